What follows belongs to an exercise in optimizing a design on an open flow for a short achievable clock period and few clock cycles; a production flow would make more cautious choices. Where RTL was checked, it was by simulation tests only, not by an equivalence proof against the original. Order is by start time. A run may have started before the one above it ended, and the first run may already hold edits. Some runs may be left out. An edit can pass the tests and still lose a function that they never use. For runs 1, 3 to 6, 8 to 15, 17 to 19 and 27, only the layout was checked, not whether the RTL still works. No activity file was given, so power comes from the tool's default toggle rates.

`flow/run.sh`:
```
#!/bin/bash
# synth_recipe.tcl (not shown) runs the flow's synth.tcl, then flattens the netlist and writes it again
# the make line also repeats each setting of config.mk as NAME=value (left out here)
make -C /OpenROAD-flow-scripts/flow DESIGN_CONFIG=/design/flow/config.mk WORK_HOME=/design/flow/orfs CLKGATE_MAP_FILE= SYNTH_SCRIPT=/design/flow/synth_recipe.tcl finish
```
`flow/config.mk`:
```
export PLATFORM = sky130hd
export DESIGN_NAME = bitty_cpu
export DESIGN_NICKNAME = bitty_cpu
export VERILOG_FILES = /design/flow/design.v
export SDC_FILE = /design/flow/constraint.sdc
export NUM_CORES = 4
export LEC_CHECK = 0
export ABC_CLOCK_PERIOD_IN_PS = 2000
export CAP_MARGIN = 20
export CORE_MARGIN = 2
export CORE_UTILIZATION = 40
export SETUP_SLACK_MARGIN = 3.5
export SLEW_MARGIN = 20
```
`flow/constraint.sdc`:
```
create_clock -name core_clock -period 6.0 [get_ports {clk}]
set_input_delay 1.2000 -clock core_clock [delete_from_list [all_inputs] [get_ports {clk}]]
set_output_delay 1.2000 -clock core_clock [all_outputs]
set_load 0.01 [all_outputs]
```
`flow/design.v`:
```
module ALU(
    input  wire [15:0] in_a,
    input  wire [15:0] in_b,
    input  wire [2:0]  select,
    output reg  [15:0] ALU_out
);
wire big = |in_b[15:4];    
always @(*) begin
    case (select)
        3'b000: ALU_out = in_a + in_b;
        3'b001: ALU_out = in_a - in_b;
        3'b010: ALU_out = in_a & in_b;
        3'b011: ALU_out = in_a | in_b;
        3'b100: ALU_out = in_a ^ in_b;
        3'b101: ALU_out = big ? 16'd0 : (in_a << in_b[3:0]);
        3'b110: ALU_out = big ? 16'd0 : (in_a >> in_b[3:0]);
        default: ALU_out = (in_a == in_b) ? 16'd0 : ((in_a > in_b) ? 16'd1 : 16'd2);
    endcase
end
endmodule
module bitty_cpu(
    input clk,
    input rst,
    output [7:0] imem_addr,
    input [15:0] imem_rdata,
    output [15:0] dmem_addr,
    output [15:0] dmem_wdata,
    output dmem_we,
    input [15:0] dmem_rdata,
    output reg halted
    );
reg [15:0] r [0:7];
reg        c0, c1, c2;
reg [7:0]  fa;           
reg        arr_ok;       
reg        in_reset;     
reg        replay;       
reg [15:0] ibuf;
reg        e_valid, e_alu, e_ld, e_st, e_br;
reg [2:0]  e_op, e_rx;
reg [1:0]  e_cond;
reg [7:0]  e_tgt;
reg [15:0] e_a, e_b;
reg        m_valid;
reg [2:0]  m_rx;
wire [15:0] alu_out;
ALU alu(.in_a(e_a), .in_b(e_b), .select(e_op), .ALU_out(alu_out));
wire e_wr    = e_valid & e_alu;
wire e_taken = e_valid & e_br &
               ((e_cond == 2'b00 & c0) | (e_cond == 2'b01 & c1) | (e_cond == 2'b10 & c2));
assign imem_addr  = e_taken ? e_tgt : fa;
assign dmem_addr  = e_b;
assign dmem_wdata = e_a;
assign dmem_we    = e_valid & e_st;
wire [15:0] ins = replay ? ibuf : imem_rdata;
wire        dv  = (replay | arr_ok) & ~e_taken & ~halted;
wire [1:0] fmt  = ins[1:0];
wire [2:0] rx   = ins[15:13];
wire [2:0] ry   = ins[12:10];
wire       d_alu  = ~fmt[1];
wire       d_ld   = fmt == 2'b11 & ~ins[2];
wire       d_st   = fmt == 2'b11 &  ins[2];
wire       d_br   = fmt == 2'b10 & ins[3:2] != 2'b11;
wire       d_halt = fmt == 2'b10 & ins[3:2] == 2'b11;
wire use_rx = d_alu | d_st;
wire use_ry = fmt == 2'b00 | fmt == 2'b11;
wire stall  = dv & e_valid & e_ld &
              ((use_rx & rx == e_rx) | (use_ry & ry == e_rx) | d_br);
wire m_wr = m_valid;
wire [15:0] ra = (e_wr & e_rx == rx) ? alu_out :
                 (m_wr & m_rx == rx) ? dmem_rdata : r[rx];
wire [15:0] rb = (e_wr & e_rx == ry) ? alu_out :
                 (m_wr & m_rx == ry) ? dmem_rdata : r[ry];
function [2:0] cflags(input [15:0] v);
    cflags = {v == 16'd2, v == 16'd1, v == 16'd0};
endfunction
wire [2:0] alu_fl = cflags(alu_out);
wire [2:0] ld_fl  = cflags(dmem_rdata);
integer i;
always @(posedge clk) begin
    if (rst) begin
        for (i = 0; i < 8; i = i + 1) r[i] <= 16'd0;
        {c2, c1, c0} <= 3'b001;
        arr_ok   <= in_reset & fa == 8'd0;
        fa       <= (in_reset & fa == 8'd0) ? 8'd1 : 8'd0;
        in_reset <= 1'b1;
        replay   <= 1'b0;
        e_valid  <= 1'b0;
        m_valid  <= 1'b0;
        halted   <= 1'b0;
    end else begin
        in_reset <= 1'b0;
        arr_ok   <= 1'b1;
        for (i = 0; i < 8; i = i + 1)
            if (e_wr & e_rx == i)
                r[i] <= alu_out;
            else if (m_wr & m_rx == i)
                r[i] <= dmem_rdata;
        if (e_wr)
            {c2, c1, c0} <= alu_fl;
        else if (m_wr)
            {c2, c1, c0} <= ld_fl;
        m_valid <= e_valid & e_ld;
        m_rx    <= e_rx;
        if (stall) begin
            fa      <= imem_addr;
            replay  <= 1'b1;
            ibuf    <= ins;
            e_valid <= 1'b0;
        end else begin
            fa      <= imem_addr + 8'd1;
            replay  <= 1'b0;
            e_valid <= dv & ~d_halt;
        end
        if (dv & d_halt)
            halted <= 1'b1;
        e_alu  <= d_alu;
        e_ld   <= d_ld;
        e_st   <= d_st;
        e_br   <= d_br;
        e_op   <= ins[4:2];
        e_rx   <= rx;
        e_cond <= ins[3:2];
        e_tgt  <= ins[11:4];
        e_a    <= ra;
        e_b    <= (fmt == 2'b01) ? {8'd0, ins[12:5]} : rb;
    end
end
endmodule
```
==> impl_metrics.csv, run 1 <==
group,metric,value,unit
floorplan,die_h,205,um
critical_path,critPathRequiredTime,4.80,ns
routing,drc,0,
layout,fin_cells,2808,
timing,period_minus_slack,3.43,ns
timing,worst_clock_skew,0.0130,ns
power_and_ir_drop,power-per-cell-area,217,mW/mm2
timing,fmaxAchievable,0.291,GHz
critical_path,worst-setup-path-type,"register to primary output",
routing,final_routed_wirelength_across_all_metal_layers,75.2,mm
clocking,clkSlewWorstSetupHoldPaths,0.06,ns
clocking,numClockSinks,213,
layout,design.final.nets,2354,
placed_design,routabilityCongestion,0.985,
timing,finalMaxSlewViolations,0,
critical_path,setup.worst_path.start_class,"register",
clocking,cts_inserted_buffers,26,
routing,drt_iter0_drc,2433,
placed_design,post_dp_cell_area,0.0182,mm2
layout,synthToLayoutAreaGrowth,52.1,%
synthesis,asyncSetResetFlopFracSynth,0,
routing,drt-pass1-iter-count,6,
timing,setup_repair_after_global_routing_missed_its_margin,"true",
synthesis,ys_ff_latch,213,
layout,drive_gt1_frac,0.429,
clocking,cts-htree-levels,1,
grt,grt_antenna_before_repair,1,
grt,grt_overflow_total,0,
min_path,min_path_type,"register to register",
critical_path,path_cells,"buf_6, mux2i_2, o22ai_2, and2_4, buf_6, mux2_4, buf_6",
critical_path,timing.critical_path.buf_inv,3,
job,maxCapViolations,0,
floorplan,io_pins,76,
critical_path,worst_path_max_delay_cell,"edfxtp_1",
routing,ant_nets,0,
clocking,clk-insertion-delay-late,0.55,ns
synthesis,synth_edf_count,68,
critical_path,crit_start,"e_op[0]",
critical_path,worst_path_largest_cell_delay,0.43,ns
synthesis,post_synth_inst_count,1966,
synthesis,synth_top_flop_cell,"dfxtp_1",
synthesis,post_synth_instance_area,0.0161,mm2
floorplan,rows,73,
power_and_ir_drop,leakagePower,9.23,nW
timing,finalHoldViolCount,0,
clocking,post_cts_hold_buffer_count,0,
critical_path,worst_path_most_repeated_cell,"buf_6",
critical_path,rrSetupSlack,2.65,ns
floorplan,initial_utilization,0.406,
clocking,cts-root-to-sink-buffers,3,
synthesis,synth-seq-area-share,0.306,
layout,layout.core_utilization,0.618,
grt,grt_use_total,0.350,
timing,tightest_slew,0.963,ns
timing,setup_viol,0,
critical_path,critPathArrivalTime,2.23,ns
routing,vias,18300,
grt,grt_start_max_net_pins,88,
synthesis,synth_fp_nets,2059,
placed_design,dp_cells,2440,
critical_path,r2r.worst_path.cells,14,
routing,route.detailed.vias_per_inst,6.51,
grt,grt_first_pass_wirelength,111,mm
synthesis,ys_top_cells_by_area,"dfxtp_1, edfxtp_1, a211oi_1, mux2_2, nand2_1",
critical_path,cp.depth,7,
critical_path,endpoint_of_the_most_critical_setup_path,"imem_addr[1]",
clocking,cts_tree,"done",
critical_path,cp-end-kind,"primary output",
layout,final_area,0.0245,mm2
floorplan,fp.coreArea,0.0397,mm2
floorplan,die-width,205,um
critical_path,critical_path_peak_fanout,4,
placed_design,port_buffers,75,
power_and_ir_drop,irDropWorstVdd,0.178,mV
timing,slew-limit-headroom,0.358,
synthesis,post_synth_num_cell_types,82,
synthesis,synth_warnings,3,
clocking,ctsRootBufferMaster,"clkbuf_16",
floorplan,floorplan_die_area,0.0420,mm2
placed_design,dp.final_hpwl,44.5,mm
synthesis,synth.top_cell.area_share,0.180,
routing,routed_wl_per_cell,26.8,um
timing,final_min_period_over_clock_period,0.572,
synthesis,synth_top_area_cell,"dfxtp_1",
timing,hold_ws,0.488,ns
grt,first_global_vias,17400,
status,status,"complete, no violations",
timing,totalNegativeSetupSlack,0,ns
critical_path,crit-reg2reg-capture,"e_a[1]",
critical_path,timing.critical_path.max_delay_family,"multiplexers",
synthesis,syn-mean-instance-area,8.21,um2
critical_path,rr_startpoint,"e_b[0]",
-- cell type report --
class | instances | area (um2)
inverters | 69 | 328
diodes | 2 | 5.00
multi-input cells | 1498 | 12700
repair buffers | 453 | 4980
clock buffers | 33 | 782
flip-flops and latches | 213 | 4950
well taps | 525 | 657
fillers | 3177 | 15200
clock inverters | 15 | 159
-- kinds of logic after synthesis --
family | synth area share
muxes | 0.135
adders and majority gates | 0.0467
buffers and inverters | 0.0629
DFF | 0.306
and+or+nand+nor | 0.187
xor gates and xnor gates | 0.0152
AOI/OAI and AO/OA | 0.247
-- worst min-delay path, delay by kind of cell, from the launching register on --
| family | cells | cell delay, ns |
|---|---|---|
| buf+inv | 1 | 0.07 |
| flops | 1 | 0.33 |
| compound gates | 1 | 0.05 |
-- per-layer routing --
metal  vias up  share of wire  GRT usage
li1       7873              -          -
met1      8859           0.38      0.450
met2      1209           0.45      0.555
met3       327          0.096     0.0584
met4         0          0.067      0.198
met5         -              0          0
-- power by group --
part	internal (W)	leakage, nW	switching (W)
sequential	0.00154	1.84	0.0000581
clock	0.00105	0.461	0.000678
combinational	0.000958	6.93	0.00105
-- through the flow --
stage / worst slack [ns] / total power (W)
finish: 2.57 / 0.00534
global route: 2.50 / 0.00548
CTS: 2.54 / 0.00511
detailed placement: 1.68 / 0.00278
global placement: 1.45 / 0.00278
floorplan: 2.96 / 0.00242
-- placed cells by master, fill, tap and decap left out, types with 14 or more instances in the layout --
cell type / netlist / routed
a211oi_2: 0 / 121
buf_8: 0 / 16
buf_12: 0 / 38
mux2_2: 73 / 69
o21ai_0: 86 / 47
dfxtp_1: 145 / 142
edfxtp_1: 68 / 68
ha_4: 0 / 17
nand2_1: 209 / 196
buf_6: 1 / 168
a211oi_1: 204 / 83
clkbuf_16: 0 / 30
buf_4: 3 / 183
ha_1: 57 / 38
o21ai_2: 0 / 15
mux4_2: 33 / 33
nor3_1: 37 / 17
inv_1: 63 / 42
o21ai_1: 4 / 24
nor2_1: 208 / 187
clkdlybuf4s50_1: 0 / 22
nand3_1: 38 / 36
nor2_2: 0 / 16
mux2i_4: 0 / 16
a31oi_1: 19 / 17
o211ai_1: 14 / 14
a21oi_1: 127 / 84
nand2b_1: 16 / 14
xnor2_1: 27 / 14
mux2i_1: 56 / 37
a21oi_2: 1 / 33
nor2b_1: 69 / 64
o22ai_1: 19 / 16
-- cells in the mapped netlist (all sizes together), types with 11 or more instances --
| cell type | count |
|---|---|
| xnor2 | 27 |
| nor2 | 208 |
| inv | 65 |
| mux2i | 57 |
| clkbuf | 149 |
| buf | 38 |
| o22ai | 20 |
| and3 | 13 |
| a211oi | 204 |
| nand2 | 209 |
| a221oi | 13 |
| a31oi | 19 |
| mux2 | 76 |
| a21oi | 128 |
| nand3 | 38 |
| a22oi | 12 |
| ha | 57 |
| dfxtp | 145 |
| mux4 | 33 |
| nand2b | 16 |
| o21ai | 90 |
| nand4 | 11 |
| nor3 | 38 |
| nor4 | 17 |
| nor2b | 69 |
| edfxtp | 68 |
| o211ai | 14 |
| a2111oi | 16 |
-- worst min path at each step --
| stage | startpoint | end | slack [ns] | depth (start not counted) |
|---|---|---|---|---|
| 6_report | c0 | c0 | 0.49 | 2 |
| 5_1_grt | c0 | c0 | 0.51 | 2 |
| 4_1_cts | in_reset | arr_ok | 0.48 | 2 |
| 3_5_place_dp | c0 | c0 | 0.46 | 2 |
| 3_3_place_gp | in_reset | arr_ok | 0.45 | 2 |
| 2_1_floorplan | e_rx[0] | m_rx[0] | 0.42 | 0 |
-- sequential cells by signal, summed over array words and instances (netlist names), 2 cells and up --
signal	count
e_a	16
e_b	16
e_op	2
e_rx	3
e_tgt	8
fa	8
ibuf	16
m_rx	3
r	128
-- what timing repair did --
action | in CTS | in global routing
pin swaps | 113 | 68
gates cloned | 16 | 1
setup endpoints to repair | 273 | 228
buffers inserted | 248 | 52
resized for setup | 655 | 134
==> run 2: changes to the inputs <==
--- a/flow/design.v
+++ b/flow/design.v
@@ -36,23 +36,49 @@
 reg        in_reset;     
 reg        replay;       
 reg [15:0] ibuf;
+reg [7:0]  ibuf_pc;
+reg        ibuf_pred;
+reg [7:0]  d_pc;         
+reg        d_pred;       
+localparam NB = 4;
+reg          b_v   [0:NB-1];
+reg [7:0]    b_pc  [0:NB-1];
+reg [7:0]    b_tgt [0:NB-1];
+reg [1:0]    b_rr;
 reg        e_valid, e_alu, e_ld, e_st, e_br;
 reg [2:0]  e_op, e_rx;
 reg [1:0]  e_cond;
-reg [7:0]  e_tgt;
+reg [7:0]  e_tgt, e_pc, e_pc1;
+reg        e_pred;
 reg [15:0] e_a, e_b;
 reg        m_valid;
 reg [2:0]  m_rx;
 wire [15:0] alu_out;
 ALU alu(.in_a(e_a), .in_b(e_b), .select(e_op), .ALU_out(alu_out));
 wire e_wr    = e_valid & e_alu;
-wire e_taken = e_valid & e_br &
+wire e_act   = e_br &
                ((e_cond == 2'b00 & c0) | (e_cond == 2'b01 & c1) | (e_cond == 2'b10 & c2));
-assign imem_addr  = e_taken ? e_tgt : fa;
+wire e_taken = e_valid & (e_act != e_pred);      
+wire [7:0] e_fix = e_act ? e_tgt : e_pc1;
+assign imem_addr  = e_taken ? e_fix : fa;
+reg       p_hit;
+reg [7:0] p_tgt;
+integer j;
+always @(*) begin
+    p_hit = 1'b0;
+    p_tgt = 8'd0;
+    for (j = 0; j < NB; j = j + 1)
+        if (b_v[j] & b_pc[j] == imem_addr) begin
+            p_hit = 1'b1;
+            p_tgt = p_tgt | b_tgt[j];
+        end
+end
 assign dmem_addr  = e_b;
 assign dmem_wdata = e_a;
 assign dmem_we    = e_valid & e_st;
-wire [15:0] ins = replay ? ibuf : imem_rdata;
+wire [15:0] ins    = replay ? ibuf : imem_rdata;
+wire [7:0]  ins_pc = replay ? ibuf_pc : d_pc;
+wire        ins_pred = replay ? ibuf_pred : d_pred;
 wire        dv  = (replay | arr_ok) & ~e_taken & ~halted;
 wire [1:0] fmt  = ins[1:0];
 wire [2:0] rx   = ins[15:13];
@@ -80,6 +106,9 @@
 always @(posedge clk) begin
     if (rst) begin
         for (i = 0; i < 8; i = i + 1) r[i] <= 16'd0;
+        for (i = 0; i < NB; i = i + 1) b_v[i] <= 1'b0;
+        b_rr     <= 2'd0;
+        d_pred   <= 1'b0;
         {c2, c1, c0} <= 3'b001;
         arr_ok   <= in_reset & fa == 8'd0;
         fa       <= (in_reset & fa == 8'd0) ? 8'd1 : 8'd0;
@@ -102,13 +131,27 @@
             {c2, c1, c0} <= ld_fl;
         m_valid <= e_valid & e_ld;
         m_rx    <= e_rx;
+        if (e_valid & e_act & ~e_pred) begin
+            b_v[b_rr]   <= 1'b1;
+            b_pc[b_rr]  <= e_pc;
+            b_tgt[b_rr] <= e_tgt;
+            b_rr        <= b_rr + 2'd1;
+        end
+        if (e_valid & e_pred & ~e_act)
+            for (i = 0; i < NB; i = i + 1)
+                if (b_pc[i] == e_pc)
+                    b_v[i] <= 1'b0;
+        d_pc   <= imem_addr;
+        d_pred <= p_hit;
         if (stall) begin
-            fa      <= imem_addr;
-            replay  <= 1'b1;
-            ibuf    <= ins;
-            e_valid <= 1'b0;
+            fa        <= imem_addr;
+            replay    <= 1'b1;
+            ibuf      <= ins;
+            ibuf_pc   <= ins_pc;
+            ibuf_pred <= ins_pred;
+            e_valid   <= 1'b0;
         end else begin
-            fa      <= imem_addr + 8'd1;
+            fa      <= p_hit ? p_tgt : imem_addr + 8'd1;
             replay  <= 1'b0;
             e_valid <= dv & ~d_halt;
         end
@@ -122,6 +165,9 @@
         e_rx   <= rx;
         e_cond <= ins[3:2];
         e_tgt  <= ins[11:4];
+        e_pc   <= ins_pc;
+        e_pc1  <= ins_pc + 8'd1;
+        e_pred <= ins_pred;
         e_a    <= ra;
         e_b    <= (fmt == 2'b01) ? {8'd0, ins[12:5]} : rb;
     end
==> impl_metrics.csv, run 2 <==
group,metric,value,unit
timing,fmaxAchievable,0.260,GHz
clocking,ctsRootBufferMaster,"clkbuf_16",
synthesis,post_synth_num_cell_types,82,
layout,insertedDiodeCount,0,
timing,worst_clock_skew,0.0353,ns
min_path,hp-start,"c2",
clocking,clk-insertion-delay-late,0.57,ns
power_and_ir_drop,power-per-cell-area,227,mW/mm2
layout,layout.core_utilization,0.593,
power_and_ir_drop,power_frac_clock,0.332,
synthesis,synth_edf_count,166,
routing,dr.max_layer_used,"met5",
floorplan,die-width,234,um
floorplan,die_h,234,um
critical_path,worst_path_max_delay_cell,"edfxtp_1",
critical_path,worst_path_largest_cell_delay,0.45,ns
floorplan,floorplan_die_area,0.0547,mm2
routing,drc,0,
job,maxCapViolations,0,
critical_path,crit_start,"e_op[1]",
power_and_ir_drop,power_switching_share,0.319,
synthesis,ys_ff_latch,318,
synthesis,post_synth_inst_count,2384,
synthesis,synth-seq-area-share,0.380,
critical_path,rr_startpoint,"e_op[1]",
routing,ant_nets,0,
layout,fin_cells,3470,
power_and_ir_drop,leakagePower,11.5,nW
timing,finalMaxSlewViolations,0,
synthesis,cell_with_the_most_instances_after_synthesis,"a211oi_1",
synthesis,asyncSetResetFlopFracSynth,0,
routing,wl_met2,41.6,mm
grt,grt_overflow_total,0,
timing,period_minus_slack,3.84,ns
clocking,numClockSinks,318,
timing,setup_viol,0,
routing,drt_iter0_drc,2561,
critical_path,path_cells,"buf_12, mux2_4, a22o_4, buf_4, mux2_4, or2_4, inv_4, buf_6",
power_and_ir_drop,pwr-share-seq,0.350,
critical_path,worst_path_most_repeated_cell,"mux2_4",
floorplan,fp.coreArea,0.0523,mm2
critical_path,cp-end-kind,"primary output",
layout,mostFrequentLayoutCell,"nand2_1",
timing,tightest_slew,1.19,ns
layout,synthToLayoutAreaGrowth,47.0,%
power_and_ir_drop,cellInternalPower,0.00481,W
layout,largest_register_ffs,128,
synthesis,post_synth_instance_area,0.0211,mm2
timing,slew-limit-headroom,0.205,
routing,wl_met1,37.7,mm
clocking,cts_tree,"done",
timing,totalNegativeSetupSlack,0,ns
synthesis,ys_top_cells_by_area,"edfxtp_1, dfxtp_1, a211oi_1, mux2_2, nor2_1",
power_and_ir_drop,total_switching_power,0.00225,W
power_and_ir_drop,comb_power_share,0.318,
floorplan,io_pins,76,
synthesis,syn-mean-instance-area,8.86,um2
floorplan,rows,84,
timing,setup_repair_after_global_routing_missed_its_margin,"true",
routing,final_routed_wirelength_across_all_metal_layers,93.7,mm
grt,grt_use_total,0.331,
synthesis,yosys-top-cells-count,"a211oi_1, nor2_1, nand2_1",
synthesis,synth.top_cell.area_share,0.236,
layout,biggestRegsByFlops,"r: 128 flops, b_pc: 32 flops, b_tgt: 32 flops",
min_path,min_path_type,"register to register",
power_and_ir_drop,report.power.total,0.00706,W
clocking,clkSlewWorstSetupHoldPaths,0.06,ns
clocking,cts_inserted_buffers,38,
routing,wl_met3,9.25,mm
placed_design,dp_cells,3002,
critical_path,critPathArrivalTime,2.64,ns
grt,grt_antenna_before_repair,1,
layout,most_frequent_cells_in_the_layout,"nand2_1, nor2_1, buf_4",
status,status,"complete, no violations",
timing,final_min_period_over_clock_period,0.641,
placed_design,routabilityCongestion,0.954,
power_and_ir_drop,irDropWorstVdd,0.165,mV
routing,drt-pass1-iter-count,12,
critical_path,worst-setup-path-type,"register to primary output",
placed_design,port_buffers,75,
synthesis,synth_top_flop_cell,"edfxtp_1",
timing,finalHoldViolCount,0,
clocking,cts-htree-levels,2,
grt,grt_first_pass_wirelength,136,mm
synthesis,synth_warnings,3,
placed_design,dp.final_hpwl,53.2,mm
synthesis,synth_fp_nets,2478,
floorplan,initial_utilization,0.404,
routing,routed_wl_per_cell,27.0,um
layout,register_with_the_most_flip_flops,"r",
routing,vias,22400,
layout,drive_gt1_frac,0.390,
grt,grt_start_max_net_pins,96,
grt,first_global_vias,21100,
synthesis,synth_top_area_cell,"edfxtp_1",
critical_path,critical_path_peak_fanout,6,
critical_path,critPathRequiredTime,4.80,ns
routing,route.detailed.vias_per_inst,6.45,
clocking,cts-root-to-sink-buffers,3,
layout,design.final.nets,2848,
critical_path,setup.worst_path.start_class,"register",
run 2: cell types whose count changed in the layout (fill, tap and decap cells not counted), sizes merged, moves of 18 or more:
| cell | before | now |
|---|---|---|
| nor2 | 208 | 243 |
| xor2 | 1 | 39 |
| mux2i | 57 | 39 |
| nand2 | 209 | 237 |
| or3 | 4 | 34 |
| nand3 | 38 | 60 |
| buf | 419 | 472 |
| edfxtp | 68 | 166 |
| clkbuf | 34 | 58 |
| mux2 | 76 | 96 |
| o21ai | 90 | 111 |
| a211oi | 204 | 254 |
run 2: cell families (layout without fill, tap and decap cells):
kind of cell             count (synthesis)  after routing  synth area share
AND/OR/NAND/NOR                        813            820             0.189
AO/OA/AOI/OAI                          695            695             0.222
flip-flops                             318            318             0.380
buffers and inverters                  275            666            0.0501
multiplexers                           159            159            0.0961
XOR/XNOR                                64             64            0.0265
adder cells (fa/ha/maj)                 60             60            0.0362
run 2: metrics by stage:
stage,hold WS (ns),worst slack (ns),cell area [um2]
after global routing,0.563,2.13,31100
after detailed placement,0.494,1.64,23000
final,0.517,2.16,31100
after floorplan,0.424,2.69,21900
after global placement,0.486,1.59,23000
after CTS,0.508,2.17,29800
run 2: metal layers:
metal | up-vias | global-route usage
met5 | - | 0
met4 | 2 | 0.155
met3 | 384 | 0.0688
met2 | 1453 | 0.509
met1 | 10900 | 0.445
li1 | 9649 | -
run 2: cell type report:
type | count | area (um2)
multi-input combinational | 1798 | 14400
fill | 4212 | 21300
clock inverter | 15 | 139
inverter | 75 | 399
clock buffer | 53 | 1100
tap | 688 | 861
timing repair inverter | 1 | 8.76
timing repair buffer | 522 | 6090
sequential | 318 | 8040
run 2: repair_timing:
action,CTS,global route
gates cloned,36,4
hold buffers,0,0
pin swaps,112,58
setup buffers,299,61
gates resized for setup,728,163
setup endpoints to repair,391,306
run 2: critical path, delay by kind of cell (launching register included):
kind            cells  cell delay [ns]
simple gates        1             0.26
flops               1             0.45
compound gates      1             0.28
mux                 2             0.63
buf+inv             4             0.48
run 2: power groups by stage:
stage | clock network, W | registers, W | logic [W]
3_5_place_dp | 0 | 0.00254 | 0.00126
5_1_grt | 0.00245 | 0.00247 | 0.00234
2_1_floorplan | 0 | 0.00249 | 0.000898
6_report | 0.00234 | 0.00247 | 0.00225
3_3_place_gp | 0 | 0.00254 | 0.00125
4_1_cts | 0.00236 | 0.00246 | 0.00198
run 2: path summary, 6_finish.rpt:
| kind | end | slack, ns | depth (start not counted) |
|---|---|---|---|
| max reg2reg | fa[0] | 2.38 | 16 |
| min reg2reg | c2 | 0.52 | 2 |
| min | c2 | 0.52 | 2 |
| max | imem_addr[6] | 2.16 | 8 |
Testbench counts for the RTL of run 2, summed over its fixed seeds: cycles 75,245.
==> run 3: changes to the inputs <==
==> flow/design.v (replaced) <==
module ALU(
    input  wire [15:0] in_a,
    input  wire [15:0] in_b,
    input  wire [7:0]  sel,
    input  wire        sub,
    output wire [15:0] ALU_out
);
wire [15:0] bb  = in_b ^ {16{sub}};
wire [16:0] sum = {1'b0, in_a} + {1'b0, bb} + {16'd0, sub};
wire        eq  = in_a == in_b;
wire        ge  = sum[16];                  
wire [15:0] cmp = {14'd0, ~ge, ge & ~eq};
wire        big = |in_b[15:4];              
wire [15:0] shl = big ? 16'd0 : in_a << in_b[3:0];
wire [15:0] shr = big ? 16'd0 : in_a >> in_b[3:0];
assign ALU_out = ({16{sel[0] | sel[1]}} & sum[15:0])
               | ({16{sel[2]}} & (in_a & in_b))
               | ({16{sel[3]}} & (in_a | in_b))
               | ({16{sel[4]}} & (in_a ^ in_b))
               | ({16{sel[5]}} & shl)
               | ({16{sel[6]}} & shr)
               | ({16{sel[7]}} & cmp);
endmodule
module bitty_cpu(
    input clk,
    input rst,
    output [7:0] imem_addr,
    input [15:0] imem_rdata,
    output [15:0] dmem_addr,
    output [15:0] dmem_wdata,
    output dmem_we,
    input [15:0] dmem_rdata,
    output reg halted
    );
reg [15:0] r [0:7];
reg [15:0] c;
reg [7:0]  fa;           
reg        arr_ok;       
reg        in_reset;     
reg [7:0]  d_pc;         
reg        d_pred;       
reg        replay;       
reg [15:0] ibuf;
reg [7:0]  ibuf_pc;
reg        ibuf_pred;
reg        e_valid, e_alu, e_ld, e_st, e_br, e_sub, e_pred;
reg [7:0]  e_sel;
reg [2:0]  e_rx;
reg [1:0]  e_cond;
reg [7:0]  e_tgt, e_pc, e_pc1;
reg [15:0] e_a, e_b;
reg        m_valid;
reg [2:0]  m_rx;
localparam NB = 4;
reg        b_v   [0:NB-1];
reg [7:0]  b_pc  [0:NB-1];
reg [7:0]  b_tgt [0:NB-1];
reg [1:0]  b_rr;
assign imem_addr  = fa;
assign dmem_addr  = e_b;
assign dmem_wdata = e_a;
assign dmem_we    = e_st;        
wire [15:0] alu_out;
ALU alu(.in_a(e_a), .in_b(e_b), .sel(e_sel), .sub(e_sub), .ALU_out(alu_out));
wire c_hi0 = c[15:2] == 14'd0;
wire e_act = e_br & c_hi0 &
             ((e_cond == 2'b00 & ~c[1] & ~c[0]) |
              (e_cond == 2'b01 & ~c[1] &  c[0]) |
              (e_cond == 2'b10 &  c[1] & ~c[0]));
wire e_miss = e_valid & (e_act != e_pred);
wire [7:0] e_fix = e_act ? e_tgt : e_pc1;
wire e_wr = e_alu;               
reg       p_hit;
reg [7:0] p_tgt;
integer j;
always @(*) begin
    p_hit = 1'b0;
    p_tgt = 8'd0;
    for (j = 0; j < NB; j = j + 1)
        if (b_v[j] & b_pc[j] == fa) begin
            p_hit = 1'b1;
            p_tgt = p_tgt | b_tgt[j];
        end
end
wire [15:0] ins      = replay ? ibuf : imem_rdata;
wire [7:0]  ins_pc   = replay ? ibuf_pc : d_pc;
wire        ins_pred = replay ? ibuf_pred : d_pred;
wire        dv       = (replay | arr_ok) & ~e_miss & ~halted;
wire [1:0] fmt    = ins[1:0];
wire [2:0] rx     = ins[15:13];
wire [2:0] ry     = ins[12:10];
wire [2:0] op     = ins[4:2];
wire       d_alu  = ~fmt[1];
wire       d_ld   = fmt == 2'b11 & ~ins[2];
wire       d_st   = fmt == 2'b11 &  ins[2];
wire       d_br   = fmt == 2'b10 & ins[3:2] != 2'b11;
wire       d_halt = fmt == 2'b10 & ins[3:2] == 2'b11;
wire use_rx = d_alu | d_st;
wire use_ry = fmt == 2'b00 | fmt == 2'b11;
wire stall  = dv & e_valid & e_ld &
              ((use_rx & rx == e_rx) | (use_ry & ry == e_rx) | d_br);
wire m_wr = m_valid;
wire [15:0] ra = (e_wr & e_rx == rx) ? alu_out :
                 (m_wr & m_rx == rx) ? dmem_rdata : r[rx];
wire [15:0] rb = (e_wr & e_rx == ry) ? alu_out :
                 (m_wr & m_rx == ry) ? dmem_rdata : r[ry];
wire go = dv & ~stall;           
integer i;
always @(posedge clk) begin
    if (rst) begin
        for (i = 0; i < 8; i = i + 1) r[i] <= 16'd0;
        for (i = 0; i < NB; i = i + 1) b_v[i] <= 1'b0;
        c        <= 16'd0;
        b_rr     <= 2'd0;
        arr_ok   <= in_reset & fa == 8'd0;
        fa       <= (in_reset & fa == 8'd0) ? 8'd1 : 8'd0;
        d_pc     <= 8'd0;
        d_pred   <= 1'b0;
        in_reset <= 1'b1;
        replay   <= 1'b0;
        e_valid  <= 1'b0;
        e_alu    <= 1'b0;
        e_ld     <= 1'b0;
        e_st     <= 1'b0;
        e_br     <= 1'b0;
        m_valid  <= 1'b0;
        halted   <= 1'b0;
    end else begin
        in_reset <= 1'b0;
        for (i = 0; i < 8; i = i + 1)
            if (e_wr & e_rx == i)
                r[i] <= alu_out;
            else if (m_wr & m_rx == i)
                r[i] <= dmem_rdata;
        if (e_wr)
            c <= alu_out;
        else if (m_wr)
            c <= dmem_rdata;
        m_valid <= e_ld;
        m_rx    <= e_rx;
        if (e_valid & e_act & ~e_pred) begin
            b_v[b_rr]   <= 1'b1;
            b_pc[b_rr]  <= e_pc;
            b_tgt[b_rr] <= e_tgt;
            b_rr        <= b_rr + 2'd1;
        end
        if (e_valid & e_pred & ~e_act)
            for (i = 0; i < NB; i = i + 1)
                if (b_pc[i] == e_pc)
                    b_v[i] <= 1'b0;
        d_pc   <= fa;
        d_pred <= p_hit;
        if (e_miss) begin
            fa     <= e_fix;
            arr_ok <= 1'b0;
            replay <= 1'b0;
        end else if (stall) begin
            fa     <= fa;
            arr_ok <= 1'b0;
            replay <= 1'b1;
        end else begin
            fa     <= p_hit ? p_tgt : fa + 8'd1;
            arr_ok <= 1'b1;
            replay <= 1'b0;
        end
        if (stall) begin
            ibuf      <= ins;
            ibuf_pc   <= ins_pc;
            ibuf_pred <= ins_pred;
        end
        if (dv & d_halt)
            halted <= 1'b1;
        e_valid <= go & ~d_halt;
        e_alu   <= go & d_alu;
        e_ld    <= go & d_ld;
        e_st    <= go & d_st;
        e_br    <= go & d_br;
        e_sub   <= op == 3'd1 | op == 3'd7;
        e_sel   <= 8'd1 << op;
        e_rx    <= rx;
        e_cond  <= ins[3:2];
        e_tgt   <= ins[11:4];
        e_pc    <= ins_pc;
        e_pc1   <= ins_pc + 8'd1;
        e_pred  <= ins_pred;
        e_a     <= ra;
        e_b     <= (fmt == 2'b01) ? {8'd0, ins[12:5]} : rb;
    end
end
endmodule
==> impl_metrics.csv, run 3 <==
group,metric,value,unit
floorplan,rows,84,
min_path,hp-start,"b_v[2]",
grt,grt_antenna_before_repair,3,
timing,fmaxAchievable,0.311,GHz
critical_path,rrSetupSlack,2.79,ns
grt,first_global_vias,20000,
timing,finalHoldViolCount,0,
floorplan,floorplan_die_area,0.0548,mm2
critical_path,worst_path_max_delay_cell,"ha_1",
synthesis,synth-seq-area-share,0.402,
clocking,cts-htree-levels,2,
synthesis,synth-adder-area-share,0.0370,
synthesis,ys_top_cells_by_area,"edfxtp_1, dfxtp_1, a211oi_1, xnor2_1, ha_1",
power_and_ir_drop,cellInternalPower,0.00480,W
timing,period_minus_slack,3.21,ns
synthesis,asyncSetResetFlopFracSynth,0,
grt,grt_start_max_net_pins,64,
synthesis,syn-mean-instance-area,9.51,um2
floorplan,io_pins,76,
timing,setup_viol,0,
routing,drt-pass1-iter-count,6,
synthesis,cell_with_the_most_instances_after_synthesis,"a211oi_1",
layout,design.final.nets,2608,
critical_path,path_cells,"buf_6, buf_12, xor2_1, ha_1, a21oi_1, o21ai_1, a31oi_1, a211o_1, o21ai_2, nor4_2, buf_6, buf_12, a211oi_2",
critical_path,rr_startpoint,"e_sub",
critical_path,setup.worst_path.start_class,"register",
synthesis,yosys-top-cells-count,"a211oi_1, nand2_1, edfxtp_1",
synthesis,synth_warnings,2,
min_path,min_path_type,"register to register",
layout,fillerInstances,4404,
power_and_ir_drop,leakagePower,10.6,nW
synthesis,post_synth_num_cell_types,96,
synthesis,yosys-mux-area-fraction,0.0737,
layout,mostFrequentLayoutCell,"buf_4",
clocking,post_cts_hold_buffer_count,0,
timing,setup_repair_after_global_routing_missed_its_margin,"true",
power_and_ir_drop,pwr-share-seq,0.366,
synthesis,synth_compound_area_frac,0.232,
timing,slew-limit-headroom,0.265,
layout,fin_cells,3228,
status,status,"complete, no violations",
grt,grt_first_pass_wirelength,134,mm
clocking,cts_inserted_buffers,38,
routing,drt_iter0_drc,2661,
power_and_ir_drop,comb_power_share,0.326,
power_and_ir_drop,irDropWorstVdd,0.188,mV
routing,final_routed_wirelength_across_all_metal_layers,92.2,mm
critical_path,critPathArrivalTime,3.63,ns
synthesis,synth_top_flop_cell,"edfxtp_1",
critical_path,critical_path_peak_fanout,8,
critical_path,timing.critical_path.max_delay_family,"compound AO/OA/AOI/OAI gates",
critical_path,crit-reg2reg-capture,"r[2][14]",
power_and_ir_drop,power-per-cell-area,245,mW/mm2
min_path,hold_critical_path_endpoint,"b_v[2]",
power_and_ir_drop,power_frac_clock,0.308,
power_and_ir_drop,total_switching_power,0.00235,W
synthesis,synth.top_cell.area_share,0.242,
power_and_ir_drop,power_switching_share,0.328,
grt,grtUsageMet1,0.428,
critical_path,critPathRequiredTime,6.42,ns
grt,met3_usage,0.0767,
routing,route.detailed.vias_per_inst,6.46,
layout,most_frequent_cells_in_the_layout,"buf_4, nand2_1, edfxtp_1",
timing,final_min_period_over_clock_period,0.536,
critical_path,r2r.worst_path.cells,13,
routing,ant_nets,0,
layout,synthToLayoutAreaGrowth,37.7,%
synthesis,synth_top_family_by_area,"compound AO/OA/AOI/OAI gates",
placed_design,dp.final_hpwl,54.7,mm
routing,routed_wl_per_cell,28.5,um
synthesis,post_synth_instance_area,0.0212,mm2
routing,vias,20800,
grt,grt_busiest_layer,"met2",
critical_path,worst_path_largest_cell_delay,0.43,ns
layout,drive_gt1_frac,0.357,
routing,drc,0,
synthesis,post_synth_inst_count,2228,
synthesis,ys_ff_latch,340,
clocking,clkSlewWorstSetupHoldPaths,0.07,ns
synthesis,synth_fp_nets,2324,
clocking,ctsRootBufferMaster,"clkbuf_16",
floorplan,initial_utilization,0.404,
layout,largest_register_ffs,128,
layout,register_with_the_most_flip_flops,"r",
clocking,cts-root-to-sink-buffers,3,
floorplan,fp.coreArea,0.0524,mm2
critical_path,worst-setup-path-type,"register to register",
synthesis,synth_top_area_cell,"edfxtp_1",
timing,finalMaxSlewViolations,0,
placed_design,dp_cells,2840,
clocking,numClockSinks,340,
timing,tightest_slew,1.10,ns
critical_path,cp-end-kind,"register",
critical_path,crit_start,"e_sub",
synthesis,synth-xor-area-share,0.0478,
placed_design,port_buffers,75,
clocking,clk-insertion-delay-late,0.58,ns
floorplan,die-width,234,um
grt,grt_use_total,0.328,
grt,gr-usage-met2,0.510,
grt,grt_overflow_total,0,
layout,biggestRegsByFlops,"r: 128 flops, b_pc: 32 flops, b_tgt: 32 flops",
job,maxCapViolations,0,
min_path,hold_depth,2,
synthesis,synth_edf_count,171,
synthesis,synthSimpleGateAreaFrac,0.152,
placed_design,routabilityCongestion,0.945,
timing,totalNegativeSetupSlack,0,ns
timing,worst_clock_skew,0.0234,ns
floorplan,die_h,234,um
critical_path,timing.critical_path.buf_inv,4,
clocking,cts_tree,"done",
[run 3: power by group through the flow]
| stage | clock, W | combinational, W | sequential (W) |
|---|---|---|---|
| 2_1_floorplan | 0 | 0.000882 | 0.00264 |
| 3_3_place_gp | 0 | 0.00122 | 0.00274 |
| 3_5_place_dp | 0 | 0.00124 | 0.00274 |
| 4_1_cts | 0.00223 | 0.00204 | 0.00261 |
| 5_1_grt | 0.00232 | 0.00240 | 0.00262 |
| 6_report | 0.00221 | 0.00233 | 0.00262 |
[run 3: routing by layer]
| metal | share of wire | vias to the layer above |
|---|---|---|
| met1 | 0.39 | 10200 |
| met4 | 0.065 | 4 |
| met2 | 0.44 | 1287 |
| met3 | 0.10 | 376 |
| li1 | - | 8932 |
| met5 | 0.00029 | - |
[run 3: worst max-delay path by stage]
stage,to,depth (start not counted)
floorplan,e_a[15],13
global placement,e_a[11],9
detailed placement,e_a[8],9
CTS,r[7][0],12
global route,r[2][14],13
finish,r[2][14],13
[run 3: worst register-to-register path, cell delays in order (launching register included)]
cell and delay [ns]:
edfxtp_1 0.39, buf_6 0.16, buf_12 0.14, xor2_1 0.17
ha_1 0.43, a21oi_1 0.32, o21ai_1 0.20, a31oi_1 0.30
a211o_1 0.24, o21ai_2 0.11, nor4_2 0.20, buf_6 0.18
buf_12 0.14, a211oi_2 0.08
[run 3: logic make-up after synthesis]
logic type                 count (synthesis)
adders and majority gates                 62
AOI/OAI and AO/OA                        681
muxes                                    123
buffers and inverters                    267
xor gates and xnor gates                 114
and+or+nand+nor                          641
DFF                                      340
[run 3: final cells by class]
| cell class | instances | area (um2) | area share |
|---|---|---|---|
| multi-input cells | 1627 | 13600 | 0.464 |
| flip-flops and latches | 340 | 8520 | 0.292 |
| repair buffers | 435 | 4770 | 0.164 |
| clock buffers | 53 | 1030 | 0.0352 |
| well taps | 688 | 861 | 0.0295 |
| inverters | 68 | 319 | 0.0109 |
| clock inverters | 14 | 114 | 0.00390 |
| repair inverters | 2 | 12.5 | 0.000429 |
| diodes | 1 | 2.50 | 0.0000857 |
[run 3: per-stage QoR]
step	hold slack, ns	instance area [um2]	setup slack, ns	utilization	power [W]
final	0.508	29200	2.79	0.557	0.00715
after global routing	0.543	29200	2.74	0.557	0.00734
after CTS	0.511	28300	2.96	0.540	0.00688
after detailed placement	0.486	22800	1.67	0.435	0.00397
after global placement	0.489	22800	1.73	0.435	0.00396
after floorplan	0.424	21800	2.98	-	0.00352
[run 3: repair_timing]
action                     CTS  global route
cloned                      23             1
setup endpoints to repair  337           254
gates resized for setup    546           124
pin swaps                   75            62
buffers inserted           260            36
==> run 4: changes to the inputs <==
--- a/flow/design.v
+++ b/flow/design.v
@@ -2,18 +2,18 @@
     input  wire [15:0] in_a,
     input  wire [15:0] in_b,
     input  wire [7:0]  sel,
-    input  wire        sub,
     output wire [15:0] ALU_out
 );
-wire [15:0] bb  = in_b ^ {16{sub}};
-wire [16:0] sum = {1'b0, in_a} + {1'b0, bb} + {16'd0, sub};
+wire [15:0] sum = in_a + in_b;
+wire [16:0] dif = {1'b0, in_a} - {1'b0, in_b};
 wire        eq  = in_a == in_b;
-wire        ge  = sum[16];                  
-wire [15:0] cmp = {14'd0, ~ge, ge & ~eq};
+wire        lt  = dif[16];                  
+wire [15:0] cmp = {14'd0, lt, ~lt & ~eq};
 wire        big = |in_b[15:4];              
 wire [15:0] shl = big ? 16'd0 : in_a << in_b[3:0];
 wire [15:0] shr = big ? 16'd0 : in_a >> in_b[3:0];
-assign ALU_out = ({16{sel[0] | sel[1]}} & sum[15:0])
+assign ALU_out = ({16{sel[0]}} & sum)
+               | ({16{sel[1]}} & dif[15:0])
                | ({16{sel[2]}} & (in_a & in_b))
                | ({16{sel[3]}} & (in_a | in_b))
                | ({16{sel[4]}} & (in_a ^ in_b))
@@ -43,14 +43,15 @@
 reg [15:0] ibuf;
 reg [7:0]  ibuf_pc;
 reg        ibuf_pred;
-reg        e_valid, e_alu, e_ld, e_st, e_br, e_sub, e_pred;
+reg        e_valid, e_alu, e_ld, e_st, e_br, e_pred;
 reg [7:0]  e_sel;
 reg [2:0]  e_rx;
 reg [1:0]  e_cond;
 reg [7:0]  e_tgt, e_pc, e_pc1;
 reg [15:0] e_a, e_b;
-reg        m_valid;
-reg [2:0]  m_rx;
+reg        w_alu, w_ld;      
+reg [2:0]  w_rx;
+reg [15:0] w_val;
 localparam NB = 4;
 reg        b_v   [0:NB-1];
 reg [7:0]  b_pc  [0:NB-1];
@@ -61,12 +62,13 @@
 assign dmem_wdata = e_a;
 assign dmem_we    = e_st;        
 wire [15:0] alu_out;
-ALU alu(.in_a(e_a), .in_b(e_b), .sel(e_sel), .sub(e_sub), .ALU_out(alu_out));
-wire c_hi0 = c[15:2] == 14'd0;
+ALU alu(.in_a(e_a), .in_b(e_b), .sel(e_sel), .ALU_out(alu_out));
+wire [15:0] cc = w_alu ? w_val : c;
+wire c_hi0 = cc[15:2] == 14'd0;
 wire e_act = e_br & c_hi0 &
-             ((e_cond == 2'b00 & ~c[1] & ~c[0]) |
-              (e_cond == 2'b01 & ~c[1] &  c[0]) |
-              (e_cond == 2'b10 &  c[1] & ~c[0]));
+             ((e_cond == 2'b00 & ~cc[1] & ~cc[0]) |
+              (e_cond == 2'b01 & ~cc[1] &  cc[0]) |
+              (e_cond == 2'b10 &  cc[1] & ~cc[0]));
 wire e_miss = e_valid & (e_act != e_pred);
 wire [7:0] e_fix = e_act ? e_tgt : e_pc1;
 wire e_wr = e_alu;               
@@ -99,11 +101,12 @@
 wire use_ry = fmt == 2'b00 | fmt == 2'b11;
 wire stall  = dv & e_valid & e_ld &
               ((use_rx & rx == e_rx) | (use_ry & ry == e_rx) | d_br);
-wire m_wr = m_valid;
+wire        w_wr   = w_alu | w_ld;
+wire [15:0] w_data = w_ld ? dmem_rdata : w_val;
 wire [15:0] ra = (e_wr & e_rx == rx) ? alu_out :
-                 (m_wr & m_rx == rx) ? dmem_rdata : r[rx];
+                 (w_wr & w_rx == rx) ? w_data : r[rx];
 wire [15:0] rb = (e_wr & e_rx == ry) ? alu_out :
-                 (m_wr & m_rx == ry) ? dmem_rdata : r[ry];
+                 (w_wr & w_rx == ry) ? w_data : r[ry];
 wire go = dv & ~stall;           
 integer i;
 always @(posedge clk) begin
@@ -123,21 +126,20 @@
         e_ld     <= 1'b0;
         e_st     <= 1'b0;
         e_br     <= 1'b0;
-        m_valid  <= 1'b0;
+        w_alu    <= 1'b0;
+        w_ld     <= 1'b0;
         halted   <= 1'b0;
     end else begin
         in_reset <= 1'b0;
         for (i = 0; i < 8; i = i + 1)
-            if (e_wr & e_rx == i)
-                r[i] <= alu_out;
-            else if (m_wr & m_rx == i)
-                r[i] <= dmem_rdata;
-        if (e_wr)
-            c <= alu_out;
-        else if (m_wr)
-            c <= dmem_rdata;
-        m_valid <= e_ld;
-        m_rx    <= e_rx;
+            if (w_wr & w_rx == i)
+                r[i] <= w_data;
+        if (w_wr)
+            c <= w_data;
+        w_alu <= e_alu;
+        w_ld  <= e_ld;
+        w_rx  <= e_rx;
+        w_val <= alu_out;
         if (e_valid & e_act & ~e_pred) begin
             b_v[b_rr]   <= 1'b1;
             b_pc[b_rr]  <= e_pc;
@@ -175,7 +177,6 @@
         e_ld    <= go & d_ld;
         e_st    <= go & d_st;
         e_br    <= go & d_br;
-        e_sub   <= op == 3'd1 | op == 3'd7;
         e_sel   <= 8'd1 << op;
         e_rx    <= rx;
         e_cond  <= ins[3:2];
==> impl_metrics.csv, run 4 <==
group,metric,value,unit
layout,final_area,0.0280,mm2
layout,synthToLayoutAreaGrowth,37.4,%
critical_path,r2r.worst_path.cells,13,
critical_path,timing.critical_path.buf_inv,4,
floorplan,io_pins,76,
synthesis,synth_edf_count,186,
timing,final_min_period_over_clock_period,0.521,
timing,period_minus_slack,3.12,ns
routing,final_routed_wirelength_across_all_metal_layers,79.8,mm
timing,setup_repair_after_global_routing_missed_its_margin,"true",
critical_path,worst_path_largest_cell_delay,0.45,ns
min_path,min_path_type,"register to register",
clocking,post_cts_hold_buffer_count,0,
floorplan,die_h,230,um
routing,ant_nets,0,
placed_design,port_buffers,75,
floorplan,floorplan_die_area,0.0528,mm2
timing,totalNegativeSetupSlack,0,ns
synthesis,synth-seq-area-share,0.441,
placed_design,dp.final_hpwl,47.8,mm
placed_design,post_dp_cell_area,0.0220,mm2
critical_path,setup.worst_path.start_class,"register",
layout,register_with_the_most_flip_flops,"r",
status,status,"complete, no violations",
routing,drc,0,
synthesis,syn-mean-instance-area,9.79,um2
layout,largest_register_ffs,128,
timing,worst_clock_skew,0.0264,ns
clocking,clk-insertion-delay-late,0.56,ns
timing,final_critical_path_setup_slack,2.88,ns
timing,tightest_slew,0.855,ns
synthesis,ys_ff_latch,356,
layout,most_frequent_cells_in_the_layout,"nor2_1, edfxtp_1, dfxtp_1",
critical_path,critPathArrivalTime,3.53,ns
routing,drt-pass1-iter-count,6,
grt,grt_first_pass_wirelength,119,mm
floorplan,die-width,230,um
grt,grt_overflow_total,0,
job,maxCapViolations,0,
grt,first_global_vias,18500,
critical_path,worst-setup-path-type,"register to register",
synthesis,yosys-top-cells-count,"nor2_1, edfxtp_1, dfxtp_1",
synthesis,asyncSetResetFlopFracSynth,0,
floorplan,initial_utilization,0.406,
layout,area_taken_by_multi_input_logic_gates,0.0121,mm2
critical_path,crit-reg2reg-capture,"e_b[14]",
routing,route.detailed.vias_per_inst,6.19,
placed_design,placement.setup.worst_slack,1.65,ns
clocking,cts_inserted_buffers,40,
critical_path,rr_startpoint,"e_a[0]",
critical_path,critPathRequiredTime,6.41,ns
routing,routed_wl_per_cell,26.1,um
clocking,clkSlewWorstSetupHoldPaths,0.06,ns
critical_path,rrSetupSlack,2.88,ns
critical_path,worst_path_max_delay_cell,"edfxtp_1",
power_and_ir_drop,power-per-cell-area,249,mW/mm2
synthesis,post_synth_num_cell_types,86,
placed_design,routabilityCongestion,0.932,
clocking,cts-root-to-sink-buffers,3,
layout,register_area,0.00900,mm2
floorplan,rows,82,
layout,design.final.nets,2451,
synthesis,synth_fp_nets,2178,
synthesis,synth_top_area_cell,"edfxtp_1",
synthesis,ys_top_cells_by_area,"edfxtp_1, dfxtp_1, a211oi_1, nor2_1, xnor2_1",
routing,drt_iter0_drc,2330,
timing,finalHoldViolCount,0,
clocking,ctsRootBufferMaster,"clkbuf_16",
synthesis,cell_with_the_most_instances_after_synthesis,"nor2_1",
layout,mostFrequentLayoutCell,"nor2_1",
grt,grt_use_total,0.294,
synthesis,post_synth_instance_area,0.0204,mm2
synthesis,synth.top_cell.area_share,0.274,
clocking,cts-htree-levels,2,
timing,finalMaxSlewViolations,0,
critical_path,path_cells,"buf_4, buf_6, ha_4, inv_2, fa_2, nor2b_4, o31a_1, o21ai_4, o31a_1, buf_4, o221a_4, o21ai_4, a22o_1",
clocking,numClockSinks,356,
timing,setup_viol,0,
timing,fmaxAchievable,0.320,GHz
layout,biggestRegsByFlops,"r: 128 flops, b_pc: 32 flops, b_tgt: 32 flops",
routing,vias,19000,
grt,grt_antenna_before_repair,0,
critical_path,crit_start,"e_a[0]",
grt,grt_start_max_net_pins,99,
critical_path,cp-end-kind,"register",
critical_path,critical_path_peak_fanout,4,
timing,slew-limit-headroom,0.430,
power_and_ir_drop,leakagePower,10.0,nW
clocking,cts_tree,"done",
synthesis,synth_top_flop_cell,"edfxtp_1",
floorplan,fp.coreArea,0.0503,mm2
synthesis,synth_warnings,2,
power_and_ir_drop,irDropWorstVdd,0.175,mV
layout,fillerInstances,4310,
layout,drive_gt1_frac,0.321,
synthesis,post_synth_inst_count,2083,
critical_path,timing.critical_path.max_delay_family,"compound AO/OA/AOI/OAI gates",
critical_path,endpoint_of_the_most_critical_setup_path,"e_b[14]",
critical_path,cp.depth,13,
-- run 4: changes by cell type in the layout (fill, tap and decap cells not counted), moves of 18 or more --
cell	delta
a211oi_2	-124
nor2_1	+124
and2_1	-55
nor2b_1	-51
a21oi_2	-38
buf_4	-31
nand2_1	-28
o21ai_0	-22
a211oi_1	+18
nor3_1	+18
-- run 4: logic make-up (layout without fill, tap and decap cells) --
logic type / after synthesis / after routing / synth area share
AO/OA/AOI/OAI: 527 / 527 / 0.186
XOR/XNOR: 94 / 94 / 0.0404
adder cells (fa/ha/maj): 61 / 61 / 0.0382
buffers and inverters: 255 / 554 / 0.0514
flip-flops: 356 / 356 / 0.441
multiplexers: 159 / 159 / 0.105
other: 0 / 1 / 0
AND/OR/NAND/NOR: 631 / 637 / 0.138
-- run 4: cell type report --
class | instances | share of cell area
antenna | 1 | 0.0000893
clock buffer | 57 | 0.0410
clock inverter | 17 | 0.00344
inverter | 82 | 0.0135
multi-input combinational | 1478 | 0.432
sequential | 356 | 0.321
tap | 672 | 0.0300
timing repair buffer | 395 | 0.158
timing repair inverter | 3 | 0.000849
-- run 4: metrics by stage --
step,instances,utilization,hold slack (ns),power [W]
6_report,3061,0.557,0.473,0.00697
5_1_grt,3060,0.557,0.482,0.00719
3_3_place_gp,2706,0.437,0.441,0.00400
4_1_cts,3014,0.539,0.473,0.00679
3_5_place_dp,2707,0.437,0.460,0.00400
2_1_floorplan,2083,-,0.438,0.00357
-- run 4: worst min-delay path by stage --
stage               from  depth (start not counted)    to  slack, ns
floorplan           e_ld                          1  w_ld       0.44
global placement    e_ld                          1  w_ld       0.44
detailed placement  e_ld                          1  w_ld       0.46
CTS                 e_ld                          1  w_ld       0.47
global route        e_ld                          1  w_ld       0.48
finish              e_ld                          1  w_ld       0.47
-- run 4: worst reg2reg max path: cells and delay by family, from the launching register on --
family | cells | cell delay [ns]
DFF | 1 | 0.45
buffers and inverters | 4 | 0.45
and+or+nand+nor | 1 | 0.13
AOI/OAI and AO/OA | 6 | 1.42
adders and majority gates | 2 | 0.55
-- run 4: timing repair --
| item | CTS | global route |
|---|---|---|
| cloned | 23 | 5 |
| setup endpoints to repair | 350 | 209 |
| hold endpoints to repair | 0 | 0 |
| resized for setup | 529 | 135 |
| buffers inserted | 210 | 41 |
| pin swaps | 77 | 75 |
-- run 4: metal layers --
metal | vias to the layer above | wire, um | GRT usage
met3 | 281 | 7860 | 0.0595
met4 | 0 | 3990 | 0.132
met2 | 1079 | 34900 | 0.447
met1 | 9291 | 33100 | 0.403
li1 | 8303 | - | -
met5 | - | 0 | 0
-- run 4: power breakdown --
| part | total (W) | internal [W] | switching (W) |
|---|---|---|---|
| Combinational | 0.00184 | 0.000828 | 0.00102 |
| Sequential | 0.00277 | 0.00266 | 0.000106 |
| Clock | 0.00236 | 0.00134 | 0.00102 |
| Total | 0.00697 | 0.00483 | 0.00214 |
==> run 5: changes to the inputs <==
--- a/flow/config.mk
+++ b/flow/config.mk
@@ -5,7 +5,7 @@
 export SDC_FILE = /design/flow/constraint.sdc
 export NUM_CORES = 4
 export LEC_CHECK = 0
-export ABC_CLOCK_PERIOD_IN_PS = 2000
+export ABC_CLOCK_PERIOD_IN_PS = 1000
 export CAP_MARGIN = 20
 export CORE_MARGIN = 2
 export CORE_UTILIZATION = 40
==> impl_metrics.csv, run 5 <==
group,metric,value,unit
status,status,"complete, no violations",
power_and_ir_drop,irDropWorstVdd,0.175,mV
routing,routed_wl_per_cell,26.1,um
clocking,cts-htree-levels,2,
layout,fin_cells,3061,
synthesis,synth_edf_count,186,
floorplan,rows,82,
timing,worst_clock_skew,0.0264,ns
critical_path,path_cells,"buf_4, buf_6, ha_4, inv_2, fa_2, nor2b_4, o31a_1, o21ai_4, o31a_1, buf_4, o221a_4, o21ai_4, a22o_1",
routing,vias,19000,
synthesis,synth_top_flop_cell,"edfxtp_1",
timing,fmaxAchievable,0.320,GHz
synthesis,synth-seq-area-share,0.441,
placed_design,dp.final_hpwl,47.8,mm
routing,drt_iter0_drc,2330,
layout,design.final.nets,2451,
layout,fillerInstances,4310,
critical_path,rr_startpoint,"e_a[0]",
timing,setup_viol,0,
layout,drive_gt1_frac,0.321,
grt,grt_overflow_total,0,
routing,ant_nets,0,
synthesis,post_synth_instance_area,0.0204,mm2
synthesis,asyncSetResetFlopFracSynth,0,
clocking,ctsRootBufferMaster,"clkbuf_16",
routing,route.detailed.vias_per_inst,6.19,
critical_path,rrSetupSlack,2.88,ns
clocking,cts_tree,"done",
power_and_ir_drop,report.power.total,0.00697,W
grt,grt_first_pass_wirelength,119,mm
floorplan,fp.coreArea,0.0503,mm2
layout,most_frequent_cells_in_the_layout,"nor2_1, edfxtp_1, dfxtp_1",
power_and_ir_drop,leakagePower,10.0,nW
timing,hold_ws,0.473,ns
placed_design,port_buffers,75,
critical_path,r2r.worst_path.cells,13,
floorplan,floorplan_die_area,0.0528,mm2
layout,register_with_the_most_flip_flops,"r",
critical_path,critPathArrivalTime,3.53,ns
synthesis,cell_with_the_most_instances_after_synthesis,"nor2_1",
min_path,hold_critical_path_endpoint,"w_ld",
job,maxCapViolations,0,
power_and_ir_drop,power-per-cell-area,249,mW/mm2
synthesis,synth_fp_nets,2178,
critical_path,setup.worst_path.start_class,"register",
clocking,numClockSinks,356,
critical_path,worst-setup-path-type,"register to register",
synthesis,ys_top_cells_by_area,"edfxtp_1, dfxtp_1, a211oi_1, nor2_1, xnor2_1",
min_path,min_path_type,"register to register",
timing,totalNegativeSetupSlack,0,ns
synthesis,syn-mean-instance-area,9.79,um2
timing,final_min_period_over_clock_period,0.521,
critical_path,critPathRequiredTime,6.41,ns
timing,slew-limit-headroom,0.430,
layout,mostFrequentLayoutCell,"nor2_1",
layout,biggestRegsByFlops,"r: 128 flops, b_pc: 32 flops, b_tgt: 32 flops",
grt,grt_antenna_before_repair,0,
critical_path,timing.critical_path.max_delay_family,"compound AO/OA/AOI/OAI gates",
synthesis,ys_ff_latch,356,
critical_path,timing.critical_path.buf_inv,4,
grt,first_global_vias,18500,
grt,grt_use_total,0.294,
timing,finalMaxSlewViolations,0,
layout,largest_register_ffs,128,
placed_design,dp_cells,2707,
synthesis,yosys-top-cells-count,"nor2_1, edfxtp_1, dfxtp_1",
min_path,hp-start,"e_ld",
synthesis,synth.top_cell.area_share,0.274,
grt,grt_start_max_net_pins,99,
floorplan,die-width,230,um
routing,drt-pass1-iter-count,6,
clocking,clk-insertion-delay-late,0.56,ns
floorplan,io_pins,76,
synthesis,post_synth_inst_count,2083,
critical_path,cp-end-kind,"register",
synthesis,synth_top_area_cell,"edfxtp_1",
floorplan,initial_utilization,0.406,
critical_path,worst_path_largest_cell_delay,0.45,ns
clocking,post_cts_hold_buffer_count,0,
timing,period_minus_slack,3.12,ns
critical_path,worst_path_max_delay_cell,"edfxtp_1",
layout,synthToLayoutAreaGrowth,37.4,%
synthesis,synth_warnings,2,
routing,drc,0,
clocking,cts_inserted_buffers,40,
synthesis,post_synth_num_cell_types,86,
timing,finalHoldViolCount,0,
timing,tightest_slew,0.855,ns
min_path,hold_depth,1,
clocking,clkSlewWorstSetupHoldPaths,0.06,ns
critical_path,critical_path_peak_fanout,4,
timing,setup_repair_after_global_routing_missed_its_margin,"true",
placed_design,routabilityCongestion,0.932,
clocking,cts-root-to-sink-buffers,3,
critical_path,crit-reg2reg-capture,"e_b[14]",
routing,final_routed_wirelength_across_all_metal_layers,79.8,mm
floorplan,die_h,230,um
## run 5: cells by family after synthesis
group / synth area share
XOR/XNOR: 0.0404
adder cells (fa/ha/maj): 0.0382
AND/OR/NAND/NOR: 0.138
multiplexers: 0.105
flip-flops: 0.441
AO/OA/AOI/OAI: 0.186
buffers and inverters: 0.0514
## run 5: cell type report
| class | count | area, um2 | share of cell area |
|---|---|---|---|
| Antenna cell | 1 | 2.50 | 0.0000893 |
| Clock buffer | 57 | 1150 | 0.0410 |
| Clock inverter | 17 | 96.3 | 0.00344 |
| Inverter | 82 | 379 | 0.0135 |
| Multi-Input combinational cell | 1478 | 12100 | 0.432 |
| Sequential cell | 356 | 9000 | 0.321 |
| Tap cell | 672 | 841 | 0.0300 |
| Timing Repair Buffer | 395 | 4420 | 0.158 |
| Timing Repair inverter | 3 | 23.8 | 0.000849 |
## run 5: repair_timing
item                                    CTS  global route
pin swaps                                77            75
gates cloned                             23             5
gates resized for setup                 529           135
buffers inserted                        210            41
endpoints found under the setup margin  350           209
## run 5: how the worst max path moves through the flow
| stage | from | endpoint | cells after the start |
|---|---|---|---|
| finish | e_a[0] | e_b[14] | 13 |
| detailed placement | imem_rdata[10] | e_b[13] | 9 |
| floorplan | imem_rdata[15] | ibuf[0] | 7 |
| global placement | imem_rdata[10] | e_b[13] | 9 |
| CTS | e_a[0] | e_a[14] | 11 |
| global route | e_a[0] | e_b[1] | 12 |
## run 5: where the power goes
part | internal [W] | switching, W
combinational | 0.000828 | 0.00102
sequential | 0.00266 | 0.000106
clock | 0.00134 | 0.00102
total | 0.00483 | 0.00214
## run 5: worst reg2reg max path, delay by kind of cell (launching register included)
| kind | cells | cell delay (ns) |
|---|---|---|
| compound gates | 6 | 1.42 |
| fa+ha+maj | 2 | 0.55 |
| buf+inv | 4 | 0.45 |
| flops | 1 | 0.45 |
| simple gates | 1 | 0.13 |
## run 5: routing by layer
layer  GRT usage  up-vias  part of all wire
met4       0.132        0             0.050
met5           0        -                 0
met2       0.447     1079              0.44
li1            -     8303                 -
met3      0.0595      281             0.098
met1       0.403     9291              0.41
## run 5: per-stage QoR
stage                     cell area (um2)  utilization  setup slack, ns
final                               28000        0.557             2.88
after global routing                28000        0.557             2.79
after CTS                           27100        0.539             2.86
after detailed placement            22000        0.437             1.65
after global placement              22000        0.437             1.71
after floorplan                     20800            -             2.77
==> run 6: changes to the inputs <==
==> flow/design.v (replaced) <==
module ALU(
    input  wire [15:0] in_a,
    input  wire [15:0] in_b,
    input  wire [7:0]  sel,
    output wire [15:0] ALU_out,
    output wire        lt
);
wire [15:0] sum, dif;
wire        sum_co, dif_co;
ks_add add_u(.a(in_a), .b(in_b),  .cin(1'b0), .s(sum), .cout(sum_co));
ks_add sub_u(.a(in_a), .b(~in_b), .cin(1'b1), .s(dif), .cout(dif_co));
wire        eq  = in_a == in_b;
assign      lt  = ~dif_co;                  
wire [15:0] cmp = {14'd0, lt, ~lt & ~eq};
wire        big = |in_b[15:4];              
wire [15:0] shl = big ? 16'd0 : in_a << in_b[3:0];
wire [15:0] shr = big ? 16'd0 : in_a >> in_b[3:0];
assign ALU_out = ({16{sel[0]}} & sum)
               | ({16{sel[1]}} & dif)
               | ({16{sel[2]}} & (in_a & in_b))
               | ({16{sel[3]}} & (in_a | in_b))
               | ({16{sel[4]}} & (in_a ^ in_b))
               | ({16{sel[5]}} & shl)
               | ({16{sel[6]}} & shr)
               | ({16{sel[7]}} & cmp);
endmodule
module ks_add(
    input  wire [15:0] a,
    input  wire [15:0] b,
    input  wire        cin,
    output wire [15:0] s,
    output wire        cout
);
wire [15:0] p = a ^ b;
wire [15:0] g0 = (a & b) | {15'd0, p[0] & cin};
wire [15:0] p0 = p;
wire [15:0] g1, p1, g2, p2, g3, p3, g4, p4;
genvar i;
generate
    for (i = 0; i < 16; i = i + 1) begin : lv
        if (i >= 1) begin
            assign g1[i] = g0[i] | (p0[i] & g0[i-1]);
            assign p1[i] = p0[i] & p0[i-1];
        end else begin
            assign g1[i] = g0[i];
            assign p1[i] = p0[i];
        end
        if (i >= 2) begin
            assign g2[i] = g1[i] | (p1[i] & g1[i-2]);
            assign p2[i] = p1[i] & p1[i-2];
        end else begin
            assign g2[i] = g1[i];
            assign p2[i] = p1[i];
        end
        if (i >= 4) begin
            assign g3[i] = g2[i] | (p2[i] & g2[i-4]);
            assign p3[i] = p2[i] & p2[i-4];
        end else begin
            assign g3[i] = g2[i];
            assign p3[i] = p2[i];
        end
        if (i >= 8) begin
            assign g4[i] = g3[i] | (p3[i] & g3[i-8]);
            assign p4[i] = p3[i] & p3[i-8];
        end else begin
            assign g4[i] = g3[i];
            assign p4[i] = p3[i];
        end
    end
endgenerate
assign s    = p ^ {g4[14:0], cin};
assign cout = g4[15];
endmodule
module ALU_flags(
    input  wire [15:0] in_a,
    input  wire [15:0] in_b,
    input  wire [7:0]  sel,
    input  wire        lt,         
    output wire [2:0]  flags       
);
wire [15:0] a = in_a, b = in_b;
wire [15:0] x  = a ^ b;
wire [15:0] o  = a | b;
wire [15:0] n  = a & b;
wire        add0 = (x[0] == 1'b0) & (x[15:1] == o[14:0]);
wire        add1 = (x[0] == 1'b1) & (x[1] == n[0]) & (x[15:2] == o[14:1]);
wire        add2 = (x[0] == 1'b0) & (x[1] == ~o[0]) & (x[2] == n[1]) & (x[15:3] == o[14:2]);
wire        eq   = x == 16'd0;
wire [15:0] ban  = b & ~a;
wire        sub1 = (x[0] == 1'b1) & (x[1] == (b[0] | ~a[0])) & (x[15:2] == ban[14:1]);
wire        sub2 = (x[0] == 1'b0) & (x[1] == 1'b1) & (x[2] == (b[1] | ~a[1])) & (x[15:3] == ban[14:2]);
function [2:0] k3(input [15:0] v);
    k3 = {v[15:2] == 14'd0} ? {v[1] & ~v[0], ~v[1] & v[0], ~v[1] & ~v[0]} : 3'b000;
endfunction
wire [2:0] fand = k3(n);
wire [2:0] forr = k3(o);
wire [2:0] fxor = k3(x);
wire        big = |b[15:4];
wire [3:0]  s   = b[3:0];
wire [15:0] mr  = 16'hffff >> s;           
wire [15:0] ml  = 16'hffff << s;           
wire [15:0] ml1 = {ml[14:0], 1'b0};        
wire [15:0] ml2 = {ml[13:0], 2'b00};       
wire        a_s  = a[s];
wire        a_s1 = (s == 4'd15) ? 1'b0 : a[s + 4'd1];
wire        shl0 = big | ((a & mr) == 16'd0);
wire        shl1 = ~big & (s == 4'd0) & (a == 16'd1);
wire        shl2 = ~big & (((s == 4'd0) & (a == 16'd2)) | ((s == 4'd1) & (a[14:0] == 15'd1)));
wire        shr0 = big | ((a & ml) == 16'd0);
wire        shr1 = ~big & a_s & ((a & ml1) == 16'd0);
wire        shr2 = ~big & a_s1 & ~a_s & ((a & ml2) == 16'd0);
wire [2:0] fadd = {add2, add1, add0};
wire [2:0] fsub = {sub2, sub1, eq};
wire [2:0] fshl = {shl2, shl1, shl0};
wire [2:0] fshr = {shr2, shr1, shr0};
wire [2:0] fcmp = {lt, ~lt & ~eq, eq};
assign flags = ({3{sel[0]}} & fadd)
             | ({3{sel[1]}} & fsub)
             | ({3{sel[2]}} & fand)
             | ({3{sel[3]}} & forr)
             | ({3{sel[4]}} & fxor)
             | ({3{sel[5]}} & fshl)
             | ({3{sel[6]}} & fshr)
             | ({3{sel[7]}} & fcmp);
endmodule
module bitty_cpu(
    input clk,
    input rst,
    output [7:0] imem_addr,
    input [15:0] imem_rdata,
    output [15:0] dmem_addr,
    output [15:0] dmem_wdata,
    output dmem_we,
    input [15:0] dmem_rdata,
    output reg halted
    );
reg [15:0] r [0:7];
reg [15:0] c;
reg [7:0]  fa;           
reg        arr_ok;       
reg        in_reset;     
reg [7:0]  d_pc;         
reg        d_pred;       
reg        replay;       
reg [15:0] ibuf;
reg [7:0]  ibuf_pc;
reg        ibuf_pred;
reg        e_alu, e_ld, e_st;    
reg [7:0]  e_sel;
reg [2:0]  e_rx;
reg [15:0] e_a, e_b;
reg        w_alu, w_ld;          
reg [2:0]  w_rx;
reg [15:0] w_val;
localparam NB = 4;
reg        b_v   [0:NB-1];
reg [7:0]  b_pc  [0:NB-1];
reg [7:0]  b_tgt [0:NB-1];
reg [1:0]  b_rr;
assign imem_addr  = fa;
assign dmem_addr  = e_b;
assign dmem_wdata = e_a;
assign dmem_we    = e_st;
wire [15:0] alu_out;
wire        alu_lt;
wire [2:0]  alu_fl;
ALU alu(.in_a(e_a), .in_b(e_b), .sel(e_sel), .ALU_out(alu_out), .lt(alu_lt));
ALU_flags alu_flags(.in_a(e_a), .in_b(e_b), .sel(e_sel), .lt(alu_lt), .flags(alu_fl));
wire        w_wr   = w_alu | w_ld;
wire [15:0] w_data = w_ld ? dmem_rdata : w_val;
reg       p_hit;
reg [7:0] p_tgt;
integer j;
always @(*) begin
    p_hit = 1'b0;
    p_tgt = 8'd0;
    for (j = 0; j < NB; j = j + 1)
        if (b_v[j] & b_pc[j] == fa) begin
            p_hit = 1'b1;
            p_tgt = p_tgt | b_tgt[j];
        end
end
wire [15:0] ins      = replay ? ibuf : imem_rdata;
wire [7:0]  ins_pc   = replay ? ibuf_pc : d_pc;
wire        ins_pred = replay ? ibuf_pred : d_pred;
wire        dv       = (replay | arr_ok) & ~halted;
wire [1:0] fmt    = ins[1:0];
wire [2:0] rx     = ins[15:13];
wire [2:0] ry     = ins[12:10];
wire [2:0] op     = ins[4:2];
wire [1:0] cond   = ins[3:2];
wire       d_alu  = ~fmt[1];
wire       d_ld   = fmt == 2'b11 & ~ins[2];
wire       d_st   = fmt == 2'b11 &  ins[2];
wire       d_br   = fmt == 2'b10 & cond != 2'b11;
wire       d_halt = fmt == 2'b10 & cond == 2'b11;
wire use_rx = d_alu | d_st;
wire use_ry = fmt == 2'b00 | fmt == 2'b11;
wire stall  = dv & e_ld &
              ((use_rx & rx == e_rx) | (use_ry & ry == e_rx) | d_br);
wire [15:0] ra = (e_alu & e_rx == rx) ? alu_out :
                 (w_wr  & w_rx == rx) ? w_data : r[rx];
wire [15:0] rb = (e_alu & e_rx == ry) ? alu_out :
                 (w_wr  & w_rx == ry) ? w_data : r[ry];
wire [15:0] cw   = w_wr ? w_data : c;
wire [2:0]  cw_fl = {cw == 16'd2, cw == 16'd1, cw == 16'd0};
wire [2:0]  fl   = e_alu ? alu_fl : cw_fl;
wire        act  = d_br & ((cond == 2'b00 & fl[0]) |
                           (cond == 2'b01 & fl[1]) |
                           (cond == 2'b10 & fl[2]));
wire        go   = dv & ~stall;              
wire        miss = go & (act != ins_pred);   
wire [7:0]  fix  = act ? ins[11:4] : ins_pc + 8'd1;
integer i;
always @(posedge clk) begin
    if (rst) begin
        for (i = 0; i < 8; i = i + 1) r[i] <= 16'd0;
        for (i = 0; i < NB; i = i + 1) b_v[i] <= 1'b0;
        c        <= 16'd0;
        b_rr     <= 2'd0;
        arr_ok   <= in_reset & fa == 8'd0;
        fa       <= (in_reset & fa == 8'd0) ? 8'd1 : 8'd0;
        d_pc     <= 8'd0;
        d_pred   <= 1'b0;
        in_reset <= 1'b1;
        replay   <= 1'b0;
        e_alu    <= 1'b0;
        e_ld     <= 1'b0;
        e_st     <= 1'b0;
        w_alu    <= 1'b0;
        w_ld     <= 1'b0;
        halted   <= 1'b0;
    end else begin
        in_reset <= 1'b0;
        for (i = 0; i < 8; i = i + 1)
            if (w_wr & w_rx == i)
                r[i] <= w_data;
        if (w_wr)
            c <= w_data;
        w_alu <= e_alu;
        w_ld  <= e_ld;
        w_rx  <= e_rx;
        w_val <= alu_out;
        if (go & act & ~ins_pred) begin
            b_v[b_rr]   <= 1'b1;
            b_pc[b_rr]  <= ins_pc;
            b_tgt[b_rr] <= ins[11:4];
            b_rr        <= b_rr + 2'd1;
        end
        if (go & ins_pred & ~act)
            for (i = 0; i < NB; i = i + 1)
                if (b_pc[i] == ins_pc)
                    b_v[i] <= 1'b0;
        d_pc   <= fa;
        d_pred <= p_hit;
        if (miss) begin
            fa     <= fix;
            arr_ok <= 1'b0;
            replay <= 1'b0;
        end else if (stall) begin
            fa     <= fa;
            arr_ok <= 1'b0;
            replay <= 1'b1;
        end else begin
            fa     <= p_hit ? p_tgt : fa + 8'd1;
            arr_ok <= 1'b1;
            replay <= 1'b0;
        end
        if (stall) begin
            ibuf      <= ins;
            ibuf_pc   <= ins_pc;
            ibuf_pred <= ins_pred;
        end
        if (dv & d_halt)
            halted <= 1'b1;
        e_alu   <= go & d_alu;
        e_ld    <= go & d_ld;
        e_st    <= go & d_st;
        e_sel   <= 8'd1 << op;
        e_rx    <= rx;
        e_a     <= ra;
        e_b     <= (fmt == 2'b01) ? {8'd0, ins[12:5]} : rb;
    end
end
endmodule
--- a/flow/config.mk
+++ b/flow/config.mk
@@ -5,7 +5,7 @@
 export SDC_FILE = /design/flow/constraint.sdc
 export NUM_CORES = 4
 export LEC_CHECK = 0
-export ABC_CLOCK_PERIOD_IN_PS = 1000
+export ABC_CLOCK_PERIOD_IN_PS = 2000
 export CAP_MARGIN = 20
 export CORE_MARGIN = 2
 export CORE_UTILIZATION = 40
==> impl_metrics.csv, run 6 <==
group,metric,value,unit
status,status,"complete, no violations",
clocking,cts-root-to-sink-buffers,3,
floorplan,initial_utilization,0.406,
grt,grt_start_max_net_pins,79,
layout,biggestRegsByFlops,"r: 128 flops, b_pc: 32 flops, b_tgt: 32 flops",
job,maxCapViolations,0,
synthesis,synth_top_flop_cell,"dfxtp_1",
routing,drc,0,
clocking,clk-insertion-delay-late,0.57,ns
power_and_ir_drop,cellInternalPower,0.00463,W
floorplan,die-width,233,um
synthesis,cell_with_the_most_instances_after_synthesis,"nor2_1",
power_and_ir_drop,power_frac_clock,0.340,
grt,grt_first_pass_wirelength,125,mm
layout,synthToLayoutAreaGrowth,32.5,%
placed_design,dp.final_hpwl,52.6,mm
routing,wl_met3,7.63,mm
layout,largest_register_ffs,128,
min_path,hp-start,"e_ld",
critical_path,r2r.worst_path.cells,17,
timing,setup_viol,0,
routing,drt-pass1-iter-count,6,
synthesis,post_synth_instance_area,0.0209,mm2
layout,design.final.nets,2732,
synthesis,syn-mean-instance-area,8.69,um2
critical_path,critPathRequiredTime,6.46,ns
min_path,min_path_type,"register to register",
routing,wl_met1,33.8,mm
layout,most_frequent_cells_in_the_layout,"nor2_1, nand2_1, dfxtp_1",
min_path,hold_depth,1,
critical_path,critical_path_peak_fanout,6,
timing,fmaxAchievable,0.258,GHz
grt,grt_use_total,0.304,
timing,final_critical_path_setup_slack,2.12,ns
clocking,numClockSinks,327,
routing,routed_wl_per_cell,25.3,um
floorplan,die_h,233,um
routing,ant_nets,0,
synthesis,synth-seq-area-share,0.389,
grt,grt_antenna_before_repair,0,
critical_path,cp-end-kind,"register",
clocking,ctsRootBufferMaster,"clkbuf_16",
routing,wl_met2,38.2,mm
grt,grt_overflow_total,0,
critical_path,crit-reg2reg-capture,"b_v[0]",
layout,drive_gt1_frac,0.268,
layout,mostFrequentLayoutCell,"nor2_1",
power_and_ir_drop,power_switching_share,0.327,
synthesis,asyncSetResetFlopFracSynth,0,
synthesis,synth_warnings,3,
synthesis,post_synth_num_cell_types,91,
floorplan,floorplan_die_area,0.0541,mm2
clocking,cts_inserted_buffers,36,
timing,slew-limit-headroom,0.230,
layout,fillerInstances,4627,
layout,area_taken_by_multi_input_logic_gates,0.0132,mm2
floorplan,rows,83,
layout,register_area,0.00815,mm2
floorplan,io_pins,76,
routing,final_routed_wirelength_across_all_metal_layers,84.2,mm
placed_design,port_buffers,75,
timing,finalMaxSlewViolations,0,
timing,totalNegativeSetupSlack,0,ns
power_and_ir_drop,irDropWorstVdd,0.180,mV
clocking,clkSlewWorstSetupHoldPaths,0.06,ns
layout,insertedDiodeCount,0,
power_and_ir_drop,leakagePower,9.87,nW
power_and_ir_drop,pwr-share-seq,0.362,
routing,drt_iter0_drc,2165,
critical_path,rrSetupSlack,2.12,ns
floorplan,fp.coreArea,0.0515,mm2
synthesis,synth_edf_count,159,
critical_path,critPathArrivalTime,4.34,ns
timing,final_min_period_over_clock_period,0.647,
critical_path,rr_startpoint,"e_b[0]",
timing,finalHoldViolCount,0,
clocking,cts_tree,"done",
routing,vias,20500,
power_and_ir_drop,power-per-cell-area,248,mW/mm2
synthesis,yosys-top-cells-count,"nor2_1, nand2_1, a211oi_1",
clocking,cts-htree-levels,2,
routing,route.detailed.vias_per_inst,6.17,
layout,register_with_the_most_flip_flops,"r",
timing,period_minus_slack,3.88,ns
synthesis,synth_top_area_cell,"edfxtp_1",
critical_path,setup.worst_path.start_class,"register",
grt,first_global_vias,19600,
placed_design,routabilityCongestion,0.988,
power_and_ir_drop,total_switching_power,0.00225,W
placed_design,placement.setup.worst_slack,1.07,ns
synthesis,ys_ff_latch,327,
timing,setup_repair_after_global_routing_missed_its_margin,"true",
power_and_ir_drop,comb_power_share,0.299,
routing,dr.max_layer_used,"met4",
min_path,hold_critical_path_endpoint,"w_ld",
synthesis,synth.top_cell.area_share,0.228,
critical_path,worst-setup-path-type,"register to register",
synthesis,ys_top_cells_by_area,"edfxtp_1, dfxtp_1, a211oi_1, nor2_1, ha_1",
timing,worst_clock_skew,0.0251,ns
synthesis,post_synth_inst_count,2405,
synthesis,synth_fp_nets,2521,
timing,tightest_slew,1.12,ns
-- run 6: cell count changes after synthesis, moves of 19 or more --
cell	before	now
ha_1	59	78
clkbuf_1	128	147
o21ai_0	57	116
xor2_1	9	65
nand2_1	169	252
a21oi_1	68	138
nor2_1	255	291
mux2_2	52	24
xnor2_1	85	66
edfxtp_1	186	159
-- run 6: worst max path at each step --
stage                   startpoint  endpoint  slack [ns]  cells past startpoint
floorplan                   e_b[1]     fa[3]        2.15                     15
global placement    dmem_rdata[11]     fa[0]        1.02                     11
detailed placement  dmem_rdata[11]     fa[5]        1.07                     11
CTS                         e_a[0]    b_v[3]        2.10                     15
global route                e_a[0]    b_v[0]        2.04                     17
finish                      e_b[0]    b_v[0]        2.12                     17
-- run 6: per-layer routing --
metal  GRT usage  up-vias
met4       0.145        0
met5           0        -
met2       0.483     1179
met3      0.0510      278
met1       0.402     9809
li1            -     9229
-- run 6: cell type report --
cell class	instances	area share
clock buffers	43	0.0342
clock inverters	23	0.00981
inverters	100	0.0163
multi-input cells	1787	0.477
flip-flops and latches	327	0.294
well taps	680	0.0307
repair buffers	361	0.137
repair inverters	3	0.00131
-- run 6: stage by stage --
stage,hold WS (ns),std cells,instance area (um2),utilization,power [W]
floorplan,0.438,2405,21300,-,0.00349
global placement,0.472,3028,22500,0.437,0.00399
detailed placement,0.470,3028,22500,0.437,0.00399
CTS,0.488,3284,26700,0.519,0.00667
global route,0.507,3324,27700,0.537,0.00710
finish,0.484,3324,27700,0.537,0.00688
-- run 6: cells by family (layout without fill, tap and decap cells) --
family,Yosys count,in the layout,synth area share
adder cells (fa/ha/maj),82,82,0.0505
XOR/XNOR,131,131,0.0549
flip-flops,327,327,0.389
buffers and inverters,295,530,0.0551
multiplexers,103,103,0.0583
AND/OR/NAND/NOR,793,797,0.171
AO/OA/AOI/OAI,674,674,0.221
-- run 6: worst max-delay path: stages, from the launching register on --
cell       delay [ns]
edfxtp_1         0.45
buf_4            0.16
ha_4             0.14
inv_2            0.04
fa_2             0.36
nor2b_4          0.15
o311a_4          0.33
o21ba_4          0.22
a2111oi_4        0.27
buf_4            0.19
nor2_2           0.06
o31ai_4          0.20
o311ai_4         0.13
buf_6            0.16
buf_6            0.13
nand2b_4         0.17
or3_4            0.34
a32o_1           0.26
-- run 6: what timing repair did --
| item | 4_1_cts | 5_1_grt |
|---|---|---|
| hold endpoints to repair | 0 | 0 |
| resized for setup | 529 | 184 |
| pin swaps | 65 | 64 |
| setup buffers | 175 | 38 |
| gates cloned | 15 | 1 |
| hold buffers | 0 | 0 |
| endpoints found under the setup margin | 328 | 299 |
-- run 6: power groups by stage --
stage	combinational [W]	sequential [W]	clock (W)
6_report	0.00205	0.00249	0.00234
5_1_grt	0.00216	0.00249	0.00245
4_1_cts	0.00183	0.00248	0.00236
3_5_place_dp	0.00142	0.00257	0
3_3_place_gp	0.00142	0.00257	0
2_1_floorplan	0.000961	0.00253	0
==> run 7: changes to the inputs <==
==> flow/design.v (replaced) <==
module ALU(
    input  wire [15:0] in_a,
    input  wire [15:0] in_b,
    input  wire [7:0]  sel,
    output wire [15:0] ALU_out
);
wire [15:0] sum, dif;
wire        sum_co, dif_co;
ks_add add_u(.a(in_a), .b(in_b),  .cin(1'b0), .s(sum), .cout(sum_co));
ks_add sub_u(.a(in_a), .b(~in_b), .cin(1'b1), .s(dif), .cout(dif_co));
wire        eq  = in_a == in_b;
wire        lt  = ~dif_co;                  
wire [15:0] cmp = {14'd0, lt, ~lt & ~eq};
wire        big = |in_b[15:4];              
wire [15:0] shl = big ? 16'd0 : in_a << in_b[3:0];
wire [15:0] shr = big ? 16'd0 : in_a >> in_b[3:0];
assign ALU_out = ({16{sel[0]}} & sum)
               | ({16{sel[1]}} & dif)
               | ({16{sel[2]}} & (in_a & in_b))
               | ({16{sel[3]}} & (in_a | in_b))
               | ({16{sel[4]}} & (in_a ^ in_b))
               | ({16{sel[5]}} & shl)
               | ({16{sel[6]}} & shr)
               | ({16{sel[7]}} & cmp);
endmodule
module ks_add(
    input  wire [15:0] a,
    input  wire [15:0] b,
    input  wire        cin,
    output wire [15:0] s,
    output wire        cout
);
wire [15:0] p = a ^ b;
wire [15:0] g0 = (a & b) | {15'd0, p[0] & cin};
wire [15:0] p0 = p;
wire [15:0] g1, p1, g2, p2, g3, p3, g4, p4;
genvar i;
generate
    for (i = 0; i < 16; i = i + 1) begin : lv
        if (i >= 1) begin
            assign g1[i] = g0[i] | (p0[i] & g0[i-1]);
            assign p1[i] = p0[i] & p0[i-1];
        end else begin
            assign g1[i] = g0[i];
            assign p1[i] = p0[i];
        end
        if (i >= 2) begin
            assign g2[i] = g1[i] | (p1[i] & g1[i-2]);
            assign p2[i] = p1[i] & p1[i-2];
        end else begin
            assign g2[i] = g1[i];
            assign p2[i] = p1[i];
        end
        if (i >= 4) begin
            assign g3[i] = g2[i] | (p2[i] & g2[i-4]);
            assign p3[i] = p2[i] & p2[i-4];
        end else begin
            assign g3[i] = g2[i];
            assign p3[i] = p2[i];
        end
        if (i >= 8) begin
            assign g4[i] = g3[i] | (p3[i] & g3[i-8]);
            assign p4[i] = p3[i] & p3[i-8];
        end else begin
            assign g4[i] = g3[i];
            assign p4[i] = p3[i];
        end
    end
endgenerate
assign s    = p ^ {g4[14:0], cin};
assign cout = g4[15];
endmodule
module bitty_cpu(
    input clk,
    input rst,
    output [7:0] imem_addr,
    input [15:0] imem_rdata,
    output [15:0] dmem_addr,
    output [15:0] dmem_wdata,
    output dmem_we,
    input [15:0] dmem_rdata,
    output reg halted
    );
reg [15:0] r [0:7];
reg [15:0] c;
reg [7:0]  fa;           
reg        arr_ok;       
reg        in_reset;     
reg [7:0]  d_pc;         
reg        d_pred;       
reg        replay;       
reg [15:0] ibuf;
reg [7:0]  ibuf_pc;
reg        ibuf_pred;
reg        e_valid, e_alu, e_ld, e_st, e_br, e_pred;
reg [7:0]  e_sel;
reg [2:0]  e_rx;
reg [1:0]  e_cond;
reg [7:0]  e_tgt, e_pc, e_pc1;
reg [15:0] e_a, e_b;
reg        w_alu, w_ld;      
reg [2:0]  w_rx;
reg [15:0] w_val;
localparam NB = 4;
reg        b_v   [0:NB-1];
reg [7:0]  b_pc  [0:NB-1];
reg [7:0]  b_tgt [0:NB-1];
reg [1:0]  b_rr;
assign imem_addr  = fa;
assign dmem_addr  = e_b;
assign dmem_wdata = e_a;
assign dmem_we    = e_st;        
wire [15:0] alu_out;
ALU alu(.in_a(e_a), .in_b(e_b), .sel(e_sel), .ALU_out(alu_out));
wire [15:0] cc = w_alu ? w_val : c;
wire c_hi0 = cc[15:2] == 14'd0;
wire e_act = e_br & c_hi0 &
             ((e_cond == 2'b00 & ~cc[1] & ~cc[0]) |
              (e_cond == 2'b01 & ~cc[1] &  cc[0]) |
              (e_cond == 2'b10 &  cc[1] & ~cc[0]));
wire e_miss = e_valid & (e_act != e_pred);
wire [7:0] e_fix = e_act ? e_tgt : e_pc1;
wire e_wr = e_alu;               
reg       p_hit;
reg [7:0] p_tgt;
integer j;
always @(*) begin
    p_hit = 1'b0;
    p_tgt = 8'd0;
    for (j = 0; j < NB; j = j + 1)
        if (b_v[j] & b_pc[j] == fa) begin
            p_hit = 1'b1;
            p_tgt = p_tgt | b_tgt[j];
        end
end
wire [15:0] ins      = replay ? ibuf : imem_rdata;
wire [7:0]  ins_pc   = replay ? ibuf_pc : d_pc;
wire        ins_pred = replay ? ibuf_pred : d_pred;
wire        dv       = (replay | arr_ok) & ~e_miss & ~halted;
wire [1:0] fmt    = ins[1:0];
wire [2:0] rx     = ins[15:13];
wire [2:0] ry     = ins[12:10];
wire [2:0] op     = ins[4:2];
wire       d_alu  = ~fmt[1];
wire       d_ld   = fmt == 2'b11 & ~ins[2];
wire       d_st   = fmt == 2'b11 &  ins[2];
wire       d_br   = fmt == 2'b10 & ins[3:2] != 2'b11;
wire       d_halt = fmt == 2'b10 & ins[3:2] == 2'b11;
wire use_rx = d_alu | d_st;
wire use_ry = fmt == 2'b00 | fmt == 2'b11;
wire stall  = dv & e_valid & e_ld &
              ((use_rx & rx == e_rx) | (use_ry & ry == e_rx) | d_br);
wire        w_wr   = w_alu | w_ld;
wire [15:0] w_data = w_ld ? dmem_rdata : w_val;
wire [15:0] ra = (e_wr & e_rx == rx) ? alu_out :
                 (w_wr & w_rx == rx) ? w_data : r[rx];
wire [15:0] rb = (e_wr & e_rx == ry) ? alu_out :
                 (w_wr & w_rx == ry) ? w_data : r[ry];
wire go = dv & ~stall;           
integer i;
always @(posedge clk) begin
    if (rst) begin
        for (i = 0; i < 8; i = i + 1) r[i] <= 16'd0;
        for (i = 0; i < NB; i = i + 1) b_v[i] <= 1'b0;
        c        <= 16'd0;
        b_rr     <= 2'd0;
        arr_ok   <= in_reset & fa == 8'd0;
        fa       <= (in_reset & fa == 8'd0) ? 8'd1 : 8'd0;
        d_pc     <= 8'd0;
        d_pred   <= 1'b0;
        in_reset <= 1'b1;
        replay   <= 1'b0;
        e_valid  <= 1'b0;
        e_alu    <= 1'b0;
        e_ld     <= 1'b0;
        e_st     <= 1'b0;
        e_br     <= 1'b0;
        w_alu    <= 1'b0;
        w_ld     <= 1'b0;
        halted   <= 1'b0;
    end else begin
        in_reset <= 1'b0;
        for (i = 0; i < 8; i = i + 1)
            if (w_wr & w_rx == i)
                r[i] <= w_data;
        if (w_wr)
            c <= w_data;
        w_alu <= e_alu;
        w_ld  <= e_ld;
        w_rx  <= e_rx;
        w_val <= alu_out;
        if (e_valid & e_act & ~e_pred) begin
            b_v[b_rr]   <= 1'b1;
            b_pc[b_rr]  <= e_pc;
            b_tgt[b_rr] <= e_tgt;
            b_rr        <= b_rr + 2'd1;
        end
        if (e_valid & e_pred & ~e_act)
            for (i = 0; i < NB; i = i + 1)
                if (b_pc[i] == e_pc)
                    b_v[i] <= 1'b0;
        d_pc   <= fa;
        d_pred <= p_hit;
        if (e_miss) begin
            fa     <= e_fix;
            arr_ok <= 1'b0;
            replay <= 1'b0;
        end else if (stall) begin
            fa     <= fa;
            arr_ok <= 1'b0;
            replay <= 1'b1;
        end else begin
            fa     <= p_hit ? p_tgt : fa + 8'd1;
            arr_ok <= 1'b1;
            replay <= 1'b0;
        end
        if (stall) begin
            ibuf      <= ins;
            ibuf_pc   <= ins_pc;
            ibuf_pred <= ins_pred;
        end
        if (dv & d_halt)
            halted <= 1'b1;
        e_valid <= go & ~d_halt;
        e_alu   <= go & d_alu;
        e_ld    <= go & d_ld;
        e_st    <= go & d_st;
        e_br    <= go & d_br;
        e_sel   <= 8'd1 << op;
        e_rx    <= rx;
        e_cond  <= ins[3:2];
        e_tgt   <= ins[11:4];
        e_pc    <= ins_pc;
        e_pc1   <= ins_pc + 8'd1;
        e_pred  <= ins_pred;
        e_a     <= ra;
        e_b     <= (fmt == 2'b01) ? {8'd0, ins[12:5]} : rb;
    end
end
endmodule
==> impl_metrics.csv, run 7 <==
group,metric,value,unit
status,status,"complete, no violations",
timing,tightest_slew,1.08,ns
synthesis,synth-xor-area-share,0.0404,
power_and_ir_drop,leakagePower,10.2,nW
layout,design.final.nets,2540,
synthesis,synth_fp_nets,2245,
floorplan,io_pins,76,
floorplan,initial_utilization,0.404,
grt,grt_antenna_before_repair,0,
layout,drive_gt1_frac,0.313,
critical_path,critical_path_peak_fanout,3,
timing,finalHoldViolCount,0,
job,maxCapViolations,0,
clocking,clkSlewWorstSetupHoldPaths,0.06,ns
grt,grt_first_pass_wirelength,116,mm
critical_path,rrSetupSlack,2.96,ns
synthesis,synth_top_area_cell,"edfxtp_1",
layout,biggestRegsByFlops,"r: 128 flops, b_pc: 32 flops, b_tgt: 32 flops",
clocking,numClockSinks,356,
critical_path,setup.worst_path.start_class,"register",
clocking,cts-root-to-sink-buffers,3,
floorplan,die-width,229,um
floorplan,rows,82,
power_and_ir_drop,power-per-cell-area,252,mW/mm2
routing,route.detailed.vias_per_inst,6.00,
synthesis,synth_compound_area_frac,0.184,
synthesis,ys_ff_latch,356,
synthesis,yosys-mux-area-fraction,0.0776,
power_and_ir_drop,power_switching_share,0.301,
timing,setup_viol,0,
timing,period_minus_slack,3.04,ns
timing,fmaxAchievable,0.329,GHz
critical_path,worst_path_max_delay_cell,"edfxtp_1",
layout,mostFrequentLayoutCell,"nor2_1",
synthesis,synth_top_family_by_area,"compound AO/OA/AOI/OAI gates",
layout,fin_cells,3150,
synthesis,cell_with_the_most_instances_after_synthesis,"nor2_1",
placed_design,port_buffers,75,
clocking,ctsRootBufferMaster,"clkbuf_16",
timing,totalNegativeSetupSlack,0,ns
power_and_ir_drop,pwr-share-seq,0.392,
timing,slew-limit-headroom,0.262,
synthesis,synth_warnings,2,
grt,first_global_vias,18100,
critical_path,crit-reg2reg-capture,"e_a[10]",
timing,setup_repair_after_global_routing_missed_its_margin,"true",
routing,drt_iter0_drc,1967,
layout,most_frequent_cells_in_the_layout,"nor2_1, nand2_1, buf_4",
critical_path,path_cells,"buf_6, ha_4, inv_2, fa_2, nor2b_4, buf_6, o2111ai_4, nand3_2, a31oi_1, o21ba_2, a221oi_2, o21ai_2, mux2_4",
clocking,cts-htree-levels,2,
routing,vias,18900,
synthesis,post_synth_instance_area,0.0202,mm2
synthesis,synth-adder-area-share,0.0386,
power_and_ir_drop,power_frac_clock,0.363,
clocking,cts_tree,"done",
grt,grt_start_max_net_pins,104,
timing,worst_clock_skew,0.0268,ns
power_and_ir_drop,cellInternalPower,0.00493,W
min_path,hold_depth,1,
clocking,clk-insertion-delay-late,0.58,ns
floorplan,fp.coreArea,0.0500,mm2
clocking,post_cts_hold_buffer_count,0,
min_path,hold_critical_path_endpoint,"w_ld",
synthesis,synthSimpleGateAreaFrac,0.162,
routing,final_routed_wirelength_across_all_metal_layers,77.2,mm
critical_path,timing.critical_path.buf_inv,3,
floorplan,floorplan_die_area,0.0522,mm2
synthesis,ys_top_cells_by_area,"edfxtp_1, dfxtp_1, a211oi_1, nor2_1, nand2_1",
synthesis,synth-seq-area-share,0.446,
synthesis,post_synth_inst_count,2150,
grt,grt_use_total,0.288,
routing,drc,0,
critical_path,worst_path_largest_cell_delay,0.50,ns
routing,routed_wl_per_cell,24.5,um
min_path,min_path_type,"register to register",
critical_path,worst_path_most_repeated_cell,"buf_6",
clocking,cts_inserted_buffers,41,
synthesis,post_synth_num_cell_types,81,
power_and_ir_drop,irDropWorstVdd,0.197,mV
routing,drt-pass1-iter-count,6,
synthesis,syn-mean-instance-area,9.38,um2
synthesis,synth_top_flop_cell,"edfxtp_1",
critical_path,r2r.worst_path.cells,13,
layout,largest_register_ffs,128,
layout,layout.core_utilization,0.559,
synthesis,synth.top_cell.area_share,0.277,
critical_path,timing.critical_path.max_delay_family,"compound AO/OA/AOI/OAI gates",
routing,ant_nets,0,
floorplan,die_h,229,um
placed_design,dp.final_hpwl,46.8,mm
timing,finalMaxSlewViolations,0,
timing,final_min_period_over_clock_period,0.507,
layout,register_with_the_most_flip_flops,"r",
synthesis,yosys-top-cells-count,"nor2_1, nand2_1, edfxtp_1",
critical_path,rr_startpoint,"e_a[0]",
placed_design,dp_cells,2768,
min_path,hp-start,"e_ld",
placed_design,placement.setup.worst_slack,1.54,ns
critical_path,cp-end-kind,"register",
placed_design,routabilityCongestion,0.980,
power_and_ir_drop,comb_power_share,0.245,
synthesis,asyncSetResetFlopFracSynth,0,
critical_path,worst-setup-path-type,"register to register",
grt,grt_overflow_total,0,
critical_path,critPathArrivalTime,3.36,ns
timing,final_critical_path_setup_slack,2.96,ns
layout,insertedDiodeCount,0,
synthesis,synth_edf_count,186,
layout,synthToLayoutAreaGrowth,38.5,%
power_and_ir_drop,total_switching_power,0.00212,W
critical_path,critPathRequiredTime,6.32,ns
## run 7: cell type report
cell class              count  area [um2]
clock inverters            19         209
flip-flops and latches    356        9000
well taps                 672         841
inverters                  89         433
clock buffers              57        1160
fillers                  4205       22000
repair buffers            416        4470
multi-input cells        1540       11800
repair inverters            1        8.76
## run 7: cell families after synthesis
| family | count (synthesis) |
|---|---|
| compound gates | 525 |
| mux | 134 |
| simple gates | 724 |
| buf+inv | 257 |
| xor+xnor | 93 |
| fa+ha+maj | 61 |
| flops | 356 |
## run 7: metrics by stage
stage | area, um2 | hold WS (ns) | total power (W)
finish | 27900 | 0.476 | 0.00705
CTS | 27100 | 0.476 | 0.00692
detailed placement | 21800 | 0.471 | 0.00394
floorplan | 20600 | 0.458 | 0.00354
global route | 27900 | 0.497 | 0.00727
global placement | 21700 | 0.478 | 0.00393
## run 7: worst max path at each step
stage	cells after the start	end	from	slack, ns
floorplan	8	ibuf[0]	imem_rdata[10]	2.89
global placement	6	e_b[3]	imem_rdata[12]	1.51
detailed placement	8	e_a[9]	imem_rdata[15]	1.54
CTS	11	e_a[0]	e_a[0]	2.99
global route	13	e_a[10]	e_a[0]	2.84
finish	13	e_a[10]	e_a[0]	2.96
## run 7: power groups by stage
stage / Clock (W) / Sequential [W] / Combinational [W]
finish: 0.00256 / 0.00276 / 0.00173
detailed placement: 0 / 0.00286 / 0.00108
CTS: 0.00259 / 0.00275 / 0.00158
global route: 0.00269 / 0.00277 / 0.00181
floorplan: 0 / 0.00278 / 0.000763
global placement: 0 / 0.00286 / 0.00107
## run 7: worst register-to-register path, cell delays in order, from the launching register on
cell and delay [ns]:
edfxtp_1 0.50, buf_6 0.16, ha_4 0.14, inv_2 0.04
fa_2 0.36, nor2b_4 0.15, buf_6 0.12, o2111ai_4 0.12
nand3_2 0.13, a31oi_1 0.08, o21ba_2 0.24, a221oi_2 0.30
o21ai_2 0.15, mux2_4 0.29
## run 7: metal layers
layer / GRT usage / vias to the layer above / part of all wire
met5: 0 / - / 0
met4: 0.118 / 0 / 0.045
met3: 0.0536 / 206 / 0.084
met2: 0.451 / 1013 / 0.45
met1: 0.392 / 9215 / 0.42
li1: - / 8480 / -
## run 7: timing repair
| item | CTS | global route |
|---|---|---|
| resized for setup | 565 | 78 |
| setup buffers | 241 | 47 |
| endpoints found under the setup margin | 224 | 195 |
| pin swaps | 97 | 60 |
| cloned | 17 | 1 |
| hold endpoints to repair | 0 | 0 |
Testbench counts for the RTL of run 7, summed over its fixed seeds: cycles 78,578.
==> run 8: changes to the inputs <==
--- a/flow/design.v
+++ b/flow/design.v
@@ -6,8 +6,8 @@
 );
 wire [15:0] sum, dif;
 wire        sum_co, dif_co;
-ks_add add_u(.a(in_a), .b(in_b),  .cin(1'b0), .s(sum), .cout(sum_co));
-ks_add sub_u(.a(in_a), .b(~in_b), .cin(1'b1), .s(dif), .cout(dif_co));
+ks_add #(0) add_u(.a(in_a), .b(in_b),  .s(sum), .cout(sum_co));
+ks_add #(1) sub_u(.a(in_a), .b(~in_b), .s(dif), .cout(dif_co));
 wire        eq  = in_a == in_b;
 wire        lt  = ~dif_co;                  
 wire [15:0] cmp = {14'd0, lt, ~lt & ~eq};
@@ -23,51 +23,57 @@
                | ({16{sel[6]}} & shr)
                | ({16{sel[7]}} & cmp);
 endmodule
-module ks_add(
+module ks_add #(parameter CIN = 0) (
     input  wire [15:0] a,
     input  wire [15:0] b,
-    input  wire        cin,
     output wire [15:0] s,
     output wire        cout
 );
 wire [15:0] p = a ^ b;
-wire [15:0] g0 = (a & b) | {15'd0, p[0] & cin};
-wire [15:0] p0 = p;
-wire [15:0] g1, p1, g2, p2, g3, p3, g4, p4;
+wire [15:0] t = a | b;
+wire [15:0] g = a & b;
+wire [15:0] g1, t1, g2, t2, g3, t3, g4, t4;
 genvar i;
 generate
     for (i = 0; i < 16; i = i + 1) begin : lv
-        if (i >= 1) begin
-            assign g1[i] = g0[i] | (p0[i] & g0[i-1]);
-            assign p1[i] = p0[i] & p0[i-1];
-        end else begin
-            assign g1[i] = g0[i];
-            assign p1[i] = p0[i];
+        if (i == 0) begin
+            if (CIN) begin
+                assign g1[i] = t[0];
+            end else begin
+                assign g1[i] = g[0];
+            end
+            assign t1[i] = t[0];
+        end else if (i == 1 && CIN) begin
+            assign g1[i] = t[1] & (g[1] | a[0] | b[0]);
+            assign t1[i] = t[1] & t[0];
+        end else begin
+            assign g1[i] = t[i] & (g[i] | a[i-1]) & (g[i] | b[i-1]);
+            assign t1[i] = t[i] & t[i-1];
         end
         if (i >= 2) begin
-            assign g2[i] = g1[i] | (p1[i] & g1[i-2]);
-            assign p2[i] = p1[i] & p1[i-2];
+            assign g2[i] = g1[i] | (t1[i] & g1[i-2]);
+            assign t2[i] = t1[i] & t1[i-2];
         end else begin
             assign g2[i] = g1[i];
-            assign p2[i] = p1[i];
+            assign t2[i] = t1[i];
         end
         if (i >= 4) begin
-            assign g3[i] = g2[i] | (p2[i] & g2[i-4]);
-            assign p3[i] = p2[i] & p2[i-4];
+            assign g3[i] = g2[i] | (t2[i] & g2[i-4]);
+            assign t3[i] = t2[i] & t2[i-4];
         end else begin
             assign g3[i] = g2[i];
-            assign p3[i] = p2[i];
+            assign t3[i] = t2[i];
         end
         if (i >= 8) begin
-            assign g4[i] = g3[i] | (p3[i] & g3[i-8]);
-            assign p4[i] = p3[i] & p3[i-8];
+            assign g4[i] = g3[i] | (t3[i] & g3[i-8]);
+            assign t4[i] = t3[i] & t3[i-8];
         end else begin
             assign g4[i] = g3[i];
-            assign p4[i] = p3[i];
+            assign t4[i] = t3[i];
         end
     end
 endgenerate
-assign s    = p ^ {g4[14:0], cin};
+assign s    = p ^ {g4[14:0], CIN[0]};
 assign cout = g4[15];
 endmodule
 module bitty_cpu(
@@ -187,8 +193,6 @@
             c <= w_data;
         w_alu <= e_alu;
         w_ld  <= e_ld;
-        w_rx  <= e_rx;
-        w_val <= alu_out;
         if (e_valid & e_act & ~e_pred) begin
             b_v[b_rr]   <= 1'b1;
             b_pc[b_rr]  <= e_pc;
@@ -214,11 +218,6 @@
             arr_ok <= 1'b1;
             replay <= 1'b0;
         end
-        if (stall) begin
-            ibuf      <= ins;
-            ibuf_pc   <= ins_pc;
-            ibuf_pred <= ins_pred;
-        end
         if (dv & d_halt)
             halted <= 1'b1;
         e_valid <= go & ~d_halt;
@@ -226,15 +225,24 @@
         e_ld    <= go & d_ld;
         e_st    <= go & d_st;
         e_br    <= go & d_br;
-        e_sel   <= 8'd1 << op;
-        e_rx    <= rx;
-        e_cond  <= ins[3:2];
-        e_tgt   <= ins[11:4];
-        e_pc    <= ins_pc;
-        e_pc1   <= ins_pc + 8'd1;
-        e_pred  <= ins_pred;
-        e_a     <= ra;
-        e_b     <= (fmt == 2'b01) ? {8'd0, ins[12:5]} : rb;
     end
 end
+always @(posedge clk) begin
+    if (stall) begin
+        ibuf      <= ins;
+        ibuf_pc   <= ins_pc;
+        ibuf_pred <= ins_pred;
+    end
+    w_rx   <= e_rx;
+    w_val  <= alu_out;
+    e_sel  <= 8'd1 << op;
+    e_rx   <= rx;
+    e_cond <= ins[3:2];
+    e_tgt  <= ins[11:4];
+    e_pc   <= ins_pc;
+    e_pc1  <= ins_pc + 8'd1;
+    e_pred <= ins_pred;
+    e_a    <= ra;
+    e_b    <= (fmt == 2'b01) ? {8'd0, ins[12:5]} : rb;
+end
 endmodule
==> impl_metrics.csv, run 8 <==
group,metric,value,unit
routing,final_routed_wirelength_across_all_metal_layers,81.7,mm
critical_path,setup.worst_path.start_class,"primary input",
synthesis,asyncSetResetFlopFracSynth,0,
grt,grt_overflow_total,0,
clocking,clk-insertion-delay-late,0.57,ns
clocking,cts_inserted_buffers,39,
critical_path,critical_path_peak_fanout,6,
routing,drt-pass1-iter-count,11,
synthesis,ys_top_cells_by_area,"dfxtp_1, edfxtp_1, a211oi_1, nor2_1, ha_1",
floorplan,initial_utilization,0.405,
routing,wl_met1,32.8,mm
layout,mostFrequentLayoutCell,"nor2_1",
synthesis,synth.top_cell.area_share,0.262,
job,maxCapViolations,0,
routing,drc,0,
synthesis,yosys-top-cells-count,"dfxtp_1, nor2_1, nand2_1",
power_and_ir_drop,comb_power_share,0.272,
floorplan,rows,81,
placed_design,routabilityCongestion,0.970,
synthesis,synth_warnings,2,
timing,worst_clock_skew,0.0252,ns
power_and_ir_drop,power-per-cell-area,253,mW/mm2
timing,finalHoldViolCount,0,
synthesis,synth_edf_count,97,
routing,ant_nets,0,
layout,drive_gt1_frac,0.316,
grt,grt_use_total,0.307,
floorplan,die-width,226,um
clocking,numClockSinks,356,
timing,setup_viol,0,
floorplan,floorplan_die_area,0.0513,mm2
routing,wl_met3,8.44,mm
timing,period_minus_slack,2.83,ns
grt,first_global_vias,18100,
clocking,ctsRootBufferMaster,"clkbuf_16",
power_and_ir_drop,power_switching_share,0.322,
routing,route.detailed.vias_per_inst,6.21,
routing,dr.max_layer_used,"met4",
layout,fillerInstances,4216,
layout,most_frequent_cells_in_the_layout,"nor2_1, dfxtp_1, buf_4",
synthesis,ys_ff_latch,356,
synthesis,synth_top_area_cell,"dfxtp_1",
critical_path,worst-setup-path-type,"primary input to register",
grt,grt_first_pass_wirelength,118,mm
timing,setup_repair_after_global_routing_missed_its_margin,"true",
timing,slew-limit-headroom,0.401,
min_path,min_path_type,"register to register",
clocking,cts-root-to-sink-buffers,3,
routing,routed_wl_per_cell,26.2,um
synthesis,post_synth_instance_area,0.0198,mm2
power_and_ir_drop,pwr-share-seq,0.392,
critical_path,critPathRequiredTime,6.29,ns
synthesis,syn-mean-instance-area,9.17,um2
placed_design,port_buffers,75,
layout,final_area,0.0271,mm2
timing,fmaxAchievable,0.353,GHz
synthesis,synth-seq-area-share,0.409,
floorplan,fp.coreArea,0.0488,mm2
grt,grt_start_max_net_pins,92,
routing,vias,19400,
timing,totalNegativeSetupSlack,0,ns
status,status,"complete, no violations",
timing,final_min_period_over_clock_period,0.472,
layout,synthToLayoutAreaGrowth,37.1,%
timing,finalMaxSlewViolations,0,
layout,area_taken_by_multi_input_logic_gates,0.0126,mm2
clocking,clkSlewWorstSetupHoldPaths,0.06,ns
power_and_ir_drop,power_frac_clock,0.337,
routing,drt_iter0_drc,2403,
clocking,post_cts_hold_buffer_count,0,
routing,wl_met2,36.9,mm
placed_design,dp.final_hpwl,49.5,mm
synthesis,synth_top_flop_cell,"dfxtp_1",
synthesis,post_synth_num_cell_types,84,
clocking,cts_tree,"done",
critical_path,cp-end-kind,"register",
layout,biggestRegsByFlops,"r: 128 flops, b_pc: 32 flops, b_tgt: 32 flops",
placed_design,post_dp_cell_area,0.0212,mm2
power_and_ir_drop,total_switching_power,0.00221,W
synthesis,post_synth_inst_count,2160,
synthesis,synth_fp_nets,2268,
floorplan,io_pins,76,
layout,design.final.nets,2528,
timing,tightest_slew,0.898,ns
floorplan,die_h,226,um
clocking,cts-htree-levels,2,
critical_path,critPathArrivalTime,3.12,ns
layout,largest_register_ffs,128,
layout,register_area,0.00823,mm2
grt,grt_antenna_before_repair,0,
power_and_ir_drop,cellInternalPower,0.00466,W
power_and_ir_drop,leakagePower,9.80,nW
power_and_ir_drop,irDropWorstVdd,0.204,mV
layout,register_with_the_most_flip_flops,"r",
==> run 8: what timing repair did <==
action	CTS	global route
endpoints found under the setup margin	336	254
pin swaps	92	95
gates cloned	16	8
gates resized for setup	469	169
buffers inserted	193	64
==> run 8: area by class of cell <==
cell class / instances / area share
multi-input combinational: 1550 / 0.463
sequential: 356 / 0.303
timing repair buffer: 380 / 0.142
clock buffer: 54 / 0.0395
tap: 664 / 0.0306
inverter: 91 / 0.0157
clock inverter: 16 / 0.00535
timing repair inverter: 2 / 0.000691
antenna: 1 / 0.0000922
==> run 8: metrics by stage <==
stage | setup WS [ns] | hold WS [ns] | total power [W] | util | instances
2_1_floorplan | 2.93 | 0.375 | 0.00350 | - | 2160
3_3_place_gp | 1.57 | 0.403 | 0.00396 | 0.433 | 2760
3_5_place_dp | 1.76 | 0.393 | 0.00397 | 0.433 | 2762
4_1_cts | 3.14 | 0.416 | 0.00666 | 0.530 | 3041
5_1_grt | 3.13 | 0.431 | 0.00708 | 0.556 | 3113
6_report | 3.17 | 0.411 | 0.00687 | 0.556 | 3114
==> run 8: worst max-delay path, stage by stage <==
cell	delay, ns
clkbuf_2	0.14
mux2i_1	0.10
inv_1	0.12
ha_2	0.21
nand2_2	0.10
a2111oi_4	0.38
o311ai_2	0.19
nand2b_4	0.25
buf_12	0.15
nor2_4	0.13
buf_6	0.15
==> run 8: layer usage <==
layer | GRT usage | vias up
met5 | 0 | -
met4 | 0.115 | 0
met3 | 0.0665 | 260
met2 | 0.482 | 1187
met1 | 0.412 | 9446
li1 | - | 8457
==> run 8: path summary, 6_finish.rpt <==
check	end	from	slack, ns	cells after the start
setup / recovery	ibuf[6]	imem_rdata[0]	3.17	11
setup reg to reg	ibuf[6]	w_val[10]	3.19	9
hold reg to reg	w_rx[0]	e_rx[0]	0.41	0
hold / removal	w_rx[0]	e_rx[0]	0.41	0
==> run 8: cells by family after synthesis <==
| kind of cell | Yosys count | share of synthesized area |
|---|---|---|
| AOI/OAI and AO/OA | 544 | 0.200 |
| xor gates and xnor gates | 112 | 0.0509 |
| adders and majority gates | 74 | 0.0468 |
| buffers and inverters | 264 | 0.0540 |
| DFF | 356 | 0.409 |
| muxes | 131 | 0.0831 |
| and+or+nand+nor | 679 | 0.156 |
==> run 8: power groups by stage <==
stage / registers (W) / clock network [W] / logic, W
2_1_floorplan: 0.00267 / 0 / 0.000831
3_3_place_gp: 0.00279 / 0 / 0.00117
3_5_place_dp: 0.00279 / 0 / 0.00118
4_1_cts: 0.00268 / 0.00234 / 0.00164
5_1_grt: 0.00269 / 0.00244 / 0.00195
6_report: 0.00269 / 0.00232 / 0.00187
==> run 9: changes to the inputs <==
--- a/flow/design.v
+++ b/flow/design.v
@@ -152,10 +152,13 @@
 wire       d_st   = fmt == 2'b11 &  ins[2];
 wire       d_br   = fmt == 2'b10 & ins[3:2] != 2'b11;
 wire       d_halt = fmt == 2'b10 & ins[3:2] == 2'b11;
-wire use_rx = d_alu | d_st;
-wire use_ry = fmt == 2'b00 | fmt == 2'b11;
-wire stall  = dv & e_valid & e_ld &
-              ((use_rx & rx == e_rx) | (use_ry & ry == e_rx) | d_br);
+wire [1:0] ifmt = imem_rdata[1:0];
+wire i_use_rx = ~ifmt[1] | ifmt == 2'b11 & imem_rdata[2];
+wire i_use_ry = ifmt == 2'b00 | ifmt == 2'b11;
+wire i_br     = ifmt == 2'b10 & imem_rdata[3:2] != 2'b11;
+wire stall  = ~replay & arr_ok & ~e_miss & ~halted & e_ld &
+              ((i_use_rx & imem_rdata[15:13] == e_rx) |
+               (i_use_ry & imem_rdata[12:10] == e_rx) | i_br);
 wire        w_wr   = w_alu | w_ld;
 wire [15:0] w_data = w_ld ? dmem_rdata : w_val;
 wire [15:0] ra = (e_wr & e_rx == rx) ? alu_out :
@@ -228,11 +231,9 @@
     end
 end
 always @(posedge clk) begin
-    if (stall) begin
-        ibuf      <= ins;
-        ibuf_pc   <= ins_pc;
-        ibuf_pred <= ins_pred;
-    end
+    ibuf      <= ins;
+    ibuf_pc   <= ins_pc;
+    ibuf_pred <= ins_pred;
     w_rx   <= e_rx;
     w_val  <= alu_out;
     e_sel  <= 8'd1 << op;
==> impl_metrics.csv, run 9 <==
group,metric,value,unit
clocking,cts-root-to-sink-buffers,3,
synthesis,asyncSetResetFlopFracSynth,0,
synthesis,synth_warnings,2,
placed_design,port_buffers,75,
floorplan,initial_utilization,0.403,
floorplan,io_pins,76,
min_path,min_path_type,"register to register",
timing,totalNegativeSetupSlack,0,ns
routing,route.detailed.vias_per_inst,6.29,
routing,final_routed_wirelength_across_all_metal_layers,77.6,mm
status,status,"complete, no violations",
clocking,clk-insertion-delay-late,0.58,ns
timing,final_min_period_over_clock_period,0.467,
synthesis,syn-mean-instance-area,8.84,um2
clocking,cts-htree-levels,2,
synthesis,synth_edf_count,73,
power_and_ir_drop,power-per-cell-area,250,mW/mm2
layout,most_frequent_cells_in_the_layout,"nor2_1, dfxtp_1, buf_4",
synthesis,synth.top_cell.area_share,0.273,
job,maxCapViolations,0,
synthesis,cell_with_the_most_instances_after_synthesis,"dfxtp_1",
clocking,cts_tree,"done",
layout,fillerInstances,4020,
critical_path,worst_path_largest_cell_delay,0.38,ns
synthesis,synth_top_flop_cell,"dfxtp_1",
critical_path,critPathArrivalTime,3.24,ns
layout,fin_cells,3066,
critical_path,cp.depth,11,
layout,design.final.nets,2532,
layout,mostFrequentLayoutCell,"nor2_1",
layout,biggestRegsByFlops,"r: 128 flops, b_pc: 32 flops, b_tgt: 32 flops",
timing,setup_repair_after_global_routing_missed_its_margin,"true",
synthesis,yosys-top-cells-count,"dfxtp_1, nor2_1, nand2_1",
critical_path,timing.critical_path.buf_inv,3,
synthesis,ys_top_cells_by_area,"dfxtp_1, edfxtp_1, a211oi_1, nor2_1, ha_1",
synthesis,synth_fp_nets,2270,
synthesis,synth-seq-area-share,0.388,
routing,ant_nets,0,
critical_path,crit_start,"e_b[2]",
grt,grt_antenna_before_repair,0,
layout,drive_gt1_frac,0.315,
floorplan,die_h,223,um
timing,tightest_slew,1.21,ns
critical_path,worst_path_max_delay_cell,"dfxtp_4",
grt,grt_overflow_total,0,
clocking,cts_inserted_buffers,35,
critical_path,worst-setup-path-type,"register to register",
grt,grt_first_pass_wirelength,115,mm
critical_path,endpoint_of_the_most_critical_setup_path,"e_b[15]",
critical_path,path_cells,"buf_6, clkinvlp_4, ha_4, o21bai_4, o211ai_1, a31oi_2, o211ai_1, mux2i_1, nand4_1, buf_6, o211a_1",
power_and_ir_drop,leakagePower,9.66,nW
synthesis,ys_ff_latch,334,
grt,grt_use_total,0.300,
timing,setup_viol,0,
clocking,clkSlewWorstSetupHoldPaths,0.06,ns
layout,layout.core_utilization,0.559,
layout,synthToLayoutAreaGrowth,38.8,%
placed_design,dp_cells,2708,
timing,slew-limit-headroom,0.170,
clocking,numClockSinks,334,
grt,first_global_vias,18200,
placed_design,placement.setup.worst_slack,1.67,ns
synthesis,post_synth_num_cell_types,82,
routing,routed_wl_per_cell,25.3,um
floorplan,floorplan_die_area,0.0495,mm2
layout,insertedDiodeCount,0,
synthesis,synth_top_area_cell,"dfxtp_1",
layout,register_with_the_most_flip_flops,"r",
routing,drt_iter0_drc,2562,
layout,largest_register_ffs,128,
floorplan,die-width,223,um
synthesis,post_synth_inst_count,2163,
critical_path,timing.critical_path.max_delay_family,"compound AO/OA/AOI/OAI gates",
floorplan,rows,80,
critical_path,rr_startpoint,"e_b[2]",
clocking,ctsRootBufferMaster,"clkbuf_16",
timing,finalHoldViolCount,0,
critical_path,setup.worst_path.start_class,"register",
critical_path,rrSetupSlack,3.20,ns
critical_path,critPathRequiredTime,6.44,ns
critical_path,critical_path_peak_fanout,4,
floorplan,fp.coreArea,0.0474,mm2
critical_path,crit-reg2reg-capture,"e_b[15]",
grt,grt_start_max_net_pins,80,
routing,drc,0,
timing,fmaxAchievable,0.357,GHz
timing,worst_clock_skew,0.0338,ns
timing,hold_ws,0.409,ns
routing,drt-pass1-iter-count,8,
routing,vias,19300,
critical_path,r2r.worst_path.cells,11,
critical_path,cp-end-kind,"register",
timing,final_critical_path_setup_slack,3.20,ns
synthesis,post_synth_instance_area,0.0191,mm2
timing,finalMaxSlewViolations,0,
placed_design,routabilityCongestion,0.940,
timing,period_minus_slack,2.80,ns
power_and_ir_drop,irDropWorstVdd,0.167,mV
placed_design,dp.final_hpwl,45.5,mm
run 9: cell types whose count changed after synthesis, moves of 15 or more:
| cell | previous run | this run |
|---|---|---|
| a21oi_1 | 87 | 72 |
| nand3_1 | 52 | 69 |
| nand2_1 | 186 | 202 |
| inv_1 | 86 | 67 |
| o21ai_0 | 43 | 73 |
| edfxtp_1 | 97 | 73 |
run 9: per-layer routing:
| metal | wire [um] | global-route usage | vias up |
|---|---|---|---|
| met3 | 7180 | 0.0492 | 303 |
| met1 | 31500 | 0.408 | 9326 |
| met4 | 4030 | 0.130 | 0 |
| met2 | 35000 | 0.471 | 1185 |
| met5 | 0 | 0 | - |
| li1 | - | - | 8466 |
run 9: power by group:
part	internal (W)	switching, W
combinational	0.000776	0.000976
sequential	0.00238	0.000120
clock	0.00143	0.000945
total	0.00458	0.00204
run 9: how the worst min path moves through the flow:
stage                 from      to  slack, ns  cells past startpoint
finish              d_pred  e_pred       0.41                      0
global route        d_pred  e_pred       0.42                      0
CTS                 d_pred  e_pred       0.40                      0
detailed placement  d_pred  e_pred       0.39                      0
global placement    d_pred  e_pred       0.39                      0
floorplan           d_pred  e_pred       0.39                      0
run 9: repair_timing:
item | 4_1_cts | 5_1_grt
pin swaps | 99 | 73
resized for setup | 453 | 146
setup buffers | 217 | 51
cloned | 24 | 3
hold buffers | 0 | 0
setup endpoints to repair | 298 | 192
run 9: logic make-up after synthesis:
logic type | after synthesis | synth area share
fa+ha+maj | 73 | 0.0478
simple gates | 712 | 0.171
buf+inv | 255 | 0.0534
compound gates | 543 | 0.203
xor+xnor | 110 | 0.0504
mux | 136 | 0.0865
flops | 334 | 0.388
run 9: stage by stage:
step	total power, W	cell area, um2
2_1_floorplan	0.00331	19500
3_3_place_gp	0.00370	20400
3_5_place_dp	0.00371	20500
4_1_cts	0.00643	25500
5_1_grt	0.00682	26500
6_report	0.00662	26500
run 9: area by class of cell:
type	instances	area, um2	share of cell area
clock buffers	53	1000	0.0378
clock inverters	10	240	0.00906
inverters	70	315	0.0119
multi-input cells	1582	12400	0.469
flip-flops and latches	334	7550	0.284
well taps	615	769	0.0290
repair buffers	401	4220	0.159
repair inverters	1	5.00	0.000189
==> run 10: changes to the inputs <==
--- a/flow/config.mk
+++ b/flow/config.mk
@@ -9,5 +9,5 @@
 export CAP_MARGIN = 20
 export CORE_MARGIN = 2
 export CORE_UTILIZATION = 40
-export SETUP_SLACK_MARGIN = 3.5
+export SETUP_SLACK_MARGIN = 3.1
 export SLEW_MARGIN = 20
==> impl_metrics.csv, run 10 <==
group,metric,value,unit
power_and_ir_drop,irDropWorstVdd,0.184,mV
layout,mostFrequentLayoutCell,"nor2_1",
timing,finalMaxSlewViolations,0,
floorplan,initial_utilization,0.403,
critical_path,critPathArrivalTime,1.65,ns
critical_path,critPathRequiredTime,4.80,ns
grt,grt_start_max_net_pins,93,
layout,register_with_the_most_flip_flops,"r",
layout,area_taken_by_multi_input_logic_gates,0.0113,mm2
clocking,cts_inserted_buffers,36,
power_and_ir_drop,power-per-cell-area,265,mW/mm2
clocking,numClockSinks,334,
critical_path,rr_startpoint,"e_b[5]",
timing,worst_clock_skew,0.0365,ns
critical_path,timing.critical_path.max_delay_family,"buffers and inverters",
synthesis,synth_fp_nets,2270,
synthesis,synth_top_area_cell,"dfxtp_1",
power_and_ir_drop,leakagePower,8.20,nW
layout,biggestRegsByFlops,"r: 128 flops, b_pc: 32 flops, b_tgt: 32 flops",
timing,totalNegativeSetupSlack,0,ns
grt,first_global_vias,16800,
synthesis,ys_top_cells_by_area,"dfxtp_1, edfxtp_1, a211oi_1, nor2_1, ha_1",
layout,synthToLayoutAreaGrowth,22.2,%
floorplan,floorplan_die_area,0.0495,mm2
clocking,cts_tree,"done",
grt,grt_overflow_total,0,
layout,register_area,0.00750,mm2
grt,grt_antenna_before_repair,0,
layout,drive_gt1_frac,0.185,
layout,final_area,0.0234,mm2
clocking,cts-htree-levels,2,
clocking,cts-root-to-sink-buffers,3,
placed_design,port_buffers,75,
floorplan,die-width,223,um
routing,ant_nets,0,
status,status,"complete, no violations",
clocking,post_cts_hold_buffer_count,0,
placed_design,routabilityCongestion,0.965,
grt,grt_first_pass_wirelength,107,mm
critical_path,r2r.worst_path.cells,9,
layout,fillerInstances,4479,
critical_path,worst_path_largest_cell_delay,0.60,ns
routing,drc,0,
critical_path,path_cells,"clkdlybuf4s50_1",
critical_path,setup.worst_path.start_class,"register",
critical_path,critical_path_peak_fanout,12,
synthesis,synth_edf_count,73,
synthesis,synth_warnings,2,
layout,design.final.nets,2346,
floorplan,io_pins,76,
timing,period_minus_slack,2.85,ns
synthesis,cell_with_the_most_instances_after_synthesis,"dfxtp_1",
routing,drt-pass1-iter-count,6,
clocking,ctsRootBufferMaster,"clkbuf_16",
floorplan,rows,80,
placed_design,placement.setup.worst_slack,1.87,ns
timing,setup_repair_after_global_routing_missed_its_margin,"true",
min_path,hold_depth,0,
layout,largest_register_ffs,128,
critical_path,timing.critical_path.buf_inv,1,
job,maxCapViolations,0,
timing,setup_viol,0,
synthesis,yosys-top-cells-count,"dfxtp_1, nor2_1, nand2_1",
critical_path,crit_start,"e_a[13]",
min_path,min_path_type,"register to register",
floorplan,die_h,223,um
clocking,clk-insertion-delay-late,0.57,ns
synthesis,synth_top_flop_cell,"dfxtp_1",
clocking,clkSlewWorstSetupHoldPaths,0.06,ns
placed_design,post_dp_cell_area,0.0203,mm2
grt,grt_use_total,0.277,
synthesis,post_synth_num_cell_types,82,
timing,final_critical_path_setup_slack,3.15,ns
synthesis,post_synth_inst_count,2163,
layout,most_frequent_cells_in_the_layout,"nor2_1, dfxtp_1, nand2_1",
min_path,hp-start,"d_pred",
synthesis,syn-mean-instance-area,8.84,um2
synthesis,post_synth_instance_area,0.0191,mm2
timing,final_min_period_over_clock_period,0.476,
routing,vias,17700,
routing,final_routed_wirelength_across_all_metal_layers,70.5,mm
timing,tightest_slew,1.14,ns
critical_path,worst-setup-path-type,"register to primary output",
layout,insertedDiodeCount,0,
synthesis,synth-seq-area-share,0.388,
timing,fmaxAchievable,0.350,GHz
routing,routed_wl_per_cell,24.5,um
placed_design,dp.final_hpwl,45.4,mm
routing,drt_iter0_drc,2176,
synthesis,synth.top_cell.area_share,0.273,
routing,route.detailed.vias_per_inst,6.16,
critical_path,cp-end-kind,"primary output",
synthesis,asyncSetResetFlopFracSynth,0,
floorplan,fp.coreArea,0.0474,mm2
synthesis,ys_ff_latch,334,
critical_path,cp.depth,1,
timing,finalHoldViolCount,0,
timing,slew-limit-headroom,0.242,
critical_path,worst_path_max_delay_cell,"clkdlybuf4s50_1",
run 10: cell counts after synthesis:
Identical to the previous run, type by type.
run 10: where the power goes:
group	internal, W	switching, W	leakage, nW
registers	0.00238	0.000133	2.84
clock network	0.00133	0.000948	0.582
logic	0.000571	0.000818	4.77
run 10: per-layer routing:
metal | vias up | GRT usage | wire [um]
met1 | 8573 | 0.388 | 30600
li1 | 8064 | - | -
met5 | - | 0 | 0
met2 | 904 | 0.427 | 31500
met3 | 194 | 0.0431 | 5640
met4 | 0 | 0.108 | 2800
run 10: logic make-up after synthesis:
| family | share of synthesized area |
|---|---|
| and+or+nand+nor | 0.171 |
| adders and majority gates | 0.0478 |
| buffers and inverters | 0.0534 |
| muxes | 0.0865 |
| AOI/OAI and AO/OA | 0.203 |
| xor gates and xnor gates | 0.0504 |
| DFF | 0.388 |
run 10: what timing repair did:
item	CTS	global route
setup endpoints to repair	176	126
resized for setup	140	60
buffers inserted	81	18
gates cloned	14	0
pin swaps	16	18
run 10: area by class of cell:
class / instances / area share
inverters: 70 / 0.0127
flip-flops and latches: 334 / 0.321
well taps: 615 / 0.0329
repair buffers: 217 / 0.0986
repair inverters: 4 / 0.00107
multi-input cells: 1576 / 0.482
clock inverters: 16 / 0.00932
clock buffers: 48 / 0.0418
run 10: path summary, 6_finish.rpt:
check | endpoint | slack [ns]
hold reg to reg | e_pred | 0.43
setup / recovery | dmem_wdata[13] | 3.15
hold / removal | e_pred | 0.43
setup reg to reg | e_a[8] | 3.17
run 10: per-stage QoR:
| stage | hold slack (ns) | power (W) | std cells | util |
|---|---|---|---|---|
| 6_report | 0.425 | 0.00618 | 2880 | 0.492 |
| 5_1_grt | 0.435 | 0.00639 | 2880 | 0.492 |
| 4_1_cts | 0.420 | 0.00611 | 2861 | 0.483 |
| 3_5_place_dp | 0.394 | 0.00370 | 2702 | 0.427 |
| 3_3_place_gp | 0.405 | 0.00369 | 2701 | 0.426 |
| 2_1_floorplan | 0.386 | 0.00328 | 2163 | - |
==> run 11: changes to the inputs <==
--- a/flow/design.v
+++ b/flow/design.v
@@ -2,14 +2,15 @@
     input  wire [15:0] in_a,
     input  wire [15:0] in_b,
     input  wire [7:0]  sel,
-    output wire [15:0] ALU_out
+    output wire [15:0] ALU_out,
+    output wire        lt
 );
 wire [15:0] sum, dif;
 wire        sum_co, dif_co;
 ks_add #(0) add_u(.a(in_a), .b(in_b),  .s(sum), .cout(sum_co));
 ks_add #(1) sub_u(.a(in_a), .b(~in_b), .s(dif), .cout(dif_co));
 wire        eq  = in_a == in_b;
-wire        lt  = ~dif_co;                  
+assign      lt  = ~dif_co;                  
 wire [15:0] cmp = {14'd0, lt, ~lt & ~eq};
 wire        big = |in_b[15:4];              
 wire [15:0] shl = big ? 16'd0 : in_a << in_b[3:0];
@@ -76,6 +77,58 @@
 assign s    = p ^ {g4[14:0], CIN[0]};
 assign cout = g4[15];
 endmodule
+module ALU_flags(
+    input  wire [15:0] in_a,
+    input  wire [15:0] in_b,
+    input  wire [7:0]  sel,
+    input  wire        lt,         
+    output wire [2:0]  flags       
+);
+wire [15:0] a = in_a, b = in_b;
+wire [15:0] x  = a ^ b;
+wire [15:0] o  = a | b;
+wire [15:0] n  = a & b;
+wire        add0 = (x[0] == 1'b0) & (x[15:1] == o[14:0]);
+wire        add1 = (x[0] == 1'b1) & (x[1] == n[0]) & (x[15:2] == o[14:1]);
+wire        add2 = (x[0] == 1'b0) & (x[1] == ~o[0]) & (x[2] == n[1]) & (x[15:3] == o[14:2]);
+wire        eq   = x == 16'd0;
+wire [15:0] ban  = b & ~a;
+wire        sub1 = (x[0] == 1'b1) & (x[1] == (b[0] | ~a[0])) & (x[15:2] == ban[14:1]);
+wire        sub2 = (x[0] == 1'b0) & (x[1] == 1'b1) & (x[2] == (b[1] | ~a[1])) & (x[15:3] == ban[14:2]);
+function [2:0] k3(input [15:0] v);
+    k3 = {v[15:2] == 14'd0} ? {v[1] & ~v[0], ~v[1] & v[0], ~v[1] & ~v[0]} : 3'b000;
+endfunction
+wire [2:0] fand = k3(n);
+wire [2:0] forr = k3(o);
+wire [2:0] fxor = k3(x);
+wire        big = |b[15:4];
+wire [3:0]  s   = b[3:0];
+wire [15:0] mr  = 16'hffff >> s;           
+wire [15:0] ml  = 16'hffff << s;           
+wire [15:0] ml1 = {ml[14:0], 1'b0};        
+wire [15:0] ml2 = {ml[13:0], 2'b00};       
+wire        a_s  = a[s];
+wire        a_s1 = (s == 4'd15) ? 1'b0 : a[s + 4'd1];
+wire        shl0 = big | ((a & mr) == 16'd0);
+wire        shl1 = ~big & (s == 4'd0) & (a == 16'd1);
+wire        shl2 = ~big & (((s == 4'd0) & (a == 16'd2)) | ((s == 4'd1) & (a[14:0] == 15'd1)));
+wire        shr0 = big | ((a & ml) == 16'd0);
+wire        shr1 = ~big & a_s & ((a & ml1) == 16'd0);
+wire        shr2 = ~big & a_s1 & ~a_s & ((a & ml2) == 16'd0);
+wire [2:0] fadd = {add2, add1, add0};
+wire [2:0] fsub = {sub2, sub1, eq};
+wire [2:0] fshl = {shl2, shl1, shl0};
+wire [2:0] fshr = {shr2, shr1, shr0};
+wire [2:0] fcmp = {lt, ~lt & ~eq, eq};
+assign flags = ({3{sel[0]}} & fadd)
+             | ({3{sel[1]}} & fsub)
+             | ({3{sel[2]}} & fand)
+             | ({3{sel[3]}} & forr)
+             | ({3{sel[4]}} & fxor)
+             | ({3{sel[5]}} & fshl)
+             | ({3{sel[6]}} & fshr)
+             | ({3{sel[7]}} & fcmp);
+endmodule
 module bitty_cpu(
     input clk,
     input rst,
@@ -88,7 +141,7 @@
     output reg halted
     );
 reg [15:0] r [0:7];
-reg [15:0] c;
+reg [2:0]  cf;           
 reg [7:0]  fa;           
 reg        arr_ok;       
 reg        in_reset;     
@@ -98,13 +151,11 @@
 reg [15:0] ibuf;
 reg [7:0]  ibuf_pc;
 reg        ibuf_pred;
-reg        e_valid, e_alu, e_ld, e_st, e_br, e_pred;
+reg        e_alu, e_ld, e_st;    
 reg [7:0]  e_sel;
 reg [2:0]  e_rx;
-reg [1:0]  e_cond;
-reg [7:0]  e_tgt, e_pc, e_pc1;
 reg [15:0] e_a, e_b;
-reg        w_alu, w_ld;      
+reg        w_alu, w_ld;          
 reg [2:0]  w_rx;
 reg [15:0] w_val;
 localparam NB = 4;
@@ -112,21 +163,19 @@
 reg [7:0]  b_pc  [0:NB-1];
 reg [7:0]  b_tgt [0:NB-1];
 reg [1:0]  b_rr;
+reg        u_ins, u_inv;         
+reg [7:0]  u_pc, u_tgt;
 assign imem_addr  = fa;
 assign dmem_addr  = e_b;
 assign dmem_wdata = e_a;
-assign dmem_we    = e_st;        
+assign dmem_we    = e_st;
 wire [15:0] alu_out;
-ALU alu(.in_a(e_a), .in_b(e_b), .sel(e_sel), .ALU_out(alu_out));
-wire [15:0] cc = w_alu ? w_val : c;
-wire c_hi0 = cc[15:2] == 14'd0;
-wire e_act = e_br & c_hi0 &
-             ((e_cond == 2'b00 & ~cc[1] & ~cc[0]) |
-              (e_cond == 2'b01 & ~cc[1] &  cc[0]) |
-              (e_cond == 2'b10 &  cc[1] & ~cc[0]));
-wire e_miss = e_valid & (e_act != e_pred);
-wire [7:0] e_fix = e_act ? e_tgt : e_pc1;
-wire e_wr = e_alu;               
+wire        alu_lt;
+wire [2:0]  alu_fl;
+ALU alu(.in_a(e_a), .in_b(e_b), .sel(e_sel), .ALU_out(alu_out), .lt(alu_lt));
+ALU_flags alu_flags(.in_a(e_a), .in_b(e_b), .sel(e_sel), .lt(alu_lt), .flags(alu_fl));
+wire        w_wr   = w_alu | w_ld;
+wire [15:0] w_data = w_ld ? dmem_rdata : w_val;
 reg       p_hit;
 reg [7:0] p_tgt;
 integer j;
@@ -142,36 +191,44 @@
 wire [15:0] ins      = replay ? ibuf : imem_rdata;
 wire [7:0]  ins_pc   = replay ? ibuf_pc : d_pc;
 wire        ins_pred = replay ? ibuf_pred : d_pred;
-wire        dv       = (replay | arr_ok) & ~e_miss & ~halted;
+wire        dv       = (replay | arr_ok) & ~halted;
 wire [1:0] fmt    = ins[1:0];
 wire [2:0] rx     = ins[15:13];
 wire [2:0] ry     = ins[12:10];
 wire [2:0] op     = ins[4:2];
+wire [1:0] cond   = ins[3:2];
 wire       d_alu  = ~fmt[1];
 wire       d_ld   = fmt == 2'b11 & ~ins[2];
 wire       d_st   = fmt == 2'b11 &  ins[2];
-wire       d_br   = fmt == 2'b10 & ins[3:2] != 2'b11;
-wire       d_halt = fmt == 2'b10 & ins[3:2] == 2'b11;
+wire       d_br   = fmt == 2'b10 & cond != 2'b11;
+wire       d_halt = fmt == 2'b10 & cond == 2'b11;
 wire [1:0] ifmt = imem_rdata[1:0];
 wire i_use_rx = ~ifmt[1] | ifmt == 2'b11 & imem_rdata[2];
 wire i_use_ry = ifmt == 2'b00 | ifmt == 2'b11;
 wire i_br     = ifmt == 2'b10 & imem_rdata[3:2] != 2'b11;
-wire stall  = ~replay & arr_ok & ~e_miss & ~halted & e_ld &
+wire stall  = ~replay & arr_ok & ~halted & e_ld &
               ((i_use_rx & imem_rdata[15:13] == e_rx) |
                (i_use_ry & imem_rdata[12:10] == e_rx) | i_br);
-wire        w_wr   = w_alu | w_ld;
-wire [15:0] w_data = w_ld ? dmem_rdata : w_val;
-wire [15:0] ra = (e_wr & e_rx == rx) ? alu_out :
-                 (w_wr & w_rx == rx) ? w_data : r[rx];
-wire [15:0] rb = (e_wr & e_rx == ry) ? alu_out :
-                 (w_wr & w_rx == ry) ? w_data : r[ry];
-wire go = dv & ~stall;           
+wire [15:0] ra = (e_alu & e_rx == rx) ? alu_out :
+                 (w_wr  & w_rx == rx) ? w_data : r[rx];
+wire [15:0] rb = (e_alu & e_rx == ry) ? alu_out :
+                 (w_wr  & w_rx == ry) ? w_data : r[ry];
+wire [2:0]  ld_fl = {dmem_rdata == 16'd2, dmem_rdata == 16'd1, dmem_rdata == 16'd0};
+wire [2:0]  fl    = e_alu ? alu_fl : w_ld ? ld_fl : cf;
+wire        act  = d_br & ((cond == 2'b00 & fl[0]) |
+                           (cond == 2'b01 & fl[1]) |
+                           (cond == 2'b10 & fl[2]));
+wire        go   = dv & ~stall;              
+wire        miss = go & (act != ins_pred);   
+wire [7:0]  fix  = act ? ins[11:4] : ins_pc + 8'd1;
 integer i;
 always @(posedge clk) begin
     if (rst) begin
         for (i = 0; i < 8; i = i + 1) r[i] <= 16'd0;
         for (i = 0; i < NB; i = i + 1) b_v[i] <= 1'b0;
-        c        <= 16'd0;
+        cf       <= 3'b001;
+        u_ins    <= 1'b0;
+        u_inv    <= 1'b0;
         b_rr     <= 2'd0;
         arr_ok   <= in_reset & fa == 8'd0;
         fa       <= (in_reset & fa == 8'd0) ? 8'd1 : 8'd0;
@@ -179,11 +236,9 @@
         d_pred   <= 1'b0;
         in_reset <= 1'b1;
         replay   <= 1'b0;
-        e_valid  <= 1'b0;
         e_alu    <= 1'b0;
         e_ld     <= 1'b0;
         e_st     <= 1'b0;
-        e_br     <= 1'b0;
         w_alu    <= 1'b0;
         w_ld     <= 1'b0;
         halted   <= 1'b0;
@@ -192,24 +247,25 @@
         for (i = 0; i < 8; i = i + 1)
             if (w_wr & w_rx == i)
                 r[i] <= w_data;
-        if (w_wr)
-            c <= w_data;
+        cf <= fl;
         w_alu <= e_alu;
         w_ld  <= e_ld;
-        if (e_valid & e_act & ~e_pred) begin
+        u_ins <= go & act & ~ins_pred;
+        u_inv <= go & ins_pred & ~act;
+        if (u_ins) begin
             b_v[b_rr]   <= 1'b1;
-            b_pc[b_rr]  <= e_pc;
-            b_tgt[b_rr] <= e_tgt;
+            b_pc[b_rr]  <= u_pc;
+            b_tgt[b_rr] <= u_tgt;
             b_rr        <= b_rr + 2'd1;
         end
-        if (e_valid & e_pred & ~e_act)
+        if (u_inv)
             for (i = 0; i < NB; i = i + 1)
-                if (b_pc[i] == e_pc)
+                if (b_pc[i] == u_pc)
                     b_v[i] <= 1'b0;
         d_pc   <= fa;
         d_pred <= p_hit;
-        if (e_miss) begin
-            fa     <= e_fix;
+        if (miss) begin
+            fa     <= fix;
             arr_ok <= 1'b0;
             replay <= 1'b0;
         end else if (stall) begin
@@ -223,27 +279,22 @@
         end
         if (dv & d_halt)
             halted <= 1'b1;
-        e_valid <= go & ~d_halt;
         e_alu   <= go & d_alu;
         e_ld    <= go & d_ld;
         e_st    <= go & d_st;
-        e_br    <= go & d_br;
     end
 end
 always @(posedge clk) begin
     ibuf      <= ins;
     ibuf_pc   <= ins_pc;
     ibuf_pred <= ins_pred;
-    w_rx   <= e_rx;
-    w_val  <= alu_out;
-    e_sel  <= 8'd1 << op;
-    e_rx   <= rx;
-    e_cond <= ins[3:2];
-    e_tgt  <= ins[11:4];
-    e_pc   <= ins_pc;
-    e_pc1  <= ins_pc + 8'd1;
-    e_pred <= ins_pred;
-    e_a    <= ra;
-    e_b    <= (fmt == 2'b01) ? {8'd0, ins[12:5]} : rb;
+    u_pc      <= ins_pc;
+    u_tgt     <= ins[11:4];
+    w_rx  <= e_rx;
+    w_val <= alu_out;
+    e_sel <= 8'd1 << op;
+    e_rx  <= rx;
+    e_a   <= ra;
+    e_b   <= (fmt == 2'b01) ? {8'd0, ins[12:5]} : rb;
 end
 endmodule
--- a/flow/config.mk
+++ b/flow/config.mk
@@ -9,5 +9,5 @@
 export CAP_MARGIN = 20
 export CORE_MARGIN = 2
 export CORE_UTILIZATION = 40
-export SETUP_SLACK_MARGIN = 3.1
+export SETUP_SLACK_MARGIN = 3.5
 export SLEW_MARGIN = 20
==> impl_metrics.csv, run 11 <==
group,metric,value,unit
status,status,"complete, no violations",
clocking,ctsRootBufferMaster,"clkbuf_16",
timing,totalNegativeSetupSlack,0,ns
placed_design,port_buffers,75,
synthesis,yosys-top-cells-count,"nand2_1, nor2_1, dfxtp_1",
layout,final_area,0.0270,mm2
clocking,numClockSinks,313,
layout,most_frequent_cells_in_the_layout,"nand2_1, nor2_1, dfxtp_1",
routing,routed_wl_per_cell,26.4,um
routing,drt-pass1-iter-count,10,
placed_design,post_dp_cell_area,0.0212,mm2
synthesis,synth.top_cell.area_share,0.247,
synthesis,ys_ff_latch,313,
synthesis,synth_edf_count,72,
routing,ant_nets,0,
clocking,clk-insertion-delay-late,0.54,ns
clocking,post_cts_hold_buffer_count,0,
timing,slew-limit-headroom,0.280,
critical_path,cp-end-kind,"register",
timing,final_min_period_over_clock_period,0.612,
synthesis,post_synth_instance_area,0.0195,mm2
timing,worst_clock_skew,0.0181,ns
floorplan,initial_utilization,0.407,
floorplan,floorplan_die_area,0.0506,mm2
synthesis,synth-seq-area-share,0.358,
timing,finalHoldViolCount,0,
critical_path,setup.worst_path.start_class,"register",
job,maxCapViolations,0,
floorplan,io_pins,76,
synthesis,synth_warnings,3,
layout,register_area,0.00710,mm2
grt,grt_start_max_net_pins,76,
synthesis,syn-mean-instance-area,8.25,um2
layout,largest_register_ffs,128,
grt,grt_overflow_total,0,
routing,wl_met1,34.9,mm
power_and_ir_drop,power-per-cell-area,247,mW/mm2
timing,setup_repair_after_global_routing_missed_its_margin,"true",
layout,biggestRegsByFlops,"r: 128 flops, b_pc: 32 flops, b_tgt: 32 flops",
critical_path,worst_path_most_repeated_cell,"a221oi_2",
synthesis,ys_top_cells_by_area,"dfxtp_1, edfxtp_1, a211oi_1, nand2_1, ha_1",
floorplan,die_h,225,um
grt,first_global_vias,19100,
critical_path,critPathRequiredTime,6.35,ns
layout,drive_gt1_frac,0.279,
grt,grt_first_pass_wirelength,125,mm
synthesis,synth_top_area_cell,"dfxtp_1",
critical_path,path_cells,"clkinvlp_4, ha_2, xnor2_1, nand4_1, nor4_4, a221oi_2, o21a_1, o211a_1, a2bb2oi_4, a21bo_4, mux2_4, a221oi_2",
power_and_ir_drop,irDropWorstVdd,0.155,mV
timing,period_minus_slack,3.67,ns
layout,register_with_the_most_flip_flops,"r",
routing,wl_met2,36.8,mm
grt,grt_antenna_before_repair,2,
layout,area_taken_by_multi_input_logic_gates,0.0134,mm2
timing,finalMaxSlewViolations,0,
critical_path,critical_path_peak_fanout,8,
layout,synthToLayoutAreaGrowth,38.2,%
timing,tightest_slew,1.05,ns
clocking,cts_tree,"done",
synthesis,synth_fp_nets,2478,
clocking,clkSlewWorstSetupHoldPaths,0.07,ns
synthesis,post_synth_inst_count,2366,
synthesis,post_synth_num_cell_types,82,
synthesis,synth_top_flop_cell,"dfxtp_1",
min_path,min_path_type,"register to register",
critical_path,worst_path_max_delay_cell,"nor4_4",
floorplan,die-width,225,um
routing,vias,20700,
timing,fmaxAchievable,0.272,GHz
layout,fillerInstances,4195,
placed_design,routabilityCongestion,0.965,
grt,grt_use_total,0.325,
critical_path,worst_path_largest_cell_delay,0.49,ns
routing,final_routed_wirelength_across_all_metal_layers,85.3,mm
critical_path,worst-setup-path-type,"register to register",
routing,route.detailed.vias_per_inst,6.39,
synthesis,asyncSetResetFlopFracSynth,0,
power_and_ir_drop,leakagePower,9.74,nW
timing,setup_viol,0,
clocking,cts-root-to-sink-buffers,3,
routing,dr.max_layer_used,"met5",
critical_path,timing.critical_path.max_delay_family,"compound AO/OA/AOI/OAI gates",
routing,drc,0,
routing,drt_iter0_drc,2611,
synthesis,cell_with_the_most_instances_after_synthesis,"nand2_1",
layout,mostFrequentLayoutCell,"nand2_1",
critical_path,timing.critical_path.buf_inv,1,
floorplan,rows,80,
layout,design.final.nets,2711,
floorplan,fp.coreArea,0.0479,mm2
routing,wl_met3,9.57,mm
placed_design,dp.final_hpwl,50.6,mm
critical_path,critPathArrivalTime,4.02,ns
clocking,cts_inserted_buffers,34,
clocking,cts-htree-levels,2,
==> run 11: path summary, 6_finish.rpt <==
| check | start | to | slack, ns | cells after the start |
|---|---|---|---|---|
| max | e_a[12] | fa[2] | 2.33 | 12 |
| min | b_v[0] | b_v[0] | 0.47 | 2 |
| max reg2reg | e_a[12] | fa[2] | 2.33 | 12 |
| min reg2reg | b_v[0] | b_v[0] | 0.47 | 2 |
==> run 11: layout make-up <==
cell class              instances  area share
diodes                          1   0.0000927
repair buffers                383       0.157
multi-input cells            1778       0.495
well taps                     615      0.0285
clock buffers                  47      0.0352
inverters                      84      0.0163
clock inverters                10     0.00223
repair inverters                5     0.00162
flip-flops and latches        313       0.263
==> run 11: routing by layer <==
metal | track usage | up-vias
met4 | 0.121 | 4
li1 | - | 9035
met5 | 0 | -
met2 | 0.496 | 1404
met3 | 0.0726 | 310
met1 | 0.449 | 9936
==> run 11: kinds of logic (layout without fill, tap and decap cells) <==
| kind of cell | after synthesis | count (layout) | share of synthesized area |
|---|---|---|---|
| buffers and inverters | 278 | 529 | 0.0542 |
| DFF | 313 | 313 | 0.358 |
| xor gates and xnor gates | 144 | 144 | 0.0646 |
| other | 0 | 1 | 0 |
| AOI/OAI and AO/OA | 641 | 641 | 0.228 |
| and+or+nand+nor | 814 | 817 | 0.188 |
| muxes | 98 | 98 | 0.0580 |
| adders and majority gates | 78 | 78 | 0.0500 |
==> run 11: metrics by stage <==
stage                     setup WS [ns]  utilization  cells  hold WS, ns  total power (W)
after global placement             1.52        0.441   2900        0.463          0.00394
after detailed placement           1.57        0.442   2900        0.466          0.00394
after floorplan                    2.36            -   2366        0.437          0.00343
final                              2.33        0.563   3236        0.475          0.00667
after CTS                          2.47        0.541   3176        0.476          0.00644
after global routing               2.24        0.563   3235        0.495          0.00687
==> run 11: report_power, final <==
| part | internal, W | total, W | switching, W |
|---|---|---|---|
| combinational | 0.00103 | 0.00233 | 0.00130 |
| clock | 0.00111 | 0.00198 | 0.000874 |
| sequential | 0.00224 | 0.00237 | 0.000122 |
| total | 0.00438 | 0.00667 | 0.00229 |
==> run 11: worst min-delay path: stages (launching register included) <==
cell and delay, ns:
dfxtp_1 0.31, nand2_1 0.06, o21ai_0 0.06
==> run 11: repair_timing <==
item	4_1_cts	5_1_grt
setup endpoints to repair	195	230
pin swaps	89	71
buffers inserted	199	57
gates resized for setup	525	139
gates cloned	20	2
==> run 12: changes to the inputs <==
==> flow/design.v: back to that of run 9 <==
==> flow/flow/run.sh (new file) <==
#!/bin/bash
# Standard ORFS layout, with the port buffers made from buf_4 cells
# instead of the delay-buffer cell buffer_ports picks on its own.
set -e
cd "$(dirname "$0")/.."
ls -la > files.log
cat standard.sh > standard_sh_copy.log
export BUFFER_PORTS_ARGS="-buffer_cell sky130_fd_sc_hd__buf_4"
bash standard.sh > standard.log 2>&1
==> flow/standard.sh (new file) <==
#!/bin/bash
# synth_recipe.tcl (not shown) runs the flow's synth.tcl, then flattens the netlist and writes it again
# the make line also repeats each setting of config.mk as NAME=value (left out here)
make -C /OpenROAD-flow-scripts/flow DESIGN_CONFIG=/design/flow/config.mk WORK_HOME=/design/flow/orfs CLKGATE_MAP_FILE= SYNTH_SCRIPT=/design/flow/synth_recipe.tcl "${@:-finish}"
removed: flow/run.sh
==> impl_metrics.csv, run 12 <==
group,metric,value,unit
status,status,"complete, no violations",
synthesis,post_synth_num_cell_types,82,
timing,setup_repair_after_global_routing_missed_its_margin,"true",
placed_design,port_buffers,75,
layout,register_area,0.00753,mm2
critical_path,setup.worst_path.start_class,"register",
grt,grt_use_total,0.281,
synthesis,synth_edf_count,73,
floorplan,rows,80,
placed_design,post_dp_cell_area,0.0202,mm2
floorplan,initial_utilization,0.403,
clocking,clk-insertion-delay-late,0.57,ns
layout,drive_gt1_frac,0.309,
synthesis,syn-mean-instance-area,8.84,um2
layout,register_with_the_most_flip_flops,"r",
routing,routed_wl_per_cell,24.8,um
floorplan,fp.coreArea,0.0474,mm2
timing,slew-limit-headroom,0.283,
layout,area_taken_by_multi_input_logic_gates,0.0121,mm2
grt,grt_first_pass_wirelength,108,mm
floorplan,die-width,223,um
min_path,min_path_type,"register to register",
synthesis,ys_ff_latch,334,
timing,period_minus_slack,2.74,ns
critical_path,critPathArrivalTime,3.18,ns
grt,first_global_vias,17400,
layout,largest_register_ffs,128,
layout,synthToLayoutAreaGrowth,34.2,%
routing,vias,18700,
clocking,cts_tree,"done",
layout,insertedDiodeCount,0,
clocking,ctsRootBufferMaster,"clkbuf_16",
timing,tightest_slew,1.07,ns
routing,route.detailed.vias_per_inst,6.21,
clocking,numClockSinks,334,
clocking,cts_inserted_buffers,37,
critical_path,path_cells,"buf_12, ha_4, o311a_4, o41a_4, o31ai_4, xnor2_1, a221o_1, mux2_4",
synthesis,synth_fp_nets,2270,
job,maxCapViolations,0,
critical_path,cp-end-kind,"register",
synthesis,synth.top_cell.area_share,0.273,
synthesis,post_synth_instance_area,0.0191,mm2
synthesis,cell_with_the_most_instances_after_synthesis,"dfxtp_1",
critical_path,critPathRequiredTime,6.44,ns
layout,fin_cells,3010,
layout,fillerInstances,4183,
timing,finalHoldViolCount,0,
placed_design,dp.final_hpwl,44.6,mm
timing,worst_clock_skew,0.0297,ns
clocking,cts-root-to-sink-buffers,3,
synthesis,yosys-top-cells-count,"dfxtp_1, nor2_1, nand2_1",
critical_path,timing.critical_path.max_delay_family,"compound AO/OA/AOI/OAI gates",
timing,setup_viol,0,
timing,finalMaxSlewViolations,0,
routing,final_routed_wirelength_across_all_metal_layers,74.6,mm
floorplan,floorplan_die_area,0.0495,mm2
timing,fmaxAchievable,0.365,GHz
timing,totalNegativeSetupSlack,0,ns
placed_design,routabilityCongestion,0.915,
floorplan,io_pins,76,
critical_path,worst-setup-path-type,"register to register",
critical_path,worst_path_largest_cell_delay,0.46,ns
grt,grt_antenna_before_repair,1,
power_and_ir_drop,leakagePower,9.26,nW
routing,drt-pass1-iter-count,6,
synthesis,ys_top_cells_by_area,"dfxtp_1, edfxtp_1, a211oi_1, nor2_1, ha_1",
clocking,post_cts_hold_buffer_count,0,
placed_design,dp_cells,2704,
power_and_ir_drop,irDropWorstVdd,0.210,mV
layout,design.final.nets,2474,
layout,final_area,0.0257,mm2
critical_path,worst_path_max_delay_cell,"o41a_4",
timing,final_min_period_over_clock_period,0.457,
layout,biggestRegsByFlops,"r: 128 flops, b_pc: 32 flops, b_tgt: 32 flops",
critical_path,critical_path_peak_fanout,4,
layout,most_frequent_cells_in_the_layout,"nor2_1, buf_4, dfxtp_1",
synthesis,asyncSetResetFlopFracSynth,0,
grt,grt_overflow_total,0,
routing,drc,0,
power_and_ir_drop,power-per-cell-area,258,mW/mm2
synthesis,synth-seq-area-share,0.388,
grt,grt_start_max_net_pins,96,
clocking,clkSlewWorstSetupHoldPaths,0.06,ns
floorplan,die_h,223,um
synthesis,synth_top_area_cell,"dfxtp_1",
clocking,cts-htree-levels,2,
power_and_ir_drop,report.power.total,0.00662,W
routing,ant_nets,0,
routing,drt_iter0_drc,2415,
critical_path,timing.critical_path.buf_inv,1,
layout,mostFrequentLayoutCell,"nor2_1",
synthesis,synth_top_flop_cell,"dfxtp_1",
synthesis,synth_warnings,2,
synthesis,post_synth_inst_count,2163,
[run 12: cell types whose count changed after synthesis, sizes merged, moves of 22 or more]
| cell | change |
|---|---|
| nand2 | -97 |
| a21oi | -44 |
| mux2 | +22 |
| o21ai | -33 |
| clkbuf | -36 |
| buf | +27 |
| xor2 | -23 |
[run 12: cells by family after synthesis]
family,after synthesis,share of synthesized area
xor gates and xnor gates,110,0.0504
and+or+nand+nor,712,0.171
buffers and inverters,255,0.0534
DFF,334,0.388
adders and majority gates,73,0.0478
AOI/OAI and AO/OA,543,0.203
muxes,136,0.0865
[run 12: repair_timing]
| action | in CTS | in global routing |
|---|---|---|
| resized for setup | 233 | 167 |
| endpoints found under the setup margin | 284 | 131 |
| endpoints found under the hold margin | 0 | 0 |
| setup buffers | 152 | 57 |
| pin swaps | 53 | 78 |
| gates cloned | 16 | 14 |
[run 12: path summary, 6_finish.rpt]
kind         startpoint  endpoint  slack (ns)  depth (start not counted)
min reg2reg      d_pred    e_pred        0.40                          0
max reg2reg      e_b[2]    e_a[8]        3.26                          8
min              d_pred    e_pred        0.40                          0
max              e_b[2]    e_a[8]        3.26                          8
[run 12: layer usage]
layer | vias to the layer above | GRT usage | wire length [um]
met5 | - | 0 | 0
met4 | 0 | 0.135 | 4380
met3 | 261 | 0.0427 | 6660
met2 | 1082 | 0.430 | 32900
met1 | 8994 | 0.387 | 30700
li1 | 8342 | - | -
[run 12: layout make-up]
class	count	area share
multi-input cells	1582	0.473
flip-flops and latches	334	0.294
repair buffers	339	0.138
clock buffers	44	0.0387
well taps	615	0.0300
inverters	70	0.0125
clock inverters	23	0.0124
repair inverters	3	0.000878
[run 12: per-stage QoR]
stage / hold slack, ns / worst slack (ns) / utilization
floorplan: 0.386 / 3.30 / -
global placement: 0.391 / 2.20 / 0.426
detailed placement: 0.391 / 2.14 / 0.426
CTS: 0.405 / 3.22 / 0.508
global route: 0.427 / 3.22 / 0.541
finish: 0.404 / 3.26 / 0.541
[run 12: where the power goes]
part	total (W)	switching, W	leakage, nW	internal [W]
Sequential	0.00251	0.000125	2.85	0.00238
Combinational	0.00166	0.000933	5.77	0.000728
Clock	0.00245	0.000958	0.651	0.00149
[run 12: worst reg2reg max path: cells and delay by family (launching register included)]
family | cells | cell delay, ns
AOI/OAI and AO/OA | 4 | 1.54
xor gates and xnor gates | 1 | 0.10
adders and majority gates | 1 | 0.15
buffers and inverters | 1 | 0.14
DFF | 1 | 0.38
muxes | 1 | 0.29
==> run 13: changes to the inputs <==
--- a/flow/design.v
+++ b/flow/design.v
@@ -91,7 +91,6 @@
 reg [15:0] c;
 reg [7:0]  fa;           
 reg        arr_ok;       
-reg        in_reset;     
 reg [7:0]  d_pc;         
 reg        d_pred;       
 reg        replay;       
@@ -113,8 +112,9 @@
 reg [7:0]  b_tgt [0:NB-1];
 reg [1:0]  b_rr;
 assign imem_addr  = fa;
-assign dmem_addr  = e_b;
-assign dmem_wdata = e_a;
+reg [15:0] m_addr, m_wdata;
+assign dmem_addr  = m_addr;
+assign dmem_wdata = m_wdata;
 assign dmem_we    = e_st;        
 wire [15:0] alu_out;
 ALU alu(.in_a(e_a), .in_b(e_b), .sel(e_sel), .ALU_out(alu_out));
@@ -161,10 +161,12 @@
                (i_use_ry & imem_rdata[12:10] == e_rx) | i_br);
 wire        w_wr   = w_alu | w_ld;
 wire [15:0] w_data = w_ld ? dmem_rdata : w_val;
+wire [15:0] rf_a = replay ? r[ibuf[15:13]] : r[imem_rdata[15:13]];
+wire [15:0] rf_b = replay ? r[ibuf[12:10]] : r[imem_rdata[12:10]];
 wire [15:0] ra = (e_wr & e_rx == rx) ? alu_out :
-                 (w_wr & w_rx == rx) ? w_data : r[rx];
+                 (w_wr & w_rx == rx) ? w_data : rf_a;
 wire [15:0] rb = (e_wr & e_rx == ry) ? alu_out :
-                 (w_wr & w_rx == ry) ? w_data : r[ry];
+                 (w_wr & w_rx == ry) ? w_data : rf_b;
 wire go = dv & ~stall;           
 integer i;
 always @(posedge clk) begin
@@ -173,11 +175,10 @@
         for (i = 0; i < NB; i = i + 1) b_v[i] <= 1'b0;
         c        <= 16'd0;
         b_rr     <= 2'd0;
-        arr_ok   <= in_reset & fa == 8'd0;
-        fa       <= (in_reset & fa == 8'd0) ? 8'd1 : 8'd0;
+        arr_ok   <= 1'b0;
+        fa       <= 8'd0;
         d_pc     <= 8'd0;
         d_pred   <= 1'b0;
-        in_reset <= 1'b1;
         replay   <= 1'b0;
         e_valid  <= 1'b0;
         e_alu    <= 1'b0;
@@ -188,7 +189,6 @@
         w_ld     <= 1'b0;
         halted   <= 1'b0;
     end else begin
-        in_reset <= 1'b0;
         for (i = 0; i < 8; i = i + 1)
             if (w_wr & w_rx == i)
                 r[i] <= w_data;
@@ -245,5 +245,9 @@
     e_pred <= ins_pred;
     e_a    <= ra;
     e_b    <= (fmt == 2'b01) ? {8'd0, ins[12:5]} : rb;
+    if (d_ld | d_st)
+        m_addr <= rb;
+    if (d_st)
+        m_wdata <= ra;
 end
 endmodule
==> impl_metrics.csv, run 13 <==
group,metric,value,unit
timing,fmaxAchievable,0.321,GHz
critical_path,rrSetupSlack,2.89,ns
placed_design,port_buffers,75,
synthesis,synth_fp_nets,2576,
power_and_ir_drop,leakagePower,9.92,nW
layout,largest_register_ffs,128,
placed_design,dp.final_hpwl,60.5,mm
critical_path,critical_path_peak_fanout,9,
power_and_ir_drop,pwr-share-seq,0.405,
synthesis,synth_top_flop_cell,"dfxtp_1",
critical_path,critPathRequiredTime,6.50,ns
routing,drt_iter0_drc,2700,
min_path,min_path_type,"register to register",
min_path,hold_depth,0,
status,status,"complete, no violations",
layout,fillerInstances,5029,
synthesis,cell_with_the_most_instances_after_synthesis,"nor2_1",
job,maxCapViolations,0,
power_and_ir_drop,irDropWorstVdd,0.194,mV
floorplan,io_pins,76,
clocking,cts-root-to-sink-buffers,3,
routing,final_routed_wirelength_across_all_metal_layers,91.4,mm
layout,insertedDiodeCount,0,
synthesis,post_synth_inst_count,2470,
grt,grt_antenna_before_repair,1,
grt,grt_use_total,0.304,
routing,drc,0,
grt,grt_first_pass_wirelength,132,mm
synthesis,synth-seq-area-share,0.371,
clocking,cts_tree,"done",
timing,worst_clock_skew,0.0421,ns
power_and_ir_drop,power_switching_share,0.309,
floorplan,floorplan_die_area,0.0577,mm2
routing,drt-pass1-iter-count,6,
clocking,cts-htree-levels,2,
routing,ant_nets,0,
grt,grt_overflow_total,0,
synthesis,synth.top_cell.area_share,0.241,
synthesis,asyncSetResetFlopFracSynth,0,
clocking,clkSlewWorstSetupHoldPaths,0.06,ns
power_and_ir_drop,power-per-cell-area,238,mW/mm2
critical_path,critPathArrivalTime,3.61,ns
routing,routed_wl_per_cell,27.2,um
floorplan,initial_utilization,0.405,
synthesis,yosys-top-cells-count,"nor2_1, dfxtp_1, a211oi_1",
timing,final_critical_path_setup_slack,2.89,ns
synthesis,ys_ff_latch,365,
layout,design.final.nets,2688,
routing,route.detailed.vias_per_inst,6.37,
grt,grt_start_max_net_pins,89,
synthesis,ys_top_cells_by_area,"dfxtp_1, edfxtp_1, a211oi_1, mux2i_1, nor2_1",
critical_path,r2r.worst_path.cells,13,
layout,most_frequent_cells_in_the_layout,"nor2_1, dfxtp_1, buf_4",
timing,period_minus_slack,3.11,ns
timing,totalNegativeSetupSlack,0,ns
grt,first_global_vias,20000,
timing,setup_viol,0,
timing,setup_repair_after_global_routing_missed_its_margin,"true",
clocking,ctsRootBufferMaster,"clkbuf_16",
floorplan,fp.coreArea,0.0551,mm2
min_path,hp-start,"d_pred",
synthesis,synth_top_area_cell,"dfxtp_1",
clocking,cts_inserted_buffers,40,
placed_design,placement.setup.worst_slack,1.99,ns
layout,final_area,0.0283,mm2
placed_design,post_dp_cell_area,0.0235,mm2
min_path,hold_critical_path_endpoint,"e_pred",
synthesis,synth_edf_count,97,
clocking,numClockSinks,365,
synthesis,post_synth_instance_area,0.0223,mm2
floorplan,rows,86,
layout,register_with_the_most_flip_flops,"r",
floorplan,die_h,240,um
power_and_ir_drop,power_frac_clock,0.376,
critical_path,worst-setup-path-type,"register to register",
layout,synthToLayoutAreaGrowth,27.0,%
power_and_ir_drop,report.power.total,0.00674,W
power_and_ir_drop,cellInternalPower,0.00465,W
synthesis,synth_warnings,2,
floorplan,die-width,240,um
critical_path,crit-reg2reg-capture,"e_b[15]",
timing,finalMaxSlewViolations,0,
synthesis,syn-mean-instance-area,9.03,um2
critical_path,cp-end-kind,"register",
timing,finalHoldViolCount,0,
clocking,clk-insertion-delay-late,0.60,ns
timing,slew-limit-headroom,0.219,
timing,tightest_slew,1.15,ns
power_and_ir_drop,comb_power_share,0.218,
routing,vias,21400,
critical_path,setup.worst_path.start_class,"register",
critical_path,rr_startpoint,"e_b[0]",
power_and_ir_drop,total_switching_power,0.00209,W
synthesis,post_synth_num_cell_types,89,
timing,final_min_period_over_clock_period,0.519,
layout,drive_gt1_frac,0.286,
placed_design,routabilityCongestion,1.04,
layout,biggestRegsByFlops,"r: 128 flops, b_pc: 32 flops, b_tgt: 32 flops",
clocking,post_cts_hold_buffer_count,0,
layout,mostFrequentLayoutCell,"nor2_1",
## run 13: cell types whose count changed after synthesis, moves of 16 or more
cell	before	now
a21oi_1	72	146
a221oi_1	19	39
a311oi_1	25	6
clkbuf_1	133	149
edfxtp_1	73	97
inv_1	67	98
mux2i_1	78	124
mux4_2	17	41
nand2_1	202	134
nand3_1	69	29
nor2_1	248	281
nor2b_1	19	47
o21ai_0	73	117
## run 13: cell families after synthesis
kind of cell	synth area share
muxes	0.125
xor gates and xnor gates	0.0420
buffers and inverters	0.0569
AOI/OAI and AO/OA	0.218
and+or+nand+nor	0.146
adders and majority gates	0.0404
DFF	0.371
## run 13: power by group through the flow
stage	clock [W]	sequential, W	combinational (W)
6_report	0.00254	0.00273	0.00147
5_1_grt	0.00267	0.00274	0.00153
4_1_cts	0.00257	0.00272	0.00126
3_5_place_dp	0	0.00278	0.00106
3_3_place_gp	0	0.00278	0.00106
2_1_floorplan	0	0.00271	0.000742
## run 13: worst max-delay path by stage
stage | from | end | slack (ns) | cells past startpoint
2_1_floorplan | imem_rdata[11] | e_b[3] | 3.03 | 9
3_3_place_gp | e_b[3] | m_addr[10] | 2.05 | 10
3_5_place_dp | imem_rdata[13] | m_wdata[11] | 1.99 | 9
4_1_cts | e_a[5] | m_wdata[14] | 2.95 | 10
5_1_grt | e_b[0] | e_b[15] | 2.76 | 13
6_report | e_b[0] | e_b[15] | 2.89 | 13
## run 13: metal layers
metal	part of all wire	up-vias	wire, um	GRT usage
met5	0.000077	-	7	0
met4	0.056	2	5120	0.135
met3	0.094	307	8620	0.0602
met2	0.44	1260	40500	0.473
met1	0.41	10500	37200	0.408
li1	-	9378	-	-
## run 13: metrics by stage
stage | util | cells | hold slack, ns
4_1_cts | 0.487 | 3278 | 0.413
3_5_place_dp | 0.427 | 3121 | 0.390
5_1_grt | 0.514 | 3359 | 0.414
3_3_place_gp | 0.427 | 3121 | 0.396
2_1_floorplan | - | 2470 | 0.326
6_report | 0.514 | 3359 | 0.410
## run 13: critical path: stages (launching register included)
cell and delay (ns):
dfxtp_4 0.37, buf_4 0.14, buf_6 0.12, clkbuf_16 0.16, buf_4 0.13, mux2i_1 0.11
mux2i_1 0.45, nor2_1 0.11, o21ai_0 0.60, nand3_1 0.19, nand4_1 0.21, a211oi_4 0.08
buf_4 0.18, a211oi_2 0.20
## run 13: layout make-up
cell class,count,area (um2),share of cell area
clock inverter,16,190,0.00671
multi-input combinational,1797,14300,0.506
sequential,365,8410,0.297
inverter,101,435,0.0154
timing repair inverter,1,8.76,0.000309
timing repair buffer,276,2830,0.0998
tap,748,936,0.0330
clock buffer,55,1180,0.0417
## run 13: repair_timing
item | 4_1_cts | 5_1_grt
endpoints found under the setup margin | 318 | 221
pin swaps | 43 | 56
setup buffers | 72 | 72
cloned | 14 | 9
gates resized for setup | 261 | 165
hold endpoints to repair | 0 | 0
==> run 14: changes to the inputs <==
==> flow/run.sh (new file) <==
#!/bin/bash
# synth_recipe.tcl (not shown) runs the flow's synth.tcl, then flattens the netlist and writes it again
# the make line also repeats each setting of config.mk as NAME=value (left out here)
make -C /OpenROAD-flow-scripts/flow DESIGN_CONFIG=/design/flow/config.mk WORK_HOME=/design/flow/orfs CLKGATE_MAP_FILE= SYNTH_SCRIPT=/design/flow/synth_recipe.tcl finish
removed: flow/flow/run.sh
removed: flow/standard.sh
==> impl_metrics.csv, run 14 <==
group,metric,value,unit
critical_path,setup.worst_path.start_class,"register",
job,maxCapViolations,0,
timing,setup_repair_after_global_routing_missed_its_margin,"true",
power_and_ir_drop,total_switching_power,0.00207,W
clocking,post_cts_hold_buffer_count,0,
layout,drive_gt1_frac,0.274,
routing,drt_iter0_drc,2465,
layout,biggestRegsByFlops,"r: 128 flops, b_pc: 32 flops, b_tgt: 32 flops",
grt,grt_overflow_total,0,
floorplan,initial_utilization,0.405,
critical_path,r2r.worst_path.cells,10,
floorplan,die_h,240,um
grt,grt_first_pass_wirelength,132,mm
clocking,cts-root-to-sink-buffers,3,
timing,fmaxAchievable,0.325,GHz
clocking,cts-htree-levels,2,
synthesis,post_synth_inst_count,2470,
layout,mostFrequentLayoutCell,"nor2_1",
layout,insertedDiodeCount,0,
routing,drt-pass1-iter-count,6,
clocking,numClockSinks,365,
power_and_ir_drop,power-per-cell-area,239,mW/mm2
layout,layout.core_utilization,0.521,
power_and_ir_drop,pwr-share-seq,0.395,
layout,most_frequent_cells_in_the_layout,"nor2_1, dfxtp_1, a211oi_1",
timing,slew-limit-headroom,0.290,
floorplan,rows,86,
clocking,ctsRootBufferMaster,"clkbuf_16",
critical_path,rrSetupSlack,2.93,ns
timing,finalHoldViolCount,0,
synthesis,cell_with_the_most_instances_after_synthesis,"nor2_1",
power_and_ir_drop,leakagePower,10.0,nW
placed_design,dp.final_hpwl,59.7,mm
critical_path,critPathArrivalTime,3.47,ns
synthesis,post_synth_instance_area,0.0223,mm2
critical_path,cp-end-kind,"register",
placed_design,routabilityCongestion,1.00,
min_path,min_path_type,"register to register",
synthesis,synth_top_area_cell,"dfxtp_1",
synthesis,yosys-top-cells-count,"nor2_1, dfxtp_1, a211oi_1",
critical_path,critical_path_peak_fanout,4,
status,status,"complete, no violations",
layout,synthToLayoutAreaGrowth,28.6,%
synthesis,syn-mean-instance-area,9.03,um2
synthesis,synth.top_cell.area_share,0.241,
placed_design,port_buffers,75,
clocking,clkSlewWorstSetupHoldPaths,0.06,ns
timing,setup_viol,0,
routing,vias,21300,
layout,largest_register_ffs,128,
clocking,clk-insertion-delay-late,0.60,ns
layout,design.final.nets,2702,
synthesis,synth_top_flop_cell,"dfxtp_1",
synthesis,synth_fp_nets,2576,
clocking,cts_tree,"done",
timing,period_minus_slack,3.07,ns
power_and_ir_drop,report.power.total,0.00686,W
power_and_ir_drop,comb_power_share,0.213,
synthesis,synth_edf_count,97,
min_path,hold_depth,0,
clocking,cts_inserted_buffers,42,
timing,finalMaxSlewViolations,0,
critical_path,worst-setup-path-type,"register to register",
synthesis,synth-seq-area-share,0.371,
routing,drc,0,
routing,routed_wl_per_cell,26.5,um
grt,grt_start_max_net_pins,78,
timing,totalNegativeSetupSlack,0,ns
synthesis,post_synth_num_cell_types,89,
grt,grt_antenna_before_repair,1,
power_and_ir_drop,irDropWorstVdd,0.200,mV
synthesis,ys_top_cells_by_area,"dfxtp_1, edfxtp_1, a211oi_1, mux2i_1, nor2_1",
grt,grt_use_total,0.302,
critical_path,critPathRequiredTime,6.40,ns
routing,final_routed_wirelength_across_all_metal_layers,89.5,mm
floorplan,floorplan_die_area,0.0577,mm2
floorplan,io_pins,76,
power_and_ir_drop,cellInternalPower,0.00480,W
power_and_ir_drop,power_frac_clock,0.392,
power_and_ir_drop,power_switching_share,0.301,
routing,ant_nets,0,
timing,tightest_slew,1.04,ns
floorplan,fp.coreArea,0.0551,mm2
synthesis,asyncSetResetFlopFracSynth,0,
routing,route.detailed.vias_per_inst,6.31,
floorplan,die-width,240,um
timing,final_min_period_over_clock_period,0.512,
synthesis,ys_ff_latch,365,
synthesis,synth_warnings,2,
layout,register_with_the_most_flip_flops,"r",
grt,first_global_vias,20400,
timing,worst_clock_skew,0.0389,ns
-- run 14: cell counts after synthesis --
Identical to the previous run, type by type.
-- run 14: per-layer routing --
layer | up-vias | share of wire | track usage
met5 | - | 0.00015 | 0
met4 | 2 | 0.050 | 0.129
met3 | 298 | 0.089 | 0.0521
met2 | 1298 | 0.45 | 0.478
met1 | 10300 | 0.42 | 0.407
li1 | 9407 | - | -
-- run 14: layout make-up --
class                   instances  area [um2]
repair buffers                289        3060
clock buffers                  57        1260
clock inverters                20         226
fillers                      4988       26400
inverters                     101         428
flip-flops and latches        365        8420
multi-input cells            1797       14400
well taps                     748         936
-- run 14: cells by family after synthesis --
group / share of synthesized area
AOI/OAI and AO/OA: 0.218
and+or+nand+nor: 0.146
DFF: 0.371
buffers and inverters: 0.0569
muxes: 0.125
xor gates and xnor gates: 0.0420
adders and majority gates: 0.0404
-- run 14: path summary, 6_finish.rpt --
kind	start	endpoint
max reg2reg	e_a[5]	m_wdata[14]
min	d_pred	e_pred
max	e_a[5]	m_wdata[14]
min reg2reg	d_pred	e_pred
-- run 14: power groups by stage --
stage	clock (W)	sequential (W)	combinational (W)
floorplan	0	0.00271	0.000742
global placement	0	0.00278	0.00104
detailed placement	0	0.00278	0.00105
CTS	0.00271	0.00271	0.00133
global route	0.00283	0.00272	0.00153
finish	0.00269	0.00271	0.00147
-- run 14: timing repair --
action	4_1_cts	5_1_grt
cloned	16	4
resized for setup	434	118
pin swaps	52	43
buffers inserted	120	31
setup endpoints to repair	294	187
-- run 14: per-stage QoR --
step / instances / hold slack [ns] / worst slack (ns) / cell area [um2]
finish: 3377 / 0.405 / 2.93 / 28700
global route: 3377 / 0.410 / 2.89 / 28700
CTS: 3342 / 0.404 / 2.98 / 27900
detailed placement: 3129 / 0.389 / 1.77 / 23700
global placement: 3129 / 0.390 / 1.79 / 23700
floorplan: 2470 / 0.326 / 3.03 / 22700
-- run 14: critical path: stages, from the launching register on --
cell	delay [ns]
dfxtp_4	0.36
inv_4	0.04
ha_4	0.15
or2_4	0.25
or4b_4	0.56
a311oi_4	0.38
nand2_2	0.13
a31oi_1	0.18
mux2_2	0.35
and3b_2	0.26
mux2i_4	0.20
==> run 15: changes to the inputs <==
--- a/flow/design.v
+++ b/flow/design.v
@@ -98,6 +98,8 @@
 reg [7:0]  ibuf_pc;
 reg        ibuf_pred;
 reg        e_valid, e_alu, e_ld, e_st, e_br, e_pred;
+reg        e_bpred;          
+reg        e_dres, e_dact;   
 reg [7:0]  e_sel;
 reg [2:0]  e_rx;
 reg [1:0]  e_cond;
@@ -124,8 +126,9 @@
              ((e_cond == 2'b00 & ~cc[1] & ~cc[0]) |
               (e_cond == 2'b01 & ~cc[1] &  cc[0]) |
               (e_cond == 2'b10 &  cc[1] & ~cc[0]));
-wire e_miss = e_valid & (e_act != e_pred);
+wire e_miss = e_valid & ~e_dres & (e_act != e_pred);
 wire [7:0] e_fix = e_act ? e_tgt : e_pc1;
+wire e_out = e_dres ? e_dact : e_act;    
 wire e_wr = e_alu;               
 reg       p_hit;
 reg [7:0] p_tgt;
@@ -168,6 +171,16 @@
 wire [15:0] rb = (e_wr & e_rx == ry) ? alu_out :
                  (w_wr & w_rx == ry) ? w_data : rf_b;
 wire go = dv & ~stall;           
+wire [15:0] cd   = w_ld ? dmem_rdata : w_alu ? w_val : c;
+wire        cd_hi0 = cd[15:2] == 14'd0;
+wire        d_res  = d_br & ~e_alu;
+wire        d_act  = cd_hi0 &
+                     ((ins[3:2] == 2'b00 & ~cd[1] & ~cd[0]) |
+                      (ins[3:2] == 2'b01 & ~cd[1] &  cd[0]) |
+                      (ins[3:2] == 2'b10 &  cd[1] & ~cd[0]));
+wire        d_back = d_br & ~d_res & ~ins_pred & ins[11:4] <= ins_pc;
+wire        d_redir = go & ((d_res & (d_act != ins_pred)) | d_back);
+wire [7:0]  d_fix   = (d_res ? d_act : 1'b1) ? ins[11:4] : ins_pc + 8'd1;
 integer i;
 always @(posedge clk) begin
     if (rst) begin
@@ -196,13 +209,13 @@
             c <= w_data;
         w_alu <= e_alu;
         w_ld  <= e_ld;
-        if (e_valid & e_act & ~e_pred) begin
+        if (e_valid & e_br & e_out & ~e_bpred) begin
             b_v[b_rr]   <= 1'b1;
             b_pc[b_rr]  <= e_pc;
             b_tgt[b_rr] <= e_tgt;
             b_rr        <= b_rr + 2'd1;
         end
-        if (e_valid & e_pred & ~e_act)
+        if (e_valid & e_bpred & ~e_out)
             for (i = 0; i < NB; i = i + 1)
                 if (b_pc[i] == e_pc)
                     b_v[i] <= 1'b0;
@@ -210,6 +223,10 @@
         d_pred <= p_hit;
         if (e_miss) begin
             fa     <= e_fix;
+            arr_ok <= 1'b0;
+            replay <= 1'b0;
+        end else if (d_redir) begin
+            fa     <= d_fix;
             arr_ok <= 1'b0;
             replay <= 1'b0;
         end else if (stall) begin
@@ -242,7 +259,10 @@
     e_tgt  <= ins[11:4];
     e_pc   <= ins_pc;
     e_pc1  <= ins_pc + 8'd1;
-    e_pred <= ins_pred;
+    e_pred  <= ins_pred | d_back;
+    e_bpred <= ins_pred;
+    e_dres  <= d_res;
+    e_dact  <= d_act;
     e_a    <= ra;
     e_b    <= (fmt == 2'b01) ? {8'd0, ins[12:5]} : rb;
     if (d_ld | d_st)
==> flow/flow/run.sh (new file) <==
#!/bin/bash
# Standard ORFS layout, with the port buffers made from buf_4 cells
# instead of the delay-buffer cell buffer_ports picks on its own.
set -e
cd "$(dirname "$0")/.."
ls -la > files.log
cat standard.sh > standard_sh_copy.log
export BUFFER_PORTS_ARGS="-buffer_cell sky130_fd_sc_hd__buf_4"
bash standard.sh > standard.log 2>&1
==> flow/standard.sh (new file) <==
#!/bin/bash
# synth_recipe.tcl (not shown) runs the flow's synth.tcl, then flattens the netlist and writes it again
# the make line also repeats each setting of config.mk as NAME=value (left out here)
make -C /OpenROAD-flow-scripts/flow DESIGN_CONFIG=/design/flow/config.mk WORK_HOME=/design/flow/orfs CLKGATE_MAP_FILE= SYNTH_SCRIPT=/design/flow/synth_recipe.tcl "${@:-finish}"
removed: flow/run.sh
==> impl_metrics.csv, run 15 <==
group,metric,value,unit
synthesis,cell_with_the_most_instances_after_synthesis,"nor2_1",
floorplan,rows,87,
floorplan,floorplan_die_area,0.0587,mm2
layout,register_with_the_most_flip_flops,"r",
critical_path,critical_path_peak_fanout,6,
grt,grt_first_pass_wirelength,136,mm
grt,grt_use_total,0.302,
clocking,post_cts_hold_buffer_count,0,
critical_path,critPathArrivalTime,3.19,ns
power_and_ir_drop,irDropWorstVdd,0.179,mV
clocking,cts-htree-levels,2,
grt,grt_antenna_before_repair,0,
layout,most_frequent_cells_in_the_layout,"nor2_1, dfxtp_1, buf_4",
layout,biggestRegsByFlops,"r: 128 flops, b_pc: 32 flops, b_tgt: 32 flops",
min_path,min_path_type,"register to register",
clocking,clk-insertion-delay-late,0.60,ns
layout,drive_gt1_frac,0.318,
timing,period_minus_slack,2.88,ns
floorplan,initial_utilization,0.404,
layout,synthToLayoutAreaGrowth,30.4,%
synthesis,synth_edf_count,96,
synthesis,asyncSetResetFlopFracSynth,0,
status,status,"complete, no violations",
grt,grt_busiest_layer,"met2",
critical_path,setup.worst_path.start_class,"register",
floorplan,die-width,242,um
synthesis,synth.top_cell.area_share,0.240,
power_and_ir_drop,power_switching_share,0.314,
routing,ant_nets,0,
floorplan,io_pins,76,
clocking,cts_tree,"done",
synthesis,synth_warnings,2,
routing,final_routed_wirelength_across_all_metal_layers,93.4,mm
synthesis,synth_fp_nets,2593,
power_and_ir_drop,power-per-cell-area,238,mW/mm2
routing,routed_wl_per_cell,27.3,um
timing,finalMaxSlewViolations,0,
clocking,numClockSinks,368,
routing,drt_iter0_drc,2862,
routing,drt-pass1-iter-count,6,
placed_design,routabilityCongestion,0.989,
grt,grt_overflow_total,0,
clocking,ctsRootBufferMaster,"clkbuf_16",
grt,met3_usage,0.0624,
synthesis,ys_ff_latch,368,
clocking,cts_inserted_buffers,41,
timing,finalHoldViolCount,0,
grt,grtUsageMet1,0.402,
layout,mostFrequentLayoutCell,"nor2_1",
power_and_ir_drop,cellInternalPower,0.00483,W
routing,route.detailed.vias_per_inst,6.40,
grt,first_global_vias,20600,
grt,gr-usage-met2,0.472,
job,maxCapViolations,0,
power_and_ir_drop,total_switching_power,0.00221,W
critical_path,cp-end-kind,"register",
layout,largest_register_ffs,128,
grt,grt_start_max_net_pins,78,
placed_design,dp.final_hpwl,60.0,mm
synthesis,synth-seq-area-share,0.367,
power_and_ir_drop,power_frac_clock,0.366,
timing,slew-limit-headroom,0.105,
timing,final_min_period_over_clock_period,0.480,
clocking,cts-root-to-sink-buffers,3,
synthesis,synth_top_flop_cell,"dfxtp_1",
layout,design.final.nets,2742,
timing,fmaxAchievable,0.347,GHz
floorplan,die_h,242,um
synthesis,yosys-top-cells-count,"nor2_1, dfxtp_1, a211oi_1",
timing,worst_clock_skew,0.0363,ns
timing,setup_viol,0,
routing,drc,0,
synthesis,post_synth_num_cell_types,96,
layout,fillerInstances,4977,
floorplan,fp.coreArea,0.0563,mm2
layout,insertedDiodeCount,0,
timing,tightest_slew,1.30,ns
power_and_ir_drop,pwr-share-seq,0.391,
power_and_ir_drop,leakagePower,10.5,nW
synthesis,syn-mean-instance-area,9.16,um2
timing,setup_repair_after_global_routing_missed_its_margin,"true",
power_and_ir_drop,report.power.total,0.00705,W
timing,totalNegativeSetupSlack,0,ns
synthesis,synth_top_area_cell,"dfxtp_1",
critical_path,worst-setup-path-type,"register to register",
power_and_ir_drop,comb_power_share,0.243,
synthesis,ys_top_cells_by_area,"dfxtp_1, edfxtp_1, a211oi_1, mux2i_1, mux4_2",
synthesis,post_synth_inst_count,2479,
critical_path,critPathRequiredTime,6.30,ns
clocking,clkSlewWorstSetupHoldPaths,0.06,ns
placed_design,port_buffers,75,
synthesis,post_synth_instance_area,0.0227,mm2
routing,vias,21900,
==> run 15: layer usage <==
metal / up-vias / share of wire
met5: - / 0
met4: 0 / 0.060
met3: 353 / 0.093
met2: 1311 / 0.44
met1: 10600 / 0.40
li1: 9589 / -
==> run 15: metrics by stage <==
step / hold WS (ns) / util / setup slack, ns / std cells / cell area, um2
finish: 0.476 / 0.526 / 3.12 / 3417 / 29600
floorplan: 0.326 / - / 2.96 / 2479 / 23200
global route: 0.490 / 0.526 / 3.08 / 3417 / 29600
global placement: 0.465 / 0.426 / 1.53 / 3144 / 24000
CTS: 0.479 / 0.502 / 3.17 / 3363 / 28200
detailed placement: 0.470 / 0.426 / 1.42 / 3145 / 24000
==> run 15: worst max-delay path, cell delays in order (launching register included) <==
cell and delay, ns:
dfxtp_4 0.40, buf_6 0.13, ha_4 0.16, nor2_4 0.14, o311ai_4 0.13, a2111oi_4 0.42, o2111ai_1 0.17, o31a_1 0.18
mux2_4 0.33, a211oi_4 0.38, mux2i_2 0.14
==> run 15: kinds of logic (layout without fill, tap and decap cells) <==
family                   after synthesis  count (layout)  synth area share
flip-flops                           368             368             0.367
adder cells (fa/ha/maj)               80              80            0.0441
multiplexers                         232             232             0.133
buffers and inverters                319             498            0.0564
AND/OR/NAND/NOR                      637             640             0.129
XOR/XNOR                             110             110            0.0424
AO/OA/AOI/OAI                        733             733             0.228
==> run 15: final timing paths <==
kind         startpoint  slack (ns)     endpoint  cells past startpoint
max              e_b[1]        3.12  m_wdata[15]                     10
min              b_v[1]        0.48       b_v[1]                      2
max reg2reg      e_b[1]        3.12  m_wdata[15]                     10
min reg2reg      b_v[1]        0.48       b_v[1]                      2
==> run 15: final cells by class <==
cell class | instances | area (um2) | area share
Clock buffer | 54 | 1160 | 0.0390
Clock inverter | 22 | 231 | 0.00781
Inverter | 109 | 469 | 0.0158
Multi-Input combinational cell | 1795 | 15000 | 0.507
Sequential cell | 368 | 8460 | 0.286
Tap cell | 756 | 946 | 0.0319
Timing Repair Buffer | 312 | 3320 | 0.112
Timing Repair inverter | 1 | 7.51 | 0.000253
==> run 15: repair_timing <==
item | in CTS | in global routing
pin swaps | 78 | 50
gates cloned | 14 | 4
resized for setup | 351 | 179
setup endpoints to repair | 208 | 166
buffers inserted | 128 | 49
==> run 15: power by group through the flow <==
stage	Combinational, W	Clock, W	Sequential [W]
2_1_floorplan	0.000840	0	0.00273
3_3_place_gp	0.00115	0	0.00281
3_5_place_dp	0.00116	0	0.00282
4_1_cts	0.00150	0.00262	0.00275
5_1_grt	0.00178	0.00272	0.00276
6_report	0.00171	0.00258	0.00276
==> run 16: changes to the inputs <==
--- a/flow/design.v
+++ b/flow/design.v
@@ -114,9 +114,8 @@
 reg [7:0]  b_tgt [0:NB-1];
 reg [1:0]  b_rr;
 assign imem_addr  = fa;
-reg [15:0] m_addr, m_wdata;
-assign dmem_addr  = m_addr;
-assign dmem_wdata = m_wdata;
+assign dmem_addr  = e_b;
+assign dmem_wdata = e_a;
 assign dmem_we    = e_st;        
 wire [15:0] alu_out;
 ALU alu(.in_a(e_a), .in_b(e_b), .sel(e_sel), .ALU_out(alu_out));
@@ -265,9 +264,5 @@
     e_dact  <= d_act;
     e_a    <= ra;
     e_b    <= (fmt == 2'b01) ? {8'd0, ins[12:5]} : rb;
-    if (d_ld | d_st)
-        m_addr <= rb;
-    if (d_st)
-        m_wdata <= ra;
 end
 endmodule
==> flow/flow/run.sh (replaced) <==
#!/bin/bash
# Standard ORFS layout (standard.sh), with two changes to how it
# is made: the port buffers are buf_4 cells instead of the delay-buffer
# cell buffer_ports picks on its own, and timing repair may resize a cell
# to one of another footprint.
set -e
cd "$(dirname "$0")/.."
export BUFFER_PORTS_ARGS="-buffer_cell sky130_fd_sc_hd__buf_4"
bash standard.sh MATCH_CELL_FOOTPRINT=0 finish > standard.log 2>&1
==> impl_metrics.csv, run 16 <==
group,metric,value,unit
status,status,"complete, no violations",
routing,ant_nets,0,
floorplan,floorplan_die_area,0.0559,mm2
timing,finalMaxSlewViolations,0,
layout,mostFrequentLayoutCell,"nor2_1",
layout,fillerInstances,4905,
clocking,clk-insertion-delay-late,0.59,ns
clocking,post_cts_hold_buffer_count,0,
layout,design.final.nets,2737,
floorplan,die-width,236,um
synthesis,post_synth_instance_area,0.0216,mm2
clocking,cts-root-to-sink-buffers,3,
placed_design,routabilityCongestion,0.979,
routing,drt-pass1-iter-count,6,
grt,grt_first_pass_wirelength,131,mm
synthesis,synth_edf_count,64,
critical_path,cp-end-kind,"register",
synthesis,synth-seq-area-share,0.341,
power_and_ir_drop,leakagePower,9.80,nW
layout,drive_gt1_frac,0.276,
synthesis,synth_top_flop_cell,"dfxtp_1",
floorplan,initial_utilization,0.403,
grt,grt_start_max_net_pins,76,
clocking,numClockSinks,336,
placed_design,dp.final_hpwl,57.1,mm
clocking,cts_inserted_buffers,39,
synthesis,asyncSetResetFlopFracSynth,0,
timing,fmaxAchievable,0.354,GHz
layout,biggestRegsByFlops,"r: 128 flops, b_pc: 32 flops, b_tgt: 32 flops",
floorplan,die_h,236,um
timing,setup_repair_after_global_routing_missed_its_margin,"true",
grt,grt_overflow_total,0,
timing,setup_viol,0,
placed_design,port_buffers,75,
job,maxCapViolations,0,
clocking,ctsRootBufferMaster,"clkbuf_16",
floorplan,rows,85,
timing,tightest_slew,1.01,ns
layout,most_frequent_cells_in_the_layout,"nor2_1, dfxtp_1, buf_4",
critical_path,setup.worst_path.start_class,"primary input",
timing,final_min_period_over_clock_period,0.471,
routing,drt_iter0_drc,2447,
critical_path,critPathArrivalTime,3.29,ns
critical_path,critPathRequiredTime,6.47,ns
layout,largest_register_ffs,128,
synthesis,synth_fp_nets,2604,
synthesis,ys_ff_latch,336,
synthesis,ys_top_cells_by_area,"dfxtp_1, edfxtp_1, a211oi_1, mux2i_1, nor2_1",
synthesis,cell_with_the_most_instances_after_synthesis,"nor2_1",
grt,grt_use_total,0.306,
power_and_ir_drop,irDropWorstVdd,0.219,mV
critical_path,critical_path_peak_fanout,5,
layout,register_with_the_most_flip_flops,"r",
power_and_ir_drop,report.power.total,0.00660,W
power_and_ir_drop,power-per-cell-area,239,mW/mm2
routing,vias,21500,
synthesis,synth_warnings,2,
synthesis,syn-mean-instance-area,8.67,um2
synthesis,synth.top_cell.area_share,0.252,
critical_path,worst-setup-path-type,"primary input to register",
routing,routed_wl_per_cell,26.8,um
floorplan,fp.coreArea,0.0536,mm2
timing,totalNegativeSetupSlack,0,ns
timing,worst_clock_skew,0.0386,ns
synthesis,synth_top_area_cell,"dfxtp_1",
routing,route.detailed.vias_per_inst,6.40,
routing,final_routed_wirelength_across_all_metal_layers,89.9,mm
clocking,clkSlewWorstSetupHoldPaths,0.06,ns
timing,period_minus_slack,2.83,ns
grt,grt_antenna_before_repair,2,
routing,drc,0,
clocking,cts_tree,"done",
clocking,cts-htree-levels,2,
timing,slew-limit-headroom,0.316,
min_path,min_path_type,"register to register",
grt,first_global_vias,20300,
synthesis,yosys-top-cells-count,"nor2_1, dfxtp_1, a211oi_1",
floorplan,io_pins,76,
synthesis,post_synth_inst_count,2490,
synthesis,post_synth_num_cell_types,93,
layout,synthToLayoutAreaGrowth,27.8,%
timing,finalHoldViolCount,0,
## run 16: cell types whose count changed in the layout (fill, tap and decap cells not counted), moves of 13 or more
cell      previous run  this run
nand3_1             23        37
nor2_1             254       278
a21oi_1            105       142
nor4_1              10        24
edfxtp_1            96        64
mux4_2              49        31
mux2i_1            100       113
## run 16: cell type report
type,count,area (um2),area share
clock buffer,50,1060,0.0384
sequential,336,7480,0.271
tap,696,871,0.0316
multi-input combinational,1839,14400,0.522
timing repair inverter,1,8.76,0.000317
timing repair buffer,299,2970,0.108
inverter,107,462,0.0167
antenna,2,5.00,0.000181
clock inverter,22,338,0.0122
## run 16: path summary, 6_finish.rpt
check,cells past startpoint,end,slack (ns),startpoint
setup / recovery,12,fa[6],3.17,imem_rdata[5]
hold / removal,2,b_v[2],0.48,b_v[2]
setup reg to reg,13,fa[6],3.21,replay
hold reg to reg,2,b_v[2],0.48,b_v[2]
## run 16: per-stage QoR
stage / setup slack (ns) / utilization / cell area [um2] / cells / hold slack, ns
after floorplan: 2.90 / - / 22100 / 2490 / 0.359
after global placement: 1.76 / 0.426 / 22800 / 3093 / 0.456
after detailed placement: 1.68 / 0.426 / 22800 / 3093 / 0.453
after CTS: 3.28 / 0.494 / 26500 / 3296 / 0.472
after global routing: 3.10 / 0.515 / 27600 / 3352 / 0.502
final: 3.17 / 0.515 / 27600 / 3352 / 0.483
## run 16: power breakdown
group	leakage, nW	switching (W)	total [W]	internal [W]
Sequential	2.83	0.000128	0.00250	0.00237
Combinational	6.30	0.000902	0.00152	0.000617
Clock	0.678	0.00105	0.00259	0.00154
## run 16: metal layers
| metal | global-route usage | wire length (um) | share of wire | vias up |
|---|---|---|---|---|
| met4 | 0.145 | 4450 | 0.050 | 0 |
| met2 | 0.469 | 39600 | 0.44 | 1330 |
| met5 | 0 | 0 | 0 | - |
| met3 | 0.0605 | 8790 | 0.098 | 289 |
| li1 | - | - | - | 9491 |
| met1 | 0.414 | 37000 | 0.41 | 10400 |
## run 16: kinds of logic (layout without fill, tap and decap cells)
logic type	after synthesis	count (layout)	share of synthesized area
xor gates and xnor gates	113	113	0.0458
adders and majority gates	80	80	0.0464
other	0	2	0
DFF	336	336	0.341
muxes	203	203	0.116
AOI/OAI and AO/OA	746	748	0.242
and+or+nand+nor	692	695	0.147
buffers and inverters	320	479	0.0617
## run 16: worst max-delay path: stages
cell and delay (ns):
buf_8 0.10, mux2_4 0.29, ha_4 0.22, nor2b_4 0.12, o21a_1 0.17, o21a_1 0.17
o21bai_1 0.19, a21oi_2 0.12, a2bb2oi_4 0.18, buf_6 0.15, o211ai_1 0.25, o211ai_2 0.12
## run 16: what timing repair did
| item | in CTS | in global routing |
|---|---|---|
| setup endpoints to repair | 217 | 195 |
| gates resized for setup | 250 | 136 |
| buffers inserted | 123 | 47 |
| cloned | 8 | 7 |
| pin swaps | 68 | 68 |
Testbench counts for the RTL of run 16, summed over its fixed seeds: cycles 77,225.
==> run 17: changes to the inputs <==
--- a/flow/design.v
+++ b/flow/design.v
@@ -101,6 +101,7 @@
 reg        e_bpred;          
 reg        e_dres, e_dact;   
 reg [7:0]  e_sel;
+reg        e_subcmp;         
 reg [2:0]  e_rx;
 reg [1:0]  e_cond;
 reg [7:0]  e_tgt, e_pc, e_pc1;
@@ -172,8 +173,10 @@
 wire go = dv & ~stall;           
 wire [15:0] cd   = w_ld ? dmem_rdata : w_alu ? w_val : c;
 wire        cd_hi0 = cd[15:2] == 14'd0;
-wire        d_res  = d_br & ~e_alu;
-wire        d_act  = cd_hi0 &
+wire        e_eq   = e_a == e_b;
+wire        d_res  = d_br & (~e_alu | e_subcmp & ins[3:2] == 2'b00);
+wire        d_act  = e_alu ? e_eq :
+                     cd_hi0 &
                      ((ins[3:2] == 2'b00 & ~cd[1] & ~cd[0]) |
                       (ins[3:2] == 2'b01 & ~cd[1] &  cd[0]) |
                       (ins[3:2] == 2'b10 &  cd[1] & ~cd[0]));
@@ -253,6 +256,7 @@
     w_rx   <= e_rx;
     w_val  <= alu_out;
     e_sel  <= 8'd1 << op;
+    e_subcmp <= op == 3'd1 | op == 3'd7;
     e_rx   <= rx;
     e_cond <= ins[3:2];
     e_tgt  <= ins[11:4];
==> flow/flow/run.sh (replaced) <==
#!/bin/bash
# Standard ORFS layout, with the port buffers made from buf_4 cells
# instead of the delay-buffer cell buffer_ports picks on its own.
set -e
cd "$(dirname "$0")/.."
ls -la > files.log
cat standard.sh > standard_sh_copy.log
export BUFFER_PORTS_ARGS="-buffer_cell sky130_fd_sc_hd__buf_4"
bash standard.sh > standard.log 2>&1
==> impl_metrics.csv, run 17 <==
group,metric,value,unit
floorplan,die_h,237,um
synthesis,synth_top_flop_cell,"dfxtp_1",
routing,drt_iter0_drc,2902,
synthesis,cell_with_the_most_instances_after_synthesis,"nor2_1",
timing,totalNegativeSetupSlack,0,ns
placed_design,placement.setup.worst_slack,1.69,ns
placed_design,post_dp_cell_area,0.0229,mm2
power_and_ir_drop,power-per-cell-area,238,mW/mm2
clocking,cts-htree-levels,2,
layout,fillerInstances,4670,
synthesis,post_synth_num_cell_types,94,
clocking,cts_inserted_buffers,39,
min_path,hp-start,"e_ld",
synthesis,synth-seq-area-share,0.339,
routing,vias,21800,
timing,period_minus_slack,2.96,ns
min_path,hold_depth,1,
layout,layout.core_utilization,0.530,
layout,register_with_the_most_flip_flops,"r",
synthesis,synth.top_cell.area_share,0.251,
timing,fmaxAchievable,0.338,GHz
grt,grt_overflow_total,0,
clocking,ctsRootBufferMaster,"clkbuf_16",
floorplan,rows,85,
synthesis,synth_edf_count,64,
grt,grt_first_pass_wirelength,133,mm
synthesis,synth_warnings,2,
clocking,clkSlewWorstSetupHoldPaths,0.06,ns
routing,final_routed_wirelength_across_all_metal_layers,91.3,mm
floorplan,initial_utilization,0.405,
synthesis,ys_top_cells_by_area,"dfxtp_1, edfxtp_1, mux2i_1, a211oi_1, nor2_1",
layout,synthToLayoutAreaGrowth,30.9,%
power_and_ir_drop,irDropWorstVdd,0.197,mV
layout,final_area,0.0285,mm2
timing,setup_repair_after_global_routing_missed_its_margin,"true",
floorplan,die-width,237,um
layout,register_area,0.00753,mm2
synthesis,asyncSetResetFlopFracSynth,0,
floorplan,io_pins,76,
placed_design,routabilityCongestion,0.994,
critical_path,cp-end-kind,"register",
synthesis,synth_top_area_cell,"dfxtp_1",
layout,biggestRegsByFlops,"r: 128 flops, b_pc: 32 flops, b_tgt: 32 flops",
layout,mostFrequentLayoutCell,"nor2_1",
critical_path,crit-reg2reg-capture,"fa[6]",
routing,ant_nets,0,
status,status,"complete, no violations",
timing,worst_clock_skew,0.0425,ns
critical_path,setup.worst_path.start_class,"primary input",
clocking,cts-root-to-sink-buffers,3,
critical_path,rrSetupSlack,3.09,ns
placed_design,dp_cells,3101,
layout,drive_gt1_frac,0.313,
placed_design,port_buffers,75,
timing,tightest_slew,1.09,ns
layout,most_frequent_cells_in_the_layout,"nor2_1, dfxtp_1, buf_4",
layout,fin_cells,3371,
synthesis,post_synth_inst_count,2498,
critical_path,critical_path_peak_fanout,7,
critical_path,worst-setup-path-type,"primary input to register",
timing,final_critical_path_setup_slack,3.04,ns
placed_design,dp.final_hpwl,57.3,mm
min_path,hold_critical_path_endpoint,"w_ld",
timing,finalHoldViolCount,0,
grt,grt_start_max_net_pins,73,
synthesis,ys_ff_latch,337,
routing,drt-pass1-iter-count,9,
power_and_ir_drop,leakagePower,10.2,nW
grt,grt_antenna_before_repair,1,
floorplan,floorplan_die_area,0.0564,mm2
synthesis,synth_fp_nets,2612,
clocking,cts_tree,"done",
timing,finalMaxSlewViolations,0,
grt,first_global_vias,20600,
timing,setup_viol,0,
layout,area_taken_by_multi_input_logic_gates,0.0152,mm2
min_path,min_path_type,"register to register",
layout,largest_register_ffs,128,
timing,slew-limit-headroom,0.252,
layout,design.final.nets,2758,
critical_path,critPathArrivalTime,3.41,ns
job,maxCapViolations,0,
clocking,numClockSinks,337,
routing,routed_wl_per_cell,27.1,um
synthesis,post_synth_instance_area,0.0218,mm2
timing,final_min_period_over_clock_period,0.493,
critical_path,critPathRequiredTime,6.45,ns
routing,route.detailed.vias_per_inst,6.48,
routing,drc,0,
critical_path,r2r.worst_path.cells,11,
synthesis,syn-mean-instance-area,8.72,um2
clocking,clk-insertion-delay-late,0.57,ns
floorplan,fp.coreArea,0.0538,mm2
grt,grt_use_total,0.308,
synthesis,yosys-top-cells-count,"nor2_1, dfxtp_1, a211oi_1",
critical_path,rr_startpoint,"e_pc[7]",
==> run 17: cell count changes after synthesis, sizes merged, moves of 5 or more <==
cell | before | now
a221oi | 48 | 43
nand3 | 40 | 56
nand3b | 1 | 7
nor4 | 32 | 27
nand2b | 25 | 14
o211ai | 36 | 16
o31a | 5 | 0
a22oi | 29 | 35
a31oi | 29 | 15
xor2 | 21 | 14
mux2 | 44 | 58
mux2i | 128 | 136
==> run 17: worst max-delay path by stage <==
stage                   start  endpoint  slack, ns  cells after the start
4_1_cts        imem_rdata[10]     fa[2]       3.12                     13
3_5_place_dp   imem_rdata[10]     fa[0]       1.69                     12
3_3_place_gp   imem_rdata[10]     fa[0]       1.68                     12
2_1_floorplan  imem_rdata[11]     fa[0]       2.73                     12
5_1_grt               e_pc[7]     fa[6]       2.98                     11
6_report        imem_rdata[5]     fa[6]       3.04                     12
==> run 17: critical path: stages <==
cell      delay [ns]
buf_4           0.12
mux2_4          0.31
ha_4            0.27
nor2b_2         0.12
o21bai_1        0.06
nand4b_1        0.12
a21boi_2        0.08
a211o_1         0.29
buf_4           0.15
o211ai_4        0.28
nand2_4         0.13
o311ai_2        0.27
==> run 17: stage by stage <==
step	hold slack, ns	total power, W
floorplan	0.326	0.00327
global placement	0.460	0.00368
detailed placement	0.459	0.00369
CTS	0.466	0.00656
global route	0.492	0.00697
finish	0.468	0.00677
==> run 17: kinds of logic after synthesis <==
logic type,after synthesis,synth area share
AOI/OAI and AO/OA,724,0.233
and+or+nand+nor,708,0.154
DFF,337,0.339
buffers and inverters,316,0.0600
muxes,224,0.124
xor gates and xnor gates,109,0.0438
adders and majority gates,80,0.0459
==> run 17: layout make-up <==
cell class | instances | share of cell area
flip-flops and latches | 337 | 0.264
well taps | 696 | 0.0305
multi-input cells | 1852 | 0.532
inverters | 106 | 0.0161
diodes | 1 | 0.0000878
repair buffers | 308 | 0.108
clock buffers | 55 | 0.0414
clock inverters | 16 | 0.00803
==> run 17: power breakdown <==
part | leakage (nW) | internal (W) | switching, W
Sequential | 2.85 | 0.00238 | 0.000136
Combinational | 6.66 | 0.000695 | 0.000953
Clock | 0.691 | 0.00159 | 0.00102
Total | 10.2 | 0.00467 | 0.00211
==> run 17: repair_timing <==
item                                    in CTS  in global routing
cloned                                      12                  1
pin swaps                                   61                 71
hold buffers                                 0                  0
gates resized for setup                    354                187
endpoints found under the setup margin     179                132
endpoints found under the hold margin        0                  0
setup buffers                              113                 72
==> run 17: layer usage <==
layer / wire, um / vias to the layer above / global-route usage
li1: - / 9588 / -
met1: 36500 / 10400 / 0.412
met2: 40300 / 1488 / 0.480
met3: 9780 / 344 / 0.0619
met4: 4650 / 2 / 0.139
met5: 49 / - / 0
==> run 18: changes to the inputs <==
==> flow/run.sh (new file) <==
#!/bin/bash
# synth_recipe.tcl (not shown) runs the flow's synth.tcl, then flattens the netlist and writes it again
# the make line also repeats each setting of config.mk as NAME=value (left out here)
make -C /OpenROAD-flow-scripts/flow DESIGN_CONFIG=/design/flow/config.mk WORK_HOME=/design/flow/orfs CLKGATE_MAP_FILE= SYNTH_SCRIPT=/design/flow/synth_recipe.tcl finish
removed: flow/flow/run.sh
removed: flow/standard.sh
==> impl_metrics.csv, run 18 <==
group,metric,value,unit
timing,finalHoldViolCount,0,
clocking,post_cts_hold_buffer_count,0,
synthesis,post_synth_num_cell_types,94,
timing,period_minus_slack,3.04,ns
routing,drt-pass1-iter-count,7,
floorplan,fp.coreArea,0.0538,mm2
layout,layout.core_utilization,0.536,
synthesis,post_synth_inst_count,2498,
synthesis,yosys-top-cells-count,"nor2_1, dfxtp_1, a211oi_1",
critical_path,critPathArrivalTime,3.49,ns
timing,setup_viol,0,
grt,grt_use_total,0.317,
synthesis,synth-seq-area-share,0.339,
routing,drc,0,
clocking,cts_tree,"done",
grt,grt_overflow_total,0,
placed_design,routabilityCongestion,1.00,
routing,drt_iter0_drc,3242,
floorplan,initial_utilization,0.405,
routing,vias,22100,
grt,grt_antenna_before_repair,2,
power_and_ir_drop,power-per-cell-area,232,mW/mm2
power_and_ir_drop,total_switching_power,0.00211,W
layout,insertedDiodeCount,0,
placed_design,dp.final_hpwl,59.1,mm
layout,biggestRegsByFlops,"r: 128 flops, b_pc: 32 flops, b_tgt: 32 flops",
synthesis,asyncSetResetFlopFracSynth,0,
synthesis,ys_ff_latch,337,
routing,route.detailed.vias_per_inst,6.46,
synthesis,synth_top_flop_cell,"dfxtp_1",
timing,fmaxAchievable,0.329,GHz
critical_path,cp-end-kind,"register",
timing,hold_ws,0.465,ns
layout,fin_cells,3422,
floorplan,floorplan_die_area,0.0564,mm2
min_path,min_path_type,"register to register",
layout,synthToLayoutAreaGrowth,32.4,%
critical_path,timing.critical_path.buf_inv,5,
timing,final_min_period_over_clock_period,0.506,
placed_design,dp_cells,3119,
critical_path,worst_path_max_delay_cell,"a211o_1",
synthesis,synth_edf_count,64,
layout,mostFrequentLayoutCell,"nor2_1",
routing,ant_nets,0,
grt,grt_first_pass_wirelength,136,mm
timing,setup_repair_after_global_routing_missed_its_margin,"true",
synthesis,synth_warnings,2,
clocking,cts-htree-levels,2,
clocking,clk-insertion-delay-late,0.59,ns
floorplan,io_pins,76,
critical_path,path_cells,"clkbuf_16, clkinvlp_4, o21ai_4, ha_4, nand3_2, nor2_1, a32oi_1, a21boi_2, a211o_1, buf_4, buf_6, o211ai_4, buf_6, nand4b_1, o311ai_1",
timing,tightest_slew,0.948,ns
layout,most_frequent_cells_in_the_layout,"nor2_1, dfxtp_1, buf_4",
clocking,clkSlewWorstSetupHoldPaths,0.07,ns
power_and_ir_drop,power_switching_share,0.315,
critical_path,critPathRequiredTime,6.46,ns
synthesis,cell_with_the_most_instances_after_synthesis,"nor2_1",
power_and_ir_drop,pwr-share-seq,0.373,
power_and_ir_drop,irDropWorstVdd,0.198,mV
clocking,numClockSinks,337,
synthesis,synth_fp_nets,2612,
power_and_ir_drop,power_frac_clock,0.376,
floorplan,die_h,237,um
floorplan,rows,85,
job,maxCapViolations,0,
synthesis,synth_top_area_cell,"dfxtp_1",
critical_path,r2r.worst_path.cells,14,
synthesis,synth.top_cell.area_share,0.251,
synthesis,syn-mean-instance-area,8.72,um2
critical_path,cp.depth,15,
layout,register_with_the_most_flip_flops,"r",
power_and_ir_drop,report.power.total,0.00669,W
min_path,hold_depth,1,
timing,worst_clock_skew,0.0312,ns
routing,final_routed_wirelength_across_all_metal_layers,93.1,mm
timing,finalMaxSlewViolations,0,
placed_design,port_buffers,75,
grt,grt_start_max_net_pins,84,
status,status,"complete, no violations",
timing,totalNegativeSetupSlack,0,ns
synthesis,ys_top_cells_by_area,"dfxtp_1, edfxtp_1, mux2i_1, a211oi_1, nor2_1",
timing,slew-limit-headroom,0.368,
critical_path,setup.worst_path.start_class,"primary input",
routing,routed_wl_per_cell,27.2,um
critical_path,worst-setup-path-type,"primary input to register",
clocking,cts-root-to-sink-buffers,3,
critical_path,worst_path_most_repeated_cell,"buf_6",
layout,largest_register_ffs,128,
power_and_ir_drop,leakagePower,10.5,nW
critical_path,timing.critical_path.max_delay_family,"compound AO/OA/AOI/OAI gates",
clocking,cts_inserted_buffers,38,
grt,first_global_vias,21000,
layout,drive_gt1_frac,0.303,
layout,design.final.nets,2810,
critical_path,critical_path_peak_fanout,3,
power_and_ir_drop,cellInternalPower,0.00458,W
clocking,ctsRootBufferMaster,"clkbuf_16",
synthesis,post_synth_instance_area,0.0218,mm2
critical_path,worst_path_largest_cell_delay,0.29,ns
floorplan,die-width,237,um
power_and_ir_drop,comb_power_share,0.250,
==> run 18: cell families (layout without fill, tap and decap cells) <==
| kind of cell | Yosys count | count (layout) | share of synthesized area |
|---|---|---|---|
| and+or+nand+nor | 708 | 714 | 0.154 |
| DFF | 337 | 337 | 0.339 |
| buffers and inverters | 316 | 538 | 0.0600 |
| muxes | 224 | 224 | 0.124 |
| xor gates and xnor gates | 109 | 109 | 0.0438 |
| AOI/OAI and AO/OA | 724 | 724 | 0.233 |
| adders and majority gates | 80 | 80 | 0.0459 |
==> run 18: repair_timing <==
item                       4_1_cts  5_1_grt
buffers inserted               172       46
pin swaps                      109       73
resized for setup              487      149
gates cloned                    10        5
setup endpoints to repair      206      158
==> run 18: area by class of cell <==
class,count,area [um2]
Timing Repair Buffer,362,3610
Inverter,106,452
Fill cell,4693,25000
Tap cell,696,871
Multi-Input combinational cell,1851,15000
Sequential cell,337,7550
Clock inverter,17,262
Clock buffer,53,1070
==> run 18: worst paths after layout <==
kind	from	to	slack [ns]
max	imem_rdata[10]	fa[7]	2.96
min	e_ld	w_ld	0.46
max reg2reg	e_b[8]	fa[7]	2.99
min reg2reg	e_ld	w_ld	0.46
==> run 18: worst register-to-register path: stages, from the launching register on <==
cell	delay, ns
dfxtp_4	0.39
inv_1	0.21
ha_2	0.36
nor4_1	0.25
nand4_1	0.13
buf_4	0.19
nor2_4	0.13
nor4_4	0.07
a211o_1	0.31
buf_4	0.15
buf_6	0.11
o211ai_4	0.21
buf_6	0.14
nand4b_1	0.10
o311ai_1	0.14
==> run 18: through the flow <==
stage / area (um2) / worst slack [ns]
after floorplan: 22200 / 2.73
after global placement: 23200 / 1.75
after detailed placement: 23200 / 1.74
after CTS: 27900 / 3.08
after global routing: 28800 / 2.90
final: 28800 / 2.96
==> run 18: power groups by stage <==
| stage | clock (W) | combinational (W) | sequential (W) |
|---|---|---|---|
| finish | 0.00252 | 0.00168 | 0.00250 |
| CTS | 0.00254 | 0.00151 | 0.00249 |
| global placement | 0 | 0.00115 | 0.00256 |
| detailed placement | 0 | 0.00115 | 0.00256 |
| global route | 0.00264 | 0.00174 | 0.00250 |
| floorplan | 0 | 0.000785 | 0.00249 |
==> run 18: layer usage <==
metal | GRT usage | up-vias | routed length [um]
li1 | - | 9671 | -
met1 | 0.421 | 10700 | 37800
met2 | 0.491 | 1428 | 41100
met3 | 0.0665 | 327 | 9030
met4 | 0.152 | 4 | 5150
met5 | 0 | - | 27
==> run 19: changes to the inputs <==
--- a/flow/design.v
+++ b/flow/design.v
@@ -106,6 +106,7 @@
 reg [1:0]  e_cond;
 reg [7:0]  e_tgt, e_pc, e_pc1;
 reg [15:0] e_a, e_b;
+reg        e_fa, e_fb;       
 reg        w_alu, w_ld;      
 reg [2:0]  w_rx;
 reg [15:0] w_val;
@@ -115,12 +116,14 @@
 reg [7:0]  b_tgt [0:NB-1];
 reg [1:0]  b_rr;
 assign imem_addr  = fa;
-assign dmem_addr  = e_b;
-assign dmem_wdata = e_a;
+wire [15:0] opa = e_fa ? w_val : e_a;
+wire [15:0] opb = e_fb ? w_val : e_b;
+assign dmem_addr  = opb;
+assign dmem_wdata = opa;
 assign dmem_we    = e_st;        
 wire [15:0] alu_out;
-ALU alu(.in_a(e_a), .in_b(e_b), .sel(e_sel), .ALU_out(alu_out));
-wire [15:0] cc = w_alu ? w_val : c;
+ALU alu(.in_a(opa), .in_b(opb), .sel(e_sel), .ALU_out(alu_out));
+wire [15:0] cc = w_ld ? dmem_rdata : w_alu ? w_val : c;
 wire c_hi0 = cc[15:2] == 14'd0;
 wire e_act = e_br & c_hi0 &
              ((e_cond == 2'b00 & ~cc[1] & ~cc[0]) |
@@ -158,23 +161,21 @@
 wire [1:0] ifmt = imem_rdata[1:0];
 wire i_use_rx = ~ifmt[1] | ifmt == 2'b11 & imem_rdata[2];
 wire i_use_ry = ifmt == 2'b00 | ifmt == 2'b11;
-wire i_br     = ifmt == 2'b10 & imem_rdata[3:2] != 2'b11;
 wire stall  = ~replay & arr_ok & ~e_miss & ~halted & e_ld &
               ((i_use_rx & imem_rdata[15:13] == e_rx) |
-               (i_use_ry & imem_rdata[12:10] == e_rx) | i_br);
+               (i_use_ry & imem_rdata[12:10] == e_rx));
 wire        w_wr   = w_alu | w_ld;
 wire [15:0] w_data = w_ld ? dmem_rdata : w_val;
 wire [15:0] rf_a = replay ? r[ibuf[15:13]] : r[imem_rdata[15:13]];
 wire [15:0] rf_b = replay ? r[ibuf[12:10]] : r[imem_rdata[12:10]];
-wire [15:0] ra = (e_wr & e_rx == rx) ? alu_out :
-                 (w_wr & w_rx == rx) ? w_data : rf_a;
-wire [15:0] rb = (e_wr & e_rx == ry) ? alu_out :
-                 (w_wr & w_rx == ry) ? w_data : rf_b;
+wire [15:0] ra = (w_wr & w_rx == rx) ? w_data : rf_a;
+wire [15:0] rb = (w_wr & w_rx == ry) ? w_data : rf_b;
+wire        imm = fmt == 2'b01;
 wire go = dv & ~stall;           
 wire [15:0] cd   = w_ld ? dmem_rdata : w_alu ? w_val : c;
 wire        cd_hi0 = cd[15:2] == 14'd0;
-wire        e_eq   = e_a == e_b;
-wire        d_res  = d_br & (~e_alu | e_subcmp & ins[3:2] == 2'b00);
+wire        e_eq   = opa == opb;
+wire        d_res  = d_br & ~e_ld & (~e_alu | e_subcmp & ins[3:2] == 2'b00);
 wire        d_act  = e_alu ? e_eq :
                      cd_hi0 &
                      ((ins[3:2] == 2'b00 & ~cd[1] & ~cd[0]) |
@@ -267,6 +268,8 @@
     e_dres  <= d_res;
     e_dact  <= d_act;
     e_a    <= ra;
-    e_b    <= (fmt == 2'b01) ? {8'd0, ins[12:5]} : rb;
+    e_b    <= imm ? {8'd0, ins[12:5]} : rb;
+    e_fa   <= e_wr & e_rx == rx;
+    e_fb   <= e_wr & e_rx == ry & ~imm;
 end
 endmodule
==> flow/flow/run.sh (new file) <==
#!/bin/bash
# Standard ORFS layout, with the port buffers made from buf_4 cells
# instead of the delay-buffer cell buffer_ports picks on its own.
set -e
cd "$(dirname "$0")/.."
ls -la > files.log
cat standard.sh > standard_sh_copy.log
export BUFFER_PORTS_ARGS="-buffer_cell sky130_fd_sc_hd__buf_4"
bash standard.sh > standard.log 2>&1
==> flow/standard.sh (new file) <==
#!/bin/bash
# synth_recipe.tcl (not shown) runs the flow's synth.tcl, then flattens the netlist and writes it again
# the make line also repeats each setting of config.mk as NAME=value (left out here)
make -C /OpenROAD-flow-scripts/flow DESIGN_CONFIG=/design/flow/config.mk WORK_HOME=/design/flow/orfs CLKGATE_MAP_FILE= SYNTH_SCRIPT=/design/flow/synth_recipe.tcl "${@:-finish}"
removed: flow/run.sh
==> impl_metrics.csv, run 19 <==
group,metric,value,unit
synthesis,synth_compound_area_frac,0.249,
critical_path,cp-end-kind,"register",
critical_path,worst_path_most_repeated_cell,"buf_12",
critical_path,path_cells,"buf_12, buf_12, buf_12, mux2i_4, ha_4, nor4_4, nand4_1, buf_6, or2_4, and3_4, a32oi_4, nand2_4, o211a_1, o31a_1, a211oi_2",
layout,insertedDiodeCount,0,
critical_path,critical_path_peak_fanout,6,
grt,grt_overflow_total,0,
synthesis,synth_warnings,2,
routing,route.detailed.vias_per_inst,6.45,
clocking,cts-root-to-sink-buffers,3,
layout,register_with_the_most_flip_flops,"r",
floorplan,fp.coreArea,0.0537,mm2
timing,totalNegativeSetupSlack,0,ns
timing,finalHoldViolCount,0,
synthesis,synth-adder-area-share,0.0456,
min_path,min_path_type,"register to register",
clocking,ctsRootBufferMaster,"clkbuf_16",
timing,tightest_slew,1.12,ns
placed_design,routabilityCongestion,0.939,
power_and_ir_drop,power-per-cell-area,236,mW/mm2
clocking,numClockSinks,339,
floorplan,floorplan_die_area,0.0560,mm2
critical_path,worst_path_largest_cell_delay,0.38,ns
layout,synthToLayoutAreaGrowth,32.6,%
clocking,cts_inserted_buffers,39,
synthesis,ys_top_cells_by_area,"dfxtp_1, edfxtp_1, mux2i_1, a211oi_1, nor2_1",
power_and_ir_drop,power_frac_clock,0.387,
power_and_ir_drop,comb_power_share,0.238,
clocking,cts_tree,"done",
timing,period_minus_slack,3.44,ns
timing,finalMaxSlewViolations,0,
routing,final_routed_wirelength_across_all_metal_layers,90.2,mm
synthesis,synth_top_area_cell,"dfxtp_1",
critical_path,worst-setup-path-type,"register to register",
layout,biggestRegsByFlops,"r: 128 flops, b_pc: 32 flops, b_tgt: 32 flops",
timing,final_min_period_over_clock_period,0.574,
synthesis,yosys-top-cells-count,"nor2_1, dfxtp_1, a21oi_1",
routing,dr.max_layer_used,"met4",
clocking,clkSlewWorstSetupHoldPaths,0.06,ns
power_and_ir_drop,report.power.total,0.00677,W
synthesis,ys_ff_latch,339,
synthesis,cell_with_the_most_instances_after_synthesis,"nor2_1",
power_and_ir_drop,leakagePower,10.3,nW
routing,routed_wl_per_cell,26.4,um
layout,most_frequent_cells_in_the_layout,"nor2_1, dfxtp_1, buf_4",
critical_path,r2r.worst_path.cells,15,
critical_path,endpoint_of_the_most_critical_setup_path,"fa[2]",
synthesis,syn-mean-instance-area,8.64,um2
floorplan,die-width,237,um
min_path,hold_depth,0,
critical_path,timing.critical_path.buf_inv,4,
timing,setup_repair_after_global_routing_missed_its_margin,"true",
synthesis,synth_top_family_by_area,"compound AO/OA/AOI/OAI gates",
synthesis,post_synth_num_cell_types,86,
power_and_ir_drop,power_switching_share,0.313,
layout,layout.core_utilization,0.535,
synthesis,synthSimpleGateAreaFrac,0.141,
timing,worst_clock_skew,0.0244,ns
critical_path,setup.worst_path.start_class,"register",
synthesis,synth.top_cell.area_share,0.254,
floorplan,die_h,237,um
critical_path,timing.critical_path.max_delay_family,"simple AND/OR/NAND/NOR gates",
clocking,clk-insertion-delay-late,0.58,ns
layout,mostFrequentLayoutCell,"nor2_1",
synthesis,synth_top_flop_cell,"dfxtp_1",
placed_design,port_buffers,75,
synthesis,synth_edf_count,64,
layout,largest_register_ffs,128,
critical_path,crit-reg2reg-capture,"fa[2]",
job,maxCapViolations,0,
clocking,post_cts_hold_buffer_count,0,
grt,grt_use_total,0.308,
power_and_ir_drop,cellInternalPower,0.00466,W
grt,grt_first_pass_wirelength,133,mm
routing,wl_met2,40.1,mm
layout,design.final.nets,2805,
min_path,hp-start,"ibuf[15]",
routing,drc,0,
power_and_ir_drop,irDropWorstVdd,0.251,mV
clocking,cts-htree-levels,2,
timing,setup_viol,0,
routing,wl_met3,7.91,mm
synthesis,post_synth_instance_area,0.0217,mm2
critical_path,rr_startpoint,"e_fb",
power_and_ir_drop,total_switching_power,0.00212,W
placed_design,dp.final_hpwl,57.4,mm
status,status,"complete, no violations",
critical_path,critPathRequiredTime,6.47,ns
grt,grt_start_max_net_pins,90,
synthesis,synth-xor-area-share,0.0449,
grt,first_global_vias,21000,
routing,vias,22100,
synthesis,synth-seq-area-share,0.343,
timing,slew-limit-headroom,0.229,
critical_path,rrSetupSlack,2.56,ns
layout,drive_gt1_frac,0.276,
grt,grt_antenna_before_repair,0,
critical_path,crit_start,"e_fb",
routing,drt-pass1-iter-count,6,
synthesis,yosys-mux-area-fraction,0.123,
placed_design,post_dp_cell_area,0.0232,mm2
critical_path,worst_path_max_delay_cell,"dfxtp_4",
floorplan,initial_utilization,0.403,
floorplan,rows,85,
synthesis,synth_fp_nets,2619,
floorplan,io_pins,76,
synthesis,asyncSetResetFlopFracSynth,0,
layout,final_area,0.0287,mm2
synthesis,post_synth_inst_count,2506,
critical_path,critPathArrivalTime,3.91,ns
routing,drt_iter0_drc,2546,
power_and_ir_drop,pwr-share-seq,0.376,
critical_path,cp.depth,15,
routing,wl_met1,36.7,mm
routing,ant_nets,0,
timing,fmaxAchievable,0.291,GHz
[run 19: timing repair]
action,CTS,global route
pin swaps,63,51
gates cloned,14,8
resized for setup,358,123
setup endpoints to repair,202,184
setup buffers,143,50
hold endpoints to repair,0,0
[run 19: layer usage]
metal	track usage	vias up
li1	-	9732
met1	0.407	10600
met2	0.489	1328
met3	0.0528	358
met4	0.148	0
met5	0	-
[run 19: stage by stage]
| stage | hold slack (ns) | setup WS, ns | instances |
|---|---|---|---|
| after CTS | 0.412 | 2.57 | 3361 |
| after global routing | 0.419 | 2.47 | 3419 |
| final | 0.416 | 2.56 | 3419 |
| after global placement | 0.406 | 1.17 | 3132 |
| after floorplan | 0.329 | 2.71 | 2506 |
| after detailed placement | 0.405 | 1.17 | 3132 |
[run 19: worst min-delay path by stage]
| stage | endpoint | slack (ns) |
|---|---|---|
| 2_1_floorplan | w_rx[0] | 0.33 |
| 3_3_place_gp | w_rx[2] | 0.41 |
| 3_5_place_dp | w_rx[2] | 0.40 |
| 4_1_cts | w_rx[2] | 0.41 |
| 5_1_grt | w_rx[2] | 0.42 |
| 6_report | w_rx[2] | 0.42 |
[run 19: cell families (layout without fill, tap and decap cells)]
logic type,count (synthesis),after routing
mux,233,233
flops,339,339
xor+xnor,111,111
compound gates,786,786
simple gates,665,670
buf+inv,293,505
fa+ha+maj,79,79
[run 19: power by group through the flow]
stage / Combinational, W / Sequential [W] / Clock, W
4_1_cts: 0.00146 / 0.00253 / 0.00265
3_3_place_gp: 0.00115 / 0.00257 / 0
5_1_grt: 0.00169 / 0.00255 / 0.00273
6_report: 0.00161 / 0.00254 / 0.00262
3_5_place_dp: 0.00115 / 0.00257 / 0
2_1_floorplan: 0.000806 / 0.00250 / 0
[run 19: cell type report]
cell class	instances	area [um2]
repair buffers	330	3580
multi-input cells	1879	14900
clock inverters	17	284
clock buffers	55	1120
inverters	100	497
well taps	696	871
repair inverters	3	21.3
flip-flops and latches	339	7480
fillers	4758	25000
==> run 20: changes to the inputs <==
==> flow/design.v: back to that of run 16 <==
==> impl_metrics.csv, run 20 <==
group,metric,value,unit
power_and_ir_drop,total_switching_power,0.00213,W
synthesis,post_synth_num_cell_types,93,
timing,slew-limit-headroom,0.192,
routing,drt_iter0_drc,2715,
floorplan,initial_utilization,0.403,
timing,totalNegativeSetupSlack,0,ns
power_and_ir_drop,power_frac_clock,0.355,
power_and_ir_drop,leakagePower,9.99,nW
synthesis,asyncSetResetFlopFracSynth,0,
routing,drc,0,
synthesis,synth_top_flop_cell,"dfxtp_1",
critical_path,rrSetupSlack,3.17,ns
layout,largest_register_ffs,128,
clocking,cts-root-to-sink-buffers,3,
power_and_ir_drop,irDropWorstVdd,0.177,mV
placed_design,post_dp_cell_area,0.0228,mm2
layout,design.final.nets,2750,
layout,most_frequent_cells_in_the_layout,"nor2_1, dfxtp_1, buf_4",
layout,synthToLayoutAreaGrowth,30.0,%
timing,finalHoldViolCount,0,
synthesis,synth_fp_nets,2604,
timing,tightest_slew,1.19,ns
timing,setup_repair_after_global_routing_missed_its_margin,"true",
layout,mostFrequentLayoutCell,"nor2_1",
routing,drt-pass1-iter-count,8,
grt,grt_start_max_net_pins,103,
synthesis,yosys-top-cells-count,"nor2_1, dfxtp_1, a211oi_1",
routing,routed_wl_per_cell,28.3,um
synthesis,cell_with_the_most_instances_after_synthesis,"nor2_1",
critical_path,critical_path_peak_fanout,5,
placed_design,port_buffers,75,
routing,vias,21900,
floorplan,fp.coreArea,0.0536,mm2
critical_path,cp-end-kind,"register",
synthesis,synth_edf_count,64,
synthesis,synth.top_cell.area_share,0.252,
critical_path,worst_path_max_delay_cell,"or4_4",
placed_design,dp.final_hpwl,58.6,mm
power_and_ir_drop,pwr-share-seq,0.386,
power_and_ir_drop,power-per-cell-area,232,mW/mm2
synthesis,ys_top_cells_by_area,"dfxtp_1, edfxtp_1, a211oi_1, mux2i_1, nor2_1",
timing,setup_viol,0,
synthesis,synth_top_area_cell,"dfxtp_1",
timing,finalMaxSlewViolations,0,
critical_path,worst_path_largest_cell_delay,0.58,ns
grt,grt_overflow_total,0,
clocking,cts_inserted_buffers,37,
routing,ant_nets,0,
layout,drive_gt1_frac,0.294,
layout,biggestRegsByFlops,"r: 128 flops, b_pc: 32 flops, b_tgt: 32 flops",
floorplan,die_h,236,um
placed_design,routabilityCongestion,0.977,
clocking,clkSlewWorstSetupHoldPaths,0.07,ns
clocking,cts-htree-levels,2,
routing,final_routed_wirelength_across_all_metal_layers,95.1,mm
timing,final_min_period_over_clock_period,0.472,
grt,grt_first_pass_wirelength,137,mm
critical_path,setup.worst_path.start_class,"register",
clocking,post_cts_hold_buffer_count,0,
synthesis,post_synth_inst_count,2490,
layout,layout.core_utilization,0.524,
grt,first_global_vias,20500,
power_and_ir_drop,power_switching_share,0.327,
power_and_ir_drop,comb_power_share,0.259,
clocking,numClockSinks,336,
layout,final_area,0.0281,mm2
power_and_ir_drop,cellInternalPower,0.00439,W
synthesis,post_synth_instance_area,0.0216,mm2
routing,route.detailed.vias_per_inst,6.52,
critical_path,worst-setup-path-type,"register to register",
grt,grt_use_total,0.322,
clocking,cts_tree,"done",
critical_path,critPathRequiredTime,6.43,ns
layout,register_with_the_most_flip_flops,"r",
synthesis,ys_ff_latch,336,
floorplan,io_pins,76,
synthesis,synth-seq-area-share,0.341,
synthesis,synth_warnings,2,
floorplan,die-width,236,um
floorplan,floorplan_die_area,0.0559,mm2
clocking,ctsRootBufferMaster,"clkbuf_16",
synthesis,syn-mean-instance-area,8.67,um2
timing,worst_clock_skew,0.0253,ns
critical_path,path_cells,"inv_4, ha_4, or4_4, nor4_4, o21a_1, nor3_2, o21ai_1, mux2_4, a211oi_4, a21oi_1",
clocking,clk-insertion-delay-late,0.59,ns
timing,period_minus_slack,2.83,ns
job,maxCapViolations,0,
timing,fmaxAchievable,0.353,GHz
layout,insertedDiodeCount,0,
min_path,min_path_type,"register to register",
critical_path,critPathArrivalTime,3.26,ns
floorplan,rows,85,
status,status,"complete, no violations",
grt,grt_antenna_before_repair,2,
[run 20: cell types whose count changed in the layout (fill, tap and decap cells not counted), moves of 19 or more]
| cell | before | now |
|---|---|---|
| mux2i_4 | 29 | 10 |
| buf_4 | 192 | 215 |
| dfxtp_1 | 253 | 230 |
| buf_6 | 82 | 41 |
| a21oi_1 | 169 | 136 |
| mux2i_1 | 129 | 108 |
[run 20: cell type report]
class                   count  area, um2
fillers                  4932      25500
clock buffers              49       1030
clock inverters            18        191
inverters                 107        469
well taps                 696        871
repair buffers            308       3240
multi-input cells        1846      14800
flip-flops and latches    336       7490
[run 20: logic make-up (layout without fill, tap and decap cells)]
group	after synthesis	in the layout	synth area share
xor gates and xnor gates	113	113	0.0458
AOI/OAI and AO/OA	746	749	0.242
DFF	336	336	0.341
muxes	203	203	0.116
buffers and inverters	320	482	0.0617
adders and majority gates	80	80	0.0464
and+or+nand+nor	692	701	0.147
[run 20: repair_timing]
action	CTS	global route
endpoints found under the setup margin	224	156
setup buffers	129	50
resized for setup	307	152
gates cloned	21	7
pin swaps	90	75
[run 20: metal layers]
layer  track usage  part of all wire
met2         0.493              0.43
met5             0           0.00017
met4         0.143             0.058
met3        0.0719              0.11
met1         0.435              0.40
[run 20: power by group through the flow]
stage	Sequential (W)	Clock, W	Combinational (W)
floorplan	0.00248	0	0.000793
global placement	0.00257	0	0.00114
detailed placement	0.00257	0	0.00114
CTS	0.00250	0.00233	0.00147
global route	0.00252	0.00244	0.00175
finish	0.00252	0.00232	0.00169
[run 20: worst paths after layout]
kind | startpoint | to | cells past startpoint
hold / removal | e_ld | w_ld | 1
setup / recovery | e_a[6] | e_a[15] | 10
setup reg to reg | e_a[6] | e_a[15] | 10
hold reg to reg | e_ld | w_ld | 1
[run 20: worst max-delay path: cells and delay by family (launching register included)]
kind | cells | cell delay (ns)
and+or+nand+nor | 3 | 0.84
AOI/OAI and AO/OA | 4 | 0.84
DFF | 1 | 0.43
muxes | 1 | 0.34
adders and majority gates | 1 | 0.16
buffers and inverters | 1 | 0.05
[run 20: per-stage QoR]
stage                     worst slack, ns  instances  power [W]  hold slack, ns
after floorplan                      2.90       2490    0.00328           0.359
after global placement               1.74       3086    0.00370           0.466
after detailed placement             1.70       3086    0.00371           0.465
after CTS                            3.28       3303    0.00631           0.476
after global routing                 3.11       3360    0.00670           0.490
final                                3.17       3360    0.00653           0.477
Testbench counts for the RTL of run 20, summed over its fixed seeds: cycles 77,225.
==> run 21: changes to the inputs <==
--- a/flow/design.v
+++ b/flow/design.v
@@ -101,6 +101,7 @@
 reg        e_bpred;          
 reg        e_dres, e_dact;   
 reg [7:0]  e_sel;
+reg        e_subcmp;         
 reg [2:0]  e_rx;
 reg [1:0]  e_cond;
 reg [7:0]  e_tgt, e_pc, e_pc1;
@@ -119,7 +120,7 @@
 assign dmem_we    = e_st;        
 wire [15:0] alu_out;
 ALU alu(.in_a(e_a), .in_b(e_b), .sel(e_sel), .ALU_out(alu_out));
-wire [15:0] cc = w_alu ? w_val : c;
+wire [15:0] cc = w_ld ? dmem_rdata : w_alu ? w_val : c;
 wire c_hi0 = cc[15:2] == 14'd0;
 wire e_act = e_br & c_hi0 &
              ((e_cond == 2'b00 & ~cc[1] & ~cc[0]) |
@@ -157,10 +158,9 @@
 wire [1:0] ifmt = imem_rdata[1:0];
 wire i_use_rx = ~ifmt[1] | ifmt == 2'b11 & imem_rdata[2];
 wire i_use_ry = ifmt == 2'b00 | ifmt == 2'b11;
-wire i_br     = ifmt == 2'b10 & imem_rdata[3:2] != 2'b11;
 wire stall  = ~replay & arr_ok & ~e_miss & ~halted & e_ld &
               ((i_use_rx & imem_rdata[15:13] == e_rx) |
-               (i_use_ry & imem_rdata[12:10] == e_rx) | i_br);
+               (i_use_ry & imem_rdata[12:10] == e_rx));
 wire        w_wr   = w_alu | w_ld;
 wire [15:0] w_data = w_ld ? dmem_rdata : w_val;
 wire [15:0] rf_a = replay ? r[ibuf[15:13]] : r[imem_rdata[15:13]];
@@ -172,8 +172,10 @@
 wire go = dv & ~stall;           
 wire [15:0] cd   = w_ld ? dmem_rdata : w_alu ? w_val : c;
 wire        cd_hi0 = cd[15:2] == 14'd0;
-wire        d_res  = d_br & ~e_alu;
-wire        d_act  = cd_hi0 &
+wire        e_eq   = e_a == e_b;
+wire        d_res  = d_br & ~e_ld & (~e_alu | e_subcmp & ins[3:2] == 2'b00);
+wire        d_act  = e_alu ? e_eq :
+                     cd_hi0 &
                      ((ins[3:2] == 2'b00 & ~cd[1] & ~cd[0]) |
                       (ins[3:2] == 2'b01 & ~cd[1] &  cd[0]) |
                       (ins[3:2] == 2'b10 &  cd[1] & ~cd[0]));
@@ -253,6 +255,7 @@
     w_rx   <= e_rx;
     w_val  <= alu_out;
     e_sel  <= 8'd1 << op;
+    e_subcmp <= op == 3'd1 | op == 3'd7;
     e_rx   <= rx;
     e_cond <= ins[3:2];
     e_tgt  <= ins[11:4];
==> impl_metrics.csv, run 21 <==
group,metric,value,unit
synthesis,post_synth_num_cell_types,95,
timing,final_min_period_over_clock_period,0.502,
timing,setup_viol,0,
grt,grt_use_total,0.291,
clocking,cts_tree,"done",
power_and_ir_drop,report.power.total,0.00643,W
synthesis,ys_top_cells_by_area,"dfxtp_1, edfxtp_1, mux2i_1, a211oi_1, nor2_1",
routing,final_routed_wirelength_across_all_metal_layers,86.7,mm
grt,grt_start_max_net_pins,77,
critical_path,setup.worst_path.start_class,"primary input",
floorplan,io_pins,76,
layout,biggestRegsByFlops,"r: 128 flops, b_pc: 32 flops, b_tgt: 32 flops",
layout,area_taken_by_multi_input_logic_gates,0.0147,mm2
critical_path,critical_path_peak_fanout,6,
routing,wl_met3,8.11,mm
layout,mostFrequentLayoutCell,"nor2_1",
synthesis,synth_top_flop_cell,"dfxtp_1",
clocking,cts_inserted_buffers,39,
critical_path,worst-setup-path-type,"primary input to register",
grt,grt_first_pass_wirelength,127,mm
routing,dr.max_layer_used,"met4",
layout,register_area,0.00753,mm2
power_and_ir_drop,irDropWorstVdd,0.187,mV
clocking,clk-insertion-delay-late,0.60,ns
synthesis,yosys-top-cells-count,"nor2_1, dfxtp_1, a21oi_1",
routing,ant_nets,0,
timing,setup_repair_after_global_routing_missed_its_margin,"true",
synthesis,synth.top_cell.area_share,0.252,
placed_design,dp.final_hpwl,54.8,mm
floorplan,die_h,237,um
job,maxCapViolations,0,
layout,most_frequent_cells_in_the_layout,"nor2_1, dfxtp_1, buf_4",
layout,largest_register_ffs,128,
clocking,post_cts_hold_buffer_count,0,
critical_path,cp-end-kind,"register",
synthesis,synth_fp_nets,2616,
timing,period_minus_slack,3.01,ns
clocking,ctsRootBufferMaster,"clkbuf_16",
layout,fin_cells,3375,
synthesis,syn-mean-instance-area,8.68,um2
timing,worst_clock_skew,0.0318,ns
floorplan,rows,85,
power_and_ir_drop,pwr-share-seq,0.393,
routing,drt-pass1-iter-count,7,
routing,routed_wl_per_cell,25.7,um
layout,design.final.nets,2760,
placed_design,dp_cells,3122,
timing,totalNegativeSetupSlack,0,ns
timing,tightest_slew,1.13,ns
critical_path,critPathArrivalTime,3.51,ns
floorplan,initial_utilization,0.404,
clocking,numClockSinks,337,
critical_path,endpoint_of_the_most_critical_setup_path,"fa[0]",
critical_path,crit_start,"dmem_rdata[8]",
clocking,cts-root-to-sink-buffers,3,
timing,finalHoldViolCount,0,
grt,grt_overflow_total,0,
critical_path,crit-reg2reg-capture,"e_b[14]",
timing,final_critical_path_setup_slack,2.99,ns
timing,finalMaxSlewViolations,0,
floorplan,die-width,237,um
critical_path,rr_startpoint,"e_a[5]",
routing,vias,21500,
synthesis,synth_edf_count,64,
layout,synthToLayoutAreaGrowth,28.1,%
layout,drive_gt1_frac,0.288,
synthesis,asyncSetResetFlopFracSynth,0,
status,status,"complete, no violations",
synthesis,synth-seq-area-share,0.340,
synthesis,post_synth_inst_count,2503,
power_and_ir_drop,total_switching_power,0.00204,W
synthesis,synth_warnings,2,
placed_design,placement.setup.worst_slack,1.74,ns
synthesis,cell_with_the_most_instances_after_synthesis,"nor2_1",
floorplan,floorplan_die_area,0.0562,mm2
routing,wl_met1,35.0,mm
power_and_ir_drop,power_switching_share,0.318,
power_and_ir_drop,cellInternalPower,0.00438,W
critical_path,path_cells,"buf_8, nor4_4, a41oi_2, a221oi_4, o211ai_1, buf_6, xor2_4, or3b_4, nand2_4, o221ai_1, a21oi_1",
placed_design,port_buffers,75,
synthesis,post_synth_instance_area,0.0217,mm2
critical_path,r2r.worst_path.cells,11,
routing,drc,0,
critical_path,critPathRequiredTime,6.50,ns
clocking,clkSlewWorstSetupHoldPaths,0.06,ns
synthesis,ys_ff_latch,337,
timing,slew-limit-headroom,0.225,
grt,first_global_vias,20200,
synthesis,synth_top_area_cell,"dfxtp_1",
routing,drt_iter0_drc,2930,
routing,route.detailed.vias_per_inst,6.37,
routing,wl_met2,39.0,mm
timing,fmaxAchievable,0.332,GHz
critical_path,rrSetupSlack,3.02,ns
min_path,min_path_type,"register to register",
layout,fillerInstances,4787,
layout,register_with_the_most_flip_flops,"r",
power_and_ir_drop,leakagePower,9.96,nW
critical_path,worst_path_max_delay_cell,"or3b_4",
grt,grt_antenna_before_repair,1,
placed_design,routabilityCongestion,0.983,
power_and_ir_drop,power_frac_clock,0.377,
clocking,cts-htree-levels,2,
power_and_ir_drop,power-per-cell-area,231,mW/mm2
power_and_ir_drop,comb_power_share,0.230,
critical_path,worst_path_largest_cell_delay,0.44,ns
floorplan,fp.coreArea,0.0537,mm2
[run 21: cell types whose count changed in the layout (fill, tap and decap cells not counted), moves of 11 or more]
cell      previous run  this run
buf_4              215       203
mux2i_1            108       141
buf_6               41        52
o21ai_0             70        96
nand2b_1            21        10
[run 21: cell type report]
cell class	instances	area share
multi-input combinational	1861	0.528
timing repair inverter	1	0.000315
tap	696	0.0313
sequential	337	0.271
timing repair buffer	292	0.105
inverter	115	0.0173
antenna	1	0.0000900
clock inverter	18	0.00769
clock buffer	54	0.0393
[run 21: how the worst min path moves through the flow]
stage,startpoint,end,slack [ns],depth (start not counted)
after global routing,b_v[1],b_v[1],0.51,2
after global placement,b_v[0],b_v[0],0.46,2
after CTS,b_v[3],b_v[3],0.47,2
final,b_v[1],b_v[1],0.48,2
after floorplan,e_rx[1],w_rx[1],0.33,0
after detailed placement,b_v[3],b_v[3],0.46,2
[run 21: power groups by stage]
stage          clock network, W  registers (W)  logic (W)
2_1_floorplan                 0        0.00249   0.000749
3_3_place_gp                  0        0.00259    0.00105
4_1_cts                 0.00245        0.00252    0.00130
3_5_place_dp                  0        0.00259    0.00106
6_report                0.00242        0.00253    0.00148
5_1_grt                 0.00254        0.00253    0.00154
[run 21: worst max-delay path, delay by kind of cell]
family	cells	cell delay [ns]
compound gates	5	1.06
xor+xnor	1	0.15
buf+inv	2	0.27
simple gates	3	0.82
[run 21: through the flow]
stage               cell area, um2  hold slack (ns)  utilization
floorplan                    22000            0.326            -
global placement             22900            0.462        0.427
global route                 27800            0.512        0.518
finish                       27800            0.485        0.518
CTS                          26400            0.469        0.491
detailed placement           22900            0.464        0.427
[run 21: repair_timing]
item,CTS,global route
buffers inserted,95,67
pin swaps,71,80
resized for setup,322,178
setup endpoints to repair,167,137
cloned,12,6
[run 21: kinds of logic (layout without fill, tap and decap cells)]
group                      after synthesis  in the layout  synth area share
buffers and inverters                  311            480            0.0580
muxes                                  246            246             0.136
other                                    0              1                 0
AOI/OAI and AO/OA                      732            732             0.230
and+or+nand+nor                        687            693             0.146
adders and majority gates               79             79            0.0455
xor gates and xnor gates               111            111            0.0448
DFF                                    337            337             0.340
[run 21: metal layers]
metal  track usage  up-vias
met5             0        -
met4         0.139        0
met3        0.0450      291
met2         0.464     1335
met1         0.386    10300
li1              -     9533
Testbench counts for the RTL of run 21, summed over its fixed seeds: cycles 75,367.
==> run 22: changes to the inputs <==
--- a/flow/config.mk
+++ b/flow/config.mk
@@ -5,6 +5,7 @@
 export SDC_FILE = /design/flow/constraint.sdc
 export NUM_CORES = 4
 export LEC_CHECK = 0
+export ABC_AREA = 1
 export ABC_CLOCK_PERIOD_IN_PS = 2000
 export CAP_MARGIN = 20
 export CORE_MARGIN = 2
==> impl_metrics.csv, run 22 <==
group,metric,value,unit
critical_path,worst-setup-path-type,"primary input to register",
routing,vias,24500,
layout,design.final.nets,3385,
synthesis,yosys-top-cells-count,"nand2_1, inv_1, o21ai_0",
grt,grt_start_max_net_pins,74,
critical_path,timing.critical_path.buf_inv,4,
grt,first_global_vias,22700,
grt,grt_antenna_before_repair,0,
critical_path,rrSetupSlack,3.32,ns
timing,totalNegativeSetupSlack,0,ns
synthesis,post_synth_num_cell_types,58,
floorplan,die-width,234,um
synthesis,synth_warnings,2,
placed_design,routabilityCongestion,1.04,
critical_path,rr_startpoint,"w_ld",
clocking,clkSlewWorstSetupHoldPaths,0.06,ns
critical_path,critPathRequiredTime,6.29,ns
clocking,cts_tree,"done",
placed_design,port_buffers,75,
synthesis,synth_top_flop_cell,"dfxtp_1",
critical_path,r2r.worst_path.cells,15,
synthesis,synth_edf_count,64,
min_path,hold_depth,0,
critical_path,worst_path_most_repeated_cell,"nor2_4",
floorplan,die_h,234,um
synthesis,synth_top_area_cell,"dfxtp_1",
clocking,post_cts_hold_buffer_count,0,
min_path,hold_critical_path_endpoint,"w_rx[0]",
power_and_ir_drop,power-per-cell-area,216,mW/mm2
layout,mostFrequentLayoutCell,"nand2_1",
synthesis,cell_with_the_most_instances_after_synthesis,"nand2_1",
grt,grt_use_total,0.357,
timing,setup_repair_after_global_routing_missed_its_margin,"true",
routing,ant_nets,0,
layout,biggestRegsByFlops,"r: 128 flops, b_pc: 32 flops, b_tgt: 32 flops",
floorplan,rows,84,
clocking,cts-root-to-sink-buffers,3,
floorplan,floorplan_die_area,0.0547,mm2
timing,worst_clock_skew,0.0257,ns
power_and_ir_drop,leakagePower,10.9,nW
critical_path,timing.critical_path.max_delay_family,"simple AND/OR/NAND/NOR gates",
synthesis,post_synth_inst_count,3062,
job,maxCapViolations,0,
timing,final_min_period_over_clock_period,0.455,
timing,setup_viol,0,
synthesis,syn-mean-instance-area,6.91,um2
critical_path,cp-end-kind,"register",
clocking,cts-htree-levels,2,
synthesis,synth_fp_nets,3175,
clocking,cts_inserted_buffers,40,
routing,drt_iter0_drc,2931,
routing,final_routed_wirelength_across_all_metal_layers,102,mm
floorplan,io_pins,76,
routing,routed_wl_per_cell,25.7,um
min_path,min_path_type,"register to register",
grt,grt_first_pass_wirelength,146,mm
synthesis,synth-seq-area-share,0.349,
timing,finalHoldViolCount,0,
status,status,"complete, no violations",
timing,finalMaxSlewViolations,0,
routing,drc,0,
layout,drive_gt1_frac,0.228,
clocking,ctsRootBufferMaster,"clkbuf_16",
critical_path,crit-reg2reg-capture,"b_pc[3][1]",
critical_path,critical_path_peak_fanout,8,
min_path,hp-start,"e_rx[0]",
clocking,clk-insertion-delay-late,0.58,ns
synthesis,ys_top_cells_by_area,"dfxtp_1, nand2_1, edfxtp_1, o21ai_0, inv_1",
synthesis,post_synth_instance_area,0.0212,mm2
clocking,numClockSinks,337,
synthesis,synth.top_cell.area_share,0.258,
layout,most_frequent_cells_in_the_layout,"nand2_1, inv_1, o21ai_0",
layout,largest_register_ffs,128,
floorplan,fp.coreArea,0.0524,mm2
placed_design,dp.final_hpwl,67.6,mm
timing,fmaxAchievable,0.367,GHz
power_and_ir_drop,irDropWorstVdd,0.248,mV
synthesis,asyncSetResetFlopFracSynth,0,
routing,route.detailed.vias_per_inst,6.15,
critical_path,path_cells,"buf_8, nor2_4, nand2_2, o21ai_4, nand3_2, nor2_4, nand2_4, o21ai_4, nand4_4, nor2_4, buf_6, nand2_4, clkinvlp_4, clkbuf_16",
grt,grt_overflow_total,0,
timing,slew-limit-headroom,0.353,
timing,tightest_slew,0.970,ns
layout,register_with_the_most_flip_flops,"r",
power_and_ir_drop,report.power.total,0.00595,W
synthesis,ys_ff_latch,337,
critical_path,critPathArrivalTime,3.01,ns
timing,period_minus_slack,2.73,ns
routing,drt-pass1-iter-count,8,
critical_path,worst_path_largest_cell_delay,0.20,ns
layout,synthToLayoutAreaGrowth,29.9,%
floorplan,initial_utilization,0.403,
critical_path,worst_path_max_delay_cell,"o21ai_4",
critical_path,setup.worst_path.start_class,"primary input",
-- run 22: changes by cell type after synthesis, sizes merged, moves of 52 or more --
cell	previous run	this run
nand2	145	628
inv	114	370
o21ai	125	351
a211oi	173	7
mux2i	160	6
nand3	37	176
o22ai	21	120
nor2	308	240
xnor2	90	22
a21oi	170	237
mux2	52	0
-- run 22: kinds of logic after synthesis --
logic type / Yosys count / share of synthesized area
AO/OA/AOI/OAI: 903 / 0.250
buffers and inverters: 522 / 0.0958
XOR/XNOR: 51 / 0.0211
flip-flops: 337 / 0.349
AND/OR/NAND/NOR: 1164 / 0.234
adder cells (fa/ha/maj): 79 / 0.0467
multiplexers: 6 / 0.00284
-- run 22: worst max-delay path by stage --
stage                              start           to  slack, ns  cells after the start
after floorplan            dmem_rdata[6]   b_pc[0][0]       2.99                     12
after global placement            e_b[1]        fa[3]       2.04                     13
after detailed placement   dmem_rdata[6]  b_tgt[0][5]       2.06                     12
after CTS                 dmem_rdata[11]  b_tgt[3][2]       3.35                     14
after global routing       dmem_rdata[1]  b_tgt[3][6]       3.22                     14
final                      dmem_rdata[6]   b_pc[3][1]       3.27                     14
-- run 22: final cells by class --
type / count / area, um2
well taps: 688 / 861
diodes: 1 / 2.50
fillers: 5082 / 25000
clock inverters: 11 / 121
repair buffers: 302 / 2920
clock buffers: 57 / 1140
multi-input cells: 2207 / 13300
inverters: 379 / 1620
flip-flops and latches: 337 / 7530
repair inverters: 5 / 37.5
-- run 22: layer usage --
| layer | global-route usage | vias up | share of wire |
|---|---|---|---|
| met4 | 0.204 | 0 | 0.069 |
| met3 | 0.0792 | 459 | 0.11 |
| li1 | - | 11000 | - |
| met5 | 0 | - | 0 |
| met1 | 0.459 | 11500 | 0.39 |
| met2 | 0.551 | 1650 | 0.43 |
-- run 22: per-stage QoR --
step / setup slack [ns] / hold WS [ns] / std cells / instance area, um2 / util
after global routing: 3.22 / 0.465 / 3986 / 27500 / 0.524
after global placement: 2.04 / 0.450 / 3710 / 22400 / 0.427
after floorplan: 2.99 / 0.326 / 3062 / 21500 / -
after CTS: 3.35 / 0.450 / 3895 / 25800 / 0.493
final: 3.27 / 0.457 / 3987 / 27500 / 0.524
after detailed placement: 2.06 / 0.453 / 3710 / 22400 / 0.427
-- run 22: where the power goes --
part | leakage [nW] | internal (W) | total, W | switching (W)
logic | 7.44 | 0.000363 | 0.00107 | 0.000706
clock network | 0.622 | 0.00141 | 0.00243 | 0.00102
registers | 2.83 | 0.00236 | 0.00245 | 0.0000926
-- run 22: timing repair --
item                                   4_1_cts  5_1_grt
gates cloned                                15        4
resized for setup                          300      241
setup buffers                              102       87
pin swaps                                   51       83
endpoints found under the hold margin        0        0
setup endpoints to repair                  293      155
-- run 22: worst reg2reg max path: stages (launching register included) --
cell and delay, ns:
dfxtp_4 0.53, nor2_4 0.12, buf_4 0.17, nand2_1 0.08, nand3_1 0.09, inv_1 0.07
nand3_2 0.09, nor2_4 0.19, nand2_4 0.09, o21ai_4 0.20, nand4_4 0.14, nor2_4 0.16
buf_6 0.14, nand2_4 0.05, clkinvlp_4 0.11, clkbuf_16 0.16
==> run 23: changes to the inputs <==
--- a/flow/design.v
+++ b/flow/design.v
@@ -179,9 +179,8 @@
                      ((ins[3:2] == 2'b00 & ~cd[1] & ~cd[0]) |
                       (ins[3:2] == 2'b01 & ~cd[1] &  cd[0]) |
                       (ins[3:2] == 2'b10 &  cd[1] & ~cd[0]));
-wire        d_back = d_br & ~d_res & ~ins_pred & ins[11:4] <= ins_pc;
-wire        d_redir = go & ((d_res & (d_act != ins_pred)) | d_back);
-wire [7:0]  d_fix   = (d_res ? d_act : 1'b1) ? ins[11:4] : ins_pc + 8'd1;
+wire        d_redir = dv & d_res & (d_act != ins_pred);
+wire [7:0]  d_fix   = d_act ? ins[11:4] : ins_pc + 8'd1;
 integer i;
 always @(posedge clk) begin
     if (rst) begin
@@ -261,7 +260,7 @@
     e_tgt  <= ins[11:4];
     e_pc   <= ins_pc;
     e_pc1  <= ins_pc + 8'd1;
-    e_pred  <= ins_pred | d_back;
+    e_pred  <= ins_pred;
     e_bpred <= ins_pred;
     e_dres  <= d_res;
     e_dact  <= d_act;
==> impl_metrics.csv, run 23 <==
group,metric,value,unit
critical_path,critPathRequiredTime,6.45,ns
power_and_ir_drop,irDropWorstVdd,0.201,mV
grt,grt_use_total,0.341,
layout,design.final.nets,3304,
power_and_ir_drop,leakagePower,10.4,nW
timing,setup_viol,0,
critical_path,endpoint_of_the_most_critical_setup_path,"e_a[8]",
timing,finalHoldViolCount,0,
critical_path,cp.depth,12,
layout,biggestRegsByFlops,"r: 128 flops, b_pc: 32 flops, b_tgt: 32 flops",
floorplan,die_h,233,um
synthesis,synth_edf_count,64,
critical_path,worst_path_largest_cell_delay,0.26,ns
layout,drive_gt1_frac,0.203,
critical_path,worst_path_most_repeated_cell,"buf_12",
clocking,cts_tree,"done",
synthesis,syn-mean-instance-area,6.88,um2
critical_path,critical_path_peak_fanout,9,
synthesis,post_synth_inst_count,3039,
critical_path,rrSetupSlack,3.50,ns
routing,drt_iter0_drc,2851,
critical_path,r2r.worst_path.cells,9,
critical_path,path_cells,"buf_12, clkinvlp_4, buf_12, nand3_2, buf_12, buf_6, buf_4, o211ai_1, o41ai_1, nand3_1, o21ai_2, o21ai_0",
clocking,cts-htree-levels,2,
grt,grt_overflow_total,0,
layout,synthToLayoutAreaGrowth,26.7,%
timing,fmaxAchievable,0.384,GHz
layout,most_frequent_cells_in_the_layout,"nand2_1, inv_1, o21ai_0",
placed_design,port_buffers,75,
routing,drt-pass1-iter-count,6,
timing,totalNegativeSetupSlack,0,ns
layout,largest_register_ffs,128,
synthesis,post_synth_instance_area,0.0209,mm2
timing,tightest_slew,0.989,ns
floorplan,io_pins,76,
floorplan,floorplan_die_area,0.0541,mm2
timing,finalMaxSlewViolations,0,
clocking,ctsRootBufferMaster,"clkbuf_16",
synthesis,asyncSetResetFlopFracSynth,0,
floorplan,initial_utilization,0.406,
routing,drc,0,
synthesis,synth_fp_nets,3144,
synthesis,post_synth_num_cell_types,54,
floorplan,die-width,233,um
clocking,cts_inserted_buffers,39,
synthesis,synth-seq-area-share,0.352,
timing,worst_clock_skew,0.0370,ns
grt,grt_first_pass_wirelength,139,mm
placed_design,dp_cells,3665,
layout,mostFrequentLayoutCell,"nand2_1",
routing,routed_wl_per_cell,24.9,um
synthesis,synth_top_area_cell,"dfxtp_1",
critical_path,timing.critical_path.max_delay_family,"buffers and inverters",
critical_path,worst_path_max_delay_cell,"o41ai_1",
layout,final_area,0.0265,mm2
clocking,clk-insertion-delay-late,0.58,ns
critical_path,timing.critical_path.buf_inv,6,
timing,slew-limit-headroom,0.340,
synthesis,ys_ff_latch,336,
min_path,hp-start,"c[10]",
timing,final_critical_path_setup_slack,3.39,ns
clocking,clkSlewWorstSetupHoldPaths,0.06,ns
power_and_ir_drop,power-per-cell-area,218,mW/mm2
routing,route.detailed.vias_per_inst,6.05,
layout,layout.core_utilization,0.514,
synthesis,ys_top_cells_by_area,"dfxtp_1, nand2_1, edfxtp_1, o21ai_0, inv_1",
job,maxCapViolations,0,
grt,first_global_vias,21700,
routing,ant_nets,0,
synthesis,synth.top_cell.area_share,0.260,
floorplan,fp.coreArea,0.0515,mm2
timing,period_minus_slack,2.61,ns
critical_path,critPathArrivalTime,3.06,ns
placed_design,routabilityCongestion,1.04,
status,status,"complete, no violations",
clocking,cts-root-to-sink-buffers,3,
routing,vias,23700,
routing,final_routed_wirelength_across_all_metal_layers,97.3,mm
grt,grt_antenna_before_repair,2,
layout,fin_cells,3909,
clocking,numClockSinks,336,
critical_path,worst-setup-path-type,"primary input to register",
placed_design,post_dp_cell_area,0.0220,mm2
placed_design,dp.final_hpwl,64.6,mm
timing,setup_repair_after_global_routing_missed_its_margin,"true",
layout,register_with_the_most_flip_flops,"r",
critical_path,crit-reg2reg-capture,"e_a[0]",
grt,grt_start_max_net_pins,82,
critical_path,rr_startpoint,"e_rx[1]",
min_path,min_path_type,"register to register",
synthesis,synth_warnings,2,
floorplan,rows,83,
critical_path,setup.worst_path.start_class,"primary input",
timing,final_min_period_over_clock_period,0.434,
synthesis,cell_with_the_most_instances_after_synthesis,"nand2_1",
critical_path,cp-end-kind,"register",
placed_design,placement.setup.worst_slack,2.12,ns
synthesis,yosys-top-cells-count,"nand2_1, inv_1, o21ai_0",
clocking,post_cts_hold_buffer_count,0,
synthesis,synth_top_flop_cell,"dfxtp_1",
critical_path,crit_start,"imem_rdata[13]",
[run 23: worst register-to-register path: stages, from the launching register on]
cell and delay (ns):
dfxtp_4 0.47, clkinvlp_4 0.24, nand3_4 0.30, inv_1 0.34, nand2_1 0.13, o21ai_0 0.09, o41ai_1 0.45, nand3_2 0.18
nand2_2 0.12, nand2_1 0.06
[run 23: power breakdown]
group          total (W)  internal, W  switching [W]
clock network    0.00243      0.00142        0.00101
logic           0.000920     0.000301       0.000619
registers        0.00243      0.00235      0.0000891
total            0.00578      0.00406        0.00172
[run 23: how the worst min path moves through the flow]
stage,to,cells after the start
floorplan,w_rx[0],0
global placement,c[8],2
detailed placement,c[9],2
CTS,c[9],2
global route,c[10],2
finish,c[10],2
[run 23: per-layer routing]
metal / GRT usage / routed length (um)
met2: 0.544 / 43000
met3: 0.0602 / 9150
met4: 0.146 / 5470
met5: 0 / 0
met1: 0.453 / 39700
[run 23: logic make-up after synthesis]
kind of cell    count (synthesis)  synth area share
simple gates                 1166             0.234
compound gates                887             0.247
buf+inv                       518            0.0978
flops                         336             0.352
fa+ha+maj                      71            0.0425
xor+xnor                       55            0.0230
mux                             6           0.00287
[run 23: final cells by class]
class	instances	area, um2
Antenna cell	1	2.50
Clock buffer	52	1100
Clock inverter	18	186
Fill cell	5047	25000
Inverter	367	1550
Multi-Input combinational cell	2190	12700
Sequential cell	336	7500
Tap cell	680	851
Timing Repair Buffer	260	2550
Timing Repair inverter	5	36.3
[run 23: stage by stage]
stage                     hold slack, ns  total power, W
after CTS                          0.462         0.00567
after global placement             0.453         0.00318
after detailed placement           0.453         0.00319
final                              0.465         0.00578
after global routing               0.485         0.00595
after floorplan                    0.326         0.00290
[run 23: what timing repair did]
action	4_1_cts	5_1_grt
cloned	11	8
setup buffers	69	85
endpoints found under the setup margin	275	206
pin swaps	21	90
resized for setup	212	228
Testbench counts for the RTL of run 23, summed over its fixed seeds: cycles 76,387.
==> run 24: changes to the inputs <==
--- a/flow/design.v
+++ b/flow/design.v
@@ -114,6 +114,8 @@
 reg [7:0]  b_pc  [0:NB-1];
 reg [7:0]  b_tgt [0:NB-1];
 reg [1:0]  b_rr;
+reg        u_ins, u_inv;     
+reg [7:0]  u_pc, u_tgt;
 assign imem_addr  = fa;
 assign dmem_addr  = e_b;
 assign dmem_wdata = e_a;
@@ -179,8 +181,9 @@
                      ((ins[3:2] == 2'b00 & ~cd[1] & ~cd[0]) |
                       (ins[3:2] == 2'b01 & ~cd[1] &  cd[0]) |
                       (ins[3:2] == 2'b10 &  cd[1] & ~cd[0]));
-wire        d_redir = dv & d_res & (d_act != ins_pred);
-wire [7:0]  d_fix   = d_act ? ins[11:4] : ins_pc + 8'd1;
+wire        d_back = d_br & ~d_res & ~ins_pred & ins[11:4] <= ins_pc;
+wire        d_redir = go & ((d_res & (d_act != ins_pred)) | d_back);
+wire [7:0]  d_fix   = (d_res ? d_act : 1'b1) ? ins[11:4] : ins_pc + 8'd1;
 integer i;
 always @(posedge clk) begin
     if (rst) begin
@@ -188,6 +191,8 @@
         for (i = 0; i < NB; i = i + 1) b_v[i] <= 1'b0;
         c        <= 16'd0;
         b_rr     <= 2'd0;
+        u_ins    <= 1'b0;
+        u_inv    <= 1'b0;
         arr_ok   <= 1'b0;
         fa       <= 8'd0;
         d_pc     <= 8'd0;
@@ -209,15 +214,17 @@
             c <= w_data;
         w_alu <= e_alu;
         w_ld  <= e_ld;
-        if (e_valid & e_br & e_out & ~e_bpred) begin
+        u_ins <= e_valid & e_br & e_out & ~e_bpred;
+        u_inv <= e_valid & e_bpred & ~e_out;
+        if (u_ins) begin
             b_v[b_rr]   <= 1'b1;
-            b_pc[b_rr]  <= e_pc;
-            b_tgt[b_rr] <= e_tgt;
+            b_pc[b_rr]  <= u_pc;
+            b_tgt[b_rr] <= u_tgt;
             b_rr        <= b_rr + 2'd1;
         end
-        if (e_valid & e_bpred & ~e_out)
+        if (u_inv)
             for (i = 0; i < NB; i = i + 1)
-                if (b_pc[i] == e_pc)
+                if (b_pc[i] == u_pc)
                     b_v[i] <= 1'b0;
         d_pc   <= fa;
         d_pred <= p_hit;
@@ -252,6 +259,8 @@
     ibuf_pc   <= ins_pc;
     ibuf_pred <= ins_pred;
     w_rx   <= e_rx;
+    u_pc   <= e_pc;
+    u_tgt  <= e_tgt;
     w_val  <= alu_out;
     e_sel  <= 8'd1 << op;
     e_subcmp <= op == 3'd1 | op == 3'd7;
@@ -260,7 +269,7 @@
     e_tgt  <= ins[11:4];
     e_pc   <= ins_pc;
     e_pc1  <= ins_pc + 8'd1;
-    e_pred  <= ins_pred;
+    e_pred  <= ins_pred | d_back;
     e_bpred <= ins_pred;
     e_dres  <= d_res;
     e_dact  <= d_act;
==> impl_metrics.csv, run 24 <==
group,metric,value,unit
critical_path,r2r.worst_path.cells,14,
clocking,cts_inserted_buffers,41,
timing,period_minus_slack,2.66,ns
clocking,cts-htree-levels,2,
routing,drt_iter0_drc,3871,
grt,grt_use_total,0.358,
synthesis,cell_with_the_most_instances_after_synthesis,"nand2_1",
layout,final_area,0.0281,mm2
critical_path,crit_start,"e_b[1]",
layout,register_area,0.00790,mm2
synthesis,synth_top_area_cell,"dfxtp_1",
layout,biggestRegsByFlops,"r: 128 flops, b_pc: 32 flops, b_tgt: 32 flops",
timing,finalHoldViolCount,0,
critical_path,crit-reg2reg-capture,"e_b[1]",
routing,routed_wl_per_cell,26.2,um
floorplan,die_h,237,um
grt,grt_antenna_before_repair,3,
floorplan,fp.coreArea,0.0537,mm2
synthesis,synth.top_cell.area_share,0.269,
synthesis,ys_ff_latch,355,
layout,fin_cells,4037,
critical_path,path_cells,"buf_12, buf_4, ha_2, inv_1, nand2_4, o31ai_4, nand3_2, nand2_2, nand4_1, nand3_1, nand4_1, buf_6, o21ai_2, nand2_1",
clocking,clkSlewWorstSetupHoldPaths,0.06,ns
clocking,ctsRootBufferMaster,"clkbuf_16",
timing,fmaxAchievable,0.376,GHz
placed_design,port_buffers,75,
grt,grt_start_max_net_pins,100,
routing,route.detailed.vias_per_inst,6.12,
timing,final_critical_path_setup_slack,3.34,ns
floorplan,die-width,237,um
layout,register_with_the_most_flip_flops,"r",
job,maxCapViolations,0,
critical_path,rrSetupSlack,3.34,ns
timing,slew-limit-headroom,0.412,
grt,grt_overflow_total,0,
clocking,cts-root-to-sink-buffers,3,
synthesis,synth_edf_count,64,
layout,area_taken_by_multi_input_logic_gates,0.0134,mm2
critical_path,worst_path_most_repeated_cell,"nand4_1",
timing,setup_viol,0,
routing,final_routed_wirelength_across_all_metal_layers,106,mm
timing,hold_ws,0.351,ns
placed_design,dp_cells,3770,
layout,fillerInstances,5245,
timing,setup_repair_after_global_routing_missed_its_margin,"true",
clocking,clk-insertion-delay-late,0.58,ns
routing,drc,0,
critical_path,endpoint_of_the_most_critical_setup_path,"e_b[1]",
synthesis,ys_top_cells_by_area,"dfxtp_1, nand2_1, edfxtp_1, o21ai_0, inv_1",
synthesis,synth_fp_nets,3230,
placed_design,dp.final_hpwl,72.4,mm
routing,vias,24700,
timing,totalNegativeSetupSlack,0,ns
synthesis,post_synth_num_cell_types,63,
placed_design,post_dp_cell_area,0.0228,mm2
timing,worst_clock_skew,0.0185,ns
min_path,min_path_type,"register to register",
critical_path,worst-setup-path-type,"register to register",
routing,drt-pass1-iter-count,8,
routing,ant_nets,0,
synthesis,synth_warnings,2,
power_and_ir_drop,irDropWorstVdd,0.250,mV
critical_path,worst_path_max_delay_cell,"o31ai_4",
status,status,"complete, no violations",
placed_design,placement.setup.worst_slack,2.10,ns
power_and_ir_drop,power-per-cell-area,224,mW/mm2
placed_design,routabilityCongestion,1.03,
clocking,cts_tree,"done",
layout,drive_gt1_frac,0.232,
synthesis,post_synth_inst_count,3117,
synthesis,yosys-mux-area-fraction,0.00370,
synthesis,synth-xor-area-share,0.0150,
critical_path,cp-end-kind,"register",
grt,first_global_vias,22700,
critical_path,critPathArrivalTime,3.13,ns
floorplan,rows,85,
synthesis,synth_top_flop_cell,"dfxtp_1",
layout,largest_register_ffs,128,
critical_path,setup.worst_path.start_class,"register",
critical_path,critical_path_peak_fanout,5,
grt,grt_first_pass_wirelength,150,mm
timing,tightest_slew,0.882,ns
synthesis,post_synth_instance_area,0.0216,mm2
floorplan,io_pins,76,
layout,design.final.nets,3420,
critical_path,worst_path_largest_cell_delay,0.39,ns
critical_path,critPathRequiredTime,6.47,ns
power_and_ir_drop,leakagePower,11.1,nW
timing,finalMaxSlewViolations,0,
synthesis,asyncSetResetFlopFracSynth,0,
floorplan,initial_utilization,0.403,
layout,mostFrequentLayoutCell,"nand2_1",
synthesis,synthSimpleGateAreaFrac,0.222,
synthesis,syn-mean-instance-area,6.94,um2
synthesis,synth_compound_area_frac,0.256,
synthesis,synth-seq-area-share,0.358,
synthesis,yosys-top-cells-count,"nand2_1, inv_1, o21ai_0",
timing,final_min_period_over_clock_period,0.443,
layout,synthToLayoutAreaGrowth,29.6,%
layout,most_frequent_cells_in_the_layout,"nand2_1, inv_1, o21ai_0",
clocking,numClockSinks,355,
floorplan,floorplan_die_area,0.0560,mm2
critical_path,rr_startpoint,"e_b[1]",
synthesis,synth-adder-area-share,0.0457,
synthesis,synth_top_family_by_area,"compound AO/OA/AOI/OAI gates",
==> run 24: power breakdown <==
group | total (W) | switching (W) | internal [W] | leakage [nW]
logic | 0.00105 | 0.000688 | 0.000359 | 7.46
registers | 0.00258 | 0.000103 | 0.00248 | 2.98
clock network | 0.00267 | 0.00110 | 0.00156 | 0.688
==> run 24: worst min path at each step <==
stage                     startpoint      end  slack [ns]  depth (start not counted)
after floorplan              e_pc[3]  u_pc[3]        0.32                          0
after global placement       e_pc[1]  u_pc[1]        0.33                          0
after detailed placement     e_pc[0]  u_pc[0]        0.33                          0
after CTS                    e_pc[7]  u_pc[7]        0.35                          0
after global routing         e_pc[1]  u_pc[1]        0.36                          0
final                        e_pc[1]  u_pc[1]        0.35                          0
==> run 24: what timing repair did <==
action,CTS,global route
buffers inserted,83,91
gates cloned,10,6
endpoints found under the setup margin,271,144
hold buffers,0,0
pin swaps,38,113
gates resized for setup,309,275
==> run 24: kinds of logic after synthesis <==
| group | count (synthesis) |
|---|---|
| buf+inv | 561 |
| xor+xnor | 37 |
| mux | 8 |
| simple gates | 1134 |
| fa+ha+maj | 79 |
| flops | 355 |
| compound gates | 943 |
==> run 24: cell type report <==
type,instances,area share
Multi-Input combinational cell,2206,0.479
Sequential cell,355,0.282
Timing Repair Buffer,291,0.0955
Inverter,409,0.0623
Clock buffer,50,0.0388
Tap cell,696,0.0310
Clock inverter,25,0.0112
Timing Repair inverter,3,0.000714
Antenna cell,2,0.000178
==> run 24: routing by layer <==
metal	share of wire	global-route usage
met1	0.41	0.485
met3	0.10	0.0809
met4	0.058	0.184
met5	0	0
met2	0.42	0.534
==> run 24: critical path, delay by kind of cell, from the launching register on <==
family                   cells  cell delay [ns]
AO/OA/AOI/OAI                2             0.49
adder cells (fa/ha/maj)      1             0.19
buffers and inverters        4             0.54
flip-flops                   1             0.36
AND/OR/NAND/NOR              7             0.97
==> run 24: through the flow <==
| step | utilization | total power, W |
|---|---|---|
| 4_1_cts | 0.487 | 0.00616 |
| 3_5_place_dp | 0.425 | 0.00339 |
| 2_1_floorplan | - | 0.00306 |
| 3_3_place_gp | 0.425 | 0.00339 |
| 6_report | 0.522 | 0.00630 |
| 5_1_grt | 0.522 | 0.00647 |
Testbench counts for the RTL of run 24, summed over its fixed seeds: cycles 75,367.
==> run 25: changes to the inputs <==
--- a/flow/config.mk
+++ b/flow/config.mk
@@ -9,6 +9,6 @@
 export ABC_CLOCK_PERIOD_IN_PS = 2000
 export CAP_MARGIN = 20
 export CORE_MARGIN = 2
-export CORE_UTILIZATION = 40
+export CORE_UTILIZATION = 55
 export SETUP_SLACK_MARGIN = 3.5
 export SLEW_MARGIN = 20
==> impl_metrics.csv, run 25 <==
group,metric,value,unit
clocking,cts-htree-levels,2,
clocking,clkSlewWorstSetupHoldPaths,0.06,ns
timing,worst_clock_skew,0.0164,ns
synthesis,synth_top_flop_cell,"dfxtp_1",
synthesis,ys_ff_latch,355,
synthesis,yosys-top-cells-count,"nand2_1, inv_1, o21ai_0",
grt,grt_start_max_net_pins,114,
routing,route.detailed.vias_per_inst,6.80,
layout,fillerInstances,3013,
grt,grt_use_total,0.457,
routing,drc,0,
clocking,numClockSinks,355,
power_and_ir_drop,irDropWorstVdd,0.258,mV
clocking,clk-insertion-delay-late,0.58,ns
critical_path,cp-end-kind,"register",
power_and_ir_drop,leakagePower,11.0,nW
min_path,min_path_type,"register to register",
routing,drt-pass1-iter-count,14,
synthesis,synth_fp_nets,3230,
routing,ant_nets,0,
grt,grt_overflow_total,0,
floorplan,initial_utilization,0.559,
floorplan,die-width,202,um
timing,fmaxAchievable,0.370,GHz
synthesis,ys_top_cells_by_area,"dfxtp_1, nand2_1, edfxtp_1, o21ai_0, inv_1",
routing,vias,26200,
job,maxCapViolations,0,
routing,routed_wl_per_cell,26.8,um
synthesis,post_synth_instance_area,0.0216,mm2
synthesis,synth_top_area_cell,"dfxtp_1",
clocking,post_cts_hold_buffer_count,0,
layout,mostFrequentLayoutCell,"nand2_1",
critical_path,worst-setup-path-type,"register to register",
status,status,"complete, no violations",
power_and_ir_drop,power-per-cell-area,221,mW/mm2
timing,setup_viol,0,
timing,slew-limit-headroom,0.229,
synthesis,post_synth_inst_count,3117,
layout,register_with_the_most_flip_flops,"r",
critical_path,critPathArrivalTime,3.21,ns
timing,totalNegativeSetupSlack,0,ns
grt,first_global_vias,23500,
floorplan,io_pins,76,
timing,setup_repair_after_global_routing_missed_its_margin,"true",
floorplan,fp.coreArea,0.0387,mm2
power_and_ir_drop,report.power.total,0.00608,W
timing,final_min_period_over_clock_period,0.451,
timing,period_minus_slack,2.70,ns
placed_design,post_dp_cell_area,0.0225,mm2
floorplan,die_h,202,um
grt,grt_first_pass_wirelength,143,mm
layout,final_area,0.0275,mm2
synthesis,synth-seq-area-share,0.358,
routing,final_routed_wirelength_across_all_metal_layers,103,mm
layout,most_frequent_cells_in_the_layout,"nand2_1, inv_1, o21ai_0",
synthesis,cell_with_the_most_instances_after_synthesis,"nand2_1",
floorplan,rows,72,
placed_design,dp.final_hpwl,64.2,mm
layout,biggestRegsByFlops,"r: 128 flops, b_pc: 32 flops, b_tgt: 32 flops",
synthesis,post_synth_num_cell_types,63,
placed_design,routabilityCongestion,1.08,
clocking,cts_tree,"done",
timing,finalMaxSlewViolations,0,
grt,grt_antenna_before_repair,1,
layout,design.final.nets,3415,
synthesis,asyncSetResetFlopFracSynth,0,
synthesis,synth_warnings,2,
critical_path,critPathRequiredTime,6.50,ns
routing,drt_iter0_drc,4515,
floorplan,floorplan_die_area,0.0410,mm2
synthesis,syn-mean-instance-area,6.94,um2
placed_design,dp_cells,3580,
critical_path,critical_path_peak_fanout,13,
clocking,cts_inserted_buffers,39,
timing,tightest_slew,1.15,ns
layout,drive_gt1_frac,0.223,
clocking,cts-root-to-sink-buffers,3,
clocking,ctsRootBufferMaster,"clkbuf_16",
synthesis,synth.top_cell.area_share,0.269,
placed_design,port_buffers,75,
timing,finalHoldViolCount,0,
critical_path,setup.worst_path.start_class,"register",
layout,synthToLayoutAreaGrowth,26.8,%
synthesis,synth_edf_count,64,
layout,largest_register_ffs,128,
layout,fin_cells,3852,
[run 25: cell counts after synthesis]
No cell type changed its count.
[run 25: area by class of cell]
type	instances	area (um2)	area share
repair inverters	11	82.6	0.00301
clock buffers	48	1060	0.0386
diodes	1	2.50	0.0000912
clock inverters	24	231	0.00843
well taps	518	648	0.0236
inverters	409	1730	0.0629
repair buffers	279	2540	0.0927
multi-input cells	2207	13300	0.483
flip-flops and latches	355	7900	0.288
[run 25: worst max-delay path, stage by stage, from the launching register on]
cell and delay, ns:
dfxtp_4 0.58, inv_8 0.15, nand2_1 0.14, nand2_1 0.13
ha_1 0.36, nand2_1 0.10, o21ai_1 0.19, a21oi_1 0.11
o21ai_2 0.25, nand2_4 0.14, buf_12 0.16, nand3_4 0.06
nand3_2 0.08, a21oi_2 0.15
[run 25: per-stage QoR]
| step | util | hold WS, ns | worst slack [ns] |
|---|---|---|---|
| after CTS | 0.661 | 0.357 | 3.49 |
| after floorplan | - | 0.323 | 3.11 |
| after detailed placement | 0.581 | 0.333 | 2.15 |
| after global placement | 0.581 | 0.330 | 2.17 |
| after global routing | 0.709 | 0.366 | 3.27 |
| final | 0.709 | 0.357 | 3.30 |
[run 25: what timing repair did]
item / CTS / global route
hold endpoints to repair: 0 / 0
pin swaps: 29 / 86
buffers inserted: 78 / 98
gates resized for setup: 255 / 278
cloned: 13 / 10
endpoints found under the setup margin: 284 / 205
[run 25: final timing paths]
path | cells after the start | start | endpoint | slack (ns)
worst max-delay path | 13 | replay | fa[5] | 3.30
worst min-delay path | 0 | e_pc[1] | u_pc[1] | 0.36
worst max register to register | 13 | replay | fa[5] | 3.30
worst min register to register | 0 | e_pc[1] | u_pc[1] | 0.36
[run 25: logic make-up (layout without fill, tap and decap cells)]
family	after synthesis	after routing	synth area share
mux	8	8	0.00370
simple gates	1134	1140	0.222
compound gates	943	943	0.256
xor+xnor	37	37	0.0150
other cells	0	1	0
fa+ha+maj	79	79	0.0457
flops	355	355	0.358
buf+inv	561	771	0.0994
[run 25: power breakdown]
group | switching, W | internal, W
logic | 0.000692 | 0.000349
registers | 0.000105 | 0.00248
clock network | 0.00109 | 0.00137
total | 0.00188 | 0.00419
[run 25: per-layer routing]
metal,vias up,wire (um),GRT usage
li1,11100,-,-
met4,0,9580,0.326
met3,798,15500,0.116
met5,-,0,0.00357
met2,2468,41500,0.659
met1,11800,36800,0.595
==> run 26: changes to the inputs <==
--- a/flow/config.mk
+++ b/flow/config.mk
@@ -9,6 +9,6 @@
 export ABC_CLOCK_PERIOD_IN_PS = 2000
 export CAP_MARGIN = 20
 export CORE_MARGIN = 2
-export CORE_UTILIZATION = 55
-export SETUP_SLACK_MARGIN = 3.5
+export CORE_UTILIZATION = 40
+export SETUP_SLACK_MARGIN = 4.2
 export SLEW_MARGIN = 20
==> impl_metrics.csv, run 26 <==
group,metric,value,unit
clocking,cts_inserted_buffers,41,
layout,synthToLayoutAreaGrowth,50.1,%
floorplan,rows,85,
layout,register_area,0.00795,mm2
grt,first_global_vias,24900,
critical_path,path_cells,"inv_1, nand3_4, inv_1, nand2_1, o21ai_0, a2111oi_2, o21ai_2, o211ai_1, nand2_1",
grt,grt_first_pass_wirelength,164,mm
grt,grt_use_total,0.392,
power_and_ir_drop,irDropWorstVdd,0.193,mV
critical_path,critical_path_peak_fanout,12,
grt,grtUsageMet1,0.500,
timing,setup_repair_after_global_routing_missed_its_margin,"true",
clocking,cts-root-to-sink-buffers,3,
routing,final_routed_wirelength_across_all_metal_layers,116,mm
floorplan,die_h,237,um
layout,mostFrequentLayoutCell,"nand2_1",
synthesis,post_synth_inst_count,3117,
critical_path,critPathRequiredTime,6.46,ns
layout,biggestRegsByFlops,"r: 128 flops, b_pc: 32 flops, b_tgt: 32 flops",
synthesis,synth_top_area_cell,"dfxtp_1",
synthesis,synth_warnings,2,
synthesis,synth_top_flop_cell,"dfxtp_1",
synthesis,asyncSetResetFlopFracSynth,0,
routing,routed_wl_per_cell,27.1,um
floorplan,fp.coreArea,0.0537,mm2
grt,grt_antenna_before_repair,1,
layout,area_taken_by_multi_input_logic_gates,0.0151,mm2
synthesis,ys_top_cells_by_area,"dfxtp_1, nand2_1, edfxtp_1, o21ai_0, inv_1",
clocking,clkSlewWorstSetupHoldPaths,0.07,ns
placed_design,dp.final_hpwl,69.3,mm
timing,slew-limit-headroom,0.500,
layout,design.final.nets,3644,
routing,route.detailed.vias_per_inst,6.30,
critical_path,worst_path_max_delay_cell,"a2111oi_2",
routing,drt-pass1-iter-count,9,
clocking,numClockSinks,355,
grt,grt_busiest_layer,"met2",
min_path,min_path_type,"register to register",
synthesis,synth_fp_nets,3230,
synthesis,post_synth_instance_area,0.0216,mm2
clocking,ctsRootBufferMaster,"clkbuf_16",
timing,final_min_period_over_clock_period,0.431,
layout,largest_register_ffs,128,
timing,setup_viol,0,
timing,finalHoldViolCount,0,
floorplan,die-width,237,um
floorplan,floorplan_die_area,0.0560,mm2
clocking,cts-htree-levels,2,
timing,period_minus_slack,2.58,ns
routing,ant_nets,0,
synthesis,post_synth_num_cell_types,63,
power_and_ir_drop,leakagePower,12.9,nW
synthesis,synth.top_cell.area_share,0.269,
critical_path,cp-end-kind,"register",
layout,most_frequent_cells_in_the_layout,"nand2_1, inv_1, buf_4",
timing,final_critical_path_setup_slack,3.42,ns
placed_design,port_buffers,75,
routing,drt_iter0_drc,3787,
floorplan,io_pins,76,
timing,tightest_slew,0.748,ns
grt,gr-usage-met2,0.584,
layout,fillerInstances,4612,
critical_path,timing.critical_path.max_delay_family,"compound AO/OA/AOI/OAI gates",
timing,totalNegativeSetupSlack,0,ns
placed_design,placement.setup.worst_slack,2.18,ns
synthesis,syn-mean-instance-area,6.94,um2
synthesis,synth-seq-area-share,0.358,
layout,drive_gt1_frac,0.358,
clocking,cts_tree,"done",
routing,vias,26800,
timing,finalMaxSlewViolations,0,
grt,met3_usage,0.114,
clocking,clk-insertion-delay-late,0.60,ns
timing,fmaxAchievable,0.387,GHz
synthesis,synth_edf_count,64,
critical_path,worst-setup-path-type,"register to register",
status,status,"complete, no violations",
job,maxCapViolations,0,
grt,grt_start_max_net_pins,71,
synthesis,ys_ff_latch,355,
critical_path,setup.worst_path.start_class,"register",
synthesis,cell_with_the_most_instances_after_synthesis,"nand2_1",
placed_design,routabilityCongestion,1.06,
floorplan,initial_utilization,0.403,
critical_path,timing.critical_path.buf_inv,2,
grt,grt_overflow_total,0,
synthesis,yosys-top-cells-count,"nand2_1, inv_1, o21ai_0",
critical_path,critPathArrivalTime,3.04,ns
critical_path,worst_path_largest_cell_delay,0.49,ns
power_and_ir_drop,power-per-cell-area,197,mW/mm2
layout,register_with_the_most_flip_flops,"r",
routing,drc,0,
timing,worst_clock_skew,0.0377,ns
-- run 26: changes by cell type in the layout (fill, tap and decap cells not counted), moves of 28 or more --
cell     delta
nor2_1     -31
nand2_1    -51
buf_4      +64
buf_12     +35
nand2_2    +28
buf_6     +117
o21ai_0   -198
o21ai_1   +139
inv_1      -33
nand3_1    -30
o21ai_2    +42
-- run 26: through the flow --
| stage | cells | hold WS (ns) | util | cell area (um2) | total power [W] |
|---|---|---|---|---|---|
| finish | 4259 | 0.339 | 0.605 | 32500 | 0.00639 |
| CTS | 4157 | 0.340 | 0.562 | 30200 | 0.00615 |
| floorplan | 3117 | 0.323 | - | 22500 | 0.00310 |
| detailed placement | 3757 | 0.335 | 0.428 | 23000 | 0.00339 |
| global placement | 3756 | 0.332 | 0.428 | 23000 | 0.00339 |
| global route | 4256 | 0.346 | 0.605 | 32500 | 0.00653 |
-- run 26: what timing repair did --
item | 4_1_cts | 5_1_grt
pin swaps | 178 | 186
hold buffers | 0 | 0
hold endpoints to repair | 0 | 0
setup endpoints to repair | 335 | 216
resized for setup | 763 | 379
cloned | 30 | 1
buffers inserted | 298 | 98
-- run 26: power by group --
group	switching [W]	internal (W)	leakage, nW
clock network	0.00106	0.00141	0.640
logic	0.000832	0.000517	9.29
registers	0.0000913	0.00248	2.99
total	0.00199	0.00440	12.9
-- run 26: final timing paths --
kind                            slack, ns    start       to  depth (start not counted)
worst max-delay path                 3.42  e_rx[1]  e_a[14]                          9
worst min-delay path                 0.34  e_pc[5]  u_pc[5]                          0
worst max register to register       3.42  e_rx[1]  e_a[14]                          9
worst min register to register       0.34  e_pc[5]  u_pc[5]                          0
-- run 26: kinds of logic (layout without fill, tap and decap cells) --
family,Yosys count,after routing,share of synthesized area
simple gates,1134,1137,0.222
compound gates,943,943,0.256
buf+inv,561,1001,0.0994
other cells,0,3,0
xor+xnor,37,37,0.0150
fa+ha+maj,79,79,0.0457
flops,355,355,0.358
mux,8,8,0.00370
-- run 26: cell type report --
cell class | count | area share
multi-input cells | 2204 | 0.465
clock buffers | 64 | 0.0380
repair buffers | 505 | 0.163
diodes | 3 | 0.000231
flip-flops and latches | 355 | 0.245
well taps | 696 | 0.0268
repair inverters | 15 | 0.00389
clock inverters | 8 | 0.00146
inverters | 409 | 0.0565
-- run 26: metal layers --
metal / share of wire / routed length [um] / vias up
met5: 0.00011 / 13 / -
met4: 0.078 / 9060 / 2
met3: 0.12 / 14400 / 637
met2: 0.42 / 48100 / 1992
met1: 0.38 / 44000 / 12600
li1: - / - / 11600
==> run 27: changes to the inputs <==
--- a/flow/design.v
+++ b/flow/design.v
@@ -117,8 +117,9 @@
 reg        u_ins, u_inv;     
 reg [7:0]  u_pc, u_tgt;
 assign imem_addr  = fa;
-assign dmem_addr  = e_b;
-assign dmem_wdata = e_a;
+reg [15:0] m_addr, m_wdata;
+assign dmem_addr  = m_addr;
+assign dmem_wdata = m_wdata;
 assign dmem_we    = e_st;        
 wire [15:0] alu_out;
 ALU alu(.in_a(e_a), .in_b(e_b), .sel(e_sel), .ALU_out(alu_out));
@@ -274,6 +275,10 @@
     e_dres  <= d_res;
     e_dact  <= d_act;
     e_a    <= ra;
+    if (d_ld | d_st)
+        m_addr <= rb;
+    if (d_st)
+        m_wdata <= ra;
     e_b    <= (fmt == 2'b01) ? {8'd0, ins[12:5]} : rb;
 end
 endmodule
==> impl_metrics.csv, run 27 <==
group,metric,value,unit
status,status,"complete, no violations",
critical_path,cp-end-kind,"register",
clocking,ctsRootBufferMaster,"clkbuf_16",
synthesis,synth_warnings,2,
layout,layout.core_utilization,0.606,
grt,grt_overflow_total,0,
synthesis,synth_fp_nets,3259,
layout,design.final.nets,3654,
grt,grt_use_total,0.387,
timing,setup_viol,0,
clocking,cts-root-to-sink-buffers,3,
placed_design,dp.final_hpwl,70.7,mm
timing,period_minus_slack,2.63,ns
floorplan,initial_utilization,0.406,
routing,drc,0,
layout,largest_register_ffs,128,
timing,fmaxAchievable,0.380,GHz
layout,register_with_the_most_flip_flops,"r",
synthesis,synth-seq-area-share,0.388,
power_and_ir_drop,power-per-cell-area,208,mW/mm2
synthesis,yosys-top-cells-count,"nand2_1, inv_1, o21ai_0",
timing,finalMaxSlewViolations,0,
placed_design,post_dp_cell_area,0.0242,mm2
clocking,clk-insertion-delay-late,0.62,ns
critical_path,critical_path_peak_fanout,9,
clocking,cts-htree-levels,2,
synthesis,post_synth_inst_count,3146,
clocking,clkSlewWorstSetupHoldPaths,0.06,ns
routing,route.detailed.vias_per_inst,6.22,
placed_design,routabilityCongestion,1.08,
clocking,cts_inserted_buffers,44,
synthesis,post_synth_num_cell_types,57,
timing,final_critical_path_setup_slack,3.37,ns
synthesis,syn-mean-instance-area,7.13,um2
routing,drt_iter0_drc,3572,
timing,tightest_slew,0.909,ns
synthesis,cell_with_the_most_instances_after_synthesis,"nand2_1",
synthesis,synth_top_flop_cell,"dfxtp_1",
critical_path,worst-setup-path-type,"register to register",
routing,vias,26900,
synthesis,ys_top_cells_by_area,"dfxtp_1, edfxtp_1, nand2_1, o21ai_0, inv_1",
timing,slew-limit-headroom,0.393,
layout,final_area,0.0335,mm2
synthesis,ys_ff_latch,387,
routing,final_routed_wirelength_across_all_metal_layers,118,mm
floorplan,rows,86,
routing,drt-pass1-iter-count,9,
floorplan,io_pins,76,
grt,grt_antenna_before_repair,3,
layout,most_frequent_cells_in_the_layout,"nand2_1, inv_1, buf_4",
floorplan,fp.coreArea,0.0553,mm2
power_and_ir_drop,irDropWorstVdd,0.185,mV
floorplan,die-width,241,um
critical_path,setup.worst_path.start_class,"register",
timing,finalHoldViolCount,0,
power_and_ir_drop,leakagePower,13.4,nW
job,maxCapViolations,0,
layout,biggestRegsByFlops,"r: 128 flops, b_pc: 32 flops, b_tgt: 32 flops",
placed_design,port_buffers,75,
synthesis,synth_edf_count,96,
layout,mostFrequentLayoutCell,"nand2_1",
synthesis,asyncSetResetFlopFracSynth,0,
grt,first_global_vias,25000,
timing,worst_clock_skew,0.0213,ns
clocking,cts_tree,"done",
timing,final_min_period_over_clock_period,0.439,
grt,grt_first_pass_wirelength,164,mm
layout,drive_gt1_frac,0.361,
floorplan,floorplan_die_area,0.0580,mm2
clocking,post_cts_hold_buffer_count,0,
routing,routed_wl_per_cell,27.2,um
clocking,numClockSinks,387,
timing,totalNegativeSetupSlack,0,ns
synthesis,synth_top_area_cell,"dfxtp_1",
placed_design,placement.setup.worst_slack,1.99,ns
routing,ant_nets,0,
min_path,min_path_type,"register to register",
synthesis,synth.top_cell.area_share,0.260,
floorplan,die_h,241,um
layout,synthToLayoutAreaGrowth,49.4,%
timing,setup_repair_after_global_routing_missed_its_margin,"true",
critical_path,critPathArrivalTime,3.17,ns
grt,grt_start_max_net_pins,72,
layout,fillerInstances,4774,
critical_path,critPathRequiredTime,6.53,ns
synthesis,post_synth_instance_area,0.0224,mm2
-- run 27: changes by cell type after synthesis, sizes merged, moves of 12 or more --
cell,delta
nand3,+24
nor2,-23
nand2,+45
o22ai,+16
o21ai,-31
a22oi,-12
edfxtp,+32
o211ai,+18
-- run 27: stage by stage --
step	std cells	total power [W]	hold slack [ns]
floorplan	3146	0.00337	0.324
global placement	3853	0.00367	0.336
detailed placement	3853	0.00367	0.335
CTS	4225	0.00675	0.354
global route	4324	0.00714	0.359
finish	4325	0.00698	0.356
-- run 27: kinds of logic after synthesis --
group | synth area share
and+or+nand+nor | 0.219
DFF | 0.388
AOI/OAI and AO/OA | 0.240
buffers and inverters | 0.0943
muxes | 0.00178
xor gates and xnor gates | 0.0129
adders and majority gates | 0.0440
-- run 27: area by class of cell --
| cell class | instances | area (um2) | share of cell area |
|---|---|---|---|
| multi-input combinational | 2209 | 15100 | 0.451 |
| clock inverter | 22 | 206 | 0.00616 |
| inverter | 417 | 1900 | 0.0568 |
| sequential | 387 | 8870 | 0.264 |
| clock buffer | 59 | 1290 | 0.0385 |
| tap | 748 | 936 | 0.0279 |
| timing repair buffer | 466 | 5040 | 0.150 |
| antenna | 1 | 2.50 | 0.0000746 |
| timing repair inverter | 16 | 151 | 0.00452 |
-- run 27: path summary, 6_finish.rpt --
| path | slack [ns] | cells after the start | to | startpoint |
|---|---|---|---|---|
| setup / recovery | 3.37 | 17 | fa[1] | replay |
| hold / removal | 0.36 | 0 | u_pc[4] | e_pc[4] |
| setup reg to reg | 3.37 | 17 | fa[1] | replay |
| hold reg to reg | 0.36 | 0 | u_pc[4] | e_pc[4] |
-- run 27: metal layers --
metal | up-vias | routed length [um] | GRT usage
met5 | - | 13 | 0.0118
met2 | 1951 | 49700 | 0.587
met3 | 651 | 14600 | 0.107
met1 | 12700 | 44100 | 0.492
met4 | 2 | 9220 | 0.227
li1 | 11600 | - | -
-- run 27: where the power goes --
group | switching, W | total, W | internal, W
Combinational | 0.000839 | 0.00135 | 0.000509
Sequential | 0.0000891 | 0.00282 | 0.00273
Clock | 0.00120 | 0.00281 | 0.00162
Total | 0.00212 | 0.00698 | 0.00486
-- run 27: critical path, cell delays in order, from the launching register on --
cell,delay [ns]
dfxtp_4,0.37
buf_8,0.14
buf_16,0.14
buf_8,0.14
o21ai_4,0.22
buf_12,0.15
ha_4,0.19
nand2_4,0.07
nor2_4,0.04
nand2_1,0.07
o211ai_1,0.10
o21ai_2,0.09
nand4_1,0.21
nand2_4,0.20
nand2_8,0.09
nand2_2,0.07
nand3_1,0.08
a21oi_2,0.15
-- run 27: timing repair --
| action | 4_1_cts | 5_1_grt |
|---|---|---|
| gates resized for setup | 756 | 386 |
| setup endpoints to repair | 407 | 286 |
| setup buffers | 260 | 96 |
| cloned | 31 | 3 |
| pin swaps | 131 | 192 |
==> run 28: changes to the inputs <==
--- a/flow/design.v
+++ b/flow/design.v
@@ -117,9 +117,8 @@
 reg        u_ins, u_inv;     
 reg [7:0]  u_pc, u_tgt;
 assign imem_addr  = fa;
-reg [15:0] m_addr, m_wdata;
-assign dmem_addr  = m_addr;
-assign dmem_wdata = m_wdata;
+assign dmem_addr  = e_b;
+assign dmem_wdata = e_a;
 assign dmem_we    = e_st;        
 wire [15:0] alu_out;
 ALU alu(.in_a(e_a), .in_b(e_b), .sel(e_sel), .ALU_out(alu_out));
@@ -275,10 +274,6 @@
     e_dres  <= d_res;
     e_dact  <= d_act;
     e_a    <= ra;
-    if (d_ld | d_st)
-        m_addr <= rb;
-    if (d_st)
-        m_wdata <= ra;
     e_b    <= (fmt == 2'b01) ? {8'd0, ins[12:5]} : rb;
 end
 endmodule
==> flow/run.sh (new file) <==
#!/bin/bash
# synth_recipe.tcl (not shown) runs the flow's synth.tcl, then flattens the netlist and writes it again
# the make line also repeats each setting of config.mk as NAME=value (left out here)
make -C /OpenROAD-flow-scripts/flow DESIGN_CONFIG=/design/flow/config.mk WORK_HOME=/design/flow/orfs CLKGATE_MAP_FILE= SYNTH_SCRIPT=/design/flow/synth_recipe.tcl finish
removed: flow/flow/run.sh
removed: flow/standard.sh
==> impl_metrics.csv, run 28 <==
group,metric,value,unit
synthesis,ys_top_cells_by_area,"dfxtp_1, nand2_1, edfxtp_1, o21ai_0, inv_1",
placed_design,dp.final_hpwl,72.1,mm
synthesis,asyncSetResetFlopFracSynth,0,
timing,totalNegativeSetupSlack,0,ns
grt,first_global_vias,25300,
clocking,cts-htree-levels,2,
critical_path,critPathArrivalTime,3.15,ns
timing,period_minus_slack,2.67,ns
routing,drt_iter0_drc,3358,
layout,register_with_the_most_flip_flops,"r",
critical_path,worst-setup-path-type,"primary input to register",
layout,largest_register_ffs,128,
routing,ant_nets,0,
layout,fillerInstances,4548,
critical_path,crit_start,"imem_rdata[11]",
clocking,cts_inserted_buffers,41,
floorplan,fp.coreArea,0.0537,mm2
layout,design.final.nets,3669,
layout,layout.core_utilization,0.624,
grt,grt_start_max_net_pins,71,
routing,vias,27100,
synthesis,synth_edf_count,64,
timing,final_min_period_over_clock_period,0.444,
clocking,post_cts_hold_buffer_count,0,
placed_design,post_dp_cell_area,0.0232,mm2
power_and_ir_drop,power_frac_clock,0.404,
synthesis,synth_top_flop_cell,"dfxtp_1",
power_and_ir_drop,power_switching_share,0.311,
timing,finalHoldViolCount,0,
clocking,ctsRootBufferMaster,"clkbuf_16",
timing,setup_viol,0,
synthesis,synth_fp_nets,3230,
floorplan,die_h,237,um
layout,biggestRegsByFlops,"r: 128 flops, b_pc: 32 flops, b_tgt: 32 flops",
timing,final_critical_path_setup_slack,3.33,ns
grt,grt_overflow_total,0,
synthesis,synth_warnings,2,
job,maxCapViolations,0,
synthesis,syn-mean-instance-area,6.94,um2
min_path,hp-start,"e_pc[1]",
routing,drt-pass1-iter-count,6,
routing,final_routed_wirelength_across_all_metal_layers,122,mm
floorplan,io_pins,76,
synthesis,synth_top_area_cell,"dfxtp_1",
timing,slew-limit-headroom,0.503,
layout,mostFrequentLayoutCell,"nand2_1",
clocking,clk-insertion-delay-late,0.61,ns
clocking,numClockSinks,355,
power_and_ir_drop,comb_power_share,0.211,
placed_design,port_buffers,75,
timing,tightest_slew,0.745,ns
power_and_ir_drop,total_switching_power,0.00207,W
floorplan,initial_utilization,0.403,
layout,drive_gt1_frac,0.381,
synthesis,ys_ff_latch,355,
power_and_ir_drop,pwr-share-seq,0.384,
clocking,clkSlewWorstSetupHoldPaths,0.06,ns
grt,grt_use_total,0.410,
power_and_ir_drop,cellInternalPower,0.00459,W
critical_path,rr_startpoint,"replay",
placed_design,routabilityCongestion,1.05,
timing,fmaxAchievable,0.375,GHz
synthesis,yosys-top-cells-count,"nand2_1, inv_1, o21ai_0",
routing,routed_wl_per_cell,28.5,um
synthesis,synth.top_cell.area_share,0.269,
min_path,min_path_type,"register to register",
critical_path,cp-end-kind,"register",
floorplan,rows,85,
critical_path,critical_path_peak_fanout,8,
power_and_ir_drop,irDropWorstVdd,0.258,mV
critical_path,setup.worst_path.start_class,"primary input",
synthesis,synth-seq-area-share,0.358,
grt,grt_first_pass_wirelength,170,mm
synthesis,post_synth_num_cell_types,63,
power_and_ir_drop,leakagePower,13.3,nW
clocking,cts_tree,"done",
timing,setup_repair_after_global_routing_missed_its_margin,"true",
synthesis,post_synth_inst_count,3117,
timing,worst_clock_skew,0.0418,ns
floorplan,floorplan_die_area,0.0560,mm2
routing,drc,0,
critical_path,critPathRequiredTime,6.48,ns
synthesis,post_synth_instance_area,0.0216,mm2
layout,synthToLayoutAreaGrowth,55.0,%
layout,most_frequent_cells_in_the_layout,"nand2_1, buf_4, inv_1",
grt,grt_antenna_before_repair,3,
timing,finalMaxSlewViolations,0,
routing,route.detailed.vias_per_inst,6.32,
synthesis,cell_with_the_most_instances_after_synthesis,"nand2_1",
floorplan,die-width,237,um
layout,area_taken_by_multi_input_logic_gates,0.0157,mm2
placed_design,placement.setup.worst_slack,1.69,ns
layout,final_area,0.0335,mm2
power_and_ir_drop,power-per-cell-area,199,mW/mm2
status,status,"complete, no violations",
clocking,cts-root-to-sink-buffers,3,
layout,register_area,0.00795,mm2
[run 28: changes by cell type after synthesis, moves of 10 or more]
cell and delta:
o21ai_1 +11, edfxtp_1 -32, a21oi_1 -11, o22ai_1 -16
a22oi_1 +12, or2_2 +10, o211ai_1 -18, nor2_1 +25
nand2_1 -46, o21ai_0 +17, inv_1 -10, nand3_1 -25
[run 28: worst max-delay path, cell delays in order]
cell        delay (ns)
buf_12            0.13
nand3_2           0.08
buf_6             0.14
clkinvlp_4        0.24
buf_6             0.20
buf_6             0.11
a22oi_2           0.17
nand3_1           0.11
o211ai_1          0.11
nand3_1           0.29
a31oi_1           0.27
a21oi_1           0.09
[run 28: kinds of logic after synthesis]
logic type / share of synthesized area
AOI/OAI and AO/OA: 0.256
DFF: 0.358
xor gates and xnor gates: 0.0150
buffers and inverters: 0.0994
muxes: 0.00370
adders and majority gates: 0.0457
and+or+nand+nor: 0.222
[run 28: path summary, 6_finish.rpt]
kind	slack [ns]	depth (start not counted)	end
worst max-delay path	3.33	12	e_b[5]
worst min-delay path	0.34	0	u_pc[1]
worst max register to register	3.40	13	e_b[5]
worst min register to register	0.34	0	u_pc[1]
[run 28: cell type report]
class	count	area share
tap	696	0.0260
clock buffer	60	0.0367
multi-input combinational	2209	0.468
inverter	409	0.0577
sequential	355	0.237
timing repair inverter	17	0.00470
timing repair buffer	523	0.163
clock inverter	16	0.00657
antenna	4	0.000298
[run 28: power by group through the flow]
stage	clock [W]	combinational [W]	sequential, W
detailed placement	0	0.000776	0.00264
global placement	0	0.000773	0.00263
global route	0.00280	0.00146	0.00256
finish	0.00269	0.00141	0.00256
CTS	0.00270	0.00119	0.00256
floorplan	0	0.000523	0.00258
[run 28: routing by layer]
metal  global-route usage  vias to the layer above  part of all wire
li1                     -                    11600                 -
met1                0.519                    12700              0.37
met2                0.632                     2107              0.43
met3               0.0937                      675              0.12
met4                0.258                        2             0.085
met5                    0                        -           0.00013
[run 28: repair_timing]
| item | CTS | global route |
|---|---|---|
| endpoints found under the setup margin | 348 | 243 |
| resized for setup | 1213 | 393 |
| pin swaps | 240 | 209 |
| gates cloned | 33 | 4 |
| buffers inserted | 302 | 107 |
[run 28: metrics by stage]
stage          hold slack, ns  total power, W  instances
5_1_grt                 0.343         0.00682       4285
6_report                0.342         0.00667       4289
3_5_place_dp            0.331         0.00341       3763
2_1_floorplan           0.323         0.00310       3117
3_3_place_gp            0.330         0.00341       3763
4_1_cts                 0.341         0.00644       4174
Testbench counts for the RTL of run 28, summed over its fixed seeds: cycles 75,367.

[afterwards: timing with drivers on the ports]
The flow's constraints put no driver on any port. The routed layouts listed below were extracted and timed again, unchanged, in two steps. Step 1: set_driving_cell puts a clkbuf_16 on clk and a buf_2 on each other input, an assumption about the parent block. Step 2, shift: input delay + t, output delay - t, t = (earliest + latest rising clock arrival at the registers) / 2. This alone moves slack from input paths to output paths. a / b / c = ideal ports / drivers / drivers and shift; a / b = the first two.
run	shift t [ns]	setup WS [ns]	hold slack, ns	worst setup path after step 2
run 1	0.599	2.569 / 2.518 / 2.426	0.488 / 0.488 / 0.488	input to register
run 2	0.619	2.155 / 2.090 / 2.162	0.517 / 0.517 / 0.517	input to register
run 3	0.623	2.787 / 2.787 / 2.571	0.508 / 0.508 / 0.508	input to register
run 4	0.609	2.876 / 2.876 / 2.533	0.473 / 0.473 / 0.473	input to register
run 5	0.609	2.876 / 2.876 / 2.533	0.473 / 0.473 / 0.473	input to register
run 6	0.619	2.119 / 2.119 / 1.689	0.484 / 0.484 / 0.484	input to register
run 7	0.619	2.956 / 2.956 / 2.557	0.476 / 0.476 / 0.476	input to register
run 8	0.619	3.167 / 3.190 / 2.580	0.411 / 0.411 / 0.411	input to register
run 9	0.618	3.197 / 3.197 / 2.762	0.409 / 0.409 / 0.409	input to register
run 10	0.613	3.146 / 3.086 / 2.562	0.425 / 0.425 / 0.425	input to register
run 11	0.581	2.326 / 2.326 / 1.941	0.475 / 0.475 / 0.475	input to register
run 12	0.615	3.258 / 3.258 / 2.709	0.404 / 0.404 / 0.404	input to register
run 13	0.639	2.888 / 2.888 / 2.568	0.410 / 0.410 / 0.410	input to register
run 14	0.641	2.927 / 2.927 / 2.409	0.405 / 0.405 / 0.405	input to register
run 15	0.638	3.120 / 3.120 / 2.488	0.476 / 0.476 / 0.476	input to register
run 16	0.633	3.174 / 3.194 / 2.561	0.483 / 0.483 / 0.483	input to register
run 17	0.609	3.041 / 2.928 / 2.318	0.468 / 0.468 / 0.468	input to register
run 18	0.627	2.964 / 2.970 / 2.342	0.465 / 0.465 / 0.465	input to register
run 19	0.630	2.558 / 2.557 / 2.120	0.416 / 0.416 / 0.416	input to register
run 20	0.632	3.170 / 3.147 / 2.515	0.477 / 0.477 / 0.477	input to register
run 21	0.634	2.986 / 3.000 / 2.366	0.485 / 0.485 / 0.485	input to register
run 22	0.621	3.272 / 3.278 / 2.657	0.457 / 0.457 / 0.457	input to register
run 23	0.613	3.394 / 3.380 / 2.768	0.465 / 0.465 / 0.465	input to register
run 24	0.630	3.343 / 3.337 / 2.804	0.351 / 0.351 / 0.351	input to register
run 25	0.635	3.296 / 3.296 / 2.701	0.357 / 0.357 / 0.357	input to register
run 26	0.645	3.416 / 3.414 / 2.794	0.339 / 0.339 / 0.339	input to register
run 27	0.665	3.367 / 3.367 / 2.722	0.356 / 0.356 / 0.356	input to register
run 28	0.647	3.334 / 3.346 / 2.699	0.342 / 0.342 / 0.342	input to register
After both steps every run listed still meets setup and hold. The setup slack of run 17, which loses most, moves by -0.113 ns with the drivers and by -0.723 ns with both steps.
